Background: an optimization exercise with open tools, aiming at small area and a short achievable clock period. Do not read the settings as production practice.
RTL that was checked went through simulation tests only; none was proved equivalent to the original.
The runs stand in the order in which they began. Some may have run side by side, so a run need not build on the results above it, and the first need not be the original design.
Not every run is shown, and edits may drop behaviour that the tests do not exercise.
The RTL of runs 2, 3, 5 to 12, 21 and 32 was laid out without a check of its function.
Power is estimated from default activity; no workload was simulated.

--- design/flow/run.sh ---
#!/bin/bash
# synth_recipe.tcl (not shown) runs the flow's synth.tcl, then flattens the netlist and writes it again
# the make line also repeats each setting of config.mk as NAME=value (left out here)
make -C /OpenROAD-flow-scripts/flow DESIGN_CONFIG=/design/flow/config.mk WORK_HOME=/design/flow/orfs CLKGATE_MAP_FILE= SYNTH_SCRIPT=/design/flow/synth_recipe.tcl finish
--- design/flow/design.v ---
module ternary_sum_nine #(
    parameter WIDTH = 32
) (
    input clk,
    input [WIDTH-1:0] i0,
    input [WIDTH-1:0] i1,
    input [WIDTH-1:0] i2,
    input [WIDTH-1:0] i3,
    input [WIDTH-1:0] i4,
    input [WIDTH-1:0] i5,
    input [WIDTH-1:0] i6,
    input [WIDTH-1:0] i7,
    input [WIDTH-1:0] i8,
    output [WIDTH+4-1:0] o
);
wire [WIDTH+2-1:0] level0_sum0, level0_sum1, level0_sum2;
ternary_node #(.WIDTH(WIDTH)) tenary_adder_l0_a(.clk(clk), .a(i0), .b(i1), .c(i2), .o(level0_sum0));
ternary_node #(.WIDTH(WIDTH)) tenary_adder_l0_b(.clk(clk), .a(i3), .b(i4), .c(i5), .o(level0_sum1));
ternary_node #(.WIDTH(WIDTH)) tenary_adder_l0_c(.clk(clk), .a(i6), .b(i7), .c(i8), .o(level0_sum2));
ternary_node #(.WIDTH(WIDTH+2)) tenary_adder_l1(.clk(clk), .a(level0_sum0), .b(level0_sum1), .c(level0_sum2), .o(o));
endmodule
module ternary_node #(
    parameter WIDTH = 32
) (
    input clk,
    input [WIDTH-1:0] a,
    input [WIDTH-1:0] b,
    input [WIDTH-1:0] c,
    output reg [WIDTH+2-1:0] o
);
always @(posedge clk) begin
    o <= a + b + c;
end
endmodule
--- design/flow/constraint.sdc ---
create_clock -name core_clock -period 5.5 [get_ports {clk}]
set_input_delay 1.1000 -clock core_clock [delete_from_list [all_inputs] [get_ports {clk}]]
set_output_delay 1.1000 -clock core_clock [all_outputs]
set_load 0.01 [all_outputs]
--- design/flow/config.mk ---
export PLATFORM = sky130hd
export DESIGN_NAME = ternary_sum_nine
export DESIGN_NICKNAME = ternary_sum_nine
export VERILOG_FILES = /design/flow/design.v
export SDC_FILE = /design/flow/constraint.sdc
export NUM_CORES = 4
export LEC_CHECK = 0
export CAP_MARGIN = 20
export CORE_MARGIN = 2
export CORE_UTILIZATION = 40
export SLEW_MARGIN = 20
==> results of run 1 <==
## final cells by class
cell class | count | area, um^2
antenna | 5 | 12.5
sequential | 138 | 2760
multi-input combinational | 1651 | 12200
fill | 3526 | 16600
tap | 511 | 639
clock inverter | 10 | 163
timing repair buffer | 474 | 4370
clock buffer | 22 | 494
inverter | 71 | 267
## registers in the layout (all words and copies together), names as in the netlist
| register | cells |
|---|---|
| tenary_adder_l1.o | 36 |
| tenary_adder_l0_a.o | 34 |
| tenary_adder_l0_c.o | 34 |
| tenary_adder_l0_b.o | 34 |
## power by group
group	leakage [nW]	switching, W	internal [W]
Combinational	7.96	0.00555	0.00482
Sequential	1.16	0.000208	0.00165
Clock	0.318	0.000421	0.000818
Total	9.44	0.00618	0.00730
## cells in the mapped netlist, drive strengths merged (9+ instances only)
cell type / n
a21o: 111
nand2: 100
o31ai: 10
o211ai: 17
o21bai: 43
inv: 71
o21ai: 126
xor2: 61
nor2b: 26
nor2: 115
nand3: 42
a21boi: 11
o21a: 31
and3: 28
a31oi: 35
nor3: 38
a21oi: 208
dfxtp: 138
nand4: 25
clkbuf: 12
a211oi: 37
a31o: 9
ha: 261
and2: 15
nand2b: 24
a41oi: 9
xnor2: 164
## worst min-delay path by stage
stage,end,startpoint,cells past startpoint
2_1_floorplan,tenary_adder_l1.o[0],tenary_adder_l0_c.o[0],1
3_3_place_gp,tenary_adder_l1.o[0],tenary_adder_l0_c.o[0],1
3_5_place_dp,tenary_adder_l1.o[0],tenary_adder_l0_c.o[0],1
4_1_cts,tenary_adder_l1.o[0],tenary_adder_l0_c.o[0],1
5_1_grt,tenary_adder_l1.o[0],tenary_adder_l0_c.o[0],1
6_report,tenary_adder_l1.o[0],tenary_adder_l0_c.o[0],1
## worst reg2reg max path, delay by kind of cell (launching register included)
kind                       cells  cell delay (ns)
DFF                            1             0.30
adders and majority gates      3             0.98
AOI/OAI and AO/OA             11             2.70
and+or+nand+nor                2             0.51
xor gates and xnor gates       1             0.17
## per-stage QoR
stage	TNS (ns)	setup slack, ns	area [um^2]	hold slack [ns]
after detailed placement	-3.42	-0.422	20200	0.469
after CTS	0	0.0381	20900	0.492
after floorplan	0	0.385	15300	0.432
after global placement	-2.43	-0.288	20200	0.490
after global routing	-0.00841	-0.00841	20900	0.499
final	0	0.299	20900	0.486
## metal layers
metal  vias to the layer above  track usage, %  wire length [um]
met3                        56            3.61              2430
met4                         4            6.69               818
met1                      6791            27.1             20500
met5                         -               0                24
met2                       361            36.9             19800
li1                       7978               -                 -
## kinds of logic (layout without fill, tap and decap cells)
group / Yosys count / in the layout / synth area share (%)
multiplexers: 3 / 3 / 0.205
buffers and inverters: 84 / 577 / 2.07
flip-flops: 138 / 138 / 18.1
AO/OA/AOI/OAI: 707 / 707 / 29.9
AND/OR/NAND/NOR: 447 / 447 / 14.4
adder cells (fa/ha/maj): 269 / 269 / 22.5
XOR/XNOR: 225 / 225 / 12.9
other: 0 / 5 / 0
## cells in the final DEF (no fill, tap or decap), types with 8 or more instances in the layout
| cell type | Yosys | routed |
|---|---|---|
| o31ai_1 | 10 | 9 |
| nor2b_1 | 26 | 25 |
| a31o_2 | 9 | 9 |
| o21bai_1 | 43 | 43 |
| ha_1 | 261 | 261 |
| nand4_1 | 25 | 25 |
| clkbuf_16 | 0 | 17 |
| a21o_1 | 111 | 111 |
| a21boi_0 | 8 | 8 |
| clkdlybuf4s50_1 | 0 | 324 |
| fa_1 | 8 | 8 |
| o21ai_0 | 123 | 120 |
| nand2_1 | 100 | 100 |
| inv_1 | 71 | 71 |
| and2_1 | 15 | 15 |
| nand3_1 | 42 | 42 |
| a21oi_1 | 208 | 208 |
| or2_2 | 8 | 8 |
| xor2_1 | 61 | 61 |
| a31oi_1 | 35 | 35 |
| o21a_1 | 31 | 31 |
| nor3_1 | 38 | 38 |
| a211oi_1 | 37 | 36 |
| o211ai_1 | 17 | 17 |
| xnor2_1 | 164 | 164 |
| dfxtp_1 | 138 | 138 |
| buf_4 | 0 | 150 |
| and3_1 | 28 | 28 |
| nand2b_1 | 24 | 24 |
| nor2_1 | 115 | 115 |
## repair_timing
item,CTS,global route
gates resized for setup,1,11
endpoints found under the setup margin,1,14
pin swaps,0,1
==> metrics.log, run 1 <==
[metrics] outcome: complete, no violations
[metrics] post-placement cell count: approximately 2800
[metrics] highest fanout seen on the critical path: 4
[metrics] Max Clock Freq: slightly below 200 MHz
[metrics] CP Capture Type: flip-flop
[metrics] Tot GR Track Use: roughly a fifth
[metrics] global placement routability congestion: around 0.9
[metrics] post-synthesis async set-or-reset flop share: 0%
[metrics] sum of overflow across all layers after global routing: 0
[metrics] data required time at the worst endpoint: ~5.9 ns
[metrics] slew at the pin closest to its max-slew limit: slightly above 0.6 ns
[metrics] via count of the first global-routing pass: 14933
[metrics] Vias/cell: around 5.3
[metrics] power per standard cell area: around 640 nW/um^2
[metrics] I/O pin count: 325
[metrics] # rows: between 70 and 80
[metrics] top cells by area, synth: ha_1 (21%), dfxtp_1 (18%), xnor2_1 (9.4%)
[metrics] CTS Root Cell: clkbuf_16
[metrics] largest buffer count on any clock path: 2
[metrics] antenna violation net count after detailed routing: 0
[metrics] synthesized flop and latch total: 138
[metrics] total via count after detailed routing: ~15000
[metrics] crit path from: i6[5]
[metrics] final-stage net count: roughly 2900
[metrics] clock latency reported for the late side of the worst-skew pair: around 0.43 ns
[metrics] number of cells traversed by the worst register-to-register path: 17
[metrics] Clock Sink Count: about 140
[metrics] hold_buf cts: 0
[metrics] post-synthesis cell type with the largest combined area: ha_1
[metrics] number of clock buffers inserted by TritonCTS: 17
[metrics] wire length of the first global-routing pass: approximately 69000 um
[metrics] number of slew-limit violations in the final report: 0
[metrics] mapped cell area: 15300 um^2
[metrics] worst stage delay on the critical path: roughly 0.4 ns
[metrics] TritonCTS clock tree: yes
[metrics] critical path capture point: tenary_adder_l0_c.o[30]
[metrics] final worst path period share: a little over nine tenths
[metrics] share of Yosys cell area claimed by the top area cell type: a little over a fifth
[metrics] combined buffer and inverter count along the critical path: 3
[metrics] sequential share of the synthesized area: approximately 18%
[metrics] area of the die: ~40000 um^2
[metrics] setup fix buffers added after clock tree synthesis: 0
[metrics] antenna violations before repair: 6
[metrics] start of the worst register-to-register path: tenary_adder_l0_a.o[0]
[metrics] final worst clock skew: 0.00622 ns
[metrics] count of placed standard cells in the final layout, fillers left out: slightly below 3000
[metrics] Critical Path Start Type: input pin
[metrics] Period minus WS final: between 5 and 6 ns
[metrics] final design utilization: 55.7%
[metrics] worst-path cell with the longest stage delay: clkdlybuf4s50_1
[metrics] share of post-route cells with drive strength above 1: about 9%
[metrics] standard cell core area: 37600 um^2
[metrics] flop2flop setup slack: about 0.72 ns
[metrics] post-DR wirelength/cell: about 15 um
[metrics] total nets after synthesis: about 2400
[metrics] chip height: roughly 200 um
[metrics] post-route total power: ~0.013 W
[metrics] Max-Cap Viols: 0
[metrics] unique cell type count in the Yosys netlist: 70
[metrics] CTS clk-pin slew, worst paths: around 0.060 ns
[metrics] total wire length: 43600 um
[metrics] cell depth of the worst setup path: 21
[metrics] final number of hold-violating endpoints: 0
[metrics] half-perimeter wire length of the detailed placement result: approximately 37000 um
[metrics] number of detailed-routing iterations run before antenna repair: 4
[metrics] maximum number of pins on one net before global-route repair: 17
[metrics] x dimension of the die: approximately 200 um
[metrics] drt drc: 0
[metrics] gate count of the mapped netlist: ~1900
[metrics] worst rel slew slack: about three fifths
[metrics] H-tree depth reported by CTS: 4
[metrics] kind of critical path: in -> reg
[metrics] capture instance of the worst register-to-register path: tenary_adder_l1.o[30]
[metrics] growth of design area from synthesis to finish: 37.2%
[metrics] number of synthesis warnings: 2
[metrics] synthesized area per cell: between 8 and 9 um^2
[metrics] starting DRC count in detailed routing: around 550
[metrics] leakage dissipation: between 9 and 10 nW
[metrics] IO Port Bufs: 324
[metrics] Cell Chain, Critical Path: clkdlybuf4s50_1, ha_1, or2_2, a31oi_1, a211oi_2, o21ai_1, a31oi_1, buf_4, a41oi_2, nor2_1, a2111oi_0, nor2_1, ha_1, a41o_1, a21oi_1, o221ai_2, a2111oi_2, buf_4, o31ai_1, a21oi_1, xnor2_1
[metrics] CP delay by family, top: compound AO/OA/AOI/OAI gates
[metrics] dominant synthesized flop cell: dfxtp_1
[metrics] arrival time reported for the critical path endpoint: 5.55 ns
[metrics] EDFF count, synth: 0
[metrics] worst vdd rail ir drop: 0.000388 V
[metrics] final setup violation count: 0
[metrics] worst min-delay path class: reg -> reg
[metrics] initial standard-cell utilization of the core: roughly 41%
==> run 2, diff against run 1 <==
==> design/flow/design.v (replaced) <==
module ternary_sum_nine #(
    parameter WIDTH = 32
) (
    input clk,
    input [WIDTH-1:0] i0,
    input [WIDTH-1:0] i1,
    input [WIDTH-1:0] i2,
    input [WIDTH-1:0] i3,
    input [WIDTH-1:0] i4,
    input [WIDTH-1:0] i5,
    input [WIDTH-1:0] i6,
    input [WIDTH-1:0] i7,
    input [WIDTH-1:0] i8,
    output [WIDTH+4-1:0] o
);
wire fs0, fc0;
wire hs0, hc0;
wire fs1, fc1;
wire fs2, fc2;
wire hs1, hc1;
wire fs3, fc3;
wire fs4, fc4;
wire fs5, fc5;
wire fs6, fc6;
wire fs7, fc7;
wire fs8, fc8;
wire fs9, fc9;
wire fs10, fc10;
wire fs11, fc11;
wire fs12, fc12;
wire fs13, fc13;
wire fs14, fc14;
wire fs15, fc15;
wire fs16, fc16;
wire fs17, fc17;
wire fs18, fc18;
wire fs19, fc19;
wire fs20, fc20;
wire fs21, fc21;
wire fs22, fc22;
wire fs23, fc23;
wire fs24, fc24;
wire fs25, fc25;
wire fs26, fc26;
wire fs27, fc27;
wire fs28, fc28;
wire fs29, fc29;
wire fs30, fc30;
wire fs31, fc31;
wire fs32, fc32;
wire fs33, fc33;
wire fs34, fc34;
wire fs35, fc35;
wire fs36, fc36;
wire fs37, fc37;
wire fs38, fc38;
wire fs39, fc39;
wire fs40, fc40;
wire fs41, fc41;
wire fs42, fc42;
wire fs43, fc43;
wire fs44, fc44;
wire fs45, fc45;
wire fs46, fc46;
wire fs47, fc47;
wire fs48, fc48;
wire fs49, fc49;
wire fs50, fc50;
wire fs51, fc51;
wire fs52, fc52;
wire fs53, fc53;
wire fs54, fc54;
wire fs55, fc55;
wire fs56, fc56;
wire fs57, fc57;
wire fs58, fc58;
wire fs59, fc59;
wire fs60, fc60;
wire fs61, fc61;
wire fs62, fc62;
wire fs63, fc63;
wire fs64, fc64;
wire fs65, fc65;
wire fs66, fc66;
wire fs67, fc67;
wire fs68, fc68;
wire fs69, fc69;
wire fs70, fc70;
wire fs71, fc71;
wire fs72, fc72;
wire fs73, fc73;
wire fs74, fc74;
wire fs75, fc75;
wire fs76, fc76;
wire fs77, fc77;
wire fs78, fc78;
wire fs79, fc79;
wire fs80, fc80;
wire fs81, fc81;
wire fs82, fc82;
wire fs83, fc83;
wire fs84, fc84;
wire fs85, fc85;
wire fs86, fc86;
wire fs87, fc87;
wire fs88, fc88;
wire fs89, fc89;
wire fs90, fc90;
wire fs91, fc91;
wire fs92, fc92;
wire fs93, fc93;
wire fs94, fc94;
wire hs2, hc2;
wire fs95, fc95;
wire fs96, fc96;
wire fs97, fc97;
wire fs98, fc98;
wire fs99, fc99;
wire fs100, fc100;
wire fs101, fc101;
wire fs102, fc102;
wire fs103, fc103;
wire fs104, fc104;
wire fs105, fc105;
wire fs106, fc106;
wire fs107, fc107;
wire fs108, fc108;
wire fs109, fc109;
wire fs110, fc110;
wire fs111, fc111;
wire fs112, fc112;
wire fs113, fc113;
wire fs114, fc114;
wire fs115, fc115;
wire fs116, fc116;
wire fs117, fc117;
wire fs118, fc118;
wire fs119, fc119;
wire fs120, fc120;
wire fs121, fc121;
wire fs122, fc122;
wire fs123, fc123;
wire fs124, fc124;
wire fs125, fc125;
wire fs126, fc126;
wire fs127, fc127;
wire fs128, fc128;
wire fs129, fc129;
wire fs130, fc130;
wire fs131, fc131;
wire fs132, fc132;
wire fs133, fc133;
wire fs134, fc134;
wire fs135, fc135;
wire fs136, fc136;
wire fs137, fc137;
wire fs138, fc138;
wire fs139, fc139;
wire fs140, fc140;
wire fs141, fc141;
wire fs142, fc142;
wire fs143, fc143;
wire fs144, fc144;
wire fs145, fc145;
wire fs146, fc146;
wire fs147, fc147;
wire fs148, fc148;
wire fs149, fc149;
wire fs150, fc150;
wire fs151, fc151;
wire fs152, fc152;
wire fs153, fc153;
wire fs154, fc154;
wire hs3, hc3;
wire hs4, hc4;
wire fs155, fc155;
wire fs156, fc156;
wire fs157, fc157;
wire fs158, fc158;
wire fs159, fc159;
wire fs160, fc160;
wire fs161, fc161;
wire fs162, fc162;
wire fs163, fc163;
wire fs164, fc164;
wire fs165, fc165;
wire fs166, fc166;
wire fs167, fc167;
wire fs168, fc168;
wire fs169, fc169;
wire fs170, fc170;
wire fs171, fc171;
wire fs172, fc172;
wire fs173, fc173;
wire fs174, fc174;
wire fs175, fc175;
wire fs176, fc176;
wire fs177, fc177;
wire fs178, fc178;
wire fs179, fc179;
wire fs180, fc180;
wire fs181, fc181;
wire fs182, fc182;
wire fs183, fc183;
wire fs184, fc184;
wire fs185, fc185;
wire fs186, fc186;
reg r1_c0_0;
reg r1_c0_1;
reg r1_c0_2;
reg r1_c1_0;
reg r1_c1_1;
reg r1_c1_2;
reg r1_c2_0;
reg r1_c2_1;
reg r1_c2_2;
reg r1_c3_0;
reg r1_c3_1;
reg r1_c3_2;
reg r1_c4_0;
reg r1_c4_1;
reg r1_c4_2;
reg r1_c5_0;
reg r1_c5_1;
reg r1_c5_2;
reg r1_c6_0;
reg r1_c6_1;
reg r1_c6_2;
reg r1_c7_0;
reg r1_c7_1;
reg r1_c7_2;
reg r1_c8_0;
reg r1_c8_1;
reg r1_c8_2;
reg r1_c9_0;
reg r1_c9_1;
reg r1_c9_2;
reg r1_c10_0;
reg r1_c10_1;
reg r1_c10_2;
reg r1_c11_0;
reg r1_c11_1;
reg r1_c11_2;
reg r1_c12_0;
reg r1_c12_1;
reg r1_c12_2;
reg r1_c13_0;
reg r1_c13_1;
reg r1_c13_2;
reg r1_c14_0;
reg r1_c14_1;
reg r1_c14_2;
reg r1_c15_0;
reg r1_c15_1;
reg r1_c15_2;
reg r1_c16_0;
reg r1_c16_1;
reg r1_c16_2;
reg r1_c17_0;
reg r1_c17_1;
reg r1_c17_2;
reg r1_c18_0;
reg r1_c18_1;
reg r1_c18_2;
reg r1_c19_0;
reg r1_c19_1;
reg r1_c19_2;
reg r1_c20_0;
reg r1_c20_1;
reg r1_c20_2;
reg r1_c21_0;
reg r1_c21_1;
reg r1_c21_2;
reg r1_c22_0;
reg r1_c22_1;
reg r1_c22_2;
reg r1_c23_0;
reg r1_c23_1;
reg r1_c23_2;
reg r1_c24_0;
reg r1_c24_1;
reg r1_c24_2;
reg r1_c25_0;
reg r1_c25_1;
reg r1_c25_2;
reg r1_c26_0;
reg r1_c26_1;
reg r1_c26_2;
reg r1_c27_0;
reg r1_c27_1;
reg r1_c27_2;
reg r1_c28_0;
reg r1_c28_1;
reg r1_c28_2;
reg r1_c29_0;
reg r1_c29_1;
reg r1_c29_2;
reg r1_c30_0;
reg r1_c30_1;
reg r1_c30_2;
reg r1_c31_0;
reg r1_c31_1;
reg r1_c31_2;
reg r1_c32_0;
reg r1_c32_1;
reg r1_c32_2;
reg r1_c33_0;
reg r1_c33_1;
wire hs5, hc5;
wire fs187, fc187;
wire fs188, fc188;
wire fs189, fc189;
wire fs190, fc190;
wire fs191, fc191;
wire fs192, fc192;
wire fs193, fc193;
wire fs194, fc194;
wire fs195, fc195;
wire fs196, fc196;
wire fs197, fc197;
wire fs198, fc198;
wire fs199, fc199;
wire fs200, fc200;
wire fs201, fc201;
wire fs202, fc202;
wire fs203, fc203;
wire fs204, fc204;
wire fs205, fc205;
wire fs206, fc206;
wire fs207, fc207;
wire fs208, fc208;
wire fs209, fc209;
wire fs210, fc210;
wire fs211, fc211;
wire fs212, fc212;
wire fs213, fc213;
wire fs214, fc214;
wire fs215, fc215;
wire fs216, fc216;
wire fs217, fc217;
wire fs218, fc218;
wire hs6, hc6;
wire [35:0] row_a, row_b;
reg [35:0] o_r;
assign fs0 = i0[0] ^ i1[0] ^ i2[0];
assign fc0 = (i0[0] & i1[0]) | (i0[0] & i2[0]) | (i1[0] & i2[0]);
assign hs0 = i3[0] ^ i4[0];
assign hc0 = i3[0] & i4[0];
assign fs1 = i0[1] ^ i1[1] ^ i2[1];
assign fc1 = (i0[1] & i1[1]) | (i0[1] & i2[1]) | (i1[1] & i2[1]);
assign fs2 = i3[1] ^ i4[1] ^ i5[1];
assign fc2 = (i3[1] & i4[1]) | (i3[1] & i5[1]) | (i4[1] & i5[1]);
assign hs1 = i6[1] ^ i7[1];
assign hc1 = i6[1] & i7[1];
assign fs3 = i0[2] ^ i1[2] ^ i2[2];
assign fc3 = (i0[2] & i1[2]) | (i0[2] & i2[2]) | (i1[2] & i2[2]);
assign fs4 = i3[2] ^ i4[2] ^ i5[2];
assign fc4 = (i3[2] & i4[2]) | (i3[2] & i5[2]) | (i4[2] & i5[2]);
assign fs5 = i6[2] ^ i7[2] ^ i8[2];
assign fc5 = (i6[2] & i7[2]) | (i6[2] & i8[2]) | (i7[2] & i8[2]);
assign fs6 = i0[3] ^ i1[3] ^ i2[3];
assign fc6 = (i0[3] & i1[3]) | (i0[3] & i2[3]) | (i1[3] & i2[3]);
assign fs7 = i3[3] ^ i4[3] ^ i5[3];
assign fc7 = (i3[3] & i4[3]) | (i3[3] & i5[3]) | (i4[3] & i5[3]);
assign fs8 = i6[3] ^ i7[3] ^ i8[3];
assign fc8 = (i6[3] & i7[3]) | (i6[3] & i8[3]) | (i7[3] & i8[3]);
assign fs9 = i0[4] ^ i1[4] ^ i2[4];
assign fc9 = (i0[4] & i1[4]) | (i0[4] & i2[4]) | (i1[4] & i2[4]);
assign fs10 = i3[4] ^ i4[4] ^ i5[4];
assign fc10 = (i3[4] & i4[4]) | (i3[4] & i5[4]) | (i4[4] & i5[4]);
assign fs11 = i6[4] ^ i7[4] ^ i8[4];
assign fc11 = (i6[4] & i7[4]) | (i6[4] & i8[4]) | (i7[4] & i8[4]);
assign fs12 = i0[5] ^ i1[5] ^ i2[5];
assign fc12 = (i0[5] & i1[5]) | (i0[5] & i2[5]) | (i1[5] & i2[5]);
assign fs13 = i3[5] ^ i4[5] ^ i5[5];
assign fc13 = (i3[5] & i4[5]) | (i3[5] & i5[5]) | (i4[5] & i5[5]);
assign fs14 = i6[5] ^ i7[5] ^ i8[5];
assign fc14 = (i6[5] & i7[5]) | (i6[5] & i8[5]) | (i7[5] & i8[5]);
assign fs15 = i0[6] ^ i1[6] ^ i2[6];
assign fc15 = (i0[6] & i1[6]) | (i0[6] & i2[6]) | (i1[6] & i2[6]);
assign fs16 = i3[6] ^ i4[6] ^ i5[6];
assign fc16 = (i3[6] & i4[6]) | (i3[6] & i5[6]) | (i4[6] & i5[6]);
assign fs17 = i6[6] ^ i7[6] ^ i8[6];
assign fc17 = (i6[6] & i7[6]) | (i6[6] & i8[6]) | (i7[6] & i8[6]);
assign fs18 = i0[7] ^ i1[7] ^ i2[7];
assign fc18 = (i0[7] & i1[7]) | (i0[7] & i2[7]) | (i1[7] & i2[7]);
assign fs19 = i3[7] ^ i4[7] ^ i5[7];
assign fc19 = (i3[7] & i4[7]) | (i3[7] & i5[7]) | (i4[7] & i5[7]);
assign fs20 = i6[7] ^ i7[7] ^ i8[7];
assign fc20 = (i6[7] & i7[7]) | (i6[7] & i8[7]) | (i7[7] & i8[7]);
assign fs21 = i0[8] ^ i1[8] ^ i2[8];
assign fc21 = (i0[8] & i1[8]) | (i0[8] & i2[8]) | (i1[8] & i2[8]);
assign fs22 = i3[8] ^ i4[8] ^ i5[8];
assign fc22 = (i3[8] & i4[8]) | (i3[8] & i5[8]) | (i4[8] & i5[8]);
assign fs23 = i6[8] ^ i7[8] ^ i8[8];
assign fc23 = (i6[8] & i7[8]) | (i6[8] & i8[8]) | (i7[8] & i8[8]);
assign fs24 = i0[9] ^ i1[9] ^ i2[9];
assign fc24 = (i0[9] & i1[9]) | (i0[9] & i2[9]) | (i1[9] & i2[9]);
assign fs25 = i3[9] ^ i4[9] ^ i5[9];
assign fc25 = (i3[9] & i4[9]) | (i3[9] & i5[9]) | (i4[9] & i5[9]);
assign fs26 = i6[9] ^ i7[9] ^ i8[9];
assign fc26 = (i6[9] & i7[9]) | (i6[9] & i8[9]) | (i7[9] & i8[9]);
assign fs27 = i0[10] ^ i1[10] ^ i2[10];
assign fc27 = (i0[10] & i1[10]) | (i0[10] & i2[10]) | (i1[10] & i2[10]);
assign fs28 = i3[10] ^ i4[10] ^ i5[10];
assign fc28 = (i3[10] & i4[10]) | (i3[10] & i5[10]) | (i4[10] & i5[10]);
assign fs29 = i6[10] ^ i7[10] ^ i8[10];
assign fc29 = (i6[10] & i7[10]) | (i6[10] & i8[10]) | (i7[10] & i8[10]);
assign fs30 = i0[11] ^ i1[11] ^ i2[11];
assign fc30 = (i0[11] & i1[11]) | (i0[11] & i2[11]) | (i1[11] & i2[11]);
assign fs31 = i3[11] ^ i4[11] ^ i5[11];
assign fc31 = (i3[11] & i4[11]) | (i3[11] & i5[11]) | (i4[11] & i5[11]);
assign fs32 = i6[11] ^ i7[11] ^ i8[11];
assign fc32 = (i6[11] & i7[11]) | (i6[11] & i8[11]) | (i7[11] & i8[11]);
assign fs33 = i0[12] ^ i1[12] ^ i2[12];
assign fc33 = (i0[12] & i1[12]) | (i0[12] & i2[12]) | (i1[12] & i2[12]);
assign fs34 = i3[12] ^ i4[12] ^ i5[12];
assign fc34 = (i3[12] & i4[12]) | (i3[12] & i5[12]) | (i4[12] & i5[12]);
assign fs35 = i6[12] ^ i7[12] ^ i8[12];
assign fc35 = (i6[12] & i7[12]) | (i6[12] & i8[12]) | (i7[12] & i8[12]);
assign fs36 = i0[13] ^ i1[13] ^ i2[13];
assign fc36 = (i0[13] & i1[13]) | (i0[13] & i2[13]) | (i1[13] & i2[13]);
assign fs37 = i3[13] ^ i4[13] ^ i5[13];
assign fc37 = (i3[13] & i4[13]) | (i3[13] & i5[13]) | (i4[13] & i5[13]);
assign fs38 = i6[13] ^ i7[13] ^ i8[13];
assign fc38 = (i6[13] & i7[13]) | (i6[13] & i8[13]) | (i7[13] & i8[13]);
assign fs39 = i0[14] ^ i1[14] ^ i2[14];
assign fc39 = (i0[14] & i1[14]) | (i0[14] & i2[14]) | (i1[14] & i2[14]);
assign fs40 = i3[14] ^ i4[14] ^ i5[14];
assign fc40 = (i3[14] & i4[14]) | (i3[14] & i5[14]) | (i4[14] & i5[14]);
assign fs41 = i6[14] ^ i7[14] ^ i8[14];
assign fc41 = (i6[14] & i7[14]) | (i6[14] & i8[14]) | (i7[14] & i8[14]);
assign fs42 = i0[15] ^ i1[15] ^ i2[15];
assign fc42 = (i0[15] & i1[15]) | (i0[15] & i2[15]) | (i1[15] & i2[15]);
assign fs43 = i3[15] ^ i4[15] ^ i5[15];
assign fc43 = (i3[15] & i4[15]) | (i3[15] & i5[15]) | (i4[15] & i5[15]);
assign fs44 = i6[15] ^ i7[15] ^ i8[15];
assign fc44 = (i6[15] & i7[15]) | (i6[15] & i8[15]) | (i7[15] & i8[15]);
assign fs45 = i0[16] ^ i1[16] ^ i2[16];
assign fc45 = (i0[16] & i1[16]) | (i0[16] & i2[16]) | (i1[16] & i2[16]);
assign fs46 = i3[16] ^ i4[16] ^ i5[16];
assign fc46 = (i3[16] & i4[16]) | (i3[16] & i5[16]) | (i4[16] & i5[16]);
assign fs47 = i6[16] ^ i7[16] ^ i8[16];
assign fc47 = (i6[16] & i7[16]) | (i6[16] & i8[16]) | (i7[16] & i8[16]);
assign fs48 = i0[17] ^ i1[17] ^ i2[17];
assign fc48 = (i0[17] & i1[17]) | (i0[17] & i2[17]) | (i1[17] & i2[17]);
assign fs49 = i3[17] ^ i4[17] ^ i5[17];
assign fc49 = (i3[17] & i4[17]) | (i3[17] & i5[17]) | (i4[17] & i5[17]);
assign fs50 = i6[17] ^ i7[17] ^ i8[17];
assign fc50 = (i6[17] & i7[17]) | (i6[17] & i8[17]) | (i7[17] & i8[17]);
assign fs51 = i0[18] ^ i1[18] ^ i2[18];
assign fc51 = (i0[18] & i1[18]) | (i0[18] & i2[18]) | (i1[18] & i2[18]);
assign fs52 = i3[18] ^ i4[18] ^ i5[18];
assign fc52 = (i3[18] & i4[18]) | (i3[18] & i5[18]) | (i4[18] & i5[18]);
assign fs53 = i6[18] ^ i7[18] ^ i8[18];
assign fc53 = (i6[18] & i7[18]) | (i6[18] & i8[18]) | (i7[18] & i8[18]);
assign fs54 = i0[19] ^ i1[19] ^ i2[19];
assign fc54 = (i0[19] & i1[19]) | (i0[19] & i2[19]) | (i1[19] & i2[19]);
assign fs55 = i3[19] ^ i4[19] ^ i5[19];
assign fc55 = (i3[19] & i4[19]) | (i3[19] & i5[19]) | (i4[19] & i5[19]);
assign fs56 = i6[19] ^ i7[19] ^ i8[19];
assign fc56 = (i6[19] & i7[19]) | (i6[19] & i8[19]) | (i7[19] & i8[19]);
assign fs57 = i0[20] ^ i1[20] ^ i2[20];
assign fc57 = (i0[20] & i1[20]) | (i0[20] & i2[20]) | (i1[20] & i2[20]);
assign fs58 = i3[20] ^ i4[20] ^ i5[20];
assign fc58 = (i3[20] & i4[20]) | (i3[20] & i5[20]) | (i4[20] & i5[20]);
assign fs59 = i6[20] ^ i7[20] ^ i8[20];
assign fc59 = (i6[20] & i7[20]) | (i6[20] & i8[20]) | (i7[20] & i8[20]);
assign fs60 = i0[21] ^ i1[21] ^ i2[21];
assign fc60 = (i0[21] & i1[21]) | (i0[21] & i2[21]) | (i1[21] & i2[21]);
assign fs61 = i3[21] ^ i4[21] ^ i5[21];
assign fc61 = (i3[21] & i4[21]) | (i3[21] & i5[21]) | (i4[21] & i5[21]);
assign fs62 = i6[21] ^ i7[21] ^ i8[21];
assign fc62 = (i6[21] & i7[21]) | (i6[21] & i8[21]) | (i7[21] & i8[21]);
assign fs63 = i0[22] ^ i1[22] ^ i2[22];
assign fc63 = (i0[22] & i1[22]) | (i0[22] & i2[22]) | (i1[22] & i2[22]);
assign fs64 = i3[22] ^ i4[22] ^ i5[22];
assign fc64 = (i3[22] & i4[22]) | (i3[22] & i5[22]) | (i4[22] & i5[22]);
assign fs65 = i6[22] ^ i7[22] ^ i8[22];
assign fc65 = (i6[22] & i7[22]) | (i6[22] & i8[22]) | (i7[22] & i8[22]);
assign fs66 = i0[23] ^ i1[23] ^ i2[23];
assign fc66 = (i0[23] & i1[23]) | (i0[23] & i2[23]) | (i1[23] & i2[23]);
assign fs67 = i3[23] ^ i4[23] ^ i5[23];
assign fc67 = (i3[23] & i4[23]) | (i3[23] & i5[23]) | (i4[23] & i5[23]);
assign fs68 = i6[23] ^ i7[23] ^ i8[23];
assign fc68 = (i6[23] & i7[23]) | (i6[23] & i8[23]) | (i7[23] & i8[23]);
assign fs69 = i0[24] ^ i1[24] ^ i2[24];
assign fc69 = (i0[24] & i1[24]) | (i0[24] & i2[24]) | (i1[24] & i2[24]);
assign fs70 = i3[24] ^ i4[24] ^ i5[24];
assign fc70 = (i3[24] & i4[24]) | (i3[24] & i5[24]) | (i4[24] & i5[24]);
assign fs71 = i6[24] ^ i7[24] ^ i8[24];
assign fc71 = (i6[24] & i7[24]) | (i6[24] & i8[24]) | (i7[24] & i8[24]);
assign fs72 = i0[25] ^ i1[25] ^ i2[25];
assign fc72 = (i0[25] & i1[25]) | (i0[25] & i2[25]) | (i1[25] & i2[25]);
assign fs73 = i3[25] ^ i4[25] ^ i5[25];
assign fc73 = (i3[25] & i4[25]) | (i3[25] & i5[25]) | (i4[25] & i5[25]);
assign fs74 = i6[25] ^ i7[25] ^ i8[25];
assign fc74 = (i6[25] & i7[25]) | (i6[25] & i8[25]) | (i7[25] & i8[25]);
assign fs75 = i0[26] ^ i1[26] ^ i2[26];
assign fc75 = (i0[26] & i1[26]) | (i0[26] & i2[26]) | (i1[26] & i2[26]);
assign fs76 = i3[26] ^ i4[26] ^ i5[26];
assign fc76 = (i3[26] & i4[26]) | (i3[26] & i5[26]) | (i4[26] & i5[26]);
assign fs77 = i6[26] ^ i7[26] ^ i8[26];
assign fc77 = (i6[26] & i7[26]) | (i6[26] & i8[26]) | (i7[26] & i8[26]);
assign fs78 = i0[27] ^ i1[27] ^ i2[27];
assign fc78 = (i0[27] & i1[27]) | (i0[27] & i2[27]) | (i1[27] & i2[27]);
assign fs79 = i3[27] ^ i4[27] ^ i5[27];
assign fc79 = (i3[27] & i4[27]) | (i3[27] & i5[27]) | (i4[27] & i5[27]);
assign fs80 = i6[27] ^ i7[27] ^ i8[27];
assign fc80 = (i6[27] & i7[27]) | (i6[27] & i8[27]) | (i7[27] & i8[27]);
assign fs81 = i0[28] ^ i1[28] ^ i2[28];
assign fc81 = (i0[28] & i1[28]) | (i0[28] & i2[28]) | (i1[28] & i2[28]);
assign fs82 = i3[28] ^ i4[28] ^ i5[28];
assign fc82 = (i3[28] & i4[28]) | (i3[28] & i5[28]) | (i4[28] & i5[28]);
assign fs83 = i6[28] ^ i7[28] ^ i8[28];
assign fc83 = (i6[28] & i7[28]) | (i6[28] & i8[28]) | (i7[28] & i8[28]);
assign fs84 = i0[29] ^ i1[29] ^ i2[29];
assign fc84 = (i0[29] & i1[29]) | (i0[29] & i2[29]) | (i1[29] & i2[29]);
assign fs85 = i3[29] ^ i4[29] ^ i5[29];
assign fc85 = (i3[29] & i4[29]) | (i3[29] & i5[29]) | (i4[29] & i5[29]);
assign fs86 = i6[29] ^ i7[29] ^ i8[29];
assign fc86 = (i6[29] & i7[29]) | (i6[29] & i8[29]) | (i7[29] & i8[29]);
assign fs87 = i0[30] ^ i1[30] ^ i2[30];
assign fc87 = (i0[30] & i1[30]) | (i0[30] & i2[30]) | (i1[30] & i2[30]);
assign fs88 = i3[30] ^ i4[30] ^ i5[30];
assign fc88 = (i3[30] & i4[30]) | (i3[30] & i5[30]) | (i4[30] & i5[30]);
assign fs89 = i6[30] ^ i7[30] ^ i8[30];
assign fc89 = (i6[30] & i7[30]) | (i6[30] & i8[30]) | (i7[30] & i8[30]);
assign fs90 = i0[31] ^ i1[31] ^ i2[31];
assign fc90 = (i0[31] & i1[31]) | (i0[31] & i2[31]) | (i1[31] & i2[31]);
assign fs91 = i3[31] ^ i4[31] ^ i5[31];
assign fc91 = (i3[31] & i4[31]) | (i3[31] & i5[31]) | (i4[31] & i5[31]);
assign fs92 = i6[31] ^ i7[31] ^ i8[31];
assign fc92 = (i6[31] & i7[31]) | (i6[31] & i8[31]) | (i7[31] & i8[31]);
assign fs93 = fs0 ^ hs0 ^ i5[0];
assign fc93 = (fs0 & hs0) | (fs0 & i5[0]) | (hs0 & i5[0]);
assign fs94 = fs1 ^ fs2 ^ hs1;
assign fc94 = (fs1 & fs2) | (fs1 & hs1) | (fs2 & hs1);
assign hs2 = i8[1] ^ fc0;
assign hc2 = i8[1] & fc0;
assign fs95 = fs3 ^ fs4 ^ fs5;
assign fc95 = (fs3 & fs4) | (fs3 & fs5) | (fs4 & fs5);
assign fs96 = fc1 ^ fc2 ^ hc1;
assign fc96 = (fc1 & fc2) | (fc1 & hc1) | (fc2 & hc1);
assign fs97 = fs6 ^ fs7 ^ fs8;
assign fc97 = (fs6 & fs7) | (fs6 & fs8) | (fs7 & fs8);
assign fs98 = fc3 ^ fc4 ^ fc5;
assign fc98 = (fc3 & fc4) | (fc3 & fc5) | (fc4 & fc5);
assign fs99 = fs9 ^ fs10 ^ fs11;
assign fc99 = (fs9 & fs10) | (fs9 & fs11) | (fs10 & fs11);
assign fs100 = fc6 ^ fc7 ^ fc8;
assign fc100 = (fc6 & fc7) | (fc6 & fc8) | (fc7 & fc8);
assign fs101 = fs12 ^ fs13 ^ fs14;
assign fc101 = (fs12 & fs13) | (fs12 & fs14) | (fs13 & fs14);
assign fs102 = fc9 ^ fc10 ^ fc11;
assign fc102 = (fc9 & fc10) | (fc9 & fc11) | (fc10 & fc11);
assign fs103 = fs15 ^ fs16 ^ fs17;
assign fc103 = (fs15 & fs16) | (fs15 & fs17) | (fs16 & fs17);
assign fs104 = fc12 ^ fc13 ^ fc14;
assign fc104 = (fc12 & fc13) | (fc12 & fc14) | (fc13 & fc14);
assign fs105 = fs18 ^ fs19 ^ fs20;
assign fc105 = (fs18 & fs19) | (fs18 & fs20) | (fs19 & fs20);
assign fs106 = fc15 ^ fc16 ^ fc17;
assign fc106 = (fc15 & fc16) | (fc15 & fc17) | (fc16 & fc17);
assign fs107 = fs21 ^ fs22 ^ fs23;
assign fc107 = (fs21 & fs22) | (fs21 & fs23) | (fs22 & fs23);
assign fs108 = fc18 ^ fc19 ^ fc20;
assign fc108 = (fc18 & fc19) | (fc18 & fc20) | (fc19 & fc20);
assign fs109 = fs24 ^ fs25 ^ fs26;
assign fc109 = (fs24 & fs25) | (fs24 & fs26) | (fs25 & fs26);
assign fs110 = fc21 ^ fc22 ^ fc23;
assign fc110 = (fc21 & fc22) | (fc21 & fc23) | (fc22 & fc23);
assign fs111 = fs27 ^ fs28 ^ fs29;
assign fc111 = (fs27 & fs28) | (fs27 & fs29) | (fs28 & fs29);
assign fs112 = fc24 ^ fc25 ^ fc26;
assign fc112 = (fc24 & fc25) | (fc24 & fc26) | (fc25 & fc26);
assign fs113 = fs30 ^ fs31 ^ fs32;
assign fc113 = (fs30 & fs31) | (fs30 & fs32) | (fs31 & fs32);
assign fs114 = fc27 ^ fc28 ^ fc29;
assign fc114 = (fc27 & fc28) | (fc27 & fc29) | (fc28 & fc29);
assign fs115 = fs33 ^ fs34 ^ fs35;
assign fc115 = (fs33 & fs34) | (fs33 & fs35) | (fs34 & fs35);
assign fs116 = fc30 ^ fc31 ^ fc32;
assign fc116 = (fc30 & fc31) | (fc30 & fc32) | (fc31 & fc32);
assign fs117 = fs36 ^ fs37 ^ fs38;
assign fc117 = (fs36 & fs37) | (fs36 & fs38) | (fs37 & fs38);
assign fs118 = fc33 ^ fc34 ^ fc35;
assign fc118 = (fc33 & fc34) | (fc33 & fc35) | (fc34 & fc35);
assign fs119 = fs39 ^ fs40 ^ fs41;
assign fc119 = (fs39 & fs40) | (fs39 & fs41) | (fs40 & fs41);
assign fs120 = fc36 ^ fc37 ^ fc38;
assign fc120 = (fc36 & fc37) | (fc36 & fc38) | (fc37 & fc38);
assign fs121 = fs42 ^ fs43 ^ fs44;
assign fc121 = (fs42 & fs43) | (fs42 & fs44) | (fs43 & fs44);
assign fs122 = fc39 ^ fc40 ^ fc41;
assign fc122 = (fc39 & fc40) | (fc39 & fc41) | (fc40 & fc41);
assign fs123 = fs45 ^ fs46 ^ fs47;
assign fc123 = (fs45 & fs46) | (fs45 & fs47) | (fs46 & fs47);
assign fs124 = fc42 ^ fc43 ^ fc44;
assign fc124 = (fc42 & fc43) | (fc42 & fc44) | (fc43 & fc44);
assign fs125 = fs48 ^ fs49 ^ fs50;
assign fc125 = (fs48 & fs49) | (fs48 & fs50) | (fs49 & fs50);
assign fs126 = fc45 ^ fc46 ^ fc47;
assign fc126 = (fc45 & fc46) | (fc45 & fc47) | (fc46 & fc47);
assign fs127 = fs51 ^ fs52 ^ fs53;
assign fc127 = (fs51 & fs52) | (fs51 & fs53) | (fs52 & fs53);
assign fs128 = fc48 ^ fc49 ^ fc50;
assign fc128 = (fc48 & fc49) | (fc48 & fc50) | (fc49 & fc50);
assign fs129 = fs54 ^ fs55 ^ fs56;
assign fc129 = (fs54 & fs55) | (fs54 & fs56) | (fs55 & fs56);
assign fs130 = fc51 ^ fc52 ^ fc53;
assign fc130 = (fc51 & fc52) | (fc51 & fc53) | (fc52 & fc53);
assign fs131 = fs57 ^ fs58 ^ fs59;
assign fc131 = (fs57 & fs58) | (fs57 & fs59) | (fs58 & fs59);
assign fs132 = fc54 ^ fc55 ^ fc56;
assign fc132 = (fc54 & fc55) | (fc54 & fc56) | (fc55 & fc56);
assign fs133 = fs60 ^ fs61 ^ fs62;
assign fc133 = (fs60 & fs61) | (fs60 & fs62) | (fs61 & fs62);
assign fs134 = fc57 ^ fc58 ^ fc59;
assign fc134 = (fc57 & fc58) | (fc57 & fc59) | (fc58 & fc59);
assign fs135 = fs63 ^ fs64 ^ fs65;
assign fc135 = (fs63 & fs64) | (fs63 & fs65) | (fs64 & fs65);
assign fs136 = fc60 ^ fc61 ^ fc62;
assign fc136 = (fc60 & fc61) | (fc60 & fc62) | (fc61 & fc62);
assign fs137 = fs66 ^ fs67 ^ fs68;
assign fc137 = (fs66 & fs67) | (fs66 & fs68) | (fs67 & fs68);
assign fs138 = fc63 ^ fc64 ^ fc65;
assign fc138 = (fc63 & fc64) | (fc63 & fc65) | (fc64 & fc65);
assign fs139 = fs69 ^ fs70 ^ fs71;
assign fc139 = (fs69 & fs70) | (fs69 & fs71) | (fs70 & fs71);
assign fs140 = fc66 ^ fc67 ^ fc68;
assign fc140 = (fc66 & fc67) | (fc66 & fc68) | (fc67 & fc68);
assign fs141 = fs72 ^ fs73 ^ fs74;
assign fc141 = (fs72 & fs73) | (fs72 & fs74) | (fs73 & fs74);
assign fs142 = fc69 ^ fc70 ^ fc71;
assign fc142 = (fc69 & fc70) | (fc69 & fc71) | (fc70 & fc71);
assign fs143 = fs75 ^ fs76 ^ fs77;
assign fc143 = (fs75 & fs76) | (fs75 & fs77) | (fs76 & fs77);
assign fs144 = fc72 ^ fc73 ^ fc74;
assign fc144 = (fc72 & fc73) | (fc72 & fc74) | (fc73 & fc74);
assign fs145 = fs78 ^ fs79 ^ fs80;
assign fc145 = (fs78 & fs79) | (fs78 & fs80) | (fs79 & fs80);
assign fs146 = fc75 ^ fc76 ^ fc77;
assign fc146 = (fc75 & fc76) | (fc75 & fc77) | (fc76 & fc77);
assign fs147 = fs81 ^ fs82 ^ fs83;
assign fc147 = (fs81 & fs82) | (fs81 & fs83) | (fs82 & fs83);
assign fs148 = fc78 ^ fc79 ^ fc80;
assign fc148 = (fc78 & fc79) | (fc78 & fc80) | (fc79 & fc80);
assign fs149 = fs84 ^ fs85 ^ fs86;
assign fc149 = (fs84 & fs85) | (fs84 & fs86) | (fs85 & fs86);
assign fs150 = fc81 ^ fc82 ^ fc83;
assign fc150 = (fc81 & fc82) | (fc81 & fc83) | (fc82 & fc83);
assign fs151 = fs87 ^ fs88 ^ fs89;
assign fc151 = (fs87 & fs88) | (fs87 & fs89) | (fs88 & fs89);
assign fs152 = fc84 ^ fc85 ^ fc86;
assign fc152 = (fc84 & fc85) | (fc84 & fc86) | (fc85 & fc86);
assign fs153 = fs90 ^ fs91 ^ fs92;
assign fc153 = (fs90 & fs91) | (fs90 & fs92) | (fs91 & fs92);
assign fs154 = fc87 ^ fc88 ^ fc89;
assign fc154 = (fc87 & fc88) | (fc87 & fc89) | (fc88 & fc89);
assign hs3 = fc90 ^ fc91;
assign hc3 = fc90 & fc91;
assign hs4 = fs93 ^ i6[0];
assign hc4 = fs93 & i6[0];
assign fs155 = fs94 ^ hs2 ^ hc0;
assign fc155 = (fs94 & hs2) | (fs94 & hc0) | (hs2 & hc0);
assign fs156 = fs95 ^ fs96 ^ fc94;
assign fc156 = (fs95 & fs96) | (fs95 & fc94) | (fs96 & fc94);
assign fs157 = fs97 ^ fs98 ^ fc95;
assign fc157 = (fs97 & fs98) | (fs97 & fc95) | (fs98 & fc95);
assign fs158 = fs99 ^ fs100 ^ fc97;
assign fc158 = (fs99 & fs100) | (fs99 & fc97) | (fs100 & fc97);
assign fs159 = fs101 ^ fs102 ^ fc99;
assign fc159 = (fs101 & fs102) | (fs101 & fc99) | (fs102 & fc99);
assign fs160 = fs103 ^ fs104 ^ fc101;
assign fc160 = (fs103 & fs104) | (fs103 & fc101) | (fs104 & fc101);
assign fs161 = fs105 ^ fs106 ^ fc103;
assign fc161 = (fs105 & fs106) | (fs105 & fc103) | (fs106 & fc103);
assign fs162 = fs107 ^ fs108 ^ fc105;
assign fc162 = (fs107 & fs108) | (fs107 & fc105) | (fs108 & fc105);
assign fs163 = fs109 ^ fs110 ^ fc107;
assign fc163 = (fs109 & fs110) | (fs109 & fc107) | (fs110 & fc107);
assign fs164 = fs111 ^ fs112 ^ fc109;
assign fc164 = (fs111 & fs112) | (fs111 & fc109) | (fs112 & fc109);
assign fs165 = fs113 ^ fs114 ^ fc111;
assign fc165 = (fs113 & fs114) | (fs113 & fc111) | (fs114 & fc111);
assign fs166 = fs115 ^ fs116 ^ fc113;
assign fc166 = (fs115 & fs116) | (fs115 & fc113) | (fs116 & fc113);
assign fs167 = fs117 ^ fs118 ^ fc115;
assign fc167 = (fs117 & fs118) | (fs117 & fc115) | (fs118 & fc115);
assign fs168 = fs119 ^ fs120 ^ fc117;
assign fc168 = (fs119 & fs120) | (fs119 & fc117) | (fs120 & fc117);
assign fs169 = fs121 ^ fs122 ^ fc119;
assign fc169 = (fs121 & fs122) | (fs121 & fc119) | (fs122 & fc119);
assign fs170 = fs123 ^ fs124 ^ fc121;
assign fc170 = (fs123 & fs124) | (fs123 & fc121) | (fs124 & fc121);
assign fs171 = fs125 ^ fs126 ^ fc123;
assign fc171 = (fs125 & fs126) | (fs125 & fc123) | (fs126 & fc123);
assign fs172 = fs127 ^ fs128 ^ fc125;
assign fc172 = (fs127 & fs128) | (fs127 & fc125) | (fs128 & fc125);
assign fs173 = fs129 ^ fs130 ^ fc127;
assign fc173 = (fs129 & fs130) | (fs129 & fc127) | (fs130 & fc127);
assign fs174 = fs131 ^ fs132 ^ fc129;
assign fc174 = (fs131 & fs132) | (fs131 & fc129) | (fs132 & fc129);
assign fs175 = fs133 ^ fs134 ^ fc131;
assign fc175 = (fs133 & fs134) | (fs133 & fc131) | (fs134 & fc131);
assign fs176 = fs135 ^ fs136 ^ fc133;
assign fc176 = (fs135 & fs136) | (fs135 & fc133) | (fs136 & fc133);
assign fs177 = fs137 ^ fs138 ^ fc135;
assign fc177 = (fs137 & fs138) | (fs137 & fc135) | (fs138 & fc135);
assign fs178 = fs139 ^ fs140 ^ fc137;
assign fc178 = (fs139 & fs140) | (fs139 & fc137) | (fs140 & fc137);
assign fs179 = fs141 ^ fs142 ^ fc139;
assign fc179 = (fs141 & fs142) | (fs141 & fc139) | (fs142 & fc139);
assign fs180 = fs143 ^ fs144 ^ fc141;
assign fc180 = (fs143 & fs144) | (fs143 & fc141) | (fs144 & fc141);
assign fs181 = fs145 ^ fs146 ^ fc143;
assign fc181 = (fs145 & fs146) | (fs145 & fc143) | (fs146 & fc143);
assign fs182 = fs147 ^ fs148 ^ fc145;
assign fc182 = (fs147 & fs148) | (fs147 & fc145) | (fs148 & fc145);
assign fs183 = fs149 ^ fs150 ^ fc147;
assign fc183 = (fs149 & fs150) | (fs149 & fc147) | (fs150 & fc147);
assign fs184 = fs151 ^ fs152 ^ fc149;
assign fc184 = (fs151 & fs152) | (fs151 & fc149) | (fs152 & fc149);
assign fs185 = fs153 ^ fs154 ^ fc151;
assign fc185 = (fs153 & fs154) | (fs153 & fc151) | (fs154 & fc151);
assign fs186 = hs3 ^ fc92 ^ fc153;
assign fc186 = (hs3 & fc92) | (hs3 & fc153) | (fc92 & fc153);
assign hs5 = r1_c0_0 ^ r1_c0_1;
assign hc5 = r1_c0_0 & r1_c0_1;
assign fs187 = r1_c1_0 ^ r1_c1_1 ^ r1_c1_2;
assign fc187 = (r1_c1_0 & r1_c1_1) | (r1_c1_0 & r1_c1_2) | (r1_c1_1 & r1_c1_2);
assign fs188 = r1_c2_0 ^ r1_c2_1 ^ r1_c2_2;
assign fc188 = (r1_c2_0 & r1_c2_1) | (r1_c2_0 & r1_c2_2) | (r1_c2_1 & r1_c2_2);
assign fs189 = r1_c3_0 ^ r1_c3_1 ^ r1_c3_2;
assign fc189 = (r1_c3_0 & r1_c3_1) | (r1_c3_0 & r1_c3_2) | (r1_c3_1 & r1_c3_2);
assign fs190 = r1_c4_0 ^ r1_c4_1 ^ r1_c4_2;
assign fc190 = (r1_c4_0 & r1_c4_1) | (r1_c4_0 & r1_c4_2) | (r1_c4_1 & r1_c4_2);
assign fs191 = r1_c5_0 ^ r1_c5_1 ^ r1_c5_2;
assign fc191 = (r1_c5_0 & r1_c5_1) | (r1_c5_0 & r1_c5_2) | (r1_c5_1 & r1_c5_2);
assign fs192 = r1_c6_0 ^ r1_c6_1 ^ r1_c6_2;
assign fc192 = (r1_c6_0 & r1_c6_1) | (r1_c6_0 & r1_c6_2) | (r1_c6_1 & r1_c6_2);
assign fs193 = r1_c7_0 ^ r1_c7_1 ^ r1_c7_2;
assign fc193 = (r1_c7_0 & r1_c7_1) | (r1_c7_0 & r1_c7_2) | (r1_c7_1 & r1_c7_2);
assign fs194 = r1_c8_0 ^ r1_c8_1 ^ r1_c8_2;
assign fc194 = (r1_c8_0 & r1_c8_1) | (r1_c8_0 & r1_c8_2) | (r1_c8_1 & r1_c8_2);
assign fs195 = r1_c9_0 ^ r1_c9_1 ^ r1_c9_2;
assign fc195 = (r1_c9_0 & r1_c9_1) | (r1_c9_0 & r1_c9_2) | (r1_c9_1 & r1_c9_2);
assign fs196 = r1_c10_0 ^ r1_c10_1 ^ r1_c10_2;
assign fc196 = (r1_c10_0 & r1_c10_1) | (r1_c10_0 & r1_c10_2) | (r1_c10_1 & r1_c10_2);
assign fs197 = r1_c11_0 ^ r1_c11_1 ^ r1_c11_2;
assign fc197 = (r1_c11_0 & r1_c11_1) | (r1_c11_0 & r1_c11_2) | (r1_c11_1 & r1_c11_2);
assign fs198 = r1_c12_0 ^ r1_c12_1 ^ r1_c12_2;
assign fc198 = (r1_c12_0 & r1_c12_1) | (r1_c12_0 & r1_c12_2) | (r1_c12_1 & r1_c12_2);
assign fs199 = r1_c13_0 ^ r1_c13_1 ^ r1_c13_2;
assign fc199 = (r1_c13_0 & r1_c13_1) | (r1_c13_0 & r1_c13_2) | (r1_c13_1 & r1_c13_2);
assign fs200 = r1_c14_0 ^ r1_c14_1 ^ r1_c14_2;
assign fc200 = (r1_c14_0 & r1_c14_1) | (r1_c14_0 & r1_c14_2) | (r1_c14_1 & r1_c14_2);
assign fs201 = r1_c15_0 ^ r1_c15_1 ^ r1_c15_2;
assign fc201 = (r1_c15_0 & r1_c15_1) | (r1_c15_0 & r1_c15_2) | (r1_c15_1 & r1_c15_2);
assign fs202 = r1_c16_0 ^ r1_c16_1 ^ r1_c16_2;
assign fc202 = (r1_c16_0 & r1_c16_1) | (r1_c16_0 & r1_c16_2) | (r1_c16_1 & r1_c16_2);
assign fs203 = r1_c17_0 ^ r1_c17_1 ^ r1_c17_2;
assign fc203 = (r1_c17_0 & r1_c17_1) | (r1_c17_0 & r1_c17_2) | (r1_c17_1 & r1_c17_2);
assign fs204 = r1_c18_0 ^ r1_c18_1 ^ r1_c18_2;
assign fc204 = (r1_c18_0 & r1_c18_1) | (r1_c18_0 & r1_c18_2) | (r1_c18_1 & r1_c18_2);
assign fs205 = r1_c19_0 ^ r1_c19_1 ^ r1_c19_2;
assign fc205 = (r1_c19_0 & r1_c19_1) | (r1_c19_0 & r1_c19_2) | (r1_c19_1 & r1_c19_2);
assign fs206 = r1_c20_0 ^ r1_c20_1 ^ r1_c20_2;
assign fc206 = (r1_c20_0 & r1_c20_1) | (r1_c20_0 & r1_c20_2) | (r1_c20_1 & r1_c20_2);
assign fs207 = r1_c21_0 ^ r1_c21_1 ^ r1_c21_2;
assign fc207 = (r1_c21_0 & r1_c21_1) | (r1_c21_0 & r1_c21_2) | (r1_c21_1 & r1_c21_2);
assign fs208 = r1_c22_0 ^ r1_c22_1 ^ r1_c22_2;
assign fc208 = (r1_c22_0 & r1_c22_1) | (r1_c22_0 & r1_c22_2) | (r1_c22_1 & r1_c22_2);
assign fs209 = r1_c23_0 ^ r1_c23_1 ^ r1_c23_2;
assign fc209 = (r1_c23_0 & r1_c23_1) | (r1_c23_0 & r1_c23_2) | (r1_c23_1 & r1_c23_2);
assign fs210 = r1_c24_0 ^ r1_c24_1 ^ r1_c24_2;
assign fc210 = (r1_c24_0 & r1_c24_1) | (r1_c24_0 & r1_c24_2) | (r1_c24_1 & r1_c24_2);
assign fs211 = r1_c25_0 ^ r1_c25_1 ^ r1_c25_2;
assign fc211 = (r1_c25_0 & r1_c25_1) | (r1_c25_0 & r1_c25_2) | (r1_c25_1 & r1_c25_2);
assign fs212 = r1_c26_0 ^ r1_c26_1 ^ r1_c26_2;
assign fc212 = (r1_c26_0 & r1_c26_1) | (r1_c26_0 & r1_c26_2) | (r1_c26_1 & r1_c26_2);
assign fs213 = r1_c27_0 ^ r1_c27_1 ^ r1_c27_2;
assign fc213 = (r1_c27_0 & r1_c27_1) | (r1_c27_0 & r1_c27_2) | (r1_c27_1 & r1_c27_2);
assign fs214 = r1_c28_0 ^ r1_c28_1 ^ r1_c28_2;
assign fc214 = (r1_c28_0 & r1_c28_1) | (r1_c28_0 & r1_c28_2) | (r1_c28_1 & r1_c28_2);
assign fs215 = r1_c29_0 ^ r1_c29_1 ^ r1_c29_2;
assign fc215 = (r1_c29_0 & r1_c29_1) | (r1_c29_0 & r1_c29_2) | (r1_c29_1 & r1_c29_2);
assign fs216 = r1_c30_0 ^ r1_c30_1 ^ r1_c30_2;
assign fc216 = (r1_c30_0 & r1_c30_1) | (r1_c30_0 & r1_c30_2) | (r1_c30_1 & r1_c30_2);
assign fs217 = r1_c31_0 ^ r1_c31_1 ^ r1_c31_2;
assign fc217 = (r1_c31_0 & r1_c31_1) | (r1_c31_0 & r1_c31_2) | (r1_c31_1 & r1_c31_2);
assign fs218 = r1_c32_0 ^ r1_c32_1 ^ r1_c32_2;
assign fc218 = (r1_c32_0 & r1_c32_1) | (r1_c32_0 & r1_c32_2) | (r1_c32_1 & r1_c32_2);
assign hs6 = r1_c33_0 ^ r1_c33_1;
assign hc6 = r1_c33_0 & r1_c33_1;
assign row_a = {1'b0, hc6, hs6, fs218, fs217, fs216, fs215, fs214, fs213, fs212, fs211, fs210, fs209, fs208, fs207, fs206, fs205, fs204, fs203, fs202, fs201, fs200, fs199, fs198, fs197, fs196, fs195, fs194, fs193, fs192, fs191, fs190, fs189, fs188, fs187, hs5};
assign row_b = {1'b0, 1'b0, fc218, fc217, fc216, fc215, fc214, fc213, fc212, fc211, fc210, fc209, fc208, fc207, fc206, fc205, fc204, fc203, fc202, fc201, fc200, fc199, fc198, fc197, fc196, fc195, fc194, fc193, fc192, fc191, fc190, fc189, fc188, fc187, hc5, r1_c0_2};
always @(posedge clk) begin
    r1_c0_0 <= hs4;
    r1_c0_1 <= i7[0];
    r1_c0_2 <= i8[0];
    r1_c1_0 <= fs155;
    r1_c1_1 <= fc93;
    r1_c1_2 <= hc4;
    r1_c2_0 <= fs156;
    r1_c2_1 <= hc2;
    r1_c2_2 <= fc155;
    r1_c3_0 <= fs157;
    r1_c3_1 <= fc96;
    r1_c3_2 <= fc156;
    r1_c4_0 <= fs158;
    r1_c4_1 <= fc98;
    r1_c4_2 <= fc157;
    r1_c5_0 <= fs159;
    r1_c5_1 <= fc100;
    r1_c5_2 <= fc158;
    r1_c6_0 <= fs160;
    r1_c6_1 <= fc102;
    r1_c6_2 <= fc159;
    r1_c7_0 <= fs161;
    r1_c7_1 <= fc104;
    r1_c7_2 <= fc160;
    r1_c8_0 <= fs162;
    r1_c8_1 <= fc106;
    r1_c8_2 <= fc161;
    r1_c9_0 <= fs163;
    r1_c9_1 <= fc108;
    r1_c9_2 <= fc162;
    r1_c10_0 <= fs164;
    r1_c10_1 <= fc110;
    r1_c10_2 <= fc163;
    r1_c11_0 <= fs165;
    r1_c11_1 <= fc112;
    r1_c11_2 <= fc164;
    r1_c12_0 <= fs166;
    r1_c12_1 <= fc114;
    r1_c12_2 <= fc165;
    r1_c13_0 <= fs167;
    r1_c13_1 <= fc116;
    r1_c13_2 <= fc166;
    r1_c14_0 <= fs168;
    r1_c14_1 <= fc118;
    r1_c14_2 <= fc167;
    r1_c15_0 <= fs169;
    r1_c15_1 <= fc120;
    r1_c15_2 <= fc168;
    r1_c16_0 <= fs170;
    r1_c16_1 <= fc122;
    r1_c16_2 <= fc169;
    r1_c17_0 <= fs171;
    r1_c17_1 <= fc124;
    r1_c17_2 <= fc170;
    r1_c18_0 <= fs172;
    r1_c18_1 <= fc126;
    r1_c18_2 <= fc171;
    r1_c19_0 <= fs173;
    r1_c19_1 <= fc128;
    r1_c19_2 <= fc172;
    r1_c20_0 <= fs174;
    r1_c20_1 <= fc130;
    r1_c20_2 <= fc173;
    r1_c21_0 <= fs175;
    r1_c21_1 <= fc132;
    r1_c21_2 <= fc174;
    r1_c22_0 <= fs176;
    r1_c22_1 <= fc134;
    r1_c22_2 <= fc175;
    r1_c23_0 <= fs177;
    r1_c23_1 <= fc136;
    r1_c23_2 <= fc176;
    r1_c24_0 <= fs178;
    r1_c24_1 <= fc138;
    r1_c24_2 <= fc177;
    r1_c25_0 <= fs179;
    r1_c25_1 <= fc140;
    r1_c25_2 <= fc178;
    r1_c26_0 <= fs180;
    r1_c26_1 <= fc142;
    r1_c26_2 <= fc179;
    r1_c27_0 <= fs181;
    r1_c27_1 <= fc144;
    r1_c27_2 <= fc180;
    r1_c28_0 <= fs182;
    r1_c28_1 <= fc146;
    r1_c28_2 <= fc181;
    r1_c29_0 <= fs183;
    r1_c29_1 <= fc148;
    r1_c29_2 <= fc182;
    r1_c30_0 <= fs184;
    r1_c30_1 <= fc150;
    r1_c30_2 <= fc183;
    r1_c31_0 <= fs185;
    r1_c31_1 <= fc152;
    r1_c31_2 <= fc184;
    r1_c32_0 <= fs186;
    r1_c32_1 <= fc154;
    r1_c32_2 <= fc185;
    r1_c33_0 <= hc3;
    r1_c33_1 <= fc186;
    o_r <= row_a + row_b;
end
assign o = o_r;
endmodule
==> metrics.log, run 2 <==
[metrics] outcome: complete, no violations
[metrics] sequential share of the synthesized area: 27.5% (+9.4 points)
[metrics] diode count: 0 (-5)
[metrics] most used cell along the critical path: o211ai_1
[metrics] power per standard cell area: 553 nW/um^2 (-14%)
[metrics] kind of critical path: reg -> reg
[metrics] slew at the pin closest to its max-slew limit: 0.447 ns (-0.173 ns)
[metrics] sum of overflow across all layers after global routing: 0 (unchanged)
[metrics] Setup TNS Final: 0 ns (unchanged)
[metrics] global placement routability congestion: 0.801 (-14%)
[metrics] startpoint of the lowest-slack hold path: r1_c0_2
[metrics] wire length of the first global-routing pass: 35000 um (-49%)
[metrics] arrival time reported for the critical path endpoint: 3.42 ns (-2.13 ns)
[metrics] post-DR wirelength/cell: 13.5 um (-11%)
[metrics] IO Port Bufs: 324 (unchanged)
[metrics] number of gates given a new drive strength after cts: 0 (-1)
[metrics] H-tree depth reported by CTS: 4 (unchanged)
[metrics] post-synthesis async set-or-reset flop share: 0% (unchanged)
[metrics] final worst clock skew: 0.00586 ns (-0.000358 ns)
[metrics] antenna violation net count after detailed routing: 0 (unchanged)
[metrics] post-synthesis cell type with the largest combined area: fa_1
[metrics] Tot GR Track Use: 16.9% (-4.5 points)
[metrics] final setup violation count: 0 (unchanged)
[metrics] total wire length: 20700 um (-52%)
[metrics] unique cell type count in the Yosys netlist: 49 (-30%)
[metrics] worst vdd rail ir drop: 0.000299 V (-23%)
[metrics] setup repair after global routing missed its margin: false
[metrics] share of post-route cells with drive strength above 1: 3.72% (-5.4 points)
[metrics] maximum number of pins on one net before global-route repair: 17 (unchanged)
[metrics] setup fix buffers added after clock tree synthesis: 0 (unchanged)
[metrics] final design utilization: 58.2% (+2.5 points)
[metrics] chip height: 162 um (-19%)
[metrics] via count of the first global-routing pass: 7602 (-49%)
[metrics] drt drc: 0 (unchanged)
[metrics] Max Clock Freq: 319 MHz (+66%)
[metrics] final number of hold-violating endpoints: 0 (unchanged)
[metrics] leading cell type in the layout, fill and taps excluded: clkdlybuf4s50_1
[metrics] number of slew-limit violations in the final report: 0 (unchanged)
[metrics] highest-count cells in the layout ignoring fill and taps: clkdlybuf4s50_1 (324), inv_1 (253), fa_1 (220)
[metrics] initial standard-cell utilization of the core: 40.9% (+0.32 points)
[metrics] most frequent cells after synthesis: inv_1 (253), fa_1 (220), dfxtp_1 (137), ha_1 (41), a21oi_1 (31)
[metrics] final-stage net count: 1747 (-40%)
[metrics] half-perimeter wire length of the detailed placement result: 18600 um (-50%)
[metrics] total via count after detailed routing: 6730 (-56%)
[metrics] mapped cell area: 9980 um^2 (-35%)
[metrics] largest buffer count on any clock path: 2 (unchanged)
[metrics] start of the worst register-to-register path: r1_c1_0
[metrics] number of clock buffers inserted by TritonCTS: 17 (unchanged)
[metrics] Period minus WS final: 3.14 ns (-2.06 ns)
[metrics] worst-path cell with the longest stage delay: fa_1
[metrics] number of flip-flops in the largest register: 36 (unchanged)
[metrics] register name with the most flops: o_r
[metrics] Max-Cap Viols: 0 (unchanged)
[metrics] final worst path period share: 57.1% (-38 points)
[metrics] combined buffer and inverter count along the critical path: 0 (-3)
[metrics] CTS Root Cell: clkbuf_16
[metrics] Vias/cell: 4.39 (-17%)
[metrics] worst rel slew slack: 69.9% (+12 points)
[metrics] top cells by area, synth: fa_1 (44%), dfxtp_1 (27%), inv_1 (9.5%)
[metrics] most repeated cell in the gate-level netlist after synthesis: inv_1
[metrics] starting DRC count in detailed routing: 157 (-71%)
[metrics] # rows: 57 (-20%)
[metrics] crit path from: r1_c1_0
[metrics] number of detailed-routing iterations run before antenna repair: 4 (unchanged)
[metrics] number of synthesis warnings: 1 (-1)
[metrics] Cell Chain, Critical Path: fa_1, ha_1, a21o_1, a21oi_1, o211ai_1, o211ai_1, nand2_1, a311oi_1, o41ai_1, xor2_1
[metrics] x dimension of the die: 162 um (-19%)
[metrics] standard cell core area: 24400 um^2 (-35%)
[metrics] share of Yosys cell area claimed by the top area cell type: 44.1% (+23 points)
[metrics] area of the die: 26200 um^2 (-34%)
[metrics] data required time at the worst endpoint: 5.78 ns (-0.07 ns)
[metrics] synthesized area per cell: 11.6 um^2 (+42%)
[metrics] worst min-delay path class: reg -> reg
[metrics] highest fanout seen on the critical path: 4 (unchanged)
[metrics] dominant synthesized flop cell: dfxtp_1
[metrics] clock latency reported for the late side of the worst-skew pair: 0.42 ns (about the same)
[metrics] EDFF count, synth: 0 (unchanged)
[metrics] hold_buf cts: 0 (unchanged)
[metrics] CP Capture Type: flip-flop
[metrics] gate count of the mapped netlist: 863 (-54%)
[metrics] I/O pin count: 325 (unchanged)
[metrics] worst stage delay on the critical path: 0.52 ns (+0.12 ns)
[metrics] CTS clk-pin slew, worst paths: 0.06 ns (about the same)
[metrics] Critical Path Start Type: flip-flop
[metrics] growth of design area from synthesis to finish: 42.1%
[metrics] synthesized flop and latch total: 137 (-0.72%)
[metrics] Clock Sink Count: 137 (-0.72%)
[metrics] CP delay by family, top: compound AO/OA/AOI/OAI gates
[metrics] TritonCTS clock tree: yes
[metrics] leakage dissipation: 6.54 nW (-31%)
[metrics] antenna violations before repair: 0 (-6)
[metrics] total nets after synthesis: 1413 (-42%)
## run 2: changes by cell type after synthesis, sizes merged, moves of 49 or more
cell	change
xnor2	-146
a21oi	-174
xor2	-49
a21o	-90
ha	-220
inv	+182
nand2	-81
o21ai	-109
fa	+212
nor2	-98
## run 2: layer usage
metal | GRT usage [%] | part of all wire [%] | up-vias | wire length (um)
met2 | 30.6 | 53 | 192 | 10900
met1 | 19.8 | 39 | 3284 | 8040
met4 | 4.51 | 1.6 | 0 | 337
met3 | 4.52 | 7.0 | 23 | 1450
li1 | - | - | 3231 | -
met5 | 0 | 0 | - | 0
## run 2: stage by stage
stage	std cells	setup WS, ns	hold WS, ns	power [W]	area, um^2
2_1_floorplan	863	2.71	0.432	0.00529	9980
3_3_place_gp	1502	2.06	0.439	0.00670	13600
3_5_place_dp	1502	2.07	0.446	0.00672	13600
4_1_cts	1534	2.34	0.464	0.00797	14200
5_1_grt	1534	2.15	0.482	0.00866	14200
6_report	1534	2.36	0.459	0.00784	14200
## run 2: cells by family after synthesis
| family | share of synthesized area (%) |
|---|---|
| simple gates | 3.47 |
| buf+inv | 10.1 |
| mux | 0.113 |
| flops | 27.5 |
| xor+xnor | 2.63 |
| compound gates | 6.97 |
| fa+ha+maj | 49.3 |
## run 2: final cells by class
class                           instances  area (um^2)
Clock buffer                           19          443
Clock inverter                         13          169
Sequential cell                       137         2740
Multi-Input combinational cell        464         6230
Timing Repair Buffer                  324         3240
Fill cell                            2122        10200
Inverter                              253          950
Tap cell                              324          405
## run 2: path summary, 6_finish.rpt
| check | to | slack, ns | cells past startpoint |
|---|---|---|---|
| hold / removal | o_r[0] | 0.46 | 1 |
| hold reg to reg | o_r[0] | 0.46 | 1 |
| setup reg to reg | o_r[23] | 2.36 | 10 |
| setup / recovery | o_r[23] | 2.36 | 10 |
## run 2: report_power, final
| group | switching (W) | internal, W | total [W] |
|---|---|---|---|
| Sequential | 0.000180 | 0.00149 | 0.00167 |
| Clock | 0.000439 | 0.000729 | 0.00117 |
| Combinational | 0.00267 | 0.00234 | 0.00500 |
==> run 3, diff against run 2 <==
==> design/flow/flow/run.sh (new file) <==
#!/bin/bash
set -e
export BUFFER_PORTS_ARGS="-buffer_cell sky130_fd_sc_hd__buf_1"
bash standard.sh > standard.log 2>&1
==> design/flow/standard.sh (new file) <==
#!/bin/bash
# synth_recipe.tcl (not shown) runs the flow's synth.tcl, then flattens the netlist and writes it again
# the make line also repeats each setting of config.mk as NAME=value (left out here)
make -C /OpenROAD-flow-scripts/flow DESIGN_CONFIG=/design/flow/config.mk WORK_HOME=/design/flow/orfs CLKGATE_MAP_FILE= SYNTH_SCRIPT=/design/flow/synth_recipe.tcl "${@:-finish}"
removed: design/flow/run.sh
==> metrics.log, run 3 <==
[metrics] final worst clock skew: 0.00741 ns (+0.00155 ns)
[metrics] worst vdd rail ir drop: 0.000252 V (-16%)
[metrics] number of flip-flops in the largest register: 36 (unchanged)
[metrics] GRT busiest layer: met2
[metrics] gate count of the mapped netlist: 863 (unchanged)
[metrics] final-stage net count: 1747 (unchanged)
[metrics] setup repair after global routing missed its margin: false
[metrics] I/O pin count: 325 (unchanged)
[metrics] outcome: complete, no violations
[metrics] H-tree depth reported by CTS: 4 (unchanged)
[metrics] Period minus WS final: 3.09 ns (-0.0439 ns)
[metrics] setup fix buffers added after clock tree synthesis: 0 (unchanged)
[metrics] IO Port Bufs: 324 (unchanged)
[metrics] Setup TNS Final: 0 ns (unchanged)
[metrics] global placement routability congestion: 0.796 (-0.67%)
[metrics] growth of design area from synthesis to finish: 21.5%
[metrics] standard cell core area: 24400 um^2 (unchanged)
[metrics] highest fanout seen on the critical path: 4 (unchanged)
[metrics] post-DR wirelength/cell: 12.2 um (-9.6%)
[metrics] total wire length: 18700 um (-9.6%)
[metrics] number of synthesis warnings: 1 (unchanged)
[metrics] antenna violation net count after detailed routing: 0 (unchanged)
[metrics] worst-path cell with the longest stage delay: fa_1
[metrics] chip height: 162 um (unchanged)
[metrics] CTS Root Cell: clkbuf_16
[metrics] antenna violations before repair: 0 (unchanged)
[metrics] CP delay by family, top: compound AO/OA/AOI/OAI gates
[metrics] number of slew-limit violations in the final report: 0 (unchanged)
[metrics] worst hold-check slack: 0.482 ns (+0.0238 ns)
[metrics] total via count after detailed routing: 6642 (-1.3%)
[metrics] Max Clock Freq: 323 MHz (+1.4%)
[metrics] area of the die: 26200 um^2 (unchanged)
[metrics] x dimension of the die: 162 um (unchanged)
[metrics] Clock Sink Count: 137 (unchanged)
[metrics] data required time at the worst endpoint: 5.82 ns (+0.04 ns)
[metrics] number of gates given a new drive strength after cts: 0 (unchanged)
[metrics] synthesized area per cell: 11.6 um^2 (unchanged)
[metrics] final setup violation count: 0 (unchanged)
[metrics] worst min-delay path class: reg -> reg
[metrics] dominant synthesized flop cell: dfxtp_1
[metrics] most frequent cells after synthesis: inv_1 (253), fa_1 (220), dfxtp_1 (137), ha_1 (41), a21oi_1 (31)
[metrics] number of detailed-routing iterations run before antenna repair: 4 (unchanged)
[metrics] TritonCTS clock tree: yes
[metrics] hold_buf cts: 0 (unchanged)
[metrics] M1 GR Usage: 18.6% (-1.1 points)
[metrics] most repeated cell in the gate-level netlist after synthesis: inv_1
[metrics] via count of the first global-routing pass: 7268 (-4.4%)
[metrics] filler instances: 2291 (+8.0%)
[metrics] sequential share of the synthesized area: 27.5% (unchanged)
[metrics] clock latency reported for the late side of the worst-skew pair: 0.42 ns (about the same)
[metrics] Vias/cell: 4.33 (-1.3%)
[metrics] post-placement cell count: 1502 (unchanged)
[metrics] share of Yosys cell area claimed by the top area cell type: 44.1% (unchanged)
[metrics] initial standard-cell utilization of the core: 40.9% (unchanged)
[metrics] unique cell type count in the Yosys netlist: 49 (unchanged)
[metrics] top cells by area, synth: fa_1 (44%), dfxtp_1 (27%), inv_1 (9.5%)
[metrics] slew at the pin closest to its max-slew limit: 0.478 ns (+0.0307 ns)
[metrics] Cell Chain, Critical Path: fa_1, ha_1, a21o_1, a21oi_1, o211ai_1, o211ai_1, a2111oi_2, o31ai_1, a21oi_1, o21a_1
[metrics] final number of hold-violating endpoints: 0 (unchanged)
[metrics] EDFF count, synth: 0 (unchanged)
[metrics] leakage dissipation: 5.65 nW (-14%)
[metrics] final worst path period share: 56.3% (-0.80 points)
[metrics] post-synthesis cell type with the largest combined area: fa_1
[metrics] met2 capacity usage during global routing: 28.2% (-2.4 points)
[metrics] Max-Cap Viols: 0 (unchanged)
[metrics] arrival time reported for the critical path endpoint: 3.41 ns (about the same)
[metrics] power per standard cell area: 613 nW/um^2 (+11%)
[metrics] synthesized flop and latch total: 137 (unchanged)
[metrics] kind of critical path: reg -> reg
[metrics] half-perimeter wire length of the detailed placement result: 16900 um (-8.7%)
[metrics] count of placed standard cells in the final layout, fillers left out: 1534 (unchanged)
[metrics] highest-count cells in the layout ignoring fill and taps: buf_1 (324), inv_1 (253), fa_1 (220)
[metrics] worst stage delay on the critical path: 0.48 ns (-0.04 ns)
[metrics] largest buffer count on any clock path: 2 (unchanged)
[metrics] wire length of the first global-routing pass: 32200 um (-8.0%)
[metrics] post-synthesis async set-or-reset flop share: 0% (unchanged)
[metrics] mapped cell area: 9980 um^2 (unchanged)
[metrics] CTS clk-pin slew, worst paths: 0.07 ns (about the same)
[metrics] fin worst setup slack: 2.41 ns (+0.0439 ns)
[metrics] Critical Path Start Type: flip-flop
[metrics] register name with the most flops: o_r
[metrics] starting DRC count in detailed routing: 131 (-17%)
[metrics] # rows: 57 (unchanged)
[metrics] drt drc: 0 (unchanged)
[metrics] post-route total power: 0.00744 W (-5.2%)
[metrics] pre-CTS WS: 2.39 ns (+0.324 ns)
[metrics] leading cell type in the layout, fill and taps excluded: buf_1
[metrics] maximum number of pins on one net before global-route repair: 17 (unchanged)
[metrics] diode count: 0 (unchanged)
[metrics] worst rel slew slack: 67.9% (-2.1 points)
[metrics] GR Util met3: 3.98% (-0.54 points)
[metrics] flop2flop setup slack: 2.41 ns (+0.04 ns)
[metrics] combined buffer and inverter count along the critical path: 0 (unchanged)
[metrics] share of post-route cells with drive strength above 1: 3.80% (+0.083 points)
[metrics] Tot GR Track Use: 15.6% (-1.3 points)
[metrics] total nets after synthesis: 1413 (unchanged)
[metrics] number of clock buffers inserted by TritonCTS: 17 (unchanged)
[metrics] sum of overflow across all layers after global routing: 0 (unchanged)
[metrics] CP Capture Type: flip-flop
run 3: cell type report:
| type | count | area, um^2 | area share, % |
|---|---|---|---|
| timing repair buffer | 324 | 1220 | 10.0 |
| clock buffer | 17 | 425 | 3.51 |
| tap | 324 | 405 | 3.34 |
| sequential | 137 | 2740 | 22.6 |
| multi-input combinational | 464 | 6230 | 51.4 |
| clock inverter | 15 | 158 | 1.30 |
| inverter | 253 | 950 | 7.83 |
run 3: worst paths after layout:
path,endpoint,start,cells after the start
hold reg to reg,o_r[0],r1_c0_2,1
hold / removal,o_r[0],r1_c0_2,1
setup reg to reg,o_r[35],r1_c4_0,10
setup / recovery,o_r[35],r1_c4_0,10
run 3: cells by family after synthesis:
family          Yosys count  share of synthesized area [%]
flops                   137                           27.5
mux                       1                          0.113
simple gates             69                           3.47
compound gates          103                           6.97
fa+ha+maj               261                           49.3
xor+xnor                 30                           2.63
buf+inv                 262                           10.1
run 3: per-stage QoR:
| step | instance area [um^2] | util, % |
|---|---|---|
| 2_1_floorplan | 9980 | - |
| 3_3_place_gp | 11500 | 47.3 |
| 3_5_place_dp | 11500 | 47.3 |
| 4_1_cts | 12100 | 49.7 |
| 5_1_grt | 12100 | 49.7 |
| 6_report | 12100 | 49.7 |
run 3: worst register-to-register path, cell delays in order, from the launching register on:
cell and delay (ns):
dfxtp_1 0.31, fa_1 0.48, ha_1 0.36, a21o_1 0.17, a21oi_1 0.31, o211ai_1 0.19
o211ai_1 0.22, a2111oi_2 0.16, o31ai_1 0.48, a21oi_1 0.13, o21a_1 0.18
run 3: per-layer routing:
layer,up-vias,share of wire (%),wire (um)
met1,3195,38,7210
met2,203,54,10000
met4,0,0.66,123
li1,3235,-,-
met5,-,0,0
met3,9,7.3,1380
run 3: power breakdown:
part	internal (W)	switching (W)
registers	0.00149	0.000184
clock network	0.000605	0.000487
logic	0.00203	0.00264
total	0.00413	0.00331
==> run 4: too many edits to list; what changed since run 3 <==
design/flow/design.v: 904 -> 685 lines; modules unchanged: 0
  ternary_sum_nine: edited, 904 -> 685 lines, shown in part
==> module ternary_sum_nine as of run 4, first 102 of 685 lines <==
module ternary_sum_nine #(
    parameter WIDTH = 32
) (
    input clk,
    input [WIDTH-1:0] i0,
    input [WIDTH-1:0] i1,
    input [WIDTH-1:0] i2,
    input [WIDTH-1:0] i3,
    input [WIDTH-1:0] i4,
    input [WIDTH-1:0] i5,
    input [WIDTH-1:0] i6,
    input [WIDTH-1:0] i7,
    input [WIDTH-1:0] i8,
    output [WIDTH+4-1:0] o
);
wire fs0, fc0;
wire hs0, hc0;
wire fs1, fc1;
wire fs2, fc2;
wire hs1, hc1;
wire fs3, fc3;
wire fs4, fc4;
wire fs5, fc5;
wire fs6, fc6;
wire fs7, fc7;
wire fs8, fc8;
wire fs9, fc9;
wire fs10, fc10;
wire fs11, fc11;
wire fs12, fc12;
wire fs13, fc13;
wire fs14, fc14;
wire fs15, fc15;
wire fs16, fc16;
wire fs17, fc17;
wire fs18, fc18;
wire fs19, fc19;
wire fs20, fc20;
wire fs21, fc21;
wire fs22, fc22;
wire fs23, fc23;
wire fs24, fc24;
wire fs25, fc25;
wire fs26, fc26;
wire fs27, fc27;
wire fs28, fc28;
wire fs29, fc29;
wire fs30, fc30;
wire fs31, fc31;
wire fs32, fc32;
wire fs33, fc33;
wire fs34, fc34;
wire fs35, fc35;
wire fs36, fc36;
wire fs37, fc37;
wire fs38, fc38;
wire fs39, fc39;
wire fs40, fc40;
wire fs41, fc41;
wire fs42, fc42;
wire fs43, fc43;
wire fs44, fc44;
wire fs45, fc45;
wire fs46, fc46;
wire fs47, fc47;
wire fs48, fc48;
wire fs49, fc49;
wire fs50, fc50;
wire fs51, fc51;
wire fs52, fc52;
wire fs53, fc53;
wire fs54, fc54;
wire fs55, fc55;
wire fs56, fc56;
wire fs57, fc57;
wire fs58, fc58;
wire fs59, fc59;
wire fs60, fc60;
wire fs61, fc61;
wire fs62, fc62;
wire fs63, fc63;
wire fs64, fc64;
wire fs65, fc65;
wire fs66, fc66;
wire fs67, fc67;
wire fs68, fc68;
wire fs69, fc69;
wire fs70, fc70;
wire fs71, fc71;
wire fs72, fc72;
wire fs73, fc73;
wire fs74, fc74;
wire fs75, fc75;
wire fs76, fc76;
wire fs77, fc77;
wire fs78, fc78;
wire fs79, fc79;
wire fs80, fc80;
wire fs81, fc81;
wire fs82, fc82;
wire fs83, fc83;
wire fs84, fc84;
--- a/design/flow/config.mk
+++ b/design/flow/config.mk
@@ -7,2 +7,3 @@
 export LEC_CHECK = 0
+export ABC_CLOCK_PERIOD_IN_PS = 2000
 export CAP_MARGIN = 20
@@ -10,2 +11,3 @@
 export CORE_UTILIZATION = 40
+export SETUP_SLACK_MARGIN = 3.3
 export SLEW_MARGIN = 20
==> metrics.log, run 4 <==
[metrics] outcome: complete, no violations
[metrics] maximum number of pins on one net before global-route repair: 17 (unchanged)
[metrics] setup repair after global routing missed its margin: true
[metrics] sum of overflow across all layers after global routing: 0 (unchanged)
[metrics] Vias/cell: 4.73 (+9.2%)
[metrics] post-synthesis cell type with the largest combined area: fa_1
[metrics] TritonCTS clock tree: yes
[metrics] register name with the most flops: o_r
[metrics] Cell Chain, Critical Path: fa_1, fa_2, a21o_1, a221oi_4, o21ai_4, and3_4, o31ai_4, o31ai_2, xor2_1
[metrics] I/O pin count: 325 (unchanged)
[metrics] standard cell core area: 22700 um^2 (-6.9%)
[metrics] data required time at the worst endpoint: 5.79 ns (-0.03 ns)
[metrics] total via count after detailed routing: 6239 (-6.1%)
[metrics] GRT busiest layer: met2
[metrics] Tot GR Track Use: 16.9% (+1.4 points)
[metrics] GR Util met3: 4.85% (+0.86 points)
[metrics] H-tree depth reported by CTS: 4 (unchanged)
[metrics] final-stage net count: 1573 (-10%)
[metrics] largest buffer count on any clock path: 2 (unchanged)
[metrics] most frequent cells after synthesis: fa_1 (220), dfxtp_1 (137), ha_1 (41), a21oi_1 (34), a21o_1 (25)
[metrics] antenna violations before repair: 0 (unchanged)
[metrics] combined buffer and inverter count along the critical path: 0 (unchanged)
[metrics] Setup TNS Final: 0 ns (unchanged)
[metrics] CTS clk-pin slew, worst paths: 0.06 ns (about the same)
[metrics] Max-Cap Viols: 0 (unchanged)
[metrics] CP Capture Type: flip-flop
[metrics] top cells by area, synth: fa_1 (47%), dfxtp_1 (30%), ha_1 (5.5%)
[metrics] number of clock buffers inserted by TritonCTS: 17 (unchanged)
[metrics] total wire length: 19700 um (+5.2%)
[metrics] growth of design area from synthesis to finish: 38.7%
[metrics] Max Clock Freq: 364 MHz (+13%)
[metrics] global placement routability congestion: 0.775 (-2.7%)
[metrics] dominant synthesized flop cell: dfxtp_1
[metrics] worst rel slew slack: 72.1% (+4.2 points)
[metrics] antenna violation net count after detailed routing: 0 (unchanged)
[metrics] area of the die: 24400 um^2 (-6.9%)
[metrics] final worst path period share: 50.0% (-6.3 points)
[metrics] number of slew-limit violations in the final report: 0 (unchanged)
[metrics] number of synthesis warnings: 1 (unchanged)
[metrics] arrival time reported for the critical path endpoint: 3.04 ns (-0.37 ns)
[metrics] # rows: 55 (-3.5%)
[metrics] met2 capacity usage during global routing: 29.6% (+1.4 points)
[metrics] most repeated cell in the gate-level netlist after synthesis: fa_1
[metrics] drt drc: 0 (unchanged)
[metrics] chip height: 156 um (-3.5%)
[metrics] worst min-delay path class: reg -> reg
[metrics] total nets after synthesis: 1211 (-14%)
[metrics] synthesized area per cell: 14.0 um^2 (+21%)
[metrics] Period minus WS final: 2.75 ns (-0.345 ns)
[metrics] worst stage delay on the critical path: 0.52 ns (+0.04 ns)
[metrics] clock latency reported for the late side of the worst-skew pair: 0.42 ns (about the same)
[metrics] final setup violation count: 0 (unchanged)
[metrics] Critical Path Start Type: flip-flop
[metrics] gate count of the mapped netlist: 661 (-23%)
[metrics] sequential share of the synthesized area: 29.6% (+2.1 points)
[metrics] CP delay by family, top: compound AO/OA/AOI/OAI gates
[metrics] diode count: 0 (unchanged)
[metrics] post-synthesis async set-or-reset flop share: 0% (unchanged)
[metrics] wire length of the first global-routing pass: 32300 um (+0.19%)
[metrics] EDFF count, synth: 0 (unchanged)
[metrics] post-DR wirelength/cell: 14.9 um (+22%)
[metrics] leading cell type in the layout, fill and taps excluded: buf_1
[metrics] M1 GR Usage: 20.4% (+1.8 points)
[metrics] highest fanout seen on the critical path: 4 (unchanged)
[metrics] share of post-route cells with drive strength above 1: 27.0% (+23 points)
[metrics] slew at the pin closest to its max-slew limit: 0.419 ns (-0.0591 ns)
[metrics] initial standard-cell utilization of the core: 40.9% (-0.066 points)
[metrics] final number of hold-violating endpoints: 0 (unchanged)
[metrics] final worst clock skew: 0.0165 ns (+0.00906 ns)
[metrics] number of flip-flops in the largest register: 36 (unchanged)
[metrics] CTS Root Cell: clkbuf_16
[metrics] Clock Sink Count: 137 (unchanged)
[metrics] worst-path cell with the longest stage delay: fa_1
[metrics] IO Port Bufs: 324 (unchanged)
[metrics] share of Yosys cell area claimed by the top area cell type: 47.5% (+3.3 points)
[metrics] via count of the first global-routing pass: 7002 (-3.7%)
[metrics] highest-count cells in the layout ignoring fill and taps: buf_1 (266), fa_1 (157), dfxtp_1 (133)
[metrics] synthesized flop and latch total: 137 (unchanged)
[metrics] starting DRC count in detailed routing: 139 (+6.1%)
[metrics] unique cell type count in the Yosys netlist: 50 (+2.0%)
[metrics] kind of critical path: reg -> reg
[metrics] number of detailed-routing iterations run before antenna repair: 4 (unchanged)
[metrics] mapped cell area: 9280 um^2 (-7.0%)
[metrics] x dimension of the die: 156 um (-3.5%)
[metrics] half-perimeter wire length of the detailed placement result: 16200 um (-4.5%)
## run 4: cell count changes after synthesis, sizes merged, moves of 4 or more
cell / delta
buf: -4
a21o: +5
clkbuf: +8
inv: -230
nand3: +4
o21ai: -5
## run 4: routing by layer
| metal | up-vias | share of wire, % | routed length [um] |
|---|---|---|---|
| met1 | 3071 | 39 | 7650 |
| met4 | 0 | 1.3 | 265 |
| li1 | 2944 | - | - |
| met5 | - | 0 | 0 |
| met3 | 18 | 6.7 | 1330 |
| met2 | 206 | 53 | 10500 |
## run 4: stage by stage
step           area (um^2)  instances  utilization, %  setup WS, ns  hold slack, ns
3_5_place_dp         11000       1258            48.3          2.44           0.475
3_3_place_gp         11000       1258            48.3          2.44           0.456
5_1_grt              12900       1319            56.7          2.64           0.508
4_1_cts              12400       1309            54.4          2.73           0.490
6_report             12900       1319            56.7          2.75           0.474
2_1_floorplan         9480        661               -          2.81           0.432
## run 4: kinds of logic (layout without fill, tap and decap cells)
group                    count (synthesis)  count (layout)  synth area share [%]
AO/OA/AOI/OAI                          112             112                  8.35
multiplexers                             1               1                 0.108
XOR/XNOR                                31              31                  2.93
adder cells (fa/ha/maj)                261             261                  53.0
buffers and inverters                   35             408                  1.46
AND/OR/NAND/NOR                         84              84                  4.61
flip-flops                             137             137                  29.6
## run 4: what timing repair did
action | in CTS | in global routing
endpoints found under the hold margin | 0 | 0
pin swaps | 133 | 91
gates resized for setup | 158 | 123
setup buffers | 21 | 10
endpoints found under the setup margin | 92 | 94
hold buffers | 0 | 0
## run 4: final timing paths
check | startpoint | endpoint | slack (ns) | depth (start not counted)
worst max-delay path | r1_c1_0 | o_r[28] | 2.75 | 9
worst min-delay path | r1_c0_2 | o_r[0] | 0.47 | 1
worst min register to register | r1_c0_2 | o_r[0] | 0.47 | 1
worst max register to register | r1_c1_0 | o_r[28] | 2.75 | 9
## run 4: layout make-up
| type | count | area (um^2) |
|---|---|---|
| fill | 1932 | 9840 |
| tap | 285 | 357 |
| sequential | 137 | 2750 |
| inverter | 23 | 93.8 |
| multi-input combinational | 489 | 7230 |
| clock buffer | 18 | 439 |
| timing repair buffer | 355 | 1880 |
| clock inverter | 12 | 128 |
Power of run 4 is not shown: the default activity estimate is doubtful for this run.
==> run 5, diff against run 4 <==
--- a/design/flow/design.v
+++ b/design/flow/design.v
@@ -579,2 +579,466 @@
 assign row_b = {1'b0, 1'b0, fc218, fc217, fc216, fc215, fc214, fc213, fc212, fc211, fc210, fc209, fc208, fc207, fc206, fc205, fc204, fc203, fc202, fc201, fc200, fc199, fc198, fc197, fc196, fc195, fc194, fc193, fc192, fc191, fc190, fc189, fc188, fc187, hc5, r1_c0_2};
+wire [35:0] cpa_sum;
+wire [35:0] pg_g0, pg_p0;
+assign pg_g0 = row_a & row_b;
+assign pg_p0 = row_a ^ row_b;
+wire gx1_1, px1_1;
+assign gx1_1 = pg_g0[1] | (pg_p0[1] & pg_g0[0]);
+wire gx1_2, px1_2;
+assign gx1_2 = pg_g0[2] | (pg_p0[2] & pg_g0[1]);
+assign px1_2 = pg_p0[2] & pg_p0[1];
+wire gx1_3, px1_3;
+assign gx1_3 = pg_g0[3] | (pg_p0[3] & pg_g0[2]);
+assign px1_3 = pg_p0[3] & pg_p0[2];
+wire gx1_4, px1_4;
+assign gx1_4 = pg_g0[4] | (pg_p0[4] & pg_g0[3]);
+assign px1_4 = pg_p0[4] & pg_p0[3];
+wire gx1_5, px1_5;
+assign gx1_5 = pg_g0[5] | (pg_p0[5] & pg_g0[4]);
+assign px1_5 = pg_p0[5] & pg_p0[4];
+wire gx1_6, px1_6;
+assign gx1_6 = pg_g0[6] | (pg_p0[6] & pg_g0[5]);
+assign px1_6 = pg_p0[6] & pg_p0[5];
+wire gx1_7, px1_7;
+assign gx1_7 = pg_g0[7] | (pg_p0[7] & pg_g0[6]);
+assign px1_7 = pg_p0[7] & pg_p0[6];
+wire gx1_8, px1_8;
+assign gx1_8 = pg_g0[8] | (pg_p0[8] & pg_g0[7]);
+assign px1_8 = pg_p0[8] & pg_p0[7];
+wire gx1_9, px1_9;
+assign gx1_9 = pg_g0[9] | (pg_p0[9] & pg_g0[8]);
+assign px1_9 = pg_p0[9] & pg_p0[8];
+wire gx1_10, px1_10;
+assign gx1_10 = pg_g0[10] | (pg_p0[10] & pg_g0[9]);
+assign px1_10 = pg_p0[10] & pg_p0[9];
+wire gx1_11, px1_11;
+assign gx1_11 = pg_g0[11] | (pg_p0[11] & pg_g0[10]);
+assign px1_11 = pg_p0[11] & pg_p0[10];
+wire gx1_12, px1_12;
+assign gx1_12 = pg_g0[12] | (pg_p0[12] & pg_g0[11]);
+assign px1_12 = pg_p0[12] & pg_p0[11];
+wire gx1_13, px1_13;
+assign gx1_13 = pg_g0[13] | (pg_p0[13] & pg_g0[12]);
+assign px1_13 = pg_p0[13] & pg_p0[12];
+wire gx1_14, px1_14;
+assign gx1_14 = pg_g0[14] | (pg_p0[14] & pg_g0[13]);
+assign px1_14 = pg_p0[14] & pg_p0[13];
+wire gx1_15, px1_15;
+assign gx1_15 = pg_g0[15] | (pg_p0[15] & pg_g0[14]);
+assign px1_15 = pg_p0[15] & pg_p0[14];
+wire gx1_16, px1_16;
+assign gx1_16 = pg_g0[16] | (pg_p0[16] & pg_g0[15]);
+assign px1_16 = pg_p0[16] & pg_p0[15];
+wire gx1_17, px1_17;
+assign gx1_17 = pg_g0[17] | (pg_p0[17] & pg_g0[16]);
+assign px1_17 = pg_p0[17] & pg_p0[16];
+wire gx1_18, px1_18;
+assign gx1_18 = pg_g0[18] | (pg_p0[18] & pg_g0[17]);
+assign px1_18 = pg_p0[18] & pg_p0[17];
+wire gx1_19, px1_19;
+assign gx1_19 = pg_g0[19] | (pg_p0[19] & pg_g0[18]);
+assign px1_19 = pg_p0[19] & pg_p0[18];
+wire gx1_20, px1_20;
+assign gx1_20 = pg_g0[20] | (pg_p0[20] & pg_g0[19]);
+assign px1_20 = pg_p0[20] & pg_p0[19];
+wire gx1_21, px1_21;
+assign gx1_21 = pg_g0[21] | (pg_p0[21] & pg_g0[20]);
+assign px1_21 = pg_p0[21] & pg_p0[20];
+wire gx1_22, px1_22;
+assign gx1_22 = pg_g0[22] | (pg_p0[22] & pg_g0[21]);
+assign px1_22 = pg_p0[22] & pg_p0[21];
+wire gx1_23, px1_23;
+assign gx1_23 = pg_g0[23] | (pg_p0[23] & pg_g0[22]);
+assign px1_23 = pg_p0[23] & pg_p0[22];
+wire gx1_24, px1_24;
+assign gx1_24 = pg_g0[24] | (pg_p0[24] & pg_g0[23]);
+assign px1_24 = pg_p0[24] & pg_p0[23];
+wire gx1_25, px1_25;
+assign gx1_25 = pg_g0[25] | (pg_p0[25] & pg_g0[24]);
+assign px1_25 = pg_p0[25] & pg_p0[24];
+wire gx1_26, px1_26;
+assign gx1_26 = pg_g0[26] | (pg_p0[26] & pg_g0[25]);
+assign px1_26 = pg_p0[26] & pg_p0[25];
+wire gx1_27, px1_27;
+assign gx1_27 = pg_g0[27] | (pg_p0[27] & pg_g0[26]);
+assign px1_27 = pg_p0[27] & pg_p0[26];
+wire gx1_28, px1_28;
+assign gx1_28 = pg_g0[28] | (pg_p0[28] & pg_g0[27]);
+assign px1_28 = pg_p0[28] & pg_p0[27];
+wire gx1_29, px1_29;
+assign gx1_29 = pg_g0[29] | (pg_p0[29] & pg_g0[28]);
+assign px1_29 = pg_p0[29] & pg_p0[28];
+wire gx1_30, px1_30;
+assign gx1_30 = pg_g0[30] | (pg_p0[30] & pg_g0[29]);
+assign px1_30 = pg_p0[30] & pg_p0[29];
+wire gx1_31, px1_31;
+assign gx1_31 = pg_g0[31] | (pg_p0[31] & pg_g0[30]);
+assign px1_31 = pg_p0[31] & pg_p0[30];
+wire gx1_32, px1_32;
+assign gx1_32 = pg_g0[32] | (pg_p0[32] & pg_g0[31]);
+assign px1_32 = pg_p0[32] & pg_p0[31];
+wire gx1_33, px1_33;
+assign gx1_33 = pg_g0[33] | (pg_p0[33] & pg_g0[32]);
+assign px1_33 = pg_p0[33] & pg_p0[32];
+wire gx1_34, px1_34;
+assign gx1_34 = pg_g0[34] | (pg_p0[34] & pg_g0[33]);
+assign px1_34 = pg_p0[34] & pg_p0[33];
+wire gx1_35, px1_35;
+assign gx1_35 = pg_g0[35] | (pg_p0[35] & pg_g0[34]);
+assign px1_35 = pg_p0[35] & pg_p0[34];
+wire gx2_2, px2_2;
+assign gx2_2 = gx1_2 | (px1_2 & pg_g0[0]);
+wire gx2_3, px2_3;
+assign gx2_3 = gx1_3 | (px1_3 & gx1_1);
+wire gx2_4, px2_4;
+assign gx2_4 = gx1_4 | (px1_4 & gx1_2);
+assign px2_4 = px1_4 & px1_2;
+wire gx2_5, px2_5;
+assign gx2_5 = gx1_5 | (px1_5 & gx1_3);
+assign px2_5 = px1_5 & px1_3;
+wire gx2_6, px2_6;
+assign gx2_6 = gx1_6 | (px1_6 & gx1_4);
+assign px2_6 = px1_6 & px1_4;
+wire gx2_7, px2_7;
+assign gx2_7 = gx1_7 | (px1_7 & gx1_5);
+assign px2_7 = px1_7 & px1_5;
+wire gx2_8, px2_8;
+assign gx2_8 = gx1_8 | (px1_8 & gx1_6);
+assign px2_8 = px1_8 & px1_6;
+wire gx2_9, px2_9;
+assign gx2_9 = gx1_9 | (px1_9 & gx1_7);
+assign px2_9 = px1_9 & px1_7;
+wire gx2_10, px2_10;
+assign gx2_10 = gx1_10 | (px1_10 & gx1_8);
+assign px2_10 = px1_10 & px1_8;
+wire gx2_11, px2_11;
+assign gx2_11 = gx1_11 | (px1_11 & gx1_9);
+assign px2_11 = px1_11 & px1_9;
+wire gx2_12, px2_12;
+assign gx2_12 = gx1_12 | (px1_12 & gx1_10);
+assign px2_12 = px1_12 & px1_10;
+wire gx2_13, px2_13;
+assign gx2_13 = gx1_13 | (px1_13 & gx1_11);
+assign px2_13 = px1_13 & px1_11;
+wire gx2_14, px2_14;
+assign gx2_14 = gx1_14 | (px1_14 & gx1_12);
+assign px2_14 = px1_14 & px1_12;
+wire gx2_15, px2_15;
+assign gx2_15 = gx1_15 | (px1_15 & gx1_13);
+assign px2_15 = px1_15 & px1_13;
+wire gx2_16, px2_16;
+assign gx2_16 = gx1_16 | (px1_16 & gx1_14);
+assign px2_16 = px1_16 & px1_14;
+wire gx2_17, px2_17;
+assign gx2_17 = gx1_17 | (px1_17 & gx1_15);
+assign px2_17 = px1_17 & px1_15;
+wire gx2_18, px2_18;
+assign gx2_18 = gx1_18 | (px1_18 & gx1_16);
+assign px2_18 = px1_18 & px1_16;
+wire gx2_19, px2_19;
+assign gx2_19 = gx1_19 | (px1_19 & gx1_17);
+assign px2_19 = px1_19 & px1_17;
+wire gx2_20, px2_20;
+assign gx2_20 = gx1_20 | (px1_20 & gx1_18);
+assign px2_20 = px1_20 & px1_18;
+wire gx2_21, px2_21;
+assign gx2_21 = gx1_21 | (px1_21 & gx1_19);
+assign px2_21 = px1_21 & px1_19;
+wire gx2_22, px2_22;
+assign gx2_22 = gx1_22 | (px1_22 & gx1_20);
+assign px2_22 = px1_22 & px1_20;
+wire gx2_23, px2_23;
+assign gx2_23 = gx1_23 | (px1_23 & gx1_21);
+assign px2_23 = px1_23 & px1_21;
+wire gx2_24, px2_24;
+assign gx2_24 = gx1_24 | (px1_24 & gx1_22);
+assign px2_24 = px1_24 & px1_22;
+wire gx2_25, px2_25;
+assign gx2_25 = gx1_25 | (px1_25 & gx1_23);
+assign px2_25 = px1_25 & px1_23;
+wire gx2_26, px2_26;
+assign gx2_26 = gx1_26 | (px1_26 & gx1_24);
+assign px2_26 = px1_26 & px1_24;
+wire gx2_27, px2_27;
+assign gx2_27 = gx1_27 | (px1_27 & gx1_25);
+assign px2_27 = px1_27 & px1_25;
+wire gx2_28, px2_28;
+assign gx2_28 = gx1_28 | (px1_28 & gx1_26);
+assign px2_28 = px1_28 & px1_26;
+wire gx2_29, px2_29;
+assign gx2_29 = gx1_29 | (px1_29 & gx1_27);
+assign px2_29 = px1_29 & px1_27;
+wire gx2_30, px2_30;
+assign gx2_30 = gx1_30 | (px1_30 & gx1_28);
+assign px2_30 = px1_30 & px1_28;
+wire gx2_31, px2_31;
+assign gx2_31 = gx1_31 | (px1_31 & gx1_29);
+assign px2_31 = px1_31 & px1_29;
+wire gx2_32, px2_32;
+assign gx2_32 = gx1_32 | (px1_32 & gx1_30);
+assign px2_32 = px1_32 & px1_30;
+wire gx2_33, px2_33;
+assign gx2_33 = gx1_33 | (px1_33 & gx1_31);
+assign px2_33 = px1_33 & px1_31;
+wire gx2_34, px2_34;
+assign gx2_34 = gx1_34 | (px1_34 & gx1_32);
+assign px2_34 = px1_34 & px1_32;
+wire gx2_35, px2_35;
+assign gx2_35 = gx1_35 | (px1_35 & gx1_33);
+assign px2_35 = px1_35 & px1_33;
+wire gx3_4, px3_4;
+assign gx3_4 = gx2_4 | (px2_4 & pg_g0[0]);
+wire gx3_5, px3_5;
+assign gx3_5 = gx2_5 | (px2_5 & gx1_1);
+wire gx3_6, px3_6;
+assign gx3_6 = gx2_6 | (px2_6 & gx2_2);
+wire gx3_7, px3_7;
+assign gx3_7 = gx2_7 | (px2_7 & gx2_3);
+wire gx3_8, px3_8;
+assign gx3_8 = gx2_8 | (px2_8 & gx2_4);
+assign px3_8 = px2_8 & px2_4;
+wire gx3_9, px3_9;
+assign gx3_9 = gx2_9 | (px2_9 & gx2_5);
+assign px3_9 = px2_9 & px2_5;
+wire gx3_10, px3_10;
+assign gx3_10 = gx2_10 | (px2_10 & gx2_6);
+assign px3_10 = px2_10 & px2_6;
+wire gx3_11, px3_11;
+assign gx3_11 = gx2_11 | (px2_11 & gx2_7);
+assign px3_11 = px2_11 & px2_7;
+wire gx3_12, px3_12;
+assign gx3_12 = gx2_12 | (px2_12 & gx2_8);
+assign px3_12 = px2_12 & px2_8;
+wire gx3_13, px3_13;
+assign gx3_13 = gx2_13 | (px2_13 & gx2_9);
+assign px3_13 = px2_13 & px2_9;
+wire gx3_14, px3_14;
+assign gx3_14 = gx2_14 | (px2_14 & gx2_10);
+assign px3_14 = px2_14 & px2_10;
+wire gx3_15, px3_15;
+assign gx3_15 = gx2_15 | (px2_15 & gx2_11);
+assign px3_15 = px2_15 & px2_11;
+wire gx3_16, px3_16;
+assign gx3_16 = gx2_16 | (px2_16 & gx2_12);
+assign px3_16 = px2_16 & px2_12;
+wire gx3_17, px3_17;
+assign gx3_17 = gx2_17 | (px2_17 & gx2_13);
+assign px3_17 = px2_17 & px2_13;
+wire gx3_18, px3_18;
+assign gx3_18 = gx2_18 | (px2_18 & gx2_14);
+assign px3_18 = px2_18 & px2_14;
+wire gx3_19, px3_19;
+assign gx3_19 = gx2_19 | (px2_19 & gx2_15);
+assign px3_19 = px2_19 & px2_15;
+wire gx3_20, px3_20;
+assign gx3_20 = gx2_20 | (px2_20 & gx2_16);
+assign px3_20 = px2_20 & px2_16;
+wire gx3_21, px3_21;
+assign gx3_21 = gx2_21 | (px2_21 & gx2_17);
+assign px3_21 = px2_21 & px2_17;
+wire gx3_22, px3_22;
+assign gx3_22 = gx2_22 | (px2_22 & gx2_18);
+assign px3_22 = px2_22 & px2_18;
+wire gx3_23, px3_23;
+assign gx3_23 = gx2_23 | (px2_23 & gx2_19);
+assign px3_23 = px2_23 & px2_19;
+wire gx3_24, px3_24;
+assign gx3_24 = gx2_24 | (px2_24 & gx2_20);
+assign px3_24 = px2_24 & px2_20;
+wire gx3_25, px3_25;
+assign gx3_25 = gx2_25 | (px2_25 & gx2_21);
+assign px3_25 = px2_25 & px2_21;
+wire gx3_26, px3_26;
+assign gx3_26 = gx2_26 | (px2_26 & gx2_22);
+assign px3_26 = px2_26 & px2_22;
+wire gx3_27, px3_27;
+assign gx3_27 = gx2_27 | (px2_27 & gx2_23);
+assign px3_27 = px2_27 & px2_23;
+wire gx3_28, px3_28;
+assign gx3_28 = gx2_28 | (px2_28 & gx2_24);
+assign px3_28 = px2_28 & px2_24;
+wire gx3_29, px3_29;
+assign gx3_29 = gx2_29 | (px2_29 & gx2_25);
+assign px3_29 = px2_29 & px2_25;
+wire gx3_30, px3_30;
+assign gx3_30 = gx2_30 | (px2_30 & gx2_26);
+assign px3_30 = px2_30 & px2_26;
+wire gx3_31, px3_31;
+assign gx3_31 = gx2_31 | (px2_31 & gx2_27);
+assign px3_31 = px2_31 & px2_27;
+wire gx3_32, px3_32;
+assign gx3_32 = gx2_32 | (px2_32 & gx2_28);
+assign px3_32 = px2_32 & px2_28;
+wire gx3_33, px3_33;
+assign gx3_33 = gx2_33 | (px2_33 & gx2_29);
+assign px3_33 = px2_33 & px2_29;
+wire gx3_34, px3_34;
+assign gx3_34 = gx2_34 | (px2_34 & gx2_30);
+assign px3_34 = px2_34 & px2_30;
+wire gx3_35, px3_35;
+assign gx3_35 = gx2_35 | (px2_35 & gx2_31);
+assign px3_35 = px2_35 & px2_31;
+wire gx4_8, px4_8;
+assign gx4_8 = gx3_8 | (px3_8 & pg_g0[0]);
+wire gx4_9, px4_9;
+assign gx4_9 = gx3_9 | (px3_9 & gx1_1);
+wire gx4_10, px4_10;
+assign gx4_10 = gx3_10 | (px3_10 & gx2_2);
+wire gx4_11, px4_11;
+assign gx4_11 = gx3_11 | (px3_11 & gx2_3);
+wire gx4_12, px4_12;
+assign gx4_12 = gx3_12 | (px3_12 & gx3_4);
+wire gx4_13, px4_13;
+assign gx4_13 = gx3_13 | (px3_13 & gx3_5);
+wire gx4_14, px4_14;
+assign gx4_14 = gx3_14 | (px3_14 & gx3_6);
+wire gx4_15, px4_15;
+assign gx4_15 = gx3_15 | (px3_15 & gx3_7);
+wire gx4_16, px4_16;
+assign gx4_16 = gx3_16 | (px3_16 & gx3_8);
+assign px4_16 = px3_16 & px3_8;
+wire gx4_17, px4_17;
+assign gx4_17 = gx3_17 | (px3_17 & gx3_9);
+assign px4_17 = px3_17 & px3_9;
+wire gx4_18, px4_18;
+assign gx4_18 = gx3_18 | (px3_18 & gx3_10);
+assign px4_18 = px3_18 & px3_10;
+wire gx4_19, px4_19;
+assign gx4_19 = gx3_19 | (px3_19 & gx3_11);
+assign px4_19 = px3_19 & px3_11;
+wire gx4_20, px4_20;
+assign gx4_20 = gx3_20 | (px3_20 & gx3_12);
+assign px4_20 = px3_20 & px3_12;
+wire gx4_21, px4_21;
+assign gx4_21 = gx3_21 | (px3_21 & gx3_13);
+assign px4_21 = px3_21 & px3_13;
+wire gx4_22, px4_22;
+assign gx4_22 = gx3_22 | (px3_22 & gx3_14);
+assign px4_22 = px3_22 & px3_14;
+wire gx4_23, px4_23;
+assign gx4_23 = gx3_23 | (px3_23 & gx3_15);
+assign px4_23 = px3_23 & px3_15;
+wire gx4_24, px4_24;
+assign gx4_24 = gx3_24 | (px3_24 & gx3_16);
+assign px4_24 = px3_24 & px3_16;
+wire gx4_25, px4_25;
+assign gx4_25 = gx3_25 | (px3_25 & gx3_17);
+assign px4_25 = px3_25 & px3_17;
+wire gx4_26, px4_26;
+assign gx4_26 = gx3_26 | (px3_26 & gx3_18);
+assign px4_26 = px3_26 & px3_18;
+wire gx4_27, px4_27;
+assign gx4_27 = gx3_27 | (px3_27 & gx3_19);
+assign px4_27 = px3_27 & px3_19;
+wire gx4_28, px4_28;
+assign gx4_28 = gx3_28 | (px3_28 & gx3_20);
+assign px4_28 = px3_28 & px3_20;
+wire gx4_29, px4_29;
+assign gx4_29 = gx3_29 | (px3_29 & gx3_21);
+assign px4_29 = px3_29 & px3_21;
+wire gx4_30, px4_30;
+assign gx4_30 = gx3_30 | (px3_30 & gx3_22);
+assign px4_30 = px3_30 & px3_22;
+wire gx4_31, px4_31;
+assign gx4_31 = gx3_31 | (px3_31 & gx3_23);
+assign px4_31 = px3_31 & px3_23;
+wire gx4_32, px4_32;
+assign gx4_32 = gx3_32 | (px3_32 & gx3_24);
+assign px4_32 = px3_32 & px3_24;
+wire gx4_33, px4_33;
+assign gx4_33 = gx3_33 | (px3_33 & gx3_25);
+assign px4_33 = px3_33 & px3_25;
+wire gx4_34, px4_34;
+assign gx4_34 = gx3_34 | (px3_34 & gx3_26);
+assign px4_34 = px3_34 & px3_26;
+wire gx4_35, px4_35;
+assign gx4_35 = gx3_35 | (px3_35 & gx3_27);
+assign px4_35 = px3_35 & px3_27;
+wire gx5_16, px5_16;
+assign gx5_16 = gx4_16 | (px4_16 & pg_g0[0]);
+wire gx5_17, px5_17;
+assign gx5_17 = gx4_17 | (px4_17 & gx1_1);
+wire gx5_18, px5_18;
+assign gx5_18 = gx4_18 | (px4_18 & gx2_2);
+wire gx5_19, px5_19;
+assign gx5_19 = gx4_19 | (px4_19 & gx2_3);
+wire gx5_20, px5_20;
+assign gx5_20 = gx4_20 | (px4_20 & gx3_4);
+wire gx5_21, px5_21;
+assign gx5_21 = gx4_21 | (px4_21 & gx3_5);
+wire gx5_22, px5_22;
+assign gx5_22 = gx4_22 | (px4_22 & gx3_6);
+wire gx5_23, px5_23;
+assign gx5_23 = gx4_23 | (px4_23 & gx3_7);
+wire gx5_24, px5_24;
+assign gx5_24 = gx4_24 | (px4_24 & gx4_8);
+wire gx5_25, px5_25;
+assign gx5_25 = gx4_25 | (px4_25 & gx4_9);
+wire gx5_26, px5_26;
+assign gx5_26 = gx4_26 | (px4_26 & gx4_10);
+wire gx5_27, px5_27;
+assign gx5_27 = gx4_27 | (px4_27 & gx4_11);
+wire gx5_28, px5_28;
+assign gx5_28 = gx4_28 | (px4_28 & gx4_12);
+wire gx5_29, px5_29;
+assign gx5_29 = gx4_29 | (px4_29 & gx4_13);
+wire gx5_30, px5_30;
+assign gx5_30 = gx4_30 | (px4_30 & gx4_14);
+wire gx5_31, px5_31;
+assign gx5_31 = gx4_31 | (px4_31 & gx4_15);
+wire gx5_32, px5_32;
+assign gx5_32 = gx4_32 | (px4_32 & gx4_16);
+assign px5_32 = px4_32 & px4_16;
+wire gx5_33, px5_33;
+assign gx5_33 = gx4_33 | (px4_33 & gx4_17);
+assign px5_33 = px4_33 & px4_17;
+wire gx5_34, px5_34;
+assign gx5_34 = gx4_34 | (px4_34 & gx4_18);
+assign px5_34 = px4_34 & px4_18;
+wire gx5_35, px5_35;
+assign gx5_35 = gx4_35 | (px4_35 & gx4_19);
+assign px5_35 = px4_35 & px4_19;
+wire gx6_32, px6_32;
+assign gx6_32 = gx5_32 | (px5_32 & pg_g0[0]);
+wire gx6_33, px6_33;
+assign gx6_33 = gx5_33 | (px5_33 & gx1_1);
+wire gx6_34, px6_34;
+assign gx6_34 = gx5_34 | (px5_34 & gx2_2);
+wire gx6_35, px6_35;
+assign gx6_35 = gx5_35 | (px5_35 & gx2_3);
+assign cpa_sum[0] = pg_p0[0];
+assign cpa_sum[1] = pg_p0[1] ^ pg_g0[0];
+assign cpa_sum[2] = pg_p0[2] ^ gx1_1;
+assign cpa_sum[3] = pg_p0[3] ^ gx2_2;
+assign cpa_sum[4] = pg_p0[4] ^ gx2_3;
+assign cpa_sum[5] = pg_p0[5] ^ gx3_4;
+assign cpa_sum[6] = pg_p0[6] ^ gx3_5;
+assign cpa_sum[7] = pg_p0[7] ^ gx3_6;
+assign cpa_sum[8] = pg_p0[8] ^ gx3_7;
+assign cpa_sum[9] = pg_p0[9] ^ gx4_8;
+assign cpa_sum[10] = pg_p0[10] ^ gx4_9;
+assign cpa_sum[11] = pg_p0[11] ^ gx4_10;
+assign cpa_sum[12] = pg_p0[12] ^ gx4_11;
+assign cpa_sum[13] = pg_p0[13] ^ gx4_12;
+assign cpa_sum[14] = pg_p0[14] ^ gx4_13;
+assign cpa_sum[15] = pg_p0[15] ^ gx4_14;
+assign cpa_sum[16] = pg_p0[16] ^ gx4_15;
+assign cpa_sum[17] = pg_p0[17] ^ gx5_16;
+assign cpa_sum[18] = pg_p0[18] ^ gx5_17;
+assign cpa_sum[19] = pg_p0[19] ^ gx5_18;
+assign cpa_sum[20] = pg_p0[20] ^ gx5_19;
+assign cpa_sum[21] = pg_p0[21] ^ gx5_20;
+assign cpa_sum[22] = pg_p0[22] ^ gx5_21;
+assign cpa_sum[23] = pg_p0[23] ^ gx5_22;
+assign cpa_sum[24] = pg_p0[24] ^ gx5_23;
+assign cpa_sum[25] = pg_p0[25] ^ gx5_24;
+assign cpa_sum[26] = pg_p0[26] ^ gx5_25;
+assign cpa_sum[27] = pg_p0[27] ^ gx5_26;
+assign cpa_sum[28] = pg_p0[28] ^ gx5_27;
+assign cpa_sum[29] = pg_p0[29] ^ gx5_28;
+assign cpa_sum[30] = pg_p0[30] ^ gx5_29;
+assign cpa_sum[31] = pg_p0[31] ^ gx5_30;
+assign cpa_sum[32] = pg_p0[32] ^ gx5_31;
+assign cpa_sum[33] = pg_p0[33] ^ gx6_32;
+assign cpa_sum[34] = pg_p0[34] ^ gx6_33;
+assign cpa_sum[35] = pg_p0[35] ^ gx6_34;
 always @(posedge clk) begin
@@ -681,3 +1145,3 @@
     r1_c33_1 <= fc186;
-    o_r <= row_a + row_b;
+    o_r <= cpa_sum;
 end
--- a/design/flow/config.mk
+++ b/design/flow/config.mk
@@ -7,3 +7,2 @@
 export LEC_CHECK = 0
-export ABC_CLOCK_PERIOD_IN_PS = 2000
 export CAP_MARGIN = 20
@@ -11,3 +10,2 @@
 export CORE_UTILIZATION = 40
-export SETUP_SLACK_MARGIN = 3.3
 export SLEW_MARGIN = 20
==> metrics.log, run 5 <==
[metrics] outcome: complete, no violations
[metrics] register name with the most flops: o_r
[metrics] filler instances: 2014 (+4.2%)
[metrics] power per standard cell area: between 600 and 700 nW/um^2
[metrics] gate count of the mapped netlist: 623 (-5.7%)
[metrics] antenna violations before repair: 0 (unchanged)
[metrics] met3 routed WL: 1280 um (-3.5%)
[metrics] I/O pin count: 325 (unchanged)
[metrics] maximum number of pins on one net before global-route repair: 17 (unchanged)
[metrics] post-synthesis async set-or-reset flop share: 0% (unchanged)
[metrics] final setup violation count: 0 (unchanged)
[metrics] highest-count cells in the layout ignoring fill and taps: buf_1 (324), fa_1 (220), dfxtp_1 (137)
[metrics] final worst path period share: 61.3% (+11 points)
[metrics] global placement routability congestion: 0.769 (-0.70%)
[metrics] data required time at the worst endpoint: 5.81 ns (+0.02 ns)
[metrics] drt drc: 0 (unchanged)
[metrics] diode count: 0 (unchanged)
[metrics] highest fanout seen on the critical path: 6 (+2)
[metrics] synthesized flop and latch total: 137 (unchanged)
[metrics] Period minus WS final: 3.37 ns (+0.624 ns)
[metrics] wire length of the first global-routing pass: 30600 um (-5.3%)
[metrics] number of slew-limit violations in the final report: 0 (unchanged)
[metrics] final-stage net count: 1511 (-3.9%)
[metrics] switching part of the total: between 40% and 50%
[metrics] kind of critical path: reg -> reg
[metrics] largest buffer count on any clock path: 2 (unchanged)
[metrics] slew at the pin closest to its max-slew limit: 0.568 ns (+0.149 ns)
[metrics] net switching power of the design: ~0.0032 W
[metrics] final number of hold-violating endpoints: 0 (unchanged)
[metrics] count of placed standard cells in the final layout, fillers left out: 1254 (-4.9%)
[metrics] Combinational Power Share: between 60% and 70%
[metrics] area post-placement: 10600 um^2 (-3.6%)
[metrics] clock latency reported for the late side of the worst-skew pair: 0.42 ns (about the same)
[metrics] number of clock buffers inserted by TritonCTS: 17 (unchanged)
[metrics] sequential share of the synthesized area: 30.4% (+0.82 points)
[metrics] Setup TNS Final: 0 ns (unchanged)
[metrics] final worst clock skew: 0.0111 ns (-0.00536 ns)
[metrics] # rows: 54 (-1.8%)
[metrics] CTS Root Cell: clkbuf_16
[metrics] post-placement cell count: 1222 (-2.9%)
[metrics] DRT met1 WL: 7180 um (-6.2%)
[metrics] routed wl met2: 9360 um (-10%)
[metrics] number of gates given a new drive strength after cts: 0 (-100%)
[metrics] internal portion of total power: ~0.0042 W
[metrics] Clock Sink Count: 137 (unchanged)
[metrics] highest metal layer with signal wires: met4
[metrics] CTS clk-pin slew, worst paths: 0.06 ns (about the same)
[metrics] total via count after detailed routing: 5817 (-6.8%)
[metrics] starting DRC count in detailed routing: 182 (+31%)
[metrics] worst vdd rail ir drop: 0.000266 V
[metrics] mapped cell area: 9030 um^2 (-2.7%)
[metrics] EDFF count, synth: 0 (unchanged)
[metrics] chip height: 154 um (-1.3%)
[metrics] total wire length: 18000 um (-8.7%)
[metrics] worst rel slew slack: 62.0% (-10 points)
[metrics] final design instance area without fill: 11200 um^2 (-13%)
[metrics] unique cell type count in the Yosys netlist: 47 (-6.0%)
[metrics] TritonCTS clock tree: yes
[metrics] arrival time reported for the critical path endpoint: 3.68 ns (+0.64 ns)
[metrics] leading cell type in the layout, fill and taps excluded: buf_1
[metrics] x dimension of the die: 154 um (-1.3%)
[metrics] leakage dissipation: 4.42 nW
[metrics] setup repair after global routing missed its margin: false
[metrics] antenna violation net count after detailed routing: 0 (unchanged)
[metrics] share of post-route cells with drive strength above 1: 4.21% (-23 points)
[metrics] area of the die: 23800 um^2 (-2.6%)
[metrics] hold_buf cts: 0 (unchanged)
[metrics] growth of design area from synthesis to finish: 23.8%
[metrics] Max-Cap Viols: 0 (unchanged)
[metrics] portion of total power attributed to sequential cells: a little under a quarter
[metrics] CP Capture Type: flip-flop
[metrics] setup fix buffers added after clock tree synthesis: 0 (-100%)
[metrics] share of Yosys cell area claimed by the top area cell type: 48.8% (+1.3 points)
[metrics] post-route total power: about 0.0074 W
[metrics] relative contribution of the clock network to total power: between 15 and 20%
[metrics] Tot GR Track Use: 16.4% (-0.50 points)
[metrics] standard cell core area: 22000 um^2 (-3.3%)
[metrics] top cells by area, synth: fa_1 (49%), dfxtp_1 (30%), ha_1 (5.7%)
[metrics] most frequent cells after synthesis: fa_1 (220), dfxtp_1 (137), ha_1 (41), inv_1 (27), a21oi_1 (25)
[metrics] number of synthesis warnings: 1 (unchanged)
[metrics] post-DR wirelength/cell: 14.3 um (-4.0%)
[metrics] H-tree depth reported by CTS: 4 (unchanged)
[metrics] sum of overflow across all layers after global routing: 0 (unchanged)
[metrics] Max Clock Freq: 296 MHz (-19%)
[metrics] post-synthesis cell type with the largest combined area: fa_1
[metrics] synthesized area per cell: 14.5 um^2 (+3.2%)
[metrics] via count of the first global-routing pass: 6625 (-5.4%)
[metrics] half-perimeter wire length of the detailed placement result: 16200 um (-0.14%)
[metrics] number of detailed-routing iterations run before antenna repair: 4 (unchanged)
[metrics] Critical Path Start Type: flip-flop
[metrics] most repeated cell in the gate-level netlist after synthesis: fa_1
[metrics] total nets after synthesis: 1173 (-3.1%)
[metrics] Vias/cell: 4.64 (-1.9%)
[metrics] dominant synthesized flop cell: dfxtp_1
[metrics] worst min-delay path class: reg -> reg
[metrics] number of flip-flops in the largest register: 36 (unchanged)
[metrics] initial standard-cell utilization of the core: 41.1% (+0.25 points)
[metrics] IO Port Bufs: 324 (unchanged)
## run 5: changes by cell type in the layout (fill, tap and decap cells not counted), sizes merged, moves of 5 or more
cell and delta:
a211oi +5, a21o -11, a21oi -8, buf -26
## run 5: cell families after synthesis
logic type               share of synthesized area, %
AO/OA/AOI/OAI                                    6.81
XOR/XNOR                                         2.91
adder cells (fa/ha/maj)                          54.5
buffers and inverters                            1.37
flip-flops                                       30.4
multiplexers                                    0.125
AND/OR/NAND/NOR                                  3.94
## run 5: layer usage
metal / GRT usage (%) / vias to the layer above
li1: - / 2738
met1: 20.3 / 2856
met2: 28.8 / 208
met3: 4.34 / 15
met4: 4.05 / 0
met5: 0 / -
## run 5: worst paths after layout
check             cells past startpoint     from       to  slack (ns)
hold reg to reg                       1  r1_c0_2   o_r[0]        0.47
setup reg to reg                     10  r1_c4_0  o_r[35]        2.13
setup / recovery                     10  r1_c4_0  o_r[35]        2.13
hold / removal                        1  r1_c0_2   o_r[0]        0.47
## run 5: power groups by stage
stage	combinational (W)	clock, W	sequential [W]
2_1_floorplan	0.00333	0	0.00174
3_3_place_gp	0.00457	0	0.00171
3_5_place_dp	0.00458	0	0.00171
4_1_cts	0.00463	0.00118	0.00170
5_1_grt	0.00522	0.00122	0.00174
6_report	0.00454	0.00115	0.00169
## run 5: cell type report
cell class,count,area [um^2],share of cell area (%)
Sequential cell,137,2740,24.5
Inverter,27,101,0.907
Multi-Input combinational cell,454,6160,55.1
Clock buffer,20,457,4.09
Clock inverter,12,148,1.32
Timing Repair Buffer,324,1220,10.9
Tap cell,280,350,3.13
## run 5: critical path, stage by stage, from the launching register on
cell	delay [ns]
dfxtp_1	0.32
fa_1	0.47
ha_1	0.37
and2_1	0.20
a221oi_1	0.32
a21oi_1	0.17
o21ai_0	0.28
a21boi_0	0.22
o21ai_1	0.45
a211oi_1	0.18
o31a_1	0.30
## run 5: metrics by stage
stage | setup WS, ns | hold slack (ns) | util [%]
2_1_floorplan | 2.55 | 0.432 | -
3_3_place_gp | 2.20 | 0.469 | 48.1
3_5_place_dp | 2.12 | 0.480 | 48.1
4_1_cts | 2.10 | 0.484 | 50.9
5_1_grt | 1.88 | 0.492 | 50.9
6_report | 2.13 | 0.471 | 50.9
## Run 6: large edit since run 5, in outline
design/flow/design.v: 1149 -> 954 lines; modules unchanged: 0
  ternary_sum_nine: edited, 1149 -> 954 lines, shown in part
==> module ternary_sum_nine, changes in run 6, first 56 of 501 lines <==
@@ -585,5 +585,2 @@
 assign gx1_1 = pg_g0[1] | (pg_p0[1] & pg_g0[0]);
-wire gx1_2, px1_2;
-assign gx1_2 = pg_g0[2] | (pg_p0[2] & pg_g0[1]);
-assign px1_2 = pg_p0[2] & pg_p0[1];
 wire gx1_3, px1_3;
@@ -591,5 +588,2 @@
 assign px1_3 = pg_p0[3] & pg_p0[2];
-wire gx1_4, px1_4;
-assign gx1_4 = pg_g0[4] | (pg_p0[4] & pg_g0[3]);
-assign px1_4 = pg_p0[4] & pg_p0[3];
 wire gx1_5, px1_5;
@@ -597,5 +591,2 @@
 assign px1_5 = pg_p0[5] & pg_p0[4];
-wire gx1_6, px1_6;
-assign gx1_6 = pg_g0[6] | (pg_p0[6] & pg_g0[5]);
-assign px1_6 = pg_p0[6] & pg_p0[5];
 wire gx1_7, px1_7;
@@ -603,5 +594,2 @@
 assign px1_7 = pg_p0[7] & pg_p0[6];
-wire gx1_8, px1_8;
-assign gx1_8 = pg_g0[8] | (pg_p0[8] & pg_g0[7]);
-assign px1_8 = pg_p0[8] & pg_p0[7];
 wire gx1_9, px1_9;
@@ -609,5 +597,2 @@
 assign px1_9 = pg_p0[9] & pg_p0[8];
-wire gx1_10, px1_10;
-assign gx1_10 = pg_g0[10] | (pg_p0[10] & pg_g0[9]);
-assign px1_10 = pg_p0[10] & pg_p0[9];
 wire gx1_11, px1_11;
@@ -615,5 +600,2 @@
 assign px1_11 = pg_p0[11] & pg_p0[10];
-wire gx1_12, px1_12;
-assign gx1_12 = pg_g0[12] | (pg_p0[12] & pg_g0[11]);
-assign px1_12 = pg_p0[12] & pg_p0[11];
 wire gx1_13, px1_13;
@@ -621,5 +603,2 @@
 assign px1_13 = pg_p0[13] & pg_p0[12];
-wire gx1_14, px1_14;
-assign gx1_14 = pg_g0[14] | (pg_p0[14] & pg_g0[13]);
-assign px1_14 = pg_p0[14] & pg_p0[13];
 wire gx1_15, px1_15;
@@ -627,5 +606,2 @@
 assign px1_15 = pg_p0[15] & pg_p0[14];
-wire gx1_16, px1_16;
-assign gx1_16 = pg_g0[16] | (pg_p0[16] & pg_g0[15]);
-assign px1_16 = pg_p0[16] & pg_p0[15];
 wire gx1_17, px1_17;
@@ -633,5 +609,2 @@
 assign px1_17 = pg_p0[17] & pg_p0[16];
-wire gx1_18, px1_18;
-assign gx1_18 = pg_g0[18] | (pg_p0[18] & pg_g0[17]);
-assign px1_18 = pg_p0[18] & pg_p0[17];
 wire gx1_19, px1_19;
@@ -639,5 +612,2 @@
 assign px1_19 = pg_p0[19] & pg_p0[18];
==> metrics.log, run 6 <==
[metrics] worst rel slew slack: 68.3% (+6.3 points)
[metrics] via count of the first global-routing pass: 6196 (-6.5%)
[metrics] setup fix buffers added after clock tree synthesis: 0 (unchanged)
[metrics] mapped cell area: 8910 um^2 (-1.3%)
[metrics] EDFF count, synth: 0 (unchanged)
[metrics] final design instance area without fill: 11100 um^2 (-0.84%)
[metrics] leakage dissipation: 4.49 nW (+1.6%)
[metrics] top cells by area, synth: fa_1 (51%), dfxtp_1 (31%), ha_1 (5.6%)
[metrics] wire length of the first global-routing pass: 28300 um (-7.6%)
[metrics] count of placed standard cells in the final layout, fillers left out: 1240 (-1.1%)
[metrics] total nets after synthesis: 1158 (-1.3%)
[metrics] start of the worst register-to-register path: r1_c1_0
[metrics] number of flip-flops in the largest register: 36 (unchanged)
[metrics] arrival time reported for the critical path endpoint: 3.70 ns (+0.02 ns)
[metrics] diode count: 0 (unchanged)
[metrics] total wire length: 16200 um (-9.7%)
[metrics] starting DRC count in detailed routing: 97 (-47%)
[metrics] number of cells traversed by the worst register-to-register path: 12 (+2)
[metrics] drt drc: 0 (unchanged)
[metrics] sequential share of the synthesized area: 30.8% (+0.41 points)
[metrics] half-perimeter wire length of the detailed placement result: 14700 um (-8.9%)
[metrics] kind of critical path: reg -> reg
[metrics] IO Port Bufs: 324 (unchanged)
[metrics] highest-count cells in the layout ignoring fill and taps: buf_1 (324), fa_1 (225), dfxtp_1 (137)
[metrics] number of slew-limit violations in the final report: 0 (unchanged)
[metrics] final design utilization: 50.8% (-0.11 points)
[metrics] setup repair after global routing missed its margin: false
[metrics] clock latency reported for the late side of the worst-skew pair: 0.41 ns (about the same)
[metrics] Max-Cap Viols: 0 (unchanged)
[metrics] post-synthesis cell type with the largest combined area: fa_1
[metrics] filler instances: 1932 (-4.1%)
[metrics] maximum number of pins on one net before global-route repair: 17 (unchanged)
[metrics] most repeated cell in the gate-level netlist after synthesis: fa_1
[metrics] CTS clk-pin slew, worst paths: 0.06 ns (about the same)
[metrics] capture instance of the worst register-to-register path: o_r[33]
[metrics] number of synthesis warnings: 1 (unchanged)
[metrics] Setup TNS Final: 0 ns (unchanged)
[metrics] highest fanout seen on the critical path: 4 (-2)
[metrics] gate count of the mapped netlist: 604 (-3.0%)
[metrics] synthesized flop and latch total: 137 (unchanged)
[metrics] crit path from: r1_c1_0
[metrics] growth of design area from synthesis to finish: 24.4%
[metrics] outcome: complete, no violations
[metrics] CTS Root Cell: clkbuf_16
[metrics] area post-placement: 10500 um^2 (-0.94%)
[metrics] final worst clock skew: 0.00911 ns (-0.00199 ns)
[metrics] most used cell along the critical path: fa_1
[metrics] Critical Path Start Type: flip-flop
[metrics] sequential standard cell area: 2740 um^2 (unchanged)
[metrics] Clock Sink Count: 137 (unchanged)
[metrics] CP Capture Type: flip-flop
[metrics] chip height: 153 um (-0.66%)
[metrics] slew at the pin closest to its max-slew limit: 0.472 ns (-0.0962 ns)
[metrics] synthesized area per cell: 14.7 um^2 (+1.8%)
[metrics] post-synthesis async set-or-reset flop share: 0% (unchanged)
[metrics] post-DR wirelength/cell: 13.1 um (-8.7%)
[metrics] unique cell type count in the Yosys netlist: 45 (-4.3%)
[metrics] H-tree depth reported by CTS: 4 (unchanged)
[metrics] number of detailed-routing iterations run before antenna repair: 4 (unchanged)
[metrics] cell depth of the worst setup path: 12 (+2)
[metrics] post-placement cell count: 1208 (-1.1%)
[metrics] dominant synthesized flop cell: dfxtp_1
[metrics] final setup violation count: 0 (unchanged)
[metrics] initial standard-cell utilization of the core: 40.8% (-0.30 points)
[metrics] sum of overflow across all layers after global routing: 0 (unchanged)
[metrics] TritonCTS clock tree: yes
[metrics] total via count after detailed routing: 5500 (-5.4%)
[metrics] critical path capture point: o_r[33]
[metrics] number of gates given a new drive strength after cts: 0 (unchanged)
[metrics] area of the die: 23500 um^2 (-1.3%)
[metrics] x dimension of the die: 153 um (-0.66%)
[metrics] standard cell core area: 21800 um^2 (-0.62%)
[metrics] leading cell type in the layout, fill and taps excluded: buf_1
[metrics] flop2flop setup slack: 2.10 ns (-0.03 ns)
[metrics] Cell Chain, Critical Path: inv_1, fa_1, inv_1, fa_1, a211oi_2, nor3_1, or2_1, a21oi_4, o21ai_2, a221o_2, fa_1, xor2_1
[metrics] final-stage net count: 1501 (-0.66%)
[metrics] Tot GR Track Use: 15.2% (-1.2 points)
[metrics] share of post-route cells with drive strength above 1: 4.48% (+0.27 points)
[metrics] number of clock buffers inserted by TritonCTS: 17 (unchanged)
[metrics] largest buffer count on any clock path: 2 (unchanged)
[metrics] register name with the most flops: o_r
[metrics] antenna violations before repair: 0 (unchanged)
[metrics] worst min-delay path class: reg -> reg
[metrics] global placement routability congestion: 0.752 (-2.2%)
[metrics] share of Yosys cell area claimed by the top area cell type: 50.6% (+1.8 points)
[metrics] worst-path cell with the longest stage delay: fa_1
[metrics] power per standard cell area: 597 nW/um^2 (-9.6%)
[metrics] Period minus WS final: 3.40 ns (+0.0285 ns)
[metrics] Max Clock Freq: 294 MHz (-0.84%)
[metrics] antenna violation net count after detailed routing: 0 (unchanged)
[metrics] CP delay by family, top: adder cells
[metrics] most frequent cells after synthesis: fa_1 (225), dfxtp_1 (137), inv_1 (65), ha_1 (40), nor2_1 (16)
[metrics] # rows: 54 (unchanged)
[metrics] worst vdd rail ir drop: 0.000234 V (-12%)
[metrics] combined buffer and inverter count along the critical path: 2 (+2)
[metrics] hold_buf cts: 0 (unchanged)
[metrics] final number of hold-violating endpoints: 0 (unchanged)
[metrics] final worst path period share: 61.9% (+0.52 points)
[metrics] area of the multi-input gates: 5920 um^2 (-3.9%)
[metrics] Vias/cell: 4.44 (-4.4%)
[metrics] worst stage delay on the critical path: 0.52 ns (+0.05 ns)
[metrics] I/O pin count: 325 (unchanged)
[metrics] data required time at the worst endpoint: 5.80 ns (about the same)
## run 6: through the flow
stage / setup slack, ns / hold slack [ns] / total power (W)
finish: 2.10 / 0.475 / 0.00661
global route: 1.85 / 0.478 / 0.00741
CTS: 2.07 / 0.475 / 0.00677
detailed placement: 2.08 / 0.446 / 0.00555
global placement: 2.10 / 0.461 / 0.00549
floorplan: 2.33 / 0.432 / 0.00454
## run 6: final cells by class
class / instances / area share (%)
Timing Repair Buffer: 324 / 11.0
Inverter: 65 / 2.20
Sequential cell: 137 / 24.7
Multi-Input combinational cell: 402 / 53.4
Tap cell: 280 / 3.16
Clock buffer: 19 / 4.00
Clock inverter: 13 / 1.50
## run 6: logic make-up after synthesis
logic type      Yosys count  synth area share (%)
simple gates             57                  3.26
xor+xnor                 23                  2.26
compound gates           57                  4.75
fa+ha+maj               265                  56.2
buf+inv                  65                  2.74
flops                   137                  30.8
## run 6: worst min path at each step
| stage | start | end | slack [ns] | cells past startpoint |
|---|---|---|---|---|
| 6_report | r1_c0_2 | o_r[0] | 0.47 | 1 |
| 3_3_place_gp | r1_c0_2 | o_r[0] | 0.46 | 1 |
| 2_1_floorplan | r1_c0_2 | o_r[0] | 0.43 | 1 |
| 5_1_grt | r1_c0_2 | o_r[0] | 0.48 | 1 |
| 4_1_cts | r1_c0_2 | o_r[0] | 0.48 | 1 |
| 3_5_place_dp | r1_c0_2 | o_r[0] | 0.45 | 1 |
## run 6: where the power goes
part	total [W]	switching, W	internal [W]
Sequential	0.00165	0.000160	0.00149
Clock	0.00116	0.000434	0.000729
Combinational	0.00380	0.00209	0.00171
Total	0.00661	0.00268	0.00393
## run 6: layer usage
| layer | global-route usage (%) | share of wire [%] | vias to the layer above |
|---|---|---|---|
| li1 | - | - | 2604 |
| met1 | 17.8 | 37 | 2682 |
| met2 | 27.1 | 54 | 195 |
| met3 | 4.56 | 7.6 | 19 |
| met4 | 4.45 | 1.5 | 0 |
| met5 | 0 | 0 | - |
==> run 7, diff against run 6 <==
==> design/flow/design.v: back to that of run 5 <==
--- a/design/flow/config.mk
+++ b/design/flow/config.mk
@@ -7,5 +7,6 @@
 export LEC_CHECK = 0
+export ABC_CLOCK_PERIOD_IN_PS = 1800
 export CAP_MARGIN = 20
 export CORE_MARGIN = 2
-export CORE_UTILIZATION = 40
+export CORE_UTILIZATION = 60
 export SLEW_MARGIN = 20
==> metrics.log, run 7 <==
[metrics] final-stage net count: 1511 (+0.67%)
[metrics] final worst path period share: 59.5% (-2.4 points)
[metrics] area of the die: 16000 um^2 (-32%)
[metrics] drt drc: 0 (unchanged)
[metrics] worst vdd rail ir drop: 0.000334 V (+43%)
[metrics] IO Port Bufs: 324 (unchanged)
[metrics] gate count of the mapped netlist: 623 (+3.1%)
[metrics] fraction of synthesized area in multiplexers: 0.125% (+0.12 points)
[metrics] synthesized flop and latch total: 137 (unchanged)
[metrics] count of placed standard cells in the final layout, fillers left out: 1157 (-6.7%)
[metrics] filler instances: 998 (-48%)
[metrics] unique cell type count in the Yosys netlist: 47 (+4.4%)
[metrics] area of the multi-input gates: 6160 um^2 (+4.1%)
[metrics] growth of design area from synthesis to finish: 22.6%
[metrics] total via count after detailed routing: 5919 (+7.6%)
[metrics] area post-placement: 10500 um^2 (-0.20%)
[metrics] clock latency reported for the late side of the worst-skew pair: 0.42 ns (about the same)
[metrics] final worst clock skew: 0.00658 ns (-0.00253 ns)
[metrics] outcome: complete, no violations
[metrics] Clock Sink Count: 137 (unchanged)
[metrics] flop2flop setup slack: 2.23 ns (+0.13 ns)
[metrics] xor/xnor cell area share of the yosys netlist: 2.91% (+0.65 points)
[metrics] standard cell core area: 14600 um^2 (-33%)
[metrics] leading cell type in the layout, fill and taps excluded: buf_1
[metrics] Critical Path Start Type: flip-flop
[metrics] diode count: 0 (unchanged)
[metrics] via count of the first global-routing pass: 6970 (+12%)
[metrics] share of Yosys cell area claimed by the top area cell type: 48.8% (-1.8 points)
[metrics] hold_buf cts: 0 (unchanged)
[metrics] setup repair after global routing missed its margin: false
[metrics] post-DR wirelength/cell: 15.8 um (+21%)
[metrics] final design utilization: 75.6% (+25 points)
[metrics] x dimension of the die: 127 um (-17%)
[metrics] final setup violation count: 0 (unchanged)
[metrics] number of synthesis warnings: 1 (unchanged)
[metrics] Setup TNS Final: 0 ns (unchanged)
[metrics] sequential share of the synthesized area: 30.4% (-0.41 points)
[metrics] post-synthesis cell type with the largest combined area: fa_1
[metrics] power per standard cell area: 670 nW/um^2 (+12%)
[metrics] mapped cell area: 9030 um^2 (+1.4%)
[metrics] # rows: 44 (-19%)
[metrics] number of clock buffers inserted by TritonCTS: 17 (unchanged)
[metrics] dominant combinational cell family by area after synthesis: adder cells
[metrics] Synth Area in Simple Gates: 3.94% (+0.68 points)
[metrics] area share of fa/ha/maj cells after synthesis: 54.5% (-1.7 points)
[metrics] TritonCTS clock tree: yes
[metrics] global placement routability congestion: 0.860 (+14%)
[metrics] Tot GR Track Use: 25.3% (+10 points)
[metrics] dominant synthesized flop cell: dfxtp_1
[metrics] half-perimeter wire length of the detailed placement result: 16200 um (+9.8%)
[metrics] EDFF count, synth: 0 (unchanged)
[metrics] number of gates given a new drive strength after cts: 0 (unchanged)
[metrics] register name with the most flops: o_r
[metrics] synthesized area per cell: 14.5 um^2 (-1.7%)
[metrics] I/O pin count: 325 (unchanged)
[metrics] slew at the pin closest to its max-slew limit: 0.537 ns (+0.0654 ns)
[metrics] antenna violations before repair: 0 (unchanged)
[metrics] largest buffer count on any clock path: 2 (unchanged)
[metrics] highest fanout seen on the critical path: 6 (+2)
[metrics] data required time at the worst endpoint: 5.80 ns (about the same)
[metrics] total wire length: 18300 um (+13%)
[metrics] most repeated cell in the gate-level netlist after synthesis: fa_1
[metrics] number of slew-limit violations in the final report: 0 (unchanged)
[metrics] setup fix buffers added after clock tree synthesis: 0 (unchanged)
[metrics] H-tree depth reported by CTS: 4 (unchanged)
[metrics] antenna violation net count after detailed routing: 0 (unchanged)
[metrics] highest-count cells in the layout ignoring fill and taps: buf_1 (324), fa_1 (220), dfxtp_1 (137)
[metrics] chip height: 127 um (-17%)
[metrics] initial standard-cell utilization of the core: 61.6% (+21 points)
[metrics] sum of overflow across all layers after global routing: 0 (unchanged)
[metrics] most frequent cells after synthesis: fa_1 (220), dfxtp_1 (137), ha_1 (41), inv_1 (27), a21oi_1 (25)
[metrics] CP Capture Type: flip-flop
[metrics] worst hold-check slack: 0.481 ns (+0.00644 ns)
[metrics] CTS clk-pin slew, worst paths: 0.05 ns (about the same)
[metrics] number of flip-flops in the largest register: 36 (unchanged)
[metrics] leakage dissipation: 4.43 nW (-1.4%)
[metrics] worst rel slew slack: 64.0% (-4.3 points)
[metrics] total nets after synthesis: 1173 (+1.3%)
[metrics] CTS Root Cell: clkbuf_16
[metrics] final number of hold-violating endpoints: 0 (unchanged)
[metrics] sequential standard cell area: 2740 um^2 (unchanged)
[metrics] number of detailed-routing iterations run before antenna repair: 4 (unchanged)
[metrics] Vias/cell: 5.12 (+15%)
[metrics] Period minus WS final: 3.27 ns (-0.132 ns)
[metrics] synthesized-area fraction occupied by ao, oa, aoi and oai cells: 6.81% (+2.1 points)
[metrics] share of post-route cells with drive strength above 1: 4.01% (-0.47 points)
[metrics] arrival time reported for the critical path endpoint: 3.57 ns (-0.13 ns)
[metrics] Max Clock Freq: 306 MHz (+4.0%)
[metrics] starting DRC count in detailed routing: 198 (+100%)
[metrics] kind of critical path: reg -> reg
[metrics] top cells by area, synth: fa_1 (49%), dfxtp_1 (30%), ha_1 (5.7%)
[metrics] worst min-delay path class: reg -> reg
[metrics] post-synthesis async set-or-reset flop share: 0% (unchanged)
[metrics] maximum number of pins on one net before global-route repair: 17 (unchanged)
[metrics] wire length of the first global-routing pass: 31600 um (+12%)
[metrics] Max-Cap Viols: 0 (unchanged)
[metrics] final design instance area without fill: 11100 um^2 (-0.14%)
[metrics] post-placement cell count: 1126 (-6.8%)
-- run 7: cell types whose count changed after synthesis, sizes merged, moves of 5 or more --
cell,previous run,this run
a21oi,15,26
inv,65,27
fa,225,220
a21o,9,15
o21ai,9,15
nand2,10,20
-- run 7: metal layers --
metal	GRT usage (%)	share of wire, %	vias up
met5	0	0	-
met4	7.18	1.7	0
met3	5.95	6.1	29
met2	45.9	55	218
met1	30.5	37	2935
li1	-	-	2737
-- run 7: where the power goes --
group | switching [W] | internal, W
combinational | 0.00255 | 0.00201
clock | 0.000398 | 0.000769
sequential | 0.000196 | 0.00150
total | 0.00315 | 0.00427
-- run 7: layout make-up --
cell class | instances | area share, %
flip-flops and latches | 137 | 24.8
inverters | 27 | 0.916
repair buffers | 324 | 11.0
multi-input cells | 454 | 55.7
clock buffers | 24 | 4.53
clock inverters | 7 | 1.03
well taps | 184 | 2.08
-- run 7: path summary, 6_finish.rpt --
check | startpoint | to | cells after the start
max | r1_c4_0 | o_r[35] | 10
min | r1_c0_2 | o_r[0] | 1
max reg2reg | r1_c4_0 | o_r[35] | 10
min reg2reg | r1_c0_2 | o_r[0] | 1
-- run 7: per-stage QoR --
stage	setup slack, ns	total power, W
6_report	2.23	0.00742
5_1_grt	1.94	0.00815
4_1_cts	2.22	0.00746
3_5_place_dp	2.33	0.00623
3_3_place_gp	2.39	0.00611
2_1_floorplan	2.55	0.00507
-- run 7: logic make-up after synthesis --
kind of cell,after synthesis
fa+ha+maj,261
flops,137
compound gates,91
simple gates,71
buf+inv,32
xor+xnor,30
mux,1
-- run 7: worst max-delay path, cell delays in order (launching register included) --
cell and delay (ns):
dfxtp_1 0.32, fa_1 0.49, ha_1 0.38, and2_1 0.20, a221oi_1 0.30, a21oi_1 0.15, o21ai_0 0.24, a21boi_0 0.18
o21ai_1 0.40, a211oi_1 0.18, o31a_1 0.31
==> run 8, diff against run 7 <==
==> design/flow/design.v: back to that of run 6 <==
==> metrics.log, run 8 <==
[metrics] worst min-delay path class: reg -> reg
[metrics] global placement routability congestion: 0.894 (+4.0%)
[metrics] worst vdd rail ir drop: 0.000332 V (-0.67%)
[metrics] top cells by area, synth: fa_1 (51%), dfxtp_1 (31%), ha_1 (5.6%)
[metrics] Setup TNS Final: 0 ns (unchanged)
[metrics] worst stage delay on the critical path: 0.54 ns (+0.05 ns)
[metrics] total wire length: 16900 um (-7.7%)
[metrics] arrival time reported for the critical path endpoint: 3.72 ns (+0.15 ns)
[metrics] maximum number of pins on one net before global-route repair: 17 (unchanged)
[metrics] data required time at the worst endpoint: 5.79 ns (about the same)
[metrics] slew at the pin closest to its max-slew limit: 0.391 ns (-0.147 ns)
[metrics] via count of the first global-routing pass: 6762 (-3.0%)
[metrics] largest buffer count on any clock path: 2 (unchanged)
[metrics] standard cell core area: 14500 um^2 (-0.75%)
[metrics] I/O pin count: 325 (unchanged)
[metrics] antenna violation net count after detailed routing: 0 (unchanged)
[metrics] Max-Cap Viols: 0 (unchanged)
[metrics] leading cell type in the layout, fill and taps excluded: buf_1
[metrics] EDFF count, synth: 0 (unchanged)
[metrics] TritonCTS clock tree: yes
[metrics] most repeated cell in the gate-level netlist after synthesis: fa_1
[metrics] synthesized-area fraction occupied by ao, oa, aoi and oai cells: 4.75% (-2.1 points)
[metrics] highest fanout seen on the critical path: 4 (-2)
[metrics] wire length of the first global-routing pass: 29400 um (-7.0%)
[metrics] gate count of the mapped netlist: 604 (-3.0%)
[metrics] portion of total power attributed to sequential cells: 25.0% (+2.2 points)
[metrics] worst rel slew slack: 73.7% (+9.7 points)
[metrics] synthesized area per cell: 14.7 um^2 (+1.8%)
[metrics] unique cell type count in the Yosys netlist: 45 (-4.3%)
[metrics] Synth Area in Simple Gates: 3.26% (-0.68 points)
[metrics] mapped cell area: 8910 um^2 (-1.3%)
[metrics] final worst clock skew: 0.00648 ns (-0.0000936 ns)
[metrics] worst-path cell with the longest stage delay: fa_1
[metrics] fraction of synthesized area in multiplexers: 0% (-0.12 points)
[metrics] Cell Chain, Critical Path: inv_1, fa_1, inv_1, fa_1, a211oi_2, nor3_1, or2_1, a21oi_4, o21ai_2, a221o_2, fa_1, xor2_1
[metrics] chip height: 126 um (-0.65%)
[metrics] post-DR wirelength/cell: 14.7 um (-6.7%)
[metrics] number of detailed-routing iterations run before antenna repair: 4 (unchanged)
[metrics] most used cell along the critical path: fa_1
[metrics] hold_buf cts: 0 (unchanged)
[metrics] Combinational Power Share: 58.4% (-3.1 points)
[metrics] # rows: 44 (unchanged)
[metrics] drt drc: 0 (unchanged)
[metrics] number of flip-flops in the largest register: 36 (unchanged)
[metrics] clock latency reported for the late side of the worst-skew pair: 0.41 ns (about the same)
[metrics] power per standard cell area: 607 nW/um^2 (-9.4%)
[metrics] post-placement cell count: 1112 (-1.2%)
[metrics] diode count: 0 (unchanged)
[metrics] IO Port Bufs: 324 (unchanged)
[metrics] number of clock buffers inserted by TritonCTS: 17 (unchanged)
[metrics] outcome: complete, no violations
[metrics] x dimension of the die: 126 um (-0.65%)
[metrics] final setup violation count: 0 (unchanged)
[metrics] register name with the most flops: o_r
[metrics] CP Capture Type: flip-flop
[metrics] number of gates given a new drive strength after cts: 0 (unchanged)
[metrics] dominant combinational cell family by area after synthesis: adder cells
[metrics] Vias/cell: 4.89 (-4.3%)
[metrics] antenna violations before repair: 0 (unchanged)
[metrics] half-perimeter wire length of the detailed placement result: 15100 um (-6.3%)
[metrics] kind of critical path: reg -> reg
[metrics] final-stage net count: 1501 (-0.66%)
[metrics] setup repair after global routing missed its margin: false
[metrics] worst hold-check slack: 0.452 ns (-0.0296 ns)
[metrics] initial standard-cell utilization of the core: 61.3% (-0.37 points)
[metrics] internal portion of total power: 0.00390 W (-8.6%)
[metrics] Tot GR Track Use: 23.7% (-1.6 points)
[metrics] Clock Sink Count: 137 (unchanged)
[metrics] dominant synthesized flop cell: dfxtp_1
[metrics] CTS clk-pin slew, worst paths: 0.06 ns (about the same)
[metrics] Critical Path Start Type: flip-flop
[metrics] CTS Root Cell: clkbuf_16
[metrics] switching part of the total: 41.2% (-1.2 points)
[metrics] number of synthesis warnings: 1 (unchanged)
[metrics] sum of overflow across all layers after global routing: 0 (unchanged)
[metrics] total nets after synthesis: 1158 (-1.3%)
[metrics] count of placed standard cells in the final layout, fillers left out: 1144 (-1.1%)
[metrics] leakage dissipation: 4.47 nW (+0.98%)
[metrics] relative contribution of the clock network to total power: 16.6% (+0.9 points)
[metrics] setup fix buffers added after clock tree synthesis: 0 (unchanged)
[metrics] most frequent cells after synthesis: fa_1 (225), dfxtp_1 (137), inv_1 (65), ha_1 (40), nor2_1 (16)
[metrics] final worst path period share: 62.3% (+2.8 points)
[metrics] synthesized flop and latch total: 137 (unchanged)
[metrics] Period minus WS final: 3.43 ns (+0.156 ns)
[metrics] starting DRC count in detailed routing: 156 (-21%)
[metrics] H-tree depth reported by CTS: 4 (unchanged)
[metrics] number of slew-limit violations in the final report: 0 (unchanged)
[metrics] share of post-route cells with drive strength above 1: 4.48% (+0.47 points)
[metrics] post-synthesis cell type with the largest combined area: fa_1
[metrics] area share of fa/ha/maj cells after synthesis: 56.2% (+1.7 points)
[metrics] total via count after detailed routing: 5599 (-5.4%)
[metrics] post-synthesis async set-or-reset flop share: 0% (unchanged)
[metrics] Max Clock Freq: 292 MHz (-4.6%)
[metrics] xor/xnor cell area share of the yosys netlist: 2.26% (-0.65 points)
[metrics] area of the die: 15800 um^2 (-1.3%)
[metrics] growth of design area from synthesis to finish: 22.7%
[metrics] share of Yosys cell area claimed by the top area cell type: 50.6% (+1.8 points)
[metrics] sequential share of the synthesized area: 30.8% (+0.41 points)
[metrics] highest-count cells in the layout ignoring fill and taps: buf_1 (324), fa_1 (225), dfxtp_1 (137)
[metrics] final number of hold-violating endpoints: 0 (unchanged)
[metrics] net switching power of the design: 0.00274 W (-13%)
run 8: cell count changes after synthesis, moves of 3 or more:
cell,change
a211oi_1,-6
a21o_1,-4
a21oi_1,-13
a31oi_1,-4
and2_1,-4
clkbuf_1,-4
fa_1,+5
inv_1,+38
nand2_1,-10
o211ai_1,+3
o21ai_0,-7
xnor2_1,-3
xor2_1,-4
run 8: logic make-up after synthesis:
| group | count (synthesis) |
|---|---|
| adders and majority gates | 265 |
| AOI/OAI and AO/OA | 57 |
| DFF | 137 |
| xor gates and xnor gates | 23 |
| buffers and inverters | 65 |
| and+or+nand+nor | 57 |
run 8: final timing paths:
kind,from,to,cells after the start,slack [ns]
worst max-delay path,r1_c1_0,o_r[33],12,2.07
worst min-delay path,r1_c0_2,o_r[0],1,0.45
worst max register to register,r1_c1_0,o_r[33],12,2.07
worst min register to register,r1_c0_2,o_r[0],1,0.45
run 8: worst max-delay path, delay by kind of cell, from the launching register on:
| kind | cells | cell delay [ns] |
|---|---|---|
| AND/OR/NAND/NOR | 2 | 0.39 |
| XOR/XNOR | 1 | 0.16 |
| adder cells (fa/ha/maj) | 3 | 1.41 |
| flip-flops | 1 | 0.30 |
| buffers and inverters | 2 | 0.11 |
| AO/OA/AOI/OAI | 4 | 0.95 |
run 8: stage by stage:
stage          utilization (%)  setup slack, ns  total power, W  cell area (um^2)
5_1_grt                   75.2             1.89         0.00733             10900
3_3_place_gp              71.2             2.12         0.00540             10400
2_1_floorplan                -             2.33         0.00454              8910
6_report                  75.2             2.07         0.00664             10900
3_5_place_dp              71.2             2.04         0.00556             10400
4_1_cts                   75.2             2.03         0.00673             10900
run 8: power groups by stage:
| stage | clock network, W | logic (W) | registers, W |
|---|---|---|---|
| global route | 0.00117 | 0.00446 | 0.00170 |
| detailed placement | 0 | 0.00388 | 0.00168 |
| CTS | 0.00113 | 0.00394 | 0.00166 |
| finish | 0.00110 | 0.00388 | 0.00166 |
| floorplan | 0 | 0.00282 | 0.00172 |
| global placement | 0 | 0.00373 | 0.00167 |
run 8: cell type report:
| class | count | area [um^2] |
|---|---|---|
| fillers | 994 | 3600 |
| clock buffers | 18 | 429 |
| repair buffers | 324 | 1220 |
| flip-flops and latches | 137 | 2740 |
| clock inverters | 14 | 149 |
| inverters | 65 | 244 |
| well taps | 184 | 230 |
| multi-input cells | 402 | 5920 |
run 8: layer usage:
| metal | share of wire [%] | global-route usage (%) | vias to the layer above |
|---|---|---|---|
| met2 | 57 | 44.7 | 194 |
| met1 | 36 | 26.8 | 2773 |
| met5 | 0 | 0 | - |
| met3 | 5.9 | 5.10 | 28 |
| met4 | 1.9 | 7.50 | 0 |
| li1 | - | - | 2604 |
==> run 9, diff against run 8 <==
==> design/flow/design.v: back to that of run 5 <==
--- a/design/flow/config.mk
+++ b/design/flow/config.mk
@@ -7,3 +7,3 @@
 export LEC_CHECK = 0
-export ABC_CLOCK_PERIOD_IN_PS = 1800
+export ABC_CLOCK_PERIOD_IN_PS = 2400
 export CAP_MARGIN = 20
@@ -11,2 +11,3 @@
 export CORE_UTILIZATION = 60
+export SETUP_SLACK_MARGIN = 3.0
 export SLEW_MARGIN = 20
==> metrics.log, run 9 <==
[metrics] clock latency reported for the late side of the worst-skew pair: 0.41 ns (about the same)
[metrics] Setup TNS Final: 0 ns (unchanged)
[metrics] diode count: 0 (unchanged)
[metrics] worst rel slew slack: 63.3% (-10 points)
[metrics] area of the die: 16000 um^2 (+1.3%)
[metrics] post-route total power: 0.00846 W (+27%)
[metrics] chip height: 127 um (+0.66%)
[metrics] number of synthesis warnings: 1 (unchanged)
[metrics] slew at the pin closest to its max-slew limit: 0.544 ns (+0.154 ns)
[metrics] drt drc: 0 (unchanged)
[metrics] I/O pin count: 325 (unchanged)
[metrics] starting DRC count in detailed routing: 312 (+100%)
[metrics] kind of critical path: reg -> reg
[metrics] dominant synthesized flop cell: dfxtp_1
[metrics] Combinational Power Share: 66.3% (+7.9 points)
[metrics] H-tree depth reported by CTS: 4 (unchanged)
[metrics] final design utilization: 79.9% (+4.7 points)
[metrics] EDFF count, synth: 0 (unchanged)
[metrics] post-synthesis cell type with the largest combined area: fa_1
[metrics] outcome: complete, no violations
[metrics] Max-Cap Viols: 0 (unchanged)
[metrics] gate count of the mapped netlist: 623 (+3.1%)
[metrics] final number of hold-violating endpoints: 0 (unchanged)
[metrics] synthesized flop and latch total: 137 (unchanged)
[metrics] antenna violation net count after detailed routing: 0 (unchanged)
[metrics] growth of design area from synthesis to finish: 29.6%
[metrics] share of Yosys cell area claimed by the top area cell type: 48.8% (-1.8 points)
[metrics] net switching power of the design: 0.00355 W (+30%)
[metrics] wire length of the first global-routing pass: 31500 um (+7.3%)
[metrics] IO Port Bufs: 324 (unchanged)
[metrics] x dimension of the die: 127 um (+0.66%)
[metrics] sequential standard cell area: 2740 um^2 (about the same)
[metrics] global placement routability congestion: 0.865 (-3.2%)
[metrics] Vias/cell: 5.13 (+4.8%)
[metrics] hold_buf cts: 0 (unchanged)
[metrics] Period minus WS final: 3.04 ns (-0.388 ns)
[metrics] leakage dissipation: 4.51 nW (+0.72%)
[metrics] Critical Path Start Type: flip-flop
[metrics] final worst clock skew: 0.00713 ns (+0.000648 ns)
[metrics] post-synthesis async set-or-reset flop share: 0% (unchanged)
[metrics] number of slew-limit violations in the final report: 0 (unchanged)
[metrics] final worst path period share: 55.2% (-7.1 points)
[metrics] sequential share of the synthesized area: 30.4% (-0.41 points)
[metrics] synthesized area per cell: 14.5 um^2 (-1.7%)
[metrics] final-stage net count: 1525 (+1.6%)
[metrics] area of the multi-input gates: 6640 um^2 (+12%)
[metrics] mapped cell area: 9030 um^2 (+1.4%)
[metrics] via count of the first global-routing pass: 7028 (+3.9%)
[metrics] standard cell core area: 14600 um^2 (+0.76%)
[metrics] antenna violations before repair: 0 (unchanged)
[metrics] share of post-route cells with drive strength above 1: 17.4% (+13 points)
[metrics] TritonCTS clock tree: yes
[metrics] worst min-delay path class: reg -> reg
[metrics] sum of overflow across all layers after global routing: 0 (unchanged)
[metrics] # rows: 44 (unchanged)
[metrics] final setup violation count: 0 (unchanged)
[metrics] highest-count cells in the layout ignoring fill and taps: buf_1 (318), fa_1 (157), dfxtp_1 (136)
[metrics] most repeated cell in the gate-level netlist after synthesis: fa_1
[metrics] worst vdd rail ir drop: 0.000409 V (+23%)
[metrics] top cells by area, synth: fa_1 (49%), dfxtp_1 (30%), ha_1 (5.7%)
[metrics] leading cell type in the layout, fill and taps excluded: buf_1
[metrics] arrival time reported for the critical path endpoint: 3.38 ns (-0.34 ns)
[metrics] power per standard cell area: 723 nW/um^2 (+19%)
[metrics] highest fanout seen on the critical path: 2 (-2)
[metrics] number of detailed-routing iterations run before antenna repair: 5 (+1)
[metrics] internal portion of total power: 0.00490 W (+26%)
[metrics] CTS clk-pin slew, worst paths: 0.06 ns (about the same)
[metrics] final design instance area without fill: 11700 um^2 (+7.0%)
[metrics] Tot GR Track Use: 25.3% (+1.6 points)
[metrics] CTS Root Cell: clkbuf_16
[metrics] unique cell type count in the Yosys netlist: 47 (+4.4%)
[metrics] initial standard-cell utilization of the core: 61.6% (+0.37 points)
[metrics] number of clock buffers inserted by TritonCTS: 17 (unchanged)
[metrics] total nets after synthesis: 1173 (+1.3%)
[metrics] CP Capture Type: flip-flop
[metrics] register name with the most flops: o_r
[metrics] total wire length: 18900 um (+12%)
[metrics] relative contribution of the clock network to total power: 13.7% (-2.9 points)
[metrics] Clock Sink Count: 137 (unchanged)
[metrics] setup repair after global routing missed its margin: true
[metrics] post-DR wirelength/cell: 16.2 um (+9.7%)
[metrics] data required time at the worst endpoint: 5.84 ns (+0.05 ns)
[metrics] half-perimeter wire length of the detailed placement result: 16000 um (+5.9%)
[metrics] total via count after detailed routing: 6005 (+7.3%)
[metrics] worst hold-check slack: 0.480 ns (+0.0283 ns)
[metrics] most frequent cells after synthesis: fa_1 (220), dfxtp_1 (137), ha_1 (41), inv_1 (27), a21oi_1 (25)
[metrics] Max Clock Freq: 329 MHz (+13%)
[metrics] maximum number of pins on one net before global-route repair: 17 (unchanged)
[metrics] filler instances: 867 (-13%)
[metrics] largest buffer count on any clock path: 2 (unchanged)
[metrics] switching part of the total: 42.0% (+0.80 points)
[metrics] area post-placement: 10800 um^2 (+3.9%)
[metrics] portion of total power attributed to sequential cells: 20.0% (-5.0 points)
[metrics] number of flip-flops in the largest register: 36 (unchanged)
[run 9: cell count changes in the layout (fill, tap and decap cells not counted), sizes merged, moves of 10 or more]
cell	change
nand2	+10
inv	-41
a21oi	+11
buf	+14
[run 9: metrics by stage]
stage | instances | worst slack (ns)
after floorplan | 623 | 2.71
after global placement | 1126 | 2.53
after detailed placement | 1126 | 2.48
after CTS | 1167 | 2.49
after global routing | 1171 | 2.34
final | 1171 | 2.46
[run 9: power by group through the flow]
stage                     sequential [W]  combinational, W  clock (W)
after floorplan                  0.00174           0.00367          0
after global placement           0.00169           0.00469          0
final                            0.00169           0.00560    0.00116
after CTS                        0.00170           0.00545    0.00118
after global routing             0.00174           0.00621    0.00123
after detailed placement         0.00171           0.00481          0
[run 9: cells by family (layout without fill, tap and decap cells)]
| group | count (synthesis) | after routing | share of synthesized area (%) |
|---|---|---|---|
| AO/OA/AOI/OAI | 91 | 91 | 6.81 |
| XOR/XNOR | 30 | 30 | 2.91 |
| adder cells (fa/ha/maj) | 261 | 261 | 54.5 |
| buffers and inverters | 32 | 396 | 1.37 |
| flip-flops | 137 | 137 | 30.4 |
| multiplexers | 1 | 1 | 0.125 |
| AND/OR/NAND/NOR | 71 | 71 | 3.94 |
[run 9: worst paths after layout]
| path | from | endpoint | slack [ns] | depth (start not counted) |
|---|---|---|---|---|
| worst max-delay path | r1_c1_2 | o_r[32] | 2.46 | 11 |
| worst min-delay path | r1_c0_2 | o_r[0] | 0.48 | 1 |
| worst max register to register | r1_c1_2 | o_r[32] | 2.46 | 11 |
| worst min register to register | r1_c0_2 | o_r[0] | 0.48 | 1 |
[run 9: area by class of cell]
type	instances	area share [%]
clock buffers	24	4.20
inverters	27	0.995
clock inverters	7	0.984
flip-flops and latches	137	23.5
multi-input cells	454	56.7
repair buffers	338	11.7
well taps	184	1.97
[run 9: per-layer routing]
layer	vias up	track usage [%]	share of wire, %
met5	-	0	0
met4	0	8.53	2.5
met3	42	6.24	6.2
met2	212	46.6	56
met1	2989	29.0	36
li1	2762	-	-
[run 9: worst max-delay path, stage by stage, from the launching register on]
cell and delay (ns):
dfxtp_2 0.33, inv_2 0.04, fa_1 0.57, fa_2 0.23, nand2b_4 0.14, a21oi_2 0.06
o211a_1 0.24, o41a_1 0.35, o31a_1 0.28, a221o_1 0.42, a41oi_2 0.17, xnor2_1 0.14
[run 9: what timing repair did]
action,in CTS,in global routing
endpoints found under the setup margin,24,29
pin swaps,19,18
buffers inserted,10,4
resized for setup,34,22
==> run 10, diff against run 9 <==
--- a/design/flow/config.mk
+++ b/design/flow/config.mk
@@ -7,3 +7,2 @@
 export LEC_CHECK = 0
-export ABC_CLOCK_PERIOD_IN_PS = 2400
 export CAP_MARGIN = 20
==> metrics.log, run 10 <==
[metrics] highest fanout seen on the critical path: 2 (unchanged)
[metrics] highest-count cells in the layout ignoring fill and taps: buf_1 (318), fa_1 (157), dfxtp_1 (136)
[metrics] post-synthesis cell type with the largest combined area: fa_1
[metrics] leading cell type in the layout, fill and taps excluded: buf_1
[metrics] most frequent cells after synthesis: fa_1 (220), dfxtp_1 (137), ha_1 (41), inv_1 (27), a21oi_1 (25)
[metrics] synthesized flop and latch total: 137 (unchanged)
[metrics] capture instance of the worst register-to-register path: o_r[32]
[metrics] worst rel slew slack: 63.3% (unchanged)
[metrics] final setup violation count: 0 (unchanged)
[metrics] final worst clock skew: 0.00713 ns (unchanged)
[metrics] worst vdd rail ir drop: 0.000409 V (unchanged)
[metrics] final worst path period share: 55.2% (unchanged)
[metrics] Tot GR Track Use: 25.3% (unchanged)
[metrics] unique cell type count in the Yosys netlist: 47 (unchanged)
[metrics] kind of critical path: reg -> reg
[metrics] Vias/cell: 5.13 (unchanged)
[metrics] arrival time reported for the critical path endpoint: 3.38 ns (about the same)
[metrics] number of cells traversed by the worst register-to-register path: 11 (unchanged)
[metrics] total wire length: 18900 um (unchanged)
[metrics] area of the die: 16000 um^2 (unchanged)
[metrics] leakage dissipation: 4.51 nW (unchanged)
[metrics] CTS Root Cell: clkbuf_16
[metrics] outcome: complete, no violations
[metrics] global placement routability congestion: 0.865 (unchanged)
[metrics] critical path capture point: o_r[32]
[metrics] DRT met1 WL: 6740 um (unchanged)
[metrics] sum of overflow across all layers after global routing: 0 (unchanged)
[metrics] post-DR wirelength/cell: 16.2 um (unchanged)
[metrics] # rows: 44 (unchanged)
[metrics] Max-Cap Viols: 0 (unchanged)
[metrics] Period minus WS final: 3.04 ns (unchanged)
[metrics] post-synthesis async set-or-reset flop share: 0% (unchanged)
[metrics] number of flip-flops in the largest register: 36 (unchanged)
[metrics] largest buffer count on any clock path: 2 (unchanged)
[metrics] final number of hold-violating endpoints: 0 (unchanged)
[metrics] crit path from: r1_c1_2
[metrics] number of detailed-routing iterations run before antenna repair: 5 (unchanged)
[metrics] Clock Sink Count: 137 (unchanged)
[metrics] EDFF count, synth: 0 (unchanged)
[metrics] growth of design area from synthesis to finish: 29.6% (unchanged)
[metrics] chip height: 127 um (unchanged)
[metrics] slew at the pin closest to its max-slew limit: 0.544 ns (unchanged)
[metrics] hold_buf cts: 0 (unchanged)
[metrics] total nets after synthesis: 1173 (unchanged)
[metrics] total via count after detailed routing: 6005 (unchanged)
[metrics] dominant synthesized flop cell: dfxtp_1
[metrics] maximum number of pins on one net before global-route repair: 17 (unchanged)
[metrics] sequential share of the synthesized area: 30.4% (unchanged)
[metrics] CTS clk-pin slew, worst paths: 0.06 ns (about the same)
[metrics] number of synthesis warnings: 1 (unchanged)
[metrics] wire length of the first global-routing pass: 31500 um (unchanged)
[metrics] CP Capture Type: flip-flop
[metrics] antenna violation net count after detailed routing: 0 (unchanged)
[metrics] diode count: 0 (unchanged)
[metrics] register name with the most flops: o_r
[metrics] final design utilization: 79.9% (unchanged)
[metrics] clock latency reported for the late side of the worst-skew pair: 0.41 ns (about the same)
[metrics] drt drc: 0 (unchanged)
[metrics] gate count of the mapped netlist: 623 (unchanged)
[metrics] final-stage net count: 1525 (unchanged)
[metrics] x dimension of the die: 127 um (unchanged)
[metrics] initial standard-cell utilization of the core: 61.6% (unchanged)
[metrics] routed wl met2: 10600 um (unchanged)
[metrics] antenna violations before repair: 0 (unchanged)
[metrics] IO Port Bufs: 324 (unchanged)
[metrics] start of the worst register-to-register path: r1_c1_2
[metrics] top cells by area, synth: fa_1 (49%), dfxtp_1 (30%), ha_1 (5.7%)
[metrics] worst min-delay path class: reg -> reg
[metrics] Setup TNS Final: 0 ns (unchanged)
[metrics] mapped cell area: 9030 um^2 (unchanged)
[metrics] I/O pin count: 325 (unchanged)
[metrics] setup repair after global routing missed its margin: true
[metrics] starting DRC count in detailed routing: 312 (unchanged)
[metrics] most repeated cell in the gate-level netlist after synthesis: fa_1
[metrics] post-route total power: 0.00846 W (unchanged)
[metrics] number of clock buffers inserted by TritonCTS: 17 (unchanged)
[metrics] half-perimeter wire length of the detailed placement result: 16000 um (unchanged)
[metrics] share of Yosys cell area claimed by the top area cell type: 48.8% (unchanged)
[metrics] number of slew-limit violations in the final report: 0 (unchanged)
[metrics] highest metal layer with signal wires: met4
[metrics] data required time at the worst endpoint: 5.84 ns (about the same)
[metrics] flop2flop setup slack: 2.46 ns (about the same)
[metrics] share of post-route cells with drive strength above 1: 17.4% (unchanged)
[metrics] met3 routed WL: 1180 um (unchanged)
[metrics] Critical Path Start Type: flip-flop
[metrics] via count of the first global-routing pass: 7028 (unchanged)
[metrics] synthesized area per cell: 14.5 um^2 (unchanged)
[metrics] H-tree depth reported by CTS: 4 (unchanged)
[metrics] TritonCTS clock tree: yes
[metrics] standard cell core area: 14600 um^2 (unchanged)
[metrics] power per standard cell area: 723 nW/um^2 (unchanged)
[metrics] Max Clock Freq: 329 MHz (unchanged)
## run 10: kinds of logic (layout without fill, tap and decap cells)
| logic type | count (synthesis) | in the layout | synth area share (%) |
|---|---|---|---|
| AOI/OAI and AO/OA | 91 | 91 | 6.81 |
| xor gates and xnor gates | 30 | 30 | 2.91 |
| adders and majority gates | 261 | 261 | 54.5 |
| buffers and inverters | 32 | 396 | 1.37 |
| DFF | 137 | 137 | 30.4 |
| muxes | 1 | 1 | 0.125 |
| and+or+nand+nor | 71 | 71 | 3.94 |
## run 10: how the worst min path moves through the flow
stage                 start      to  cells past startpoint
finish              r1_c0_2  o_r[0]                      1
global route        r1_c0_2  o_r[0]                      1
CTS                 r1_c0_2  o_r[0]                      1
detailed placement  r1_c0_2  o_r[0]                      1
global placement    r1_c0_2  o_r[0]                      1
floorplan           r1_c0_2  o_r[0]                      1
## run 10: metrics by stage
stage	hold WS [ns]	worst slack [ns]	std cells	instance area, um^2
finish	0.480	2.46	1171	11700
global route	0.497	2.34	1171	11700
CTS	0.488	2.49	1167	11600
detailed placement	0.448	2.48	1126	10800
global placement	0.441	2.53	1126	10800
floorplan	0.432	2.71	623	9350
## run 10: power breakdown
group | leakage, nW | switching, W | internal, W
Clock | 0.292 | 0.000402 | 0.000757
Combinational | 3.06 | 0.00295 | 0.00265
Sequential | 1.16 | 0.000199 | 0.00150
Total | 4.51 | 0.00355 | 0.00490
## run 10: routing by layer
metal | GRT usage, % | up-vias
li1 | - | 2762
met1 | 29.0 | 2989
met2 | 46.6 | 212
met3 | 6.24 | 42
met4 | 8.53 | 0
met5 | 0 | -
## run 10: layout make-up
class                      count  area [um^2]
multi-input combinational    454         6640
fill                         867         2940
sequential                   137         2740
timing repair buffer         338         1370
clock buffer                  24          492
tap                          184          230
inverter                      27          116
clock inverter                 7          115
## run 10: timing repair
item | in CTS | in global routing
gates resized for setup | 34 | 22
pin swaps | 19 | 18
endpoints found under the setup margin | 24 | 29
buffers inserted | 10 | 4
## run 10: critical path: stages (launching register included)
cell and delay (ns):
dfxtp_2 0.33, inv_2 0.04, fa_1 0.57, fa_2 0.23
nand2b_4 0.14, a21oi_2 0.06, o211a_1 0.24, o41a_1 0.35
o31a_1 0.28, a221o_1 0.42, a41oi_2 0.17, xnor2_1 0.14
==> run 11, diff against run 10 <==
--- a/design/flow/config.mk
+++ b/design/flow/config.mk
@@ -7,2 +7,3 @@
 export LEC_CHECK = 0
+export ABC_CLOCK_PERIOD_IN_PS = 700
 export CAP_MARGIN = 20
==> metrics.log, run 11 <==
[metrics] outcome: complete, no violations
[metrics] CTS clk-pin slew, worst paths: 0.06 ns (about the same)
[metrics] largest buffer count on any clock path: 2 (unchanged)
[metrics] data required time at the worst endpoint: 5.84 ns (about the same)
[metrics] total via count after detailed routing: 6005 (unchanged)
[metrics] post-synthesis async set-or-reset flop share: 0% (unchanged)
[metrics] final number of hold-violating endpoints: 0 (unchanged)
[metrics] Critical Path Start Type: flip-flop
[metrics] # rows: 44 (unchanged)
[metrics] antenna violation net count after detailed routing: 0 (unchanged)
[metrics] diode count: 0 (unchanged)
[metrics] area of the die: 16000 um^2 (unchanged)
[metrics] final worst path period share: 55.2% (unchanged)
[metrics] number of synthesis warnings: 1 (unchanged)
[metrics] worst-path cell with the longest stage delay: fa_1
[metrics] relative contribution of the clock network to total power: 13.7% (about the same)
[metrics] worst hold-check slack: 0.480 ns (unchanged)
[metrics] total wire length: 18900 um (unchanged)
[metrics] post-DR wirelength/cell: 16.2 um (unchanged)
[metrics] net switching power of the design: 0.00355 W (unchanged)
[metrics] final worst clock skew: 0.00713 ns (unchanged)
[metrics] global placement routability congestion: 0.865 (unchanged)
[metrics] unique cell type count in the Yosys netlist: 47 (unchanged)
[metrics] portion of total power attributed to sequential cells: 20.0% (about the same)
[metrics] CP Capture Type: flip-flop
[metrics] standard cell core area: 14600 um^2 (unchanged)
[metrics] Synth Area in Simple Gates: 3.94% (unchanged)
[metrics] antenna violations before repair: 0 (unchanged)
[metrics] drt drc: 0 (unchanged)
[metrics] highest fanout seen on the critical path: 2 (unchanged)
[metrics] power per standard cell area: 723 nW/um^2 (unchanged)
[metrics] Max-Cap Viols: 0 (unchanged)
[metrics] hold_buf cts: 0 (unchanged)
[metrics] area post-placement: 10800 um^2 (unchanged)
[metrics] dominant synthesized flop cell: dfxtp_1
[metrics] via count of the first global-routing pass: 7028 (unchanged)
[metrics] worst stage delay on the critical path: 0.57 ns (about the same)
[metrics] filler instances: 867 (unchanged)
[metrics] mapped cell area: 9030 um^2 (unchanged)
[metrics] leakage dissipation: 4.51 nW (unchanged)
[metrics] top cells by area, synth: fa_1 (49%), dfxtp_1 (30%), ha_1 (5.7%)
[metrics] internal portion of total power: 0.00490 W (unchanged)
[metrics] leading cell type in the layout, fill and taps excluded: buf_1
[metrics] number of clock buffers inserted by TritonCTS: 17 (unchanged)
[metrics] kind of critical path: reg -> reg
[metrics] EDFF count, synth: 0 (unchanged)
[metrics] most frequent cells after synthesis: fa_1 (220), dfxtp_1 (137), ha_1 (41), inv_1 (27), a21oi_1 (25)
[metrics] final-stage net count: 1525 (unchanged)
[metrics] initial standard-cell utilization of the core: 61.6% (unchanged)
[metrics] H-tree depth reported by CTS: 4 (unchanged)
[metrics] worst rel slew slack: 63.3% (unchanged)
[metrics] Vias/cell: 5.13 (unchanged)
[metrics] share of Yosys cell area claimed by the top area cell type: 48.8% (unchanged)
[metrics] Combinational Power Share: 66.3% (about the same)
[metrics] highest-count cells in the layout ignoring fill and taps: buf_1 (318), fa_1 (157), dfxtp_1 (136)
[metrics] post-route total power: 0.00846 W (unchanged)
[metrics] area share of fa/ha/maj cells after synthesis: 54.5% (unchanged)
[metrics] wire length of the first global-routing pass: 31500 um (unchanged)
[metrics] final design instance area without fill: 11700 um^2 (unchanged)
[metrics] register name with the most flops: o_r
[metrics] arrival time reported for the critical path endpoint: 3.38 ns (about the same)
[metrics] synthesized area per cell: 14.5 um^2 (unchanged)
[metrics] number of slew-limit violations in the final report: 0 (unchanged)
[metrics] setup repair after global routing missed its margin: true
[metrics] dominant combinational cell family by area after synthesis: adder cells
[metrics] growth of design area from synthesis to finish: 29.6% (unchanged)
[metrics] final design utilization: 79.9% (unchanged)
[metrics] CTS Root Cell: clkbuf_16
[metrics] slew at the pin closest to its max-slew limit: 0.544 ns (unchanged)
[metrics] starting DRC count in detailed routing: 312 (unchanged)
[metrics] post-synthesis cell type with the largest combined area: fa_1
[metrics] TritonCTS clock tree: yes
[metrics] chip height: 127 um (unchanged)
[metrics] sequential standard cell area: 2740 um^2 (unchanged)
[metrics] Tot GR Track Use: 25.3% (unchanged)
[metrics] sequential share of the synthesized area: 30.4% (unchanged)
[metrics] most repeated cell in the gate-level netlist after synthesis: fa_1
[metrics] number of detailed-routing iterations run before antenna repair: 5 (unchanged)
[metrics] Cell Chain, Critical Path: inv_2, fa_1, fa_2, nand2b_4, a21oi_2, o211a_1, o41a_1, o31a_1, a221o_1, a41oi_2, xnor2_1
[metrics] worst min-delay path class: reg -> reg
[metrics] xor/xnor cell area share of the yosys netlist: 2.91% (unchanged)
[metrics] number of cells traversed by the worst register-to-register path: 11 (unchanged)
[metrics] number of flip-flops in the largest register: 36 (unchanged)
[metrics] clock latency reported for the late side of the worst-skew pair: 0.41 ns (about the same)
[metrics] x dimension of the die: 127 um (unchanged)
[metrics] synthesized-area fraction occupied by ao, oa, aoi and oai cells: 6.81% (unchanged)
[metrics] sum of overflow across all layers after global routing: 0 (unchanged)
[metrics] fraction of synthesized area in multiplexers: 0.125% (unchanged)
[metrics] gate count of the mapped netlist: 623 (unchanged)
[metrics] half-perimeter wire length of the detailed placement result: 16000 um (unchanged)
[metrics] switching part of the total: 42.0% (unchanged)
[metrics] total nets after synthesis: 1173 (unchanged)
[metrics] Period minus WS final: 3.04 ns (unchanged)
[metrics] Clock Sink Count: 137 (unchanged)
[metrics] synthesized flop and latch total: 137 (unchanged)
[metrics] Max Clock Freq: 329 MHz (unchanged)
[metrics] IO Port Bufs: 324 (unchanged)
[metrics] I/O pin count: 325 (unchanged)
[metrics] final setup violation count: 0 (unchanged)
[metrics] worst vdd rail ir drop: 0.000409 V (unchanged)
[metrics] maximum number of pins on one net before global-route repair: 17 (unchanged)
[metrics] share of post-route cells with drive strength above 1: 17.4% (unchanged)
[metrics] number of stages on the worst hold path: 1 (unchanged)
[metrics] Setup TNS Final: 0 ns (unchanged)
[metrics] area of the multi-input gates: 6640 um^2 (unchanged)
## run 11: cell counts after synthesis
Identical to the previous run, type by type.
## run 11: kinds of logic (layout without fill, tap and decap cells)
kind of cell / Yosys count / in the layout
buffers and inverters: 32 / 396
muxes: 1 / 1
AOI/OAI and AO/OA: 91 / 91
DFF: 137 / 137
and+or+nand+nor: 71 / 71
adders and majority gates: 261 / 261
xor gates and xnor gates: 30 / 30
## run 11: path summary, 6_finish.rpt
path | startpoint | end | slack [ns]
setup / recovery | r1_c1_2 | o_r[32] | 2.46
hold reg to reg | r1_c0_2 | o_r[0] | 0.48
hold / removal | r1_c0_2 | o_r[0] | 0.48
setup reg to reg | r1_c1_2 | o_r[32] | 2.46
## run 11: per-layer routing
metal | up-vias | wire length (um) | GRT usage (%)
li1 | 2762 | - | -
met1 | 2989 | 6740 | 29.0
met2 | 212 | 10600 | 46.6
met3 | 42 | 1180 | 6.24
met4 | 0 | 465 | 8.53
met5 | - | 0 | 0
## run 11: cell type report
class | count | area share, %
inverters | 27 | 0.995
clock buffers | 24 | 4.20
repair buffers | 338 | 11.7
multi-input cells | 454 | 56.7
well taps | 184 | 1.97
flip-flops and latches | 137 | 23.5
clock inverters | 7 | 0.984
## run 11: critical path, delay by kind of cell, from the launching register on
family / cells / cell delay, ns
buffers and inverters: 1 / 0.04
DFF: 1 / 0.33
AOI/OAI and AO/OA: 6 / 1.52
xor gates and xnor gates: 1 / 0.14
and+or+nand+nor: 1 / 0.14
adders and majority gates: 2 / 0.80
## run 11: power groups by stage
stage          clock (W)  combinational (W)  sequential [W]
3_5_place_dp           0            0.00481         0.00171
6_report         0.00116            0.00560         0.00169
2_1_floorplan          0            0.00367         0.00174
3_3_place_gp           0            0.00469         0.00169
4_1_cts          0.00118            0.00545         0.00170
5_1_grt          0.00123            0.00621         0.00174
## run 11: per-stage QoR
step	std cells	worst slack, ns
floorplan	623	2.71
global placement	1126	2.53
detailed placement	1126	2.48
CTS	1167	2.49
global route	1171	2.34
finish	1171	2.46
## run 11: repair_timing
item,4_1_cts,5_1_grt
resized for setup,34,22
setup buffers,10,4
cloned,0,0
pin swaps,19,18
endpoints found under the setup margin,24,29
==> run 12, diff against run 11 <==
--- a/design/flow/config.mk
+++ b/design/flow/config.mk
@@ -11,3 +11,2 @@
 export CORE_UTILIZATION = 60
-export SETUP_SLACK_MARGIN = 3.0
 export SLEW_MARGIN = 20
==> metrics.log, run 12 <==
[metrics] most frequent cells after synthesis: fa_1 (220), dfxtp_1 (137), ha_1 (41), inv_1 (27), a21oi_1 (25)
[metrics] internal portion of total power: 0.00427 W (-13%)
[metrics] register name with the most flops: o_r
[metrics] relative contribution of the clock network to total power: 15.7% (+2.0 points)
[metrics] number of cells traversed by the worst register-to-register path: 10 (-1)
[metrics] worst min-delay path class: reg -> reg
[metrics] final number of hold-violating endpoints: 0 (unchanged)
[metrics] leading cell type in the layout, fill and taps excluded: buf_1
[metrics] data required time at the worst endpoint: 5.80 ns (-0.04 ns)
[metrics] number of gates given a new drive strength after cts: 0 (-100%)
[metrics] post-DR wirelength/cell: 15.8 um (-2.3%)
[metrics] sum of overflow across all layers after global routing: 0 (unchanged)
[metrics] Max Clock Freq: 306 MHz (-7.1%)
[metrics] Combinational Power Share: 61.5% (-4.8 points)
[metrics] final-stage net count: 1511 (-0.92%)
[metrics] outcome: complete, no violations
[metrics] highest fanout seen on the critical path: 6 (+4)
[metrics] power per standard cell area: 670 nW/um^2 (-7.3%)
[metrics] total via count after detailed routing: 5919 (-1.4%)
[metrics] maximum number of pins on one net before global-route repair: 17 (unchanged)
[metrics] capture instance of the worst register-to-register path: o_r[35]
[metrics] cell depth of the worst setup path: 10 (-1)
[metrics] IO Port Bufs: 324 (unchanged)
[metrics] hold_buf cts: 0 (unchanged)
[metrics] Max-Cap Viols: 0 (unchanged)
[metrics] clock latency reported for the late side of the worst-skew pair: 0.42 ns (about the same)
[metrics] dominant synthesized flop cell: dfxtp_1
[metrics] filler instances: 998 (+15%)
[metrics] chip height: 127 um (unchanged)
[metrics] via count of the first global-routing pass: 6970 (-0.83%)
[metrics] startpoint of the lowest-slack hold path: r1_c0_2
[metrics] Critical Path Start Type: flip-flop
[metrics] post-synthesis async set-or-reset flop share: 0% (unchanged)
[metrics] leakage dissipation: 4.43 nW (-1.7%)
[metrics] switching part of the total: 42.4% (+0.39 points)
[metrics] number of slew-limit violations in the final report: 0 (unchanged)
[metrics] EDFF count, synth: 0 (unchanged)
[metrics] area of the die: 16000 um^2 (unchanged)
[metrics] number of detailed-routing iterations run before antenna repair: 4 (-1)
[metrics] worst vdd rail ir drop: 0.000334 V (-18%)
[metrics] mapped cell area: 9030 um^2 (unchanged)
[metrics] antenna violations before repair: 0 (unchanged)
[metrics] H-tree depth reported by CTS: 4 (unchanged)
[metrics] number of clock buffers inserted by TritonCTS: 17 (unchanged)
[metrics] total wire length: 18300 um (-3.5%)
[metrics] combined buffer and inverter count along the critical path: 0 (-1)
[metrics] global placement routability congestion: 0.860 (-0.61%)
[metrics] number of flip-flops in the largest register: 36 (unchanged)
[metrics] diode count: 0 (unchanged)
[metrics] flop2flop setup slack: 2.23 ns (-0.23 ns)
[metrics] final worst clock skew: 0.00658 ns (-0.000555 ns)
[metrics] sequential share of the synthesized area: 30.4% (unchanged)
[metrics] share of Yosys cell area claimed by the top area cell type: 48.8% (unchanged)
[metrics] number of synthesis warnings: 1 (unchanged)
[metrics] Setup TNS Final: 0 ns (unchanged)
[metrics] share of post-route cells with drive strength above 1: 4.01% (-13 points)
[metrics] setup repair after global routing missed its margin: false
[metrics] post-placement cell count: 1126 (unchanged)
[metrics] post-synthesis cell type with the largest combined area: fa_1
[metrics] drt drc: 0 (unchanged)
[metrics] count of placed standard cells in the final layout, fillers left out: 1157 (-1.2%)
[metrics] growth of design area from synthesis to finish: 22.6%
[metrics] Cell Chain, Critical Path: fa_1, ha_1, and2_1, a221oi_1, a21oi_1, o21ai_0, a21boi_0, o21ai_1, a211oi_1, o31a_1
[metrics] slew at the pin closest to its max-slew limit: 0.537 ns (-0.00717 ns)
[metrics] Vias/cell: 5.12 (-0.24%)
[metrics] Tot GR Track Use: 25.3% (about the same)
[metrics] terminating pin of the worst hold path: o_r[0]
[metrics] top cells by area, synth: fa_1 (49%), dfxtp_1 (30%), ha_1 (5.7%)
[metrics] antenna violation net count after detailed routing: 0 (unchanged)
[metrics] starting DRC count in detailed routing: 198 (-37%)
[metrics] worst stage delay on the critical path: 0.49 ns (-0.08 ns)
[metrics] most repeated cell in the gate-level netlist after synthesis: fa_1
[metrics] I/O pin count: 325 (unchanged)
[metrics] largest buffer count on any clock path: 2 (unchanged)
[metrics] number of stages on the worst hold path: 1 (unchanged)
[metrics] CP Capture Type: flip-flop
[metrics] CTS clk-pin slew, worst paths: 0.05 ns (about the same)
[metrics] gate count of the mapped netlist: 623 (unchanged)
[metrics] Clock Sink Count: 137 (unchanged)
[metrics] TritonCTS clock tree: yes
[metrics] half-perimeter wire length of the detailed placement result: 16200 um (+0.76%)
[metrics] Period minus WS final: 3.27 ns (+0.232 ns)
[metrics] final setup violation count: 0 (unchanged)
[metrics] worst rel slew slack: 64.0% (+0.69 points)
[metrics] setup fix buffers added after clock tree synthesis: 0 (-10)
[metrics] final worst path period share: 59.5% (+4.2 points)
[metrics] net switching power of the design: 0.00315 W (-11%)
[metrics] total nets after synthesis: 1173 (unchanged)
[metrics] synthesized area per cell: 14.5 um^2 (unchanged)
[metrics] highest-count cells in the layout ignoring fill and taps: buf_1 (324), fa_1 (220), dfxtp_1 (137)
[metrics] x dimension of the die: 127 um (unchanged)
[metrics] unique cell type count in the Yosys netlist: 47 (unchanged)
[metrics] CTS Root Cell: clkbuf_16
[metrics] worst-path cell with the longest stage delay: fa_1
[metrics] synthesized flop and latch total: 137 (unchanged)
[metrics] start of the worst register-to-register path: r1_c4_0
[metrics] wire length of the first global-routing pass: 31600 um (+0.13%)
[metrics] standard cell core area: 14600 um^2 (unchanged)
[metrics] portion of total power attributed to sequential cells: 22.8% (+2.8 points)
[metrics] # rows: 44 (unchanged)
[metrics] kind of critical path: reg -> reg
[metrics] CP delay by family, top: compound AO/OA/AOI/OAI gates
[metrics] initial standard-cell utilization of the core: 61.6% (unchanged)
[metrics] arrival time reported for the critical path endpoint: 3.57 ns (+0.19 ns)
[run 12: cell count changes in the layout (fill, tap and decap cells not counted), moves of 4 or more]
cell      delta
o21ai_0      +6
buf_1        +6
ha_4        -10
a21oi_1      +7
a211oi_1     +4
ha_1        +10
inv_1        +5
a211oi_2     -4
fa_2        -63
buf_4       -14
o21ai_2      -5
a21oi_2      -6
buf_6        -6
fa_1        +63
[run 12: layout make-up]
type / instances / area [um^2] / area share (%)
clock inverters: 7 / 114 / 1.03
inverters: 27 / 101 / 0.916
well taps: 184 / 230 / 2.08
multi-input cells: 454 / 6160 / 55.7
clock buffers: 24 / 502 / 4.53
repair buffers: 324 / 1220 / 11.0
flip-flops and latches: 137 / 2740 / 24.8
[run 12: kinds of logic after synthesis]
family	share of synthesized area [%]
mux	0.125
buf+inv	1.37
compound gates	6.81
xor+xnor	2.91
fa+ha+maj	54.5
simple gates	3.94
flops	30.4
[run 12: worst max-delay path by stage]
stage | slack [ns] | endpoint | start
after floorplan | 2.55 | o_r[32] | r1_c7_0
after global placement | 2.39 | o_r[32] | r1_c1_0
final | 2.23 | o_r[35] | r1_c4_0
after detailed placement | 2.33 | o_r[35] | r1_c4_0
after global routing | 1.94 | o_r[35] | r1_c4_0
after CTS | 2.22 | o_r[35] | r1_c4_0
[run 12: power groups by stage]
stage	clock network, W	logic [W]	registers (W)
final	0.00117	0.00456	0.00169
after global routing	0.00124	0.00518	0.00174
after CTS	0.00119	0.00458	0.00170
after detailed placement	0	0.00452	0.00171
after global placement	0	0.00442	0.00170
after floorplan	0	0.00333	0.00174
[run 12: metal layers]
| metal | up-vias | track usage (%) | routed length (um) |
|---|---|---|---|
| met5 | - | 0 | 0 |
| met4 | 0 | 7.18 | 305 |
| met3 | 29 | 5.95 | 1110 |
| met2 | 218 | 45.9 | 10000 |
| met1 | 2935 | 30.5 | 6840 |
| li1 | 2737 | - | - |
[run 12: metrics by stage]
step	hold slack (ns)	util (%)	instance area (um^2)	setup slack [ns]	total power, W
floorplan	0.432	-	9030	2.55	0.00507
global placement	0.443	71.4	10500	2.39	0.00611
detailed placement	0.463	71.4	10500	2.33	0.00623
CTS	0.491	75.6	11100	2.22	0.00746
global route	0.513	75.6	11100	1.94	0.00815
finish	0.481	75.6	11100	2.23	0.00742
==> run 13, diff against run 12 <==
==> design/flow/design.v: back to that of run 4 <==
--- a/design/flow/config.mk
+++ b/design/flow/config.mk
@@ -7,6 +7,5 @@
 export LEC_CHECK = 0
-export ABC_CLOCK_PERIOD_IN_PS = 700
 export CAP_MARGIN = 20
 export CORE_MARGIN = 2
-export CORE_UTILIZATION = 60
+export CORE_UTILIZATION = 40
 export SLEW_MARGIN = 20
==> metrics.log, run 13 <==
[metrics] standard cell core area: 22700 um^2 (+55%)
[metrics] chip height: 156 um (+23%)
[metrics] setup fix buffers added after clock tree synthesis: 0 (unchanged)
[metrics] Tot GR Track Use: 16.6% (-8.7 points)
[metrics] final worst clock skew: 0.00949 ns (+0.00291 ns)
[metrics] arrival time reported for the critical path endpoint: 3.24 ns (-0.33 ns)
[metrics] maximum number of pins on one net before global-route repair: 17 (unchanged)
[metrics] x dimension of the die: 156 um (+23%)
[metrics] sum of overflow across all layers after global routing: 0 (unchanged)
[metrics] number of slew-limit violations in the final report: 0 (unchanged)
[metrics] largest buffer count on any clock path: 2 (unchanged)
[metrics] top cells by area, synth: fa_1 (47%), dfxtp_1 (30%), ha_1 (5.5%)
[metrics] worst vdd rail ir drop: 0.000253 V (-24%)
[metrics] final-stage net count: 1542 (+2.1%)
[metrics] I/O pin count: 325 (unchanged)
[metrics] total via count after detailed routing: 6056 (+2.3%)
[metrics] post-placement cell count: 1258 (+12%)
[metrics] Vias/cell: 4.69 (-8.2%)
[metrics] total wire length: 18900 um (+3.4%)
[metrics] EDFF count, synth: 0 (unchanged)
[metrics] initial standard-cell utilization of the core: 40.9% (-21 points)
[metrics] leakage dissipation: 4.52 nW (+2.1%)
[metrics] TritonCTS clock tree: yes
[metrics] IO Port Bufs: 324 (unchanged)
[metrics] final number of hold-violating endpoints: 0 (unchanged)
[metrics] area of the die: 24400 um^2 (+52%)
[metrics] highest-count cells in the layout ignoring fill and taps: buf_1 (324), fa_1 (220), dfxtp_1 (137)
[metrics] Period minus WS final: 2.96 ns (-0.309 ns)
[metrics] via count of the first global-routing pass: 6839 (-1.9%)
[metrics] half-perimeter wire length of the detailed placement result: 16600 um (+2.8%)
[metrics] CP Capture Type: flip-flop
[metrics] most frequent cells after synthesis: fa_1 (220), dfxtp_1 (137), ha_1 (41), a21oi_1 (34), a21o_1 (25)
[metrics] total nets after synthesis: 1211 (+3.2%)
[metrics] power per standard cell area: 694 nW/um^2 (+3.5%)
[metrics] count of placed standard cells in the final layout, fillers left out: 1290 (+11%)
[metrics] post-route total power: 0.00790 W (+6.5%)
[metrics] Setup TNS Final: 0 ns (unchanged)
[metrics] clock latency reported for the late side of the worst-skew pair: 0.41 ns (about the same)
[metrics] starting DRC count in detailed routing: 165 (-17%)
[metrics] global placement routability congestion: 0.793 (-7.8%)
[metrics] number of stages on the worst hold path: 1 (unchanged)
[metrics] post-DR wirelength/cell: 14.6 um (-7.3%)
[metrics] drt drc: 0 (unchanged)
[metrics] number of clock buffers inserted by TritonCTS: 17 (unchanged)
[metrics] number of cells traversed by the worst register-to-register path: 9 (-1)
[metrics] antenna violations before repair: 0 (unchanged)
[metrics] gate count of the mapped netlist: 661 (+6.1%)
[metrics] unique cell type count in the Yosys netlist: 50 (+6.4%)
[metrics] number of synthesis warnings: 1 (unchanged)
[metrics] CTS Root Cell: clkbuf_16
[metrics] CTS clk-pin slew, worst paths: 0.06 ns (about the same)
[metrics] most repeated cell in the gate-level netlist after synthesis: fa_1
[metrics] Max Clock Freq: 338 MHz (+10%)
[metrics] share of post-route cells with drive strength above 1: 4.18% (+0.17 points)
[metrics] number of gates given a new drive strength after cts: 0 (unchanged)
[metrics] leading cell type in the layout, fill and taps excluded: buf_1
[metrics] hold_buf cts: 0 (unchanged)
[metrics] antenna violation net count after detailed routing: 0 (unchanged)
[metrics] outcome: complete, no violations
[metrics] final worst path period share: 53.8% (-5.6 points)
[metrics] synthesized area per cell: 14.0 um^2 (-3.1%)
[metrics] dominant synthesized flop cell: dfxtp_1
[metrics] number of flip-flops in the largest register: 36 (unchanged)
[metrics] Critical Path Start Type: flip-flop
[metrics] growth of design area from synthesis to finish: 22.8%
[metrics] setup repair after global routing missed its margin: false
[metrics] Max-Cap Viols: 0 (unchanged)
[metrics] final setup violation count: 0 (unchanged)
[metrics] data required time at the worst endpoint: 5.78 ns (-0.02 ns)
[metrics] Clock Sink Count: 137 (unchanged)
[metrics] register name with the most flops: o_r
[metrics] kind of critical path: reg -> reg
[metrics] worst hold-check slack: 0.476 ns (-0.00540 ns)
[metrics] diode count: 0 (unchanged)
[metrics] H-tree depth reported by CTS: 4 (unchanged)
[metrics] synthesized flop and latch total: 137 (unchanged)
[metrics] share of Yosys cell area claimed by the top area cell type: 47.5% (-1.3 points)
[metrics] wire length of the first global-routing pass: 31600 um (+0.15%)
[metrics] worst rel slew slack: 69.7% (+5.7 points)
[metrics] # rows: 55 (+25%)
[metrics] post-synthesis cell type with the largest combined area: fa_1
[metrics] slew at the pin closest to its max-slew limit: 0.453 ns (-0.0843 ns)
[metrics] worst min-delay path class: reg -> reg
[metrics] sequential share of the synthesized area: 29.6% (-0.82 points)
[metrics] mapped cell area: 9280 um^2 (+2.8%)
[metrics] post-synthesis async set-or-reset flop share: 0% (unchanged)
[metrics] number of detailed-routing iterations run before antenna repair: 4 (unchanged)
[metrics] highest fanout seen on the critical path: 4 (-2)
-- run 13: cell count changes after synthesis, moves of 4 or more --
cell,change
a211oi_1,-6
a21o_1,+12
a21oi_1,+9
and3_1,+4
clkbuf_1,+5
inv_1,-4
nand4_1,+4
o21bai_1,+4
-- run 13: worst max-delay path, cell delays in order (launching register included) --
cell	delay (ns)
dfxtp_1	0.31
fa_1	0.52
fa_1	0.45
a21o_1	0.23
a221oi_2	0.32
o21ai_2	0.18
and3_4	0.21
o31ai_4	0.33
o31ai_1	0.12
xor2_1	0.16
-- run 13: path summary, 6_finish.rpt --
kind / slack [ns] / start / endpoint
setup / recovery: 2.54 / r1_c1_0 / o_r[28]
hold / removal: 0.48 / r1_c0_2 / o_r[0]
setup reg to reg: 2.54 / r1_c1_0 / o_r[28]
hold reg to reg: 0.48 / r1_c0_2 / o_r[0]
-- run 13: report_power, final --
| group | internal, W | switching (W) |
|---|---|---|
| clock network | 0.000702 | 0.000420 |
| registers | 0.00150 | 0.000187 |
| logic | 0.00218 | 0.00292 |
-- run 13: layer usage --
layer / up-vias / global-route usage (%) / part of all wire (%) / wire [um]
li1: 2886 / - / - / -
met1: 2920 / 20.7 / 40 / 7640
met2: 229 / 28.7 / 50 / 9520
met3: 21 / 3.74 / 7.1 / 1340
met4: 0 / 5.20 / 2.1 / 388
met5: - / 0 / 0 / 0
-- run 13: final cells by class --
class	instances	area [um^2]
Tap cell	285	357
Clock buffer	21	470
Timing Repair Buffer	324	1220
Multi-Input combinational cell	489	6400
Sequential cell	137	2740
Inverter	23	86.3
Clock inverter	11	120
Fill cell	2080	11300
-- run 13: cells by family after synthesis --
kind of cell | count (synthesis) | synth area share (%)
xor+xnor | 31 | 2.93
mux | 1 | 0.108
flops | 137 | 29.6
buf+inv | 35 | 1.46
simple gates | 84 | 4.61
compound gates | 112 | 8.35
fa+ha+maj | 261 | 53.0
-- run 13: per-stage QoR --
stage / utilization (%) / setup slack [ns] / cell area [um^2]
2_1_floorplan: - / 2.71 / 9280
3_3_place_gp: 47.6 / 2.53 / 10800
3_5_place_dp: 47.6 / 2.52 / 10800
4_1_cts: 50.2 / 2.51 / 11400
5_1_grt: 50.2 / 2.32 / 11400
6_report: 50.2 / 2.54 / 11400
==> run 14, diff against run 13 <==
--- a/design/flow/config.mk
+++ b/design/flow/config.mk
@@ -9,3 +9,5 @@
 export CORE_MARGIN = 2
-export CORE_UTILIZATION = 40
+export CORE_UTILIZATION = 60
+export CTS_BUF_LIST = sky130_fd_sc_hd__clkbuf_8
+export SETUP_SLACK_MARGIN = 2.9
 export SLEW_MARGIN = 20
==> metrics.log, run 14 <==
[metrics] initial standard-cell utilization of the core: 61.3% (+20 points)
[metrics] Period minus WS final: 2.74 ns (-0.225 ns)
[metrics] dominant synthesized flop cell: dfxtp_1
[metrics] final setup violation count: 0 (unchanged)
[metrics] Cell Chain, Critical Path: fa_1, fa_2, a21o_1, a221oi_4, o21ai_2, and3_4, o31ai_4, o31ai_2, xor2_1
[metrics] number of detailed-routing iterations run before antenna repair: 5 (+1)
[metrics] most repeated cell in the gate-level netlist after synthesis: fa_1
[metrics] number of cells traversed by the worst register-to-register path: 9 (unchanged)
[metrics] synthesized area per cell: 14.0 um^2 (unchanged)
[metrics] arrival time reported for the critical path endpoint: 3.05 ns (-0.19 ns)
[metrics] via count of the first global-routing pass: 7212 (+5.5%)
[metrics] # rows: 45 (-18%)
[metrics] TritonCTS clock tree: yes
[metrics] setup repair after global routing missed its margin: true
[metrics] capture instance of the worst register-to-register path: o_r[28]
[metrics] outcome: complete, no violations
[metrics] final-stage net count: 1569 (+1.8%)
[metrics] unique cell type count in the Yosys netlist: 50 (unchanged)
[metrics] worst rel slew slack: 65.8% (-3.9 points)
[metrics] final worst path period share: 49.7% (-4.1 points)
[metrics] number of stages on the worst hold path: 1 (unchanged)
[metrics] maximum number of pins on one net before global-route repair: 17 (unchanged)
[metrics] mapped cell area: 9280 um^2 (unchanged)
[metrics] total wire length: 20200 um (+6.9%)
[metrics] register name with the most flops: o_r
[metrics] data required time at the worst endpoint: 5.81 ns (+0.03 ns)
[metrics] highest fanout seen on the critical path: 4 (unchanged)
[metrics] worst min-delay path class: reg -> reg
[metrics] post-DR wirelength/cell: 16.6 um (+13%)
[metrics] CTS clk-pin slew, worst paths: 0.07 ns (about the same)
[metrics] post-synthesis cell type with the largest combined area: fa_1
[metrics] growth of design area from synthesis to finish: 27.7%
[metrics] Clock Sink Count: 137 (unchanged)
[metrics] H-tree depth reported by CTS: 4 (unchanged)
[metrics] final number of hold-violating endpoints: 0 (unchanged)
[metrics] antenna violation net count after detailed routing: 0 (unchanged)
[metrics] half-perimeter wire length of the detailed placement result: 16100 um (-3.2%)
[metrics] Vias/cell: 5.33 (+13%)
[metrics] gate count of the mapped netlist: 661 (unchanged)
[metrics] CTS Root Cell: clkbuf_8
[metrics] kind of critical path: reg -> reg
[metrics] most frequent cells after synthesis: fa_1 (220), dfxtp_1 (137), ha_1 (41), a21oi_1 (34), a21o_1 (25)
[metrics] synthesized flop and latch total: 137 (unchanged)
[metrics] antenna violations before repair: 0 (unchanged)
[metrics] sequential share of the synthesized area: 29.6% (unchanged)
[metrics] largest buffer count on any clock path: 2 (unchanged)
[metrics] highest-count cells in the layout ignoring fill and taps: buf_1 (324), fa_1 (218), dfxtp_1 (131)
[metrics] CP Capture Type: flip-flop
[metrics] EDFF count, synth: 0 (unchanged)
[metrics] sequential standard cell area: 2750 um^2 (+0.27%)
[metrics] share of Yosys cell area claimed by the top area cell type: 47.5% (unchanged)
[metrics] flop2flop setup slack: 2.76 ns (+0.23 ns)
[metrics] startpoint of the lowest-slack hold path: r1_c0_2
[metrics] clock latency reported for the late side of the worst-skew pair: 0.45 ns (+0.04 ns)
[metrics] number of clock buffers inserted by TritonCTS: 17 (unchanged)
[metrics] global placement routability congestion: 0.858 (+8.2%)
[metrics] number of synthesis warnings: 1 (unchanged)
[metrics] chip height: 128 um (-18%)
[metrics] number of slew-limit violations in the final report: 0 (unchanged)
[metrics] final worst clock skew: 0.0194 ns (+0.00988 ns)
[metrics] worst stage delay on the critical path: 0.51 ns (about the same)
[metrics] filler instances: 933 (-55%)
[metrics] total nets after synthesis: 1211 (unchanged)
[metrics] Tot GR Track Use: 25.4% (+8.8 points)
[metrics] share of post-route cells with drive strength above 1: 13.9% (+9.7 points)
[metrics] IO Port Bufs: 324 (unchanged)
[metrics] total via count after detailed routing: 6489 (+7.1%)
[metrics] Max Clock Freq: 366 MHz (+8.2%)
[metrics] leading cell type in the layout, fill and taps excluded: buf_1
[metrics] start of the worst register-to-register path: r1_c1_2
[metrics] hold_buf cts: 0 (unchanged)
[metrics] Max-Cap Viols: 0 (unchanged)
[metrics] sum of overflow across all layers after global routing: 0 (unchanged)
[metrics] I/O pin count: 325 (unchanged)
[metrics] area of the multi-input gates: 6970 um^2 (+9.0%)
[metrics] drt drc: 0 (unchanged)
[metrics] starting DRC count in detailed routing: 250 (+52%)
[metrics] standard cell core area: 15100 um^2 (-33%)
[metrics] diode count: 0 (unchanged)
[metrics] terminating pin of the worst hold path: o_r[0]
[metrics] slew at the pin closest to its max-slew limit: 0.507 ns (+0.0542 ns)
[metrics] Setup TNS Final: 0 ns (unchanged)
[metrics] post-synthesis async set-or-reset flop share: 0% (unchanged)
[metrics] wire length of the first global-routing pass: 32500 um (+2.8%)
[metrics] area of the die: 16500 um^2 (-33%)
[metrics] top cells by area, synth: fa_1 (47%), dfxtp_1 (30%), ha_1 (5.5%)
[metrics] x dimension of the die: 128 um (-18%)
[metrics] Critical Path Start Type: flip-flop
[metrics] number of flip-flops in the largest register: 36 (unchanged)
[metrics] worst-path cell with the longest stage delay: fa_1
-- run 14: cell counts after synthesis --
Identical to the previous run, type by type.
-- run 14: critical path: cells and delay by family (launching register included) --
family,cells,cell delay (ns)
compound gates,5,1.05
xor+xnor,1,0.16
simple gates,1,0.20
fa+ha+maj,2,0.88
flops,1,0.32
-- run 14: metal layers --
metal,up-vias,GRT usage [%],part of all wire (%)
li1,2935,-,-
met1,3232,30.2,37
met2,279,46.3,55
met3,43,5.90,6.4
met4,0,7.37,2.2
met5,-,0,0
-- run 14: cell type report --
type | count | area share [%]
Multi-Input combinational cell | 489 | 58.9
Clock buffer | 19 | 2.21
Timing Repair Buffer | 351 | 12.0
Sequential cell | 137 | 23.2
Inverter | 23 | 0.792
Tap cell | 188 | 1.99
Clock inverter | 11 | 0.919
-- run 14: per-stage QoR --
step / cells / area, um^2 / setup WS [ns] / utilization [%] / hold WS [ns]
2_1_floorplan: 661 / 9300 / 2.81 / - / 0.432
3_3_place_gp: 1161 / 10700 / 2.57 / 70.6 / 0.438
3_5_place_dp: 1161 / 10700 / 2.55 / 70.6 / 0.444
4_1_cts: 1204 / 11400 / 2.79 / 75.6 / 0.492
5_1_grt: 1218 / 11900 / 2.67 / 78.2 / 0.496
6_report: 1218 / 11900 / 2.76 / 78.2 / 0.487
-- run 14: worst max-delay path by stage --
| stage | startpoint | to | slack [ns] | cells after the start |
|---|---|---|---|---|
| 2_1_floorplan | i0[11] | r1_c11_0 | 2.81 | 3 |
| 3_3_place_gp | i2[31] | r1_c31_0 | 2.57 | 6 |
| 3_5_place_dp | i2[31] | r1_c32_0 | 2.55 | 6 |
| 4_1_cts | r1_c11_0 | o_r[28] | 2.79 | 9 |
| 5_1_grt | r1_c6_0 | o_r[29] | 2.67 | 10 |
| 6_report | r1_c1_2 | o_r[28] | 2.76 | 9 |
-- run 14: timing repair --
action	in CTS	in global routing
buffers inserted	13	14
pin swaps	23	33
gates resized for setup	54	58
setup endpoints to repair	17	18
-- run 14: cells by family (layout without fill, tap and decap cells) --
group           Yosys count  count (layout)  synth area share [%]
simple gates             84              84                  4.61
xor+xnor                 31              31                  2.93
flops                   137             137                  29.6
buf+inv                  35             404                  1.46
mux                       1               1                 0.108
compound gates          112             112                  8.35
fa+ha+maj               261             261                  53.0
Power of run 14 is not shown: the default activity estimate is doubtful for this run.
==> run 15, diff against run 14 <==
--- a/design/flow/config.mk
+++ b/design/flow/config.mk
@@ -7,2 +7,3 @@
 export LEC_CHECK = 0
+export ABC_AREA = 1
 export CAP_MARGIN = 20
@@ -10,4 +11,3 @@
 export CORE_UTILIZATION = 60
-export CTS_BUF_LIST = sky130_fd_sc_hd__clkbuf_8
-export SETUP_SLACK_MARGIN = 2.9
+export SETUP_SLACK_MARGIN = 3.0
 export SLEW_MARGIN = 20
==> metrics.log, run 15 <==
[metrics] outcome: complete, no violations
[metrics] initial standard-cell utilization of the core: 61.1% (-0.12 points)
[metrics] antenna violations before repair: 0 (unchanged)
[metrics] standard cell core area: 15800 um^2 (+4.1%)
[metrics] number of flip-flops in the largest register: 36 (unchanged)
[metrics] drt drc: 0 (unchanged)
[metrics] largest buffer count on any clock path: 2 (unchanged)
[metrics] x dimension of the die: 131 um (+1.9%)
[metrics] slew at the pin closest to its max-slew limit: 0.366 ns (-0.141 ns)
[metrics] setup repair after global routing missed its margin: true
[metrics] post-DR wirelength/cell: 13.1 um (-21%)
[metrics] TritonCTS clock tree: yes
[metrics] I/O pin count: 325 (unchanged)
[metrics] chip height: 131 um (+1.9%)
[metrics] total via count after detailed routing: 6798 (+4.8%)
[metrics] sequential share of the synthesized area: 28.4% (-1.1 points)
[metrics] share of Yosys cell area claimed by the top area cell type: 45.7% (-1.8 points)
[metrics] final-stage net count: 1743 (+11%)
[metrics] H-tree depth reported by CTS: 4 (unchanged)
[metrics] Clock Sink Count: 137 (unchanged)
[metrics] Period minus WS final: 2.44 ns (-0.294 ns)
[metrics] diode count: 0 (unchanged)
[metrics] final setup violation count: 0 (unchanged)
[metrics] number of detailed-routing iterations run before antenna repair: 4 (-1)
[metrics] maximum number of pins on one net before global-route repair: 17 (unchanged)
[metrics] worst min-delay path class: reg -> reg
[metrics] IO Port Bufs: 324 (unchanged)
[metrics] antenna violation net count after detailed routing: 0 (unchanged)
[metrics] number of synthesis warnings: 1 (unchanged)
[metrics] gate count of the mapped netlist: 850 (+29%)
[metrics] wire length of the first global-routing pass: 31000 um (-4.5%)
[metrics] area of the die: 17100 um^2 (+3.8%)
[metrics] area of the multi-input gates: 6530 um^2 (-6.4%)
[metrics] CTS clk-pin slew, worst paths: 0.06 ns (about the same)
[metrics] EDFF count, synth: 0 (unchanged)
[metrics] most frequent cells after synthesis: fa_1 (220), nand2_1 (178), dfxtp_1 (137), inv_1 (101), nor2_1 (43)
[metrics] final worst path period share: 44.4% (-5.4 points)
[metrics] sum of overflow across all layers after global routing: 0 (unchanged)
[metrics] global placement routability congestion: 0.882 (+2.9%)
[metrics] final worst clock skew: 0.00815 ns (-0.0112 ns)
[metrics] final number of hold-violating endpoints: 0 (unchanged)
[metrics] register name with the most flops: o_r
[metrics] highest-count cells in the layout ignoring fill and taps: buf_1 (323), fa_1 (219), nand2_1 (178)
[metrics] starting DRC count in detailed routing: 185 (-26%)
[metrics] Vias/cell: 4.78 (-10%)
[metrics] CTS Root Cell: clkbuf_16
[metrics] via count of the first global-routing pass: 7187 (-0.35%)
[metrics] Max Clock Freq: 410 MHz (+12%)
[metrics] clock latency reported for the late side of the worst-skew pair: 0.42 ns (-0.03 ns)
[metrics] synthesized area per cell: 11.3 um^2 (-19%)
[metrics] post-synthesis cell type with the largest combined area: fa_1
[metrics] mapped cell area: 9640 um^2 (+3.9%)
[metrics] CP Capture Type: flip-flop
[metrics] Critical Path Start Type: input pin
[metrics] top cells by area, synth: fa_1 (46%), dfxtp_1 (28%), nand2_1 (6.9%)
[metrics] unique cell type count in the Yosys netlist: 23 (-54%)
[metrics] sequential standard cell area: 2740 um^2 (-0.27%)
[metrics] post-synthesis async set-or-reset flop share: 0% (unchanged)
[metrics] highest fanout seen on the critical path: 1 (-3)
[metrics] final design utilization: 74.0% (-4.3 points)
[metrics] kind of critical path: in -> reg
[metrics] data required time at the worst endpoint: 5.80 ns (about the same)
[metrics] total wire length: 18600 um (-7.8%)
[metrics] worst rel slew slack: 75.3% (+9.5 points)
[metrics] Setup TNS Final: 0 ns (unchanged)
[metrics] leading cell type in the layout, fill and taps excluded: buf_1
[metrics] total nets after synthesis: 1400 (+16%)
[metrics] growth of design area from synthesis to finish: 21.0%
[metrics] number of slew-limit violations in the final report: 0 (unchanged)
[metrics] most repeated cell in the gate-level netlist after synthesis: fa_1
[metrics] arrival time reported for the critical path endpoint: 2.74 ns (-0.31 ns)
[metrics] # rows: 46 (+2.2%)
[metrics] half-perimeter wire length of the detailed placement result: 16500 um (+2.4%)
[metrics] Max-Cap Viols: 0 (unchanged)
[metrics] Tot GR Track Use: 23.5% (-1.9 points)
[metrics] dominant synthesized flop cell: dfxtp_1
[metrics] share of post-route cells with drive strength above 1: 3.90% (-10 points)
[metrics] filler instances: 1170 (+25%)
[metrics] synthesized flop and latch total: 137 (unchanged)
[metrics] number of clock buffers inserted by TritonCTS: 17 (unchanged)
run 15: cell count changes in the layout (fill, tap and decap cells not counted), sizes merged, moves of 7 or more:
cell | previous run | this run
a21o | 26 | 1
and3 | 7 | 0
o21ai | 12 | 24
nand4 | 9 | 1
nor2 | 18 | 45
nand2 | 22 | 186
nand3 | 10 | 28
buf | 351 | 323
inv | 26 | 101
xnor2 | 19 | 0
run 15: layer usage:
layer / part of all wire (%) / global-route usage [%]
met5: 0 / 0
met4: 1.9 / 7.45
met3: 6.2 / 4.28
met2: 52 / 42.3
met1: 40 / 28.9
run 15: worst max-delay path, cell delays in order:
cell and delay [ns]:
buf_1 0.10, fa_1 0.52, fa_1 0.60, fa_1 0.42
run 15: metrics by stage:
stage,instances,instance area [um^2],setup WS [ns],hold slack [ns]
after floorplan,850,9650,2.81,0.432
after global placement,1390,11100,2.58,0.439
after detailed placement,1390,11100,2.57,0.472
after CTS,1421,11700,3.01,0.488
after global routing,1421,11700,2.99,0.510
final,1421,11700,3.06,0.480
run 15: repair_timing:
item / CTS / global route
buffers inserted: 0 / 0
endpoints found under the hold margin: 0 / 0
endpoints found under the setup margin: 0 / 9
hold buffers: 0 / 0
gates resized for setup: 0 / 3
run 15: kinds of logic (layout without fill, tap and decap cells):
logic type | after synthesis | count (layout) | synth area share, %
AO/OA/AOI/OAI | 66 | 66 | 3.58
AND/OR/NAND/NOR | 268 | 268 | 11.5
buffers and inverters | 101 | 456 | 3.93
adder cells (fa/ha/maj) | 261 | 261 | 51.0
flip-flops | 137 | 137 | 28.4
XOR/XNOR | 17 | 17 | 1.54
run 15: path summary, 6_finish.rpt:
| check | start | to | slack, ns | cells past startpoint |
|---|---|---|---|---|
| worst min-delay path | r1_c0_2 | o_r[0] | 0.48 | 1 |
| worst max register to register | r1_c1_0 | o_r[30] | 3.16 | 12 |
| worst min register to register | r1_c0_2 | o_r[0] | 0.48 | 1 |
| worst max-delay path | i0[12] | r1_c12_0 | 3.06 | 4 |
run 15: final cells by class:
type                       count  area share, %
multi-input combinational    612           55.9
sequential                   137           23.5
timing repair buffer         324           10.4
clock buffer                  23           3.84
inverter                     101           3.31
tap                          216           2.32
clock inverter                 8          0.643
Power of run 15 is not shown: the default activity estimate is doubtful for this run.
==> run 16, diff against run 15 <==
--- a/design/flow/config.mk
+++ b/design/flow/config.mk
@@ -11,3 +11,2 @@
 export CORE_UTILIZATION = 60
-export SETUP_SLACK_MARGIN = 3.0
 export SLEW_MARGIN = 20
==> metrics.log, run 16 <==
[metrics] synthesized-area fraction occupied by ao, oa, aoi and oai cells: 3.58% (unchanged)
[metrics] register name with the most flops: o_r
[metrics] number of clock buffers inserted by TritonCTS: 17 (unchanged)
[metrics] number of synthesis warnings: 1 (unchanged)
[metrics] slew at the pin closest to its max-slew limit: 0.385 ns (+0.0192 ns)
[metrics] initial standard-cell utilization of the core: 61.1% (unchanged)
[metrics] dominant combinational cell family by area after synthesis: adder cells
[metrics] data required time at the worst endpoint: 5.79 ns (about the same)
[metrics] IO Port Bufs: 324 (unchanged)
[metrics] worst stage delay on the critical path: 0.55 ns (-0.05 ns)
[metrics] number of slew-limit violations in the final report: 0 (unchanged)
[metrics] final worst path period share: 45.0% (+0.62 points)
[metrics] post-synthesis async set-or-reset flop share: 0% (unchanged)
[metrics] clock latency reported for the late side of the worst-skew pair: 0.42 ns (about the same)
[metrics] half-perimeter wire length of the detailed placement result: 16900 um (+2.5%)
[metrics] I/O pin count: 325 (unchanged)
[metrics] kind of critical path: in -> reg
[metrics] CTS clk-pin slew, worst paths: 0.05 ns (about the same)
[metrics] TritonCTS clock tree: yes
[metrics] Tot GR Track Use: 24.1% (+0.61 points)
[metrics] highest-count cells in the layout ignoring fill and taps: buf_1 (324), fa_1 (220), nand2_1 (178)
[metrics] number of detailed-routing iterations run before antenna repair: 4 (unchanged)
[metrics] highest metal layer with signal wires: met4
[metrics] outcome: complete, no violations
[metrics] share of post-route cells with drive strength above 1: 3.82% (-0.080 points)
[metrics] largest buffer count on any clock path: 2 (unchanged)
[metrics] final-stage net count: 1743 (unchanged)
[metrics] synthesized flop and latch total: 137 (unchanged)
[metrics] global placement routability congestion: 0.866 (-1.9%)
[metrics] CP Capture Type: flip-flop
[metrics] most repeated cell in the gate-level netlist after synthesis: fa_1
[metrics] maximum number of pins on one net before global-route repair: 17 (unchanged)
[metrics] setup fix buffers added after clock tree synthesis: 0 (unchanged)
[metrics] Max-Cap Viols: 0 (unchanged)
[metrics] synthesized area per cell: 11.3 um^2 (unchanged)
[metrics] Vias/cell: 4.78 (about the same)
[metrics] total wire length: 19000 um (+1.9%)
[metrics] top cells by area, synth: fa_1 (46%), dfxtp_1 (28%), nand2_1 (6.9%)
[metrics] highest fanout seen on the critical path: 1 (unchanged)
[metrics] area share of fa/ha/maj cells after synthesis: 51.0% (unchanged)
[metrics] DRT met1 WL: 7320 um (-0.61%)
[metrics] via count of the first global-routing pass: 7200 (+0.18%)
[metrics] H-tree depth reported by CTS: 4 (unchanged)
[metrics] sequential share of the synthesized area: 28.4% (unchanged)
[metrics] post-DR wirelength/cell: 13.4 um (+2.0%)
[metrics] wire length of the first global-routing pass: 31500 um (+1.5%)
[metrics] growth of design area from synthesis to finish: 21.4%
[metrics] xor/xnor cell area share of the yosys netlist: 1.54% (unchanged)
[metrics] Max Clock Freq: 404 MHz (-1.4%)
[metrics] most used cell along the critical path: fa_1
[metrics] Setup TNS Final: 0 ns (unchanged)
[metrics] fraction of synthesized area in multiplexers: 0% (unchanged)
[metrics] x dimension of the die: 131 um (unchanged)
[metrics] drt drc: 0 (unchanged)
[metrics] most frequent cells after synthesis: fa_1 (220), nand2_1 (178), dfxtp_1 (137), inv_1 (101), nor2_1 (43)
[metrics] final setup violation count: 0 (unchanged)
[metrics] number of flip-flops in the largest register: 36 (unchanged)
[metrics] worst rel slew slack: 74.0% (-1.3 points)
[metrics] antenna violation net count after detailed routing: 0 (unchanged)
[metrics] unique cell type count in the Yosys netlist: 23 (unchanged)
[metrics] met3 routed WL: 1130 um (-3.0%)
[metrics] dominant synthesized flop cell: dfxtp_1
[metrics] starting DRC count in detailed routing: 162 (-12%)
[metrics] worst min-delay path class: reg -> reg
[metrics] Critical Path Start Type: input pin
[metrics] EDFF count, synth: 0 (unchanged)
[metrics] Synth Area in Simple Gates: 11.5% (unchanged)
[metrics] diode count: 0 (unchanged)
[metrics] share of Yosys cell area claimed by the top area cell type: 45.7% (unchanged)
[metrics] worst-path cell with the longest stage delay: fa_1
[metrics] CTS Root Cell: clkbuf_16
[metrics] final number of hold-violating endpoints: 0 (unchanged)
[metrics] leading cell type in the layout, fill and taps excluded: buf_1
[metrics] total nets after synthesis: 1400 (unchanged)
[metrics] Clock Sink Count: 137 (unchanged)
[metrics] setup repair after global routing missed its margin: false
[metrics] Period minus WS final: 2.48 ns (+0.0344 ns)
[metrics] final worst clock skew: 0.00935 ns (+0.00120 ns)
[metrics] arrival time reported for the critical path endpoint: 2.77 ns (+0.03 ns)
[metrics] post-synthesis cell type with the largest combined area: fa_1
[metrics] standard cell core area: 15800 um^2 (unchanged)
[metrics] mapped cell area: 9640 um^2 (unchanged)
[metrics] sum of overflow across all layers after global routing: 0 (unchanged)
[metrics] chip height: 131 um (unchanged)
[metrics] hold_buf cts: 0 (unchanged)
[metrics] number of gates given a new drive strength after cts: 0 (unchanged)
[metrics] antenna violations before repair: 0 (unchanged)
[metrics] gate count of the mapped netlist: 850 (unchanged)
[metrics] Cell Chain, Critical Path: buf_1, inv_1, fa_1, inv_1, fa_1, fa_1
[metrics] total via count after detailed routing: 6789 (-0.13%)
[metrics] routed wl met2: 10300 um (+6.0%)
[metrics] # rows: 46 (unchanged)
[metrics] area of the die: 17100 um^2 (unchanged)
run 16: cell families (layout without fill, tap and decap cells):
| kind of cell | after synthesis | after routing |
|---|---|---|
| AO/OA/AOI/OAI | 66 | 66 |
| adder cells (fa/ha/maj) | 261 | 261 |
| flip-flops | 137 | 137 |
| buffers and inverters | 101 | 455 |
| AND/OR/NAND/NOR | 268 | 268 |
| XOR/XNOR | 17 | 17 |
run 16: critical path: cells and delay by family:
kind / cells / cell delay, ns
buf+inv: 3 / 0.17
fa+ha+maj: 3 / 1.49
run 16: final timing paths:
kind / slack, ns / to / from / depth (start not counted)
worst min register to register: 0.46 / o_r[0] / r1_c0_2 / 1
worst max register to register: 3.09 / o_r[30] / r1_c1_0 / 12
worst max-delay path: 3.02 / r1_c1_0 / i0[1] / 6
worst min-delay path: 0.46 / o_r[0] / r1_c0_2 / 1
run 16: final cells by class:
cell class,instances,area [um^2]
Multi-Input combinational cell,612,6520
Fill cell,1173,4060
Sequential cell,137,2740
Timing Repair Buffer,324,1220
Clock buffer,22,484
Inverter,101,379
Tap cell,216,270
Clock inverter,8,95.1
run 16: metal layers:
| metal | GRT usage [%] | vias to the layer above |
|---|---|---|
| li1 | - | 3311 |
| met2 | 44.3 | 210 |
| met3 | 5.33 | 21 |
| met1 | 28.8 | 3247 |
| met4 | 6.13 | 0 |
| met5 | 0 | - |
run 16: stage by stage:
stage	instances	util [%]	cell area (um^2)	hold slack (ns)	worst slack (ns)
after floorplan	850	-	9640	0.432	2.71
after global placement	1390	70.6	11100	0.442	2.61
after detailed placement	1390	70.6	11100	0.456	2.58
after CTS	1420	74.2	11700	0.472	3.03
after global routing	1420	74.2	11700	0.482	2.86
final	1420	74.2	11700	0.464	3.02
Power of run 16 is not shown: the default activity estimate is doubtful for this run.
==> run 17, diff against run 16 <==
==> design/flow/design.v (replaced) <==
module ternary_sum_nine #(
    parameter WIDTH = 32
) (
    input clk,
    input [WIDTH-1:0] i0,
    input [WIDTH-1:0] i1,
    input [WIDTH-1:0] i2,
    input [WIDTH-1:0] i3,
    input [WIDTH-1:0] i4,
    input [WIDTH-1:0] i5,
    input [WIDTH-1:0] i6,
    input [WIDTH-1:0] i7,
    input [WIDTH-1:0] i8,
    output [WIDTH+4-1:0] o
);
wire s0, c0;
wire s1, c1;
wire s2, c2;
wire s3, c3;
wire s4, c4;
wire s5, c5;
wire s6, c6;
wire s7, c7;
wire s8, c8;
wire s9, c9;
wire s10, c10;
wire s11, c11;
wire s12, c12;
wire s13, c13;
wire s14, c14;
wire s15, c15;
wire s16, c16;
wire s17, c17;
wire s18, c18;
wire s19, c19;
wire s20, c20;
wire s21, c21;
wire s22, c22;
wire s23, c23;
wire s24, c24;
wire s25, c25;
wire s26, c26;
wire s27, c27;
wire s28, c28;
wire s29, c29;
wire s30, c30;
wire s31, c31;
wire s32, c32;
wire s33, c33;
wire s34, c34;
wire s35, c35;
wire s36, c36;
wire s37, c37;
wire s38, c38;
wire s39, c39;
wire s40, c40;
wire s41, c41;
wire s42, c42;
wire s43, c43;
wire s44, c44;
wire s45, c45;
wire s46, c46;
wire s47, c47;
wire s48, c48;
wire s49, c49;
wire s50, c50;
wire s51, c51;
wire s52, c52;
wire s53, c53;
wire s54, c54;
wire s55, c55;
wire s56, c56;
wire s57, c57;
wire s58, c58;
wire s59, c59;
wire s60, c60;
wire s61, c61;
wire s62, c62;
wire s63, c63;
wire s64, c64;
wire s65, c65;
wire s66, c66;
wire s67, c67;
wire s68, c68;
wire s69, c69;
wire s70, c70;
wire s71, c71;
wire s72, c72;
wire s73, c73;
wire s74, c74;
wire s75, c75;
wire s76, c76;
wire s77, c77;
wire s78, c78;
wire s79, c79;
wire s80, c80;
wire s81, c81;
wire s82, c82;
wire s83, c83;
wire s84, c84;
wire s85, c85;
wire s86, c86;
wire s87, c87;
wire s88, c88;
wire s89, c89;
wire s90, c90;
wire s91, c91;
wire s92, c92;
wire s93, c93;
wire s94, c94;
wire s95, c95;
wire s96, c96;
wire s97, c97;
wire s98, c98;
wire s99, c99;
wire s100, c100;
wire s101, c101;
wire s102, c102;
wire s103, c103;
wire s104, c104;
wire s105, c105;
wire s106, c106;
wire s107, c107;
wire s108, c108;
wire s109, c109;
wire s110, c110;
wire s111, c111;
wire s112, c112;
wire s113, c113;
wire s114, c114;
wire s115, c115;
wire s116, c116;
wire s117, c117;
wire s118, c118;
wire s119, c119;
wire s120, c120;
wire s121, c121;
wire s122, c122;
wire s123, c123;
wire s124, c124;
wire s125, c125;
wire s126, c126;
wire s127, c127;
wire s128, c128;
wire s129, c129;
wire s130, c130;
wire s131, c131;
wire s132, c132;
wire s133, c133;
wire s134, c134;
wire s135, c135;
wire s136, c136;
wire s137, c137;
wire s138, c138;
wire s139, c139;
wire s140, c140;
wire s141, c141;
wire s142, c142;
wire s143, c143;
wire s144, c144;
wire s145, c145;
wire s146, c146;
wire s147, c147;
wire s148, c148;
wire s149, c149;
wire s150, c150;
wire s151, c151;
wire s152, c152;
wire s153, c153;
wire s154, c154;
wire s155, c155;
wire s156, c156;
wire s157, c157;
wire s158, c158;
wire s159, c159;
wire s160, c160;
wire s161, c161;
wire s162, c162;
wire s163, c163;
wire s164, c164;
wire s165, c165;
wire s166, c166;
wire s167, c167;
wire s168, c168;
wire s169, c169;
wire s170, c170;
wire s171, c171;
wire s172, c172;
wire s173, c173;
wire s174, c174;
wire s175, c175;
wire s176, c176;
wire s177, c177;
wire s178, c178;
wire s179, c179;
wire s180, c180;
wire s181, c181;
wire s182, c182;
wire s183, c183;
wire s184, c184;
wire s185, c185;
wire s186, c186;
wire s187, c187;
wire s188, c188;
wire s189, c189;
reg r1_c0_0;
reg r1_c0_1;
reg r1_c0_2;
reg r1_c1_0;
reg r1_c1_1;
reg r1_c2_0;
reg r1_c2_1;
reg r1_c3_0;
reg r1_c3_1;
reg r1_c3_2;
reg r1_c4_0;
reg r1_c4_1;
reg r1_c4_2;
reg r1_c5_0;
reg r1_c5_1;
reg r1_c5_2;
reg r1_c6_0;
reg r1_c6_1;
reg r1_c6_2;
reg r1_c7_0;
reg r1_c7_1;
reg r1_c7_2;
reg r1_c8_0;
reg r1_c8_1;
reg r1_c8_2;
reg r1_c9_0;
reg r1_c9_1;
reg r1_c9_2;
reg r1_c10_0;
reg r1_c10_1;
reg r1_c10_2;
reg r1_c11_0;
reg r1_c11_1;
reg r1_c11_2;
reg r1_c12_0;
reg r1_c12_1;
reg r1_c12_2;
reg r1_c13_0;
reg r1_c13_1;
reg r1_c13_2;
reg r1_c14_0;
reg r1_c14_1;
reg r1_c14_2;
reg r1_c15_0;
reg r1_c15_1;
reg r1_c15_2;
reg r1_c16_0;
reg r1_c16_1;
reg r1_c16_2;
reg r1_c17_0;
reg r1_c17_1;
reg r1_c17_2;
reg r1_c18_0;
reg r1_c18_1;
reg r1_c18_2;
reg r1_c19_0;
reg r1_c19_1;
reg r1_c19_2;
reg r1_c20_0;
reg r1_c20_1;
reg r1_c20_2;
reg r1_c21_0;
reg r1_c21_1;
reg r1_c21_2;
reg r1_c22_0;
reg r1_c22_1;
reg r1_c22_2;
reg r1_c23_0;
reg r1_c23_1;
reg r1_c23_2;
reg r1_c24_0;
reg r1_c24_1;
reg r1_c24_2;
reg r1_c25_0;
reg r1_c25_1;
reg r1_c25_2;
reg r1_c26_0;
reg r1_c26_1;
reg r1_c26_2;
reg r1_c27_0;
reg r1_c27_1;
reg r1_c27_2;
reg r1_c28_0;
reg r1_c28_1;
reg r1_c28_2;
reg r1_c29_0;
reg r1_c29_1;
reg r1_c29_2;
reg r1_c30_0;
reg r1_c30_1;
reg r1_c30_2;
reg r1_c31_0;
reg r1_c31_1;
reg r1_c31_2;
reg r1_c32_0;
reg r1_c32_1;
reg r1_c33_0;
reg r1_c33_1;
wire s190, c190;
wire s191, c191;
wire s192, c192;
wire s193, c193;
wire s194, c194;
wire s195, c195;
wire s196, c196;
wire s197, c197;
wire s198, c198;
wire s199, c199;
wire s200, c200;
wire s201, c201;
wire s202, c202;
wire s203, c203;
wire s204, c204;
wire s205, c205;
wire s206, c206;
wire s207, c207;
wire s208, c208;
wire s209, c209;
wire s210, c210;
wire s211, c211;
wire s212, c212;
wire s213, c213;
wire s214, c214;
wire s215, c215;
wire s216, c216;
wire s217, c217;
wire s218, c218;
wire s219, c219;
wire s220, c220;
wire s221, c221;
wire s222, c222;
wire s223, c223;
wire [35:0] row_a, row_b;
reg [35:0] o_r;
assign {c0, s0} = i0[0] + i1[0] + i2[0];
assign {c1, s1} = i3[0] + i4[0] + i5[0];
assign {c2, s2} = i6[0] + i7[0] + i8[0];
assign {c3, s3} = i0[1] + i1[1] + i2[1];
assign {c4, s4} = i3[1] + i4[1] + i5[1];
assign {c5, s5} = i6[1] + i7[1] + i8[1];
assign {c6, s6} = c0 + c1 + c2;
assign {c7, s7} = s3 + s4 + s5;
assign {c8, s8} = i0[2] + i1[2] + i2[2];
assign {c9, s9} = i3[2] + i4[2] + i5[2];
assign {c10, s10} = i6[2] + i7[2] + i8[2];
assign {c11, s11} = c3 + c4 + c5;
assign {c12, s12} = s8 + s9 + s10;
assign {c13, s13} = c6 + c7 + s11;
assign {c14, s14} = i0[3] + i1[3] + i2[3];
assign {c15, s15} = i3[3] + i4[3] + i5[3];
assign {c16, s16} = i6[3] + i7[3] + i8[3];
assign {c17, s17} = c8 + c9 + c10;
assign {c18, s18} = s14 + s15 + s16;
assign {c19, s19} = c11 + c12 + s17;
assign {c20, s20} = i0[4] + i1[4] + i2[4];
assign {c21, s21} = i3[4] + i4[4] + i5[4];
assign {c22, s22} = i6[4] + i7[4] + i8[4];
assign {c23, s23} = c14 + c15 + c16;
assign {c24, s24} = s20 + s21 + s22;
assign {c25, s25} = c17 + c18 + s23;
assign {c26, s26} = i0[5] + i1[5] + i2[5];
assign {c27, s27} = i3[5] + i4[5] + i5[5];
assign {c28, s28} = i6[5] + i7[5] + i8[5];
assign {c29, s29} = c20 + c21 + c22;
assign {c30, s30} = s26 + s27 + s28;
assign {c31, s31} = c23 + c24 + s29;
assign {c32, s32} = i0[6] + i1[6] + i2[6];
assign {c33, s33} = i3[6] + i4[6] + i5[6];
assign {c34, s34} = i6[6] + i7[6] + i8[6];
assign {c35, s35} = c26 + c27 + c28;
assign {c36, s36} = s32 + s33 + s34;
assign {c37, s37} = c29 + c30 + s35;
assign {c38, s38} = i0[7] + i1[7] + i2[7];
assign {c39, s39} = i3[7] + i4[7] + i5[7];
assign {c40, s40} = i6[7] + i7[7] + i8[7];
assign {c41, s41} = c32 + c33 + c34;
assign {c42, s42} = s38 + s39 + s40;
assign {c43, s43} = c35 + c36 + s41;
assign {c44, s44} = i0[8] + i1[8] + i2[8];
assign {c45, s45} = i3[8] + i4[8] + i5[8];
assign {c46, s46} = i6[8] + i7[8] + i8[8];
assign {c47, s47} = c38 + c39 + c40;
assign {c48, s48} = s44 + s45 + s46;
assign {c49, s49} = c41 + c42 + s47;
assign {c50, s50} = i0[9] + i1[9] + i2[9];
assign {c51, s51} = i3[9] + i4[9] + i5[9];
assign {c52, s52} = i6[9] + i7[9] + i8[9];
assign {c53, s53} = c44 + c45 + c46;
assign {c54, s54} = s50 + s51 + s52;
assign {c55, s55} = c47 + c48 + s53;
assign {c56, s56} = i0[10] + i1[10] + i2[10];
assign {c57, s57} = i3[10] + i4[10] + i5[10];
assign {c58, s58} = i6[10] + i7[10] + i8[10];
assign {c59, s59} = c50 + c51 + c52;
assign {c60, s60} = s56 + s57 + s58;
assign {c61, s61} = c53 + c54 + s59;
assign {c62, s62} = i0[11] + i1[11] + i2[11];
assign {c63, s63} = i3[11] + i4[11] + i5[11];
assign {c64, s64} = i6[11] + i7[11] + i8[11];
assign {c65, s65} = c56 + c57 + c58;
assign {c66, s66} = s62 + s63 + s64;
assign {c67, s67} = c59 + c60 + s65;
assign {c68, s68} = i0[12] + i1[12] + i2[12];
assign {c69, s69} = i3[12] + i4[12] + i5[12];
assign {c70, s70} = i6[12] + i7[12] + i8[12];
assign {c71, s71} = c62 + c63 + c64;
assign {c72, s72} = s68 + s69 + s70;
assign {c73, s73} = c65 + c66 + s71;
assign {c74, s74} = i0[13] + i1[13] + i2[13];
assign {c75, s75} = i3[13] + i4[13] + i5[13];
assign {c76, s76} = i6[13] + i7[13] + i8[13];
assign {c77, s77} = c68 + c69 + c70;
assign {c78, s78} = s74 + s75 + s76;
assign {c79, s79} = c71 + c72 + s77;
assign {c80, s80} = i0[14] + i1[14] + i2[14];
assign {c81, s81} = i3[14] + i4[14] + i5[14];
assign {c82, s82} = i6[14] + i7[14] + i8[14];
assign {c83, s83} = c74 + c75 + c76;
assign {c84, s84} = s80 + s81 + s82;
assign {c85, s85} = c77 + c78 + s83;
assign {c86, s86} = i0[15] + i1[15] + i2[15];
assign {c87, s87} = i3[15] + i4[15] + i5[15];
assign {c88, s88} = i6[15] + i7[15] + i8[15];
assign {c89, s89} = c80 + c81 + c82;
assign {c90, s90} = s86 + s87 + s88;
assign {c91, s91} = c83 + c84 + s89;
assign {c92, s92} = i0[16] + i1[16] + i2[16];
assign {c93, s93} = i3[16] + i4[16] + i5[16];
assign {c94, s94} = i6[16] + i7[16] + i8[16];
assign {c95, s95} = c86 + c87 + c88;
assign {c96, s96} = s92 + s93 + s94;
assign {c97, s97} = c89 + c90 + s95;
assign {c98, s98} = i0[17] + i1[17] + i2[17];
assign {c99, s99} = i3[17] + i4[17] + i5[17];
assign {c100, s100} = i6[17] + i7[17] + i8[17];
assign {c101, s101} = c92 + c93 + c94;
assign {c102, s102} = s98 + s99 + s100;
assign {c103, s103} = c95 + c96 + s101;
assign {c104, s104} = i0[18] + i1[18] + i2[18];
assign {c105, s105} = i3[18] + i4[18] + i5[18];
assign {c106, s106} = i6[18] + i7[18] + i8[18];
assign {c107, s107} = c98 + c99 + c100;
assign {c108, s108} = s104 + s105 + s106;
assign {c109, s109} = c101 + c102 + s107;
assign {c110, s110} = i0[19] + i1[19] + i2[19];
assign {c111, s111} = i3[19] + i4[19] + i5[19];
assign {c112, s112} = i6[19] + i7[19] + i8[19];
assign {c113, s113} = c104 + c105 + c106;
assign {c114, s114} = s110 + s111 + s112;
assign {c115, s115} = c107 + c108 + s113;
assign {c116, s116} = i0[20] + i1[20] + i2[20];
assign {c117, s117} = i3[20] + i4[20] + i5[20];
assign {c118, s118} = i6[20] + i7[20] + i8[20];
assign {c119, s119} = c110 + c111 + c112;
assign {c120, s120} = s116 + s117 + s118;
assign {c121, s121} = c113 + c114 + s119;
assign {c122, s122} = i0[21] + i1[21] + i2[21];
assign {c123, s123} = i3[21] + i4[21] + i5[21];
assign {c124, s124} = i6[21] + i7[21] + i8[21];
assign {c125, s125} = c116 + c117 + c118;
assign {c126, s126} = s122 + s123 + s124;
assign {c127, s127} = c119 + c120 + s125;
assign {c128, s128} = i0[22] + i1[22] + i2[22];
assign {c129, s129} = i3[22] + i4[22] + i5[22];
assign {c130, s130} = i6[22] + i7[22] + i8[22];
assign {c131, s131} = c122 + c123 + c124;
assign {c132, s132} = s128 + s129 + s130;
assign {c133, s133} = c125 + c126 + s131;
assign {c134, s134} = i0[23] + i1[23] + i2[23];
assign {c135, s135} = i3[23] + i4[23] + i5[23];
assign {c136, s136} = i6[23] + i7[23] + i8[23];
assign {c137, s137} = c128 + c129 + c130;
assign {c138, s138} = s134 + s135 + s136;
assign {c139, s139} = c131 + c132 + s137;
assign {c140, s140} = i0[24] + i1[24] + i2[24];
assign {c141, s141} = i3[24] + i4[24] + i5[24];
assign {c142, s142} = i6[24] + i7[24] + i8[24];
assign {c143, s143} = c134 + c135 + c136;
assign {c144, s144} = s140 + s141 + s142;
assign {c145, s145} = c137 + c138 + s143;
assign {c146, s146} = i0[25] + i1[25] + i2[25];
assign {c147, s147} = i3[25] + i4[25] + i5[25];
assign {c148, s148} = i6[25] + i7[25] + i8[25];
assign {c149, s149} = c140 + c141 + c142;
assign {c150, s150} = s146 + s147 + s148;
assign {c151, s151} = c143 + c144 + s149;
assign {c152, s152} = i0[26] + i1[26] + i2[26];
assign {c153, s153} = i3[26] + i4[26] + i5[26];
assign {c154, s154} = i6[26] + i7[26] + i8[26];
assign {c155, s155} = c146 + c147 + c148;
assign {c156, s156} = s152 + s153 + s154;
assign {c157, s157} = c149 + c150 + s155;
assign {c158, s158} = i0[27] + i1[27] + i2[27];
assign {c159, s159} = i3[27] + i4[27] + i5[27];
assign {c160, s160} = i6[27] + i7[27] + i8[27];
assign {c161, s161} = c152 + c153 + c154;
assign {c162, s162} = s158 + s159 + s160;
assign {c163, s163} = c155 + c156 + s161;
assign {c164, s164} = i0[28] + i1[28] + i2[28];
assign {c165, s165} = i3[28] + i4[28] + i5[28];
assign {c166, s166} = i6[28] + i7[28] + i8[28];
assign {c167, s167} = c158 + c159 + c160;
assign {c168, s168} = s164 + s165 + s166;
assign {c169, s169} = c161 + c162 + s167;
assign {c170, s170} = i0[29] + i1[29] + i2[29];
assign {c171, s171} = i3[29] + i4[29] + i5[29];
assign {c172, s172} = i6[29] + i7[29] + i8[29];
assign {c173, s173} = c164 + c165 + c166;
assign {c174, s174} = s170 + s171 + s172;
assign {c175, s175} = c167 + c168 + s173;
assign {c176, s176} = i0[30] + i1[30] + i2[30];
assign {c177, s177} = i3[30] + i4[30] + i5[30];
assign {c178, s178} = i6[30] + i7[30] + i8[30];
assign {c179, s179} = c170 + c171 + c172;
assign {c180, s180} = s176 + s177 + s178;
assign {c181, s181} = c173 + c174 + s179;
assign {c182, s182} = i0[31] + i1[31] + i2[31];
assign {c183, s183} = i3[31] + i4[31] + i5[31];
assign {c184, s184} = i6[31] + i7[31] + i8[31];
assign {c185, s185} = c176 + c177 + c178;
assign {c186, s186} = s182 + s183 + s184;
assign {c187, s187} = c179 + c180 + s185;
assign {c188, s188} = c182 + c183 + c184;
assign {c189, s189} = c185 + c186 + s188;
assign {c190, s190} = r1_c0_0 + r1_c0_1;
assign {c191, s191} = r1_c1_0 + r1_c1_1;
assign {c192, s192} = r1_c2_0 + r1_c2_1;
assign {c193, s193} = r1_c3_0 + r1_c3_1 + r1_c3_2;
assign {c194, s194} = r1_c4_0 + r1_c4_1 + r1_c4_2;
assign {c195, s195} = r1_c5_0 + r1_c5_1 + r1_c5_2;
assign {c196, s196} = r1_c6_0 + r1_c6_1 + r1_c6_2;
assign {c197, s197} = r1_c7_0 + r1_c7_1 + r1_c7_2;
assign {c198, s198} = r1_c8_0 + r1_c8_1 + r1_c8_2;
assign {c199, s199} = r1_c9_0 + r1_c9_1 + r1_c9_2;
assign {c200, s200} = r1_c10_0 + r1_c10_1 + r1_c10_2;
assign {c201, s201} = r1_c11_0 + r1_c11_1 + r1_c11_2;
assign {c202, s202} = r1_c12_0 + r1_c12_1 + r1_c12_2;
assign {c203, s203} = r1_c13_0 + r1_c13_1 + r1_c13_2;
assign {c204, s204} = r1_c14_0 + r1_c14_1 + r1_c14_2;
assign {c205, s205} = r1_c15_0 + r1_c15_1 + r1_c15_2;
assign {c206, s206} = r1_c16_0 + r1_c16_1 + r1_c16_2;
assign {c207, s207} = r1_c17_0 + r1_c17_1 + r1_c17_2;
assign {c208, s208} = r1_c18_0 + r1_c18_1 + r1_c18_2;
assign {c209, s209} = r1_c19_0 + r1_c19_1 + r1_c19_2;
assign {c210, s210} = r1_c20_0 + r1_c20_1 + r1_c20_2;
assign {c211, s211} = r1_c21_0 + r1_c21_1 + r1_c21_2;
assign {c212, s212} = r1_c22_0 + r1_c22_1 + r1_c22_2;
assign {c213, s213} = r1_c23_0 + r1_c23_1 + r1_c23_2;
assign {c214, s214} = r1_c24_0 + r1_c24_1 + r1_c24_2;
assign {c215, s215} = r1_c25_0 + r1_c25_1 + r1_c25_2;
assign {c216, s216} = r1_c26_0 + r1_c26_1 + r1_c26_2;
assign {c217, s217} = r1_c27_0 + r1_c27_1 + r1_c27_2;
assign {c218, s218} = r1_c28_0 + r1_c28_1 + r1_c28_2;
assign {c219, s219} = r1_c29_0 + r1_c29_1 + r1_c29_2;
assign {c220, s220} = r1_c30_0 + r1_c30_1 + r1_c30_2;
assign {c221, s221} = r1_c31_0 + r1_c31_1 + r1_c31_2;
assign {c222, s222} = r1_c32_0 + r1_c32_1;
assign {c223, s223} = r1_c33_0 + r1_c33_1;
assign row_a = {1'b0, c223, c222, s222, c220, c219, c218, c217, c216, c215, c214, c213, c212, c211, c210, c209, c208, c207, c206, c205, c204, c203, c202, c201, c200, c199, c198, c197, c196, c195, c194, c193, c192, c191, c190, r1_c0_2};
assign row_b = {1'b0, 1'b0, s223, c221, s221, s220, s219, s218, s217, s216, s215, s214, s213, s212, s211, s210, s209, s208, s207, s206, s205, s204, s203, s202, s201, s200, s199, s198, s197, s196, s195, s194, s193, s192, s191, s190};
always @(posedge clk) begin
    r1_c0_0 <= s0;
    r1_c0_1 <= s1;
    r1_c0_2 <= s2;
    r1_c1_0 <= s6;
    r1_c1_1 <= s7;
    r1_c2_0 <= s12;
    r1_c2_1 <= s13;
    r1_c3_0 <= s18;
    r1_c3_1 <= c13;
    r1_c3_2 <= s19;
    r1_c4_0 <= s24;
    r1_c4_1 <= c19;
    r1_c4_2 <= s25;
    r1_c5_0 <= s30;
    r1_c5_1 <= c25;
    r1_c5_2 <= s31;
    r1_c6_0 <= s36;
    r1_c6_1 <= c31;
    r1_c6_2 <= s37;
    r1_c7_0 <= s42;
    r1_c7_1 <= c37;
    r1_c7_2 <= s43;
    r1_c8_0 <= s48;
    r1_c8_1 <= c43;
    r1_c8_2 <= s49;
    r1_c9_0 <= s54;
    r1_c9_1 <= c49;
    r1_c9_2 <= s55;
    r1_c10_0 <= s60;
    r1_c10_1 <= c55;
    r1_c10_2 <= s61;
    r1_c11_0 <= s66;
    r1_c11_1 <= c61;
    r1_c11_2 <= s67;
    r1_c12_0 <= s72;
    r1_c12_1 <= c67;
    r1_c12_2 <= s73;
    r1_c13_0 <= s78;
    r1_c13_1 <= c73;
    r1_c13_2 <= s79;
    r1_c14_0 <= s84;
    r1_c14_1 <= c79;
    r1_c14_2 <= s85;
    r1_c15_0 <= s90;
    r1_c15_1 <= c85;
    r1_c15_2 <= s91;
    r1_c16_0 <= s96;
    r1_c16_1 <= c91;
    r1_c16_2 <= s97;
    r1_c17_0 <= s102;
    r1_c17_1 <= c97;
    r1_c17_2 <= s103;
    r1_c18_0 <= s108;
    r1_c18_1 <= c103;
    r1_c18_2 <= s109;
    r1_c19_0 <= s114;
    r1_c19_1 <= c109;
    r1_c19_2 <= s115;
    r1_c20_0 <= s120;
    r1_c20_1 <= c115;
    r1_c20_2 <= s121;
    r1_c21_0 <= s126;
    r1_c21_1 <= c121;
    r1_c21_2 <= s127;
    r1_c22_0 <= s132;
    r1_c22_1 <= c127;
    r1_c22_2 <= s133;
    r1_c23_0 <= s138;
    r1_c23_1 <= c133;
    r1_c23_2 <= s139;
    r1_c24_0 <= s144;
    r1_c24_1 <= c139;
    r1_c24_2 <= s145;
    r1_c25_0 <= s150;
    r1_c25_1 <= c145;
    r1_c25_2 <= s151;
    r1_c26_0 <= s156;
    r1_c26_1 <= c151;
    r1_c26_2 <= s157;
    r1_c27_0 <= s162;
    r1_c27_1 <= c157;
    r1_c27_2 <= s163;
    r1_c28_0 <= s168;
    r1_c28_1 <= c163;
    r1_c28_2 <= s169;
    r1_c29_0 <= s174;
    r1_c29_1 <= c169;
    r1_c29_2 <= s175;
    r1_c30_0 <= s180;
    r1_c30_1 <= c175;
    r1_c30_2 <= s181;
    r1_c31_0 <= s186;
    r1_c31_1 <= c181;
    r1_c31_2 <= s187;
    r1_c32_0 <= c187;
    r1_c32_1 <= s189;
    r1_c33_0 <= c188;
    r1_c33_1 <= c189;
    o_r <= row_a + row_b;
end
assign o = o_r;
endmodule
--- a/design/flow/config.mk
+++ b/design/flow/config.mk
@@ -11,2 +11,3 @@
 export CORE_UTILIZATION = 60
+export SETUP_SLACK_MARGIN = 3.0
 export SLEW_MARGIN = 20
==> metrics.log, run 17 <==
[metrics] CTS Root Cell: clkbuf_16
[metrics] worst min-delay path class: reg -> reg
[metrics] via count of the first global-routing pass: 7265 (+0.90%)
[metrics] mapped cell area: 9680 um^2 (+0.40%)
[metrics] share of Yosys cell area claimed by the top area cell type: 45.5% (-0.18 points)
[metrics] capture instance of the worst register-to-register path: o_r[28]
[metrics] dominant combinational cell family by area after synthesis: adder cells
[metrics] final-stage net count: 1747 (+0.23%)
[metrics] final number of hold-violating endpoints: 0 (unchanged)
[metrics] half-perimeter wire length of the detailed placement result: 16700 um (-0.85%)
[metrics] largest buffer count on any clock path: 2 (unchanged)
[metrics] sequential share of the synthesized area: 27.7% (-0.73 points)
[metrics] setup repair after global routing missed its margin: false
[metrics] leading cell type in the layout, fill and taps excluded: buf_1
[metrics] most frequent cells after synthesis: fa_1 (220), nand2_1 (165), dfxtp_1 (134), inv_1 (92), a21oi_1 (41)
[metrics] synthesized flop and latch total: 134 (-2.2%)
[metrics] final design utilization: 75.7% (+1.5 points)
[metrics] register name with the most flops: o_r
[metrics] arrival time reported for the critical path endpoint: 2.67 ns (-0.10 ns)
[metrics] Vias/cell: 4.84 (+1.3%)
[metrics] Cell Chain, Critical Path: inv_1, fa_1, inv_1, ha_2, nand3_1, nand3_1, nand2_1, nand2_2, nand2_1, nand2_1, nand2_1, nand3_1, nand2_1
[metrics] count of placed standard cells in the final layout, fillers left out: 1427 (+0.49%)
[metrics] CP delay by family, top: adder cells
[metrics] drt drc: 0 (unchanged)
[metrics] slew at the pin closest to its max-slew limit: 0.347 ns (-0.0379 ns)
[metrics] post-DR wirelength/cell: 13.3 um (-0.34%)
[metrics] number of gates given a new drive strength after cts: 0 (unchanged)
[metrics] number of stages on the worst hold path: 1 (unchanged)
[metrics] final worst path period share: 42.8% (-2.2 points)
[metrics] antenna violations before repair: 0 (unchanged)
[metrics] total nets after synthesis: 1404 (+0.29%)
[metrics] sequential standard cell area: 2680 um^2 (-2.2%)
[metrics] top cells by area, synth: fa_1 (45%), dfxtp_1 (28%), nand2_1 (6.4%)
[metrics] hold_buf cts: 0 (unchanged)
[metrics] final worst clock skew: 0.00667 ns (-0.00268 ns)
[metrics] highest-count cells in the layout ignoring fill and taps: buf_1 (324), nand2_1 (164), dfxtp_1 (134)
[metrics] combined buffer and inverter count along the critical path: 2 (-1)
[metrics] number of flip-flops in the largest register: 36 (unchanged)
[metrics] IO Port Bufs: 324 (unchanged)
[metrics] worst hold-check slack: 0.450 ns (-0.0141 ns)
[metrics] setup fix buffers added after clock tree synthesis: 0 (unchanged)
[metrics] total wire length: 19000 um (+0.15%)
[metrics] worst rel slew slack: 76.6% (+2.6 points)
[metrics] chip height: 131 um (+0.19%)
[metrics] diode count: 0 (unchanged)
[metrics] x dimension of the die: 131 um (+0.19%)
[metrics] growth of design area from synthesis to finish: 23.8%
[metrics] wire length of the first global-routing pass: 31700 um (+0.57%)
[metrics] Clock Sink Count: 134 (-2.2%)
[metrics] dominant synthesized flop cell: dfxtp_1
[metrics] starting DRC count in detailed routing: 283 (+75%)
[metrics] synthesized area per cell: 11.3 um^2 (-0.30%)
[metrics] unique cell type count in the Yosys netlist: 23 (unchanged)
[metrics] outcome: complete, no violations
[metrics] antenna violation net count after detailed routing: 0 (unchanged)
[metrics] Max Clock Freq: 424 MHz (+5.1%)
[metrics] start of the worst register-to-register path: r1_c3_0
[metrics] standard cell core area: 15800 um^2 (+0.37%)
[metrics] Synth Area in Simple Gates: 12.8% (+1.3 points)
[metrics] Setup TNS Final: 0 ns (unchanged)
[metrics] fraction of synthesized area in multiplexers: 0% (unchanged)
[metrics] TritonCTS clock tree: yes
[metrics] number of clock buffers inserted by TritonCTS: 17 (unchanged)
[metrics] number of detailed-routing iterations run before antenna repair: 4 (unchanged)
[metrics] sum of overflow across all layers after global routing: 0 (unchanged)
[metrics] clock latency reported for the late side of the worst-skew pair: 0.42 ns (about the same)
[metrics] post-synthesis cell type with the largest combined area: fa_1
[metrics] CTS clk-pin slew, worst paths: 0.05 ns (about the same)
[metrics] flop2flop setup slack: 3.14 ns (+0.05 ns)
[metrics] post-placement cell count: 1396 (+0.43%)
[metrics] EDFF count, synth: 0 (unchanged)
[metrics] data required time at the worst endpoint: 5.81 ns (+0.02 ns)
[metrics] global placement routability congestion: 0.858 (-0.92%)
[metrics] synthesized-area fraction occupied by ao, oa, aoi and oai cells: 3.48% (-0.10 points)
[metrics] Tot GR Track Use: 23.9% (-0.22 points)
[metrics] H-tree depth reported by CTS: 4 (unchanged)
[metrics] kind of critical path: reg -> reg
[metrics] most used cell along the critical path: nand2_1
[metrics] xor/xnor cell area share of the yosys netlist: 1.54% (-0.0062 points)
[metrics] final setup violation count: 0 (unchanged)
[metrics] maximum number of pins on one net before global-route repair: 17 (unchanged)
[metrics] Period minus WS final: 2.36 ns (-0.119 ns)
[metrics] number of cells traversed by the worst register-to-register path: 13 (+1)
[metrics] Critical Path Start Type: flip-flop
[metrics] I/O pin count: 325 (unchanged)
[metrics] area of the die: 17200 um^2 (+0.39%)
[metrics] post-synthesis async set-or-reset flop share: 0% (unchanged)
[metrics] terminating pin of the worst hold path: o_r[0]
[metrics] startpoint of the lowest-slack hold path: r1_c0_2
[metrics] filler instances: 1149 (-2.0%)
[metrics] share of post-route cells with drive strength above 1: 14.8% (+11 points)
[metrics] area of the multi-input gates: 6860 um^2 (+5.3%)
[metrics] number of synthesis warnings: 1 (unchanged)
[metrics] worst-path cell with the longest stage delay: fa_1
[metrics] worst stage delay on the critical path: 0.55 ns (about the same)
[metrics] Max-Cap Viols: 0 (unchanged)
[metrics] most repeated cell in the gate-level netlist after synthesis: fa_1
[metrics] highest fanout seen on the critical path: 5 (+4)
[metrics] initial standard-cell utilization of the core: 61.2% (about the same)
[metrics] total via count after detailed routing: 6910 (+1.8%)
[metrics] area share of fa/ha/maj cells after synthesis: 50.5% (-0.46 points)
[metrics] CP Capture Type: flip-flop
[metrics] # rows: 46 (unchanged)
[metrics] number of slew-limit violations in the final report: 0 (unchanged)
[metrics] gate count of the mapped netlist: 856 (+0.71%)
==> run 17: routing by layer <==
layer,global-route usage [%],up-vias,routed length (um)
li1,-,3327,-
met1,29.2,3343,7510
met2,42.9,219,10000
met3,5.78,21,1220
met4,5.76,0,264
met5,0,-,0
==> run 17: how the worst max path moves through the flow <==
stage | cells after the start | slack, ns | to | from
5_1_grt | 16 | 3.01 | o_r[30] | r1_c3_0
3_3_place_gp | 4 | 2.80 | r1_c10_2 | i3[9]
6_report | 13 | 3.14 | o_r[28] | r1_c3_0
4_1_cts | 14 | 3.12 | o_r[32] | r1_c3_0
2_1_floorplan | 3 | 2.93 | r1_c10_2 | i3[9]
3_5_place_dp | 4 | 2.76 | r1_c7_2 | i3[6]
==> run 17: worst reg2reg max path, stage by stage (launching register included) <==
cell and delay [ns]:
dfxtp_1 0.31, inv_1 0.06, fa_1 0.55, inv_1 0.06
ha_2 0.37, nand3_1 0.10, nand3_1 0.14, nand2_1 0.10
nand2_2 0.13, nand2_1 0.06, nand2_1 0.14, nand2_1 0.09
nand3_1 0.09, nand2_1 0.06
==> run 17: metrics by stage <==
stage                     setup slack, ns  cell area, um^2
final                                3.14            12000
after global routing                 3.01            12000
after CTS                            3.12            12000
after detailed placement             2.76            11400
after global placement               2.80            11400
after floorplan                      2.93             9920
==> run 17: cell families after synthesis <==
kind of cell,after synthesis
buf+inv,102
simple gates,278
compound gates,66
fa+ha+maj,259
xor+xnor,17
flops,134
==> run 17: cell type report <==
type,count,share of cell area [%]
Clock inverter,8,0.835
Sequential cell,134,22.4
Timing Repair Buffer,324,10.1
Tap cell,216,2.26
Clock buffer,23,3.90
Multi-Input combinational cell,620,57.3
Inverter,102,3.19
Power of run 17 is not shown: the default activity estimate is doubtful for this run.
==> run 18, diff against run 17 <==
==> design/flow/design.v (replaced) <==
module ternary_sum_nine #(
    parameter WIDTH = 32
) (
    input clk,
    input [WIDTH-1:0] i0,
    input [WIDTH-1:0] i1,
    input [WIDTH-1:0] i2,
    input [WIDTH-1:0] i3,
    input [WIDTH-1:0] i4,
    input [WIDTH-1:0] i5,
    input [WIDTH-1:0] i6,
    input [WIDTH-1:0] i7,
    input [WIDTH-1:0] i8,
    output [WIDTH+4-1:0] o
);
wire s0, c0;
wire s1, c1;
wire s2, c2;
wire s3, c3;
wire s4, c4;
wire s5, c5;
wire s6, c6;
wire s7, c7;
wire s8, c8;
wire s9, c9;
wire s10, c10;
wire s11, c11;
wire s12, c12;
wire s13, c13;
wire s14, c14;
wire s15, c15;
wire s16, c16;
wire s17, c17;
wire s18, c18;
wire s19, c19;
wire s20, c20;
wire s21, c21;
wire s22, c22;
wire s23, c23;
wire s24, c24;
wire s25, c25;
wire s26, c26;
wire s27, c27;
wire s28, c28;
wire s29, c29;
wire s30, c30;
wire s31, c31;
wire s32, c32;
wire s33, c33;
wire s34, c34;
wire s35, c35;
wire s36, c36;
wire s37, c37;
wire s38, c38;
wire s39, c39;
wire s40, c40;
wire s41, c41;
wire s42, c42;
wire s43, c43;
wire s44, c44;
wire s45, c45;
wire s46, c46;
wire s47, c47;
wire s48, c48;
wire s49, c49;
wire s50, c50;
wire s51, c51;
wire s52, c52;
wire s53, c53;
wire s54, c54;
wire s55, c55;
wire s56, c56;
wire s57, c57;
wire s58, c58;
wire s59, c59;
wire s60, c60;
wire s61, c61;
wire s62, c62;
wire s63, c63;
wire s64, c64;
wire s65, c65;
wire s66, c66;
wire s67, c67;
wire s68, c68;
wire s69, c69;
wire s70, c70;
wire s71, c71;
wire s72, c72;
wire s73, c73;
wire s74, c74;
wire s75, c75;
wire s76, c76;
wire s77, c77;
wire s78, c78;
wire s79, c79;
wire s80, c80;
wire s81, c81;
wire s82, c82;
wire s83, c83;
wire s84, c84;
wire s85, c85;
wire s86, c86;
wire s87, c87;
wire s88, c88;
wire s89, c89;
wire s90, c90;
wire s91, c91;
wire s92, c92;
wire s93, c93;
wire s94, c94;
wire s95, c95;
wire s96, c96;
wire s97, c97;
wire s98, c98;
wire s99, c99;
wire s100, c100;
wire s101, c101;
wire s102, c102;
wire s103, c103;
wire s104, c104;
wire s105, c105;
wire s106, c106;
wire s107, c107;
wire s108, c108;
wire s109, c109;
wire s110, c110;
wire s111, c111;
wire s112, c112;
wire s113, c113;
wire s114, c114;
wire s115, c115;
wire s116, c116;
wire s117, c117;
wire s118, c118;
wire s119, c119;
wire s120, c120;
wire s121, c121;
wire s122, c122;
wire s123, c123;
wire s124, c124;
wire s125, c125;
wire s126, c126;
wire s127, c127;
wire s128, c128;
wire s129, c129;
wire s130, c130;
wire s131, c131;
wire s132, c132;
wire s133, c133;
wire s134, c134;
wire s135, c135;
wire s136, c136;
wire s137, c137;
wire s138, c138;
wire s139, c139;
wire s140, c140;
wire s141, c141;
wire s142, c142;
wire s143, c143;
wire s144, c144;
wire s145, c145;
wire s146, c146;
wire s147, c147;
wire s148, c148;
wire s149, c149;
wire s150, c150;
wire s151, c151;
wire s152, c152;
wire s153, c153;
wire s154, c154;
wire s155, c155;
wire s156, c156;
wire s157, c157;
wire s158, c158;
wire s159, c159;
wire s160, c160;
wire s161, c161;
wire s162, c162;
wire s163, c163;
wire s164, c164;
wire s165, c165;
wire s166, c166;
wire s167, c167;
wire s168, c168;
wire s169, c169;
wire s170, c170;
wire s171, c171;
wire s172, c172;
wire s173, c173;
wire s174, c174;
wire s175, c175;
wire s176, c176;
wire s177, c177;
wire s178, c178;
wire s179, c179;
wire s180, c180;
wire s181, c181;
wire s182, c182;
wire s183, c183;
wire s184, c184;
wire s185, c185;
wire s186, c186;
wire s187, c187;
wire s188, c188;
wire s189, c189;
wire s190, c190;
reg r1_c0_0;
reg r1_c1_0;
reg r1_c1_1;
reg r1_c1_2;
reg r1_c2_0;
reg r1_c2_1;
reg r1_c3_0;
reg r1_c3_1;
reg r1_c3_2;
reg r1_c4_0;
reg r1_c4_1;
reg r1_c4_2;
reg r1_c5_0;
reg r1_c5_1;
reg r1_c5_2;
reg r1_c6_0;
reg r1_c6_1;
reg r1_c6_2;
reg r1_c7_0;
reg r1_c7_1;
reg r1_c7_2;
reg r1_c8_0;
reg r1_c8_1;
reg r1_c8_2;
reg r1_c9_0;
reg r1_c9_1;
reg r1_c9_2;
reg r1_c10_0;
reg r1_c10_1;
reg r1_c10_2;
reg r1_c11_0;
reg r1_c11_1;
reg r1_c11_2;
reg r1_c12_0;
reg r1_c12_1;
reg r1_c12_2;
reg r1_c13_0;
reg r1_c13_1;
reg r1_c13_2;
reg r1_c14_0;
reg r1_c14_1;
reg r1_c14_2;
reg r1_c15_0;
reg r1_c15_1;
reg r1_c15_2;
reg r1_c16_0;
reg r1_c16_1;
reg r1_c16_2;
reg r1_c17_0;
reg r1_c17_1;
reg r1_c17_2;
reg r1_c18_0;
reg r1_c18_1;
reg r1_c18_2;
reg r1_c19_0;
reg r1_c19_1;
reg r1_c19_2;
reg r1_c20_0;
reg r1_c20_1;
reg r1_c20_2;
reg r1_c21_0;
reg r1_c21_1;
reg r1_c21_2;
reg r1_c22_0;
reg r1_c22_1;
reg r1_c22_2;
reg r1_c23_0;
reg r1_c23_1;
reg r1_c23_2;
reg r1_c24_0;
reg r1_c24_1;
reg r1_c24_2;
reg r1_c25_0;
reg r1_c25_1;
reg r1_c25_2;
reg r1_c26_0;
reg r1_c26_1;
reg r1_c26_2;
reg r1_c27_0;
reg r1_c27_1;
reg r1_c27_2;
reg r1_c28_0;
reg r1_c28_1;
reg r1_c28_2;
reg r1_c29_0;
reg r1_c29_1;
reg r1_c29_2;
reg r1_c30_0;
reg r1_c30_1;
reg r1_c30_2;
reg r1_c31_0;
reg r1_c31_1;
reg r1_c31_2;
reg r1_c32_0;
reg r1_c32_1;
reg r1_c33_0;
reg r1_c33_1;
wire s191, c191;
wire s192, c192;
wire s193, c193;
wire s194, c194;
wire s195, c195;
wire s196, c196;
wire s197, c197;
wire s198, c198;
wire s199, c199;
wire s200, c200;
wire s201, c201;
wire s202, c202;
wire s203, c203;
wire s204, c204;
wire s205, c205;
wire s206, c206;
wire s207, c207;
wire s208, c208;
wire s209, c209;
wire s210, c210;
wire s211, c211;
wire s212, c212;
wire s213, c213;
wire s214, c214;
wire s215, c215;
wire s216, c216;
wire s217, c217;
wire s218, c218;
wire s219, c219;
wire s220, c220;
wire s221, c221;
wire s222, c222;
wire s223, c223;
wire [35:0] row_a, row_b;
reg [35:0] o_r;
assign {c0, s0} = i0[0] + i1[0] + i2[0];
assign {c1, s1} = i3[0] + i4[0] + i5[0];
assign {c2, s2} = i6[0] + i7[0] + i8[0];
assign {c3, s3} = s0 + s1 + s2;
assign {c4, s4} = i0[1] + i1[1] + i2[1];
assign {c5, s5} = i3[1] + i4[1] + i5[1];
assign {c6, s6} = i6[1] + i7[1] + i8[1];
assign {c7, s7} = c0 + c1 + c2;
assign {c8, s8} = s4 + s5 + s6;
assign {c9, s9} = i0[2] + i1[2] + i2[2];
assign {c10, s10} = i3[2] + i4[2] + i5[2];
assign {c11, s11} = i6[2] + i7[2] + i8[2];
assign {c12, s12} = c4 + c5 + c6;
assign {c13, s13} = s9 + s10 + s11;
assign {c14, s14} = c7 + c8 + s12;
assign {c15, s15} = i0[3] + i1[3] + i2[3];
assign {c16, s16} = i3[3] + i4[3] + i5[3];
assign {c17, s17} = i6[3] + i7[3] + i8[3];
assign {c18, s18} = c9 + c10 + c11;
assign {c19, s19} = s15 + s16 + s17;
assign {c20, s20} = c12 + c13 + s18;
assign {c21, s21} = i0[4] + i1[4] + i2[4];
assign {c22, s22} = i3[4] + i4[4] + i5[4];
assign {c23, s23} = i6[4] + i7[4] + i8[4];
assign {c24, s24} = c15 + c16 + c17;
assign {c25, s25} = s21 + s22 + s23;
assign {c26, s26} = c18 + c19 + s24;
assign {c27, s27} = i0[5] + i1[5] + i2[5];
assign {c28, s28} = i3[5] + i4[5] + i5[5];
assign {c29, s29} = i6[5] + i7[5] + i8[5];
assign {c30, s30} = c21 + c22 + c23;
assign {c31, s31} = s27 + s28 + s29;
assign {c32, s32} = c24 + c25 + s30;
assign {c33, s33} = i0[6] + i1[6] + i2[6];
assign {c34, s34} = i3[6] + i4[6] + i5[6];
assign {c35, s35} = i6[6] + i7[6] + i8[6];
assign {c36, s36} = c27 + c28 + c29;
assign {c37, s37} = s33 + s34 + s35;
assign {c38, s38} = c30 + c31 + s36;
assign {c39, s39} = i0[7] + i1[7] + i2[7];
assign {c40, s40} = i3[7] + i4[7] + i5[7];
assign {c41, s41} = i6[7] + i7[7] + i8[7];
assign {c42, s42} = c33 + c34 + c35;
assign {c43, s43} = s39 + s40 + s41;
assign {c44, s44} = c36 + c37 + s42;
assign {c45, s45} = i0[8] + i1[8] + i2[8];
assign {c46, s46} = i3[8] + i4[8] + i5[8];
assign {c47, s47} = i6[8] + i7[8] + i8[8];
assign {c48, s48} = c39 + c40 + c41;
assign {c49, s49} = s45 + s46 + s47;
assign {c50, s50} = c42 + c43 + s48;
assign {c51, s51} = i0[9] + i1[9] + i2[9];
assign {c52, s52} = i3[9] + i4[9] + i5[9];
assign {c53, s53} = i6[9] + i7[9] + i8[9];
assign {c54, s54} = c45 + c46 + c47;
assign {c55, s55} = s51 + s52 + s53;
assign {c56, s56} = c48 + c49 + s54;
assign {c57, s57} = i0[10] + i1[10] + i2[10];
assign {c58, s58} = i3[10] + i4[10] + i5[10];
assign {c59, s59} = i6[10] + i7[10] + i8[10];
assign {c60, s60} = c51 + c52 + c53;
assign {c61, s61} = s57 + s58 + s59;
assign {c62, s62} = c54 + c55 + s60;
assign {c63, s63} = i0[11] + i1[11] + i2[11];
assign {c64, s64} = i3[11] + i4[11] + i5[11];
assign {c65, s65} = i6[11] + i7[11] + i8[11];
assign {c66, s66} = c57 + c58 + c59;
assign {c67, s67} = s63 + s64 + s65;
assign {c68, s68} = c60 + c61 + s66;
assign {c69, s69} = i0[12] + i1[12] + i2[12];
assign {c70, s70} = i3[12] + i4[12] + i5[12];
assign {c71, s71} = i6[12] + i7[12] + i8[12];
assign {c72, s72} = c63 + c64 + c65;
assign {c73, s73} = s69 + s70 + s71;
assign {c74, s74} = c66 + c67 + s72;
assign {c75, s75} = i0[13] + i1[13] + i2[13];
assign {c76, s76} = i3[13] + i4[13] + i5[13];
assign {c77, s77} = i6[13] + i7[13] + i8[13];
assign {c78, s78} = c69 + c70 + c71;
assign {c79, s79} = s75 + s76 + s77;
assign {c80, s80} = c72 + c73 + s78;
assign {c81, s81} = i0[14] + i1[14] + i2[14];
assign {c82, s82} = i3[14] + i4[14] + i5[14];
assign {c83, s83} = i6[14] + i7[14] + i8[14];
assign {c84, s84} = c75 + c76 + c77;
assign {c85, s85} = s81 + s82 + s83;
assign {c86, s86} = c78 + c79 + s84;
assign {c87, s87} = i0[15] + i1[15] + i2[15];
assign {c88, s88} = i3[15] + i4[15] + i5[15];
assign {c89, s89} = i6[15] + i7[15] + i8[15];
assign {c90, s90} = c81 + c82 + c83;
assign {c91, s91} = s87 + s88 + s89;
assign {c92, s92} = c84 + c85 + s90;
assign {c93, s93} = i0[16] + i1[16] + i2[16];
assign {c94, s94} = i3[16] + i4[16] + i5[16];
assign {c95, s95} = i6[16] + i7[16] + i8[16];
assign {c96, s96} = c87 + c88 + c89;
assign {c97, s97} = s93 + s94 + s95;
assign {c98, s98} = c90 + c91 + s96;
assign {c99, s99} = i0[17] + i1[17] + i2[17];
assign {c100, s100} = i3[17] + i4[17] + i5[17];
assign {c101, s101} = i6[17] + i7[17] + i8[17];
assign {c102, s102} = c93 + c94 + c95;
assign {c103, s103} = s99 + s100 + s101;
assign {c104, s104} = c96 + c97 + s102;
assign {c105, s105} = i0[18] + i1[18] + i2[18];
assign {c106, s106} = i3[18] + i4[18] + i5[18];
assign {c107, s107} = i6[18] + i7[18] + i8[18];
assign {c108, s108} = c99 + c100 + c101;
assign {c109, s109} = s105 + s106 + s107;
assign {c110, s110} = c102 + c103 + s108;
assign {c111, s111} = i0[19] + i1[19] + i2[19];
assign {c112, s112} = i3[19] + i4[19] + i5[19];
assign {c113, s113} = i6[19] + i7[19] + i8[19];
assign {c114, s114} = c105 + c106 + c107;
assign {c115, s115} = s111 + s112 + s113;
assign {c116, s116} = c108 + c109 + s114;
assign {c117, s117} = i0[20] + i1[20] + i2[20];
assign {c118, s118} = i3[20] + i4[20] + i5[20];
assign {c119, s119} = i6[20] + i7[20] + i8[20];
assign {c120, s120} = c111 + c112 + c113;
assign {c121, s121} = s117 + s118 + s119;
assign {c122, s122} = c114 + c115 + s120;
assign {c123, s123} = i0[21] + i1[21] + i2[21];
assign {c124, s124} = i3[21] + i4[21] + i5[21];
assign {c125, s125} = i6[21] + i7[21] + i8[21];
assign {c126, s126} = c117 + c118 + c119;
assign {c127, s127} = s123 + s124 + s125;
assign {c128, s128} = c120 + c121 + s126;
assign {c129, s129} = i0[22] + i1[22] + i2[22];
assign {c130, s130} = i3[22] + i4[22] + i5[22];
assign {c131, s131} = i6[22] + i7[22] + i8[22];
assign {c132, s132} = c123 + c124 + c125;
assign {c133, s133} = s129 + s130 + s131;
assign {c134, s134} = c126 + c127 + s132;
assign {c135, s135} = i0[23] + i1[23] + i2[23];
assign {c136, s136} = i3[23] + i4[23] + i5[23];
assign {c137, s137} = i6[23] + i7[23] + i8[23];
assign {c138, s138} = c129 + c130 + c131;
assign {c139, s139} = s135 + s136 + s137;
assign {c140, s140} = c132 + c133 + s138;
assign {c141, s141} = i0[24] + i1[24] + i2[24];
assign {c142, s142} = i3[24] + i4[24] + i5[24];
assign {c143, s143} = i6[24] + i7[24] + i8[24];
assign {c144, s144} = c135 + c136 + c137;
assign {c145, s145} = s141 + s142 + s143;
assign {c146, s146} = c138 + c139 + s144;
assign {c147, s147} = i0[25] + i1[25] + i2[25];
assign {c148, s148} = i3[25] + i4[25] + i5[25];
assign {c149, s149} = i6[25] + i7[25] + i8[25];
assign {c150, s150} = c141 + c142 + c143;
assign {c151, s151} = s147 + s148 + s149;
assign {c152, s152} = c144 + c145 + s150;
assign {c153, s153} = i0[26] + i1[26] + i2[26];
assign {c154, s154} = i3[26] + i4[26] + i5[26];
assign {c155, s155} = i6[26] + i7[26] + i8[26];
assign {c156, s156} = c147 + c148 + c149;
assign {c157, s157} = s153 + s154 + s155;
assign {c158, s158} = c150 + c151 + s156;
assign {c159, s159} = i0[27] + i1[27] + i2[27];
assign {c160, s160} = i3[27] + i4[27] + i5[27];
assign {c161, s161} = i6[27] + i7[27] + i8[27];
assign {c162, s162} = c153 + c154 + c155;
assign {c163, s163} = s159 + s160 + s161;
assign {c164, s164} = c156 + c157 + s162;
assign {c165, s165} = i0[28] + i1[28] + i2[28];
assign {c166, s166} = i3[28] + i4[28] + i5[28];
assign {c167, s167} = i6[28] + i7[28] + i8[28];
assign {c168, s168} = c159 + c160 + c161;
assign {c169, s169} = s165 + s166 + s167;
assign {c170, s170} = c162 + c163 + s168;
assign {c171, s171} = i0[29] + i1[29] + i2[29];
assign {c172, s172} = i3[29] + i4[29] + i5[29];
assign {c173, s173} = i6[29] + i7[29] + i8[29];
assign {c174, s174} = c165 + c166 + c167;
assign {c175, s175} = s171 + s172 + s173;
assign {c176, s176} = c168 + c169 + s174;
assign {c177, s177} = i0[30] + i1[30] + i2[30];
assign {c178, s178} = i3[30] + i4[30] + i5[30];
assign {c179, s179} = i6[30] + i7[30] + i8[30];
assign {c180, s180} = c171 + c172 + c173;
assign {c181, s181} = s177 + s178 + s179;
assign {c182, s182} = c174 + c175 + s180;
assign {c183, s183} = i0[31] + i1[31] + i2[31];
assign {c184, s184} = i3[31] + i4[31] + i5[31];
assign {c185, s185} = i6[31] + i7[31] + i8[31];
assign {c186, s186} = c177 + c178 + c179;
assign {c187, s187} = s183 + s184 + s185;
assign {c188, s188} = c180 + c181 + s186;
assign {c189, s189} = c183 + c184 + c185;
assign {c190, s190} = c186 + c187 + s189;
assign {c191, s191} = r1_c1_0 + r1_c1_1;
assign {c192, s192} = r1_c2_0 + r1_c2_1;
assign {c193, s193} = r1_c3_0 + r1_c3_1 + r1_c3_2;
assign {c194, s194} = r1_c4_0 + r1_c4_1 + r1_c4_2;
assign {c195, s195} = r1_c5_0 + r1_c5_1 + r1_c5_2;
assign {c196, s196} = r1_c6_0 + r1_c6_1 + r1_c6_2;
assign {c197, s197} = r1_c7_0 + r1_c7_1 + r1_c7_2;
assign {c198, s198} = r1_c8_0 + r1_c8_1 + r1_c8_2;
assign {c199, s199} = r1_c9_0 + r1_c9_1 + r1_c9_2;
assign {c200, s200} = r1_c10_0 + r1_c10_1 + r1_c10_2;
assign {c201, s201} = r1_c11_0 + r1_c11_1 + r1_c11_2;
assign {c202, s202} = r1_c12_0 + r1_c12_1 + r1_c12_2;
assign {c203, s203} = r1_c13_0 + r1_c13_1 + r1_c13_2;
assign {c204, s204} = r1_c14_0 + r1_c14_1 + r1_c14_2;
assign {c205, s205} = r1_c15_0 + r1_c15_1 + r1_c15_2;
assign {c206, s206} = r1_c16_0 + r1_c16_1 + r1_c16_2;
assign {c207, s207} = r1_c17_0 + r1_c17_1 + r1_c17_2;
assign {c208, s208} = r1_c18_0 + r1_c18_1 + r1_c18_2;
assign {c209, s209} = r1_c19_0 + r1_c19_1 + r1_c19_2;
assign {c210, s210} = r1_c20_0 + r1_c20_1 + r1_c20_2;
assign {c211, s211} = r1_c21_0 + r1_c21_1 + r1_c21_2;
assign {c212, s212} = r1_c22_0 + r1_c22_1 + r1_c22_2;
assign {c213, s213} = r1_c23_0 + r1_c23_1 + r1_c23_2;
assign {c214, s214} = r1_c24_0 + r1_c24_1 + r1_c24_2;
assign {c215, s215} = r1_c25_0 + r1_c25_1 + r1_c25_2;
assign {c216, s216} = r1_c26_0 + r1_c26_1 + r1_c26_2;
assign {c217, s217} = r1_c27_0 + r1_c27_1 + r1_c27_2;
assign {c218, s218} = r1_c28_0 + r1_c28_1 + r1_c28_2;
assign {c219, s219} = r1_c29_0 + r1_c29_1 + r1_c29_2;
assign {c220, s220} = r1_c30_0 + r1_c30_1 + r1_c30_2;
assign {c221, s221} = r1_c31_0 + r1_c31_1 + r1_c31_2;
assign {c222, s222} = r1_c32_0 + r1_c32_1;
assign {c223, s223} = r1_c33_0 + r1_c33_1;
assign row_a = {1'b0, c223, c222, s222, c220, c219, c218, c217, c216, c215, c214, c213, c212, c211, c210, c209, c208, c207, c206, c205, c204, c203, c202, c201, c200, c199, c198, c197, c196, c195, c194, c193, c192, c191, r1_c1_2, r1_c0_0};
assign row_b = {1'b0, 1'b0, s223, c221, s221, s220, s219, s218, s217, s216, s215, s214, s213, s212, s211, s210, s209, s208, s207, s206, s205, s204, s203, s202, s201, s200, s199, s198, s197, s196, s195, s194, s193, s192, s191, 1'b0};
always @(posedge clk) begin
    r1_c0_0 <= s3;
    r1_c1_0 <= c3;
    r1_c1_1 <= s7;
    r1_c1_2 <= s8;
    r1_c2_0 <= s13;
    r1_c2_1 <= s14;
    r1_c3_0 <= s19;
    r1_c3_1 <= c14;
    r1_c3_2 <= s20;
    r1_c4_0 <= s25;
    r1_c4_1 <= c20;
    r1_c4_2 <= s26;
    r1_c5_0 <= s31;
    r1_c5_1 <= c26;
    r1_c5_2 <= s32;
    r1_c6_0 <= s37;
    r1_c6_1 <= c32;
    r1_c6_2 <= s38;
    r1_c7_0 <= s43;
    r1_c7_1 <= c38;
    r1_c7_2 <= s44;
    r1_c8_0 <= s49;
    r1_c8_1 <= c44;
    r1_c8_2 <= s50;
    r1_c9_0 <= s55;
    r1_c9_1 <= c50;
    r1_c9_2 <= s56;
    r1_c10_0 <= s61;
    r1_c10_1 <= c56;
    r1_c10_2 <= s62;
    r1_c11_0 <= s67;
    r1_c11_1 <= c62;
    r1_c11_2 <= s68;
    r1_c12_0 <= s73;
    r1_c12_1 <= c68;
    r1_c12_2 <= s74;
    r1_c13_0 <= s79;
    r1_c13_1 <= c74;
    r1_c13_2 <= s80;
    r1_c14_0 <= s85;
    r1_c14_1 <= c80;
    r1_c14_2 <= s86;
    r1_c15_0 <= s91;
    r1_c15_1 <= c86;
    r1_c15_2 <= s92;
    r1_c16_0 <= s97;
    r1_c16_1 <= c92;
    r1_c16_2 <= s98;
    r1_c17_0 <= s103;
    r1_c17_1 <= c98;
    r1_c17_2 <= s104;
    r1_c18_0 <= s109;
    r1_c18_1 <= c104;
    r1_c18_2 <= s110;
    r1_c19_0 <= s115;
    r1_c19_1 <= c110;
    r1_c19_2 <= s116;
    r1_c20_0 <= s121;
    r1_c20_1 <= c116;
    r1_c20_2 <= s122;
    r1_c21_0 <= s127;
    r1_c21_1 <= c122;
    r1_c21_2 <= s128;
    r1_c22_0 <= s133;
    r1_c22_1 <= c128;
    r1_c22_2 <= s134;
    r1_c23_0 <= s139;
    r1_c23_1 <= c134;
    r1_c23_2 <= s140;
    r1_c24_0 <= s145;
    r1_c24_1 <= c140;
    r1_c24_2 <= s146;
    r1_c25_0 <= s151;
    r1_c25_1 <= c146;
    r1_c25_2 <= s152;
    r1_c26_0 <= s157;
    r1_c26_1 <= c152;
    r1_c26_2 <= s158;
    r1_c27_0 <= s163;
    r1_c27_1 <= c158;
    r1_c27_2 <= s164;
    r1_c28_0 <= s169;
    r1_c28_1 <= c164;
    r1_c28_2 <= s170;
    r1_c29_0 <= s175;
    r1_c29_1 <= c170;
    r1_c29_2 <= s176;
    r1_c30_0 <= s181;
    r1_c30_1 <= c176;
    r1_c30_2 <= s182;
    r1_c31_0 <= s187;
    r1_c31_1 <= c182;
    r1_c31_2 <= s188;
    r1_c32_0 <= c188;
    r1_c32_1 <= s190;
    r1_c33_0 <= c189;
    r1_c33_1 <= c190;
    o_r <= row_a + row_b;
end
assign o = o_r;
endmodule
--- a/design/flow/config.mk
+++ b/design/flow/config.mk
@@ -11,2 +11,3 @@
 export CORE_UTILIZATION = 60
+export CTS_BUF_LIST = sky130_fd_sc_hd__clkbuf_8
 export SETUP_SLACK_MARGIN = 3.0
==> metrics.log, run 18 <==
[metrics] post-synthesis async set-or-reset flop share: 0% (unchanged)
[metrics] synthesized flop and latch total: 133 (-0.75%)
[metrics] worst-path cell with the longest stage delay: fa_1
[metrics] sequential share of the synthesized area: 28.2% (+0.51 points)
[metrics] I/O pin count: 325 (unchanged)
[metrics] final worst path period share: 42.8% (about the same)
[metrics] area of the die: 16700 um^2 (-2.5%)
[metrics] Setup TNS Final: 0 ns (unchanged)
[metrics] IO Port Bufs: 324 (unchanged)
[metrics] CP Capture Type: flip-flop
[metrics] total wire length: 18600 um (-2.3%)
[metrics] mapped cell area: 9440 um^2 (-2.5%)
[metrics] drt drc: 0 (unchanged)
[metrics] via count of the first global-routing pass: 7307 (+0.58%)
[metrics] antenna violations before repair: 0 (unchanged)
[metrics] clock latency reported for the late side of the worst-skew pair: 0.44 ns (+0.02 ns)
[metrics] slew at the pin closest to its max-slew limit: 0.376 ns (+0.0285 ns)
[metrics] area of the multi-input gates: 6680 um^2 (-2.7%)
[metrics] diode count: 0 (unchanged)
[metrics] most frequent cells after synthesis: fa_1 (221), nand2_1 (172), dfxtp_1 (133), inv_1 (91), nor2_1 (49)
[metrics] sum of overflow across all layers after global routing: 0 (unchanged)
[metrics] largest buffer count on any clock path: 2 (unchanged)
[metrics] sequential standard cell area: 2660 um^2 (-0.75%)
[metrics] share of Yosys cell area claimed by the top area cell type: 46.9% (+1.4 points)
[metrics] final-stage net count: 1719 (-1.6%)
[metrics] post-DR wirelength/cell: 13.3 um (about the same)
[metrics] capture instance of the worst register-to-register path: o_r[29]
[metrics] flop2flop setup slack: 3.15 ns (about the same)
[metrics] gate count of the mapped netlist: 829 (-3.2%)
[metrics] Max Clock Freq: 425 MHz (about the same)
[metrics] H-tree depth reported by CTS: 4 (unchanged)
[metrics] CTS Root Cell: clkbuf_8
[metrics] post-synthesis cell type with the largest combined area: fa_1
[metrics] worst rel slew slack: 74.7% (-1.9 points)
[metrics] maximum number of pins on one net before global-route repair: 17 (unchanged)
[metrics] antenna violation net count after detailed routing: 0 (unchanged)
[metrics] Vias/cell: 4.82 (-0.44%)
[metrics] Cell Chain, Critical Path: inv_1, fa_1, inv_1, ha_2, nand3_1, nand2_1, nand2_1, nand2_1, nand2_1, nand2_1, nand2_1, nand3_1, nand2_1
[metrics] most repeated cell in the gate-level netlist after synthesis: fa_1
[metrics] x dimension of the die: 129 um (-1.2%)
[metrics] final worst clock skew: 0.0107 ns (+0.00403 ns)
[metrics] total via count after detailed routing: 6725 (-2.7%)
[metrics] # rows: 45 (-2.2%)
[metrics] worst min-delay path class: reg -> reg
[metrics] terminating pin of the worst hold path: o_r[0]
[metrics] global placement routability congestion: 0.889 (+3.7%)
[metrics] Clock Sink Count: 133 (-0.75%)
[metrics] top cells by area, synth: fa_1 (47%), dfxtp_1 (28%), nand2_1 (6.8%)
[metrics] final setup violation count: 0 (unchanged)
[metrics] dominant synthesized flop cell: dfxtp_1
[metrics] TritonCTS clock tree: yes
[metrics] data required time at the worst endpoint: 5.84 ns (+0.03 ns)
[metrics] number of clock buffers inserted by TritonCTS: 17 (unchanged)
[metrics] Period minus WS final: 2.35 ns (-0.00190 ns)
[metrics] starting DRC count in detailed routing: 223 (-21%)
[metrics] half-perimeter wire length of the detailed placement result: 16500 um (-1.2%)
[metrics] Max-Cap Viols: 0 (unchanged)
[metrics] kind of critical path: reg -> reg
[metrics] register name with the most flops: o_r
[metrics] initial standard-cell utilization of the core: 61.8% (+0.67 points)
[metrics] wire length of the first global-routing pass: 31500 um (-0.41%)
[metrics] standard cell core area: 15300 um^2 (-3.6%)
[metrics] number of flip-flops in the largest register: 36 (unchanged)
[metrics] worst stage delay on the critical path: 0.53 ns (-0.02 ns)
[metrics] number of synthesis warnings: 1 (unchanged)
[metrics] highest fanout seen on the critical path: 6 (+1)
[metrics] number of detailed-routing iterations run before antenna repair: 5 (+1)
[metrics] startpoint of the lowest-slack hold path: r1_c0_0
[metrics] outcome: complete, no violations
[metrics] start of the worst register-to-register path: r1_c3_0
[metrics] CTS clk-pin slew, worst paths: 0.07 ns (+0.02 ns)
[metrics] final number of hold-violating endpoints: 0 (unchanged)
[metrics] leading cell type in the layout, fill and taps excluded: buf_1
[metrics] chip height: 129 um (-1.2%)
[metrics] total nets after synthesis: 1376 (-2.0%)
[metrics] setup repair after global routing missed its margin: false
[metrics] filler instances: 1077 (-6.3%)
[metrics] number of stages on the worst hold path: 0 (-1)
[metrics] synthesized area per cell: 11.4 um^2 (+0.63%)
[metrics] growth of design area from synthesis to finish: 22.1%
[metrics] highest-count cells in the layout ignoring fill and taps: buf_1 (324), nand2_1 (171), dfxtp_1 (133)
[metrics] share of post-route cells with drive strength above 1: 10.9% (-3.9 points)
[metrics] Critical Path Start Type: flip-flop
[metrics] number of cells traversed by the worst register-to-register path: 13 (unchanged)
[metrics] arrival time reported for the critical path endpoint: 2.69 ns (+0.02 ns)
[metrics] EDFF count, synth: 0 (unchanged)
[metrics] most used cell along the critical path: nand2_1
[metrics] Tot GR Track Use: 24.4% (+0.51 points)
[metrics] unique cell type count in the Yosys netlist: 21 (-8.7%)
[metrics] number of slew-limit violations in the final report: 0 (unchanged)
==> run 18: changes by cell type after synthesis, moves of 3 or more <==
cell     before  now
nand2_2      24    3
nor2_4        3    0
nand2_1     165  172
nand3_2       4    0
nor2_1       39   49
nor2_2        8    2
nand3_1      23   28
inv_2        10    0
==> run 18: area by class of cell <==
| type | count | area share (%) |
|---|---|---|
| Inverter | 91 | 2.96 |
| Tap cell | 211 | 2.29 |
| Multi-Input combinational cell | 605 | 58.0 |
| Sequential cell | 133 | 23.1 |
| Timing Repair Buffer | 324 | 10.6 |
| Clock inverter | 10 | 0.597 |
| Clock buffer | 21 | 2.51 |
==> run 18: critical path, delay by kind of cell, from the launching register on <==
family | cells | cell delay [ns]
fa+ha+maj | 2 | 0.89
buf+inv | 2 | 0.10
flops | 1 | 0.31
simple gates | 9 | 0.95
==> run 18: stage by stage <==
step	cells	hold WS, ns	setup slack [ns]	utilization [%]	area, um^2
after floorplan	829	0.310	2.93	-	9670
after global placement	1364	0.312	2.78	73.1	11100
after detailed placement	1364	0.315	2.77	73.1	11100
after CTS	1395	0.331	3.09	75.4	11500
after global routing	1395	0.348	3.00	75.5	11500
final	1395	0.328	3.15	75.5	11500
==> run 18: worst max-delay path by stage <==
stage / end / depth (start not counted) / startpoint
finish: o_r[29] / 13 / r1_c3_0
global route: o_r[26] / 16 / r1_c3_0
CTS: o_r[30] / 14 / r1_c3_0
detailed placement: r1_c30_2 / 4 / i0[29]
global placement: r1_c12_2 / 4 / i0[11]
floorplan: r1_c10_2 / 3 / i3[9]
==> run 18: what timing repair did <==
action                     in CTS  in global routing
setup endpoints to repair       0                 10
hold buffers                    0                  0
hold endpoints to repair        0                  0
gates resized for setup         0                  7
buffers inserted                0                  0
==> run 18: kinds of logic (layout without fill, tap and decap cells) <==
| family | Yosys count | after routing | synth area share [%] |
|---|---|---|---|
| xor+xnor | 16 | 16 | 1.49 |
| simple gates | 264 | 264 | 11.3 |
| compound gates | 67 | 67 | 3.62 |
| flops | 133 | 133 | 28.2 |
| fa+ha+maj | 258 | 258 | 51.8 |
| buf+inv | 91 | 446 | 3.62 |
==> run 18: routing by layer <==
| layer | global-route usage [%] | part of all wire, % | vias up |
|---|---|---|---|
| met3 | 6.15 | 6.7 | 32 |
| met5 | 0 | 0 | - |
| li1 | - | - | 3251 |
| met2 | 44.2 | 52 | 244 |
| met1 | 29.2 | 39 | 3198 |
| met4 | 6.14 | 1.5 | 0 |
Power of run 18 is not shown: the default activity estimate is doubtful for this run.
==> run 19, diff against run 18 <==
--- a/design/flow/config.mk
+++ b/design/flow/config.mk
@@ -11,3 +11,3 @@
 export CORE_UTILIZATION = 60
-export CTS_BUF_LIST = sky130_fd_sc_hd__clkbuf_8
+export CTS_BUF_LIST = sky130_fd_sc_hd__clkbuf_4
 export SETUP_SLACK_MARGIN = 3.0
==> metrics.log, run 19 <==
[metrics] via count of the first global-routing pass: 7240 (-0.92%)
[metrics] data required time at the worst endpoint: 5.93 ns (+0.09 ns)
[metrics] number of clock buffers inserted by TritonCTS: 17 (unchanged)
[metrics] # rows: 45 (unchanged)
[metrics] dominant synthesized flop cell: dfxtp_1
[metrics] TritonCTS clock tree: yes
[metrics] number of synthesis warnings: 1 (unchanged)
[metrics] highest fanout seen on the critical path: 6 (unchanged)
[metrics] Period minus WS final: 2.36 ns (+0.00628 ns)
[metrics] synthesized area per cell: 11.4 um^2 (unchanged)
[metrics] global placement routability congestion: 0.889 (unchanged)
[metrics] Cell Chain, Critical Path: inv_1, fa_1, inv_1, ha_2, nand3_1, nand2_1, nand2_1, nand2_1, nand2_1, nand2_1, nand2_1, nand3_1, nand2_1
[metrics] IO Port Bufs: 324 (unchanged)
[metrics] number of gates given a new drive strength after cts: 0 (unchanged)
[metrics] Tot GR Track Use: 24.0% (-0.40 points)
[metrics] chip height: 129 um (unchanged)
[metrics] Setup TNS Final: 0 ns (unchanged)
[metrics] CP Capture Type: flip-flop
[metrics] initial standard-cell utilization of the core: 61.8% (unchanged)
[metrics] share of Yosys cell area claimed by the top area cell type: 46.9% (unchanged)
[metrics] H-tree depth reported by CTS: 4 (unchanged)
[metrics] highest-count cells in the layout ignoring fill and taps: buf_1 (324), nand2_1 (171), dfxtp_1 (133)
[metrics] starting DRC count in detailed routing: 264 (+18%)
[metrics] synthesized flop and latch total: 133 (unchanged)
[metrics] register name with the most flops: o_r
[metrics] final worst clock skew: 0.0142 ns (+0.00353 ns)
[metrics] wire length of the first global-routing pass: 31200 um (-1.2%)
[metrics] most frequent cells after synthesis: fa_1 (221), nand2_1 (172), dfxtp_1 (133), inv_1 (91), nor2_1 (49)
[metrics] clock latency reported for the late side of the worst-skew pair: 0.53 ns (+0.09 ns)
[metrics] fraction of synthesized area in multiplexers: 0% (unchanged)
[metrics] setup repair after global routing missed its margin: false
[metrics] number of detailed-routing iterations run before antenna repair: 4 (-1)
[metrics] final worst path period share: 42.9% (+0.11 points)
[metrics] area of the die: 16700 um^2 (unchanged)
[metrics] Synth Area in Simple Gates: 11.3% (unchanged)
[metrics] post-synthesis async set-or-reset flop share: 0% (unchanged)
[metrics] Max Clock Freq: 424 MHz (-0.27%)
[metrics] mapped cell area: 9440 um^2 (unchanged)
[metrics] dominant combinational cell family by area after synthesis: adder cells
[metrics] share of post-route cells with drive strength above 1: 11.1% (+0.25 points)
[metrics] post-synthesis cell type with the largest combined area: fa_1
[metrics] most used cell along the critical path: nand2_1
[metrics] half-perimeter wire length of the detailed placement result: 16500 um (unchanged)
[metrics] leading cell type in the layout, fill and taps excluded: buf_1
[metrics] largest buffer count on any clock path: 2 (unchanged)
[metrics] standard cell core area: 15300 um^2 (unchanged)
[metrics] xor/xnor cell area share of the yosys netlist: 1.49% (unchanged)
[metrics] final number of hold-violating endpoints: 0 (unchanged)
[metrics] final setup violation count: 0 (unchanged)
[metrics] sequential share of the synthesized area: 28.2% (unchanged)
[metrics] post-DR wirelength/cell: 13.2 um (-1.0%)
[metrics] total nets after synthesis: 1376 (unchanged)
[metrics] most repeated cell in the gate-level netlist after synthesis: fa_1
[metrics] gate count of the mapped netlist: 829 (unchanged)
[metrics] number of slew-limit violations in the final report: 0 (unchanged)
[metrics] worst stage delay on the critical path: 0.53 ns (about the same)
[metrics] synthesized-area fraction occupied by ao, oa, aoi and oai cells: 3.62% (unchanged)
[metrics] sum of overflow across all layers after global routing: 0 (unchanged)
[metrics] CP delay by family, top: simple AND/OR/NAND/NOR gates
[metrics] top cells by area, synth: fa_1 (47%), dfxtp_1 (28%), nand2_1 (6.8%)
[metrics] worst-path cell with the longest stage delay: fa_1
[metrics] kind of critical path: reg -> reg
[metrics] Max-Cap Viols: 0 (unchanged)
[metrics] area share of fa/ha/maj cells after synthesis: 51.8% (unchanged)
[metrics] slew at the pin closest to its max-slew limit: 0.373 ns (-0.00296 ns)
[metrics] maximum number of pins on one net before global-route repair: 17 (unchanged)
[metrics] worst min-delay path class: reg -> reg
[metrics] combined buffer and inverter count along the critical path: 2 (unchanged)
[metrics] hold_buf cts: 0 (unchanged)
[metrics] EDFF count, synth: 0 (unchanged)
[metrics] antenna violation net count after detailed routing: 0 (unchanged)
[metrics] Vias/cell: 4.79 (-0.74%)
[metrics] CTS clk-pin slew, worst paths: 0.11 ns (+0.04 ns)
[metrics] arrival time reported for the critical path endpoint: 2.79 ns (+0.10 ns)
[metrics] unique cell type count in the Yosys netlist: 21 (unchanged)
[metrics] Critical Path Start Type: flip-flop
[metrics] number of flip-flops in the largest register: 36 (unchanged)
[metrics] growth of design area from synthesis to finish: 20.9%
[metrics] final-stage net count: 1719 (unchanged)
[metrics] drt drc: 0 (unchanged)
[metrics] antenna violations before repair: 1 (+1)
[metrics] outcome: complete, no violations
[metrics] CTS Root Cell: clkbuf_4
[metrics] Clock Sink Count: 133 (unchanged)
[metrics] total via count after detailed routing: 6680 (-0.67%)
[metrics] total wire length: 18400 um (-0.97%)
[metrics] worst rel slew slack: 74.9% (+0.20 points)
[metrics] x dimension of the die: 129 um (unchanged)
[metrics] setup fix buffers added after clock tree synthesis: 0 (unchanged)
[metrics] I/O pin count: 325 (unchanged)
## run 19: cell count changes in the layout (fill, tap and decap cells not counted), sizes merged
| cell | before | now |
|---|---|---|
| diode | 0 | 1 |
| clkinv | 1 | 5 |
| clkbuf | 21 | 24 |
| inv | 98 | 91 |
## run 19: kinds of logic (layout without fill, tap and decap cells)
kind of cell             Yosys count  after routing
XOR/XNOR                          16             16
buffers and inverters             91            446
AND/OR/NAND/NOR                  264            264
other                              0              1
AO/OA/AOI/OAI                     67             67
adder cells (fa/ha/maj)          258            258
flip-flops                       133            133
## run 19: area by class of cell
class                      count  area, um^2
antenna                        1        2.50
clock buffer                  24         180
clock inverter                 7        57.6
fill                        1106        3850
inverter                      91         342
multi-input combinational    605        6680
sequential                   133        2660
tap                          211         264
timing repair buffer         324        1220
## run 19: through the flow
step / instances / hold slack, ns / utilization, % / area, um^2 / setup slack [ns]
6_report: 1396 / 0.335 / 74.8 / 11400 / 3.14
5_1_grt: 1396 / 0.355 / 74.8 / 11400 / 2.99
4_1_cts: 1395 / 0.338 / 74.6 / 11400 / 3.09
3_5_place_dp: 1364 / 0.315 / 73.1 / 11100 / 2.77
3_3_place_gp: 1364 / 0.312 / 73.1 / 11100 / 2.78
2_1_floorplan: 829 / 0.310 / - / 9670 / 2.93
## run 19: path summary, 6_finish.rpt
check | startpoint | to | slack (ns) | cells past startpoint
min reg2reg | r1_c0_0 | o_r[0] | 0.34 | 0
min | r1_c0_0 | o_r[0] | 0.34 | 0
max | r1_c3_0 | o_r[29] | 3.14 | 13
max reg2reg | r1_c3_0 | o_r[29] | 3.14 | 13
## run 19: routing by layer
metal  track usage [%]  part of all wire (%)  vias to the layer above
met3              5.33                   6.9                       21
met2              43.9                    53                      226
met1              29.3                    39                     3177
met5                 0                     0                        -
met4              4.99                   1.1                        0
li1                  -                     -                     3256
Power of run 19 is not shown: the default activity estimate is doubtful for this run.
==> run 20, diff against run 19 <==
==> design/flow/design.v: back to that of run 17 <==
==> metrics.log, run 20 <==
[metrics] outcome: complete, no violations
[metrics] arrival time reported for the critical path endpoint: 2.75 ns (-0.04 ns)
[metrics] clock latency reported for the late side of the worst-skew pair: 0.55 ns (+0.02 ns)
[metrics] I/O pin count: 325 (unchanged)
[metrics] CP delay by family, top: adder cells
[metrics] Vias/cell: 4.78 (about the same)
[metrics] most frequent cells after synthesis: fa_1 (220), nand2_1 (165), dfxtp_1 (134), inv_1 (92), a21oi_1 (41)
[metrics] highest-count cells in the layout ignoring fill and taps: buf_1 (324), nand2_1 (165), dfxtp_1 (134)
[metrics] share of post-route cells with drive strength above 1: 14.8% (+3.6 points)
[metrics] via count of the first global-routing pass: 7074 (-2.3%)
[metrics] IO Port Bufs: 324 (unchanged)
[metrics] chip height: 131 um (+1.3%)
[metrics] EDFF count, synth: 0 (unchanged)
[metrics] post-synthesis async set-or-reset flop share: 0% (unchanged)
[metrics] number of detailed-routing iterations run before antenna repair: 4 (unchanged)
[metrics] Clock Sink Count: 134 (+0.75%)
[metrics] maximum number of pins on one net before global-route repair: 17 (unchanged)
[metrics] global placement routability congestion: 0.858 (-3.5%)
[metrics] total nets after synthesis: 1404 (+2.0%)
[metrics] worst stage delay on the critical path: 0.53 ns (about the same)
[metrics] standard cell core area: 15800 um^2 (+3.7%)
[metrics] final setup violation count: 0 (unchanged)
[metrics] Max-Cap Viols: 0 (unchanged)
[metrics] growth of design area from synthesis to finish: 20.6%
[metrics] x dimension of the die: 131 um (+1.3%)
[metrics] top cells by area, synth: fa_1 (45%), dfxtp_1 (28%), nand2_1 (6.4%)
[metrics] drt drc: 0 (unchanged)
[metrics] Critical Path Start Type: flip-flop
[metrics] starting DRC count in detailed routing: 244 (-7.6%)
[metrics] most used cell along the critical path: nand2_1
[metrics] synthesized flop and latch total: 134 (+0.75%)
[metrics] data required time at the worst endpoint: 5.95 ns (+0.02 ns)
[metrics] Period minus WS final: 2.30 ns (-0.0624 ns)
[metrics] CTS clk-pin slew, worst paths: 0.10 ns (about the same)
[metrics] final-stage net count: 1747 (+1.6%)
[metrics] sequential share of the synthesized area: 27.7% (-0.51 points)
[metrics] # rows: 46 (+2.2%)
[metrics] Tot GR Track Use: 23.1% (-0.86 points)
[metrics] worst rel slew slack: 77.9% (+3.1 points)
[metrics] antenna violations before repair: 0 (-1)
[metrics] register name with the most flops: o_r
[metrics] final worst path period share: 41.8% (-1.1 points)
[metrics] final number of hold-violating endpoints: 0 (unchanged)
[metrics] unique cell type count in the Yosys netlist: 23 (+9.5%)
[metrics] share of Yosys cell area claimed by the top area cell type: 45.5% (-1.4 points)
[metrics] sum of overflow across all layers after global routing: 0 (unchanged)
[metrics] total via count after detailed routing: 6828 (+2.2%)
[metrics] synthesized area per cell: 11.3 um^2 (-0.62%)
[metrics] Max Clock Freq: 435 MHz (+2.7%)
[metrics] dominant synthesized flop cell: dfxtp_1
[metrics] post-DR wirelength/cell: 12.9 um (-2.2%)
[metrics] antenna violation net count after detailed routing: 0 (unchanged)
[metrics] H-tree depth reported by CTS: 4 (unchanged)
[metrics] most repeated cell in the gate-level netlist after synthesis: fa_1
[metrics] filler instances: 1189 (+7.5%)
[metrics] leading cell type in the layout, fill and taps excluded: buf_1
[metrics] number of gates given a new drive strength after cts: 0 (unchanged)
[metrics] wire length of the first global-routing pass: 30700 um (-1.6%)
[metrics] largest buffer count on any clock path: 2 (unchanged)
[metrics] area of the die: 17200 um^2 (+2.5%)
[metrics] setup repair after global routing missed its margin: false
[metrics] kind of critical path: reg -> reg
[metrics] half-perimeter wire length of the detailed placement result: 16700 um (+1.2%)
[metrics] mapped cell area: 9680 um^2 (+2.6%)
[metrics] CTS Root Cell: clkbuf_4
[metrics] gate count of the mapped netlist: 856 (+3.3%)
[metrics] number of clock buffers inserted by TritonCTS: 17 (unchanged)
[metrics] Setup TNS Final: 0 ns (unchanged)
[metrics] diode count: 0 (-1)
[metrics] initial standard-cell utilization of the core: 61.2% (-0.67 points)
[metrics] CP Capture Type: flip-flop
[metrics] final worst clock skew: 0.0111 ns (-0.00308 ns)
[metrics] highest fanout seen on the critical path: 5 (-1)
[metrics] number of synthesis warnings: 1 (unchanged)
[metrics] worst-path cell with the longest stage delay: fa_1
[metrics] worst min-delay path class: reg -> reg
[metrics] TritonCTS clock tree: yes
[metrics] hold_buf cts: 0 (unchanged)
[metrics] setup fix buffers added after clock tree synthesis: 0 (unchanged)
[metrics] slew at the pin closest to its max-slew limit: 0.328 ns (-0.0453 ns)
[metrics] number of slew-limit violations in the final report: 0 (unchanged)
[metrics] Cell Chain, Critical Path: inv_1, fa_1, inv_1, ha_2, nand3_1, nand3_1, nand2_1, nand2_2, nand2_1, nand2_1, nand2_1, nand3_1, nand2_1
[metrics] post-synthesis cell type with the largest combined area: fa_1
[metrics] combined buffer and inverter count along the critical path: 2 (unchanged)
[metrics] total wire length: 18400 um (about the same)
[metrics] number of flip-flops in the largest register: 36 (unchanged)
==> run 20: cell count changes in the layout (fill, tap and decap cells not counted), moves of 3 or more <==
cell / change
clkbuf_4: -3
nand3_2: +4
a21oi_1: +3
nor2_4: +3
nand2_1: -6
nand2_2: +20
ha_1: +4
nor2_2: +6
nand3_1: -5
inv_2: +10
nor2_1: -10
==> run 20: cell type report <==
cell class	instances	area [um^2]	share of cell area [%]
multi-input cells	620	6860	58.7
clock inverters	10	108	0.922
flip-flops and latches	134	2680	23.0
inverters	102	383	3.28
well taps	216	270	2.31
clock buffers	21	158	1.35
repair buffers	324	1220	10.4
==> run 20: cells by family (layout without fill, tap and decap cells) <==
group           after synthesis  count (layout)  synth area share (%)
simple gates                278             278                  12.8
flops                       134             134                  27.7
buf+inv                     102             457                  3.95
xor+xnor                     17              17                  1.54
fa+ha+maj                   259             259                  50.5
compound gates               66              66                  3.48
==> run 20: worst paths after layout <==
| path | cells past startpoint | end | from | slack [ns] |
|---|---|---|---|---|
| setup reg to reg | 13 | o_r[28] | r1_c3_0 | 3.20 |
| hold reg to reg | 1 | o_r[0] | r1_c0_2 | 0.46 |
| setup / recovery | 13 | o_r[28] | r1_c3_0 | 3.20 |
| hold / removal | 1 | o_r[0] | r1_c0_2 | 0.46 |
==> run 20: layer usage <==
layer | share of wire [%] | vias up | GRT usage (%)
met4 | 1.3 | 0 | 5.19
met2 | 52 | 189 | 41.2
met1 | 41 | 3294 | 28.7
met5 | 0 | - | 0
li1 | - | 3323 | -
met3 | 5.9 | 22 | 5.74
==> run 20: per-stage QoR <==
stage | std cells | util, % | hold WS, ns | worst slack [ns] | instance area [um^2]
floorplan | 856 | - | 0.432 | 2.93 | 9920
global placement | 1396 | 72.0 | 0.439 | 2.80 | 11400
detailed placement | 1396 | 72.0 | 0.442 | 2.76 | 11400
CTS | 1427 | 73.7 | 0.465 | 3.15 | 11700
global route | 1427 | 73.8 | 0.491 | 3.01 | 11700
finish | 1427 | 73.8 | 0.459 | 3.20 | 11700
Power of run 20 is not shown: the default activity estimate is doubtful for this run.
==> run 21, diff against run 20 <==
==> design/flow/design.v (replaced) <==
module ternary_sum_nine #(
    parameter WIDTH = 32
) (
    input clk,
    input [WIDTH-1:0] i0,
    input [WIDTH-1:0] i1,
    input [WIDTH-1:0] i2,
    input [WIDTH-1:0] i3,
    input [WIDTH-1:0] i4,
    input [WIDTH-1:0] i5,
    input [WIDTH-1:0] i6,
    input [WIDTH-1:0] i7,
    input [WIDTH-1:0] i8,
    output [WIDTH+4-1:0] o
);
wire s0, c0;
wire s1, c1;
wire s2, c2;
wire s3, c3;
wire s4, c4;
wire s5, c5;
wire s6, c6;
wire s7, c7;
wire s8, c8;
wire s9, c9;
wire s10, c10;
wire s11, c11;
wire s12, c12;
wire s13, c13;
wire s14, c14;
wire s15, c15;
wire s16, c16;
wire s17, c17;
wire s18, c18;
wire s19, c19;
wire s20, c20;
wire s21, c21;
wire s22, c22;
wire s23, c23;
wire s24, c24;
wire s25, c25;
wire s26, c26;
wire s27, c27;
wire s28, c28;
wire s29, c29;
wire s30, c30;
wire s31, c31;
wire s32, c32;
wire s33, c33;
wire s34, c34;
wire s35, c35;
wire s36, c36;
wire s37, c37;
wire s38, c38;
wire s39, c39;
wire s40, c40;
wire s41, c41;
wire s42, c42;
wire s43, c43;
wire s44, c44;
wire s45, c45;
wire s46, c46;
wire s47, c47;
wire s48, c48;
wire s49, c49;
wire s50, c50;
wire s51, c51;
wire s52, c52;
wire s53, c53;
wire s54, c54;
wire s55, c55;
wire s56, c56;
wire s57, c57;
wire s58, c58;
wire s59, c59;
wire s60, c60;
wire s61, c61;
wire s62, c62;
wire s63, c63;
wire s64, c64;
wire s65, c65;
wire s66, c66;
wire s67, c67;
wire s68, c68;
wire s69, c69;
wire s70, c70;
wire s71, c71;
wire s72, c72;
wire s73, c73;
wire s74, c74;
wire s75, c75;
wire s76, c76;
wire s77, c77;
wire s78, c78;
wire s79, c79;
wire s80, c80;
wire s81, c81;
wire s82, c82;
wire s83, c83;
wire s84, c84;
wire s85, c85;
wire s86, c86;
wire s87, c87;
wire s88, c88;
wire s89, c89;
wire s90, c90;
wire s91, c91;
wire s92, c92;
wire s93, c93;
wire s94, c94;
wire s95, c95;
wire s96, c96;
wire s97, c97;
wire s98, c98;
wire s99, c99;
wire s100, c100;
wire s101, c101;
wire s102, c102;
wire s103, c103;
wire s104, c104;
wire s105, c105;
wire s106, c106;
wire s107, c107;
wire s108, c108;
wire s109, c109;
wire s110, c110;
wire s111, c111;
wire s112, c112;
wire s113, c113;
wire s114, c114;
wire s115, c115;
wire s116, c116;
wire s117, c117;
wire s118, c118;
wire s119, c119;
wire s120, c120;
wire s121, c121;
wire s122, c122;
wire s123, c123;
wire s124, c124;
wire s125, c125;
wire s126, c126;
wire s127, c127;
wire s128, c128;
wire s129, c129;
wire s130, c130;
wire s131, c131;
wire s132, c132;
wire s133, c133;
wire s134, c134;
wire s135, c135;
wire s136, c136;
wire s137, c137;
wire s138, c138;
wire s139, c139;
wire s140, c140;
wire s141, c141;
wire s142, c142;
wire s143, c143;
wire s144, c144;
wire s145, c145;
wire s146, c146;
wire s147, c147;
wire s148, c148;
wire s149, c149;
wire s150, c150;
wire s151, c151;
wire s152, c152;
wire s153, c153;
wire s154, c154;
wire s155, c155;
wire s156, c156;
wire s157, c157;
wire s158, c158;
wire s159, c159;
wire s160, c160;
wire s161, c161;
wire s162, c162;
wire s163, c163;
wire s164, c164;
wire s165, c165;
wire s166, c166;
wire s167, c167;
wire s168, c168;
wire s169, c169;
wire s170, c170;
wire s171, c171;
wire s172, c172;
wire s173, c173;
wire s174, c174;
wire s175, c175;
wire s176, c176;
wire s177, c177;
wire s178, c178;
wire s179, c179;
wire s180, c180;
wire s181, c181;
wire s182, c182;
wire s183, c183;
wire s184, c184;
wire s185, c185;
wire s186, c186;
wire s187, c187;
wire s188, c188;
wire s189, c189;
wire s190, c190;
reg r1_c0_0;
reg r1_c1_0;
reg r1_c1_1;
reg r1_c1_2;
reg r1_c2_0;
reg r1_c2_1;
reg r1_c2_2;
reg r1_c3_0;
reg r1_c3_1;
reg r1_c3_2;
reg r1_c4_0;
reg r1_c4_1;
reg r1_c4_2;
reg r1_c5_0;
reg r1_c5_1;
reg r1_c5_2;
reg r1_c6_0;
reg r1_c6_1;
reg r1_c6_2;
reg r1_c7_0;
reg r1_c7_1;
reg r1_c7_2;
reg r1_c8_0;
reg r1_c8_1;
reg r1_c8_2;
reg r1_c9_0;
reg r1_c9_1;
reg r1_c9_2;
reg r1_c10_0;
reg r1_c10_1;
reg r1_c10_2;
reg r1_c11_0;
reg r1_c11_1;
reg r1_c11_2;
reg r1_c12_0;
reg r1_c12_1;
reg r1_c12_2;
reg r1_c13_0;
reg r1_c13_1;
reg r1_c13_2;
reg r1_c14_0;
reg r1_c14_1;
reg r1_c14_2;
reg r1_c15_0;
reg r1_c15_1;
reg r1_c15_2;
reg r1_c16_0;
reg r1_c16_1;
reg r1_c16_2;
reg r1_c17_0;
reg r1_c17_1;
reg r1_c17_2;
reg r1_c18_0;
reg r1_c18_1;
reg r1_c18_2;
reg r1_c19_0;
reg r1_c19_1;
reg r1_c19_2;
reg r1_c20_0;
reg r1_c20_1;
reg r1_c20_2;
reg r1_c21_0;
reg r1_c21_1;
reg r1_c21_2;
reg r1_c22_0;
reg r1_c22_1;
reg r1_c22_2;
reg r1_c23_0;
reg r1_c23_1;
reg r1_c23_2;
reg r1_c24_0;
reg r1_c24_1;
reg r1_c24_2;
reg r1_c25_0;
reg r1_c25_1;
reg r1_c25_2;
reg r1_c26_0;
reg r1_c26_1;
reg r1_c26_2;
reg r1_c27_0;
reg r1_c27_1;
reg r1_c27_2;
reg r1_c28_0;
reg r1_c28_1;
reg r1_c28_2;
reg r1_c29_0;
reg r1_c29_1;
reg r1_c29_2;
reg r1_c30_0;
reg r1_c30_1;
reg r1_c30_2;
reg r1_c31_0;
reg r1_c31_1;
reg r1_c31_2;
reg r1_c32_0;
reg r1_c32_1;
reg r1_c32_2;
reg r1_c33_0;
reg r1_c33_1;
wire s191, c191;
wire s192, c192;
wire s193, c193;
wire s194, c194;
wire s195, c195;
wire s196, c196;
wire s197, c197;
wire s198, c198;
wire s199, c199;
wire s200, c200;
wire s201, c201;
wire s202, c202;
wire s203, c203;
wire s204, c204;
wire s205, c205;
wire s206, c206;
wire s207, c207;
wire s208, c208;
wire s209, c209;
wire s210, c210;
wire s211, c211;
wire s212, c212;
wire s213, c213;
wire s214, c214;
wire s215, c215;
wire s216, c216;
wire s217, c217;
wire s218, c218;
wire s219, c219;
wire s220, c220;
wire s221, c221;
wire s222, c222;
wire s223, c223;
wire [35:0] row_a, row_b;
reg [35:0] o_r;
assign {c0, s0} = i0[0] + i1[0] + i2[0];
assign {c1, s1} = i3[0] + i4[0] + i5[0];
assign {c2, s2} = i6[0] + i7[0] + i8[0];
assign {c3, s3} = s0 + s1 + s2;
assign {c4, s4} = i0[1] + i1[1] + i2[1];
assign {c5, s5} = i3[1] + i4[1] + i5[1];
assign {c6, s6} = i6[1] + i7[1] + i8[1];
assign {c7, s7} = c0 + c1 + c2;
assign {c8, s8} = s4 + s5 + s6;
assign {c9, s9} = i0[2] + i1[2] + i2[2];
assign {c10, s10} = i3[2] + i4[2] + i5[2];
assign {c11, s11} = i6[2] + i7[2] + i8[2];
assign {c12, s12} = c4 + c5 + c6;
assign {c13, s13} = s9 + s10 + s11;
assign {c14, s14} = c7 + c8;
assign {c15, s15} = i0[3] + i1[3] + i2[3];
assign {c16, s16} = i3[3] + i4[3] + i5[3];
assign {c17, s17} = i6[3] + i7[3] + i8[3];
assign {c18, s18} = c9 + c10 + c11;
assign {c19, s19} = s15 + s16 + s17;
assign {c20, s20} = c12 + c13 + s18;
assign {c21, s21} = i0[4] + i1[4] + i2[4];
assign {c22, s22} = i3[4] + i4[4] + i5[4];
assign {c23, s23} = i6[4] + i7[4] + i8[4];
assign {c24, s24} = c15 + c16 + c17;
assign {c25, s25} = s21 + s22 + s23;
assign {c26, s26} = c18 + c19 + s24;
assign {c27, s27} = i0[5] + i1[5] + i2[5];
assign {c28, s28} = i3[5] + i4[5] + i5[5];
assign {c29, s29} = i6[5] + i7[5] + i8[5];
assign {c30, s30} = c21 + c22 + c23;
assign {c31, s31} = s27 + s28 + s29;
assign {c32, s32} = c24 + c25 + s30;
assign {c33, s33} = i0[6] + i1[6] + i2[6];
assign {c34, s34} = i3[6] + i4[6] + i5[6];
assign {c35, s35} = i6[6] + i7[6] + i8[6];
assign {c36, s36} = c27 + c28 + c29;
assign {c37, s37} = s33 + s34 + s35;
assign {c38, s38} = c30 + c31 + s36;
assign {c39, s39} = i0[7] + i1[7] + i2[7];
assign {c40, s40} = i3[7] + i4[7] + i5[7];
assign {c41, s41} = i6[7] + i7[7] + i8[7];
assign {c42, s42} = c33 + c34 + c35;
assign {c43, s43} = s39 + s40 + s41;
assign {c44, s44} = c36 + c37 + s42;
assign {c45, s45} = i0[8] + i1[8] + i2[8];
assign {c46, s46} = i3[8] + i4[8] + i5[8];
assign {c47, s47} = i6[8] + i7[8] + i8[8];
assign {c48, s48} = c39 + c40 + c41;
assign {c49, s49} = s45 + s46 + s47;
assign {c50, s50} = c42 + c43 + s48;
assign {c51, s51} = i0[9] + i1[9] + i2[9];
assign {c52, s52} = i3[9] + i4[9] + i5[9];
assign {c53, s53} = i6[9] + i7[9] + i8[9];
assign {c54, s54} = c45 + c46 + c47;
assign {c55, s55} = s51 + s52 + s53;
assign {c56, s56} = c48 + c49 + s54;
assign {c57, s57} = i0[10] + i1[10] + i2[10];
assign {c58, s58} = i3[10] + i4[10] + i5[10];
assign {c59, s59} = i6[10] + i7[10] + i8[10];
assign {c60, s60} = c51 + c52 + c53;
assign {c61, s61} = s57 + s58 + s59;
assign {c62, s62} = c54 + c55 + s60;
assign {c63, s63} = i0[11] + i1[11] + i2[11];
assign {c64, s64} = i3[11] + i4[11] + i5[11];
assign {c65, s65} = i6[11] + i7[11] + i8[11];
assign {c66, s66} = c57 + c58 + c59;
assign {c67, s67} = s63 + s64 + s65;
assign {c68, s68} = c60 + c61 + s66;
assign {c69, s69} = i0[12] + i1[12] + i2[12];
assign {c70, s70} = i3[12] + i4[12] + i5[12];
assign {c71, s71} = i6[12] + i7[12] + i8[12];
assign {c72, s72} = c63 + c64 + c65;
assign {c73, s73} = s69 + s70 + s71;
assign {c74, s74} = c66 + c67 + s72;
assign {c75, s75} = i0[13] + i1[13] + i2[13];
assign {c76, s76} = i3[13] + i4[13] + i5[13];
assign {c77, s77} = i6[13] + i7[13] + i8[13];
assign {c78, s78} = c69 + c70 + c71;
assign {c79, s79} = s75 + s76 + s77;
assign {c80, s80} = c72 + c73 + s78;
assign {c81, s81} = i0[14] + i1[14] + i2[14];
assign {c82, s82} = i3[14] + i4[14] + i5[14];
assign {c83, s83} = i6[14] + i7[14] + i8[14];
assign {c84, s84} = c75 + c76 + c77;
assign {c85, s85} = s81 + s82 + s83;
assign {c86, s86} = c78 + c79 + s84;
assign {c87, s87} = i0[15] + i1[15] + i2[15];
assign {c88, s88} = i3[15] + i4[15] + i5[15];
assign {c89, s89} = i6[15] + i7[15] + i8[15];
assign {c90, s90} = c81 + c82 + c83;
assign {c91, s91} = s87 + s88 + s89;
assign {c92, s92} = c84 + c85 + s90;
assign {c93, s93} = i0[16] + i1[16] + i2[16];
assign {c94, s94} = i3[16] + i4[16] + i5[16];
assign {c95, s95} = i6[16] + i7[16] + i8[16];
assign {c96, s96} = c87 + c88 + c89;
assign {c97, s97} = s93 + s94 + s95;
assign {c98, s98} = c90 + c91 + s96;
assign {c99, s99} = i0[17] + i1[17] + i2[17];
assign {c100, s100} = i3[17] + i4[17] + i5[17];
assign {c101, s101} = i6[17] + i7[17] + i8[17];
assign {c102, s102} = c93 + c94 + c95;
assign {c103, s103} = s99 + s100 + s101;
assign {c104, s104} = c96 + c97 + s102;
assign {c105, s105} = i0[18] + i1[18] + i2[18];
assign {c106, s106} = i3[18] + i4[18] + i5[18];
assign {c107, s107} = i6[18] + i7[18] + i8[18];
assign {c108, s108} = c99 + c100 + c101;
assign {c109, s109} = s105 + s106 + s107;
assign {c110, s110} = c102 + c103 + s108;
assign {c111, s111} = i0[19] + i1[19] + i2[19];
assign {c112, s112} = i3[19] + i4[19] + i5[19];
assign {c113, s113} = i6[19] + i7[19] + i8[19];
assign {c114, s114} = c105 + c106 + c107;
assign {c115, s115} = s111 + s112 + s113;
assign {c116, s116} = c108 + c109 + s114;
assign {c117, s117} = i0[20] + i1[20] + i2[20];
assign {c118, s118} = i3[20] + i4[20] + i5[20];
assign {c119, s119} = i6[20] + i7[20] + i8[20];
assign {c120, s120} = c111 + c112 + c113;
assign {c121, s121} = s117 + s118 + s119;
assign {c122, s122} = c114 + c115 + s120;
assign {c123, s123} = i0[21] + i1[21] + i2[21];
assign {c124, s124} = i3[21] + i4[21] + i5[21];
assign {c125, s125} = i6[21] + i7[21] + i8[21];
assign {c126, s126} = c117 + c118 + c119;
assign {c127, s127} = s123 + s124 + s125;
assign {c128, s128} = c120 + c121 + s126;
assign {c129, s129} = i0[22] + i1[22] + i2[22];
assign {c130, s130} = i3[22] + i4[22] + i5[22];
assign {c131, s131} = i6[22] + i7[22] + i8[22];
assign {c132, s132} = c123 + c124 + c125;
assign {c133, s133} = s129 + s130 + s131;
assign {c134, s134} = c126 + c127 + s132;
assign {c135, s135} = i0[23] + i1[23] + i2[23];
assign {c136, s136} = i3[23] + i4[23] + i5[23];
assign {c137, s137} = i6[23] + i7[23] + i8[23];
assign {c138, s138} = c129 + c130 + c131;
assign {c139, s139} = s135 + s136 + s137;
assign {c140, s140} = c132 + c133 + s138;
assign {c141, s141} = i0[24] + i1[24] + i2[24];
assign {c142, s142} = i3[24] + i4[24] + i5[24];
assign {c143, s143} = i6[24] + i7[24] + i8[24];
assign {c144, s144} = c135 + c136 + c137;
assign {c145, s145} = s141 + s142 + s143;
assign {c146, s146} = c138 + c139 + s144;
assign {c147, s147} = i0[25] + i1[25] + i2[25];
assign {c148, s148} = i3[25] + i4[25] + i5[25];
assign {c149, s149} = i6[25] + i7[25] + i8[25];
assign {c150, s150} = c141 + c142 + c143;
assign {c151, s151} = s147 + s148 + s149;
assign {c152, s152} = c144 + c145 + s150;
assign {c153, s153} = i0[26] + i1[26] + i2[26];
assign {c154, s154} = i3[26] + i4[26] + i5[26];
assign {c155, s155} = i6[26] + i7[26] + i8[26];
assign {c156, s156} = c147 + c148 + c149;
assign {c157, s157} = s153 + s154 + s155;
assign {c158, s158} = c150 + c151 + s156;
assign {c159, s159} = i0[27] + i1[27] + i2[27];
assign {c160, s160} = i3[27] + i4[27] + i5[27];
assign {c161, s161} = i6[27] + i7[27] + i8[27];
assign {c162, s162} = c153 + c154 + c155;
assign {c163, s163} = s159 + s160 + s161;
assign {c164, s164} = c156 + c157 + s162;
assign {c165, s165} = i0[28] + i1[28] + i2[28];
assign {c166, s166} = i3[28] + i4[28] + i5[28];
assign {c167, s167} = i6[28] + i7[28] + i8[28];
assign {c168, s168} = c159 + c160 + c161;
assign {c169, s169} = s165 + s166 + s167;
assign {c170, s170} = c162 + c163 + s168;
assign {c171, s171} = i0[29] + i1[29] + i2[29];
assign {c172, s172} = i3[29] + i4[29] + i5[29];
assign {c173, s173} = i6[29] + i7[29] + i8[29];
assign {c174, s174} = c165 + c166 + c167;
assign {c175, s175} = s171 + s172 + s173;
assign {c176, s176} = c168 + c169 + s174;
assign {c177, s177} = i0[30] + i1[30] + i2[30];
assign {c178, s178} = i3[30] + i4[30] + i5[30];
assign {c179, s179} = i6[30] + i7[30] + i8[30];
assign {c180, s180} = c171 + c172 + c173;
assign {c181, s181} = s177 + s178 + s179;
assign {c182, s182} = c174 + c175 + s180;
assign {c183, s183} = i0[31] + i1[31] + i2[31];
assign {c184, s184} = i3[31] + i4[31] + i5[31];
assign {c185, s185} = i6[31] + i7[31] + i8[31];
assign {c186, s186} = c177 + c178 + c179;
assign {c187, s187} = s183 + s184 + s185;
assign {c188, s188} = c180 + c181 + s186;
assign {c189, s189} = c183 + c184 + c185;
assign {c190, s190} = c186 + c187;
assign {c191, s191} = r1_c1_0 + r1_c1_1;
assign {c192, s192} = r1_c2_0 + r1_c2_1 + r1_c2_2;
assign {c193, s193} = r1_c3_0 + r1_c3_1 + r1_c3_2;
assign {c194, s194} = r1_c4_0 + r1_c4_1 + r1_c4_2;
assign {c195, s195} = r1_c5_0 + r1_c5_1 + r1_c5_2;
assign {c196, s196} = r1_c6_0 + r1_c6_1 + r1_c6_2;
assign {c197, s197} = r1_c7_0 + r1_c7_1 + r1_c7_2;
assign {c198, s198} = r1_c8_0 + r1_c8_1 + r1_c8_2;
assign {c199, s199} = r1_c9_0 + r1_c9_1 + r1_c9_2;
assign {c200, s200} = r1_c10_0 + r1_c10_1 + r1_c10_2;
assign {c201, s201} = r1_c11_0 + r1_c11_1 + r1_c11_2;
assign {c202, s202} = r1_c12_0 + r1_c12_1 + r1_c12_2;
assign {c203, s203} = r1_c13_0 + r1_c13_1 + r1_c13_2;
assign {c204, s204} = r1_c14_0 + r1_c14_1 + r1_c14_2;
assign {c205, s205} = r1_c15_0 + r1_c15_1 + r1_c15_2;
assign {c206, s206} = r1_c16_0 + r1_c16_1 + r1_c16_2;
assign {c207, s207} = r1_c17_0 + r1_c17_1 + r1_c17_2;
assign {c208, s208} = r1_c18_0 + r1_c18_1 + r1_c18_2;
assign {c209, s209} = r1_c19_0 + r1_c19_1 + r1_c19_2;
assign {c210, s210} = r1_c20_0 + r1_c20_1 + r1_c20_2;
assign {c211, s211} = r1_c21_0 + r1_c21_1 + r1_c21_2;
assign {c212, s212} = r1_c22_0 + r1_c22_1 + r1_c22_2;
assign {c213, s213} = r1_c23_0 + r1_c23_1 + r1_c23_2;
assign {c214, s214} = r1_c24_0 + r1_c24_1 + r1_c24_2;
assign {c215, s215} = r1_c25_0 + r1_c25_1 + r1_c25_2;
assign {c216, s216} = r1_c26_0 + r1_c26_1 + r1_c26_2;
assign {c217, s217} = r1_c27_0 + r1_c27_1 + r1_c27_2;
assign {c218, s218} = r1_c28_0 + r1_c28_1 + r1_c28_2;
assign {c219, s219} = r1_c29_0 + r1_c29_1 + r1_c29_2;
assign {c220, s220} = r1_c30_0 + r1_c30_1 + r1_c30_2;
assign {c221, s221} = r1_c31_0 + r1_c31_1 + r1_c31_2;
assign {c222, s222} = r1_c32_0 + r1_c32_1 + r1_c32_2;
assign {c223, s223} = r1_c33_0 + r1_c33_1;
assign row_a = {1'b0, c223, s223, c221, c220, c219, c218, c217, c216, c215, c214, c213, c212, c211, c210, c209, c208, c207, c206, c205, c204, c203, c202, c201, c200, c199, c198, c197, c196, c195, c194, c193, c192, c191, r1_c1_2, r1_c0_0};
assign row_b = {1'b0, 1'b0, c222, s222, s221, s220, s219, s218, s217, s216, s215, s214, s213, s212, s211, s210, s209, s208, s207, s206, s205, s204, s203, s202, s201, s200, s199, s198, s197, s196, s195, s194, s193, s192, s191, 1'b0};
always @(posedge clk) begin
    r1_c0_0 <= s3;
    r1_c1_0 <= c3;
    r1_c1_1 <= s7;
    r1_c1_2 <= s8;
    r1_c2_0 <= s12;
    r1_c2_1 <= s13;
    r1_c2_2 <= s14;
    r1_c3_0 <= s19;
    r1_c3_1 <= c14;
    r1_c3_2 <= s20;
    r1_c4_0 <= s25;
    r1_c4_1 <= c20;
    r1_c4_2 <= s26;
    r1_c5_0 <= s31;
    r1_c5_1 <= c26;
    r1_c5_2 <= s32;
    r1_c6_0 <= s37;
    r1_c6_1 <= c32;
    r1_c6_2 <= s38;
    r1_c7_0 <= s43;
    r1_c7_1 <= c38;
    r1_c7_2 <= s44;
    r1_c8_0 <= s49;
    r1_c8_1 <= c44;
    r1_c8_2 <= s50;
    r1_c9_0 <= s55;
    r1_c9_1 <= c50;
    r1_c9_2 <= s56;
    r1_c10_0 <= s61;
    r1_c10_1 <= c56;
    r1_c10_2 <= s62;
    r1_c11_0 <= s67;
    r1_c11_1 <= c62;
    r1_c11_2 <= s68;
    r1_c12_0 <= s73;
    r1_c12_1 <= c68;
    r1_c12_2 <= s74;
    r1_c13_0 <= s79;
    r1_c13_1 <= c74;
    r1_c13_2 <= s80;
    r1_c14_0 <= s85;
    r1_c14_1 <= c80;
    r1_c14_2 <= s86;
    r1_c15_0 <= s91;
    r1_c15_1 <= c86;
    r1_c15_2 <= s92;
    r1_c16_0 <= s97;
    r1_c16_1 <= c92;
    r1_c16_2 <= s98;
    r1_c17_0 <= s103;
    r1_c17_1 <= c98;
    r1_c17_2 <= s104;
    r1_c18_0 <= s109;
    r1_c18_1 <= c104;
    r1_c18_2 <= s110;
    r1_c19_0 <= s115;
    r1_c19_1 <= c110;
    r1_c19_2 <= s116;
    r1_c20_0 <= s121;
    r1_c20_1 <= c116;
    r1_c20_2 <= s122;
    r1_c21_0 <= s127;
    r1_c21_1 <= c122;
    r1_c21_2 <= s128;
    r1_c22_0 <= s133;
    r1_c22_1 <= c128;
    r1_c22_2 <= s134;
    r1_c23_0 <= s139;
    r1_c23_1 <= c134;
    r1_c23_2 <= s140;
    r1_c24_0 <= s145;
    r1_c24_1 <= c140;
    r1_c24_2 <= s146;
    r1_c25_0 <= s151;
    r1_c25_1 <= c146;
    r1_c25_2 <= s152;
    r1_c26_0 <= s157;
    r1_c26_1 <= c152;
    r1_c26_2 <= s158;
    r1_c27_0 <= s163;
    r1_c27_1 <= c158;
    r1_c27_2 <= s164;
    r1_c28_0 <= s169;
    r1_c28_1 <= c164;
    r1_c28_2 <= s170;
    r1_c29_0 <= s175;
    r1_c29_1 <= c170;
    r1_c29_2 <= s176;
    r1_c30_0 <= s181;
    r1_c30_1 <= c176;
    r1_c30_2 <= s182;
    r1_c31_0 <= s187;
    r1_c31_1 <= c182;
    r1_c31_2 <= s188;
    r1_c32_0 <= s189;
    r1_c32_1 <= s190;
    r1_c32_2 <= c188;
    r1_c33_0 <= c189;
    r1_c33_1 <= c190;
    o_r <= row_a + row_b;
end
assign o = o_r;
endmodule
==> metrics.log, run 21 <==
[metrics] post-placement cell count: 1381 (-1.1%)
[metrics] outcome: complete, no violations
[metrics] total nets after synthesis: 1388 (-1.1%)
[metrics] antenna violation net count after detailed routing: 0 (unchanged)
[metrics] capture instance of the worst register-to-register path: o_r[31]
[metrics] Vias/cell: 4.77 (-0.26%)
[metrics] dominant synthesized flop cell: dfxtp_1
[metrics] most repeated cell in the gate-level netlist after synthesis: fa_1
[metrics] share of post-route cells with drive strength above 1: 11.7% (-3.1 points)
[metrics] gate count of the mapped netlist: 841 (-1.8%)
[metrics] register name with the most flops: o_r
[metrics] number of synthesis warnings: 1 (unchanged)
[metrics] Clock Sink Count: 135 (+0.75%)
[metrics] CTS clk-pin slew, worst paths: 0.11 ns (about the same)
[metrics] slew at the pin closest to its max-slew limit: 0.360 ns (+0.0319 ns)
[metrics] growth of design area from synthesis to finish: 20.9%
[metrics] number of clock buffers inserted by TritonCTS: 17 (unchanged)
[metrics] chip height: 130 um (-0.63%)
[metrics] share of Yosys cell area claimed by the top area cell type: 46.3% (+0.81 points)
[metrics] setup repair after global routing missed its margin: true
[metrics] terminating pin of the worst hold path: o_r[0]
[metrics] count of placed standard cells in the final layout, fillers left out: 1414 (-0.91%)
[metrics] unique cell type count in the Yosys netlist: 27 (+17%)
[metrics] number of stages on the worst hold path: 0 (-1)
[metrics] Setup TNS Final: 0 ns (unchanged)
[metrics] final worst clock skew: 0.0136 ns (+0.00244 ns)
[metrics] antenna violations before repair: 0 (unchanged)
[metrics] final design utilization: 73.5% (-0.23 points)
[metrics] worst-path cell with the longest stage delay: fa_1
[metrics] area of the die: 17000 um^2 (-1.3%)
[metrics] start of the worst register-to-register path: r1_c2_0
[metrics] initial standard-cell utilization of the core: 60.8% (-0.35 points)
[metrics] synthesized area per cell: 11.4 um^2 (+0.47%)
[metrics] arrival time reported for the critical path endpoint: 2.79 ns (+0.04 ns)
[metrics] worst stage delay on the critical path: 0.52 ns (about the same)
[metrics] post-synthesis cell type with the largest combined area: fa_1
[metrics] starting DRC count in detailed routing: 239 (-2.0%)
[metrics] highest fanout seen on the critical path: 4 (-1)
[metrics] flop2flop setup slack: 3.17 ns (-0.04 ns)
[metrics] top cells by area, synth: fa_1 (46%), dfxtp_1 (28%), nand2_1 (6.5%)
[metrics] H-tree depth reported by CTS: 4 (unchanged)
[metrics] global placement routability congestion: 0.890 (+3.8%)
[metrics] sequential share of the synthesized area: 28.3% (+0.57 points)
[metrics] sequential standard cell area: 2700 um^2 (+0.75%)
[metrics] number of detailed-routing iterations run before antenna repair: 4 (unchanged)
[metrics] Period minus WS final: 2.33 ns (+0.0356 ns)
[metrics] wire length of the first global-routing pass: 31700 um (+3.2%)
[metrics] post-synthesis async set-or-reset flop share: 0% (unchanged)
[metrics] total via count after detailed routing: 6748 (-1.2%)
[metrics] Critical Path Start Type: flip-flop
[metrics] EDFF count, synth: 0 (unchanged)
[metrics] CP Capture Type: flip-flop
[metrics] standard cell core area: 15700 um^2 (-0.73%)
[metrics] number of flip-flops in the largest register: 36 (unchanged)
[metrics] worst hold-check slack: 0.340 ns (-0.119 ns)
[metrics] leading cell type in the layout, fill and taps excluded: buf_1
[metrics] highest-count cells in the layout ignoring fill and taps: buf_1 (324), nand2_1 (162), fa_1 (135), dfxtp_1 (135), inv_1 (100)
[metrics] worst min-delay path class: reg -> reg
[metrics] x dimension of the die: 130 um (-0.63%)
[metrics] hold_buf cts: 0 (unchanged)
[metrics] area of the multi-input gates: 6720 um^2 (-2.0%)
[metrics] number of slew-limit violations in the final report: 0 (unchanged)
[metrics] CTS Root Cell: clkbuf_4
[metrics] most used cell along the critical path: nand2_1
[metrics] worst rel slew slack: 75.8% (-2.1 points)
[metrics] number of cells traversed by the worst register-to-register path: 14 (+1)
[metrics] mapped cell area: 9560 um^2 (-1.3%)
[metrics] synthesized flop and latch total: 135 (+0.75%)
[metrics] maximum number of pins on one net before global-route repair: 17 (unchanged)
[metrics] drt drc: 0 (unchanged)
[metrics] data required time at the worst endpoint: 5.95 ns (about the same)
[metrics] IO Port Bufs: 324 (unchanged)
[metrics] I/O pin count: 325 (unchanged)
[metrics] total wire length: 18900 um (+2.7%)
[metrics] final number of hold-violating endpoints: 0 (unchanged)
[metrics] largest buffer count on any clock path: 2 (unchanged)
[metrics] most frequent cells after synthesis: fa_1 (221), nand2_1 (165), dfxtp_1 (135), inv_1 (100), nor2_1 (47)
[metrics] Max-Cap Viols: 0 (unchanged)
[metrics] # rows: 46 (unchanged)
[metrics] Tot GR Track Use: 24.2% (+1.0 points)
[metrics] final worst path period share: 42.4% (+0.65 points)
[metrics] post-DR wirelength/cell: 13.4 um (+3.7%)
[metrics] filler instances: 1214 (+2.1%)
[metrics] half-perimeter wire length of the detailed placement result: 17100 um (+2.3%)
[metrics] Max Clock Freq: 428 MHz (-1.5%)
[metrics] TritonCTS clock tree: yes
[metrics] Cell Chain, Critical Path: inv_1, fa_1, inv_1, fa_2, nand3_1, nand2_2, nand3_1, nand2_1, nand2_1, nand2_2, nand2_1, nand2_1, nand2_1, nand2_1
[metrics] final setup violation count: 0 (unchanged)
[metrics] startpoint of the lowest-slack hold path: r1_c0_0
[metrics] final-stage net count: 1731 (-0.92%)
[metrics] via count of the first global-routing pass: 7328 (+3.6%)
[metrics] clock latency reported for the late side of the worst-skew pair: 0.55 ns (about the same)
[metrics] kind of critical path: reg -> reg
[metrics] sum of overflow across all layers after global routing: 0 (unchanged)
-- run 21: cell count changes after synthesis, sizes merged, moves of 2 or more --
cell / delta
ha: -2
o21ai: +2
nand3: +3
a21oi: -2
nand2: -18
nand4: +3
nor3: -4
-- run 21: worst max-delay path by stage --
stage,start,endpoint,slack [ns],cells past startpoint
2_1_floorplan,i3[9],r1_c10_2,2.93,3
3_3_place_gp,i0[28],r1_c29_2,2.80,4
3_5_place_dp,i3[4],r1_c5_2,2.74,4
4_1_cts,r1_c2_0,o_r[31],3.01,14
5_1_grt,r1_c2_0,o_r[23],3.00,14
6_report,r1_c2_0,o_r[31],3.17,14
-- run 21: critical path: cells and delay by family (launching register included) --
family | cells | cell delay, ns
adder cells (fa/ha/maj) | 2 | 0.92
buffers and inverters | 2 | 0.12
flip-flops | 1 | 0.33
AND/OR/NAND/NOR | 10 | 0.87
-- run 21: per-stage QoR --
stage / setup slack (ns) / instance area (um^2)
after detailed placement: 2.74 / 11300
after floorplan: 2.93 / 9770
after global placement: 2.80 / 11300
after global routing: 3.00 / 11600
final: 3.17 / 11600
after CTS: 3.01 / 11500
-- run 21: cell families (layout without fill, tap and decap cells) --
| group | after synthesis | in the layout | synth area share, % |
|---|---|---|---|
| AO/OA/AOI/OAI | 69 | 69 | 3.78 |
| flip-flops | 135 | 135 | 28.3 |
| other | 0 | 1 | 0 |
| XOR/XNOR | 16 | 16 | 1.47 |
| adder cells (fa/ha/maj) | 258 | 258 | 51.1 |
| buffers and inverters | 101 | 457 | 3.97 |
| AND/OR/NAND/NOR | 262 | 262 | 11.4 |
-- run 21: per-layer routing --
layer	up-vias	wire [um]	global-route usage, %
li1	3290	-	-
met1	3218	7250	28.7
met4	0	349	7.53
met3	28	1240	5.04
met5	-	0	0
met2	212	10100	44.2
-- run 21: what timing repair did --
action                                  4_1_cts  5_1_grt
setup buffers                                 0        0
resized for setup                             0       10
endpoints found under the setup margin        0       11
-- run 21: area by class of cell --
class / count / area share (%)
diodes: 1 / 0.0217
clock buffers: 17 / 1.10
clock inverters: 15 / 1.19
inverters: 101 / 3.28
multi-input cells: 605 / 58.1
flip-flops and latches: 135 / 23.4
well taps: 216 / 2.34
repair buffers: 324 / 10.5
Power of run 21 is not shown: the default activity estimate is doubtful for this run.
==> run 22, diff against run 21 <==
--- a/design/flow/design.v
+++ b/design/flow/design.v
@@ -212,3 +212,2 @@
 reg r1_c2_1;
-reg r1_c2_2;
 reg r1_c3_0;
@@ -302,3 +301,2 @@
 reg r1_c32_1;
-reg r1_c32_2;
 reg r1_c33_0;
@@ -354,3 +352,3 @@
 assign {c13, s13} = s9 + s10 + s11;
-assign {c14, s14} = c7 + c8;
+assign {c14, s14} = c7 + c8 + s12;
 assign {c15, s15} = i0[3] + i1[3] + i2[3];
@@ -530,5 +528,5 @@
 assign {c189, s189} = c183 + c184 + c185;
-assign {c190, s190} = c186 + c187;
+assign {c190, s190} = c186 + c187 + s189;
 assign {c191, s191} = r1_c1_0 + r1_c1_1;
-assign {c192, s192} = r1_c2_0 + r1_c2_1 + r1_c2_2;
+assign {c192, s192} = r1_c2_0 + r1_c2_1;
 assign {c193, s193} = r1_c3_0 + r1_c3_1 + r1_c3_2;
@@ -562,6 +560,6 @@
 assign {c221, s221} = r1_c31_0 + r1_c31_1 + r1_c31_2;
-assign {c222, s222} = r1_c32_0 + r1_c32_1 + r1_c32_2;
+assign {c222, s222} = r1_c32_0 + r1_c32_1;
 assign {c223, s223} = r1_c33_0 + r1_c33_1;
-assign row_a = {1'b0, c223, s223, c221, c220, c219, c218, c217, c216, c215, c214, c213, c212, c211, c210, c209, c208, c207, c206, c205, c204, c203, c202, c201, c200, c199, c198, c197, c196, c195, c194, c193, c192, c191, r1_c1_2, r1_c0_0};
-assign row_b = {1'b0, 1'b0, c222, s222, s221, s220, s219, s218, s217, s216, s215, s214, s213, s212, s211, s210, s209, s208, s207, s206, s205, s204, s203, s202, s201, s200, s199, s198, s197, s196, s195, s194, s193, s192, s191, 1'b0};
+assign row_a = {1'b0, c223, c222, s222, c220, c219, c218, c217, c216, c215, c214, c213, c212, c211, c210, c209, c208, c207, c206, c205, c204, c203, c202, c201, c200, c199, c198, c197, c196, c195, c194, c193, c192, c191, r1_c1_2, r1_c0_0};
+assign row_b = {1'b0, 1'b0, s223, c221, s221, s220, s219, s218, s217, s216, s215, s214, s213, s212, s211, s210, s209, s208, s207, s206, s205, s204, s203, s202, s201, s200, s199, s198, s197, s196, s195, s194, s193, s192, s191, 1'b0};
 always @(posedge clk) begin
@@ -571,5 +569,4 @@
     r1_c1_2 <= s8;
-    r1_c2_0 <= s12;
-    r1_c2_1 <= s13;
-    r1_c2_2 <= s14;
+    r1_c2_0 <= s13;
+    r1_c2_1 <= s14;
     r1_c3_0 <= s19;
@@ -661,5 +658,4 @@
     r1_c31_2 <= s188;
-    r1_c32_0 <= s189;
+    r1_c32_0 <= c188;
     r1_c32_1 <= s190;
-    r1_c32_2 <= c188;
     r1_c33_0 <= c189;
--- a/design/flow/config.mk
+++ b/design/flow/config.mk
@@ -12,3 +12,2 @@
 export CTS_BUF_LIST = sky130_fd_sc_hd__clkbuf_4
-export SETUP_SLACK_MARGIN = 3.0
 export SLEW_MARGIN = 20
==> metrics.log, run 22 <==
[metrics] outcome: complete, no violations
[metrics] most frequent cells after synthesis: fa_1 (221), nand2_1 (172), dfxtp_1 (133), inv_1 (91), nor2_1 (49)
[metrics] Tot GR Track Use: 24.5% (+0.32 points)
[metrics] worst min-delay path class: reg -> reg
[metrics] # rows: 45 (-2.2%)
[metrics] area share of fa/ha/maj cells after synthesis: 51.8% (+0.66 points)
[metrics] post-synthesis cell type with the largest combined area: fa_1
[metrics] final number of hold-violating endpoints: 0 (unchanged)
[metrics] number of clock buffers inserted by TritonCTS: 17 (unchanged)
[metrics] x dimension of the die: 129 um (-0.62%)
[metrics] antenna violations before repair: 1 (+1)
[metrics] worst stage delay on the critical path: 0.53 ns (about the same)
[metrics] number of synthesis warnings: 1 (unchanged)
[metrics] register name with the most flops: o_r
[metrics] Max-Cap Viols: 0 (unchanged)
[metrics] H-tree depth reported by CTS: 4 (unchanged)
[metrics] number of flip-flops in the largest register: 36 (unchanged)
[metrics] total wire length: 18500 um (-1.9%)
[metrics] IO Port Bufs: 324 (unchanged)
[metrics] number of cells traversed by the worst register-to-register path: 14 (unchanged)
[metrics] flop2flop setup slack: 3.10 ns (-0.07 ns)
[metrics] start of the worst register-to-register path: r1_c3_0
[metrics] standard cell core area: 15300 um^2 (-2.9%)
[metrics] final worst clock skew: 0.0171 ns (+0.00356 ns)
[metrics] CP Capture Type: flip-flop
[metrics] total via count after detailed routing: 6739 (-0.13%)
[metrics] CTS Root Cell: clkbuf_4
[metrics] EDFF count, synth: 0 (unchanged)
[metrics] growth of design area from synthesis to finish: 18.8%
[metrics] count of placed standard cells in the final layout, fillers left out: 1397 (-1.2%)
[metrics] leading cell type in the layout, fill and taps excluded: buf_1
[metrics] Period minus WS final: 2.40 ns (+0.0659 ns)
[metrics] initial standard-cell utilization of the core: 61.8% (+1.0 points)
[metrics] CTS clk-pin slew, worst paths: 0.12 ns (about the same)
[metrics] setup fix buffers added after clock tree synthesis: 0 (unchanged)
[metrics] kind of critical path: reg -> reg
[metrics] post-DR wirelength/cell: 13.3 um (-0.71%)
[metrics] I/O pin count: 325 (unchanged)
[metrics] capture instance of the worst register-to-register path: o_r[30]
[metrics] gate count of the mapped netlist: 829 (-1.4%)
[metrics] dominant combinational cell family by area after synthesis: adder cells
[metrics] arrival time reported for the critical path endpoint: 2.86 ns (+0.07 ns)
[metrics] dominant synthesized flop cell: dfxtp_1
[metrics] cell depth of the worst setup path: 14 (unchanged)
[metrics] Synth Area in Simple Gates: 11.3% (-0.11 points)
[metrics] unique cell type count in the Yosys netlist: 21 (-22%)
[metrics] final-stage net count: 1719 (-0.69%)
[metrics] Clock Sink Count: 133 (-1.5%)
[metrics] number of gates given a new drive strength after cts: 0 (unchanged)
[metrics] highest-count cells in the layout ignoring fill and taps: buf_1 (324), fa_1 (221), nand2_1 (172)
[metrics] share of post-route cells with drive strength above 1: 3.04% (-8.7 points)
[metrics] half-perimeter wire length of the detailed placement result: 16700 um (-2.3%)
[metrics] CP delay by family, top: simple AND/OR/NAND/NOR gates
[metrics] wire length of the first global-routing pass: 31600 um (-0.35%)
[metrics] share of Yosys cell area claimed by the top area cell type: 46.9% (+0.60 points)
[metrics] worst-path cell with the longest stage delay: fa_1
[metrics] chip height: 129 um (-0.62%)
[metrics] combined buffer and inverter count along the critical path: 2 (unchanged)
[metrics] Max Clock Freq: 417 MHz (-2.7%)
[metrics] total nets after synthesis: 1376 (-0.86%)
[metrics] post-synthesis async set-or-reset flop share: 0% (unchanged)
[metrics] top cells by area, synth: fa_1 (47%), dfxtp_1 (28%), nand2_1 (6.8%)
[metrics] xor/xnor cell area share of the yosys netlist: 1.49% (+0.019 points)
[metrics] hold_buf cts: 0 (unchanged)
[metrics] Vias/cell: 4.82 (+1.1%)
[metrics] clock latency reported for the late side of the worst-skew pair: 0.57 ns (+0.02 ns)
[metrics] crit path from: r1_c3_0
[metrics] Setup TNS Final: 0 ns (unchanged)
[metrics] largest buffer count on any clock path: 2 (unchanged)
[metrics] most used cell along the critical path: nand2_1
[metrics] startpoint of the lowest-slack hold path: r1_c0_0
[metrics] maximum number of pins on one net before global-route repair: 17 (unchanged)
[metrics] final worst path period share: 43.6% (+1.2 points)
[metrics] fraction of synthesized area in multiplexers: 0% (unchanged)
[metrics] Cell Chain, Critical Path: inv_1, fa_1, inv_1, ha_1, nand2_1, nand3_1, nand2_1, nand2_1, nand3_1, nand2_1, nand2_1, nand2_1, nand2_1, nand2_1
[metrics] highest fanout seen on the critical path: 6 (+2)
[metrics] synthesized-area fraction occupied by ao, oa, aoi and oai cells: 3.62% (-0.16 points)
[metrics] setup repair after global routing missed its margin: false
[metrics] mapped cell area: 9440 um^2 (-1.3%)
[metrics] via count of the first global-routing pass: 7224 (-1.4%)
[metrics] slew at the pin closest to its max-slew limit: 0.379 ns (+0.0190 ns)
[metrics] most repeated cell in the gate-level netlist after synthesis: fa_1
[metrics] area of the die: 16700 um^2 (-1.2%)
[metrics] sequential share of the synthesized area: 28.2% (-0.061 points)
[metrics] number of detailed-routing iterations run before antenna repair: 6 (+2)
[metrics] starting DRC count in detailed routing: 233 (-2.5%)
[metrics] Critical Path Start Type: flip-flop
[metrics] synthesized area per cell: 11.4 um^2 (+0.16%)
[metrics] global placement routability congestion: 0.914 (+2.7%)
[metrics] number of slew-limit violations in the final report: 0 (unchanged)
[metrics] final setup violation count: 0 (unchanged)
[metrics] sum of overflow across all layers after global routing: 0 (unchanged)
[metrics] critical path capture point: o_r[30]
[metrics] worst rel slew slack: 74.5% (-1.3 points)
[metrics] synthesized flop and latch total: 133 (-1.5%)
[metrics] antenna violation net count after detailed routing: 0 (unchanged)
[metrics] data required time at the worst endpoint: 5.96 ns (about the same)
[metrics] drt drc: 0 (unchanged)
[metrics] TritonCTS clock tree: yes
[metrics] post-placement cell count: 1364 (-1.2%)
run 22: changes by cell type in the layout (fill, tap and decap cells not counted), sizes merged, moves of 2 or more:
cell | previous run | this run
inv | 101 | 91
nand4 | 3 | 1
dfxtp | 135 | 133
nand2 | 171 | 175
nor2 | 49 | 51
nand3 | 30 | 28
run 22: worst min-delay path by stage:
stage,end,depth (start not counted)
finish,o_r[0],0
global placement,o_r[0],0
floorplan,o_r[0],0
detailed placement,o_r[0],0
CTS,o_r[0],0
global route,o_r[0],0
run 22: through the flow:
step	utilization (%)	cell area, um^2	setup slack [ns]	hold slack, ns
6_report	73.5	11200	3.10	0.330
4_1_cts	73.4	11200	3.09	0.332
2_1_floorplan	-	9440	2.87	0.310
3_5_place_dp	71.5	10900	2.67	0.319
5_1_grt	73.5	11200	2.87	0.340
3_3_place_gp	71.5	10900	2.73	0.312
run 22: layout make-up:
type	count	area (um^2)
Antenna cell	1	2.50
Clock buffer	17	128
Inverter	91	342
Clock inverter	15	164
Fill cell	1136	4050
Timing Repair Buffer	324	1220
Tap cell	211	264
Sequential cell	133	2660
Multi-Input combinational cell	605	6430
run 22: kinds of logic (layout without fill, tap and decap cells):
logic type / count (synthesis) / in the layout
AOI/OAI and AO/OA: 67 / 67
xor gates and xnor gates: 16 / 16
adders and majority gates: 258 / 258
buffers and inverters: 91 / 447
DFF: 133 / 133
other: 0 / 1
and+or+nand+nor: 264 / 264
run 22: layer usage:
metal	GRT usage (%)	wire (um)	up-vias
li1	-	-	3253
met1	29.9	7400	3227
met2	43.6	9550	228
met3	5.74	1190	31
met4	7.29	386	0
met5	0	0	-
Power of run 22 is not shown: the default activity estimate is doubtful for this run.
==> run 23, diff against run 22 <==
--- a/design/flow/config.mk
+++ b/design/flow/config.mk
@@ -12,2 +12,3 @@
 export CTS_BUF_LIST = sky130_fd_sc_hd__clkbuf_4
+export SETUP_SLACK_MARGIN = 3.4
 export SLEW_MARGIN = 20
==> metrics.log, run 23 <==
[metrics] total wire length: 23700 um (+28%)
[metrics] total nets after synthesis: 1376 (unchanged)
[metrics] leading cell type in the layout, fill and taps excluded: buf_1
[metrics] final-stage net count: 1741 (+1.3%)
[metrics] setup repair after global routing missed its margin: true
[metrics] # rows: 45 (unchanged)
[metrics] CP Capture Type: flip-flop
[metrics] synthesized area per cell: 11.4 um^2 (unchanged)
[metrics] highest-count cells in the layout ignoring fill and taps: buf_1 (273), fa_2 (135), nand2_1 (123)
[metrics] kind of critical path: reg -> reg
[metrics] fin worst setup slack: 3.02 ns (-0.0823 ns)
[metrics] synthesized flop and latch total: 133 (unchanged)
[metrics] chip height: 129 um (unchanged)
[metrics] start of the worst register-to-register path: r1_c5_2
[metrics] growth of design area from synthesis to finish: 37.0%
[metrics] post-synthesis async set-or-reset flop share: 0% (unchanged)
[metrics] worst min-delay path class: reg -> reg
[metrics] Max Clock Freq: 403 MHz (-3.3%)
[metrics] share of post-route cells with drive strength above 1: 35.7% (+33 points)
[metrics] area of the die: 16700 um^2 (unchanged)
[metrics] global placement routability congestion: 0.887 (-3.0%)
[metrics] total via count after detailed routing: 7346 (+9.0%)
[metrics] post-placement cell count: 1364 (unchanged)
[metrics] wire length of the first global-routing pass: 33300 um (+5.4%)
[metrics] final worst clock skew: 0.0235 ns (+0.00639 ns)
[metrics] dominant synthesized flop cell: dfxtp_1
[metrics] CTS Root Cell: clkbuf_4
[metrics] mapped cell area: 9440 um^2 (unchanged)
[metrics] starting DRC count in detailed routing: 362 (+55%)
[metrics] sum of overflow across all layers after global routing: 0 (unchanged)
[metrics] I/O pin count: 325 (unchanged)
[metrics] highest fanout seen on the critical path: 5 (-1)
[metrics] capture instance of the worst register-to-register path: o_r[11]
[metrics] flop2flop setup slack: 3.02 ns (-0.08 ns)
[metrics] number of clock buffers inserted by TritonCTS: 17 (unchanged)
[metrics] post-synthesis cell type with the largest combined area: fa_1
[metrics] Setup TNS Final: 0 ns (unchanged)
[metrics] half-perimeter wire length of the detailed placement result: 16800 um (+0.50%)
[metrics] unique cell type count in the Yosys netlist: 21 (unchanged)
[metrics] final design instance area without fill: 12900 um^2 (+15%)
[metrics] antenna violations before repair: 1 (unchanged)
[metrics] number of flip-flops in the largest register: 36 (unchanged)
[metrics] arrival time reported for the critical path endpoint: 2.95 ns (+0.09 ns)
[metrics] area post-placement: 11200 um^2 (+2.3%)
[metrics] sequential share of the synthesized area: 28.2% (unchanged)
[metrics] startpoint of the lowest-slack hold path: r1_c0_0
[metrics] Period minus WS final: 2.48 ns (+0.0823 ns)
[metrics] via count of the first global-routing pass: 7654 (+6.0%)
[metrics] Max-Cap Viols: 0 (unchanged)
[metrics] number of detailed-routing iterations run before antenna repair: 5 (-1)
[metrics] initial standard-cell utilization of the core: 61.8% (unchanged)
[metrics] number of slew-limit violations in the final report: 0 (unchanged)
[metrics] x dimension of the die: 129 um (unchanged)
[metrics] Tot GR Track Use: 25.8% (+1.3 points)
[metrics] H-tree depth reported by CTS: 4 (unchanged)
[metrics] Vias/cell: 5.18 (+7.4%)
[metrics] maximum number of pins on one net before global-route repair: 17 (unchanged)
[metrics] Clock Sink Count: 133 (unchanged)
[metrics] TritonCTS clock tree: yes
[metrics] largest buffer count on any clock path: 2 (unchanged)
[metrics] most frequent cells after synthesis: fa_1 (221), nand2_1 (172), dfxtp_1 (133), inv_1 (91), nor2_1 (49)
[metrics] Critical Path Start Type: flip-flop
[metrics] post-DR wirelength/cell: 16.7 um (+26%)
[metrics] top cells by area, synth: fa_1 (47%), dfxtp_1 (28%), nand2_1 (6.8%)
[metrics] number of cells traversed by the worst register-to-register path: 8 (-6)
[metrics] number of synthesis warnings: 1 (unchanged)
[metrics] slew at the pin closest to its max-slew limit: 0.315 ns (-0.0638 ns)
[metrics] crit path from: r1_c5_2
[metrics] drt drc: 0 (unchanged)
[metrics] final setup violation count: 0 (unchanged)
[metrics] CTS clk-pin slew, worst paths: 0.11 ns (about the same)
[metrics] hold_buf cts: 0 (unchanged)
[metrics] EDFF count, synth: 0 (unchanged)
[metrics] count of placed standard cells in the final layout, fillers left out: 1418 (+1.5%)
[metrics] data required time at the worst endpoint: 5.96 ns (about the same)
[metrics] final worst path period share: 45.1% (+1.5 points)
[metrics] worst rel slew slack: 78.9% (+4.4 points)
[metrics] clock latency reported for the late side of the worst-skew pair: 0.57 ns (about the same)
[metrics] pre-CTS WS: 2.76 ns (+0.0904 ns)
[metrics] antenna violation net count after detailed routing: 0 (unchanged)
[metrics] register name with the most flops: o_r
[metrics] critical path capture point: o_r[11]
[metrics] outcome: complete, no violations
[metrics] final number of hold-violating endpoints: 0 (unchanged)
[metrics] gate count of the mapped netlist: 829 (unchanged)
[metrics] most repeated cell in the gate-level netlist after synthesis: fa_1
[metrics] share of Yosys cell area claimed by the top area cell type: 46.9% (unchanged)
[metrics] standard cell core area: 15300 um^2 (unchanged)
[metrics] IO Port Bufs: 324 (unchanged)
[run 23: cell counts after synthesis]
No cell type changed its count.
[run 23: kinds of logic (layout without fill, tap and decap cells)]
kind of cell               count (synthesis)  count (layout)  share of synthesized area (%)
and+or+nand+nor                          264             264                           11.3
adders and majority gates                258             258                           51.8
DFF                                      133             133                           28.2
buffers and inverters                     91             468                           3.62
AOI/OAI and AO/OA                         67              67                           3.62
xor gates and xnor gates                  16              16                           1.49
other                                      0               1                              0
[run 23: stage by stage]
step                      utilization [%]  hold WS [ns]
final                                84.7         0.344
after global routing                 84.7         0.349
after CTS                            80.3         0.341
after detailed placement             73.2         0.315
after global placement               73.2         0.312
after floorplan                         -         0.310
[run 23: timing repair]
item | in CTS | in global routing
endpoints found under the setup margin | 76 | 92
setup buffers | 11 | 11
pin swaps | 50 | 103
gates resized for setup | 189 | 183
[run 23: area by class of cell]
class                      instances  area [um^2]
multi-input combinational        605         7680
sequential                       133         2720
fill                             792         2330
timing repair buffer             346         1690
inverter                          91          342
tap                              211          264
clock buffer                      24          180
clock inverter                     7         57.6
antenna                            1         2.50
[run 23: critical path: stages (launching register included)]
cell and delay (ns):
dfxtp_1 0.42, fa_1 0.52, ha_4 0.38, nand2_2 0.13, o21ai_1 0.26, nand2_1 0.13
nand3b_1 0.17, buf_4 0.15, xor2_1 0.25
[run 23: how the worst min path moves through the flow]
stage / end / cells after the start
2_1_floorplan: o_r[0] / 0
3_3_place_gp: o_r[0] / 0
3_5_place_dp: o_r[0] / 0
4_1_cts: o_r[0] / 0
5_1_grt: o_r[0] / 0
6_report: o_r[0] / 0
[run 23: layer usage]
metal,share of wire (%),track usage [%]
met5,0,0
met3,6.9,5.45
met2,54,48.4
met1,35,29.3
met4,3.8,7.99
Power of run 23 is not shown: the default activity estimate is doubtful for this run.
==> run 24, diff against run 23 <==
==> design/flow/design.v: back to that of run 4 <==
--- a/design/flow/config.mk
+++ b/design/flow/config.mk
@@ -12,3 +12,3 @@
 export CTS_BUF_LIST = sky130_fd_sc_hd__clkbuf_4
-export SETUP_SLACK_MARGIN = 3.4
+export SETUP_SLACK_MARGIN = 3.0
 export SLEW_MARGIN = 20
==> metrics.log, run 24 <==
[metrics] outcome: complete, no violations
[metrics] number of clock buffers inserted by TritonCTS: 17 (unchanged)
[metrics] chip height: 131 um (+1.1%)
[metrics] Critical Path Start Type: input pin
[metrics] number of flip-flops in the largest register: 36 (unchanged)
[metrics] Max-Cap Viols: 0 (unchanged)
[metrics] EDFF count, synth: 0 (unchanged)
[metrics] filler instances: 1217 (+54%)
[metrics] global placement routability congestion: 0.882 (-0.48%)
[metrics] starting DRC count in detailed routing: 220 (-39%)
[metrics] CP Capture Type: flip-flop
[metrics] wire length of the first global-routing pass: 30400 um (-8.5%)
[metrics] share of Yosys cell area claimed by the top area cell type: 45.7% (-1.2 points)
[metrics] hold_buf cts: 0 (unchanged)
[metrics] sequential standard cell area: 2740 um^2 (+0.97%)
[metrics] Max Clock Freq: 420 MHz (+4.2%)
[metrics] Clock Sink Count: 137 (+3.0%)
[metrics] highest-count cells in the layout ignoring fill and taps: buf_1 (324), fa_1 (219), nand2_1 (178)
[metrics] maximum number of pins on one net before global-route repair: 17 (unchanged)
[metrics] number of slew-limit violations in the final report: 0 (unchanged)
[metrics] share of post-route cells with drive strength above 1: 4.32% (-31 points)
[metrics] post-synthesis async set-or-reset flop share: 0% (unchanged)
[metrics] total nets after synthesis: 1400 (+1.7%)
[metrics] via count of the first global-routing pass: 7092 (-7.3%)
[metrics] antenna violation net count after detailed routing: 0 (unchanged)
[metrics] diode count: 0 (-1)
[metrics] most repeated cell in the gate-level netlist after synthesis: fa_1
[metrics] largest buffer count on any clock path: 2 (unchanged)
[metrics] highest fanout seen on the critical path: 1 (-4)
[metrics] dominant synthesized flop cell: dfxtp_1
[metrics] most frequent cells after synthesis: fa_1 (220), nand2_1 (178), dfxtp_1 (137), inv_1 (101), nor2_1 (43)
[metrics] mapped cell area: 9640 um^2 (+2.2%)
[metrics] growth of design area from synthesis to finish: 18.1%
[metrics] top cells by area, synth: fa_1 (46%), dfxtp_1 (28%), nand2_1 (6.9%)
[metrics] total via count after detailed routing: 6736 (-8.3%)
[metrics] Setup TNS Final: 0 ns (unchanged)
[metrics] arrival time reported for the critical path endpoint: 2.80 ns (-0.15 ns)
[metrics] Period minus WS final: 2.38 ns (-0.0990 ns)
[metrics] half-perimeter wire length of the detailed placement result: 16500 um (-2.1%)
[metrics] post-synthesis cell type with the largest combined area: fa_1
[metrics] drt drc: 0 (unchanged)
[metrics] Tot GR Track Use: 23.0% (-2.8 points)
[metrics] final-stage net count: 1743 (+0.11%)
[metrics] synthesized flop and latch total: 137 (+3.0%)
[metrics] x dimension of the die: 131 um (+1.1%)
[metrics] final setup violation count: 0 (unchanged)
[metrics] sum of overflow across all layers after global routing: 0 (unchanged)
[metrics] data required time at the worst endpoint: 5.91 ns (-0.05 ns)
[metrics] register name with the most flops: o_r
[metrics] setup repair after global routing missed its margin: true
[metrics] final number of hold-violating endpoints: 0 (unchanged)
[metrics] worst rel slew slack: 75.2% (-3.6 points)
[metrics] worst hold-check slack: 0.496 ns (+0.151 ns)
[metrics] area of the multi-input gates: 6530 um^2 (-15%)
[metrics] # rows: 46 (+2.2%)
[metrics] worst min-delay path class: reg -> reg
[metrics] slew at the pin closest to its max-slew limit: 0.367 ns (+0.0526 ns)
[metrics] Vias/cell: 4.74 (-8.5%)
[metrics] I/O pin count: 325 (unchanged)
[metrics] TritonCTS clock tree: yes
[metrics] antenna violations before repair: 0 (-1)
[metrics] area of the die: 17100 um^2 (+2.1%)
[metrics] gate count of the mapped netlist: 850 (+2.5%)
[metrics] number of detailed-routing iterations run before antenna repair: 4 (-1)
[metrics] initial standard-cell utilization of the core: 61.1% (-0.69 points)
[metrics] kind of critical path: in -> reg
[metrics] post-DR wirelength/cell: 12.8 um (-24%)
[metrics] standard cell core area: 15800 um^2 (+3.4%)
[metrics] final worst path period share: 43.3% (-1.8 points)
[metrics] leading cell type in the layout, fill and taps excluded: buf_1
[metrics] clock latency reported for the late side of the worst-skew pair: 0.53 ns (-0.04 ns)
[metrics] synthesized area per cell: 11.3 um^2 (-0.32%)
[metrics] IO Port Bufs: 324 (unchanged)
[metrics] total wire length: 18100 um (-24%)
[metrics] H-tree depth reported by CTS: 4 (unchanged)
[metrics] number of synthesis warnings: 1 (unchanged)
[metrics] CTS clk-pin slew, worst paths: 0.11 ns (about the same)
[metrics] CTS Root Cell: clkbuf_4
[metrics] final worst clock skew: 0.0178 ns (-0.00574 ns)
[metrics] sequential share of the synthesized area: 28.4% (+0.22 points)
[metrics] unique cell type count in the Yosys netlist: 23 (+9.5%)
==> run 24: cell count changes after synthesis, moves of 2 or more <==
cell and delta:
dfxtp_1 +4, ha_1 +4, inv_1 +10, nand2_1 +6, nand2_2 +5, nand3_1 -4, nand3_2 +4, nor2_1 -6
nor4_1 -2
==> run 24: per-layer routing <==
layer  up-vias  GRT usage [%]  share of wire (%)
li1       3309              -                  -
met2       199           41.6                 52
met4         0           5.82                1.3
met1      3211           28.4                 40
met3        17           4.68                6.0
met5         -              0                  0
==> run 24: worst max-delay path, stage by stage <==
cell	delay (ns)
buf_1	0.19
inv_8	0.03
fa_1	0.52
inv_1	0.05
fa_1	0.49
fa_1	0.41
==> run 24: timing repair <==
item | CTS | global route
setup buffers | 0 | 0
resized for setup | 0 | 2
setup endpoints to repair | 0 | 8
==> run 24: logic make-up after synthesis <==
group                      Yosys count  share of synthesized area (%)
and+or+nand+nor                    268                           11.5
DFF                                137                           28.4
xor gates and xnor gates            17                           1.54
AOI/OAI and AO/OA                   66                           3.58
adders and majority gates          261                           51.0
buffers and inverters              101                           3.93
==> run 24: path summary, 6_finish.rpt <==
path | cells after the start | slack (ns) | endpoint | from
hold / removal | 1 | 0.50 | o_r[0] | r1_c0_2
hold reg to reg | 1 | 0.50 | o_r[0] | r1_c0_2
setup reg to reg | 10 | 3.15 | o_r[30] | r1_c13_0
setup / recovery | 6 | 3.12 | r1_c31_0 | i2[31]
==> run 24: cell type report <==
| type | instances | area share (%) |
|---|---|---|
| Multi-Input combinational cell | 612 | 57.3 |
| Sequential cell | 137 | 24.1 |
| Timing Repair Buffer | 324 | 10.7 |
| Inverter | 101 | 3.39 |
| Tap cell | 216 | 2.37 |
| Clock buffer | 23 | 1.52 |
| Clock inverter | 8 | 0.659 |
==> run 24: through the flow <==
stage	setup WS [ns]	utilization (%)	cells	area, um^2
6_report	3.12	72.2	1421	11400
3_3_place_gp	2.58	70.6	1390	11100
2_1_floorplan	2.81	-	850	9650
5_1_grt	2.98	72.2	1421	11400
4_1_cts	3.11	72.2	1421	11400
3_5_place_dp	2.57	70.6	1390	11100
Power of run 24 is not shown: the default activity estimate is doubtful for this run.
==> run 25, diff against run 24 <==
==> design/flow/design.v: back to that of run 18 <==
--- a/design/flow/config.mk
+++ b/design/flow/config.mk
@@ -12,3 +12,3 @@
 export CTS_BUF_LIST = sky130_fd_sc_hd__clkbuf_4
-export SETUP_SLACK_MARGIN = 3.0
+export SETUP_SLACK_MARGIN = 3.6
 export SLEW_MARGIN = 20
==> metrics.log, run 25 <==
[metrics] growth of design area from synthesis to finish: 46.3%
[metrics] x dimension of the die: 129 um (-1.1%)
[metrics] slew at the pin closest to its max-slew limit: 0.350 ns (-0.0169 ns)
[metrics] clock latency reported for the late side of the worst-skew pair: 0.58 ns (+0.05 ns)
[metrics] drt drc: 0 (unchanged)
[metrics] mapped cell area: 9440 um^2 (-2.2%)
[metrics] share of post-route cells with drive strength above 1: 52.1% (+48 points)
[metrics] leading cell type in the layout, fill and taps excluded: fa_2
[metrics] most frequent cells after synthesis: fa_1 (221), nand2_1 (172), dfxtp_1 (133), inv_1 (91), nor2_1 (49)
[metrics] final setup violation count: 0 (unchanged)
[metrics] Cell Chain, Critical Path: inv_2, fa_1, inv_2, ha_4, nand2_4, nand2_2, nand2_1, nand2_1, nand2_1, nand3_2, nand2_2, nand2_4, nand2_4, nand2_2, nand2_1, nand2_1
[metrics] xor/xnor cell area share of the yosys netlist: 1.49% (-0.059 points)
[metrics] wire length of the first global-routing pass: 37400 um (+23%)
[metrics] antenna violation net count after detailed routing: 0 (unchanged)
[metrics] largest buffer count on any clock path: 2 (unchanged)
[metrics] dominant combinational cell family by area after synthesis: adder cells
[metrics] synthesized area per cell: 11.4 um^2 (+0.32%)
[metrics] kind of critical path: reg -> reg
[metrics] final worst clock skew: 0.0214 ns (+0.00360 ns)
[metrics] synthesized flop and latch total: 133 (-2.9%)
[metrics] worst-path cell with the longest stage delay: fa_1
[metrics] unique cell type count in the Yosys netlist: 21 (-8.7%)
[metrics] worst rel slew slack: 76.4% (+1.1 points)
[metrics] register name with the most flops: o_r
[metrics] global placement routability congestion: 0.896 (+1.5%)
[metrics] CTS Root Cell: clkbuf_4
[metrics] share of Yosys cell area claimed by the top area cell type: 46.9% (+1.2 points)
[metrics] combined buffer and inverter count along the critical path: 2 (-1)
[metrics] data required time at the worst endpoint: 5.95 ns (+0.04 ns)
[metrics] CP delay by family, top: simple AND/OR/NAND/NOR gates
[metrics] number of slew-limit violations in the final report: 0 (unchanged)
[metrics] pre-CTS WS: 2.73 ns (+0.160 ns)
[metrics] post-synthesis cell type with the largest combined area: fa_1
[metrics] number of detailed-routing iterations run before antenna repair: 8 (+4)
[metrics] setup repair after global routing missed its margin: true
[metrics] top cells by area, synth: fa_1 (47%), dfxtp_1 (28%), nand2_1 (6.8%)
[metrics] Critical Path Start Type: flip-flop
[metrics] standard cell core area: 15300 um^2 (-3.2%)
[metrics] Clock Sink Count: 133 (-2.9%)
[metrics] highest-count cells in the layout ignoring fill and taps: fa_2 (190), buf_1 (159), nand2_1 (111)
[metrics] H-tree depth reported by CTS: 4 (unchanged)
[metrics] final number of hold-violating endpoints: 0 (unchanged)
[metrics] most used cell along the critical path: nand2_1
[metrics] Tot GR Track Use: 29.4% (+6.4 points)
[metrics] area of the die: 16700 um^2 (-2.1%)
[metrics] gate count of the mapped netlist: 829 (-2.5%)
[metrics] highest fanout seen on the critical path: 6 (+5)
[metrics] sum of overflow across all layers after global routing: 0 (unchanged)
[metrics] CTS clk-pin slew, worst paths: 0.11 ns (about the same)
[metrics] fin worst setup slack: 3.11 ns (-0.00629 ns)
[metrics] number of flip-flops in the largest register: 36 (unchanged)
[metrics] arrival time reported for the critical path endpoint: 2.84 ns (+0.04 ns)
[metrics] total nets after synthesis: 1376 (-1.7%)
[metrics] diode count: 0 (unchanged)
[metrics] most repeated cell in the gate-level netlist after synthesis: fa_1
[metrics] final worst path period share: 43.4% (+0.11 points)
[metrics] maximum number of pins on one net before global-route repair: 17 (unchanged)
[metrics] TritonCTS clock tree: yes
[metrics] worst min-delay path class: reg -> reg
[metrics] filler instances: 575 (-53%)
[metrics] chip height: 129 um (-1.1%)
[metrics] dominant synthesized flop cell: dfxtp_1
[metrics] total via count after detailed routing: 7790 (+16%)
[metrics] Max Clock Freq: 418 MHz (-0.26%)
[metrics] post-synthesis async set-or-reset flop share: 0% (unchanged)
[metrics] Vias/cell: 5.47 (+15%)
[metrics] IO Port Bufs: 324 (unchanged)
[metrics] sequential standard cell area: 2720 um^2 (-0.82%)
[metrics] initial standard-cell utilization of the core: 61.8% (+0.69 points)
[metrics] I/O pin count: 325 (unchanged)
[metrics] outcome: complete, no violations
[metrics] synthesized-area fraction occupied by ao, oa, aoi and oai cells: 3.62% (+0.039 points)
[metrics] number of clock buffers inserted by TritonCTS: 17 (unchanged)
[metrics] antenna violations before repair: 0 (unchanged)
[metrics] worst stage delay on the critical path: 0.56 ns (+0.04 ns)
[metrics] sequential share of the synthesized area: 28.2% (-0.22 points)
[metrics] Max-Cap Viols: 0 (unchanged)
[metrics] hold_buf cts: 0 (unchanged)
[metrics] starting DRC count in detailed routing: 462 (+110%)
[metrics] final-stage net count: 1746 (+0.17%)
[metrics] post-DR wirelength/cell: 20.6 um (+61%)
[metrics] Synth Area in Simple Gates: 11.3% (-0.25 points)
[metrics] Period minus WS final: 2.39 ns (+0.00629 ns)
[metrics] number of synthesis warnings: 1 (unchanged)
[metrics] # rows: 45 (-2.2%)
[metrics] area share of fa/ha/maj cells after synthesis: 51.8% (+0.80 points)
[metrics] total wire length: 29300 um (+61%)
[metrics] area of the multi-input gates: 7930 um^2 (+22%)
[metrics] Setup TNS Final: 0 ns (unchanged)
[metrics] CP Capture Type: flip-flop
[metrics] half-perimeter wire length of the detailed placement result: 17400 um (+6.0%)
[metrics] fraction of synthesized area in multiplexers: 0% (unchanged)
[metrics] EDFF count, synth: 0 (unchanged)
[metrics] via count of the first global-routing pass: 8296 (+17%)
[run 25: path summary, 6_finish.rpt]
path | start | endpoint | slack [ns] | cells after the start
worst min register to register | r1_c0_0 | o_r[0] | 0.34 | 0
worst max-delay path | r1_c3_1 | o_r[26] | 3.11 | 16
worst max register to register | r1_c3_1 | o_r[26] | 3.11 | 16
worst min-delay path | r1_c0_0 | o_r[0] | 0.34 | 0
[run 25: cell type report]
| class | instances | area share, % |
|---|---|---|
| sequential | 133 | 19.7 |
| timing repair buffer | 351 | 16.3 |
| tap | 211 | 1.91 |
| multi-input combinational | 605 | 57.5 |
| inverter | 91 | 2.49 |
| clock inverter | 12 | 0.988 |
| clock buffer | 20 | 1.09 |
[run 25: timing repair]
item                       CTS  global route
resized for setup          321           277
setup endpoints to repair  124           129
pin swaps                  136           150
setup buffers               19             8
[run 25: kinds of logic (layout without fill, tap and decap cells)]
| kind of cell | count (synthesis) | count (layout) |
|---|---|---|
| and+or+nand+nor | 264 | 264 |
| adders and majority gates | 258 | 258 |
| DFF | 133 | 133 |
| buffers and inverters | 91 | 474 |
| AOI/OAI and AO/OA | 67 | 67 |
| xor gates and xnor gates | 16 | 16 |
[run 25: layer usage]
layer  routed length (um)  share of wire (%)  GRT usage [%]
met1                 8980                 31           31.1
met2                16300                 56           56.2
met3                 1950                6.7           7.02
met4                 2050                7.0           11.3
met5                    0                  0              0
[run 25: through the flow]
stage	instances	hold slack [ns]	util, %	instance area (um^2)
6_report	1423	0.339	90.5	13800
5_1_grt	1423	0.351	90.5	13800
4_1_cts	1415	0.350	85.0	13000
3_5_place_dp	1364	0.325	75.2	11500
3_3_place_gp	1364	0.312	75.2	11500
2_1_floorplan	829	0.310	-	9990
Power of run 25 is not shown: the default activity estimate is doubtful for this run.
==> run 26, diff against run 25 <==
--- a/design/flow/config.mk
+++ b/design/flow/config.mk
@@ -12,3 +12,4 @@
 export CTS_BUF_LIST = sky130_fd_sc_hd__clkbuf_4
-export SETUP_SLACK_MARGIN = 3.6
+export SETUP_SLACK_MARGIN = 3.2
 export SLEW_MARGIN = 20
+export TNS_END_PERCENT = 10
==> metrics.log, run 26 <==
[metrics] total wire length: 19500 um (-33%)
[metrics] I/O pin count: 325 (unchanged)
[metrics] chip height: 129 um (unchanged)
[metrics] share of Yosys cell area claimed by the top area cell type: 46.9% (unchanged)
[metrics] Cell Chain, Critical Path: buf_1, fa_1, fa_1, fa_1
[metrics] antenna violations before repair: 0 (unchanged)
[metrics] unique cell type count in the Yosys netlist: 21 (unchanged)
[metrics] mapped cell area: 9440 um^2 (unchanged)
[metrics] Critical Path Start Type: input pin
[metrics] via count of the first global-routing pass: 7215 (-13%)
[metrics] capture instance of the worst register-to-register path: o_r[33]
[metrics] area of the multi-input gates: 6830 um^2 (-14%)
[metrics] Synth Area in Simple Gates: 11.3% (unchanged)
[metrics] IO Port Bufs: 324 (unchanged)
[metrics] number of detailed-routing iterations run before antenna repair: 5 (-3)
[metrics] worst stage delay on the critical path: 0.62 ns (+0.06 ns)
[metrics] area share of fa/ha/maj cells after synthesis: 51.8% (unchanged)
[metrics] cell depth of the worst setup path: 4 (-12)
[metrics] # rows: 45 (unchanged)
[metrics] initial standard-cell utilization of the core: 61.8% (unchanged)
[metrics] post-synthesis cell type with the largest combined area: fa_1
[metrics] share of post-route cells with drive strength above 1: 11.4% (-41 points)
[metrics] wire length of the first global-routing pass: 31300 um (-16%)
[metrics] sum of overflow across all layers after global routing: 0 (unchanged)
[metrics] number of slew-limit violations in the final report: 0 (unchanged)
[metrics] register name with the most flops: o_r
[metrics] total via count after detailed routing: 6867 (-12%)
[metrics] dominant synthesized flop cell: dfxtp_1
[metrics] area of the die: 16700 um^2 (unchanged)
[metrics] Setup TNS Final: 0 ns (unchanged)
[metrics] post-synthesis async set-or-reset flop share: 0% (unchanged)
[metrics] gate count of the mapped netlist: 829 (unchanged)
[metrics] EDFF count, synth: 0 (unchanged)
[metrics] CP delay by family, top: adder cells
[metrics] setup repair after global routing missed its margin: true
[metrics] sequential standard cell area: 2660 um^2 (-2.1%)
[metrics] filler instances: 1112 (+93%)
[metrics] sequential share of the synthesized area: 28.2% (unchanged)
[metrics] number of cells traversed by the worst register-to-register path: 12 (-4)
[metrics] final setup violation count: 0 (unchanged)
[metrics] final worst path period share: 41.1% (-2.4 points)
[metrics] number of clock buffers inserted by TritonCTS: 17 (unchanged)
[metrics] most frequent cells after synthesis: fa_1 (221), nand2_1 (172), dfxtp_1 (133), inv_1 (91), nor2_1 (49)
[metrics] Period minus WS final: 2.26 ns (-0.131 ns)
[metrics] slew at the pin closest to its max-slew limit: 0.337 ns (-0.0136 ns)
[metrics] worst rel slew slack: 77.3% (+0.91 points)
[metrics] flop2flop setup slack: 3.25 ns (+0.14 ns)
[metrics] Max-Cap Viols: 0 (unchanged)
[metrics] synthesized-area fraction occupied by ao, oa, aoi and oai cells: 3.62% (unchanged)
[metrics] CTS Root Cell: clkbuf_4
[metrics] H-tree depth reported by CTS: 4 (unchanged)
[metrics] CTS clk-pin slew, worst paths: 0.11 ns (about the same)
[metrics] post-DR wirelength/cell: 13.9 um (-33%)
[metrics] CP Capture Type: flip-flop
[metrics] standard cell core area: 15300 um^2 (unchanged)
[metrics] startpoint of the lowest-slack hold path: r1_c0_0
[metrics] maximum number of pins on one net before global-route repair: 17 (unchanged)
[metrics] half-perimeter wire length of the detailed placement result: 16500 um (-5.4%)
[metrics] synthesized flop and latch total: 133 (unchanged)
[metrics] arrival time reported for the critical path endpoint: 2.72 ns (-0.12 ns)
[metrics] growth of design area from synthesis to finish: 23.2%
[metrics] clock latency reported for the late side of the worst-skew pair: 0.57 ns (about the same)
[metrics] dominant combinational cell family by area after synthesis: adder cells
[metrics] start of the worst register-to-register path: r1_c6_0
[metrics] largest buffer count on any clock path: 2 (unchanged)
[metrics] highest fanout seen on the critical path: 1 (-5)
[metrics] drt drc: 0 (unchanged)
[metrics] antenna violation net count after detailed routing: 0 (unchanged)
[metrics] final worst clock skew: 0.0167 ns (-0.00472 ns)
[metrics] TritonCTS clock tree: yes
[metrics] final-stage net count: 1729 (-0.97%)
[metrics] combined buffer and inverter count along the critical path: 1 (-1)
[metrics] worst min-delay path class: reg -> reg
[metrics] final number of hold-violating endpoints: 0 (unchanged)
[metrics] data required time at the worst endpoint: 5.96 ns (about the same)
[metrics] leading cell type in the layout, fill and taps excluded: buf_1
[metrics] most repeated cell in the gate-level netlist after synthesis: fa_1
[metrics] global placement routability congestion: 0.923 (+3.1%)
[metrics] most used cell along the critical path: fa_1
[metrics] number of stages on the worst hold path: 0 (unchanged)
[metrics] worst-path cell with the longest stage delay: fa_1
[metrics] Vias/cell: 4.88 (-11%)
[metrics] Clock Sink Count: 133 (unchanged)
[metrics] total nets after synthesis: 1376 (unchanged)
[metrics] starting DRC count in detailed routing: 243 (-47%)
[metrics] number of synthesis warnings: 1 (unchanged)
[metrics] outcome: complete, no violations
[metrics] terminating pin of the worst hold path: o_r[0]
[metrics] hold_buf cts: 0 (unchanged)
[metrics] number of flip-flops in the largest register: 36 (unchanged)
[metrics] fraction of synthesized area in multiplexers: 0% (unchanged)
[metrics] synthesized area per cell: 11.4 um^2 (unchanged)
[metrics] xor/xnor cell area share of the yosys netlist: 1.49% (unchanged)
[metrics] Tot GR Track Use: 24.3% (-5.1 points)
[metrics] top cells by area, synth: fa_1 (47%), dfxtp_1 (28%), nand2_1 (6.8%)
[metrics] Max Clock Freq: 443 MHz (+5.8%)
[metrics] x dimension of the die: 129 um (unchanged)
[metrics] highest-count cells in the layout ignoring fill and taps: buf_1 (324), fa_1 (204), nand2_1 (151)
[metrics] kind of critical path: in -> reg
## run 26: kinds of logic (layout without fill, tap and decap cells)
logic type,after synthesis,in the layout
fa+ha+maj,258,258
xor+xnor,16,16
compound gates,67,67
buf+inv,91,456
simple gates,264,264
other cells,0,1
flops,133,133
## run 26: area by class of cell
class,count,area share (%)
Multi-Input combinational cell,605,58.8
Sequential cell,133,22.9
Timing Repair Buffer,334,11.1
Inverter,91,2.94
Tap cell,211,2.27
Clock buffer,19,1.23
Clock inverter,12,0.775
Antenna cell,1,0.0215
## run 26: what timing repair did
| action | CTS | global route |
|---|---|---|
| resized for setup | 5 | 86 |
| buffers inserted | 1 | 9 |
| pin swaps | 1 | 9 |
| setup endpoints to repair | 10 | 21 |
## run 26: through the flow
| step | hold slack (ns) | instances | cell area [um^2] | util [%] | worst slack (ns) |
|---|---|---|---|---|---|
| 2_1_floorplan | 0.310 | 829 | 9480 | - | 2.87 |
| 3_3_place_gp | 0.313 | 1364 | 11000 | 71.8 | 2.74 |
| 3_5_place_dp | 0.323 | 1364 | 11000 | 71.8 | 2.70 |
| 4_1_cts | 0.337 | 1396 | 11200 | 73.6 | 3.20 |
| 5_1_grt | 0.353 | 1405 | 11600 | 76.2 | 3.14 |
| 6_report | 0.336 | 1406 | 11600 | 76.2 | 3.24 |
## run 26: how the worst max path moves through the flow
stage / startpoint / end
after detailed placement: i0[26] / r1_c27_2
after floorplan: i0[15] / r1_c16_2
after global placement: i0[20] / r1_c21_2
after CTS: r1_c9_0 / o_r[34]
after global routing: r1_c10_0 / o_r[27]
final: i0[8] / r1_c9_2
## run 26: layer usage
| layer | track usage (%) | up-vias | part of all wire, % |
|---|---|---|---|
| li1 | - | 3275 | - |
| met1 | 29.4 | 3314 | 39 |
| met2 | 43.1 | 244 | 53 |
| met3 | 6.15 | 34 | 6.5 |
| met4 | 7.10 | 0 | 1.8 |
| met5 | 0 | - | 0 |
Power of run 26 is not shown: the default activity estimate is doubtful for this run.
==> run 27, diff against run 26 <==
==> design/flow/flow/run.sh (replaced) <==
#!/bin/bash
set -e
export BUFFER_PORTS_ARGS="-buffer_cell sky130_fd_sc_hd__buf_1"
export CTS_ARGS="-sink_clustering_enable -repair_clock_nets -dont_use_dummy_load -buf_list sky130_fd_sc_hd__clkbuf_8"
bash standard.sh > standard.log 2>&1
--- a/design/flow/config.mk
+++ b/design/flow/config.mk
@@ -11,5 +11,3 @@
 export CORE_UTILIZATION = 60
-export CTS_BUF_LIST = sky130_fd_sc_hd__clkbuf_4
 export SETUP_SLACK_MARGIN = 3.2
 export SLEW_MARGIN = 20
-export TNS_END_PERCENT = 10
==> metrics.log, run 27 <==
[metrics] clock latency reported for the late side of the worst-skew pair: 0.44 ns (-0.13 ns)
[metrics] post-synthesis cell type with the largest combined area: fa_1
[metrics] drt drc: 0 (unchanged)
[metrics] synthesized-area fraction occupied by ao, oa, aoi and oai cells: 3.62% (unchanged)
[metrics] top cells by area, synth: fa_1 (47%), dfxtp_1 (28%), nand2_1 (6.8%)
[metrics] mapped cell area: 9440 um^2 (unchanged)
[metrics] area share of fa/ha/maj cells after synthesis: 51.8% (unchanged)
[metrics] CP Capture Type: flip-flop
[metrics] data required time at the worst endpoint: 5.81 ns (-0.15 ns)
[metrics] register name with the most flops: o_r
[metrics] initial standard-cell utilization of the core: 61.8% (unchanged)
[metrics] final setup violation count: 0 (unchanged)
[metrics] worst rel slew slack: 75.1% (-2.2 points)
[metrics] chip height: 129 um (unchanged)
[metrics] hold_buf cts: 0 (unchanged)
[metrics] wire length of the first global-routing pass: 30600 um (-2.2%)
[metrics] # rows: 45 (unchanged)
[metrics] global placement routability congestion: 0.883 (-4.4%)
[metrics] CTS clk-pin slew, worst paths: 0.07 ns (-0.04 ns)
[metrics] number of synthesis warnings: 1 (unchanged)
[metrics] final worst path period share: 41.8% (+0.74 points)
[metrics] x dimension of the die: 129 um (unchanged)
[metrics] maximum number of pins on one net before global-route repair: 17 (unchanged)
[metrics] met2 capacity usage during global routing: 43.4% (+0.25 points)
[metrics] growth of design area from synthesis to finish: 25.4%
[metrics] number of flip-flops in the largest register: 36 (unchanged)
[metrics] gate count of the mapped netlist: 829 (unchanged)
[metrics] Vias/cell: 4.88 (-0.17%)
[metrics] post-placement cell count: 1364 (unchanged)
[metrics] highest-count cells in the layout ignoring fill and taps: buf_1 (323), nand2_1 (150), dfxtp_1 (133)
[metrics] kind of critical path: in -> reg
[metrics] outcome: complete, no violations
[metrics] leading cell type in the layout, fill and taps excluded: buf_1
[metrics] xor/xnor cell area share of the yosys netlist: 1.49% (unchanged)
[metrics] Clock Sink Count: 133 (unchanged)
[metrics] Critical Path Start Type: input pin
[metrics] fraction of synthesized area in multiplexers: 0% (unchanged)
[metrics] worst min-delay path class: reg -> reg
[metrics] most repeated cell in the gate-level netlist after synthesis: fa_1
[metrics] post-DR wirelength/cell: 13.9 um (+0.46%)
[metrics] synthesized area per cell: 11.4 um^2 (unchanged)
[metrics] final-stage net count: 1722 (-0.40%)
[metrics] diode count: 0 (-1)
[metrics] half-perimeter wire length of the detailed placement result: 16700 um (+1.0%)
[metrics] via count of the first global-routing pass: 7151 (-0.89%)
[metrics] share of Yosys cell area claimed by the top area cell type: 46.9% (unchanged)
[metrics] Setup TNS Final: 0 ns (unchanged)
[metrics] Max-Cap Viols: 0 (unchanged)
[metrics] total nets after synthesis: 1376 (unchanged)
[metrics] I/O pin count: 325 (unchanged)
[metrics] final worst clock skew: 0.0186 ns (+0.00191 ns)
[metrics] starting DRC count in detailed routing: 220 (-9.5%)
[metrics] highest fanout seen on the critical path: 1 (unchanged)
[metrics] slew at the pin closest to its max-slew limit: 0.370 ns (+0.0332 ns)
[metrics] Max Clock Freq: 435 MHz (-1.8%)
[metrics] dominant synthesized flop cell: dfxtp_1
[metrics] dominant combinational cell family by area after synthesis: adder cells
[metrics] standard cell core area: 15300 um^2 (unchanged)
[metrics] Tot GR Track Use: 23.7% (-0.54 points)
[metrics] antenna violation net count after detailed routing: 0 (unchanged)
[metrics] M1 GR Usage: 28.3% (-1.1 points)
[metrics] Period minus WS final: 2.30 ns (+0.0406 ns)
[metrics] GR Util met3: 5.53% (-0.62 points)
[metrics] area of the die: 16700 um^2 (unchanged)
[metrics] unique cell type count in the Yosys netlist: 21 (unchanged)
[metrics] largest buffer count on any clock path: 2 (unchanged)
[metrics] post-synthesis async set-or-reset flop share: 0% (unchanged)
[metrics] number of detailed-routing iterations run before antenna repair: 4 (-1)
[metrics] setup repair after global routing missed its margin: true
[metrics] number of slew-limit violations in the final report: 0 (unchanged)
[metrics] most frequent cells after synthesis: fa_1 (221), nand2_1 (172), dfxtp_1 (133), inv_1 (91), nor2_1 (49)
[metrics] IO Port Bufs: 324 (unchanged)
[metrics] synthesized flop and latch total: 133 (unchanged)
[metrics] total wire length: 19300 um (-1.1%)
[metrics] antenna violations before repair: 0 (unchanged)
[metrics] sum of overflow across all layers after global routing: 0 (unchanged)
[metrics] H-tree depth reported by CTS: 4 (unchanged)
[metrics] CTS Root Cell: clkbuf_8
[metrics] GRT busiest layer: met2
[metrics] total via count after detailed routing: 6748 (-1.7%)
[metrics] EDFF count, synth: 0 (unchanged)
[metrics] arrival time reported for the critical path endpoint: 2.61 ns (-0.11 ns)
[metrics] number of clock buffers inserted by TritonCTS: 17 (unchanged)
[metrics] TritonCTS clock tree: yes
[metrics] count of placed standard cells in the final layout, fillers left out: 1384 (-1.6%)
[metrics] final number of hold-violating endpoints: 0 (unchanged)
[metrics] share of post-route cells with drive strength above 1: 17.5% (+6.1 points)
[metrics] Synth Area in Simple Gates: 11.3% (unchanged)
[metrics] sequential share of the synthesized area: 28.2% (unchanged)
-- run 27: cell types whose count changed in the layout (fill, tap and decap cells not counted), moves of 2 or more --
cell / delta
a21oi_2: -2
buf_4: -7
clkbuf_4: -19
clkbuf_8: +17
clkinv_1: -5
clkinv_2: -2
clkinvlp_4: -3
fa_1: -85
fa_2: +85
ha_2: -2
ha_4: +3
o21ai_0: +4
o21ai_1: -4
-- run 27: cell type report --
class	instances	area [um^2]
Clock buffer	17	234
Tap cell	211	264
Sequential cell	133	2660
Fill cell	1028	3430
Timing Repair Buffer	327	1250
Multi-Input combinational cell	605	7080
Inverter	91	342
-- run 27: logic make-up after synthesis --
group / after synthesis
AOI/OAI and AO/OA: 67
xor gates and xnor gates: 16
buffers and inverters: 91
and+or+nand+nor: 264
DFF: 133
adders and majority gates: 258
-- run 27: layer usage --
metal / part of all wire [%] / vias up
li1: - / 3244
met5: 0 / -
met4: 1.2 / 0
met3: 6.1 / 19
met1: 39 / 3259
met2: 54 / 226
-- run 27: what timing repair did --
action,in CTS,in global routing
setup endpoints to repair,13,21
buffers inserted,0,3
gates resized for setup,4,89
pin swaps,0,15
-- run 27: metrics by stage --
stage / util, % / cell area [um^2] / hold WS, ns / worst slack, ns
6_report: 77.5 / 11800 / 0.336 / 3.20
5_1_grt: 77.5 / 11800 / 0.350 / 3.14
4_1_cts: 74.9 / 11400 / 0.341 / 3.20
3_5_place_dp: 73.2 / 11200 / 0.326 / 2.75
3_3_place_gp: 73.2 / 11200 / 0.311 / 2.79
2_1_floorplan: - / 9690 / 0.310 / 2.92
-- run 27: worst max-delay path, stage by stage --
cell,delay [ns]
buf_6,0.09
fa_2,0.39
fa_2,0.59
fa_1,0.44
-- run 27: worst paths after layout --
check                              start  endpoint  slack [ns]  cells after the start
worst max-delay path               i8[7]   r1_c8_2        3.20                      4
worst min-delay path             r1_c0_0    o_r[0]        0.34                      0
worst min register to register   r1_c0_0    o_r[0]        0.34                      0
worst max register to register  r1_c11_0   o_r[34]        3.29                     10
Power of run 27 is not shown: the default activity estimate is doubtful for this run.
==> run 28, diff against run 27 <==
==> design/flow/flow/run.sh (replaced) <==
#!/bin/bash
set -e
export BUFFER_PORTS_ARGS="-buffer_cell sky130_fd_sc_hd__buf_1"
bash standard.sh > standard.log 2>&1
--- a/design/flow/config.mk
+++ b/design/flow/config.mk
@@ -11,3 +11,4 @@
 export CORE_UTILIZATION = 60
-export SETUP_SLACK_MARGIN = 3.2
+export CTS_BUF_LIST = sky130_fd_sc_hd__clkbuf_4
+export SETUP_SLACK_MARGIN = 3.3
 export SLEW_MARGIN = 20
==> metrics.log, run 28 <==
[metrics] outcome: complete, no violations
[metrics] final-stage net count: 1735 (+0.75%)
[metrics] start of the worst register-to-register path: r1_c5_1
[metrics] Period minus WS final: 2.25 ns (-0.0540 ns)
[metrics] Critical Path Start Type: flip-flop
[metrics] post-DR wirelength/cell: 14.9 um (+7.0%)
[metrics] CP delay by family, top: adder cells
[metrics] antenna violation net count after detailed routing: 0 (unchanged)
[metrics] growth of design area from synthesis to finish: 31.9%
[metrics] CTS clk-pin slew, worst paths: 0.13 ns (+0.06 ns)
[metrics] CTS Root Cell: clkbuf_4
[metrics] via count of the first global-routing pass: 7327 (+2.5%)
[metrics] largest buffer count on any clock path: 2 (unchanged)
[metrics] GRT busiest layer: met2
[metrics] half-perimeter wire length of the detailed placement result: 16700 um (unchanged)
[metrics] clock latency reported for the late side of the worst-skew pair: 0.56 ns (+0.12 ns)
[metrics] maximum number of pins on one net before global-route repair: 17 (unchanged)
[metrics] arrival time reported for the critical path endpoint: 2.72 ns (+0.11 ns)
[metrics] setup repair after global routing missed its margin: true
[metrics] post-synthesis cell type with the largest combined area: fa_1
[metrics] dominant synthesized flop cell: dfxtp_1
[metrics] Clock Sink Count: 133 (unchanged)
[metrics] worst hold-check slack: 0.350 ns (+0.0140 ns)
[metrics] mapped cell area: 9440 um^2 (unchanged)
[metrics] flop2flop setup slack: 3.25 ns (-0.04 ns)
[metrics] CP Capture Type: flip-flop
[metrics] number of flip-flops in the largest register: 36 (unchanged)
[metrics] kind of critical path: reg -> reg
[metrics] final number of hold-violating endpoints: 0 (unchanged)
[metrics] total via count after detailed routing: 6990 (+3.6%)
[metrics] starting DRC count in detailed routing: 271 (+23%)
[metrics] I/O pin count: 325 (unchanged)
[metrics] share of post-route cells with drive strength above 1: 28.0% (+11 points)
[metrics] drt drc: 0 (unchanged)
[metrics] register name with the most flops: o_r
[metrics] sum of overflow across all layers after global routing: 0 (unchanged)
[metrics] crit path from: r1_c5_1
[metrics] EDFF count, synth: 0 (unchanged)
[metrics] Max Clock Freq: 445 MHz (+2.4%)
[metrics] x dimension of the die: 129 um (unchanged)
[metrics] combined buffer and inverter count along the critical path: 0 (-1)
[metrics] final worst path period share: 40.8% (-0.98 points)
[metrics] critical path capture point: o_r[28]
[metrics] initial standard-cell utilization of the core: 61.8% (unchanged)
[metrics] Setup TNS Final: 0 ns (unchanged)
[metrics] # rows: 45 (unchanged)
[metrics] synthesized flop and latch total: 133 (unchanged)
[metrics] highest fanout seen on the critical path: 5 (+4)
[metrics] highest-count cells in the layout ignoring fill and taps: buf_1 (290), nand2_1 (129), dfxtp_1 (120)
[metrics] area of the die: 16700 um^2 (unchanged)
[metrics] TritonCTS clock tree: yes
[metrics] worst-path cell with the longest stage delay: fa_1
[metrics] unique cell type count in the Yosys netlist: 21 (unchanged)
[metrics] synthesized area per cell: 11.4 um^2 (unchanged)
[metrics] standard cell core area: 15300 um^2 (unchanged)
[metrics] most used cell along the critical path: nand2_1
[metrics] final setup violation count: 0 (unchanged)
[metrics] final worst clock skew: 0.0231 ns (+0.00450 ns)
[metrics] most frequent cells after synthesis: fa_1 (221), nand2_1 (172), dfxtp_1 (133), inv_1 (91), nor2_1 (49)
[metrics] GR Util met3: 5.70% (+0.17 points)
[metrics] top cells by area, synth: fa_1 (47%), dfxtp_1 (28%), nand2_1 (6.8%)
[metrics] met2 capacity usage during global routing: 46.2% (+2.8 points)
[metrics] number of detailed-routing iterations run before antenna repair: 5 (+1)
[metrics] slew at the pin closest to its max-slew limit: 0.278 ns (-0.0917 ns)
[metrics] number of synthesis warnings: 1 (unchanged)
[metrics] leading cell type in the layout, fill and taps excluded: buf_1
[metrics] global placement routability congestion: 0.883 (unchanged)
[metrics] capture instance of the worst register-to-register path: o_r[28]
[metrics] number of slew-limit violations in the final report: 0 (unchanged)
[metrics] Max-Cap Viols: 0 (unchanged)
[metrics] total wire length: 21100 um (+9.2%)
[metrics] total nets after synthesis: 1376 (unchanged)
[metrics] Tot GR Track Use: 24.8% (+1.1 points)
[metrics] gate count of the mapped netlist: 829 (unchanged)
[metrics] Vias/cell: 4.95 (+1.5%)
[metrics] share of Yosys cell area claimed by the top area cell type: 46.9% (unchanged)
[metrics] worst rel slew slack: 81.2% (+6.2 points)
[metrics] H-tree depth reported by CTS: 4 (unchanged)
[metrics] M1 GR Usage: 28.6% (+0.38 points)
[metrics] IO Port Bufs: 324 (unchanged)
[metrics] worst stage delay on the critical path: 0.59 ns (about the same)
[metrics] cell depth of the worst setup path: 12 (+8)
[metrics] sequential share of the synthesized area: 28.2% (unchanged)
[metrics] antenna violations before repair: 1 (+1)
[metrics] number of clock buffers inserted by TritonCTS: 17 (unchanged)
[metrics] chip height: 129 um (unchanged)
[metrics] post-synthesis async set-or-reset flop share: 0% (unchanged)
[metrics] wire length of the first global-routing pass: 31900 um (+4.0%)
[metrics] worst min-delay path class: reg -> reg
[metrics] number of cells traversed by the worst register-to-register path: 12 (+2)
[metrics] hold_buf cts: 0 (unchanged)
[metrics] data required time at the worst endpoint: 5.97 ns (+0.16 ns)
[metrics] most repeated cell in the gate-level netlist after synthesis: fa_1
[metrics] Cell Chain, Critical Path: fa_1, ha_4, a21oi_4, nor2_1, nor2_1, nand2_2, nand2_1, nand2_2, nand2_2, nand2_1, nand2_1, nand2_1
==> run 28: kinds of logic after synthesis <==
family          after synthesis  synth area share (%)
buf+inv                      91                  3.62
simple gates                264                  11.3
flops                       133                  28.2
xor+xnor                     16                  1.49
compound gates               67                  3.62
fa+ha+maj                   258                  51.8
==> run 28: cell type report <==
class | instances | area (um^2)
diodes | 1 | 2.50
clock buffers | 18 | 135
clock inverters | 14 | 161
fillers | 933 | 2810
inverters | 91 | 342
multi-input cells | 605 | 7480
flip-flops and latches | 133 | 2680
well taps | 211 | 264
repair buffers | 340 | 1380
==> run 28: timing repair <==
item / in CTS / in global routing
pin swaps: 7 / 55
gates resized for setup: 44 / 182
setup endpoints to repair: 23 / 56
setup buffers: 2 / 14
==> run 28: worst min-delay path by stage <==
stage / to / from / slack, ns / cells past startpoint
2_1_floorplan: o_r[0] / r1_c0_0 / 0.31 / 0
4_1_cts: o_r[0] / r1_c0_0 / 0.35 / 0
5_1_grt: o_r[0] / r1_c0_0 / 0.36 / 0
6_report: o_r[0] / r1_c0_0 / 0.35 / 0
3_3_place_gp: o_r[0] / r1_c0_0 / 0.31 / 0
3_5_place_dp: o_r[0] / r1_c0_0 / 0.33 / 0
==> run 28: per-layer routing <==
layer  wire, um  vias to the layer above
li1           -                     3290
met1       7940                     3416
met2      11500                      252
met3       1250                       32
met4        388                        0
met5          0                        -
==> run 28: stage by stage <==
stage | util (%) | area, um^2 | worst slack, ns | instances
global placement | 73.2 | 11200 | 2.79 | 1364
CTS | 76.9 | 11700 | 3.29 | 1398
detailed placement | 73.2 | 11200 | 2.75 | 1364
finish | 81.6 | 12400 | 3.25 | 1413
global route | 81.6 | 12400 | 3.19 | 1413
floorplan | - | 9690 | 2.92 | 829
Power of run 28 is not shown: the default activity estimate is doubtful for this run.
==> run 29, diff against run 28 <==
==> design/flow/flow/run.sh (replaced) <==
#!/bin/bash
set -e
export BUFFER_PORTS_ARGS="-buffer_cell sky130_fd_sc_hd__buf_1"
export CTS_ARGS="-sink_clustering_enable -repair_clock_nets -dont_use_dummy_load -buf_list sky130_fd_sc_hd__clkbuf_4"
bash standard.sh > standard.log 2>&1
--- a/design/flow/config.mk
+++ b/design/flow/config.mk
@@ -11,4 +11,3 @@
 export CORE_UTILIZATION = 60
-export CTS_BUF_LIST = sky130_fd_sc_hd__clkbuf_4
-export SETUP_SLACK_MARGIN = 3.3
+export SETUP_SLACK_MARGIN = 3.2
 export SLEW_MARGIN = 20
==> metrics.log, run 29 <==
[metrics] total nets after synthesis: 1376 (unchanged)
[metrics] leading cell type in the layout, fill and taps excluded: buf_1
[metrics] total wire length: 19100 um (-9.3%)
[metrics] sequential share of the synthesized area: 28.2% (unchanged)
[metrics] number of detailed-routing iterations run before antenna repair: 6 (+1)
[metrics] worst rel slew slack: 77.4% (-3.8 points)
[metrics] standard cell core area: 15300 um^2 (unchanged)
[metrics] Vias/cell: 4.87 (-1.5%)
[metrics] register name with the most flops: o_r
[metrics] initial standard-cell utilization of the core: 61.8% (unchanged)
[metrics] area of the die: 16700 um^2 (unchanged)
[metrics] via count of the first global-routing pass: 7171 (-2.1%)
[metrics] global placement routability congestion: 0.883 (unchanged)
[metrics] final number of hold-violating endpoints: 0 (unchanged)
[metrics] final-stage net count: 1722 (-0.75%)
[metrics] Setup TNS Final: 0 ns (unchanged)
[metrics] most frequent cells after synthesis: fa_1 (221), nand2_1 (172), dfxtp_1 (133), inv_1 (91), nor2_1 (49)
[metrics] CP Capture Type: flip-flop
[metrics] top cells by area, synth: fa_1 (47%), dfxtp_1 (28%), nand2_1 (6.8%)
[metrics] area of the multi-input gates: 7110 um^2 (-4.9%)
[metrics] post-DR wirelength/cell: 13.8 um (-7.5%)
[metrics] post-synthesis async set-or-reset flop share: 0% (unchanged)
[metrics] I/O pin count: 325 (unchanged)
[metrics] final design instance area without fill: 11800 um^2 (-5.6%)
[metrics] share of Yosys cell area claimed by the top area cell type: 46.9% (unchanged)
[metrics] largest buffer count on any clock path: 2 (unchanged)
[metrics] final design utilization: 77.0% (-4.5 points)
[metrics] Max Clock Freq: 444 MHz (-0.25%)
[metrics] Max-Cap Viols: 0 (unchanged)
[metrics] starting DRC count in detailed routing: 220 (-19%)
[metrics] number of slew-limit violations in the final report: 0 (unchanged)
[metrics] arrival time reported for the critical path endpoint: 2.63 ns (-0.09 ns)
[metrics] highest fanout seen on the critical path: 1 (-4)
[metrics] x dimension of the die: 129 um (unchanged)
[metrics] highest-count cells in the layout ignoring fill and taps: buf_1 (324), nand2_1 (150), dfxtp_1 (130)
[metrics] drt drc: 0 (unchanged)
[metrics] final worst path period share: 40.9% (+0.10 points)
[metrics] chip height: 129 um (unchanged)
[metrics] Critical Path Start Type: input pin
[metrics] CTS clk-pin slew, worst paths: 0.10 ns (-0.03 ns)
[metrics] kind of critical path: in -> reg
[metrics] H-tree depth reported by CTS: 4 (unchanged)
[metrics] data required time at the worst endpoint: 5.88 ns (-0.09 ns)
[metrics] wire length of the first global-routing pass: 30800 um (-3.3%)
[metrics] worst min-delay path class: reg -> reg
[metrics] flop2flop setup slack: 3.29 ns (+0.04 ns)
[metrics] setup repair after global routing missed its margin: true
[metrics] start of the worst register-to-register path: r1_c5_0
[metrics] total via count after detailed routing: 6748 (-3.5%)
[metrics] CTS Root Cell: clkbuf_4
[metrics] dominant synthesized flop cell: dfxtp_1
[metrics] clock latency reported for the late side of the worst-skew pair: 0.52 ns (-0.04 ns)
[metrics] number of cells traversed by the worst register-to-register path: 11 (-1)
[metrics] final worst clock skew: 0.0391 ns (+0.0160 ns)
[metrics] EDFF count, synth: 0 (unchanged)
[metrics] capture instance of the worst register-to-register path: o_r[34]
[metrics] share of post-route cells with drive strength above 1: 17.9% (-10 points)
[metrics] synthesized flop and latch total: 133 (unchanged)
[metrics] number of flip-flops in the largest register: 36 (unchanged)
[metrics] # rows: 45 (unchanged)
[metrics] number of clock buffers inserted by TritonCTS: 17 (unchanged)
[metrics] outcome: complete, no violations
[metrics] IO Port Bufs: 324 (unchanged)
[metrics] growth of design area from synthesis to finish: 24.6%
[metrics] most repeated cell in the gate-level netlist after synthesis: fa_1
[metrics] terminating pin of the worst hold path: o_r[0]
[metrics] number of stages on the worst hold path: 0 (unchanged)
[metrics] antenna violations before repair: 1 (unchanged)
[metrics] antenna violation net count after detailed routing: 0 (unchanged)
[metrics] maximum number of pins on one net before global-route repair: 17 (unchanged)
[metrics] Clock Sink Count: 133 (unchanged)
[metrics] final setup violation count: 0 (unchanged)
[metrics] post-synthesis cell type with the largest combined area: fa_1
[metrics] filler instances: 1052 (+13%)
[metrics] Tot GR Track Use: 23.8% (-0.99 points)
[metrics] TritonCTS clock tree: yes
[metrics] mapped cell area: 9440 um^2 (unchanged)
[metrics] slew at the pin closest to its max-slew limit: 0.335 ns (+0.0570 ns)
[metrics] gate count of the mapped netlist: 829 (unchanged)
[metrics] half-perimeter wire length of the detailed placement result: 16700 um (unchanged)
[metrics] synthesized area per cell: 11.4 um^2 (unchanged)
[metrics] number of synthesis warnings: 1 (unchanged)
[metrics] startpoint of the lowest-slack hold path: r1_c0_0
[metrics] Period minus WS final: 2.25 ns (+0.00553 ns)
[metrics] sequential standard cell area: 2670 um^2 (-0.47%)
[metrics] unique cell type count in the Yosys netlist: 21 (unchanged)
[metrics] area post-placement: 11200 um^2 (unchanged)
[metrics] sum of overflow across all layers after global routing: 0 (unchanged)
-- run 29: through the flow --
step	std cells	hold slack [ns]	setup slack, ns
after floorplan	829	0.310	2.92
after global placement	1364	0.311	2.79
after detailed placement	1364	0.326	2.75
after CTS	1381	0.348	3.21
after global routing	1385	0.356	3.13
final	1385	0.345	3.25
-- run 29: worst max path at each step --
stage | end | slack (ns) | startpoint
CTS | o_r[26] | 3.21 | r1_c7_1
floorplan | r1_c5_2 | 2.92 | i3[4]
finish | r1_c8_2 | 3.25 | i3[7]
global placement | r1_c12_2 | 2.79 | i0[11]
detailed placement | r1_c10_2 | 2.75 | i3[8]
global route | o_r[33] | 3.13 | r1_c13_0
-- run 29: kinds of logic (layout without fill, tap and decap cells) --
family / count (synthesis) / in the layout / share of synthesized area, %
buf+inv: 91 / 435 / 3.62
compound gates: 67 / 67 / 3.62
simple gates: 264 / 264 / 11.3
fa+ha+maj: 258 / 258 / 51.8
other cells: 0 / 1 / 0
flops: 133 / 133 / 28.2
xor+xnor: 16 / 16 / 1.49
-- run 29: final cells by class --
class | count | share of cell area [%]
multi-input combinational | 605 | 60.5
sequential | 133 | 22.7
timing repair buffer | 327 | 10.5
inverter | 91 | 2.91
tap | 211 | 2.25
clock buffer | 17 | 1.09
antenna | 1 | 0.0213
-- run 29: layer usage --
metal | routed length (um) | part of all wire [%] | global-route usage, %
met2 | 10200 | 53 | 43.8
met5 | 0 | 0 | 0
met4 | 298 | 1.6 | 5.69
met1 | 7490 | 39 | 28.3
met3 | 1120 | 5.9 | 5.53
-- run 29: critical path, cell delays in order --
cell and delay [ns]:
buf_1 0.09, fa_2 0.40, fa_2 0.59, fa_1 0.45
-- run 29: what timing repair did --
item / 4_1_cts / 5_1_grt
gates resized for setup: 6 / 94
setup endpoints to repair: 13 / 20
pin swaps: 0 / 14
hold buffers: 0 / 0
buffers inserted: 0 / 3
Power of run 29 is not shown: the default activity estimate is doubtful for this run.
==> run 30, diff against run 29 <==
==> design/flow/flow/run.sh (replaced) <==
#!/bin/bash
set -e
export BUFFER_PORTS_ARGS="-buffer_cell sky130_fd_sc_hd__buf_1"
export CTS_ARGS="-sink_clustering_enable -repair_clock_nets -dont_use_dummy_load -buf_list sky130_fd_sc_hd__clkbuf_8"
bash standard.sh > standard.log 2>&1
--- a/design/flow/config.mk
+++ b/design/flow/config.mk
@@ -13 +13,2 @@
 export SLEW_MARGIN = 20
+export TNS_END_PERCENT = 10
==> metrics.log, run 30 <==
[metrics] sequential share of the synthesized area: 28.2% (unchanged)
[metrics] arrival time reported for the critical path endpoint: 2.64 ns (about the same)
[metrics] Period minus WS final: 2.32 ns (+0.0659 ns)
[metrics] chip height: 129 um (unchanged)
[metrics] CTS Root Cell: clkbuf_8
[metrics] gate count of the mapped netlist: 829 (unchanged)
[metrics] outcome: complete, no violations
[metrics] Clock Sink Count: 133 (unchanged)
[metrics] antenna violation net count after detailed routing: 0 (unchanged)
[metrics] total via count after detailed routing: 6741 (-0.10%)
[metrics] unique cell type count in the Yosys netlist: 21 (unchanged)
[metrics] final number of hold-violating endpoints: 0 (unchanged)
[metrics] share of post-route cells with drive strength above 1: 9.45% (-8.4 points)
[metrics] Setup TNS Final: 0 ns (unchanged)
[metrics] number of synthesis warnings: 1 (unchanged)
[metrics] TritonCTS clock tree: yes
[metrics] antenna violations before repair: 0 (-1)
[metrics] leading cell type in the layout, fill and taps excluded: buf_1
[metrics] Vias/cell: 4.87 (-0.10%)
[metrics] share of Yosys cell area claimed by the top area cell type: 46.9% (unchanged)
[metrics] synthesized area per cell: 11.4 um^2 (unchanged)
[metrics] global placement routability congestion: 0.923 (+4.6%)
[metrics] diode count: 0 (-1)
[metrics] setup repair after global routing missed its margin: true
[metrics] slew at the pin closest to its max-slew limit: 0.352 ns (+0.0162 ns)
[metrics] post-DR wirelength/cell: 13.6 um (-1.3%)
[metrics] number of clock buffers inserted by TritonCTS: 17 (unchanged)
[metrics] H-tree depth reported by CTS: 4 (unchanged)
[metrics] CP Capture Type: flip-flop
[metrics] sum of overflow across all layers after global routing: 0 (unchanged)
[metrics] Max-Cap Viols: 0 (unchanged)
[metrics] drt drc: 0 (unchanged)
[metrics] post-synthesis cell type with the largest combined area: fa_1
[metrics] I/O pin count: 325 (unchanged)
[metrics] EDFF count, synth: 0 (unchanged)
[metrics] post-synthesis async set-or-reset flop share: 0% (unchanged)
[metrics] area of the die: 16700 um^2 (unchanged)
[metrics] met3 routed WL: 1320 um (+18%)
[metrics] final worst path period share: 42.1% (+1.2 points)
[metrics] most frequent cells after synthesis: fa_1 (221), nand2_1 (172), dfxtp_1 (133), inv_1 (91), nor2_1 (49)
[metrics] mapped cell area: 9440 um^2 (unchanged)
[metrics] highest-count cells in the layout ignoring fill and taps: buf_1 (324), fa_1 (196), nand2_1 (157)
[metrics] Tot GR Track Use: 23.9% (+0.15 points)
[metrics] initial standard-cell utilization of the core: 61.8% (unchanged)
[metrics] number of flip-flops in the largest register: 36 (unchanged)
[metrics] kind of critical path: in -> reg
[metrics] total wire length: 18800 um (-1.3%)
[metrics] number of slew-limit violations in the final report: 0 (unchanged)
[metrics] DRT met1 WL: 7440 um (-0.64%)
[metrics] via count of the first global-routing pass: 7146 (-0.35%)
[metrics] # rows: 45 (unchanged)
[metrics] wire length of the first global-routing pass: 30900 um (+0.38%)
[metrics] final-stage net count: 1723 (+0.058%)
[metrics] IO Port Bufs: 324 (unchanged)
[metrics] synthesized flop and latch total: 133 (unchanged)
[metrics] Critical Path Start Type: input pin
[metrics] growth of design area from synthesis to finish: 22.2%
[metrics] top cells by area, synth: fa_1 (47%), dfxtp_1 (28%), nand2_1 (6.8%)
[metrics] highest fanout seen on the critical path: 1 (unchanged)
[metrics] Max Clock Freq: 432 MHz (-2.8%)
[metrics] CTS clk-pin slew, worst paths: 0.07 ns (-0.03 ns)
[metrics] final worst clock skew: 0.0152 ns (-0.0240 ns)
[metrics] x dimension of the die: 129 um (unchanged)
[metrics] dominant synthesized flop cell: dfxtp_1
[metrics] largest buffer count on any clock path: 2 (unchanged)
[metrics] flop2flop setup slack: 3.26 ns (-0.03 ns)
[metrics] total nets after synthesis: 1376 (unchanged)
[metrics] clock latency reported for the late side of the worst-skew pair: 0.45 ns (-0.07 ns)
[metrics] most repeated cell in the gate-level netlist after synthesis: fa_1
[metrics] worst min-delay path class: reg -> reg
[metrics] highest metal layer with signal wires: met4
[metrics] worst rel slew slack: 76.3% (-1.1 points)
[metrics] half-perimeter wire length of the detailed placement result: 16500 um (-1.0%)
[metrics] routed wl met2: 9750 um (-4.2%)
[metrics] hold_buf cts: 0 (unchanged)
[metrics] data required time at the worst endpoint: 5.83 ns (-0.05 ns)
[metrics] starting DRC count in detailed routing: 232 (+5.5%)
[metrics] number of detailed-routing iterations run before antenna repair: 5 (-1)
[metrics] final setup violation count: 0 (unchanged)
[metrics] maximum number of pins on one net before global-route repair: 17 (unchanged)
[metrics] standard cell core area: 15300 um^2 (unchanged)
[metrics] register name with the most flops: o_r
run 30: cell counts after synthesis:
No cell type changed its count.
run 30: kinds of logic after synthesis:
logic type                 synth area share [%]
DFF                                        28.2
xor gates and xnor gates                   1.49
adders and majority gates                  51.8
AOI/OAI and AO/OA                          3.62
buffers and inverters                      3.62
and+or+nand+nor                            11.3
run 30: cell type report:
type / instances / area [um^2]
Multi-Input combinational cell: 605 / 6780
Fill cell: 1111 / 3730
Timing Repair Buffer: 328 / 1250
Clock buffer: 17 / 234
Sequential cell: 133 / 2660
Inverter: 91 / 342
Tap cell: 211 / 264
run 30: metrics by stage:
stage                     instance area, um^2  utilization [%]  hold WS [ns]  worst slack [ns]  std cells
after floorplan                          9480                -         0.310              2.87        829
after global placement                  11000             71.8         0.313              2.74       1364
after detailed placement                11000             71.8         0.323              2.70       1364
after CTS                               11200             73.5         0.336              3.17       1381
after global routing                    11500             75.6         0.350              3.15       1385
final                                   11500             75.6         0.332              3.18       1385
run 30: layer usage:
metal,track usage (%),up-vias
met4,6.71,0
met3,6.07,27
li1,-,3242
met1,29.2,3231
met2,42.4,241
met5,0,-
run 30: critical path, stage by stage:
cell and delay (ns):
buf_1 0.09, fa_1 0.46, fa_1 0.58, fa_1 0.41
run 30: path summary, 6_finish.rpt:
path | depth (start not counted) | endpoint | from
max | 4 | r1_c8_2 | i0[7]
min | 0 | o_r[0] | r1_c0_0
max reg2reg | 11 | o_r[32] | r1_c15_0
min reg2reg | 0 | o_r[0] | r1_c0_0
run 30: repair_timing:
item                       CTS  global route
setup endpoints to repair   16            44
buffers inserted             0             4
cloned                       0             0
gates resized for setup      3            72
pin swaps                    0            10
Power of run 30 is not shown: the default activity estimate is doubtful for this run.
==> run 31, diff against run 30 <==
==> design/flow/design.v: back to that of run 4 <==
==> metrics.log, run 31 <==
[metrics] outcome: complete, no violations
[metrics] clock latency reported for the late side of the worst-skew pair: 0.44 ns (about the same)
[metrics] final worst clock skew: 0.0201 ns (+0.00493 ns)
[metrics] met3 routed WL: 1140 um (-14%)
[metrics] Max Clock Freq: 419 MHz (-3.0%)
[metrics] IO Port Bufs: 324 (unchanged)
[metrics] worst rel slew slack: 78.3% (+2.0 points)
[metrics] synthesized flop and latch total: 137 (+3.0%)
[metrics] post-synthesis async set-or-reset flop share: 0% (unchanged)
[metrics] hold_buf cts: 0 (unchanged)
[metrics] register name with the most flops: o_r
[metrics] mapped cell area: 9640 um^2 (+2.2%)
[metrics] pre-CTS WS: 2.56 ns (-0.143 ns)
[metrics] highest fanout seen on the critical path: 1 (unchanged)
[metrics] kind of critical path: in -> reg
[metrics] diode count: 0 (unchanged)
[metrics] area share of fa/ha/maj cells after synthesis: 51.0% (-0.80 points)
[metrics] share of Yosys cell area claimed by the top area cell type: 45.7% (-1.2 points)
[metrics] starting DRC count in detailed routing: 244 (+5.2%)
[metrics] setup repair after global routing missed its margin: true
[metrics] arrival time reported for the critical path endpoint: 2.71 ns (+0.07 ns)
[metrics] Critical Path Start Type: input pin
[metrics] fin worst setup slack: 3.11 ns (-0.0721 ns)
[metrics] data required time at the worst endpoint: 5.82 ns (about the same)
[metrics] antenna violations before repair: 0 (unchanged)
[metrics] routed wl met2: 9880 um (+1.3%)
[metrics] synthesized-area fraction occupied by ao, oa, aoi and oai cells: 3.58% (-0.039 points)
[metrics] gate count of the mapped netlist: 850 (+2.5%)
[metrics] CTS clk-pin slew, worst paths: 0.07 ns (about the same)
[metrics] dominant combinational cell family by area after synthesis: adder cells
[metrics] final setup violation count: 0 (unchanged)
[metrics] Setup TNS Final: 0 ns (unchanged)
[metrics] number of slew-limit violations in the final report: 0 (unchanged)
[metrics] CP Capture Type: flip-flop
[metrics] sequential share of the synthesized area: 28.4% (+0.22 points)
[metrics] area of the multi-input gates: 6750 um^2 (-0.53%)
[metrics] sequential standard cell area: 2740 um^2 (+3.0%)
[metrics] number of flip-flops in the largest register: 36 (unchanged)
[metrics] number of detailed-routing iterations run before antenna repair: 4 (-1)
[metrics] filler instances: 1222 (+10%)
[metrics] CTS Root Cell: clkbuf_8
[metrics] highest-count cells in the layout ignoring fill and taps: buf_1 (323), fa_1 (219), nand2_1 (172)
[metrics] final number of hold-violating endpoints: 0 (unchanged)
[metrics] half-perimeter wire length of the detailed placement result: 16500 um (-0.12%)
[metrics] most frequent cells after synthesis: fa_1 (220), nand2_1 (178), dfxtp_1 (137), inv_1 (101), nor2_1 (43)
[metrics] xor/xnor cell area share of the yosys netlist: 1.54% (+0.059 points)
[metrics] x dimension of the die: 131 um (+1.1%)
[metrics] worst min-delay path class: reg -> reg
[metrics] number of synthesis warnings: 1 (unchanged)
[metrics] I/O pin count: 325 (unchanged)
[metrics] sum of overflow across all layers after global routing: 0 (unchanged)
[metrics] drt drc: 0 (unchanged)
[metrics] DRT met1 WL: 7440 um (unchanged)
[metrics] area of the die: 17100 um^2 (+2.1%)
[metrics] start of the worst register-to-register path: r1_c13_0
[metrics] share of post-route cells with drive strength above 1: 6.86% (-2.6 points)
[metrics] via count of the first global-routing pass: 7150 (+0.056%)
[metrics] H-tree depth reported by CTS: 4 (unchanged)
[metrics] maximum number of pins on one net before global-route repair: 17 (unchanged)
[metrics] antenna violation net count after detailed routing: 0 (unchanged)
[metrics] fraction of synthesized area in multiplexers: 0% (unchanged)
[metrics] Vias/cell: 4.81 (-1.1%)
[metrics] total wire length: 18700 um (-0.66%)
[metrics] startpoint of the lowest-slack hold path: r1_c0_2
[metrics] Tot GR Track Use: 23.3% (-0.65 points)
[metrics] slew at the pin closest to its max-slew limit: 0.323 ns (-0.0290 ns)
[metrics] unique cell type count in the Yosys netlist: 23 (+9.5%)
[metrics] Synth Area in Simple Gates: 11.5% (+0.25 points)
[metrics] crit path from: i2[31]
[metrics] total nets after synthesis: 1400 (+1.7%)
[metrics] post-synthesis cell type with the largest combined area: fa_1
[metrics] largest buffer count on any clock path: 2 (unchanged)
[metrics] TritonCTS clock tree: yes
[metrics] # rows: 46 (+2.2%)
[metrics] leading cell type in the layout, fill and taps excluded: buf_1
[metrics] final-stage net count: 1747 (+1.4%)
[metrics] top cells by area, synth: fa_1 (46%), dfxtp_1 (28%), nand2_1 (6.9%)
[metrics] Period minus WS final: 2.39 ns (+0.0721 ns)
[metrics] chip height: 131 um (+1.1%)
[metrics] final worst path period share: 43.4% (+1.3 points)
[metrics] initial standard-cell utilization of the core: 61.1% (-0.69 points)
[metrics] EDFF count, synth: 0 (unchanged)
[metrics] highest metal layer with signal wires: met4
[metrics] total via count after detailed routing: 6793 (+0.77%)
[metrics] standard cell core area: 15800 um^2 (+3.4%)
[metrics] post-DR wirelength/cell: 13.3 um (-2.5%)
[metrics] wire length of the first global-routing pass: 30600 um (-1.1%)
[metrics] dominant synthesized flop cell: dfxtp_1
[metrics] growth of design area from synthesis to finish: 20.6%
[metrics] global placement routability congestion: 0.873 (-5.5%)
[metrics] number of clock buffers inserted by TritonCTS: 17 (unchanged)
[metrics] synthesized area per cell: 11.3 um^2 (-0.32%)
[metrics] Max-Cap Viols: 0 (unchanged)
[metrics] Clock Sink Count: 137 (+3.0%)
[metrics] most repeated cell in the gate-level netlist after synthesis: fa_1
==> run 31: worst paths after layout <==
kind | slack, ns | to | depth (start not counted)
setup reg to reg | 3.25 | o_r[30] | 10
setup / recovery | 3.11 | r1_c31_0 | 6
hold / removal | 0.49 | o_r[0] | 1
hold reg to reg | 0.49 | o_r[0] | 1
==> run 31: worst max-delay path, stage by stage <==
cell and delay, ns:
buf_4 0.11, inv_8 0.03, fa_1 0.52, inv_1 0.05, fa_1 0.49, fa_1 0.40
==> run 31: timing repair <==
action	in CTS	in global routing
hold endpoints to repair	0	0
cloned	0	0
setup buffers	0	4
setup endpoints to repair	43	80
pin swaps	19	6
gates resized for setup	5	48
==> run 31: logic make-up after synthesis <==
group / Yosys count
xor gates and xnor gates: 17
and+or+nand+nor: 268
AOI/OAI and AO/OA: 66
buffers and inverters: 101
DFF: 137
adders and majority gates: 261
==> run 31: area by class of cell <==
| class | count | area share [%] |
|---|---|---|
| inverters | 101 | 3.32 |
| flip-flops and latches | 137 | 23.6 |
| well taps | 216 | 2.32 |
| repair buffers | 328 | 10.7 |
| clock buffers | 17 | 2.01 |
| multi-input cells | 612 | 58.0 |
==> run 31: routing by layer <==
layer,vias up,track usage (%)
met5,-,0
met4,0,7.20
met3,22,4.97
met2,206,41.6
met1,3269,28.5
li1,3296,-
==> run 31: metrics by stage <==
step	area, um^2	util (%)	cells	hold WS, ns
2_1_floorplan	9650	-	850	0.432
3_3_place_gp	11100	70.6	1390	0.457
3_5_place_dp	11100	70.6	1390	0.467
4_1_cts	11400	72.2	1407	0.467
5_1_grt	11600	73.8	1411	0.507
6_report	11600	73.8	1411	0.489
Power of run 31 is not shown: the default activity estimate is doubtful for this run.
==> run 32, diff against run 31 <==
==> design/flow/design.v: back to that of run 21 <==
==> metrics.log, run 32 <==
[metrics] largest buffer count on any clock path: 2 (unchanged)
[metrics] filler instances: 1181 (-3.4%)
[metrics] EDFF count, synth: 0 (unchanged)
[metrics] chip height: 130 um (-0.44%)
[metrics] final worst clock skew: 0.0200 ns (-0.000145 ns)
[metrics] growth of design area from synthesis to finish: 23.0%
[metrics] I/O pin count: 325 (unchanged)
[metrics] number of stages on the worst hold path: 0 (-1)
[metrics] most used cell along the critical path: fa_1
[metrics] CTS clk-pin slew, worst paths: 0.07 ns (about the same)
[metrics] top cells by area, synth: fa_1 (46%), dfxtp_1 (28%), nand2_1 (6.5%)
[metrics] Setup TNS Final: 0 ns (unchanged)
[metrics] worst-path cell with the longest stage delay: fa_1
[metrics] total via count after detailed routing: 6770 (-0.34%)
[metrics] post-synthesis cell type with the largest combined area: fa_1
[metrics] number of synthesis warnings: 1 (unchanged)
[metrics] number of clock buffers inserted by TritonCTS: 17 (unchanged)
[metrics] leading cell type in the layout, fill and taps excluded: buf_1
[metrics] diode count: 0 (unchanged)
[metrics] number of flip-flops in the largest register: 36 (unchanged)
[metrics] Vias/cell: 4.82 (about the same)
[metrics] kind of critical path: in -> reg
[metrics] sum of overflow across all layers after global routing: 0 (unchanged)
[metrics] mapped cell area: 9560 um^2 (-0.90%)
[metrics] number of slew-limit violations in the final report: 0 (unchanged)
[metrics] cell depth of the worst setup path: 4 (-2)
[metrics] outcome: complete, no violations
[metrics] area post-placement: 11100 um^2 (-0.48%)
[metrics] worst rel slew slack: 74.4% (-3.9 points)
[metrics] pre-CTS WS: 2.69 ns (+0.131 ns)
[metrics] worst stage delay on the critical path: 0.59 ns (+0.07 ns)
[metrics] Clock Sink Count: 135 (-1.5%)
[metrics] H-tree depth reported by CTS: 4 (unchanged)
[metrics] final-stage net count: 1739 (-0.46%)
[metrics] sequential standard cell area: 2700 um^2 (-1.5%)
[metrics] final setup violation count: 0 (unchanged)
[metrics] Tot GR Track Use: 23.8% (+0.55 points)
[metrics] register name with the most flops: o_r
[metrics] CP Capture Type: flip-flop
[metrics] drt drc: 0 (unchanged)
[metrics] arrival time reported for the critical path endpoint: 2.67 ns (-0.04 ns)
[metrics] via count of the first global-routing pass: 7333 (+2.6%)
[metrics] fin worst setup slack: 3.15 ns (+0.0357 ns)
[metrics] hold_buf cts: 0 (unchanged)
[metrics] x dimension of the die: 130 um (-0.44%)
[metrics] wire length of the first global-routing pass: 31400 um (+2.6%)
[metrics] highest fanout seen on the critical path: 1 (unchanged)
[metrics] Cell Chain, Critical Path: buf_1, fa_1, fa_1, fa_1
[metrics] CTS Root Cell: clkbuf_8
[metrics] combined buffer and inverter count along the critical path: 1 (-2)
[metrics] setup repair after global routing missed its margin: true
[metrics] final design utilization: 74.8% (+1.0 points)
[metrics] most frequent cells after synthesis: fa_1 (221), nand2_1 (165), dfxtp_1 (135), inv_1 (100), nor2_1 (47)
[metrics] initial standard-cell utilization of the core: 60.8% (-0.33 points)
[metrics] Critical Path Start Type: input pin
[metrics] worst min-delay path class: reg -> reg
[metrics] share of post-route cells with drive strength above 1: 11.3% (+4.4 points)
[metrics] slew at the pin closest to its max-slew limit: 0.380 ns (+0.0576 ns)
[metrics] Period minus WS final: 2.35 ns (-0.0357 ns)
[metrics] global placement routability congestion: 0.893 (+2.3%)
[metrics] final design instance area without fill: 11800 um^2 (+1.0%)
[metrics] gate count of the mapped netlist: 841 (-1.1%)
[metrics] maximum number of pins on one net before global-route repair: 17 (unchanged)
[metrics] final worst path period share: 42.8% (-0.65 points)
[metrics] antenna violations before repair: 0 (unchanged)
[metrics] highest-count cells in the layout ignoring fill and taps: buf_1 (324), fa_1 (197), nand2_1 (144)
[metrics] final number of hold-violating endpoints: 0 (unchanged)
[metrics] antenna violation net count after detailed routing: 0 (unchanged)
[metrics] half-perimeter wire length of the detailed placement result: 16600 um (+0.77%)
[metrics] unique cell type count in the Yosys netlist: 27 (+17%)
[metrics] TritonCTS clock tree: yes
[metrics] CP delay by family, top: adder cells
[metrics] most repeated cell in the gate-level netlist after synthesis: fa_1
[metrics] starting DRC count in detailed routing: 232 (-4.9%)
[metrics] IO Port Bufs: 324 (unchanged)
[metrics] clock latency reported for the late side of the worst-skew pair: 0.45 ns (about the same)
[metrics] Max-Cap Viols: 0 (unchanged)
[metrics] post-DR wirelength/cell: 13.6 um (+2.6%)
[metrics] Max Clock Freq: 425 MHz (+1.5%)
[metrics] synthesized area per cell: 11.4 um^2 (+0.17%)
[metrics] number of cells traversed by the worst register-to-register path: 9 (-1)
[metrics] synthesized flop and latch total: 135 (-1.5%)
[metrics] dominant synthesized flop cell: dfxtp_1
[metrics] share of Yosys cell area claimed by the top area cell type: 46.3% (+0.62 points)
[metrics] number of detailed-routing iterations run before antenna repair: 5 (+1)
[metrics] area of the multi-input gates: 6890 um^2 (+2.1%)
[metrics] total nets after synthesis: 1388 (-0.86%)
[metrics] # rows: 46 (unchanged)
[metrics] data required time at the worst endpoint: 5.82 ns (about the same)
[metrics] post-synthesis async set-or-reset flop share: 0% (unchanged)
[metrics] standard cell core area: 15700 um^2 (-0.36%)
[metrics] sequential share of the synthesized area: 28.3% (-0.16 points)
[metrics] total wire length: 19100 um (+2.2%)
[metrics] area of the die: 17000 um^2 (-0.87%)
[run 32: path summary, 6_finish.rpt]
path	from	to	slack, ns
max	i0[7]	r1_c8_2	3.15
min	r1_c0_0	o_r[0]	0.35
max reg2reg	r1_c26_0	o_r[30]	3.26
min reg2reg	r1_c0_0	o_r[0]	0.35
[run 32: layout make-up]
| class | count | area share (%) |
|---|---|---|
| clock buffers | 17 | 1.99 |
| multi-input cells | 605 | 58.6 |
| repair buffers | 332 | 10.9 |
| flip-flops and latches | 135 | 23.0 |
| inverters | 101 | 3.23 |
| well taps | 216 | 2.30 |
[run 32: logic make-up after synthesis]
| group | count (synthesis) | synth area share (%) |
|---|---|---|
| and+or+nand+nor | 262 | 11.4 |
| adders and majority gates | 258 | 51.1 |
| DFF | 135 | 28.3 |
| buffers and inverters | 101 | 3.97 |
| AOI/OAI and AO/OA | 69 | 3.78 |
| xor gates and xnor gates | 16 | 1.47 |
[run 32: metal layers]
layer,part of all wire (%),GRT usage [%],vias up
li1,-,-,3294
met1,39,28.8,3210
met2,52,42.9,229
met3,6.4,5.33,37
met4,2.2,7.15,0
met5,0,0,-
[run 32: what timing repair did]
action | CTS | global route
gates resized for setup | 8 | 82
hold endpoints to repair | 0 | 0
setup buffers | 0 | 8
pin swaps | 1 | 18
setup endpoints to repair | 21 | 48
[run 32: metrics by stage]
step,cells,hold slack [ns]
final,1406,0.347
after global routing,1406,0.361
after CTS,1398,0.344
after detailed placement,1381,0.319
after global placement,1381,0.310
after floorplan,841,0.310
Power of run 32 is not shown: the default activity estimate is doubtful for this run.
==> run 33, diff against run 32 <==
--- a/design/flow/design.v
+++ b/design/flow/design.v
@@ -212,3 +212,2 @@
 reg r1_c2_1;
-reg r1_c2_2;
 reg r1_c3_0;
@@ -302,3 +301,2 @@
 reg r1_c32_1;
-reg r1_c32_2;
 reg r1_c33_0;
@@ -354,3 +352,3 @@
 assign {c13, s13} = s9 + s10 + s11;
-assign {c14, s14} = c7 + c8;
+assign {c14, s14} = c7 + c8 + s12;
 assign {c15, s15} = i0[3] + i1[3] + i2[3];
@@ -530,5 +528,5 @@
 assign {c189, s189} = c183 + c184 + c185;
-assign {c190, s190} = c186 + c187;
+assign {c190, s190} = c186 + c187 + s189;
 assign {c191, s191} = r1_c1_0 + r1_c1_1;
-assign {c192, s192} = r1_c2_0 + r1_c2_1 + r1_c2_2;
+assign {c192, s192} = r1_c2_0 + r1_c2_1;
 assign {c193, s193} = r1_c3_0 + r1_c3_1 + r1_c3_2;
@@ -562,6 +560,6 @@
 assign {c221, s221} = r1_c31_0 + r1_c31_1 + r1_c31_2;
-assign {c222, s222} = r1_c32_0 + r1_c32_1 + r1_c32_2;
+assign {c222, s222} = r1_c32_0 + r1_c32_1;
 assign {c223, s223} = r1_c33_0 + r1_c33_1;
-assign row_a = {1'b0, c223, s223, c221, c220, c219, c218, c217, c216, c215, c214, c213, c212, c211, c210, c209, c208, c207, c206, c205, c204, c203, c202, c201, c200, c199, c198, c197, c196, c195, c194, c193, c192, c191, r1_c1_2, r1_c0_0};
-assign row_b = {1'b0, 1'b0, c222, s222, s221, s220, s219, s218, s217, s216, s215, s214, s213, s212, s211, s210, s209, s208, s207, s206, s205, s204, s203, s202, s201, s200, s199, s198, s197, s196, s195, s194, s193, s192, s191, 1'b0};
+assign row_a = {1'b0, c223, c222, s222, c220, c219, c218, c217, c216, c215, c214, c213, c212, c211, c210, c209, c208, c207, c206, c205, c204, c203, c202, c201, c200, c199, c198, c197, c196, c195, c194, c193, c192, c191, r1_c1_2, r1_c0_0};
+assign row_b = {1'b0, 1'b0, s223, c221, s221, s220, s219, s218, s217, s216, s215, s214, s213, s212, s211, s210, s209, s208, s207, s206, s205, s204, s203, s202, s201, s200, s199, s198, s197, s196, s195, s194, s193, s192, s191, 1'b0};
 always @(posedge clk) begin
@@ -571,5 +569,4 @@
     r1_c1_2 <= s8;
-    r1_c2_0 <= s12;
-    r1_c2_1 <= s13;
-    r1_c2_2 <= s14;
+    r1_c2_0 <= s13;
+    r1_c2_1 <= s14;
     r1_c3_0 <= s19;
@@ -661,5 +658,4 @@
     r1_c31_2 <= s188;
-    r1_c32_0 <= s189;
+    r1_c32_0 <= c188;
     r1_c32_1 <= s190;
-    r1_c32_2 <= c188;
     r1_c33_0 <= c189;
--- a/design/flow/config.mk
+++ b/design/flow/config.mk
@@ -11,3 +11,3 @@
 export CORE_UTILIZATION = 60
-export SETUP_SLACK_MARGIN = 3.2
+export SETUP_SLACK_MARGIN = 3.1
 export SLEW_MARGIN = 20
==> metrics.log, run 33 <==
[metrics] filler instances: 1153 (-2.4%)
[metrics] gate count of the mapped netlist: 829 (-1.4%)
[metrics] post-DR wirelength/cell: 13.5 um (-0.97%)
[metrics] initial standard-cell utilization of the core: 61.8% (+1.0 points)
[metrics] drt drc: 0 (unchanged)
[metrics] largest buffer count on any clock path: 2 (unchanged)
[metrics] leading cell type in the layout, fill and taps excluded: buf_1
[metrics] final worst path period share: 42.7% (-0.072 points)
[metrics] final worst clock skew: 0.0175 ns (-0.00249 ns)
[metrics] EDFF count, synth: 0 (unchanged)
[metrics] CP Capture Type: flip-flop
[metrics] slew at the pin closest to its max-slew limit: 0.362 ns (-0.0178 ns)
[metrics] worst stage delay on the critical path: 0.60 ns (about the same)
[metrics] x dimension of the die: 129 um (-0.62%)
[metrics] data required time at the worst endpoint: 5.83 ns (about the same)
[metrics] clock latency reported for the late side of the worst-skew pair: 0.45 ns (about the same)
[metrics] antenna violation net count after detailed routing: 0 (unchanged)
[metrics] sequential share of the synthesized area: 28.2% (-0.061 points)
[metrics] synthesized flop and latch total: 133 (-1.5%)
[metrics] total wire length: 18600 um (-2.7%)
[metrics] CTS Root Cell: clkbuf_8
[metrics] synthesized area per cell: 11.4 um^2 (+0.16%)
[metrics] post-synthesis async set-or-reset flop share: 0% (unchanged)
[metrics] wire length of the first global-routing pass: 30900 um (-1.7%)
[metrics] H-tree depth reported by CTS: 4 (unchanged)
[metrics] total via count after detailed routing: 6749 (-0.31%)
[metrics] I/O pin count: 325 (unchanged)
[metrics] Cell Chain, Critical Path: buf_1, fa_1, fa_1, fa_1
[metrics] setup fix buffers added after clock tree synthesis: 0 (unchanged)
[metrics] sum of overflow across all layers after global routing: 0 (unchanged)
[metrics] setup repair after global routing missed its margin: true
[metrics] number of flip-flops in the largest register: 36 (unchanged)
[metrics] half-perimeter wire length of the detailed placement result: 16500 um (-0.65%)
[metrics] highest-count cells in the layout ignoring fill and taps: buf_1 (324), fa_1 (205), nand2_1 (165)
[metrics] top cells by area, synth: fa_1 (47%), dfxtp_1 (28%), nand2_1 (6.8%)
[metrics] area of the die: 16700 um^2 (-1.2%)
[metrics] TritonCTS clock tree: yes
[metrics] Max Clock Freq: 426 MHz (+0.17%)
[metrics] most frequent cells after synthesis: fa_1 (221), nand2_1 (172), dfxtp_1 (133), inv_1 (91), nor2_1 (49)
[metrics] number of detailed-routing iterations run before antenna repair: 5 (unchanged)
[metrics] worst-path cell with the longest stage delay: fa_1
[metrics] global placement routability congestion: 0.923 (+3.4%)
[metrics] final setup violation count: 0 (unchanged)
[metrics] number of slew-limit violations in the final report: 0 (unchanged)
[metrics] starting DRC count in detailed routing: 234 (+0.86%)
[metrics] via count of the first global-routing pass: 7138 (-2.7%)
[metrics] share of post-route cells with drive strength above 1: 5.47% (-5.8 points)
[metrics] outcome: complete, no violations
[metrics] area of the multi-input gates: 6600 um^2 (-4.2%)
[metrics] area post-placement: 11000 um^2 (-1.2%)
[metrics] highest fanout seen on the critical path: 1 (unchanged)
[metrics] post-synthesis cell type with the largest combined area: fa_1
[metrics] combined buffer and inverter count along the critical path: 1 (unchanged)
[metrics] share of Yosys cell area claimed by the top area cell type: 46.9% (+0.60 points)
[metrics] Vias/cell: 4.89 (+1.5%)
[metrics] final number of hold-violating endpoints: 0 (unchanged)
[metrics] most used cell along the critical path: fa_1
[metrics] number of clock buffers inserted by TritonCTS: 17 (unchanged)
[metrics] CTS clk-pin slew, worst paths: 0.06 ns (about the same)
[metrics] arrival time reported for the critical path endpoint: 2.68 ns (about the same)
[metrics] Max-Cap Viols: 0 (unchanged)
[metrics] CP delay by family, top: adder cells
[metrics] sequential standard cell area: 2660 um^2 (-1.5%)
[metrics] most repeated cell in the gate-level netlist after synthesis: fa_1
[metrics] register name with the most flops: o_r
[metrics] flop2flop setup slack: 3.20 ns (-0.06 ns)
[metrics] Critical Path Start Type: input pin
[metrics] dominant synthesized flop cell: dfxtp_1
[metrics] worst rel slew slack: 75.6% (+1.2 points)
[metrics] chip height: 129 um (-0.62%)
[metrics] kind of critical path: in -> reg
[metrics] growth of design area from synthesis to finish: 19.9%
[metrics] diode count: 0 (unchanged)
[metrics] unique cell type count in the Yosys netlist: 21 (-22%)
[metrics] Clock Sink Count: 133 (-1.5%)
[metrics] standard cell core area: 15300 um^2 (-2.9%)
[metrics] # rows: 45 (-2.2%)
[metrics] worst min-delay path class: reg -> reg
[metrics] number of synthesis warnings: 1 (unchanged)
[metrics] Tot GR Track Use: 23.9% (+0.059 points)
[metrics] IO Port Bufs: 324 (unchanged)
[metrics] Period minus WS final: 2.35 ns (-0.00398 ns)
[metrics] maximum number of pins on one net before global-route repair: 17 (unchanged)
[metrics] final-stage net count: 1719 (-1.2%)
[metrics] final design instance area without fill: 11300 um^2 (-3.7%)
[metrics] mapped cell area: 9440 um^2 (-1.3%)
[metrics] total nets after synthesis: 1376 (-0.86%)
[metrics] antenna violations before repair: 0 (unchanged)
[metrics] Setup TNS Final: 0 ns (unchanged)
run 33: cell count changes in the layout (fill, tap and decap cells not counted), moves of 9 or more:
cell and delta:
a21oi_1 +12, a21oi_2 -10, ha_1 +15, ha_2 -9, inv_1 -9, nand2_1 +21
nand2_2 -15
run 33: routing by layer:
layer	share of wire (%)	wire length (um)	up-vias	GRT usage (%)
met4	1.4	252	0	6.71
met2	52	9670	238	42.3
li1	-	-	3238	-
met5	0	0	-	0
met3	6.5	1210	20	6.07
met1	40	7480	3253	29.2
run 33: final cells by class:
class                      count  area share (%)
multi-input combinational    605            58.3
sequential                   133            23.5
timing repair buffer         324            10.7
inverter                      91            3.02
tap                          211            2.33
clock buffer                  17            2.07
run 33: timing repair:
item | in CTS | in global routing
setup endpoints to repair | 1 | 20
gates resized for setup | 1 | 26
hold buffers | 0 | 0
pin swaps | 0 | 1
run 33: stage by stage:
stage | hold WS (ns) | std cells | setup slack [ns] | utilization (%)
after floorplan | 0.310 | 829 | 2.87 | -
after global placement | 0.313 | 1364 | 2.74 | 71.8
after detailed placement | 0.323 | 1364 | 2.70 | 71.8
after CTS | 0.336 | 1381 | 3.13 | 73.3
after global routing | 0.350 | 1381 | 3.04 | 74.2
final | 0.331 | 1381 | 3.15 | 74.2
run 33: final timing paths:
check / start / to / depth (start not counted)
worst max-delay path: i0[7] / r1_c8_2 / 4
worst min-delay path: r1_c0_0 / o_r[0] / 0
worst max register to register: r1_c5_0 / o_r[32] / 12
worst min register to register: r1_c0_0 / o_r[0] / 0
run 33: logic make-up (layout without fill, tap and decap cells):
family                     Yosys count  count (layout)  synth area share (%)
and+or+nand+nor                    264             264                  11.3
buffers and inverters               91             432                  3.62
adders and majority gates          258             258                  51.8
xor gates and xnor gates            16              16                  1.49
DFF                                133             133                  28.2
AOI/OAI and AO/OA                   67              67                  3.62
Power of run 33 is not shown: the default activity estimate is doubtful for this run.
==> run 34, diff against run 33 <==
==> design/flow/flow/run.sh (replaced) <==
#!/bin/bash
set -e
export BUFFER_PORTS_ARGS="-buffer_cell sky130_fd_sc_hd__buf_1"
export CTS_ARGS="-sink_clustering_enable -repair_clock_nets -dont_use_dummy_load -buf_list sky130_fd_sc_hd__clkbuf_8 -sink_clustering_size 24 -sink_clustering_max_diameter 80"
bash standard.sh > standard.log 2>&1
==> metrics.log, run 34 <==
[metrics] outcome: complete, no violations
[metrics] total via count after detailed routing: 6749 (unchanged)
[metrics] clock latency reported for the late side of the worst-skew pair: 0.45 ns (about the same)
[metrics] worst min-delay path class: reg -> reg
[metrics] kind of critical path: in -> reg
[metrics] # rows: 45 (unchanged)
[metrics] I/O pin count: 325 (unchanged)
[metrics] CP Capture Type: flip-flop
[metrics] mapped cell area: 9440 um^2 (unchanged)
[metrics] synthesized flop and latch total: 133 (unchanged)
[metrics] leading cell type in the layout, fill and taps excluded: buf_1
[metrics] H-tree depth reported by CTS: 4 (unchanged)
[metrics] diode count: 0 (unchanged)
[metrics] highest fanout seen on the critical path: 1 (unchanged)
[metrics] CTS Root Cell: clkbuf_8
[metrics] half-perimeter wire length of the detailed placement result: 16500 um (unchanged)
[metrics] post-synthesis cell type with the largest combined area: fa_1
[metrics] slew at the pin closest to its max-slew limit: 0.362 ns (unchanged)
[metrics] Clock Sink Count: 133 (unchanged)
[metrics] drt drc: 0 (unchanged)
[metrics] Max Clock Freq: 426 MHz (unchanged)
[metrics] hold_buf cts: 0 (unchanged)
[metrics] Setup TNS Final: 0 ns (unchanged)
[metrics] capture instance of the worst register-to-register path: o_r[32]
[metrics] post-DR wirelength/cell: 13.5 um (unchanged)
[metrics] global placement routability congestion: 0.923 (unchanged)
[metrics] wire length of the first global-routing pass: 30900 um (unchanged)
[metrics] growth of design area from synthesis to finish: 19.9% (unchanged)
[metrics] flop2flop setup slack: 3.20 ns (about the same)
[metrics] count of placed standard cells in the final layout, fillers left out: 1381 (unchanged)
[metrics] final-stage net count: 1719 (unchanged)
[metrics] sum of overflow across all layers after global routing: 0 (unchanged)
[metrics] terminating pin of the worst hold path: o_r[0]
[metrics] start of the worst register-to-register path: r1_c5_0
[metrics] most repeated cell in the gate-level netlist after synthesis: fa_1
[metrics] number of detailed-routing iterations run before antenna repair: 5 (unchanged)
[metrics] largest buffer count on any clock path: 2 (unchanged)
[metrics] IO Port Bufs: 324 (unchanged)
[metrics] chip height: 129 um (unchanged)
[metrics] final number of hold-violating endpoints: 0 (unchanged)
[metrics] number of stages on the worst hold path: 0 (unchanged)
[metrics] final worst clock skew: 0.0175 ns (unchanged)
[metrics] antenna violations before repair: 0 (unchanged)
[metrics] total wire length: 18600 um (unchanged)
[metrics] worst rel slew slack: 75.6% (unchanged)
[metrics] via count of the first global-routing pass: 7138 (unchanged)
[metrics] share of post-route cells with drive strength above 1: 5.47% (unchanged)
[metrics] unique cell type count in the Yosys netlist: 21 (unchanged)
[metrics] fin worst setup slack: 3.15 ns (unchanged)
[metrics] Vias/cell: 4.89 (unchanged)
[metrics] standard cell core area: 15300 um^2 (unchanged)
[metrics] Tot GR Track Use: 23.9% (unchanged)
[metrics] post-synthesis async set-or-reset flop share: 0% (unchanged)
[metrics] number of flip-flops in the largest register: 36 (unchanged)
[metrics] CTS clk-pin slew, worst paths: 0.06 ns (about the same)
[metrics] starting DRC count in detailed routing: 234 (unchanged)
[metrics] most frequent cells after synthesis: fa_1 (221), nand2_1 (172), dfxtp_1 (133), inv_1 (91), nor2_1 (49)
[metrics] EDFF count, synth: 0 (unchanged)
[metrics] TritonCTS clock tree: yes
[metrics] area of the die: 16700 um^2 (unchanged)
[metrics] setup repair after global routing missed its margin: true
[metrics] final worst path period share: 42.7% (unchanged)
[metrics] number of synthesis warnings: 1 (unchanged)
[metrics] startpoint of the lowest-slack hold path: r1_c0_0
[metrics] final setup violation count: 0 (unchanged)
[metrics] Critical Path Start Type: input pin
[metrics] register name with the most flops: o_r
[metrics] post-placement cell count: 1364 (unchanged)
[metrics] top cells by area, synth: fa_1 (47%), dfxtp_1 (28%), nand2_1 (6.8%)
[metrics] filler instances: 1153 (unchanged)
[metrics] Max-Cap Viols: 0 (unchanged)
[metrics] maximum number of pins on one net before global-route repair: 17 (unchanged)
[metrics] sequential share of the synthesized area: 28.2% (unchanged)
[metrics] number of clock buffers inserted by TritonCTS: 17 (unchanged)
[metrics] dominant synthesized flop cell: dfxtp_1
[metrics] synthesized area per cell: 11.4 um^2 (unchanged)
[metrics] share of Yosys cell area claimed by the top area cell type: 46.9% (unchanged)
[metrics] number of cells traversed by the worst register-to-register path: 12 (unchanged)
[metrics] gate count of the mapped netlist: 829 (unchanged)
[metrics] arrival time reported for the critical path endpoint: 2.68 ns (about the same)
[metrics] highest-count cells in the layout ignoring fill and taps: buf_1 (324), fa_1 (205), nand2_1 (165)
[metrics] pre-CTS WS: 2.70 ns (unchanged)
[metrics] initial standard-cell utilization of the core: 61.8% (unchanged)
[metrics] number of slew-limit violations in the final report: 0 (unchanged)
[metrics] Period minus WS final: 2.35 ns (unchanged)
[metrics] data required time at the worst endpoint: 5.83 ns (about the same)
[metrics] total nets after synthesis: 1376 (unchanged)
[metrics] x dimension of the die: 129 um (unchanged)
[metrics] antenna violation net count after detailed routing: 0 (unchanged)
## run 34: cell counts in the layout (fill, tap and decap cells not counted)
Identical to the previous run, type by type.
## run 34: worst max path at each step
stage                     to  startpoint  cells after the start  slack (ns)
CTS                  o_r[32]     r1_c3_0                     14        3.13
detailed placement  r1_c27_2      i0[26]                      4        2.70
floorplan           r1_c16_2      i0[15]                      3        2.87
finish               r1_c8_2       i0[7]                      4        3.15
global route         o_r[29]     r1_c1_0                     13        3.04
global placement    r1_c21_2      i0[20]                      4        2.74
## run 34: stage by stage
step           utilization, %  instance area [um^2]  hold slack, ns
2_1_floorplan               -                  9480           0.310
3_3_place_gp             71.8                 11000           0.313
3_5_place_dp             71.8                 11000           0.323
4_1_cts                  73.3                 11200           0.336
5_1_grt                  74.2                 11300           0.350
6_report                 74.2                 11300           0.331
## run 34: routing by layer
layer / part of all wire [%] / vias up / global-route usage, %
li1: - / 3238 / -
met1: 40 / 3253 / 29.2
met2: 52 / 238 / 42.3
met3: 6.5 / 20 / 6.07
met4: 1.4 / 0 / 6.71
met5: 0 / - / 0
## run 34: area by class of cell
type / count / area (um^2) / share of cell area (%)
multi-input combinational: 605 / 6600 / 58.3
timing repair buffer: 324 / 1220 / 10.7
clock buffer: 17 / 234 / 2.07
inverter: 91 / 342 / 3.02
tap: 211 / 264 / 2.33
sequential: 133 / 2660 / 23.5
## run 34: critical path, cell delays in order
cell and delay [ns]:
buf_1 0.09, fa_1 0.46, fa_1 0.60, fa_1 0.43
## run 34: kinds of logic (layout without fill, tap and decap cells)
kind of cell	count (synthesis)	in the layout	share of synthesized area [%]
AOI/OAI and AO/OA	67	67	3.62
and+or+nand+nor	264	264	11.3
buffers and inverters	91	432	3.62
DFF	133	133	28.2
adders and majority gates	258	258	51.8
xor gates and xnor gates	16	16	1.49
## run 34: repair_timing
item                       4_1_cts  5_1_grt
pin swaps                        0        1
gates resized for setup          1       26
setup buffers                    0        0
setup endpoints to repair        1       20
Power of run 34 is not shown: the default activity estimate is doubtful for this run.
==> run 35, diff against run 34 <==
==> design/flow/flow/run.sh (replaced) <==
#!/bin/bash
set -e
export BUFFER_PORTS_ARGS="-buffer_cell sky130_fd_sc_hd__buf_1"
export CTS_ARGS="-sink_clustering_enable -repair_clock_nets -dont_use_dummy_load -buf_list sky130_fd_sc_hd__clkbuf_8 -sink_clustering_size 40 -sink_clustering_max_diameter 80"
bash standard.sh > standard.log 2>&1
==> metrics.log, run 35 <==
[metrics] outcome: complete, no violations
[metrics] GRT busiest layer: met2
[metrics] number of clock buffers inserted by TritonCTS: 17 (unchanged)
[metrics] half-perimeter wire length of the detailed placement result: 16500 um (unchanged)
[metrics] I/O pin count: 325 (unchanged)
[metrics] total via count after detailed routing: 6749 (unchanged)
[metrics] met2 capacity usage during global routing: 42.3% (unchanged)
[metrics] Period minus WS final: 2.35 ns (unchanged)
[metrics] x dimension of the die: 129 um (unchanged)
[metrics] Max Clock Freq: 426 MHz (unchanged)
[metrics] antenna violations before repair: 0 (unchanged)
[metrics] antenna violation net count after detailed routing: 0 (unchanged)
[metrics] number of slew-limit violations in the final report: 0 (unchanged)
[metrics] post-DR wirelength/cell: 13.5 um (unchanged)
[metrics] start of the worst register-to-register path: r1_c5_0
[metrics] setup fix buffers added after clock tree synthesis: 0 (unchanged)
[metrics] capture instance of the worst register-to-register path: o_r[32]
[metrics] worst rel slew slack: 75.6% (unchanged)
[metrics] critical path capture point: r1_c8_2
[metrics] final worst clock skew: 0.0175 ns (unchanged)
[metrics] post-synthesis async set-or-reset flop share: 0% (unchanged)
[metrics] unique cell type count in the Yosys netlist: 21 (unchanged)
[metrics] IO Port Bufs: 324 (unchanged)
[metrics] sequential share of the synthesized area: 28.2% (unchanged)
[metrics] Max-Cap Viols: 0 (unchanged)
[metrics] standard cell core area: 15300 um^2 (unchanged)
[metrics] count of placed standard cells in the final layout, fillers left out: 1381 (unchanged)
[metrics] M1 GR Usage: 29.2% (unchanged)
[metrics] starting DRC count in detailed routing: 234 (unchanged)
[metrics] CTS Root Cell: clkbuf_8
[metrics] largest buffer count on any clock path: 2 (unchanged)
[metrics] Critical Path Start Type: input pin
[metrics] chip height: 129 um (unchanged)
[metrics] # rows: 45 (unchanged)
[metrics] diode count: 0 (unchanged)
[metrics] kind of critical path: in -> reg
[metrics] number of flip-flops in the largest register: 36 (unchanged)
[metrics] share of Yosys cell area claimed by the top area cell type: 46.9% (unchanged)
[metrics] growth of design area from synthesis to finish: 19.9% (unchanged)
[metrics] Clock Sink Count: 133 (unchanged)
[metrics] gate count of the mapped netlist: 829 (unchanged)
[metrics] crit path from: i0[7]
[metrics] total nets after synthesis: 1376 (unchanged)
[metrics] data required time at the worst endpoint: 5.83 ns (about the same)
[metrics] TritonCTS clock tree: yes
[metrics] EDFF count, synth: 0 (unchanged)
[metrics] Setup TNS Final: 0 ns (unchanged)
[metrics] CP Capture Type: flip-flop
[metrics] sum of overflow across all layers after global routing: 0 (unchanged)
[metrics] Tot GR Track Use: 23.9% (unchanged)
[metrics] total wire length: 18600 um (unchanged)
[metrics] post-placement cell count: 1364 (unchanged)
[metrics] most repeated cell in the gate-level netlist after synthesis: fa_1
[metrics] leading cell type in the layout, fill and taps excluded: buf_1
[metrics] arrival time reported for the critical path endpoint: 2.68 ns (about the same)
[metrics] worst min-delay path class: reg -> reg
[metrics] area of the die: 16700 um^2 (unchanged)
[metrics] slew at the pin closest to its max-slew limit: 0.362 ns (unchanged)
[metrics] mapped cell area: 9440 um^2 (unchanged)
[metrics] drt drc: 0 (unchanged)
[metrics] highest fanout seen on the critical path: 1 (unchanged)
[metrics] number of cells traversed by the worst register-to-register path: 12 (unchanged)
[metrics] GR Util met3: 6.07% (unchanged)
[metrics] Vias/cell: 4.89 (unchanged)
[metrics] maximum number of pins on one net before global-route repair: 17 (unchanged)
[metrics] final number of hold-violating endpoints: 0 (unchanged)
[metrics] post-synthesis cell type with the largest combined area: fa_1
[metrics] flop2flop setup slack: 3.20 ns (about the same)
[metrics] clock latency reported for the late side of the worst-skew pair: 0.45 ns (about the same)
[metrics] wire length of the first global-routing pass: 30900 um (unchanged)
[metrics] synthesized flop and latch total: 133 (unchanged)
[metrics] dominant synthesized flop cell: dfxtp_1
[metrics] most frequent cells after synthesis: fa_1 (221), nand2_1 (172), dfxtp_1 (133), inv_1 (91), nor2_1 (49)
[metrics] final setup violation count: 0 (unchanged)
[metrics] final worst path period share: 42.7% (unchanged)
[metrics] final-stage net count: 1719 (unchanged)
[metrics] share of post-route cells with drive strength above 1: 5.47% (unchanged)
[metrics] via count of the first global-routing pass: 7138 (unchanged)
[metrics] number of detailed-routing iterations run before antenna repair: 5 (unchanged)
[metrics] top cells by area, synth: fa_1 (47%), dfxtp_1 (28%), nand2_1 (6.8%)
[metrics] synthesized area per cell: 11.4 um^2 (unchanged)
[metrics] number of synthesis warnings: 1 (unchanged)
[metrics] highest-count cells in the layout ignoring fill and taps: buf_1 (324), fa_1 (205), nand2_1 (165)
[metrics] hold_buf cts: 0 (unchanged)
[metrics] CTS clk-pin slew, worst paths: 0.06 ns (about the same)
[metrics] register name with the most flops: o_r
[metrics] global placement routability congestion: 0.923 (unchanged)
[metrics] setup repair after global routing missed its margin: true
[metrics] H-tree depth reported by CTS: 4 (unchanged)
[metrics] initial standard-cell utilization of the core: 61.8% (unchanged)
-- run 35: repair_timing --
action	in CTS	in global routing
resized for setup	1	26
pin swaps	0	1
setup endpoints to repair	1	20
gates cloned	0	0
hold endpoints to repair	0	0
-- run 35: cells by family after synthesis --
kind of cell / count (synthesis) / synth area share [%]
AO/OA/AOI/OAI: 67 / 3.62
flip-flops: 133 / 28.2
XOR/XNOR: 16 / 1.49
buffers and inverters: 91 / 3.62
AND/OR/NAND/NOR: 264 / 11.3
adder cells (fa/ha/maj): 258 / 51.8
-- run 35: layout make-up --
type                            count  area (um^2)
Multi-Input combinational cell    605         6600
Fill cell                        1153         3940
Sequential cell                   133         2660
Timing Repair Buffer              324         1220
Inverter                           91          342
Tap cell                          211          264
Clock buffer                       17          234
-- run 35: worst max-delay path: stages --
cell and delay, ns:
buf_1 0.09, fa_1 0.46, fa_1 0.60, fa_1 0.43
-- run 35: metal layers --
layer	up-vias	wire length [um]	part of all wire, %
li1	3238	-	-
met1	3253	7480	40
met2	238	9670	52
met3	20	1210	6.5
met4	0	252	1.4
met5	-	0	0
-- run 35: worst min path at each step --
stage | from | endpoint | slack [ns] | cells after the start
6_report | r1_c0_0 | o_r[0] | 0.33 | 0
5_1_grt | r1_c0_0 | o_r[0] | 0.35 | 0
4_1_cts | r1_c0_0 | o_r[0] | 0.34 | 0
3_5_place_dp | r1_c0_0 | o_r[0] | 0.32 | 0
3_3_place_gp | r1_c0_0 | o_r[0] | 0.31 | 0
2_1_floorplan | r1_c0_0 | o_r[0] | 0.31 | 0
-- run 35: per-stage QoR --
| step | util [%] | cell area [um^2] | setup slack (ns) | hold WS, ns |
|---|---|---|---|---|
| after floorplan | - | 9480 | 2.87 | 0.310 |
| after global placement | 71.8 | 11000 | 2.74 | 0.313 |
| after detailed placement | 71.8 | 11000 | 2.70 | 0.323 |
| after CTS | 73.3 | 11200 | 3.13 | 0.336 |
| after global routing | 74.2 | 11300 | 3.04 | 0.350 |
| final | 74.2 | 11300 | 3.15 | 0.331 |
Power of run 35 is not shown: the default activity estimate is doubtful for this run.
==> run 36, diff against run 35 <==
==> design/flow/flow/run.sh (replaced) <==
#!/bin/bash
set -e
export BUFFER_PORTS_ARGS="-buffer_cell sky130_fd_sc_hd__buf_1"
export CTS_ARGS="-sink_clustering_enable -repair_clock_nets -dont_use_dummy_load -buf_list sky130_fd_sc_hd__clkbuf_8"
bash standard.sh > standard.log 2>&1
--- a/design/flow/config.mk
+++ b/design/flow/config.mk
@@ -10,3 +10,3 @@
 export CORE_MARGIN = 2
-export CORE_UTILIZATION = 60
+export CORE_UTILIZATION = 55
 export SETUP_SLACK_MARGIN = 3.1
==> metrics.log, run 36 <==
[metrics] outcome: complete, no violations
[metrics] synthesized area per cell: 11.4 um^2 (unchanged)
[metrics] filler instances: 1390 (+21%)
[metrics] x dimension of the die: 135 um (+4.3%)
[metrics] antenna violations before repair: 0 (unchanged)
[metrics] half-perimeter wire length of the detailed placement result: 16600 um (+0.46%)
[metrics] post-synthesis async set-or-reset flop share: 0% (unchanged)
[metrics] Critical Path Start Type: input pin
[metrics] Vias/cell: 4.72 (-3.3%)
[metrics] growth of design area from synthesis to finish: 20.3%
[metrics] drt drc: 0 (unchanged)
[metrics] worst min-delay path class: reg -> reg
[metrics] number of clock buffers inserted by TritonCTS: 17 (unchanged)
[metrics] TritonCTS clock tree: yes
[metrics] IO Port Bufs: 324 (unchanged)
[metrics] number of slew-limit violations in the final report: 0 (unchanged)
[metrics] EDFF count, synth: 0 (unchanged)
[metrics] chip height: 135 um (+4.3%)
[metrics] highest fanout seen on the critical path: 1 (unchanged)
[metrics] post-DR wirelength/cell: 13.1 um (-2.6%)
[metrics] number of synthesis warnings: 1 (unchanged)
[metrics] kind of critical path: in -> reg
[metrics] fin worst setup slack: 3.14 ns (-0.0122 ns)
[metrics] wire length of the first global-routing pass: 30700 um (-0.40%)
[metrics] total nets after synthesis: 1376 (unchanged)
[metrics] number of flip-flops in the largest register: 36 (unchanged)
[metrics] total via count after detailed routing: 6571 (-2.6%)
[metrics] Setup TNS Final: 0 ns (unchanged)
[metrics] pre-CTS WS: 2.69 ns (-0.0113 ns)
[metrics] share of post-route cells with drive strength above 1: 5.89% (+0.42 points)
[metrics] dominant synthesized flop cell: dfxtp_1
[metrics] Clock Sink Count: 133 (unchanged)
[metrics] sequential share of the synthesized area: 28.2% (unchanged)
[metrics] total wire length: 18300 um (-1.9%)
[metrics] register name with the most flops: o_r
[metrics] data required time at the worst endpoint: 5.80 ns (-0.03 ns)
[metrics] mapped cell area: 9440 um^2 (unchanged)
[metrics] worst hold-check slack: 0.326 ns (-0.00534 ns)
[metrics] global placement routability congestion: 0.889 (-3.7%)
[metrics] final design utilization: 68.0% (-6.2 points)
[metrics] Tot GR Track Use: 21.6% (-2.3 points)
[metrics] top cells by area, synth: fa_1 (47%), dfxtp_1 (28%), nand2_1 (6.8%)
[metrics] # rows: 47 (+4.4%)
[metrics] final worst path period share: 42.9% (+0.22 points)
[metrics] standard cell core area: 16700 um^2 (+9.5%)
[metrics] most repeated cell in the gate-level netlist after synthesis: fa_1
[metrics] final setup violation count: 0 (unchanged)
[metrics] arrival time reported for the critical path endpoint: 2.66 ns (-0.02 ns)
[metrics] H-tree depth reported by CTS: 4 (unchanged)
[metrics] CP Capture Type: flip-flop
[metrics] final number of hold-violating endpoints: 0 (unchanged)
[metrics] M1 GR Usage: 27.0% (-2.3 points)
[metrics] antenna violation net count after detailed routing: 0 (unchanged)
[metrics] number of detailed-routing iterations run before antenna repair: 5 (unchanged)
[metrics] GR Util met3: 4.62% (-1.5 points)
[metrics] setup repair after global routing missed its margin: true
[metrics] slew at the pin closest to its max-slew limit: 0.391 ns (+0.0281 ns)
[metrics] Period minus WS final: 2.36 ns (+0.0122 ns)
[metrics] maximum number of pins on one net before global-route repair: 17 (unchanged)
[metrics] final-stage net count: 1720 (+0.058%)
[metrics] highest-count cells in the layout ignoring fill and taps: buf_1 (324), fa_1 (205), nand2_1 (164)
[metrics] diode count: 0 (unchanged)
[metrics] synthesized flop and latch total: 133 (unchanged)
[metrics] hold_buf cts: 0 (unchanged)
[metrics] leading cell type in the layout, fill and taps excluded: buf_1
[metrics] worst rel slew slack: 73.7% (-1.9 points)
[metrics] most frequent cells after synthesis: fa_1 (221), nand2_1 (172), dfxtp_1 (133), inv_1 (91), nor2_1 (49)
[metrics] final worst clock skew: 0.0187 ns (+0.00118 ns)
[metrics] Max-Cap Viols: 0 (unchanged)
[metrics] GRT busiest layer: met2
[metrics] met2 capacity usage during global routing: 38.3% (-4.0 points)
[metrics] starting DRC count in detailed routing: 226 (-3.4%)
[metrics] CTS Root Cell: clkbuf_8
[metrics] Max Clock Freq: 423 MHz (-0.52%)
[metrics] initial standard-cell utilization of the core: 56.5% (-5.3 points)
[metrics] sum of overflow across all layers after global routing: 0 (unchanged)
[metrics] via count of the first global-routing pass: 7036 (-1.4%)
[metrics] share of Yosys cell area claimed by the top area cell type: 46.9% (unchanged)
[metrics] unique cell type count in the Yosys netlist: 21 (unchanged)
[metrics] clock latency reported for the late side of the worst-skew pair: 0.43 ns (-0.02 ns)
[metrics] gate count of the mapped netlist: 829 (unchanged)
[metrics] CTS clk-pin slew, worst paths: 0.06 ns (about the same)
[metrics] largest buffer count on any clock path: 2 (unchanged)
[metrics] area of the die: 18200 um^2 (+8.8%)
[metrics] post-synthesis cell type with the largest combined area: fa_1
[metrics] I/O pin count: 325 (unchanged)
run 36: stage by stage:
step,area (um^2),std cells
floorplan,9480,829
global placement,11000,1373
detailed placement,11000,1373
CTS,11200,1390
global route,11400,1391
finish,11400,1391
run 36: worst paths after layout:
path	start	to	slack, ns	cells after the start
worst max-delay path	i0[30]	r1_c31_2	3.14	4
worst min-delay path	r1_c0_0	o_r[0]	0.33	0
worst max register to register	r1_c21_0	o_r[34]	3.22	10
worst min register to register	r1_c0_0	o_r[0]	0.33	0
run 36: area by class of cell:
class                   instances  area [um^2]  area share [%]
clock buffers                  17          234            2.06
inverters                      91          342            3.01
multi-input cells             605         6620            58.3
flip-flops and latches        133         2660            23.4
well taps                     220          275            2.42
repair buffers                325         1220            10.8
run 36: routing by layer:
metal	vias to the layer above	part of all wire [%]
li1	3234	-
met1	3113	41
met2	205	52
met3	19	5.8
met4	0	1.6
met5	-	0
run 36: cell families (layout without fill, tap and decap cells):
kind of cell               count (synthesis)  count (layout)  synth area share [%]
buffers and inverters                     91             433                  3.62
DFF                                      133             133                  28.2
xor gates and xnor gates                  16              16                  1.49
AOI/OAI and AO/OA                         67              67                  3.62
adders and majority gates                258             258                  51.8
and+or+nand+nor                          264             264                  11.3
run 36: critical path: stages:
cell,delay (ns)
buf_1,0.10
fa_1,0.47
fa_1,0.57
fa_1,0.41
run 36: repair_timing:
action                                  4_1_cts  5_1_grt
pin swaps                                     0        1
gates resized for setup                       1       31
endpoints found under the setup margin        1       19
setup buffers                                 0        1
Power of run 36 is not shown: the default activity estimate is doubtful for this run.
==> run 37, diff against run 36 <==
--- a/design/flow/config.mk
+++ b/design/flow/config.mk
@@ -10,3 +10,3 @@
 export CORE_MARGIN = 2
-export CORE_UTILIZATION = 55
+export CORE_UTILIZATION = 65
 export SETUP_SLACK_MARGIN = 3.1
==> metrics.log, run 37 <==
[metrics] highest-count cells in the layout ignoring fill and taps: buf_1 (324), fa_1 (204), nand2_1 (168)
[metrics] total nets after synthesis: 1376 (unchanged)
[metrics] mapped cell area: 9440 um^2 (unchanged)
[metrics] worst hold-check slack: 0.334 ns (+0.00757 ns)
[metrics] most repeated cell in the gate-level netlist after synthesis: fa_1
[metrics] share of post-route cells with drive strength above 1: 5.21% (-0.68 points)
[metrics] gate count of the mapped netlist: 829 (unchanged)
[metrics] initial standard-cell utilization of the core: 65.7% (+9.2 points)
[metrics] synthesized area per cell: 11.4 um^2 (unchanged)
[metrics] most frequent cells after synthesis: fa_1 (221), nand2_1 (172), dfxtp_1 (133), inv_1 (91), nor2_1 (49)
[metrics] sequential share of the synthesized area: 28.2% (unchanged)
[metrics] final worst clock skew: 0.0117 ns (-0.00695 ns)
[metrics] data required time at the worst endpoint: 5.81 ns (about the same)
[metrics] chip height: 124 um (-7.8%)
[metrics] Setup TNS Final: 0 ns (unchanged)
[metrics] CTS Root Cell: clkbuf_8
[metrics] H-tree depth reported by CTS: 4 (unchanged)
[metrics] diode count: 0 (unchanged)
[metrics] leading cell type in the layout, fill and taps excluded: buf_1
[metrics] outcome: complete, no violations
[metrics] setup fix buffers added after clock tree synthesis: 0 (unchanged)
[metrics] # rows: 44 (-6.4%)
[metrics] I/O pin count: 325 (unchanged)
[metrics] worst stage delay on the critical path: 0.61 ns (+0.04 ns)
[metrics] arrival time reported for the critical path endpoint: 2.69 ns (+0.03 ns)
[metrics] post-DR wirelength/cell: 14.1 um (+7.8%)
[metrics] CP Capture Type: flip-flop
[metrics] slew at the pin closest to its max-slew limit: 0.379 ns (-0.0111 ns)
[metrics] Tot GR Track Use: 26.9% (+5.3 points)
[metrics] dominant synthesized flop cell: dfxtp_1
[metrics] number of clock buffers inserted by TritonCTS: 17 (unchanged)
[metrics] x dimension of the die: 124 um (-7.8%)
[metrics] clock latency reported for the late side of the worst-skew pair: 0.44 ns (about the same)
[metrics] via count of the first global-routing pass: 7534 (+7.1%)
[metrics] Cell Chain, Critical Path: buf_1, fa_1, fa_1, fa_1
[metrics] share of Yosys cell area claimed by the top area cell type: 46.9% (unchanged)
[metrics] Critical Path Start Type: input pin
[metrics] antenna violations before repair: 0 (unchanged)
[metrics] global placement routability congestion: 0.903 (+1.5%)
[metrics] highest fanout seen on the critical path: 1 (unchanged)
[metrics] CP delay by family, top: adder cells
[metrics] number of slew-limit violations in the final report: 0 (unchanged)
[metrics] worst rel slew slack: 74.4% (+0.75 points)
[metrics] combined buffer and inverter count along the critical path: 1 (unchanged)
[metrics] half-perimeter wire length of the detailed placement result: 16800 um (+1.5%)
[metrics] standard cell core area: 14400 um^2 (-14%)
[metrics] number of flip-flops in the largest register: 36 (unchanged)
[metrics] largest buffer count on any clock path: 2 (unchanged)
[metrics] TritonCTS clock tree: yes
[metrics] pre-CTS WS: 2.69 ns (+0.00157 ns)
[metrics] hold_buf cts: 0 (unchanged)
[metrics] Vias/cell: 5.00 (+5.8%)
[metrics] sum of overflow across all layers after global routing: 0 (unchanged)
[metrics] final-stage net count: 1719 (-0.058%)
[metrics] IO Port Bufs: 324 (unchanged)
[metrics] post-synthesis cell type with the largest combined area: fa_1
[metrics] worst min-delay path class: reg -> reg
[metrics] final setup violation count: 0 (unchanged)
[metrics] kind of critical path: in -> reg
[metrics] EDFF count, synth: 0 (unchanged)
[metrics] drt drc: 0 (unchanged)
[metrics] unique cell type count in the Yosys netlist: 21 (unchanged)
[metrics] setup repair after global routing missed its margin: true
[metrics] growth of design area from synthesis to finish: 19.4%
[metrics] Clock Sink Count: 133 (unchanged)
[metrics] final design utilization: 78.4% (+10 points)
[metrics] final number of hold-violating endpoints: 0 (unchanged)
[metrics] starting DRC count in detailed routing: 252 (+12%)
[metrics] post-synthesis async set-or-reset flop share: 0% (unchanged)
[metrics] most used cell along the critical path: fa_1
[metrics] number of synthesis warnings: 1 (unchanged)
[metrics] worst-path cell with the longest stage delay: fa_1
[metrics] number of detailed-routing iterations run before antenna repair: 5 (unchanged)
[metrics] Max-Cap Viols: 0 (unchanged)
[metrics] Period minus WS final: 2.38 ns (+0.0191 ns)
[metrics] top cells by area, synth: fa_1 (47%), dfxtp_1 (28%), nand2_1 (6.8%)
[metrics] wire length of the first global-routing pass: 33000 um (+7.2%)
[metrics] register name with the most flops: o_r
[metrics] CTS clk-pin slew, worst paths: 0.06 ns (about the same)
[metrics] fin worst setup slack: 3.12 ns (-0.0191 ns)
[metrics] Max Clock Freq: 420 MHz (-0.80%)
[metrics] area of the die: 15500 um^2 (-15%)
[metrics] final worst path period share: 43.3% (+0.35 points)
[metrics] synthesized flop and latch total: 133 (unchanged)
[metrics] antenna violation net count after detailed routing: 0 (unchanged)
[metrics] total wire length: 19200 um (+4.9%)
[metrics] maximum number of pins on one net before global-route repair: 17 (unchanged)
[metrics] total via count after detailed routing: 6770 (+3.0%)
[run 37: cell counts after synthesis]
No cell type changed its count.
[run 37: kinds of logic after synthesis]
logic type | count (synthesis) | share of synthesized area, %
AND/OR/NAND/NOR | 264 | 11.3
adder cells (fa/ha/maj) | 258 | 51.8
flip-flops | 133 | 28.2
buffers and inverters | 91 | 3.62
AO/OA/AOI/OAI | 67 | 3.62
XOR/XNOR | 16 | 1.49
[run 37: worst reg2reg max path: cells and delay by family, from the launching register on]
kind                       cells  cell delay, ns
AOI/OAI and AO/OA              1            0.17
DFF                            1            0.33
adders and majority gates      2            0.89
and+or+nand+nor                9            0.80
[run 37: what timing repair did]
action	in CTS	in global routing
pin swaps	0	1
gates resized for setup	1	24
endpoints found under the setup margin	1	15
[run 37: per-layer routing]
metal	vias up	track usage, %	wire (um)	part of all wire, %
met5	-	0	0	0
met4	0	8.39	261	1.4
met3	18	5.50	1180	6.1
met2	237	48.9	10700	56
met1	3272	32.1	7060	37
li1	3243	-	-	-
[run 37: path summary, 6_finish.rpt]
check	to	cells past startpoint	startpoint	slack, ns
worst max-delay path	r1_c9_2	4	i0[8]	3.12
worst min-delay path	o_r[0]	0	r1_c0_0	0.33
worst max register to register	o_r[29]	12	r1_c4_0	3.21
worst min register to register	o_r[0]	0	r1_c0_0	0.33
[run 37: final cells by class]
type | count | area, um^2
Timing Repair Buffer | 324 | 1220
Inverter | 91 | 342
Sequential cell | 133 | 2660
Multi-Input combinational cell | 605 | 6580
Fill cell | 977 | 3110
Tap cell | 184 | 230
Clock buffer | 17 | 234
[run 37: through the flow]
step / cell area [um^2] / cells
3_3_place_gp: 10900 / 1337
5_1_grt: 11300 / 1354
4_1_cts: 11200 / 1354
3_5_place_dp: 10900 / 1337
2_1_floorplan: 9480 / 829
6_report: 11300 / 1354
Power of run 37 is not shown: the default activity estimate is doubtful for this run.
==> run 38, diff against run 37 <==
--- a/design/flow/config.mk
+++ b/design/flow/config.mk
@@ -10,5 +10,5 @@
 export CORE_MARGIN = 2
-export CORE_UTILIZATION = 65
-export SETUP_SLACK_MARGIN = 3.1
+export CORE_UTILIZATION = 60
+export SETUP_SLACK_MARGIN = 3.15
 export SLEW_MARGIN = 20
-export TNS_END_PERCENT = 10
+export TNS_END_PERCENT = 5
==> metrics.log, run 38 <==
[metrics] most used cell along the critical path: fa_1
[metrics] half-perimeter wire length of the detailed placement result: 16500 um (-1.7%)
[metrics] # rows: 45 (+2.3%)
[metrics] final number of hold-violating endpoints: 0 (unchanged)
[metrics] Max-Cap Viols: 0 (unchanged)
[metrics] EDFF count, synth: 0 (unchanged)
[metrics] worst rel slew slack: 76.7% (+2.3 points)
[metrics] highest-count cells in the layout ignoring fill and taps: buf_1 (324), fa_1 (213), nand2_1 (159)
[metrics] combined buffer and inverter count along the critical path: 1 (unchanged)
[metrics] gate count of the mapped netlist: 829 (unchanged)
[metrics] Period minus WS final: 2.34 ns (-0.0370 ns)
[metrics] most frequent cells after synthesis: fa_1 (221), nand2_1 (172), dfxtp_1 (133), inv_1 (91), nor2_1 (49)
[metrics] share of post-route cells with drive strength above 1: 6.56% (+1.4 points)
[metrics] kind of critical path: in -> reg
[metrics] worst min-delay path class: reg -> reg
[metrics] cell depth of the worst setup path: 4 (unchanged)
[metrics] Tot GR Track Use: 23.9% (-2.9 points)
[metrics] outcome: complete, no violations
[metrics] arrival time reported for the critical path endpoint: 2.65 ns (-0.04 ns)
[metrics] antenna violation net count after detailed routing: 0 (unchanged)
[metrics] final setup violation count: 0 (unchanged)
[metrics] M1 GR Usage: 29.6% (-2.5 points)
[metrics] number of clock buffers inserted by TritonCTS: 17 (unchanged)
[metrics] chip height: 129 um (+4.0%)
[metrics] most repeated cell in the gate-level netlist after synthesis: fa_1
[metrics] Critical Path Start Type: input pin
[metrics] number of synthesis warnings: 1 (unchanged)
[metrics] top cells by area, synth: fa_1 (47%), dfxtp_1 (28%), nand2_1 (6.8%)
[metrics] unique cell type count in the Yosys netlist: 21 (unchanged)
[metrics] CP delay by family, top: adder cells
[metrics] register name with the most flops: o_r
[metrics] share of Yosys cell area claimed by the top area cell type: 46.9% (unchanged)
[metrics] Max Clock Freq: 427 MHz (+1.6%)
[metrics] number of detailed-routing iterations run before antenna repair: 5 (unchanged)
[metrics] Clock Sink Count: 133 (unchanged)
[metrics] post-synthesis cell type with the largest combined area: fa_1
[metrics] slew at the pin closest to its max-slew limit: 0.346 ns (-0.0336 ns)
[metrics] flop2flop setup slack: 3.24 ns (+0.03 ns)
[metrics] number of cells traversed by the worst register-to-register path: 10 (-2)
[metrics] number of stages on the worst hold path: 0 (unchanged)
[metrics] final worst clock skew: 0.0179 ns (+0.00621 ns)
[metrics] worst-path cell with the longest stage delay: fa_1
[metrics] via count of the first global-routing pass: 7104 (-5.7%)
[metrics] sequential share of the synthesized area: 28.2% (unchanged)
[metrics] highest fanout seen on the critical path: 1 (unchanged)
[metrics] antenna violations before repair: 0 (unchanged)
[metrics] dominant synthesized flop cell: dfxtp_1
[metrics] GR Util met3: 5.41% (-0.090 points)
[metrics] met2 capacity usage during global routing: 43.0% (-5.9 points)
[metrics] leading cell type in the layout, fill and taps excluded: buf_1
[metrics] GRT busiest layer: met2
[metrics] CTS Root Cell: clkbuf_8
[metrics] synthesized area per cell: 11.4 um^2 (unchanged)
[metrics] worst hold-check slack: 0.330 ns (-0.00346 ns)
[metrics] wire length of the first global-routing pass: 30900 um (-6.2%)
[metrics] mapped cell area: 9440 um^2 (unchanged)
[metrics] initial standard-cell utilization of the core: 61.8% (-3.8 points)
[metrics] total via count after detailed routing: 6760 (-0.15%)
[metrics] synthesized flop and latch total: 133 (unchanged)
[metrics] largest buffer count on any clock path: 2 (unchanged)
[metrics] post-synthesis async set-or-reset flop share: 0% (unchanged)
[metrics] growth of design area from synthesis to finish: 20.8%
[metrics] final-stage net count: 1722 (+0.17%)
[metrics] number of flip-flops in the largest register: 36 (unchanged)
[metrics] CTS clk-pin slew, worst paths: 0.06 ns (about the same)
[metrics] diode count: 0 (unchanged)
[metrics] x dimension of the die: 129 um (+4.0%)
[metrics] number of slew-limit violations in the final report: 0 (unchanged)
[metrics] CP Capture Type: flip-flop
[metrics] H-tree depth reported by CTS: 4 (unchanged)
[metrics] worst stage delay on the critical path: 0.59 ns (-0.02 ns)
[metrics] final worst path period share: 42.6% (-0.67 points)
[metrics] post-DR wirelength/cell: 13.8 um (-2.3%)
[metrics] sum of overflow across all layers after global routing: 0 (unchanged)
[metrics] Cell Chain, Critical Path: buf_1, fa_1, fa_1, fa_1
[metrics] IO Port Bufs: 324 (unchanged)
[metrics] setup repair after global routing missed its margin: true
[metrics] drt drc: 0 (unchanged)
[metrics] TritonCTS clock tree: yes
[metrics] total wire length: 19100 um (-0.15%)
[metrics] standard cell core area: 15300 um^2 (+6.2%)
[metrics] starting DRC count in detailed routing: 259 (+2.8%)
[metrics] Setup TNS Final: 0 ns (unchanged)
[metrics] global placement routability congestion: 0.915 (+1.3%)
[metrics] maximum number of pins on one net before global-route repair: 17 (unchanged)
[metrics] data required time at the worst endpoint: 5.81 ns (about the same)
[metrics] I/O pin count: 325 (unchanged)
[metrics] clock latency reported for the late side of the worst-skew pair: 0.44 ns (about the same)
[metrics] area of the die: 16700 um^2 (+8.1%)
[metrics] total nets after synthesis: 1376 (unchanged)
[metrics] Vias/cell: 4.88 (-2.3%)
## run 38: path summary, 6_finish.rpt
check,from,end
worst max-delay path,i0[8],r1_c9_2
worst min-delay path,r1_c0_0,o_r[0]
worst max register to register,r1_c21_0,o_r[30]
worst min register to register,r1_c0_0,o_r[0]
## run 38: cell families after synthesis
logic type	count (synthesis)	share of synthesized area (%)
buf+inv	91	3.62
compound gates	67	3.62
fa+ha+maj	258	51.8
simple gates	264	11.3
xor+xnor	16	1.49
flops	133	28.2
## run 38: final cells by class
| type | instances | area [um^2] |
|---|---|---|
| Multi-Input combinational cell | 605 | 6650 |
| Fill cell | 1136 | 3860 |
| Sequential cell | 133 | 2660 |
| Timing Repair Buffer | 327 | 1240 |
| Inverter | 91 | 342 |
| Tap cell | 211 | 264 |
| Clock buffer | 17 | 234 |
## run 38: metrics by stage
stage | cells | area [um^2] | utilization, % | setup WS [ns]
floorplan | 829 | 9450 | - | 2.87
global placement | 1364 | 10900 | 71.7 | 2.74
detailed placement | 1364 | 10900 | 71.7 | 2.70
CTS | 1381 | 11200 | 73.3 | 3.16
global route | 1384 | 11400 | 74.7 | 3.10
finish | 1384 | 11400 | 74.7 | 3.16
## run 38: routing by layer
metal / vias up / share of wire (%)
li1: 3244 / -
met1: 3245 / 39
met2: 246 / 53
met3: 25 / 6.6
met4: 0 / 1.1
met5: - / 0
## run 38: what timing repair did
item / 4_1_cts / 5_1_grt
hold buffers: 0 / 0
pin swaps: 0 / 2
setup buffers: 0 / 3
endpoints found under the setup margin: 5 / 24
gates resized for setup: 3 / 47
hold endpoints to repair: 0 / 0
cloned: 0 / 0
Power of run 38 is not shown: the default activity estimate is doubtful for this run.

==> static timing again, ports no longer ideal <==
How much do the figures lean on ideal ports? The routed layouts below were timed once more, with nothing changed but the port constraints. Step 1 assumes that a clkbuf_16 drives the clock port and a buf_2 every other input. Step 2 also shifts input and output timing later by t, the mid clock arrival at the registers, as if the neighbouring blocks saw the same clock. a / b / c = ideal ports / drivers / drivers and shift; a / b = the first two.
run | t, ns | setup slack, ns | worst hold slack (ns) | worst register clock-pin slew, ns | worst data-port slew with drivers (ns)
run 1 | 0.471 | 0.299 / 0.317 / -0.154 | 0.486 / 0.486 / 0.486 | 0.06 / 0.06 | 0.09
run 2 | 0.457 | 2.362 / 2.362 / 2.092 | 0.459 / 0.459 / 0.459 | 0.06 / 0.06 | 0.06
run 3 | 0.464 | 2.406 / 2.406 / 2.406 | 0.482 / 0.482 / 0.482 | 0.07 / 0.07 | 0.04
run 4 | 0.460 | 2.751 / 2.751 / 2.569 | 0.474 / 0.474 / 0.474 | 0.06 / 0.06 | 0.06
run 5 | 0.456 | 2.127 / 2.127 / 2.127 | 0.471 / 0.471 / 0.471 | 0.06 / 0.06 | 0.06
run 6 | 0.455 | 2.098 / 2.098 / 2.098 | 0.475 / 0.475 / 0.475 | 0.06 / 0.06 | 0.04
run 7 | 0.455 | 2.230 / 2.230 / 2.230 | 0.481 / 0.481 / 0.481 | 0.06 / 0.06 | 0.04
run 8 | 0.451 | 2.073 / 2.073 / 2.073 | 0.452 / 0.452 / 0.452 | 0.06 / 0.06 | 0.05
run 9 | 0.451 | 2.462 / 2.462 / 2.462 | 0.480 / 0.480 / 0.480 | 0.06 / 0.06 | 0.05
run 10 | 0.451 | 2.462 / 2.462 / 2.462 | 0.480 / 0.480 / 0.480 | 0.06 / 0.06 | 0.05
run 11 | 0.451 | 2.462 / 2.462 / 2.462 | 0.480 / 0.480 / 0.480 | 0.06 / 0.06 | 0.05
run 12 | 0.455 | 2.230 / 2.230 / 2.230 | 0.481 / 0.481 / 0.481 | 0.06 / 0.06 | 0.04
run 13 | 0.451 | 2.539 / 2.539 / 2.529 | 0.476 / 0.476 / 0.476 | 0.06 / 0.06 | 0.06
run 14 | 0.478 | 2.764 / 2.764 / 2.552 | 0.487 / 0.487 / 0.487 | 0.08 / 0.08 | 0.04
run 15 | 0.452 | 3.059 / 3.076 / 2.624 | 0.480 / 0.480 / 0.480 | 0.06 / 0.06 | 0.05
run 16 | 0.455 | 3.024 / 3.039 / 2.584 | 0.464 / 0.464 / 0.464 | 0.06 / 0.06 | 0.04
run 17 | 0.462 | 3.143 / 3.143 / 2.743 | 0.450 / 0.450 / 0.450 | 0.06 / 0.06 | 0.04
run 18 | 0.475 | 3.145 / 3.145 / 2.755 | 0.328 / 0.328 / 0.328 | 0.07 / 0.07 | 0.04
run 19 | 0.556 | 3.139 / 3.139 / 2.762 | 0.335 / 0.335 / 0.335 | 0.11 / 0.11 | 0.04
run 20 | 0.579 | 3.201 / 3.201 / 2.758 | 0.459 / 0.459 / 0.459 | 0.11 / 0.11 | 0.04
run 21 | 0.578 | 3.166 / 3.166 / 2.767 | 0.340 / 0.340 / 0.340 | 0.12 / 0.12 | 0.04
run 22 | 0.599 | 3.100 / 3.100 / 2.679 | 0.330 / 0.330 / 0.330 | 0.12 / 0.12 | 0.04
run 23 | 0.593 | 3.018 / 3.018 / 2.747 | 0.344 / 0.344 / 0.344 | 0.12 / 0.12 | 0.06
run 24 | 0.557 | 3.117 / 3.129 / 2.572 | 0.496 / 0.496 / 0.496 | 0.12 / 0.12 | 0.05
run 25 | 0.603 | 3.110 / 3.110 / 2.695 | 0.339 / 0.339 / 0.339 | 0.12 / 0.12 | 0.08
run 26 | 0.597 | 3.241 / 3.254 / 2.657 | 0.336 / 0.336 / 0.336 | 0.11 / 0.11 | 0.04
run 27 | 0.469 | 3.200 / 3.203 / 2.735 | 0.336 / 0.336 / 0.336 | 0.07 / 0.07 | 0.04
run 28 | 0.591 | 3.254 / 3.254 / 2.757 | 0.350 / 0.350 / 0.350 | 0.13 / 0.13 | 0.04
run 29 | 0.542 | 3.249 / 3.262 / 2.720 | 0.345 / 0.345 / 0.345 | 0.12 / 0.12 | 0.04
run 30 | 0.476 | 3.183 / 3.196 / 2.720 | 0.332 / 0.332 / 0.332 | 0.07 / 0.07 | 0.04
run 31 | 0.468 | 3.111 / 3.119 / 2.651 | 0.489 / 0.489 / 0.489 | 0.07 / 0.07 | 0.04
run 32 | 0.471 | 3.146 / 3.158 / 2.687 | 0.347 / 0.347 / 0.347 | 0.07 / 0.07 | 0.04
run 33 | 0.481 | 3.150 / 3.166 / 2.685 | 0.331 / 0.331 / 0.331 | 0.07 / 0.07 | 0.04
run 34 | 0.481 | 3.150 / 3.166 / 2.685 | 0.331 / 0.331 / 0.331 | 0.07 / 0.07 | 0.04
run 35 | 0.481 | 3.150 / 3.166 / 2.685 | 0.331 / 0.331 / 0.331 | 0.07 / 0.07 | 0.04
run 36 | 0.457 | 3.138 / 3.149 / 2.693 | 0.326 / 0.326 / 0.326 | 0.07 / 0.07 | 0.04
run 37 | 0.474 | 3.119 / 3.133 / 2.659 | 0.334 / 0.334 / 0.334 | 0.07 / 0.07 | 0.05
run 38 | 0.473 | 3.156 / 3.165 / 2.692 | 0.330 / 0.330 / 0.330 | 0.07 / 0.07 | 0.04
Met with ideal ports but missed after step 2: setup timing in run 1. The setup slack of run 26, which loses most, moves by +0.013 ns with the drivers and by -0.584 ns with both steps.
